Source: an optimization exercise on an open RTL-to-GDS flow (aim: small area). Production flows keep margins and buffers that such runs may drop.
At most, simulation tests tie the RTL to the original design; equivalence was not proved.
Runs are listed by start time; runs that overlapped did not see each other's results, and the first one shown may already differ from the original design.
Some runs may be left out. An edit can pass the tests and still lose a function that they never use.
Only the layout flow was run in runs 8 to 11, 21 and 22; the RTL was not checked for function there.
Power is estimated from default activity; no workload was simulated. No driver is modelled on the clock port, so clocking that relies on it looks cheaper here than on a real chip.

`config.mk`:
```
export PLATFORM = sky130hd
export DESIGN_NAME = ANITA3_simple_trigger
export DESIGN_NICKNAME = ANITA3_simple_trigger
export VERILOG_FILES = /design/flow/design.v
export SDC_FILE = /design/flow/constraint.sdc
export NUM_CORES = 4
export LEC_CHECK = 0
export CAP_MARGIN = 20
export CORE_MARGIN = 2
export CORE_UTILIZATION = 40
export SLEW_MARGIN = 20
```
`constraint.sdc`:
```
create_clock -name core_clock -period 4.0 [get_ports {clk250_i}]
set_input_delay 0.8000 -clock core_clock [delete_from_list [all_inputs] [get_ports {clk250_i}]]
set_output_delay 0.8000 -clock core_clock [all_outputs]
set_load 0.01 [all_outputs]
```
`design.v`:
```
`timescale 1ns / 1ps
module srl_oneshot(
		input clk250_i,
		input rst_i,
		input trig_i,
		output scal_o
    );
	parameter ONESHOT_LENGTH = 16;
	reg flag;
	reg [15:0] delay_line;
	always @(posedge clk250_i) begin
		if (rst_i) begin
			flag <= 0;
			delay_line <= {16{1'b0}};
		end else begin
			if (trig_i) flag <= 1;
			else if (delay_line[ONESHOT_LENGTH-1]) flag <= 0;
			delay_line <= {delay_line[14:0],trig_i};
		end
	end
	assign scal_o = flag;
endmodule
`timescale 1ns / 1ps
module srl_oneshot_with_ref(
		input clk250_i,
		input rst_i,
		input pulse_i,
		input trig_i,
		output mon_scal_o,
		output scal_o
    );
	parameter ONESHOT_LENGTH = 16;
	reg [1:0] mon_flag_reg;
	reg mon_flag;
	reg flag;
	reg [15:0] delay_line;
	reg [15:0] mon_delay_line;
	always @(posedge clk250_i) begin
		if (rst_i) begin
			mon_flag_reg <= 2'b00;
			mon_flag <= 0;
			mon_delay_line <= {16{1'b0}};
			flag <= 0;
			delay_line <= {16{1'b0}};
		end else begin
			mon_flag_reg <= {mon_flag_reg[0],flag & pulse_i};
			if (mon_flag_reg[0] && !mon_flag_reg[1]) mon_flag <= 1;
			else if (mon_delay_line[ONESHOT_LENGTH-1]) mon_flag <= 0;
			mon_delay_line <= {mon_delay_line[14:0],mon_flag_reg[0] && !mon_flag_reg[1]};
			if (trig_i) flag <= 1;
			else if (delay_line[ONESHOT_LENGTH-1]) flag <= 0;
			delay_line <= {delay_line[14:0],trig_i};
		end
	end
	assign scal_o = flag;
	assign mon_scal_o = mon_flag;
endmodule
`timescale 1ns / 1ps
module ANITA3_trigger_holdoff(
		input clk250_i,
		input rst_i,
		input trig_i,
		output holdoff_o
    );
	reg holdoff_div_2;
	reg [3:0] holdoff_counter;
	wire [4:0] holdoff_counter_plus_one = holdoff_counter + 1;
	reg trigger_holdoff;
	reg clear_holdoff;
	always @(posedge clk250_i) begin
		if (rst_i) begin
			trigger_holdoff <= 0;
			holdoff_div_2 <= 0;
			holdoff_counter <= {4{1'b0}};
			clear_holdoff <= 0;
		end else begin
			if (clear_holdoff) trigger_holdoff <= 0;
			else if (trig_i) trigger_holdoff <= 1;
			if (!trigger_holdoff) holdoff_div_2 <= 0;
			else holdoff_div_2 <= ~holdoff_div_2;
			if (!trigger_holdoff) holdoff_counter <= {4{1'b0}};
			else if (holdoff_div_2) holdoff_counter <= holdoff_counter_plus_one;
			clear_holdoff <= holdoff_counter_plus_one[4];
		end
	end
	assign holdoff_o = trigger_holdoff;
endmodule
`timescale 1ns / 1ps
module ANITA3_simple_trigger_map(
		clk250_i,
		rst_i,
		L1_i,
		mask_i,
		V_pol_phi_o,
		H_pol_phi_o
    );
	parameter NUM_SURFS = 12;
	parameter NUM_TRIG = 4;
	parameter NUM_PHI = 16;
	input clk250_i;
	input rst_i;
	input [NUM_SURFS*NUM_TRIG-1:0] L1_i;
	input [2*NUM_PHI-1:0] mask_i;
	output [NUM_PHI-1:0] V_pol_phi_o;
	output [NUM_PHI-1:0] H_pol_phi_o;
	wire [NUM_PHI-1:0] V_pol_phi_in;
	wire [NUM_PHI-1:0] H_pol_phi_in;
	wire [NUM_TRIG-1:0] SURF_L1[NUM_SURFS-1:0];
	generate
		genvar s;
		for (s=0;s<NUM_SURFS;s=s+1) begin : SL
			assign SURF_L1[s] = L1_i[4*s +: 4];
		end
	endgenerate
	wire [NUM_PHI-1:0] V_pol_mask = mask_i[0 +: NUM_PHI];
	wire [NUM_PHI-1:0] H_pol_mask = mask_i[NUM_PHI +: NUM_PHI];
	reg [NUM_PHI-1:0] V_pol_phi_reg;
	reg [NUM_PHI-1:0] H_pol_phi_reg;
	reg [NUM_PHI-1:0] V_pol_phi_pipe;
	reg [NUM_PHI-1:0] H_pol_phi_pipe;
	assign V_pol_phi_in[0] = SURF_L1[2][0];
	assign V_pol_phi_in[4] = SURF_L1[2][1];
	assign H_pol_phi_in[0] = SURF_L1[2][2];
	assign H_pol_phi_in[4] = SURF_L1[2][3];
	assign V_pol_phi_in[2] = SURF_L1[3][0];
	assign V_pol_phi_in[6] = SURF_L1[3][1];
	assign H_pol_phi_in[2] = SURF_L1[3][2];
	assign H_pol_phi_in[6] = SURF_L1[3][3];
	assign V_pol_phi_in[1] = SURF_L1[4][0];
	assign V_pol_phi_in[5] = SURF_L1[4][1];
	assign H_pol_phi_in[1] = SURF_L1[4][2];
	assign H_pol_phi_in[5] = SURF_L1[4][3];
	assign V_pol_phi_in[3] = SURF_L1[5][0];
	assign V_pol_phi_in[7] = SURF_L1[5][1];
	assign H_pol_phi_in[3] = SURF_L1[5][2];
	assign H_pol_phi_in[7] = SURF_L1[5][3];
	assign V_pol_phi_in[15] = SURF_L1[6][0];
	assign V_pol_phi_in[11] = SURF_L1[6][1];
	assign H_pol_phi_in[15] = SURF_L1[6][2];
	assign H_pol_phi_in[11] = SURF_L1[6][3];
	assign V_pol_phi_in[13] = SURF_L1[7][0];
	assign V_pol_phi_in[9] = SURF_L1[7][1];
	assign H_pol_phi_in[13] = SURF_L1[7][2];
	assign H_pol_phi_in[9] = SURF_L1[7][3];
	assign V_pol_phi_in[14] = SURF_L1[8][0];
	assign V_pol_phi_in[10] = SURF_L1[8][1];
	assign H_pol_phi_in[14] = SURF_L1[8][2];
	assign H_pol_phi_in[10] = SURF_L1[8][3];
	assign V_pol_phi_in[12] = SURF_L1[9][0];
	assign V_pol_phi_in[8] = SURF_L1[9][1];
	assign H_pol_phi_in[12] = SURF_L1[9][2];
	assign H_pol_phi_in[8] = SURF_L1[9][3];
	generate
		genvar j;
		for (j=0;j<NUM_PHI;j=j+1) begin : PHI
			always @(posedge clk250_i) begin : IFF
				if (rst_i) V_pol_phi_reg[j] <= 0;
				else if (V_pol_mask[j]) V_pol_phi_reg[j] <= 0;
				else V_pol_phi_reg[j] <= V_pol_phi_in[j];
				if (rst_i) H_pol_phi_reg[j] <= 0;
				else if (H_pol_mask[j]) H_pol_phi_reg[j] <= 0;
				else H_pol_phi_reg[j] <= H_pol_phi_in[j];
			end
		end
	endgenerate
	always @(posedge clk250_i) begin
		if (rst_i) begin
			V_pol_phi_pipe <= {NUM_PHI{1'b0}};
			H_pol_phi_pipe <= {NUM_PHI{1'b0}};
		end else begin
			V_pol_phi_pipe <= V_pol_phi_reg;
			H_pol_phi_pipe <= H_pol_phi_reg;
		end
	end
	assign V_pol_phi_o = V_pol_phi_pipe;
	assign H_pol_phi_o = H_pol_phi_pipe;
endmodule
`timescale 1ns / 1ps
module ANITA3_simple_trigger( clk250_i,
										rst_i,
										L1_i,
										trig_o,
										scal_o,
										scal_L1_o,
										disable_i,
										refpulse_i,
										mon_scal_o,
										ant_mask_i,
										phi_mask_i,
										phi_o,
										count_o
										);
   parameter NUM_SURFS = 12;
   parameter NUM_TRIG = 4;
   parameter NUM_HOLD = 4;   
	parameter NUM_PHI = 16;
   input clk250_i;
	input rst_i;
   input [NUM_SURFS*NUM_TRIG-1:0] L1_i;
	input [2*NUM_PHI-1:0] ant_mask_i;
	input [2*NUM_PHI-1:0] phi_mask_i;
   output 			  trig_o;
	output [2*NUM_PHI-1:0] phi_o;
	output [2*NUM_PHI-1:0] scal_o;
	output [2*NUM_PHI-1:0] scal_L1_o;
	input refpulse_i;
	output [2*NUM_PHI-1:0] mon_scal_o;
	output [7:0] count_o;
	input disable_i;
	wire [NUM_PHI-1:0] V_pol_phi;
	wire [NUM_PHI-1:0] H_pol_phi;
	ANITA3_simple_trigger_map u_map(.clk250_i(clk250_i),
											  .rst_i(rst_i),
											  .mask_i(ant_mask_i),
											  .L1_i(L1_i),
											  .V_pol_phi_o(V_pol_phi),
											  .H_pol_phi_o(H_pol_phi));
	reg [NUM_PHI-1:0] V_pol_trig;
	reg [NUM_PHI-1:0] H_pol_trig;
	reg [NUM_PHI-1:0] V_pol_phi_del;
	reg [NUM_PHI-1:0] H_pol_phi_del;
	reg [NUM_PHI-1:0] V_pol_hold;
	reg [NUM_PHI-1:0] H_pol_hold;
	reg [NUM_PHI-1:0] V_pol_pat;
	reg [NUM_PHI-1:0] H_pol_pat;	
	reg H_rf_trigger;
	reg V_rf_trigger;
	reg rf_trigger;
	reg [1:0] raw_rf_trigger;
	wire trigger_holdoff;
	reg [7:0] raw_rf_count;
	reg rf_count_flag;
	reg [7:0] rf_count;	
	reg trig_disable;
	generate
		genvar i;
		for (i=0;i<NUM_PHI;i=i+1) begin : RF_TRIG
			srl_oneshot l1v_scaler(.clk250_i(clk250_i),.rst_i(rst_i),.trig_i(V_pol_phi[i]), 
													.scal_o(scal_L1_o[i]));
			srl_oneshot l1h_scaler(.clk250_i(clk250_i),.rst_i(rst_i),.trig_i(H_pol_phi[i]), 
													.scal_o(scal_L1_o[NUM_PHI+i]));
			srl_oneshot_with_ref v_scaler(.clk250_i(clk250_i),.rst_i(rst_i),.trig_i(V_pol_trig[i]),.pulse_i(refpulse_i), 
													.scal_o(scal_o[i]), .mon_scal_o(mon_scal_o[i]));
			srl_oneshot_with_ref h_scaler(.clk250_i(clk250_i),.rst_i(rst_i),.trig_i(H_pol_trig[i]),.pulse_i(refpulse_i), 
													.scal_o(scal_o[NUM_PHI+i]), .mon_scal_o(mon_scal_o[NUM_PHI+i]));
			always @(posedge clk250_i) begin
				if (rst_i) begin
					V_pol_trig[i] <= 1'b0;
					H_pol_trig[i] <= 1'b0;
				end else begin
				V_pol_trig[i] <= ((V_pol_phi[i]) && (V_pol_phi[(i+1)%NUM_PHI])) && !phi_mask_i[i];  
				H_pol_trig[i] <= ((H_pol_phi[i]) && (H_pol_phi[(i+1)%NUM_PHI])) && !phi_mask_i[NUM_PHI+i];	
				end
				end
		end
	endgenerate
	always @(posedge clk250_i) begin
		if (rst_i) begin
			trig_disable <= 0;
			V_pol_phi_del <= {NUM_PHI{1'b0}};
			H_pol_phi_del <= {NUM_PHI{1'b0}};
			H_pol_hold <= {NUM_PHI{1'b0}};
			V_pol_hold <= {NUM_PHI{1'b0}};
			H_pol_pat <= {NUM_PHI{1'b0}};
			V_pol_pat <= {NUM_PHI{1'b0}};
			H_rf_trigger <= 0;
			V_rf_trigger <= 0;
			rf_trigger <= 0;
			raw_rf_trigger <= {2{1'b0}};
			rf_count_flag <= 0;
			raw_rf_count <= {8{1'b0}};
			rf_count <= {8{1'b0}};
		end else begin
		trig_disable <= disable_i;
		V_pol_phi_del <= V_pol_phi;
		H_pol_phi_del <= H_pol_phi;
		H_pol_hold <= H_pol_phi_del;
		V_pol_hold <= V_pol_phi_del;
		if ((H_rf_trigger || V_rf_trigger) && !trigger_holdoff) H_pol_pat <= H_pol_hold;
		if ((H_rf_trigger || V_rf_trigger) && !trigger_holdoff) V_pol_pat <= V_pol_hold;		
		H_rf_trigger <= |H_pol_trig;
		V_rf_trigger <= |V_pol_trig;
		rf_trigger <= (H_rf_trigger | V_rf_trigger) && !trigger_holdoff && !trig_disable;
		raw_rf_trigger <= {raw_rf_trigger[0],(H_rf_trigger | V_rf_trigger)};
		rf_count_flag <= (raw_rf_trigger[0] && !raw_rf_trigger[1]);
		if (rf_count_flag) raw_rf_count <= raw_rf_count + 1;
		if (rf_count_flag && trigger_holdoff) rf_count <= raw_rf_count;
			end
	end
	ANITA3_trigger_holdoff u_rf_holdoff(.clk250_i(clk250_i),
													.rst_i(rst_i),
													.trig_i(V_rf_trigger | H_rf_trigger),
													.holdoff_o(trigger_holdoff));
	assign trig_o = rf_trigger;
	assign phi_o = {H_pol_pat,V_pol_pat};
	assign count_o = rf_count;
endmodule
```
`run.sh`:
```
#!/bin/bash
# synth_recipe.tcl (not shown) runs the flow's synth.tcl, then flattens the netlist and writes it again
# the make line also repeats each setting of config.mk as NAME=value (left out here)
make -C /OpenROAD-flow-scripts/flow DESIGN_CONFIG=/design/flow/config.mk WORK_HOME=/design/flow/orfs CLKGATE_MAP_FILE= SYNTH_SCRIPT=/design/flow/synth_recipe.tcl finish
```
==> results by group, run 1 <==
Timing
  • Fin crit share: 0.672
  • RSZ-0062 raised after global routing: no
  • Setup TNS: 0 ps
  • Fmax: 372 MHz
  • Fin. Hold Viols: 0
  • Max Slew Vio Count: 0
  • Minimum clock period: 2690 ps
  • Final setup margin: 1310 ps
  • Slew margin rel.: 0.421
  • Worst Skew: 19.5 ps
  • Worst slew pin tran: 861 ps
  • Final setup fails: 0

Drt
  • Post-route antenna net violation count: 0
  • Via Count: 26000
  • Via density: 4.08
  • Routed Wire Length: 83300 µm
  • DR iter-0 viols: 1232
  • Remaining DRCs: 0
  • Wire per inst: 13.1 µm
  • Router iterations before antenna repair: 4

CTS
  • Clk slew on worst S/H paths: 60 ps
  • H-tree levels: 4
  • CTS Root Cell: clkbuf_16
  • Clk sinks: 1854
  • Hold_buf cts: 0
  • Setup Buffers After CTS: 0
  • CTS Buffer Depth: 3
  • Worst-skew pair later-pin latency: 770 ps
  • CTS tree: yes
  • Post-CTS Resized: 0
  • CTS Buf Count: 179

Worst setup path
  • CP max stage delay: 800 ps
  • Worst r2r src: u_rf_holdoff.trigger_holdoff
  • Worst path required time: 3200 ps
  • Setup CP Type: flip-flop to output port
  • Reg2Reg Setup Slack: 2070 ps
  • Buf/Inv on CP: 1
  • Setup crit end kind: output port
  • RR Endpoint: H_pol_pat[3]
  • Crit path max fanout: 2
  • CP Launch Point: V_pol_pat[5]
  • Critical path arrival: 1890 ps
  • Cell count along the critical path: 1
  • Crit path max-delay cell type: clkdlybuf4s50_1
  • R2R depth: 4
  • Startpoint Class: flip-flop
  • CP top delay family: buffers and inverters
  • Worst Setup EP: phi_o[5]
  • Cells along the critical path: clkdlybuf4s50_1

Floorplanning
  • Initial core utilization: 0.404
  • Die Width: 366 µm
  • Row cnt: 132
  • I/O pin cnt: 253
  • Die Height: 366 µm
  • Die area: 0.134 mm²
  • Core ar.: 0.130 mm²

Yosys
  • Sequential area share after synthesis: 0.708
  • Synthesis Warnings: 5
  • Mapped Cells: 4322
  • Synthesized area: 0.0524 mm²
  • Netlist cell types: 31
  • Syn_nets: 4440
  • #FFs+latches synth: 1854
  • Avg Cell Area, Syn: 12.1 µm²

Global route
  • First-pass GRT wire length: 134000 µm
  • Largest net degree at the start of global routing: 147
  • Initial antenna violation count: 10
  • Number of global-route vias before repair: 24800
  • Grt ovf: 0
  • Gr usage total: 0.125

Worst hold path
  • Min-delay src: u_rf_holdoff.clear_holdoff
  • Worst Hold Class: flip-flop to flip-flop

Finish
  • Fin nets: 4599
  • Area grow syn2layout: 17.7%
  • Commonest non-fill, non-tap cell in the layout: dfxtp_1
  • Layout cells sized above 1: 0.0704
  • Leading cell types in the layout, fill and taps excluded: 1854 x dfxtp_1, 1100 x nor2b_1, 503 x and2b_1
  • Layout Utilization: 0.475

Placement
  • Gpl congestion: 0.713
  • Final HPWL DP: 49500 µm
  • PortBufs: 236
  • Place WS: 1430 ps

Power and ir drop
  • Sw power: 7160 µW
  • Net Sw Frac: 0.201
  • P_leak: 0.0257 µW
  • Peak VDD IR: 0.000325 V
  • Share of power burned in combinational logic: 0.015
  • Share of power burned in registers: 0.521
  • P per Cell Area: 577 mW/mm²
  • Internal: 28400 µW
  • Clock power share: 0.464

Flow run
  • Max-cap violation count: 0

Outcome
  • Status: timing/DRC/antenna clean
area by class of cell:
class,count,area [µm²]
Fill cell,11700,68100
Sequential cell,1854,37100
Multi-Input combinational cell,2102,13400
Clock buffer,274,5310
Timing Repair Buffer,279,2870
Tap cell,1742,2180
Clock inverter,54,579
Inverter,65,244
Antenna cell,3,7.51
logic make-up after synthesis:
family | after synthesis | synth area share
AO/OA/AOI/OAI | 147 | 0.0143
buffers and inverters | 366 | 0.0367
adder cells (fa/ha/maj) | 2 | 0.000477
AND/OR/NAND/NOR | 1944 | 0.239
multiplexers | 2 | 0.000382
XOR/XNOR | 7 | 0.00117
flip-flops | 1854 | 0.708
cells in the mapped netlist:
master / instances / area [µm²]
dfxtp_1: 1854 / 37100
nor2b_1: 1100 / 6880
and2b_1: 504 / 3780
clkbuf_1: 144 / 541
a21oi_1: 140 / 701
buf_4: 109 / 818
nand2_1: 76 / 285
nor2_1: 75 / 282
inv_1: 65 / 244
nand2b_1: 65 / 407
buf_2: 34 / 170
and2_1: 32 / 200
and3b_1: 32 / 280
nor3b_1: 32 / 240
buf_6: 13 / 146
nand3_1: 10 / 50.1
nor4_1: 8 / 50.1
xor2_1: 5 / 43.8
nand4_1: 4 / 25.0
o21ai_0: 3 / 15.0
or3_1: 3 / 18.8
a41oi_1: 2 / 17.5
ha_1: 2 / 25.0
mux2i_1: 2 / 20.0
xnor2_1: 2 / 17.5
and4b_1: 1 / 10.0
clkbuf_2: 1 / 5.00
nor3_1: 1 / 5.00
o21ba_2: 1 / 10.0
o21bai_1: 1 / 7.51
or2_2: 1 / 6.26
metrics by stage:
step | hold WS, ps | cell area (µm²) | total power (µW) | instances
6_report | 390 | 61700 | 35600 | 6373
3_5_place_dp | 388 | 55800 | 19500 | 6042
5_1_grt | 404 | 61700 | 37000 | 6370
4_1_cts | 397 | 61700 | 36200 | 6370
3_3_place_gp | 367 | 55800 | 19500 | 6042
2_1_floorplan | 365 | 52400 | 19300 | 4322
layer usage:
metal  GRT usage  part of all wire  up-vias
met3      0.0397             0.069      167
met2       0.177              0.40      426
li1            -                 -    13400
met4      0.0476             0.025        4
met5           0           0.00031        -
met1       0.178              0.50    12000
power by group through the flow:
stage	sequential, µW	clock (µW)	combinational (µW)
floorplan	18900	0	362
global placement	19000	0	560
detailed placement	19000	0	563
CTS	18500	17000	565
global route	18500	17800	608
finish	18500	16500	547
worst min path at each step:
stage | endpoint | cells after the start
after global placement | u_rf_holdoff.trigger_holdoff | 1
after detailed placement | u_rf_holdoff.trigger_holdoff | 1
final | u_rf_holdoff.trigger_holdoff | 1
after CTS | u_rf_holdoff.trigger_holdoff | 1
after global routing | u_rf_holdoff.trigger_holdoff | 1
after floorplan | u_rf_holdoff.trigger_holdoff | 1
==> run 2: changes to the inputs <==
==> design.v (replaced) <==
`timescale 1ns / 1ps
module srl_oneshot(
		input clk250_i,
		input rst_i,
		input valid_i,
		input trig_i,
		output hold_o,
		output scal_o
    );
	reg flag;
	reg [15:0] delay_line;
	always @(posedge clk250_i) begin
		if (rst_i) flag <= 1'b0;
		else if (trig_i) flag <= 1'b1;
		else if (delay_line[15] && valid_i) flag <= 1'b0;
		delay_line <= {delay_line[14:0],trig_i};
	end
	assign scal_o = flag;
	assign hold_o = delay_line[1];
endmodule
`timescale 1ns / 1ps
module srl_oneshot_with_ref(
		input clk250_i,
		input rst_i,
		input valid_i,
		input pulse_i,
		input trig_i,
		output mon_scal_o,
		output scal_o
    );
	reg [1:0] mon_flag_reg;
	reg mon_flag;
	reg flag;
	reg [15:0] delay_line;
	reg [15:0] mon_hist;
	wire mon_edge = mon_flag_reg[0] && !mon_flag_reg[1];
	wire mon_old = mon_hist[14] && !mon_hist[15];
	always @(posedge clk250_i) begin
		if (rst_i) begin
			mon_flag_reg <= 2'b00;
			mon_flag <= 1'b0;
			flag <= 1'b0;
		end else begin
			mon_flag_reg <= {mon_flag_reg[0],flag & pulse_i};
			if (mon_edge) mon_flag <= 1'b1;
			else if (mon_old && valid_i) mon_flag <= 1'b0;
			if (trig_i) flag <= 1'b1;
			else if (delay_line[15] && valid_i) flag <= 1'b0;
		end
		mon_hist <= {mon_hist[14:0],mon_flag_reg[1]};
		delay_line <= {delay_line[14:0],trig_i};
	end
	assign scal_o = flag;
	assign mon_scal_o = mon_flag;
endmodule
`timescale 1ns / 1ps
module ANITA3_trigger_holdoff(
		input clk250_i,
		input rst_i,
		input trig_i,
		output holdoff_o
    );
	reg holdoff_div_2;
	reg [3:0] holdoff_counter;
	wire [4:0] holdoff_counter_plus_one = holdoff_counter + 1;
	reg trigger_holdoff;
	reg clear_holdoff;
	always @(posedge clk250_i) begin
		if (rst_i) begin
			trigger_holdoff <= 0;
			holdoff_div_2 <= 0;
			holdoff_counter <= {4{1'b0}};
			clear_holdoff <= 0;
		end else begin
			if (clear_holdoff) trigger_holdoff <= 0;
			else if (trig_i) trigger_holdoff <= 1;
			if (!trigger_holdoff) holdoff_div_2 <= 0;
			else holdoff_div_2 <= ~holdoff_div_2;
			if (!trigger_holdoff) holdoff_counter <= {4{1'b0}};
			else if (holdoff_div_2) holdoff_counter <= holdoff_counter_plus_one;
			clear_holdoff <= holdoff_counter_plus_one[4];
		end
	end
	assign holdoff_o = trigger_holdoff;
endmodule
`timescale 1ns / 1ps
module ANITA3_simple_trigger_map(
		input clk250_i,
		input rst_i,
		input [47:0] L1_i,
		input [31:0] mask_i,
		output [15:0] V_pol_phi_o,
		output [15:0] H_pol_phi_o
    );
	wire [15:0] V_in;
	wire [15:0] H_in;
	assign V_in[0]  = L1_i[4*2+0];  assign V_in[4]  = L1_i[4*2+1];
	assign H_in[0]  = L1_i[4*2+2];  assign H_in[4]  = L1_i[4*2+3];
	assign V_in[2]  = L1_i[4*3+0];  assign V_in[6]  = L1_i[4*3+1];
	assign H_in[2]  = L1_i[4*3+2];  assign H_in[6]  = L1_i[4*3+3];
	assign V_in[1]  = L1_i[4*4+0];  assign V_in[5]  = L1_i[4*4+1];
	assign H_in[1]  = L1_i[4*4+2];  assign H_in[5]  = L1_i[4*4+3];
	assign V_in[3]  = L1_i[4*5+0];  assign V_in[7]  = L1_i[4*5+1];
	assign H_in[3]  = L1_i[4*5+2];  assign H_in[7]  = L1_i[4*5+3];
	assign V_in[15] = L1_i[4*6+0];  assign V_in[11] = L1_i[4*6+1];
	assign H_in[15] = L1_i[4*6+2];  assign H_in[11] = L1_i[4*6+3];
	assign V_in[13] = L1_i[4*7+0];  assign V_in[9]  = L1_i[4*7+1];
	assign H_in[13] = L1_i[4*7+2];  assign H_in[9]  = L1_i[4*7+3];
	assign V_in[14] = L1_i[4*8+0];  assign V_in[10] = L1_i[4*8+1];
	assign H_in[14] = L1_i[4*8+2];  assign H_in[10] = L1_i[4*8+3];
	assign V_in[12] = L1_i[4*9+0];  assign V_in[8]  = L1_i[4*9+1];
	assign H_in[12] = L1_i[4*9+2];  assign H_in[8]  = L1_i[4*9+3];
	reg [15:0] V_pol_phi_reg;
	reg [15:0] H_pol_phi_reg;
	reg [15:0] V_pol_phi_pipe;
	reg [15:0] H_pol_phi_pipe;
	always @(posedge clk250_i) begin
		if (rst_i) begin
			V_pol_phi_reg <= 16'd0;
			H_pol_phi_reg <= 16'd0;
			V_pol_phi_pipe <= 16'd0;
			H_pol_phi_pipe <= 16'd0;
		end else begin
			V_pol_phi_reg <= V_in & ~mask_i[15:0];
			H_pol_phi_reg <= H_in & ~mask_i[31:16];
			V_pol_phi_pipe <= V_pol_phi_reg;
			H_pol_phi_pipe <= H_pol_phi_reg;
		end
	end
	assign V_pol_phi_o = V_pol_phi_pipe;
	assign H_pol_phi_o = H_pol_phi_pipe;
endmodule
`timescale 1ns / 1ps
module ANITA3_simple_trigger( clk250_i,
										rst_i,
										L1_i,
										trig_o,
										scal_o,
										scal_L1_o,
										disable_i,
										refpulse_i,
										mon_scal_o,
										ant_mask_i,
										phi_mask_i,
										phi_o,
										count_o
										);
	input clk250_i;
	input rst_i;
	input [47:0] L1_i;
	input [31:0] ant_mask_i;
	input [31:0] phi_mask_i;
	output trig_o;
	output [31:0] phi_o;
	output [31:0] scal_o;
	output [31:0] scal_L1_o;
	input refpulse_i;
	output [31:0] mon_scal_o;
	output [7:0] count_o;
	input disable_i;
	wire [15:0] V_pol_phi;
	wire [15:0] H_pol_phi;
	wire [15:0] V_pol_hold;
	wire [15:0] H_pol_hold;
	ANITA3_simple_trigger_map u_map(.clk250_i(clk250_i),
											  .rst_i(rst_i),
											  .mask_i(ant_mask_i),
											  .L1_i(L1_i),
											  .V_pol_phi_o(V_pol_phi),
											  .H_pol_phi_o(H_pol_phi));
	reg [4:0] rst_age;
	wire valid = rst_age[4];
	always @(posedge clk250_i) begin
		if (rst_i) rst_age <= 5'd0;
		else if (!rst_age[4]) rst_age <= rst_age + 5'd1;
	end
	reg [15:0] V_pol_trig;
	reg [15:0] H_pol_trig;
	reg [15:0] V_pol_pat;
	reg [15:0] H_pol_pat;
	reg rf_trigger;
	reg any_rf_trigger;
	reg [1:0] raw_rf_trigger;
	wire trigger_holdoff;
	reg [7:0] raw_rf_count;
	reg rf_count_flag;
	reg [7:0] rf_count;
	reg trig_disable;
	generate
		genvar i;
		for (i=0;i<16;i=i+1) begin : RF_TRIG
			srl_oneshot l1v_scaler(.clk250_i(clk250_i),.rst_i(rst_i),.valid_i(valid),.trig_i(V_pol_phi[i]),
													.hold_o(V_pol_hold[i]),.scal_o(scal_L1_o[i]));
			srl_oneshot l1h_scaler(.clk250_i(clk250_i),.rst_i(rst_i),.valid_i(valid),.trig_i(H_pol_phi[i]),
													.hold_o(H_pol_hold[i]),.scal_o(scal_L1_o[16+i]));
			srl_oneshot_with_ref v_scaler(.clk250_i(clk250_i),.rst_i(rst_i),.valid_i(valid),.trig_i(V_pol_trig[i]),.pulse_i(refpulse_i),
													.scal_o(scal_o[i]), .mon_scal_o(mon_scal_o[i]));
			srl_oneshot_with_ref h_scaler(.clk250_i(clk250_i),.rst_i(rst_i),.valid_i(valid),.trig_i(H_pol_trig[i]),.pulse_i(refpulse_i),
													.scal_o(scal_o[16+i]), .mon_scal_o(mon_scal_o[16+i]));
			always @(posedge clk250_i) begin
				if (rst_i) begin
					V_pol_trig[i] <= 1'b0;
					H_pol_trig[i] <= 1'b0;
				end else begin
					V_pol_trig[i] <= V_pol_phi[i] && V_pol_phi[(i+1)%16] && !phi_mask_i[i];
					H_pol_trig[i] <= H_pol_phi[i] && H_pol_phi[(i+1)%16] && !phi_mask_i[16+i];
				end
			end
		end
	endgenerate
	wire latch_pat = any_rf_trigger && !trigger_holdoff;
	always @(posedge clk250_i) begin
		if (rst_i) begin
			trig_disable <= 1'b0;
			H_pol_pat <= 16'd0;
			V_pol_pat <= 16'd0;
			any_rf_trigger <= 1'b0;
			rf_trigger <= 1'b0;
			raw_rf_trigger <= 2'b00;
			rf_count_flag <= 1'b0;
			raw_rf_count <= 8'd0;
			rf_count <= 8'd0;
		end else begin
			trig_disable <= disable_i;
			if (latch_pat) H_pol_pat <= H_pol_hold;
			if (latch_pat) V_pol_pat <= V_pol_hold;
			any_rf_trigger <= (|H_pol_trig) | (|V_pol_trig);
			rf_trigger <= latch_pat && !trig_disable;
			raw_rf_trigger <= {raw_rf_trigger[0],any_rf_trigger};
			rf_count_flag <= raw_rf_trigger[0] && !raw_rf_trigger[1];
			if (rf_count_flag) raw_rf_count <= raw_rf_count + 8'd1;
			if (rf_count_flag && trigger_holdoff) rf_count <= raw_rf_count;
		end
	end
	ANITA3_trigger_holdoff u_rf_holdoff(.clk250_i(clk250_i),
													.rst_i(rst_i),
													.trig_i(any_rf_trigger),
													.holdoff_o(trigger_holdoff));
	assign trig_o = rf_trigger;
	assign phi_o = {H_pol_pat,V_pol_pat};
	assign count_o = rf_count;
endmodule
==> results by group, run 2 <==
Power and ir drop
  • P per Cell Area: 689 mW/mm²
  • Peak VDD IR: 0.000411 V
  • Share of power burned in combinational logic: 0.007
  • Clock power share: 0.457
  • Internal: 28300 µW
  • Sw power: 6690 µW
  • Net Sw Frac: 0.191
  • Share of power burned in registers: 0.536
  • P_leak: 0.0197 µW

Yosys
  • Async SR Flop Fraction: 0
  • Sequential area share after synthesis: 0.889
  • Post-synth EDFFs: 0
  • Cell with the most instances after synthesis: dfxtp_1
  • Syn_nets: 2807
  • Synth area leader: dfxtp_1
  • Post-synth top cells: 1858 x dfxtp_1, 144 x nand2_1, 141 x a21oi_1, 111 x nor2_1, 102 x nor2b_1
  • Synthesized area: 0.0418 mm²
  • Netlist cell types: 33
  • Mapped Cells: 2688
  • Synthesis Warnings: 5
  • #FFs+latches synth: 1858
  • Avg Cell Area, Syn: 15.6 µm²
  • Largest cells by area after synthesis: dfxtp_1 89%, buf_4 1.7%, a21oi_1 1.7%, nor2b_1 1.5%, nand2_1 1.3%
  • Synth Flop Type: dfxtp_1
  • Synth top area share: 0.889

Timing
  • Fin. Hold Viols: 0
  • Worst slew pin tran: 1010 ps
  • Final setup margin: 1410 ps
  • Final setup fails: 0
  • Worst Skew: 25.1 ps
  • RSZ-0062 raised after global routing: no
  • Slew margin rel.: 0.325
  • Max Slew Vio Count: 0
  • Fin crit share: 0.647
  • Min Hold Slack: 304 ps
  • Setup TNS: 0 ps
  • Minimum clock period: 2590 ps
  • Fmax: 387 MHz

CTS
  • CTS tree: yes
  • Clk slew on worst S/H paths: 60 ps
  • Clk sinks: 1858
  • Post-CTS Resized: 0
  • Hold_buf cts: 0
  • CTS Root Cell: clkbuf_16
  • H-tree levels: 4
  • Setup Buffers After CTS: 0
  • CTS Buffer Depth: 3
  • Worst-skew pair later-pin latency: 740 ps
  • CTS Buf Count: 170

Finish
  • Fin nets: 3071
  • Layout cells sized above 1: 0.0893
  • Leading cell types in the layout, fill and taps excluded: 1857 x dfxtp_1, 235 x clkdlybuf4s50_1, 174 x clkbuf_16
  • Commonest non-fill, non-tap cell in the layout: dfxtp_1
  • Area grow syn2layout: 21.3%
  • Final instance area: 0.0508 mm²
  • Post-route insts no fill: 4464

Drt
  • Routed Wire Length: 61700 µm
  • DR iter-0 viols: 661
  • Wire per inst: 13.8 µm
  • Via density: 3.97
  • Via Count: 17700
  • Remaining DRCs: 0
  • Post-route antenna net violation count: 0
  • Router iterations before antenna repair: 4

Floorplanning
  • Die area: 0.107 mm²
  • Row cnt: 118
  • I/O pin cnt: 253
  • Core ar.: 0.104 mm²
  • Initial core utilization: 0.404
  • Die Width: 327 µm
  • Die Height: 327 µm

Worst setup path
  • CP top delay family: buffers and inverters
  • Worst path required time: 3200 ps
  • Buf/Inv on CP: 1
  • Worst r2r src: u_rf_holdoff.trigger_holdoff
  • Crit path max-delay cell type: clkdlybuf4s50_1
  • Setup CP Type: flip-flop to output port
  • Crit path max fanout: 3
  • Setup crit end kind: output port
  • Critical path arrival: 1790 ps
  • CP Launch Point: RF_TRIG[7].h_scaler.flag
  • Startpoint Class: flip-flop
  • CP max stage delay: 620 ps
  • Cells along the critical path: clkdlybuf4s50_1

Placement
  • PortBufs: 236
  • Final HPWL DP: 38400 µm
  • Inst Count DP: 4160
  • Gpl congestion: 0.709
  • Place WS: 1530 ps
  • Placement Cell Area: 0.0451 mm²

Global route
  • Number of global-route vias before repair: 17000
  • Initial antenna violation count: 12
  • Gr usage total: 0.116
  • Largest net degree at the start of global routing: 101
  • Grt ovf: 0
  • First-pass GRT wire length: 94400 µm

Worst hold path
  • Min-delay src: RF_TRIG[4].h_scaler.delay_line[1]
  • Worst Hold Class: flip-flop to flip-flop

Outcome
  • Status: timing/DRC/antenna clean

Flow run
  • Max-cap violation count: 0
-- run 2: cell count changes in the layout (fill, tap and decap cells not counted), sizes merged, moves of 36 or more --
cell / delta
nand2b: -62
nor2: +36
buf: -37
nand2: +68
nor2b: -998
and2b: -504
inv: -63
-- run 2: path summary, 6_finish.rpt --
path / endpoint / depth (start not counted) / slack [ps]
worst max-delay path: scal_o[23] / 1 / 1410
worst min-delay path: RF_TRIG[4].h_scaler.delay_line[2] / 0 / 300
worst max register to register: V_pol_pat[7] / 3 / 2110
worst min register to register: RF_TRIG[4].h_scaler.delay_line[2] / 0 / 300
-- run 2: kinds of logic after synthesis --
family	Yosys count	share of synthesized area
multiplexers	3	0.000718
buffers and inverters	152	0.0232
AO/OA/AOI/OAI	145	0.0174
XOR/XNOR	10	0.00209
AND/OR/NAND/NOR	517	0.0666
adder cells (fa/ha/maj)	3	0.000897
flip-flops	1858	0.889
-- run 2: layout make-up --
type | instances | area (µm²)
diodes | 5 | 12.5
clock buffers | 244 | 4950
clock inverters | 55 | 747
fillers | 8919 | 52900
inverters | 2 | 7.51
multi-input cells | 678 | 3690
flip-flops and latches | 1858 | 37200
well taps | 1380 | 1730
repair buffers | 242 | 2440
-- run 2: power groups by stage --
stage                     Combinational (µW)  Clock, µW  Sequential, µW
after floorplan                          111          0           19100
after global placement                   250          0           19200
after detailed placement                 252          0           19200
after CTS                                253      16500           18800
after global routing                     269      17300           18800
final                                    247      16000           18700
-- run 2: per-stage QoR --
| step | power [µW] | utilization |
|---|---|---|
| after floorplan | 19200 | - |
| after global placement | 19400 | 0.435 |
| final | 35000 | 0.490 |
| after detailed placement | 19400 | 0.435 |
| after global routing | 36300 | 0.490 |
| after CTS | 35500 | 0.490 |
-- run 2: layer usage --
metal | track usage | wire (µm) | vias up | share of wire
met4 | 0.0584 | 1850 | 0 | 0.030
li1 | - | - | 8985 | -
met3 | 0.0429 | 4030 | 126 | 0.065
met2 | 0.167 | 25900 | 348 | 0.42
met1 | 0.154 | 29900 | 8261 | 0.48
met5 | 0 | 0 | - | 0
==> run 3: changes to the inputs <==
--- a/config.mk
+++ b/config.mk
@@ -8,4 +8,5 @@
 export CAP_MARGIN = 20
 export CORE_MARGIN = 2
 export CORE_UTILIZATION = 40
+export CTS_BUF_LIST = sky130_fd_sc_hd__clkbuf_4 sky130_fd_sc_hd__clkbuf_8
 export SLEW_MARGIN = 20
==> results by group, run 3 <==
Outcome
  • Status: timing/DRC/antenna clean

Worst setup path
  • Crit path max-delay cell type: clkdlybuf4s50_1
  • Setup CP Type: flip-flop to output port
  • CP top delay family: buffers and inverters
  • R2R depth: 3
  • Worst path required time: 3200 ps
  • Critical path arrival: 1930 ps
  • Cell count along the critical path: 1
  • Worst Setup EP: scal_o[23]
  • Cells along the critical path: clkdlybuf4s50_1
  • Setup crit end kind: output port
  • Worst r2r src: u_rf_holdoff.trigger_holdoff
  • Reg2Reg Setup Slack: 2110 ps
  • Startpoint Class: flip-flop
  • CP max stage delay: 610 ps
  • Crit path max fanout: 3
  • Buf/Inv on CP: 1
  • CP Launch Point: RF_TRIG[7].h_scaler.flag
  • RR Endpoint: V_pol_pat[7]

Finish
  • Post-route insts no fill: 4658
  • Area grow syn2layout: 22.1%
  • Fin nets: 3194
  • Leading cell types in the layout, fill and taps excluded: 1857 x dfxtp_1, 360 x clkbuf_8, 235 x clkdlybuf4s50_1
  • Filler cells: 8963
  • Final instance area: 0.0511 mm²
  • Layout cells sized above 1: 0.155
  • Commonest non-fill, non-tap cell in the layout: dfxtp_1

Drt
  • DR iter-0 viols: 601
  • Via density: 3.95
  • Remaining DRCs: 0
  • Post-route antenna net violation count: 0
  • Router iterations before antenna repair: 4
  • Via Count: 18400
  • Wire per inst: 13.5 µm
  • Routed Wire Length: 63000 µm

Global route
  • Gr usage total: 0.119
  • Grt ovf: 0
  • First-pass GRT wire length: 97000 µm
  • Initial antenna violation count: 10
  • Number of global-route vias before repair: 18200
  • Largest net degree at the start of global routing: 101

Yosys
  • Netlist cell types: 33
  • Synthesis Warnings: 5
  • Post-synth top cells: 1858 x dfxtp_1, 144 x nand2_1, 141 x a21oi_1, 111 x nor2_1, 102 x nor2b_1
  • Synth area leader: dfxtp_1
  • Async SR Flop Fraction: 0
  • Cell with the most instances after synthesis: dfxtp_1
  • Avg Cell Area, Syn: 15.6 µm²
  • Largest cells by area after synthesis: dfxtp_1 89%, buf_4 1.7%, a21oi_1 1.7%, nor2b_1 1.5%, nand2_1 1.3%
  • Sequential area share after synthesis: 0.889
  • Syn_nets: 2807
  • #FFs+latches synth: 1858
  • Synth Flop Type: dfxtp_1
  • Mapped Cells: 2688
  • Synthesized area: 0.0418 mm²
  • Synth top area share: 0.889
  • Post-synth EDFFs: 0

Floorplanning
  • Die Height: 327 µm
  • Die Width: 327 µm
  • Row cnt: 118
  • I/O pin cnt: 253
  • Initial core utilization: 0.404
  • Die area: 0.107 mm²
  • Core ar.: 0.104 mm²

CTS
  • CTS tree: yes
  • Setup Buffers After CTS: 0
  • Worst-skew pair later-pin latency: 900 ps
  • CTS Buf Count: 293
  • Hold_buf cts: 0
  • Clk slew on worst S/H paths: 60 ps
  • CTS Root Cell: clkbuf_8
  • Clk sinks: 1858
  • Post-CTS Resized: 0
  • H-tree levels: 5
  • CTS Buffer Depth: 4

Power and ir drop
  • P per Cell Area: 681 mW/mm²
  • Peak VDD IR: 0.000317 V
  • P_leak: 0.0201 µW

Placement
  • Inst Count DP: 4160
  • Place WS: 1530 ps
  • Final HPWL DP: 38400 µm
  • Gpl congestion: 0.709
  • PortBufs: 236
  • Placement Cell Area: 0.0451 mm²

Timing
  • Worst slew pin tran: 989 ps
  • Min Hold Slack: 285 ps
  • RSZ-0062 raised after global routing: no
  • Fin crit share: 0.682
  • Fmax: 367 MHz
  • Final setup fails: 0
  • Slew margin rel.: 0.340
  • Final setup margin: 1270 ps
  • Worst Skew: 62.1 ps
  • Fin. Hold Viols: 0
  • Minimum clock period: 2730 ps
  • Setup TNS: 0 ps
  • Max Slew Vio Count: 0

Worst hold path
  • Worst Hold Class: flip-flop to flip-flop

Flow run
  • Max-cap violation count: 0
==> run 3: cell types whose count changed in the layout (fill, tap and decap cells not counted), moves of 4 or more <==
| cell | previous run | this run |
|---|---|---|
| clkbuf_1 | 37 | 0 |
| clkinv_2 | 25 | 21 |
| clkbuf_4 | 0 | 94 |
| clkbuf_8 | 33 | 360 |
| bufinv_16 | 13 | 4 |
| clkbuf_16 | 174 | 0 |
==> run 3: final cells by class <==
class | count | area, µm² | area share
clock inverters | 39 | 348 | 0.00681
multi-input cells | 678 | 3690 | 0.0722
diodes | 5 | 12.5 | 0.000245
clock buffers | 454 | 5660 | 0.111
well taps | 1380 | 1730 | 0.0338
repair buffers | 242 | 2440 | 0.0477
flip-flops and latches | 1858 | 37200 | 0.728
inverters | 2 | 7.51 | 0.000147
==> run 3: metrics by stage <==
step,util,total power (µW)
2_1_floorplan,-,19200
3_3_place_gp,0.435,19400
3_5_place_dp,0.435,19400
4_1_cts,0.493,35400
5_1_grt,0.493,36300
6_report,0.493,34800
==> run 3: worst min-delay path by stage <==
stage / endpoint / slack, ps / startpoint / depth (start not counted)
finish: RF_TRIG[13].v_scaler.delay_line[9] / 290 / RF_TRIG[13].v_scaler.delay_line[8] / 0
global route: RF_TRIG[12].h_scaler.delay_line[6] / 280 / RF_TRIG[12].h_scaler.delay_line[5] / 0
CTS: u_map.V_pol_phi_pipe[14] / 270 / rst_i / 2
detailed placement: RF_TRIG[0].v_scaler.delay_line[13] / 310 / RF_TRIG[0].v_scaler.delay_line[12] / 0
global placement: RF_TRIG[15].h_scaler.delay_line[8] / 310 / RF_TRIG[15].h_scaler.delay_line[7] / 0
floorplan: RF_TRIG[0].h_scaler.delay_line[10] / 310 / RF_TRIG[0].h_scaler.delay_line[9] / 0
==> run 3: cells by family (layout without fill, tap and decap cells) <==
kind of cell | count (synthesis) | in the layout | share of synthesized area
mux | 3 | 3 | 0.000718
fa+ha+maj | 3 | 3 | 0.000897
xor+xnor | 10 | 10 | 0.00209
simple gates | 517 | 517 | 0.0666
flops | 1858 | 1858 | 0.889
buf+inv | 152 | 737 | 0.0232
other cells | 0 | 5 | 0
compound gates | 145 | 145 | 0.0174
==> run 3: metal layers <==
layer / GRT usage / part of all wire
met4: 0.0595 / 0.026
met2: 0.170 / 0.43
met5: 0 / 0
met3: 0.0507 / 0.071
met1: 0.153 / 0.48
==> run 3: power by group <==
part           internal (µW)  total (µW)  leakage (µW)  switching, µW
registers              18700       18800        0.0150           63.8
clock network           9230       15800       0.00320           6560
logic                    139         247       0.00189            108
==> run 4: changes to the inputs <==
--- a/config.mk
+++ b/config.mk
@@ -8,5 +8,7 @@
 export CAP_MARGIN = 20
 export CORE_MARGIN = 2
 export CORE_UTILIZATION = 40
-export CTS_BUF_LIST = sky130_fd_sc_hd__clkbuf_4 sky130_fd_sc_hd__clkbuf_8
+export CTS_BUF_LIST = sky130_fd_sc_hd__clkbuf_8
+export CTS_CLUSTER_DIAMETER = 60
+export CTS_CLUSTER_SIZE = 20
 export SLEW_MARGIN = 20
==> results by group, run 4 <==
Outcome
  • Status: timing/DRC/antenna clean

Yosys
  • Cell with the most instances after synthesis: dfxtp_1
  • Synthesis Warnings: 5
  • Synthesized area: 0.0418 mm²
  • Sequential area share after synthesis: 0.889
  • Async SR Flop Fraction: 0
  • Synth top area share: 0.889
  • Post-synth top cells: 1858 x dfxtp_1, 144 x nand2_1, 141 x a21oi_1, 111 x nor2_1, 102 x nor2b_1
  • Syn_nets: 2807
  • Largest cells by area after synthesis: dfxtp_1 89%, buf_4 1.7%, a21oi_1 1.7%, nor2b_1 1.5%, nand2_1 1.3%
  • Synth Flop Type: dfxtp_1
  • Post-synth EDFFs: 0
  • Netlist cell types: 33
  • #FFs+latches synth: 1858
  • Mapped Cells: 2688
  • Avg Cell Area, Syn: 15.6 µm²
  • Synth area leader: dfxtp_1

Timing
  • Fin. Hold Viols: 0
  • Fmax: 377 MHz
  • Slew margin rel.: 0.358
  • Final setup fails: 0
  • Setup TNS: 0 ps
  • Fin crit share: 0.663
  • Worst Skew: 33.6 ps
  • Minimum clock period: 2650 ps
  • Worst slew pin tran: 961 ps
  • Min Hold Slack: 307 ps
  • Final setup margin: 1350 ps
  • RSZ-0062 raised after global routing: no
  • Max Slew Vio Count: 0

Floorplanning
  • Die Height: 327 µm
  • Core ar.: 0.104 mm²
  • Initial core utilization: 0.404
  • Row cnt: 118
  • Die area: 0.107 mm²
  • Die Width: 327 µm
  • I/O pin cnt: 253

Placement
  • PortBufs: 236
  • Final HPWL DP: 38400 µm
  • Inst Count DP: 4160
  • Gpl congestion: 0.709
  • Place WS: 1530 ps

Finish
  • Layout cells sized above 1: 0.0578
  • Layout Utilization: 0.456
  • Leading cell types in the layout, fill and taps excluded: 1857 x dfxtp_1, 235 x clkdlybuf4s50_1, 144 x nand2_1
  • Area grow syn2layout: 13.0%
  • Commonest non-fill, non-tap cell in the layout: dfxtp_1
  • Filler cells: 9258
  • Fin nets: 3016
  • Post-route insts no fill: 4325

Worst setup path
  • Crit path max-delay cell type: clkdlybuf4s50_1
  • Crit path max fanout: 3
  • Buf/Inv on CP: 1
  • CP max stage delay: 590 ps
  • Cells along the critical path: clkdlybuf4s50_1
  • CP top delay family: buffers and inverters
  • Critical path arrival: 1850 ps
  • Setup crit end kind: output port
  • Startpoint Class: flip-flop
  • Worst path required time: 3200 ps
  • Setup CP Type: flip-flop to output port

Power and ir drop
  • P_leak: 0.0180 µW
  • Share of power burned in combinational logic: 0.009
  • Net Sw Frac: 0.203
  • Peak VDD IR: 0.000259 V
  • Sw power: 5640 µW
  • Clock power share: 0.317
  • P per Cell Area: 588 mW/mm²
  • Internal: 22200 µW
  • Share of power burned in registers: 0.674

CTS
  • CTS Buffer Depth: 3
  • Clk slew on worst S/H paths: 110 ps
  • H-tree levels: 3
  • Setup Buffers After CTS: 0
  • CTS tree: yes
  • CTS Buf Count: 115
  • Post-CTS Resized: 0
  • Hold_buf cts: 0
  • Clk sinks: 1858
  • CTS Root Cell: clkbuf_8
  • Worst-skew pair later-pin latency: 780 ps

Flow run
  • Max-cap violation count: 0

Global route
  • Number of global-route vias before repair: 16200
  • Gr usage total: 0.111
  • First-pass GRT wire length: 91100 µm
  • Initial antenna violation count: 12
  • Grt ovf: 0
  • Largest net degree at the start of global routing: 101

Worst hold path
  • Worst Hold Class: flip-flop to flip-flop

Drt
  • Remaining DRCs: 0
  • Wire per inst: 13.8 µm
  • Via Count: 17200
  • Via density: 3.99
  • DR iter-0 viols: 575
  • Routed Wire Length: 59900 µm
  • Post-route antenna net violation count: 0
  • Router iterations before antenna repair: 4
## run 4: final timing paths
| path | from | endpoint | slack (ps) | cells past startpoint |
|---|---|---|---|---|
| max | RF_TRIG[6].h_scaler.flag | scal_o[22] | 1350 | 1 |
| min | RF_TRIG[12].h_scaler.mon_hist[0] | RF_TRIG[12].h_scaler.mon_hist[1] | 310 | 0 |
| max reg2reg | u_rf_holdoff.trigger_holdoff | V_pol_pat[7] | 2080 | 3 |
| min reg2reg | RF_TRIG[12].h_scaler.mon_hist[0] | RF_TRIG[12].h_scaler.mon_hist[1] | 310 | 0 |
## run 4: layout make-up
class / instances / area (µm²) / share of cell area
flip-flops and latches: 1858 / 37200 / 0.787
multi-input cells: 678 / 3690 / 0.0780
repair buffers: 242 / 2440 / 0.0516
well taps: 1380 / 1730 / 0.0365
clock buffers: 124 / 1710 / 0.0361
clock inverters: 37 / 504 / 0.0107
diodes: 4 / 10.0 / 0.000212
inverters: 2 / 7.51 / 0.000159
## run 4: cell families (layout without fill, tap and decap cells)
family                   Yosys count  count (layout)  share of synthesized area
flip-flops                      1858            1858                      0.889
AND/OR/NAND/NOR                  517             517                     0.0666
buffers and inverters            152             405                     0.0232
AO/OA/AOI/OAI                    145             145                     0.0174
XOR/XNOR                          10              10                    0.00209
adder cells (fa/ha/maj)            3               3                   0.000897
multiplexers                       3               3                   0.000718
other                              0               4                          0
## run 4: power by group through the flow
| stage | logic [µW] | clock network [µW] | registers, µW |
|---|---|---|---|
| floorplan | 111 | 0 | 19100 |
| global placement | 250 | 0 | 19200 |
| detailed placement | 252 | 0 | 19200 |
| CTS | 253 | 9250 | 18700 |
| global route | 269 | 9930 | 18800 |
| finish | 246 | 8810 | 18700 |
## run 4: routing by layer
metal  part of all wire  track usage  vias up  routed length (µm)
met4              0.028       0.0459        0                1690
li1                   -            -     8763                   -
met1               0.49        0.153     8067               29500
met2               0.42        0.162      293               24900
met5                  0            0        -                   0
met3              0.064       0.0356      116                3810
## run 4: per-stage QoR
step                cell area [µm²]  power [µW]
global placement              45100       19400
detailed placement            45100       19400
floorplan                     41800       19200
CTS                           47300       28200
finish                        47300       27800
global route                  47300       29000
==> run 5: changes to the inputs <==
--- a/config.mk
+++ b/config.mk
@@ -7,8 +7,8 @@
 export LEC_CHECK = 0
 export CAP_MARGIN = 20
 export CORE_MARGIN = 2
-export CORE_UTILIZATION = 40
-export CTS_BUF_LIST = sky130_fd_sc_hd__clkbuf_8
+export CORE_UTILIZATION = 60
+export CTS_BUF_LIST = sky130_fd_sc_hd__clkbuf_16
 export CTS_CLUSTER_DIAMETER = 60
-export CTS_CLUSTER_SIZE = 20
+export CTS_CLUSTER_SIZE = 36
 export SLEW_MARGIN = 20
==> results by group, run 5 <==
Yosys
  • Netlist cell types: 33
  • #FFs+latches synth: 1858
  • Post-synth EDFFs: 0
  • Synth area leader: dfxtp_1
  • Synthesized area: 0.0418 mm²
  • Largest cells by area after synthesis: dfxtp_1 89%, buf_4 1.7%, a21oi_1 1.7%, nor2b_1 1.5%, nand2_1 1.3%
  • Synth Flop Type: dfxtp_1
  • Async SR Flop Fraction: 0
  • Post-synth top cells: 1858 x dfxtp_1, 144 x nand2_1, 141 x a21oi_1, 111 x nor2_1, 102 x nor2b_1
  • Mapped Cells: 2688
  • Synthesis Warnings: 5
  • Avg Cell Area, Syn: 15.6 µm²
  • Cell with the most instances after synthesis: dfxtp_1
  • Sequential area share after synthesis: 0.889
  • Syn_nets: 2807
  • Synth top area share: 0.889

Worst setup path
  • Setup crit end kind: output port
  • CP max stage delay: 780 ps
  • Worst path required time: 3200 ps
  • Crit path max-delay cell type: clkdlybuf4s50_1
  • CP top delay family: buffers and inverters
  • Buf/Inv on CP: 1
  • Startpoint Class: flip-flop
  • Critical path arrival: 1780 ps
  • Cells along the critical path: clkdlybuf4s50_1
  • Crit path max fanout: 2
  • Setup CP Type: flip-flop to output port

Timing
  • Setup TNS: 0 ps
  • Final setup fails: 0
  • RSZ-0062 raised after global routing: no
  • Fin crit share: 0.645
  • Fin. Hold Viols: 0
  • Slew margin rel.: 0.382
  • Worst Skew: 37.8 ps
  • Fmax: 387 MHz
  • Max Slew Vio Count: 0
  • Minimum clock period: 2580 ps
  • Worst slew pin tran: 926 ps

Floorplanning
  • I/O pin cnt: 253
  • Core ar.: 0.0688 mm²
  • Die Width: 268 µm
  • Die area: 0.0719 mm²
  • Die Height: 268 µm
  • Initial core utilization: 0.608
  • Row cnt: 96

CTS
  • Setup Buffers After CTS: 0
  • Clk slew on worst S/H paths: 120 ps
  • CTS Buffer Depth: 3
  • CTS Root Cell: clkbuf_16
  • CTS tree: yes
  • Post-CTS Resized: 0
  • Hold_buf cts: 0
  • CTS Buf Count: 72
  • Worst-skew pair later-pin latency: 650 ps
  • Clk sinks: 1858
  • H-tree levels: 3

Placement
  • Final HPWL DP: 36200 µm
  • Gpl congestion: 0.761
  • PortBufs: 236
  • Placement Cell Area: 0.0445 mm²

Global route
  • First-pass GRT wire length: 87200 µm
  • Gr usage total: 0.158
  • Largest net degree at the start of global routing: 165
  • Initial antenna violation count: 8
  • Number of global-route vias before repair: 16300
  • Grt ovf: 0

Finish
  • Layout cells sized above 1: 0.0448
  • Commonest non-fill, non-tap cell in the layout: dfxtp_1
  • Filler cells: 4832
  • Final instance area: 0.0470 mm²
  • Fin nets: 2974
  • Leading cell types in the layout, fill and taps excluded: 1857 x dfxtp_1, 235 x clkdlybuf4s50_1, 144 x nand2_1
  • Area grow syn2layout: 12.4%

Drt
  • DR iter-0 viols: 786
  • Remaining DRCs: 0
  • Wire per inst: 14.8 µm
  • Routed Wire Length: 56700 µm
  • Router iterations before antenna repair: 4
  • Via density: 4.46
  • Via Count: 17100
  • Post-route antenna net violation count: 0

Power and ir drop
  • Net Sw Frac: 0.201
  • Share of power burned in combinational logic: 0.009
  • Peak VDD IR: 0.000422 V
  • Sw power: 5730 µW
  • Clock power share: 0.334
  • Internal: 22800 µW
  • P_leak: 0.0181 µW
  • Share of power burned in registers: 0.657
  • P per Cell Area: 606 mW/mm²

Outcome
  • Status: timing/DRC/antenna clean

Flow run
  • Max-cap violation count: 0

Worst hold path
  • Worst Hold Class: flip-flop to flip-flop
[run 5: cell counts after synthesis]
No cell type changed its count.
[run 5: power by group through the flow]
| stage | logic [µW] | clock network, µW | registers, µW |
|---|---|---|---|
| after floorplan | 111 | 0 | 19100 |
| after global placement | 241 | 0 | 19200 |
| after detailed placement | 245 | 0 | 19200 |
| after CTS | 247 | 9840 | 18700 |
| after global routing | 265 | 10500 | 18800 |
| final | 246 | 9530 | 18700 |
[run 5: final timing paths]
path / cells past startpoint / to / startpoint / slack (ps)
worst min register to register: 0 / RF_TRIG[4].h_scaler.mon_hist[4] / RF_TRIG[4].h_scaler.mon_hist[3] / 290
worst max-delay path: 1 / count_o[6] / rf_count[6] / 1420
worst max register to register: 4 / RF_TRIG[1].h_scaler.mon_flag / rst_age[4] / 2010
worst min-delay path: 0 / RF_TRIG[4].h_scaler.mon_hist[4] / RF_TRIG[4].h_scaler.mon_hist[3] / 290
[run 5: kinds of logic (layout without fill, tap and decap cells)]
family,after synthesis,count (layout),share of synthesized area
compound gates,145,145,0.0174
buf+inv,152,369,0.0232
xor+xnor,10,10,0.00209
simple gates,517,517,0.0666
mux,3,3,0.000718
fa+ha+maj,3,3,0.000897
other cells,0,5,0
flops,1858,1858,0.889
[run 5: routing by layer]
layer,vias up,part of all wire,GRT usage
li1,8708,-,-
met1,8070,0.49,0.220
met2,249,0.43,0.242
met3,99,0.057,0.0463
met4,8,0.024,0.0479
met5,-,0.00090,0
[run 5: through the flow]
| stage | std cells | util | power, µW | worst slack [ps] | hold WS, ps |
|---|---|---|---|---|---|
| global route | 3838 | 0.683 | 29500 | 1260 | 300 |
| CTS | 3835 | 0.683 | 28800 | 1370 | 297 |
| detailed placement | 3711 | 0.646 | 19400 | 1350 | 312 |
| floorplan | 2688 | - | 19200 | 2460 | 310 |
| global placement | 3711 | 0.646 | 19400 | 1390 | 310 |
| finish | 3841 | 0.683 | 28500 | 1420 | 291 |
[run 5: layout make-up]
type	count	area [µm²]	area share
clock inverter	49	634	0.0135
antenna	5	12.5	0.000266
clock buffer	75	1880	0.0399
timing repair buffer	243	2440	0.0519
tap	931	1160	0.0248
sequential	1858	37200	0.791
inverter	2	7.51	0.000160
multi-input combinational	678	3680	0.0783
==> run 6: changes to the inputs <==
--- a/design.v
+++ b/design.v
@@ -32,22 +32,22 @@
 	reg mon_flag;
 	reg flag;
 	reg [15:0] delay_line;
-	reg [15:0] mon_hist;
+	reg [15:0] mon_delay_line;
 	wire mon_edge = mon_flag_reg[0] && !mon_flag_reg[1];
-	wire mon_old = mon_hist[14] && !mon_hist[15];
-	always @(posedge clk250_i) begin
-		if (rst_i) begin
-			mon_flag_reg <= 2'b00;
+	always @(posedge clk250_i) begin
+		if (rst_i) begin
+			mon_flag_reg[1] <= 1'b1;
 			mon_flag <= 1'b0;
 			flag <= 1'b0;
 		end else begin
-			mon_flag_reg <= {mon_flag_reg[0],flag & pulse_i};
+			mon_flag_reg[1] <= mon_flag_reg[0];
 			if (mon_edge) mon_flag <= 1'b1;
-			else if (mon_old && valid_i) mon_flag <= 1'b0;
+			else if (mon_delay_line[15] && valid_i) mon_flag <= 1'b0;
 			if (trig_i) flag <= 1'b1;
 			else if (delay_line[15] && valid_i) flag <= 1'b0;
 		end
-		mon_hist <= {mon_hist[14:0],mon_flag_reg[1]};
+		mon_flag_reg[0] <= flag & pulse_i;
+		mon_delay_line <= {mon_delay_line[14:0],mon_edge};
 		delay_line <= {delay_line[14:0],trig_i};
 	end
 	assign scal_o = flag;
@@ -209,11 +209,15 @@
 		end
 	endgenerate
 	wire latch_pat = any_rf_trigger && !trigger_holdoff;
+	wire pat_load = latch_pat & ~rst_i;
+	wire pat_keep = ~latch_pat & ~rst_i;
+	always @(posedge clk250_i) begin
+		V_pol_pat <= (V_pol_hold & {16{pat_load}}) | (V_pol_pat & {16{pat_keep}});
+		H_pol_pat <= (H_pol_hold & {16{pat_load}}) | (H_pol_pat & {16{pat_keep}});
+	end
 	always @(posedge clk250_i) begin
 		if (rst_i) begin
 			trig_disable <= 1'b0;
-			H_pol_pat <= 16'd0;
-			V_pol_pat <= 16'd0;
 			any_rf_trigger <= 1'b0;
 			rf_trigger <= 1'b0;
 			raw_rf_trigger <= 2'b00;
@@ -222,8 +226,6 @@
 			rf_count <= 8'd0;
 		end else begin
 			trig_disable <= disable_i;
-			if (latch_pat) H_pol_pat <= H_pol_hold;
-			if (latch_pat) V_pol_pat <= V_pol_hold;
 			any_rf_trigger <= (|H_pol_trig) | (|V_pol_trig);
 			rf_trigger <= latch_pat && !trig_disable;
 			raw_rf_trigger <= {raw_rf_trigger[0],any_rf_trigger};
==> config.mk (replaced) <==
export PLATFORM = sky130hd
export DESIGN_NAME = ANITA3_simple_trigger
export DESIGN_NICKNAME = ANITA3_simple_trigger
export VERILOG_FILES = /design/flow/design.v
export SDC_FILE = /design/flow/constraint.sdc
export NUM_CORES = 4
export LEC_CHECK = 0
export ABC_AREA = 1
export CAP_MARGIN = 20
export CORE_MARGIN = 2
export CORE_UTILIZATION = 40
export CTS_BUF_LIST = sky130_fd_sc_hd__clkbuf_8
export CTS_CLUSTER_DIAMETER = 60
export CTS_CLUSTER_SIZE = 20
export SLEW_MARGIN = 20
==> results by group, run 6 <==
Finish
  • Layout Utilization: 0.455
  • Fin nets: 3185
  • Layout cells sized above 1: 0.0522
  • Commonest non-fill, non-tap cell in the layout: dfxtp_1
  • Leading cell types in the layout, fill and taps excluded: 1857 x dfxtp_1, 235 x clkdlybuf4s50_1, 230 x nand2_1
  • Area grow syn2layout: 12.6%
  • Filler cells: 9171

Drt
  • Remaining DRCs: 0
  • Routed Wire Length: 60200 µm
  • Via Count: 17700
  • Post-route antenna net violation count: 0
  • Via density: 3.94
  • DR iter-0 viols: 706
  • Wire per inst: 13.4 µm
  • Router iterations before antenna repair: 4

Worst setup path
  • Crit path max fanout: 2
  • Reg2Reg Setup Slack: 2370 ps
  • Worst r2r src: rst_age[4]
  • RR Endpoint: RF_TRIG[4].l1h_scaler.flag
  • CP max stage delay: 830 ps
  • Startpoint Class: flip-flop
  • Setup crit end kind: output port
  • Critical path arrival: 1970 ps
  • Crit path max-delay cell type: clkdlybuf4s50_1
  • R2R depth: 4
  • Cells along the critical path: clkdlybuf4s50_1
  • Cell count along the critical path: 1
  • Worst path required time: 3200 ps
  • Worst Setup EP: scal_L1_o[28]
  • CP Launch Point: RF_TRIG[12].l1h_scaler.flag
  • Buf/Inv on CP: 1
  • CP top delay family: buffers and inverters
  • Setup CP Type: flip-flop to output port

Timing
  • Minimum clock period: 2770 ps
  • Fin crit share: 0.693
  • Slew margin rel.: 0.312
  • Fmax: 361 MHz
  • Final setup fails: 0
  • RSZ-0062 raised after global routing: no
  • Setup TNS: 0 ps
  • Worst slew pin tran: 1030 ps
  • Max Slew Vio Count: 0
  • Worst Skew: 38.0 ps
  • Fin. Hold Viols: 0

Global route
  • Largest net degree at the start of global routing: 115
  • Number of global-route vias before repair: 16700
  • Grt ovf: 0
  • First-pass GRT wire length: 92400 µm
  • Gr usage total: 0.113
  • Initial antenna violation count: 10

CTS
  • CTS Buffer Depth: 3
  • Setup Buffers After CTS: 0
  • Hold_buf cts: 0
  • Clk slew on worst S/H paths: 110 ps
  • Post-CTS Resized: 0
  • CTS Root Cell: clkbuf_8
  • Worst-skew pair later-pin latency: 790 ps
  • H-tree levels: 3
  • CTS Buf Count: 112
  • CTS tree: yes
  • Clk sinks: 1858

Worst hold path
  • Worst Hold Class: flip-flop to flip-flop
  • Hold Crit Depth: 0

Power and ir drop
  • Net Sw Frac: 0.202
  • Peak VDD IR: 0.000249 V
  • Internal: 22000 µW
  • Sw power: 5560 µW
  • Tot Pwr: 27600 µW
  • Clock power share: 0.310
  • P_leak: 0.0186 µW
  • Share of power burned in combinational logic: 0.010
  • P per Cell Area: 584 mW/mm²
  • Share of power burned in registers: 0.680

Yosys
  • #FFs+latches synth: 1858
  • Async SR Flop Fraction: 0
  • Synth Flop Type: dfxtp_1
  • Largest cells by area after synthesis: dfxtp_1 89%, nand2_1 2.1%, buf_4 1.8%, nor2_1 1.6%, inv_1 1.5%
  • Syn_nets: 2972
  • Synthesis Warnings: 5
  • Sequential area share after synthesis: 0.887
  • Mapped Cells: 2853
  • Post-synth top cells: 1858 x dfxtp_1, 230 x nand2_1, 180 x nor2_1, 165 x inv_1, 99 x buf_4
  • Avg Cell Area, Syn: 14.7 µm²
  • Synth area leader: dfxtp_1
  • Synthesized area: 0.0419 mm²
  • Post-synth EDFFs: 0
  • Cell with the most instances after synthesis: dfxtp_1
  • Netlist cell types: 25
  • Synth top area share: 0.887

Floorplanning
  • Die area: 0.107 mm²
  • I/O pin cnt: 253
  • Die Height: 328 µm
  • Die Width: 328 µm
  • Initial core utilization: 0.404
  • Core ar.: 0.104 mm²
  • Row cnt: 118

Placement
  • PortBufs: 236
  • Final HPWL DP: 39100 µm
  • Gpl congestion: 0.757

Flow run
  • Max-cap violation count: 0

Outcome
  • Status: timing/DRC/antenna clean
[run 6: kinds of logic after synthesis]
logic type	Yosys count	share of synthesized area
fa+ha+maj	3	0.000896
compound gates	178	0.0252
simple gates	501	0.0480
buf+inv	312	0.0384
xor+xnor	1	0.000209
flops	1858	0.887
[run 6: layout make-up]
cell class              instances  area (µm²)  area share
multi-input cells             683        3120      0.0661
well taps                    1380        1730      0.0366
flip-flops and latches       1858       37200       0.788
clock inverters                34         458     0.00970
clock buffers                 118        1620      0.0344
repair buffers                244        2430      0.0515
diodes                          5        12.5    0.000265
inverters                     167         632      0.0134
[run 6: worst min path at each step]
stage               slack, ps                                   start                                endpoint
finish                    300  RF_TRIG[5].h_scaler.mon_delay_line[13]  RF_TRIG[5].h_scaler.mon_delay_line[14]
global route              300                                   rst_i                 u_map.H_pol_phi_pipe[4]
CTS                       260                                   rst_i                 u_map.H_pol_phi_pipe[4]
detailed placement        310  RF_TRIG[15].v_scaler.mon_delay_line[0]  RF_TRIG[15].v_scaler.mon_delay_line[1]
global placement          310       RF_TRIG[4].h_scaler.delay_line[1]       RF_TRIG[4].h_scaler.delay_line[2]
floorplan                 310       RF_TRIG[0].h_scaler.delay_line[9]      RF_TRIG[0].h_scaler.delay_line[10]
[run 6: power by group through the flow]
| stage | logic [µW] | clock network (µW) | registers [µW] |
|---|---|---|---|
| final | 274 | 8550 | 18700 |
| after global placement | 278 | 0 | 19200 |
| after detailed placement | 281 | 0 | 19200 |
| after global routing | 302 | 9650 | 18800 |
| after floorplan | 120 | 0 | 19100 |
| after CTS | 281 | 8970 | 18700 |
[run 6: worst reg2reg max path: cells and delay by family, from the launching register on]
kind                   cells  cell delay, ps
buffers and inverters      1             390
AND/OR/NAND/NOR            3             320
flip-flops                 1             800
[run 6: per-stage QoR]
step,cell area (µm²),std cells,hold slack (ps),setup slack (ps)
2_1_floorplan,41900,2853,310,2610
3_3_place_gp,45100,4331,309,1390
3_5_place_dp,45100,4331,312,1340
4_1_cts,47200,4483,257,1160
5_1_grt,47200,4485,305,1170
6_report,47200,4489,301,1230
[run 6: layer usage]
layer	wire (µm)	share of wire	global-route usage
met4	1610	0.027	0.0401
met1	29200	0.48	0.151
met5	88	0.0015	0
met3	4430	0.074	0.0399
met2	24900	0.41	0.168
==> run 7: changes to the inputs <==
==> flow/run.sh (new file) <==
#!/bin/bash
# Standard ORFS layout with three changes: port buffers are buf_1, CTS uses
# clkbuf_8 sink clusters of up to 20 flops, and CTS adds no dummy loads.
set -euo pipefail
export BUFFER_PORTS_ARGS="-buffer_cell sky130_fd_sc_hd__buf_1"
export CTS_ARGS="-sink_clustering_enable -repair_clock_nets -buf_list sky130_fd_sc_hd__clkbuf_8 -sink_clustering_size 20 -sink_clustering_max_diameter 60 -dont_use_dummy_load"
bash standard.sh finish > standard_make.log 2>&1
==> standard.sh (new file) <==
#!/bin/bash
# synth_recipe.tcl (not shown) runs the flow's synth.tcl, then flattens the netlist and writes it again
# the make line also repeats each setting of config.mk as NAME=value (left out here)
make -C /OpenROAD-flow-scripts/flow DESIGN_CONFIG=/design/flow/config.mk WORK_HOME=/design/flow/orfs CLKGATE_MAP_FILE= SYNTH_SCRIPT=/design/flow/synth_recipe.tcl "${@:-finish}"
==> config.mk (replaced) <==
export PLATFORM = sky130hd
export DESIGN_NAME = ANITA3_simple_trigger
export DESIGN_NICKNAME = ANITA3_simple_trigger
export VERILOG_FILES = /design/flow/design.v
export SDC_FILE = /design/flow/constraint.sdc
export NUM_CORES = 4
export LEC_CHECK = 0
export CAP_MARGIN = 20
export CORE_MARGIN = 2
export CORE_UTILIZATION = 40
export SLEW_MARGIN = 20
removed: run.sh
==> results by group, run 7 <==
Worst setup path
  • Crit path max fanout: 2
  • Buf/Inv on CP: 1
  • R2R depth: 4
  • RR Endpoint: V_pol_pat[11]
  • Worst r2r src: u_rf_holdoff.trigger_holdoff
  • Reg2Reg Setup Slack: 1970 ps
  • Critical path arrival: 1530 ps
  • CP top delay family: buffers and inverters
  • Cells along the critical path: buf_1
  • CP max stage delay: 420 ps
  • Setup crit end kind: output port
  • Setup CP Type: flip-flop to output port
  • Crit path max-delay cell type: buf_1
  • Worst path required time: 3200 ps
  • Startpoint Class: flip-flop

Yosys
  • Netlist cell types: 32
  • Main combinational cell family by area after synthesis: simple AND/OR/NAND/NOR gates
  • Synth area leader: dfxtp_1
  • #FFs+latches synth: 1858
  • Avg Cell Area, Syn: 15.9 µm²
  • Cell with the most instances after synthesis: dfxtp_1
  • Post-Synth Simple-Gate Area: 0.0582
  • Mapped Cells: 2620
  • Post-synthesis mux area share: 0.000722
  • Synthesis Warnings: 5
  • Post-synth top cells: 1858 x dfxtp_1, 112 x nand2_1, 111 x nor2_1, 110 x a21oi_1, 104 x buf_4
  • Synth Flop Type: dfxtp_1
  • Async SR Flop Fraction: 0
  • Syn_nets: 2739
  • Post-synth EDFFs: 0
  • Synth top area share: 0.894
  • Synthesized area: 0.0416 mm²
  • Adder-cell area share of the yosys netlist: 0.000902
  • Synth Area in Compound Gates: 0.0205
  • Sequential area share after synthesis: 0.894
  • Post-Synth XOR/XNOR Area: 0.00211
  • Largest cells by area after synthesis: dfxtp_1 89%, buf_4 1.9%, a21oi_1 1.3%, nor2b_1 1.0%, nand2_1 1.0%

Finish
  • Fin nets: 2955
  • Layout Utilization: 0.435
  • Layout cells sized above 1: 0.0469
  • Filler cells: 9274
  • Commonest non-fill, non-tap cell in the layout: dfxtp_1
  • Area grow syn2layout: 8.07%
  • Leading cell types in the layout, fill and taps excluded: 1857 x dfxtp_1, 234 x buf_1, 116 x clkbuf_8

Drt
  • DR iter-0 viols: 707
  • Routed Wire Length: 61300 µm
  • Router iterations before antenna repair: 5
  • Wire per inst: 14.5 µm
  • Via density: 3.98
  • Remaining DRCs: 0
  • Post-route antenna net violation count: 0
  • Via Count: 16800

Timing
  • Fmax: 430 MHz
  • Worst Skew: 106 ps
  • Final setup fails: 0
  • Max Slew Vio Count: 0
  • Setup TNS: 0 ps
  • RSZ-0062 raised after global routing: no
  • Minimum clock period: 2330 ps
  • Worst slew pin tran: 830 ps
  • Fin. Hold Viols: 0
  • Slew margin rel.: 0.447
  • Fin crit share: 0.582

Global route
  • First-pass GRT wire length: 91900 µm
  • Gr usage total: 0.114
  • Initial antenna violation count: 15
  • Largest net degree at the start of global routing: 111
  • Grt ovf: 0
  • Number of global-route vias before repair: 15900

CTS
  • CTS tree: yes
  • CTS Buf Count: 116
  • Post-CTS Resized: 0
  • Hold_buf cts: 0
  • CTS Buffer Depth: 3
  • Clk slew on worst S/H paths: 120 ps
  • Setup Buffers After CTS: 0
  • Worst-skew pair later-pin latency: 780 ps
  • CTS Root Cell: clkbuf_8
  • H-tree levels: 3
  • Clk sinks: 1858

Placement
  • Gpl congestion: 0.695
  • Final HPWL DP: 38800 µm
  • PortBufs: 236

Worst hold path
  • Worst Hold Class: input pin to flip-flop
  • Min-delay src: ant_mask_i[28]
  • Hold Crit Depth: 2
  • Hold endpoint: u_map.H_pol_phi_reg[12]

Floorplanning
  • I/O pin cnt: 253
  • Die area: 0.107 mm²
  • Die Width: 327 µm
  • Initial core utilization: 0.403
  • Row cnt: 118
  • Core ar.: 0.103 mm²
  • Die Height: 327 µm

Power and ir drop
  • Clock power share: 0.287
  • Peak VDD IR: 0.000268 V
  • Net Sw Frac: 0.196
  • P_leak: 0.0172 µW
  • P per Cell Area: 591 mW/mm²
  • Internal: 21400 µW
  • Share of power burned in combinational logic: 0.007
  • Sw power: 5220 µW
  • Share of power burned in registers: 0.706

Outcome
  • Status: timing/DRC/antenna clean

Flow run
  • Max-cap violation count: 0
[run 7: how the worst max path moves through the flow]
stage                                           from                      endpoint  slack [ps]  cells after the start
after global routing                     rf_count[2]                    count_o[2]        1510                      1
after CTS                                rf_count[2]                    count_o[2]        1510                      1
after global placement                         rst_i  u_rf_holdoff.trigger_holdoff        1700                      4
after detailed placement                       rst_i  u_rf_holdoff.trigger_holdoff        1700                      4
after floorplan                                rst_i      RF_TRIG[0].h_scaler.flag        2350                      5
final                     RF_TRIG[3].l1h_scaler.flag                 scal_L1_o[19]        1670                      1
[run 7: power groups by stage]
| stage | clock network, µW | registers, µW | logic, µW |
|---|---|---|---|
| after floorplan | 0 | 19200 | 119 |
| after global placement | 0 | 19200 | 192 |
| after detailed placement | 0 | 19200 | 194 |
| after CTS | 8080 | 18800 | 194 |
| after global routing | 8690 | 18800 | 210 |
| final | 7630 | 18800 | 187 |
[run 7: kinds of logic after synthesis]
kind of cell | Yosys count
simple gates | 452
compound gates | 146
flops | 1858
buf+inv | 148
xor+xnor | 10
mux | 3
fa+ha+maj | 3
[run 7: per-layer routing]
metal  wire (µm)  GRT usage  up-vias
met2       24700      0.164      301
met5          27          0        -
met4        1970     0.0420        4
met3        3650     0.0329      127
li1            -          -     8535
met1       30900      0.163     7860
[run 7: area by class of cell]
class	instances	area, µm²	area share
clock buffers	116	1600	0.0355
well taps	1380	1730	0.0384
diodes	10	25.0	0.000557
repair buffers	244	963	0.0214
flip-flops and latches	1858	37200	0.827
inverters	2	7.51	0.000167
multi-input cells	614	3440	0.0766
[run 7: per-stage QoR]
step	worst slack (ps)	std cells	total power, µW	instance area [µm²]	hold WS (ps)
2_1_floorplan	2350	2620	19300	41600	310
3_3_place_gp	1700	4098	19400	43300	309
3_5_place_dp	1700	4098	19400	43300	312
4_1_cts	1510	4214	27000	44900	34.9
5_1_grt	1510	4216	27700	44900	63.8
6_report	1670	4224	26600	45000	162
==> run 8: changes to the inputs <==
--- a/design.v
+++ b/design.v
@@ -86,7 +86,6 @@
 `timescale 1ns / 1ps
 module ANITA3_simple_trigger_map(
 		input clk250_i,
-		input rst_i,
 		input [47:0] L1_i,
 		input [31:0] mask_i,
 		output [15:0] V_pol_phi_o,
@@ -115,17 +114,10 @@
 	reg [15:0] V_pol_phi_pipe;
 	reg [15:0] H_pol_phi_pipe;
 	always @(posedge clk250_i) begin
-		if (rst_i) begin
-			V_pol_phi_reg <= 16'd0;
-			H_pol_phi_reg <= 16'd0;
-			V_pol_phi_pipe <= 16'd0;
-			H_pol_phi_pipe <= 16'd0;
-		end else begin
-			V_pol_phi_reg <= V_in & ~mask_i[15:0];
-			H_pol_phi_reg <= H_in & ~mask_i[31:16];
-			V_pol_phi_pipe <= V_pol_phi_reg;
-			H_pol_phi_pipe <= H_pol_phi_reg;
-		end
+		V_pol_phi_reg <= V_in & ~mask_i[15:0];
+		H_pol_phi_reg <= H_in & ~mask_i[31:16];
+		V_pol_phi_pipe <= V_pol_phi_reg;
+		H_pol_phi_pipe <= H_pol_phi_reg;
 	end
 	assign V_pol_phi_o = V_pol_phi_pipe;
 	assign H_pol_phi_o = H_pol_phi_pipe;
@@ -163,16 +155,18 @@
 	wire [15:0] V_pol_hold;
 	wire [15:0] H_pol_hold;
 	ANITA3_simple_trigger_map u_map(.clk250_i(clk250_i),
-											  .rst_i(rst_i),
 											  .mask_i(ant_mask_i),
 											  .L1_i(L1_i),
 											  .V_pol_phi_o(V_pol_phi),
 											  .H_pol_phi_o(H_pol_phi));
+	reg [1:0] rst_d;
+	always @(posedge clk250_i) rst_d <= {rst_d[0], rst_i};
+	wire rst_hold = rst_i | rst_d[0] | rst_d[1];
 	reg [4:0] rst_age;
-	wire valid = rst_age[4];
+	wire valid = rst_age[4] & rst_age[1];
 	always @(posedge clk250_i) begin
 		if (rst_i) rst_age <= 5'd0;
-		else if (!rst_age[4]) rst_age <= rst_age + 5'd1;
+		else if (!valid) rst_age <= rst_age + 5'd1;
 	end
 	reg [15:0] V_pol_trig;
 	reg [15:0] H_pol_trig;
@@ -189,16 +183,16 @@
 	generate
 		genvar i;
 		for (i=0;i<16;i=i+1) begin : RF_TRIG
-			srl_oneshot l1v_scaler(.clk250_i(clk250_i),.rst_i(rst_i),.valid_i(valid),.trig_i(V_pol_phi[i]),
+			srl_oneshot l1v_scaler(.clk250_i(clk250_i),.rst_i(rst_hold),.valid_i(valid),.trig_i(V_pol_phi[i]),
 													.hold_o(V_pol_hold[i]),.scal_o(scal_L1_o[i]));
-			srl_oneshot l1h_scaler(.clk250_i(clk250_i),.rst_i(rst_i),.valid_i(valid),.trig_i(H_pol_phi[i]),
+			srl_oneshot l1h_scaler(.clk250_i(clk250_i),.rst_i(rst_hold),.valid_i(valid),.trig_i(H_pol_phi[i]),
 													.hold_o(H_pol_hold[i]),.scal_o(scal_L1_o[16+i]));
 			srl_oneshot_with_ref v_scaler(.clk250_i(clk250_i),.rst_i(rst_i),.valid_i(valid),.trig_i(V_pol_trig[i]),.pulse_i(refpulse_i),
 													.scal_o(scal_o[i]), .mon_scal_o(mon_scal_o[i]));
 			srl_oneshot_with_ref h_scaler(.clk250_i(clk250_i),.rst_i(rst_i),.valid_i(valid),.trig_i(H_pol_trig[i]),.pulse_i(refpulse_i),
 													.scal_o(scal_o[16+i]), .mon_scal_o(mon_scal_o[16+i]));
 			always @(posedge clk250_i) begin
-				if (rst_i) begin
+				if (rst_hold) begin
 					V_pol_trig[i] <= 1'b0;
 					H_pol_trig[i] <= 1'b0;
 				end else begin
==> results by group, run 8 <==
Drt
  • Router iterations before antenna repair: 4
  • Remaining DRCs: 0
  • Via density: 4.03
  • DR iter-0 viols: 707
  • Via Count: 17000
  • Routed Wire Length: 60000 µm
  • Post-route antenna net violation count: 0
  • Wire per inst: 14.3 µm

CTS
  • CTS Root Cell: clkbuf_8
  • Worst-skew pair later-pin latency: 760 ps
  • Setup Buffers After CTS: 0
  • CTS Buf Count: 115
  • Clk sinks: 1860
  • Hold_buf cts: 0
  • CTS tree: yes
  • CTS Buffer Depth: 3
  • H-tree levels: 3
  • Post-CTS Resized: 0
  • Clk slew on worst S/H paths: 110 ps

Floorplanning
  • Initial core utilization: 0.403
  • Row cnt: 118
  • Die area: 0.106 mm²
  • I/O pin cnt: 253
  • Die Height: 326 µm
  • Core ar.: 0.103 mm²
  • Die Width: 326 µm

Power and ir drop
  • Share of power burned in combinational logic: 0.008
  • Share of power burned in registers: 0.711
  • Internal: 21500 µW
  • Tot Pwr: 26800 µW
  • Net Sw Frac: 0.196
  • Sw power: 5250 µW
  • P per Cell Area: 597 mW/mm²
  • Peak VDD IR: 0.000338 V
  • Clock power share: 0.282
  • P_leak: 0.0173 µW

Yosys
  • Post-synth top cells: 1860 x dfxtp_1, 111 x a21oi_1, 111 x nor2_1, 107 x nand3_1, 97 x buf_4
  • Post-synth EDFFs: 0
  • Synth area leader: dfxtp_1
  • Mapped Cells: 2611
  • Avg Cell Area, Syn: 15.9 µm²
  • Synth Flop Type: dfxtp_1
  • Syn_nets: 2730
  • Netlist cell types: 38
  • #FFs+latches synth: 1860
  • Synthesized area: 0.0415 mm²
  • Synth top area share: 0.896
  • Cell with the most instances after synthesis: dfxtp_1
  • Sequential area share after synthesis: 0.896
  • Async SR Flop Fraction: 0
  • Synthesis Warnings: 5
  • Largest cells by area after synthesis: dfxtp_1 90%, buf_4 1.8%, a21oi_1 1.3%, nand3_1 1.3%, nor2b_1 1.0%

Worst setup path
  • CP top delay family: buffers and inverters
  • Setup crit end kind: output port
  • Crit path max fanout: 2
  • Reg2Reg Setup Slack: 1840 ps
  • Cells along the critical path: buf_1
  • Setup CP Type: flip-flop to output port
  • Worst r2r src: u_rf_holdoff.trigger_holdoff
  • Crit path max-delay cell type: buf_1
  • RR Endpoint: V_pol_pat[8]
  • Startpoint Class: flip-flop
  • Worst path required time: 3200 ps
  • CP max stage delay: 420 ps
  • R2R depth: 3
  • Critical path arrival: 1470 ps
  • Buf/Inv on CP: 1

Timing
  • RSZ-0062 raised after global routing: no
  • Fin. Hold Viols: 0
  • Max Slew Vio Count: 0
  • Final setup margin: 1730 ps
  • Worst slew pin tran: 1010 ps
  • Fmax: 440 MHz
  • Setup TNS: 0 ps
  • Minimum clock period: 2270 ps
  • Final setup fails: 0
  • Slew margin rel.: 0.328
  • Fin crit share: 0.568
  • Worst Skew: 88.7 ps

Placement
  • PortBufs: 236
  • Final HPWL DP: 38600 µm
  • Place WS: 1460 ps
  • Gpl congestion: 0.720
  • Inst Count DP: 4085

Global route
  • First-pass GRT wire length: 91400 µm
  • Grt ovf: 0
  • Number of global-route vias before repair: 16300
  • Largest net degree at the start of global routing: 124
  • Initial antenna violation count: 9
  • Gr usage total: 0.113

Finish
  • Fin nets: 2941
  • Post-route insts no fill: 4207
  • Commonest non-fill, non-tap cell in the layout: dfxtp_1
  • Layout Utilization: 0.435
  • Leading cell types in the layout, fill and taps excluded: 1858 x dfxtp_1, 234 x buf_1, 115 x clkbuf_8
  • Layout cells sized above 1: 0.0574
  • Area grow syn2layout: 7.99%

Worst hold path
  • Min-delay src: ant_mask_i[28]
  • Worst Hold Class: input pin to flip-flop
  • Hold Crit Depth: 2
  • Hold endpoint: u_map.H_pol_phi_reg[12]

Outcome
  • Status: timing/DRC/antenna clean

Flow run
  • Max-cap violation count: 0
## run 8: changes by cell type after synthesis, moves of 3 or more
cell	delta
buf_2	-10
nand2_1	-81
clkbuf_1	+13
or2_1	-32
nor3b_1	-4
or2_2	+32
inv_1	+3
buf_4	-7
buf_6	+5
nor4bb_1	-28
nand3_1	+97
## run 8: final cells by class
type,count,area (µm²)
fill,9289,58300
inverter,3,11.3
timing repair buffer,242,948
multi-input combinational,600,3340
clock buffer,115,1580
sequential,1860,37200
antenna,7,17.5
tap,1380,1730
## run 8: power by group through the flow
stage | clock network (µW) | registers [µW] | logic (µW)
after floorplan | 0 | 19400 | 143
after global placement | 0 | 19500 | 211
after detailed placement | 0 | 19500 | 214
after CTS | 7980 | 19000 | 215
after global routing | 8650 | 19100 | 230
final | 7540 | 19000 | 207
## run 8: stage by stage
stage	hold slack, ps	cell area (µm²)
after floorplan	310	41500
after detailed placement	312	43300
after global routing	96.5	44900
after CTS	59.3	44800
final	170	44900
after global placement	309	43300
## run 8: cell families (layout without fill, tap and decap cells)
kind of cell,after synthesis,count (layout),share of synthesized area
flip-flops,1860,1860,0.896
AND/OR/NAND/NOR,436,436,0.0554
buffers and inverters,151,360,0.0239
AO/OA/AOI/OAI,149,149,0.0211
XOR/XNOR,10,10,0.00211
adder cells (fa/ha/maj),3,3,0.000904
multiplexers,2,2,0.000482
other,0,7,0
## run 8: worst max-delay path by stage
stage,depth (start not counted),endpoint,start,slack (ps)
floorplan,5,RF_TRIG[10].l1h_scaler.flag,rst_i,2310
global placement,4,V_pol_trig[9],rst_i,1450
detailed placement,4,H_pol_trig[15],rst_i,1460
CTS,1,count_o[4],rf_count[4],1560
global route,1,count_o[5],rf_count[5],1550
finish,1,count_o[5],rf_count[5],1730
## run 8: per-layer routing
metal	GRT usage	part of all wire	routed length, µm
met5	0	0	0
met4	0.0477	0.029	1740
met3	0.0285	0.057	3450
met2	0.172	0.43	25900
met1	0.154	0.48	29000
==> run 9: changes to the inputs <==
==> flow/run.sh (replaced) <==
#!/bin/bash
set -euo pipefail
export BUFFER_PORTS_ARGS="-buffer_cell sky130_fd_sc_hd__buf_1"
export CTS_ARGS="-sink_clustering_enable -repair_clock_nets -dont_use_dummy_load -buf_list sky130_fd_sc_hd__clkbuf_16 -sink_clustering_size 40 -sink_clustering_max_diameter 60"

bash standard.sh finish > standard_make.log 2>&1
==> results by group, run 9 <==
Yosys
  • Synthesized area: 0.0415 mm²
  • Syn_nets: 2730
  • Avg Cell Area, Syn: 15.9 µm²
  • Synth top area share: 0.896
  • Mapped Cells: 2611
  • Synthesis Warnings: 5
  • Post-synth top cells: 1860 x dfxtp_1, 111 x a21oi_1, 111 x nor2_1, 107 x nand3_1, 97 x buf_4
  • Synth area leader: dfxtp_1
  • #FFs+latches synth: 1860
  • Cell with the most instances after synthesis: dfxtp_1
  • Sequential area share after synthesis: 0.896
  • Synth Flop Type: dfxtp_1
  • Netlist cell types: 38
  • Largest cells by area after synthesis: dfxtp_1 90%, buf_4 1.8%, a21oi_1 1.3%, nand3_1 1.3%, nor2b_1 1.0%
  • Async SR Flop Fraction: 0
  • Post-synth EDFFs: 0

Finish
  • Fin nets: 2929
  • Layout cells sized above 1: 0.0534
  • Leading cell types in the layout, fill and taps excluded: 1858 x dfxtp_1, 234 x buf_1, 111 x nor2_1
  • Multi-input gate area: 0.00334 mm²
  • Commonest non-fill, non-tap cell in the layout: dfxtp_1
  • Register area: 0.0372 mm²
  • Filler cells: 9159
  • Area grow syn2layout: 10.4%
  • Final instance area: 0.0459 mm²

Timing
  • Worst slew pin tran: 1020 ps
  • Fmax: 446 MHz
  • Setup TNS: 0 ps
  • Slew margin rel.: 0.319
  • Max Slew Vio Count: 0
  • Minimum clock period: 2240 ps
  • Worst Skew: 71.0 ps
  • RSZ-0062 raised after global routing: no
  • Final setup fails: 0
  • Fin. Hold Viols: 0
  • Fin crit share: 0.561

Worst setup path
  • Worst path required time: 3200 ps
  • Cell count along the critical path: 1
  • R2R depth: 3
  • Startpoint Class: flip-flop
  • Setup crit end kind: output port
  • Cells along the critical path: buf_1
  • Crit path max fanout: 2
  • Crit path max-delay cell type: buf_1
  • CP top delay family: buffers and inverters
  • CP max stage delay: 420 ps
  • Critical path arrival: 1440 ps
  • Setup CP Type: flip-flop to output port
  • Buf/Inv on CP: 1

Global route
  • First-pass GRT wire length: 91700 µm
  • Number of global-route vias before repair: 16100
  • Grt ovf: 0
  • Largest net degree at the start of global routing: 124
  • Gr usage total: 0.114
  • Initial antenna violation count: 9

Floorplanning
  • Die area: 0.106 mm²
  • Die Width: 326 µm
  • Die Height: 326 µm
  • I/O pin cnt: 253
  • Core ar.: 0.103 mm²
  • Row cnt: 118
  • Initial core utilization: 0.403

Drt
  • Post-route antenna net violation count: 0
  • DR iter-0 viols: 697
  • Routed Wire Length: 60500 µm
  • Router iterations before antenna repair: 4
  • Via Count: 17000
  • Via density: 4.04
  • Remaining DRCs: 0
  • Wire per inst: 14.4 µm

Flow run
  • Max-cap violation count: 0

CTS
  • CTS tree: yes
  • CTS Buf Count: 103
  • Post-CTS Resized: 0
  • Worst-skew pair later-pin latency: 710 ps
  • Hold_buf cts: 0
  • CTS Buffer Depth: 3
  • Clk slew on worst S/H paths: 110 ps
  • Setup Buffers After CTS: 0
  • Clk sinks: 1860
  • CTS Root Cell: clkbuf_16
  • H-tree levels: 3

Power and ir drop
  • Peak VDD IR: 0.000428 V
  • P per Cell Area: 633 mW/mm²
  • P_leak: 0.0177 µW

Placement
  • PortBufs: 236
  • Placement Cell Area: 0.0433 mm²
  • Final HPWL DP: 38600 µm
  • Gpl congestion: 0.720

Worst hold path
  • Worst Hold Class: input pin to flip-flop
  • Hold Crit Depth: 2

Outcome
  • Status: timing/DRC/antenna clean
## run 9: cell types whose count changed in the layout (fill, tap and decap cells not counted)
cell       delta
clkbuf_16   +103
clkbuf_8    -115
diode_2       -1
## run 9: layout make-up
class,instances,share of cell area
inverter,3,0.000246
clock buffer,103,0.0562
timing repair buffer,242,0.0207
multi-input combinational,600,0.0728
sequential,1860,0.812
tap,1380,0.0377
antenna,6,0.000327
## run 9: metal layers
layer,wire length [µm],share of wire,vias to the layer above,track usage
li1,-,-,8517,-
met3,3360,0.056,110,0.0296
met5,13,0.00022,-,0
met1,29300,0.48,8007,0.154
met2,26000,0.43,317,0.174
met4,1830,0.030,2,0.0483
## run 9: final timing paths
kind              slack [ps]                          startpoint                            endpoint
hold reg to reg          250  RF_TRIG[15].h_scaler.delay_line[5]  RF_TRIG[15].h_scaler.delay_line[6]
setup / recovery        1760                         rf_count[5]                          count_o[5]
setup reg to reg        1830        u_rf_holdoff.trigger_holdoff                        V_pol_pat[3]
hold / removal           230                      ant_mask_i[28]             u_map.H_pol_phi_reg[12]
## run 9: cell families after synthesis
group	Yosys count	synth area share
xor+xnor	10	0.00211
flops	1860	0.896
fa+ha+maj	3	0.000904
buf+inv	151	0.0239
compound gates	149	0.0211
simple gates	436	0.0554
mux	2	0.000482
## run 9: worst register-to-register path, stage by stage, from the launching register on
cell	delay (ps)
dfxtp_1	790
inv_1	170
a21oi_4	820
a22o_1	300
## run 9: through the flow
stage	std cells	setup slack, ps	hold WS, ps	total power (µW)	utilization
global placement	4085	1450	309	19700	0.419
global route	4189	1630	204	30200	0.444
floorplan	2611	2310	310	19500	-
finish	4194	1760	230	29000	0.444
CTS	4188	1660	160	29500	0.444
detailed placement	4085	1460	312	19700	0.419
## run 9: where the power goes
part | internal (µW) | switching [µW] | total (µW)
Clock | 4550 | 5250 | 9810
Sequential | 18900 | 152 | 19000
Combinational | 78.5 | 129 | 207
==> run 10: changes to the inputs <==
--- a/design.v
+++ b/design.v
@@ -28,25 +28,26 @@
 		output mon_scal_o,
 		output scal_o
     );
-	reg [1:0] mon_flag_reg;
+	reg mon_x;
+	reg mon_edge;
 	reg mon_flag;
 	reg flag;
 	reg [15:0] delay_line;
 	reg [15:0] mon_delay_line;
-	wire mon_edge = mon_flag_reg[0] && !mon_flag_reg[1];
+	wire x = flag & pulse_i;
 	always @(posedge clk250_i) begin
 		if (rst_i) begin
-			mon_flag_reg[1] <= 1'b1;
+			mon_edge <= 1'b0;
 			mon_flag <= 1'b0;
 			flag <= 1'b0;
 		end else begin
-			mon_flag_reg[1] <= mon_flag_reg[0];
+			mon_edge <= x && !mon_x;
 			if (mon_edge) mon_flag <= 1'b1;
 			else if (mon_delay_line[15] && valid_i) mon_flag <= 1'b0;
 			if (trig_i) flag <= 1'b1;
 			else if (delay_line[15] && valid_i) flag <= 1'b0;
 		end
-		mon_flag_reg[0] <= flag & pulse_i;
+		mon_x <= x;
 		mon_delay_line <= {mon_delay_line[14:0],mon_edge};
 		delay_line <= {delay_line[14:0],trig_i};
 	end
==> flow/run.sh (replaced) <==
#!/bin/bash
# Standard ORFS layout with three changes: port buffers are buf_1, CTS uses
# clkbuf_8 sink clusters of up to 20 flops, and CTS adds no dummy loads.
set -euo pipefail
export BUFFER_PORTS_ARGS="-buffer_cell sky130_fd_sc_hd__buf_1"
export CTS_ARGS="-sink_clustering_enable -repair_clock_nets -buf_list sky130_fd_sc_hd__clkbuf_8 -sink_clustering_size 20 -sink_clustering_max_diameter 60 -dont_use_dummy_load"
bash standard.sh finish > standard_make.log 2>&1
==> results by group, run 10 <==
Floorplanning
  • Initial core utilization: 0.405
  • Die Height: 326 µm
  • Die Width: 326 µm
  • I/O pin cnt: 253
  • Die area: 0.106 mm²
  • Row cnt: 117
  • Core ar.: 0.102 mm²

CTS
  • CTS Buffer Depth: 3
  • Clk sinks: 1860
  • CTS tree: yes
  • Setup Buffers After CTS: 0
  • Clk slew on worst S/H paths: 120 ps
  • CTS Root Cell: clkbuf_8
  • H-tree levels: 3
  • CTS Buf Count: 114
  • Post-CTS Resized: 0
  • Worst-skew pair later-pin latency: 770 ps
  • Hold_buf cts: 0

Global route
  • Grt ovf: 0
  • Initial antenna violation count: 10
  • GRT Max-Usage Layer: met2
  • GR Layer Usage met1: 0.165
  • Gr usage total: 0.119
  • Number of global-route vias before repair: 16300
  • Met3 Use GR: 0.0368
  • Grt met2 use: 0.175
  • Largest net degree at the start of global routing: 83
  • First-pass GRT wire length: 95600 µm

Worst hold path
  • Hold Crit Depth: 2
  • Hold endpoint: u_map.V_pol_phi_reg[14]
  • Min-delay src: ant_mask_i[14]
  • Worst Hold Class: input pin to flip-flop

Yosys
  • Synth Flop Type: dfxtp_1
  • Sequential area share after synthesis: 0.900
  • #FFs+latches synth: 1860
  • Avg Cell Area, Syn: 16.0 µm²
  • Syn_nets: 2698
  • Synthesis Warnings: 5
  • Synthesized area: 0.0414 mm²
  • Async SR Flop Fraction: 0
  • Cell with the most instances after synthesis: dfxtp_1
  • Largest cells by area after synthesis: dfxtp_1 90%, buf_4 1.8%, a21oi_1 1.3%, nand3_1 1.3%, nor3b_1 1.1%
  • Synth area leader: dfxtp_1
  • Synth top area share: 0.900
  • Post-synth top cells: 1860 x dfxtp_1, 112 x nor2_1, 111 x a21oi_1, 107 x nand3_1, 97 x buf_4
  • Post-synth EDFFs: 0
  • Mapped Cells: 2579
  • Netlist cell types: 32

Worst setup path
  • Setup crit end kind: output port
  • CP top delay family: flip-flops
  • Crit path max-delay cell type: dfxtp_1
  • Buf/Inv on CP: 1
  • Worst r2r src: rst_age[4]
  • Startpoint Class: flip-flop
  • Critical path arrival: 1480 ps
  • Reg2Reg Setup Slack: 2040 ps
  • R2R depth: 4
  • Setup CP Type: flip-flop to output port
  • Crit path max fanout: 4
  • CP max stage delay: 420 ps
  • Cells along the critical path: buf_1
  • RR Endpoint: RF_TRIG[2].v_scaler.flag
  • Worst path required time: 3200 ps

Placement
  • Inst Count DP: 4047
  • Gpl congestion: 0.730
  • PortBufs: 236
  • Final HPWL DP: 39500 µm

Finish
  • Filler cells: 9327
  • Commonest non-fill, non-tap cell in the layout: dfxtp_1
  • Layout cells sized above 1: 0.0480
  • Multi-input gate area: 0.00318 mm²
  • Layout Utilization: 0.437
  • Post-route insts no fill: 4164
  • Fin nets: 2914
  • Register area: 0.0372 mm²
  • Area grow syn2layout: 8.04%
  • Leading cell types in the layout, fill and taps excluded: 1858 x dfxtp_1, 234 x buf_1, 114 x clkbuf_8

Power and ir drop
  • Tot Pwr: 26800 µW
  • P_leak: 0.0171 µW
  • P per Cell Area: 600 mW/mm²
  • Peak VDD IR: 0.000273 V

Drt
  • Via density: 4.08
  • Post-route antenna net violation count: 0
  • Via Count: 17000
  • Wire per inst: 15.1 µm
  • Router iterations before antenna repair: 4
  • Routed Wire Length: 63100 µm
  • DR iter-0 viols: 738
  • Remaining DRCs: 0

Timing
  • Minimum clock period: 2280 ps
  • RSZ-0062 raised after global routing: no
  • Fin crit share: 0.570
  • Worst Skew: 89.4 ps
  • Worst slew pin tran: 1080 ps
  • Fmax: 438 MHz
  • Setup TNS: 0 ps
  • Max Slew Vio Count: 0
  • Fin. Hold Viols: 0
  • Slew margin rel.: 0.282
  • Min Hold Slack: 157 ps
  • Final setup fails: 0

Outcome
  • Status: timing/DRC/antenna clean

Flow run
  • Max-cap violation count: 0
run 10: cell count changes after synthesis, sizes merged, moves of 7 or more:
cell | before | now
nor3b | 28 | 60
nor2b | 67 | 35
buf | 121 | 128
clkbuf | 27 | 19
or2 | 32 | 0
run 10: cells by family after synthesis:
| kind of cell | Yosys count | share of synthesized area |
|---|---|---|
| flip-flops | 1860 | 0.900 |
| AND/OR/NAND/NOR | 406 | 0.0515 |
| AO/OA/AOI/OAI | 149 | 0.0211 |
| buffers and inverters | 149 | 0.0237 |
| XOR/XNOR | 10 | 0.00212 |
| adder cells (fa/ha/maj) | 3 | 0.000908 |
| multiplexers | 2 | 0.000484 |
run 10: through the flow:
stage	instance area, µm²	worst slack [ps]
after floorplan	41400	2400
after global placement	43100	1320
after detailed placement	43100	1250
after CTS	44700	1600
after global routing	44700	1560
final	44700	1720
run 10: report_power, final:
part	internal, µW	total, µW	switching, µW
registers	18900	19000	151
logic	70.9	210	139
clock network	2550	7600	5040
run 10: worst max-delay path by stage:
stage	from	endpoint	slack (ps)	cells after the start
finish	RF_TRIG[0].h_scaler.flag	scal_o[16]	1720	1
global route	RF_TRIG[0].v_scaler.flag	scal_o[0]	1560	1
CTS	RF_TRIG[0].v_scaler.flag	scal_o[0]	1600	1
detailed placement	rst_i	V_pol_trig[15]	1250	4
global placement	rst_i	V_pol_trig[15]	1320	4
floorplan	rst_i	RF_TRIG[0].l1h_scaler.flag	2400	4
run 10: area by class of cell:
class | count | share of cell area
Sequential cell | 1860 | 0.833
Multi-Input combinational cell | 570 | 0.0711
Tap cell | 1368 | 0.0383
Clock buffer | 114 | 0.0351
Timing Repair Buffer | 247 | 0.0218
Inverter | 2 | 0.000168
Antenna cell | 3 | 0.000168
run 10: layer usage:
layer,vias up,wire length [µm]
met3,125,4080
met2,297,25900
met4,4,1750
met1,8113,31300
li1,8468,-
met5,-,24
==> run 11: changes to the inputs <==
==> flow/run.sh (replaced) <==
#!/bin/bash
set -euo pipefail
export BUFFER_PORTS_ARGS="-buffer_cell sky130_fd_sc_hd__buf_1"
export CTS_ARGS="-sink_clustering_enable -repair_clock_nets -dont_use_dummy_load -buf_list sky130_fd_sc_hd__clkbuf_4 -sink_clustering_size 10 -sink_clustering_max_diameter 50"

bash standard.sh finish > standard_make.log 2>&1
==> results by group, run 11 <==
Floorplanning
  • Die Width: 326 µm
  • I/O pin cnt: 253
  • Initial core utilization: 0.405
  • Core ar.: 0.102 mm²
  • Die Height: 326 µm
  • Die area: 0.106 mm²
  • Row cnt: 117

CTS
  • H-tree levels: 4
  • CTS tree: yes
  • Clk slew on worst S/H paths: 100 ps
  • Post-CTS Resized: 0
  • Clk sinks: 1860
  • CTS Root Cell: clkbuf_4
  • Worst-skew pair later-pin latency: 1060 ps
  • Hold_buf cts: 98
  • Setup Buffers After CTS: 0
  • CTS Buf Count: 209
  • CTS Buffer Depth: 3

Worst setup path
  • Buf/Inv on CP: 1
  • Setup crit end kind: output port
  • CP top delay family: flip-flops
  • Crit path max-delay cell type: dfxtp_1
  • Cells along the critical path: buf_1
  • CP max stage delay: 410 ps
  • Critical path arrival: 1740 ps
  • Worst path required time: 3200 ps
  • Crit path max fanout: 4
  • Setup CP Type: flip-flop to output port
  • Startpoint Class: flip-flop

Placement
  • Inst Count DP: 4047
  • PortBufs: 236
  • Final HPWL DP: 39500 µm
  • Gpl congestion: 0.730

Finish
  • Filler cells: 9272
  • Leading cell types in the layout, fill and taps excluded: 1858 x dfxtp_1, 234 x buf_1, 210 x clkbuf_4
  • Post-route insts no fill: 4359
  • Commonest non-fill, non-tap cell in the layout: dfxtp_1
  • Layout Utilization: 0.447
  • Register area: 0.0372 mm²
  • Fin nets: 3107
  • Area grow syn2layout: 10.4%
  • Multi-input gate area: 0.00318 mm²
  • Layout cells sized above 1: 0.0767

Power and ir drop
  • P_leak: 0.0177 µW
  • Sw power: 5470 µW
  • P per Cell Area: 588 mW/mm²
  • Internal: 21400 µW
  • Clock power share: 0.281
  • Net Sw Frac: 0.204
  • Share of power burned in combinational logic: 0.011
  • Share of power burned in registers: 0.708
  • Tot Pwr: 26900 µW
  • Peak VDD IR: 0.000271 V

Timing
  • Setup TNS: 0 ps
  • Slew margin rel.: 0.286
  • Fin. Hold Viols: 0
  • Min Hold Slack: 205 ps
  • Final setup fails: 0
  • RSZ-0062 raised after global routing: no
  • Fmax: 394 MHz
  • Worst Skew: 123 ps
  • Fin crit share: 0.634
  • Worst slew pin tran: 1070 ps
  • Minimum clock period: 2540 ps
  • Max Slew Vio Count: 0

Yosys
  • Post-synth EDFFs: 0
  • #FFs+latches synth: 1860
  • Synthesized area: 0.0414 mm²
  • Synth area leader: dfxtp_1
  • Synth Flop Type: dfxtp_1
  • Mapped Cells: 2579
  • Netlist cell types: 32
  • Synthesis Warnings: 5
  • Syn_nets: 2698
  • Cell with the most instances after synthesis: dfxtp_1
  • Sequential area share after synthesis: 0.900
  • Post-synth top cells: 1860 x dfxtp_1, 112 x nor2_1, 111 x a21oi_1, 107 x nand3_1, 97 x buf_4
  • Synth top area share: 0.900
  • Async SR Flop Fraction: 0
  • Avg Cell Area, Syn: 16.0 µm²
  • Largest cells by area after synthesis: dfxtp_1 90%, buf_4 1.8%, a21oi_1 1.3%, nand3_1 1.3%, nor3b_1 1.1%

Drt
  • Remaining DRCs: 0
  • Router iterations before antenna repair: 6
  • DR iter-0 viols: 676
  • Via density: 4.12
  • Routed Wire Length: 65000 µm
  • Via Count: 17900
  • Post-route antenna net violation count: 0
  • Wire per inst: 14.9 µm

Worst hold path
  • Worst Hold Class: flip-flop to flip-flop

Global route
  • First-pass GRT wire length: 99800 µm
  • Largest net degree at the start of global routing: 83
  • Number of global-route vias before repair: 17700
  • Gr usage total: 0.125
  • Grt ovf: 0
  • Initial antenna violation count: 10

Outcome
  • Status: timing/DRC/antenna clean

Flow run
  • Max-cap violation count: 0
==> run 11: cell counts after synthesis <==
Identical to the previous run, type by type.
==> run 11: final timing paths <==
kind,slack (ps),from,depth (start not counted),endpoint
min reg2reg,200,RF_TRIG[10].l1h_scaler.delay_line[10],0,RF_TRIG[10].l1h_scaler.delay_line[11]
min,200,RF_TRIG[10].l1h_scaler.delay_line[10],0,RF_TRIG[10].l1h_scaler.delay_line[11]
max reg2reg,2010,rst_age[4],4,RF_TRIG[1].l1v_scaler.flag
max,1460,RF_TRIG[11].v_scaler.flag,1,scal_o[11]
==> run 11: logic make-up after synthesis <==
family / Yosys count / share of synthesized area
muxes: 2 / 0.000484
adders and majority gates: 3 / 0.000908
AOI/OAI and AO/OA: 149 / 0.0211
DFF: 1860 / 0.900
and+or+nand+nor: 406 / 0.0515
buffers and inverters: 149 / 0.0237
xor gates and xnor gates: 10 / 0.00212
==> run 11: per-stage QoR <==
step                      area [µm²]  setup WS, ps
after floorplan                41400          2400
after global placement         43100          1320
after detailed placement       43100          1250
after CTS                      45700          1220
after global routing           45700          1220
final                          45700          1460
==> run 11: per-layer routing <==
metal / track usage / share of wire
met1: 0.165 / 0.48
met2: 0.183 / 0.42
met3: 0.0427 / 0.065
met4: 0.0588 / 0.030
met5: 0 / 0.00037
==> run 11: cell type report <==
class / instances / share of cell area
Tap cell: 1368 / 0.0375
Clock buffer: 209 / 0.0344
Multi-Input combinational cell: 570 / 0.0696
Sequential cell: 1860 / 0.815
Inverter: 2 / 0.000164
Antenna cell: 5 / 0.000274
Timing Repair Buffer: 345 / 0.0428
==> run 11: power by group through the flow <==
| stage | clock network [µW] | logic, µW | registers [µW] |
|---|---|---|---|
| 2_1_floorplan | 0 | 131 | 19400 |
| 3_3_place_gp | 0 | 214 | 19400 |
| 3_5_place_dp | 0 | 216 | 19500 |
| 4_1_cts | 8000 | 291 | 19000 |
| 5_1_grt | 8740 | 316 | 19100 |
| 6_report | 7560 | 289 | 19000 |
==> run 12: changes to the inputs <==
--- a/design.v
+++ b/design.v
@@ -164,10 +164,15 @@
 	always @(posedge clk250_i) rst_d <= {rst_d[0], rst_i};
 	wire rst_hold = rst_i | rst_d[0] | rst_d[1];
 	reg [4:0] rst_age;
-	wire valid = rst_age[4] & rst_age[1];
-	always @(posedge clk250_i) begin
-		if (rst_i) rst_age <= 5'd0;
-		else if (!valid) rst_age <= rst_age + 5'd1;
+	reg valid;
+	always @(posedge clk250_i) begin
+		if (rst_i) begin
+			rst_age <= 5'd0;
+			valid <= 1'b0;
+		end else begin
+			if (!valid) rst_age <= rst_age + 5'd1;
+			if (rst_age == 5'd17) valid <= 1'b1;
+		end
 	end
 	reg [15:0] V_pol_trig;
 	reg [15:0] H_pol_trig;
==> flow/run.sh (replaced) <==
#!/bin/bash
set -euo pipefail
export BUFFER_PORTS_ARGS="-buffer_cell sky130_fd_sc_hd__buf_1"
export CTS_ARGS="-sink_clustering_enable -repair_clock_nets -dont_use_dummy_load -buf_list sky130_fd_sc_hd__clkbuf_8 -sink_clustering_size 22 -sink_clustering_max_diameter 60"

bash standard.sh finish > standard_make.log 2>&1
==> results by group, run 12 <==
Outcome
  • Status: timing/DRC/antenna clean

Yosys
  • Post-Synth Simple-Gate Area: 0.0493
  • Sequential area share after synthesis: 0.903
  • Synthesized area: 0.0413 mm²
  • Cell with the most instances after synthesis: dfxtp_1
  • Adder-cell area share of the yosys netlist: 0.00121
  • Post-synthesis mux area share: 0.000485
  • Mapped Cells: 2573
  • #FFs+latches synth: 1861
  • Post-synth EDFFs: 0
  • Synthesis Warnings: 5
  • Post-Synth XOR/XNOR Area: 0.00234
  • Async SR Flop Fraction: 0
  • Largest cells by area after synthesis: dfxtp_1 90%, buf_4 1.8%, a21oi_1 1.3%, nand2_1 1.1%, nor3b_1 1.1%
  • Post-synth top cells: 1861 x dfxtp_1, 126 x nand2_1, 115 x nor2_1, 111 x a21oi_1, 97 x buf_4
  • Main combinational cell family by area after synthesis: simple AND/OR/NAND/NOR gates
  • Avg Cell Area, Syn: 16.0 µm²
  • Synth Area in Compound Gates: 0.0208
  • Synth Flop Type: dfxtp_1
  • Synth top area share: 0.903
  • Netlist cell types: 34
  • Syn_nets: 2693
  • Synth area leader: dfxtp_1

CTS
  • Worst-skew pair later-pin latency: 780 ps
  • Hold_buf cts: 0
  • Setup Buffers After CTS: 0
  • CTS Buffer Depth: 3
  • CTS tree: yes
  • Clk sinks: 1861
  • Post-CTS Resized: 0
  • Clk slew on worst S/H paths: 120 ps
  • H-tree levels: 3
  • CTS Buf Count: 112
  • CTS Root Cell: clkbuf_8

Floorplanning
  • Initial core utilization: 0.404
  • Row cnt: 117
  • I/O pin cnt: 253
  • Die Width: 325 µm
  • Core ar.: 0.102 mm²
  • Die Height: 325 µm
  • Die area: 0.106 mm²

Timing
  • Minimum clock period: 2260 ps
  • Worst slew pin tran: 895 ps
  • Setup TNS: 0 ps
  • Fin. Hold Viols: 0
  • Worst Skew: 118 ps
  • Min Hold Slack: 149 ps
  • Fmax: 442 MHz
  • Final setup margin: 1740 ps
  • Slew margin rel.: 0.403
  • Max Slew Vio Count: 0
  • Final setup fails: 0
  • Fin crit share: 0.566
  • RSZ-0062 raised after global routing: no

Drt
  • Router iterations before antenna repair: 4
  • Via Count: 16500
  • Via density: 3.96
  • Wire per inst: 14.0 µm
  • Remaining DRCs: 0
  • DR iter-0 viols: 682
  • Routed Wire Length: 58500 µm
  • Post-route antenna net violation count: 0

Worst setup path
  • Cells along the critical path: buf_1
  • Crit path max fanout: 4
  • Buf/Inv on CP: 1
  • Startpoint Class: flip-flop
  • Worst path required time: 3200 ps
  • Crit path max-delay cell type: dfxtp_1
  • Critical path arrival: 1460 ps
  • CP top delay family: flip-flops
  • CP max stage delay: 400 ps
  • Setup CP Type: flip-flop to output port
  • Setup crit end kind: output port

Global route
  • Initial antenna violation count: 4
  • Number of global-route vias before repair: 15700
  • Gr usage total: 0.111
  • First-pass GRT wire length: 89100 µm
  • Largest net degree at the start of global routing: 59
  • Grt ovf: 0

Placement
  • Inst Count DP: 4048
  • Place WS: 1320 ps
  • Gpl congestion: 0.710
  • Final HPWL DP: 37300 µm
  • PortBufs: 236

Worst hold path
  • Worst Hold Class: input pin to flip-flop

Finish
  • Fin nets: 2914
  • Commonest non-fill, non-tap cell in the layout: dfxtp_1
  • Area grow syn2layout: 8.07%
  • Filler cells: 9205
  • Layout cells sized above 1: 0.0462
  • Post-route insts no fill: 4164
  • Leading cell types in the layout, fill and taps excluded: 1860 x dfxtp_1, 234 x buf_1, 126 x nand2_1

Flow run
  • Max-cap violation count: 0

Power and ir drop
  • P_leak: 0.0171 µW
  • Peak VDD IR: 0.000303 V
  • P per Cell Area: 598 mW/mm²
-- run 12: power by group --
| group | internal, µW | switching [µW] | total, µW |
|---|---|---|---|
| clock network | 2510 | 4960 | 7470 |
| logic | 66.3 | 116 | 182 |
| registers | 18900 | 121 | 19000 |
-- run 12: per-stage QoR --
| stage | area [µm²] | util | total power [µW] |
|---|---|---|---|
| 3_3_place_gp | 43000 | 0.422 | 19600 |
| 5_1_grt | 44600 | 0.437 | 27800 |
| 4_1_cts | 44600 | 0.437 | 27100 |
| 2_1_floorplan | 41300 | - | 19500 |
| 3_5_place_dp | 43000 | 0.422 | 19600 |
| 6_report | 44600 | 0.437 | 26700 |
-- run 12: worst reg2reg max path, stage by stage (launching register included) --
cell     delay [ps]
dfxtp_1         730
inv_1           160
a21oi_4         620
buf_4           390
a22o_1          190
-- run 12: cell type report --
class	count	area, µm²	share of cell area
inverters	4	15.0	0.000337
multi-input cells	572	3090	0.0693
flip-flops and latches	1861	37300	0.836
well taps	1368	1710	0.0384
clock buffers	112	1540	0.0346
diodes	4	10.0	0.000225
repair buffers	243	956	0.0214
-- run 12: logic make-up (layout without fill, tap and decap cells) --
group,count (synthesis),count (layout)
buffers and inverters,140,359
XOR/XNOR,11,11
multiplexers,2,2
other,0,4
AO/OA/AOI/OAI,147,147
flip-flops,1861,1861
adder cells (fa/ha/maj),4,4
AND/OR/NAND/NOR,408,408
-- run 12: path summary, 6_finish.rpt --
kind | from | endpoint | slack, ps | depth (start not counted)
min reg2reg | RF_TRIG[2].h_scaler.delay_line[0] | RF_TRIG[2].h_scaler.delay_line[1] | 230 | 0
max reg2reg | u_rf_holdoff.trigger_holdoff | V_pol_pat[1] | 1780 | 4
max | RF_TRIG[0].h_scaler.flag | scal_o[16] | 1740 | 1
min | ant_mask_i[1] | u_map.V_pol_phi_reg[1] | 150 | 2
-- run 12: per-layer routing --
layer,global-route usage,share of wire,up-vias
met5,0,0.00017,-
met1,0.149,0.49,7725
met4,0.0426,0.025,2
li1,-,-,8366
met3,0.0338,0.063,103
met2,0.168,0.42,276
==> run 13: changes to the inputs <==
==> flow/run.sh (replaced) <==
#!/bin/bash
set -euo pipefail
export BUFFER_PORTS_ARGS="-buffer_cell sky130_fd_sc_hd__buf_1"
export CTS_ARGS="-sink_clustering_enable -repair_clock_nets -dont_use_dummy_load -buf_list sky130_fd_sc_hd__clkbuf_8 -sink_clustering_size 20 -sink_clustering_max_diameter 60"

bash standard.sh finish > standard_make.log 2>&1
--- a/config.mk
+++ b/config.mk
@@ -7,5 +7,6 @@
 export LEC_CHECK = 0
 export CAP_MARGIN = 20
 export CORE_MARGIN = 2
-export CORE_UTILIZATION = 40
+export CORE_UTILIZATION = 60
+export PLACE_DENSITY = 0.7
 export SLEW_MARGIN = 20
==> results by group, run 13 <==
Yosys
  • Adder-cell area share of the yosys netlist: 0.00121
  • Netlist cell types: 34
  • Post-synth top cells: 1861 x dfxtp_1, 126 x nand2_1, 115 x nor2_1, 111 x a21oi_1, 97 x buf_4
  • Avg Cell Area, Syn: 16.0 µm²
  • Sequential area share after synthesis: 0.903
  • Mapped Cells: 2573
  • Synth Flop Type: dfxtp_1
  • Synthesis Warnings: 5
  • Largest cells by area after synthesis: dfxtp_1 90%, buf_4 1.8%, a21oi_1 1.3%, nand2_1 1.1%, nor3b_1 1.1%
  • Post-Synth XOR/XNOR Area: 0.00234
  • Cell with the most instances after synthesis: dfxtp_1
  • Post-Synth Simple-Gate Area: 0.0493
  • Post-synth EDFFs: 0
  • Synthesized area: 0.0413 mm²
  • Synth area leader: dfxtp_1
  • Syn_nets: 2693
  • Async SR Flop Fraction: 0
  • Post-synthesis mux area share: 0.000485
  • Synth top area share: 0.903
  • #FFs+latches synth: 1861
  • Main combinational cell family by area after synthesis: simple AND/OR/NAND/NOR gates
  • Synth Area in Compound Gates: 0.0208

CTS
  • Post-CTS Resized: 0
  • CTS Root Cell: clkbuf_8
  • Clk sinks: 1861
  • CTS tree: yes
  • Worst-skew pair later-pin latency: 730 ps
  • CTS Buf Count: 104
  • Clk slew on worst S/H paths: 110 ps
  • H-tree levels: 3
  • Hold_buf cts: 0
  • CTS Buffer Depth: 3
  • Setup Buffers After CTS: 0

Drt
  • Post-route antenna net violation count: 0
  • Remaining DRCs: 0
  • Router iterations before antenna repair: 4
  • Via density: 4.56
  • Via Count: 16700
  • DR iter-0 viols: 634
  • Wire per inst: 15.0 µm
  • Routed Wire Length: 55200 µm

Worst setup path
  • RR Endpoint: RF_TRIG[3].v_scaler.flag
  • Crit path max-delay cell type: dfxtp_1
  • Buf/Inv on CP: 1
  • CP Launch Point: RF_TRIG[1].v_scaler.flag
  • Cells along the critical path: buf_1
  • Setup crit end kind: output port
  • Critical path arrival: 1340 ps
  • Setup CP Type: flip-flop to output port
  • CP top delay family: flip-flops
  • R2R depth: 4
  • Reg2Reg Setup Slack: 2170 ps
  • Crit path max fanout: 4
  • Worst r2r src: valid
  • CP max stage delay: 390 ps
  • Startpoint Class: flip-flop
  • Worst path required time: 3200 ps

Timing
  • Fin. Hold Viols: 0
  • Worst slew pin tran: 1070 ps
  • Fin crit share: 0.534
  • Final setup fails: 0
  • Setup TNS: 0 ps
  • RSZ-0062 raised after global routing: no
  • Worst Skew: 81.8 ps
  • Minimum clock period: 2140 ps
  • Fmax: 468 MHz
  • Slew margin rel.: 0.284
  • Max Slew Vio Count: 0

Finish
  • Filler cells: 4816
  • Leading cell types in the layout, fill and taps excluded: 1860 x dfxtp_1, 235 x buf_1, 126 x nand2_1
  • Fin nets: 2907
  • Layout Utilization: 0.642
  • Commonest non-fill, non-tap cell in the layout: dfxtp_1
  • Area grow syn2layout: 6.41%
  • Layout cells sized above 1: 0.0431

Worst hold path
  • Hold endpoint: u_map.V_pol_phi_reg[3]
  • Hold Crit Depth: 2
  • Worst Hold Class: input pin to flip-flop
  • Min-delay src: ant_mask_i[3]

Placement
  • Final HPWL DP: 36000 µm
  • PortBufs: 236
  • Gpl congestion: 0.809

Flow run
  • Max-cap violation count: 0

Floorplanning
  • I/O pin cnt: 253
  • Row cnt: 96
  • Die area: 0.0709 mm²
  • Die Width: 266 µm
  • Die Height: 266 µm
  • Initial core utilization: 0.604
  • Core ar.: 0.0683 mm²

Global route
  • Grt ovf: 0
  • First-pass GRT wire length: 85800 µm
  • Gr usage total: 0.157
  • Number of global-route vias before repair: 16700
  • Largest net degree at the start of global routing: 92
  • Initial antenna violation count: 10

Power and ir drop
  • Peak VDD IR: 0.000335 V
  • P per Cell Area: 600 mW/mm²
  • P_leak: 0.0171 µW

Outcome
  • Status: timing/DRC/antenna clean
-- run 13: layout make-up --
class / instances / area, µm² / area share
antenna: 6 / 15.0 / 0.000342
multi-input combinational: 572 / 3080 / 0.0702
tap: 882 / 1100 / 0.0251
inverter: 4 / 15.0 / 0.000342
timing repair buffer: 244 / 990 / 0.0225
sequential: 1861 / 37300 / 0.849
clock buffer: 104 / 1430 / 0.0326
-- run 13: logic make-up after synthesis --
| family | after synthesis |
|---|---|
| adders and majority gates | 4 |
| muxes | 2 |
| DFF | 1861 |
| and+or+nand+nor | 408 |
| buffers and inverters | 140 |
| xor gates and xnor gates | 11 |
| AOI/OAI and AO/OA | 147 |
-- run 13: power breakdown --
part,switching [µW],internal [µW],leakage [µW]
registers,121,18900,0.0152
clock network,4820,2350,0.000748
logic,109,72.5,0.00115
-- run 13: worst max path at each step --
stage                                 end  slack (ps)  cells after the start
6_report                        scal_o[1]        1860                      1
5_1_grt                     scal_L1_o[13]        1770                      1
4_1_cts                         scal_o[5]        1780                      1
3_5_place_dp                H_pol_pat[14]        1470                      4
3_3_place_gp                 V_pol_pat[4]        1530                      4
2_1_floorplan  RF_TRIG[0].l1h_scaler.flag        2400                      4
-- run 13: routing by layer --
layer  GRT usage  vias to the layer above  routed length [µm]
li1            -                     8344                   -
met1       0.210                     7948               25900
met2       0.251                      323               25000
met3      0.0349                      113                2700
met4      0.0624                        8                1600
met5           0                        -                  57
-- run 13: metrics by stage --
step | cells | setup WS (ps) | power, µW | instance area, µm² | hold WS [ps]
after floorplan | 2573 | 2400 | 19500 | 41300 | 310
after global routing | 3669 | 1770 | 27300 | 43900 | 164
after detailed placement | 3563 | 1470 | 19600 | 42500 | 312
after CTS | 3667 | 1780 | 26600 | 43900 | 127
final | 3673 | 1860 | 26300 | 43900 | 205
after global placement | 3561 | 1530 | 19600 | 42400 | 310
==> run 14: changes to the inputs <==
==> flow/run.sh (replaced) <==
#!/bin/bash
# Standard ORFS layout with three changes: port buffers are buf_1, CTS uses
# clkbuf_8 sink clusters of up to 20 flops, and CTS adds no dummy loads.
set -euo pipefail
export BUFFER_PORTS_ARGS="-buffer_cell sky130_fd_sc_hd__buf_1"
export CTS_ARGS="-sink_clustering_enable -repair_clock_nets -buf_list sky130_fd_sc_hd__clkbuf_8 -sink_clustering_size 20 -sink_clustering_max_diameter 60 -dont_use_dummy_load"
bash standard.sh finish > standard_make.log 2>&1
--- a/config.mk
+++ b/config.mk
@@ -7,6 +7,5 @@
 export LEC_CHECK = 0
 export CAP_MARGIN = 20
 export CORE_MARGIN = 2
-export CORE_UTILIZATION = 60
-export PLACE_DENSITY = 0.7
+export CORE_UTILIZATION = 40
 export SLEW_MARGIN = 20
==> results by group, run 14 <==
Outcome
  • Status: timing/DRC/antenna clean

Yosys
  • Synthesis Warnings: 5
  • Mapped Cells: 2573
  • Syn_nets: 2693
  • Post-synth EDFFs: 0
  • #FFs+latches synth: 1861
  • Synth Flop Type: dfxtp_1
  • Avg Cell Area, Syn: 16.0 µm²
  • Synth area leader: dfxtp_1
  • Synth top area share: 0.903
  • Async SR Flop Fraction: 0
  • Cell with the most instances after synthesis: dfxtp_1
  • Netlist cell types: 34
  • Synthesized area: 0.0413 mm²
  • Largest cells by area after synthesis: dfxtp_1 90%, buf_4 1.8%, a21oi_1 1.3%, nand2_1 1.1%, nor3b_1 1.1%
  • Post-synth top cells: 1861 x dfxtp_1, 126 x nand2_1, 115 x nor2_1, 111 x a21oi_1, 97 x buf_4
  • Sequential area share after synthesis: 0.903

CTS
  • H-tree levels: 3
  • CTS tree: yes
  • CTS Buf Count: 115
  • CTS Root Cell: clkbuf_8
  • Worst-skew pair later-pin latency: 780 ps
  • Clk sinks: 1861
  • CTS Buffer Depth: 3
  • Setup Buffers After CTS: 0
  • Hold_buf cts: 0
  • Clk slew on worst S/H paths: 110 ps
  • Post-CTS Resized: 0

Power and ir drop
  • Peak VDD IR: 0.000382 V
  • Internal: 21500 µW
  • Sw power: 5230 µW
  • Share of power burned in registers: 0.710
  • Net Sw Frac: 0.196
  • Share of power burned in combinational logic: 0.007
  • P_leak: 0.0171 µW
  • P per Cell Area: 599 mW/mm²
  • Clock power share: 0.283

Floorplanning
  • Row cnt: 117
  • Die area: 0.106 mm²
  • Core ar.: 0.102 mm²
  • Die Height: 325 µm
  • Die Width: 325 µm
  • I/O pin cnt: 253
  • Initial core utilization: 0.404

Flow run
  • Max-cap violation count: 0

Worst setup path
  • Crit path max fanout: 4
  • Crit path max-delay cell type: dfxtp_1
  • CP max stage delay: 400 ps
  • Startpoint Class: flip-flop
  • Setup crit end kind: output port
  • Cells along the critical path: buf_1
  • Buf/Inv on CP: 1
  • Critical path arrival: 1470 ps
  • Worst path required time: 3200 ps
  • Setup CP Type: flip-flop to output port
  • CP top delay family: flip-flops

Timing
  • Fmax: 441 MHz
  • Worst slew pin tran: 901 ps
  • Fin crit share: 0.567
  • Minimum clock period: 2270 ps
  • Max Slew Vio Count: 0
  • Worst Skew: 106 ps
  • Slew margin rel.: 0.399
  • Setup TNS: 0 ps
  • Fin. Hold Viols: 0
  • Final setup fails: 0
  • RSZ-0062 raised after global routing: no

Worst hold path
  • Worst Hold Class: input pin to flip-flop

Drt
  • Remaining DRCs: 0
  • Via Count: 16500
  • Wire per inst: 14.1 µm
  • Via density: 3.95
  • Router iterations before antenna repair: 4
  • Post-route antenna net violation count: 0
  • Routed Wire Length: 58700 µm
  • DR iter-0 viols: 685

Finish
  • Commonest non-fill, non-tap cell in the layout: dfxtp_1
  • Leading cell types in the layout, fill and taps excluded: 1860 x dfxtp_1, 234 x buf_1, 126 x nand2_1
  • Layout Utilization: 0.437
  • Fin nets: 2917
  • Layout cells sized above 1: 0.0472
  • Filler cells: 9181
  • Area grow syn2layout: 8.17%

Global route
  • Number of global-route vias before repair: 15800
  • Largest net degree at the start of global routing: 59
  • Initial antenna violation count: 4
  • Gr usage total: 0.112
  • First-pass GRT wire length: 89600 µm
  • Grt ovf: 0

Placement
  • Gpl congestion: 0.710
  • PortBufs: 236
  • Final HPWL DP: 37300 µm
[run 14: worst paths after layout]
kind                            cells after the start                                 start  slack, ps                              endpoint
worst max-delay path                                1              RF_TRIG[0].h_scaler.flag       1730                            scal_o[16]
worst min register to register                      0  RF_TRIG[12].l1v_scaler.delay_line[6]        270  RF_TRIG[12].l1v_scaler.delay_line[7]
worst max register to register                      4          u_rf_holdoff.trigger_holdoff       1880                          V_pol_pat[1]
worst min-delay path                                2                        ant_mask_i[17]        160                u_map.H_pol_phi_reg[1]
[run 14: power by group through the flow]
stage | clock (µW) | sequential [µW] | combinational (µW)
after floorplan | 0 | 19400 | 101
after global placement | 0 | 19400 | 187
after detailed placement | 0 | 19400 | 189
after CTS | 7990 | 19000 | 189
after global routing | 8700 | 19000 | 204
final | 7570 | 19000 | 181
[run 14: logic make-up (layout without fill, tap and decap cells)]
| group | count (synthesis) | count (layout) | synth area share |
|---|---|---|---|
| simple gates | 408 | 408 | 0.0493 |
| flops | 1861 | 1861 | 0.903 |
| compound gates | 147 | 147 | 0.0208 |
| fa+ha+maj | 4 | 4 | 0.00121 |
| xor+xnor | 11 | 11 | 0.00234 |
| buf+inv | 140 | 362 | 0.0227 |
| other cells | 0 | 4 | 0 |
| mux | 2 | 2 | 0.000485 |
[run 14: per-stage QoR]
stage | cells | worst slack [ps] | total power, µW | area (µm²) | hold WS [ps]
after floorplan | 2573 | 2400 | 19500 | 41300 | 310
after global placement | 4048 | 1350 | 19600 | 43000 | 309
after detailed placement | 4048 | 1320 | 19600 | 43000 | 312
after CTS | 4163 | 1620 | 27200 | 44600 | 39.2
after global routing | 4164 | 1590 | 27900 | 44600 | 66.7
final | 4167 | 1730 | 26700 | 44600 | 160
[run 14: area by class of cell]
type	instances	area, µm²	area share
diodes	4	10.0	0.000224
inverters	4	15.0	0.000336
clock buffers	115	1580	0.0355
multi-input cells	572	3090	0.0693
repair buffers	243	956	0.0214
flip-flops and latches	1861	37300	0.835
well taps	1368	1710	0.0384
[run 14: metal layers]
| layer | wire length, µm | up-vias | global-route usage |
|---|---|---|---|
| met5 | 13 | - | 0 |
| met2 | 24800 | 279 | 0.169 |
| met4 | 1640 | 2 | 0.0443 |
| met1 | 28400 | 7697 | 0.148 |
| li1 | - | 8374 | - |
| met3 | 3880 | 119 | 0.0348 |
==> run 15: changes to the inputs <==
==> flow/run.sh (replaced) <==
#!/bin/bash
set -euo pipefail
export BUFFER_PORTS_ARGS="-buffer_cell sky130_fd_sc_hd__buf_1"
export CTS_ARGS="-sink_clustering_enable -repair_clock_nets -dont_use_dummy_load -buf_list sky130_fd_sc_hd__clkbuf_8 -sink_clustering_size 20 -sink_clustering_max_diameter 60"

bash standard.sh finish > standard_make.log 2>&1
--- a/config.mk
+++ b/config.mk
@@ -7,5 +7,6 @@
 export LEC_CHECK = 0
 export CAP_MARGIN = 20
 export CORE_MARGIN = 2
-export CORE_UTILIZATION = 40
+export CORE_UTILIZATION = 75
+export PLACE_DENSITY = 0.85
 export SLEW_MARGIN = 20
==> results by group, run 15 <==
Worst setup path
  • Buf/Inv on CP: 1
  • Critical path arrival: 1390 ps
  • Crit path max fanout: 2
  • Cells along the critical path: buf_1
  • Startpoint Class: flip-flop
  • Worst path required time: 3200 ps
  • CP top delay family: flip-flops
  • Setup crit end kind: output port
  • CP max stage delay: 370 ps
  • Setup CP Type: flip-flop to output port
  • Crit path max-delay cell type: dfxtp_1

CTS
  • Setup Buffers After CTS: 0
  • Hold_buf cts: 0
  • Post-CTS Resized: 0
  • CTS Buf Count: 103
  • CTS Buffer Depth: 3
  • Clk slew on worst S/H paths: 110 ps
  • Clk sinks: 1861
  • CTS tree: yes
  • CTS Root Cell: clkbuf_8
  • H-tree levels: 3
  • Worst-skew pair later-pin latency: 720 ps

Yosys
  • Synth area leader: dfxtp_1
  • Synthesized area: 0.0413 mm²
  • Avg Cell Area, Syn: 16.0 µm²
  • Cell with the most instances after synthesis: dfxtp_1
  • Post-synth top cells: 1861 x dfxtp_1, 126 x nand2_1, 115 x nor2_1, 111 x a21oi_1, 97 x buf_4
  • Largest cells by area after synthesis: dfxtp_1 90%, buf_4 1.8%, a21oi_1 1.3%, nand2_1 1.1%, nor3b_1 1.1%
  • #FFs+latches synth: 1861
  • Netlist cell types: 34
  • Async SR Flop Fraction: 0
  • Synth top area share: 0.903
  • Post-synth EDFFs: 0
  • Synthesis Warnings: 5
  • Sequential area share after synthesis: 0.903
  • Syn_nets: 2693
  • Synth Flop Type: dfxtp_1
  • Mapped Cells: 2573

Drt
  • Wire per inst: 17.3 µm
  • Via Count: 17000
  • Via density: 4.89
  • Post-route antenna net violation count: 0
  • Routed Wire Length: 60200 µm
  • DR iter-0 viols: 683
  • Remaining DRCs: 0
  • Router iterations before antenna repair: 5

Timing
  • Setup TNS: 0 ps
  • Final setup fails: 0
  • RSZ-0062 raised after global routing: no
  • Fin. Hold Viols: 0
  • Worst slew pin tran: 1040 ps
  • Max Slew Vio Count: 0
  • Final setup margin: 1810 ps
  • Fin crit share: 0.547
  • Fmax: 457 MHz
  • Worst Skew: 71.1 ps
  • Slew margin rel.: 0.308
  • Minimum clock period: 2190 ps

Global route
  • Initial antenna violation count: 8
  • First-pass GRT wire length: 93700 µm
  • Grt ovf: 0
  • Largest net degree at the start of global routing: 93
  • Gr usage total: 0.217
  • Number of global-route vias before repair: 17900

Power and ir drop
  • Internal: 21300 µW
  • Sw power: 5110 µW
  • Share of power burned in registers: 0.721
  • Share of power burned in combinational logic: 0.007
  • Peak VDD IR: 0.000537 V
  • Tot Pwr: 26400 µW
  • P per Cell Area: 605 mW/mm²
  • Clock power share: 0.273
  • Net Sw Frac: 0.194
  • P_leak: 0.0170 µW

Placement
  • Place WS: 1280 ps
  • Placement Cell Area: 0.0422 mm²
  • Gpl congestion: 0.793
  • Final HPWL DP: 39000 µm
  • PortBufs: 236

Finish
  • Leading cell types in the layout, fill and taps excluded: 1860 x dfxtp_1, 235 x buf_1, 126 x nand2_1
  • Layout cells sized above 1: 0.0417
  • Area grow syn2layout: 5.67%
  • Final instance area: 0.0436 mm²
  • Fin nets: 2903
  • Commonest non-fill, non-tap cell in the layout: dfxtp_1

Floorplanning
  • Row cnt: 85
  • I/O pin cnt: 253
  • Core ar.: 0.0541 mm²
  • Die area: 0.0569 mm²
  • Die Width: 239 µm
  • Die Height: 239 µm
  • Initial core utilization: 0.762

Outcome
  • Status: timing/DRC/antenna clean

Worst hold path
  • Worst Hold Class: input pin to flip-flop

Flow run
  • Max-cap violation count: 0
[run 15: cell counts after synthesis]
Identical to the previous run, type by type.
[run 15: per-layer routing]
metal | wire, µm | global-route usage
met1 | 26900 | 0.280
met2 | 28500 | 0.361
met3 | 2610 | 0.0430
met4 | 2140 | 0.0955
met5 | 41 | 0
[run 15: layout make-up]
| type | instances | area [µm²] |
|---|---|---|
| diodes | 4 | 10.0 |
| clock buffers | 103 | 1420 |
| fillers | 2747 | 10500 |
| inverters | 4 | 15.0 |
| multi-input cells | 572 | 3090 |
| flip-flops and latches | 1861 | 37300 |
| well taps | 696 | 871 |
| repair buffers | 241 | 935 |
[run 15: per-stage QoR]
step / hold WS, ps / instances / util
3_3_place_gp: 310 / 3373 / 0.779
2_1_floorplan: 310 / 2573 / -
5_1_grt: 180 / 3480 / 0.805
3_5_place_dp: 312 / 3373 / 0.779
4_1_cts: 146 / 3476 / 0.805
6_report: 215 / 3481 / 0.805
[run 15: cells by family after synthesis]
kind of cell,Yosys count,synth area share
mux,2,0.000485
buf+inv,140,0.0227
flops,1861,0.903
simple gates,408,0.0493
xor+xnor,11,0.00234
compound gates,147,0.0208
fa+ha+maj,4,0.00121
[run 15: path summary, 6_finish.rpt]
kind                                                           from                                  end  slack (ps)  cells after the start
worst max-delay path                     RF_TRIG[0].l1h_scaler.flag                        scal_L1_o[16]        1810                      1
worst max register to register         u_rf_holdoff.trigger_holdoff                         H_pol_pat[3]        1920                      4
worst min register to register  RF_TRIG[8].l1v_scaler.delay_line[3]  RF_TRIG[8].l1v_scaler.delay_line[4]         240                      0
worst min-delay path                                  ant_mask_i[3]               u_map.V_pol_phi_reg[3]         220                      2
[run 15: power by group through the flow]
| stage | Sequential [µW] | Combinational, µW | Clock, µW |
|---|---|---|---|
| final | 19000 | 178 | 7190 |
| after global routing | 19100 | 193 | 8040 |
| after CTS | 19000 | 176 | 7370 |
| after detailed placement | 19400 | 174 | 0 |
| after global placement | 19400 | 164 | 0 |
| after floorplan | 19400 | 101 | 0 |
==> run 16: changes to the inputs <==
==> flow/run.sh (replaced) <==
#!/bin/bash
set -euo pipefail
export BUFFER_PORTS_ARGS="-buffer_cell sky130_fd_sc_hd__buf_1"
export CTS_ARGS="-sink_clustering_enable -repair_clock_nets -dont_use_dummy_load -buf_list sky130_fd_sc_hd__clkbuf_8 -sink_clustering_size 24 -sink_clustering_max_diameter 40"

bash standard.sh finish > standard_make.log 2>&1
--- a/config.mk
+++ b/config.mk
@@ -7,6 +7,6 @@
 export LEC_CHECK = 0
 export CAP_MARGIN = 20
 export CORE_MARGIN = 2
-export CORE_UTILIZATION = 75
-export PLACE_DENSITY = 0.85
+export CORE_UTILIZATION = 60
+export PLACE_DENSITY = 0.7
 export SLEW_MARGIN = 20
==> results by group, run 16 <==
Floorplanning
  • I/O pin cnt: 253
  • Core ar.: 0.0683 mm²
  • Initial core utilization: 0.604
  • Row cnt: 96
  • Die area: 0.0709 mm²
  • Die Height: 266 µm
  • Die Width: 266 µm

Worst hold path
  • Hold Crit Depth: 2
  • Worst Hold Class: input pin to flip-flop

CTS
  • Post-CTS Resized: 0
  • CTS Buffer Depth: 3
  • Clk sinks: 1861
  • CTS Buf Count: 141
  • Hold_buf cts: 0
  • Clk slew on worst S/H paths: 110 ps
  • Worst-skew pair later-pin latency: 790 ps
  • CTS tree: yes
  • Setup Buffers After CTS: 0
  • H-tree levels: 4
  • CTS Root Cell: clkbuf_8

Yosys
  • Synthesis Warnings: 5
  • Synth top area share: 0.903
  • Synthesized area: 0.0413 mm²
  • Avg Cell Area, Syn: 16.0 µm²
  • Cell with the most instances after synthesis: dfxtp_1
  • Mapped Cells: 2573
  • Synth area leader: dfxtp_1
  • Largest cells by area after synthesis: dfxtp_1 90%, buf_4 1.8%, a21oi_1 1.3%, nand2_1 1.1%, nor3b_1 1.1%
  • #FFs+latches synth: 1861
  • Post-synth EDFFs: 0
  • Synth Flop Type: dfxtp_1
  • Sequential area share after synthesis: 0.903
  • Netlist cell types: 34
  • Syn_nets: 2693
  • Post-synth top cells: 1861 x dfxtp_1, 126 x nand2_1, 115 x nor2_1, 111 x a21oi_1, 97 x buf_4
  • Async SR Flop Fraction: 0

Power and ir drop
  • Tot Pwr: 27300 µW
  • P per Cell Area: 616 mW/mm²
  • Peak VDD IR: 0.000350 V
  • P_leak: 0.0173 µW

Worst setup path
  • Reg2Reg Setup Slack: 2090 ps
  • Cell count along the critical path: 1
  • CP top delay family: flip-flops
  • Worst path required time: 3200 ps
  • Setup CP Type: flip-flop to output port
  • Startpoint Class: flip-flop
  • R2R depth: 4
  • Crit path max-delay cell type: dfxtp_1
  • CP max stage delay: 370 ps
  • Setup crit end kind: output port
  • Buf/Inv on CP: 1
  • Cells along the critical path: buf_1
  • Critical path arrival: 1380 ps
  • Crit path max fanout: 4

Timing
  • Max Slew Vio Count: 0
  • Final setup fails: 0
  • Final setup margin: 1820 ps
  • Minimum clock period: 2180 ps
  • Slew margin rel.: 0.276
  • RSZ-0062 raised after global routing: no
  • Fin. Hold Viols: 0
  • Fmax: 458 MHz
  • Setup TNS: 0 ps
  • Worst Skew: 105 ps
  • Worst slew pin tran: 1080 ps
  • Fin crit share: 0.545

Drt
  • Router iterations before antenna repair: 4
  • Wire per inst: 15.1 µm
  • Via Count: 16900
  • Routed Wire Length: 55900 µm
  • DR iter-0 viols: 576
  • Via density: 4.55
  • Remaining DRCs: 0
  • Post-route antenna net violation count: 0

Global route
  • Initial antenna violation count: 9
  • Gr usage total: 0.160
  • Number of global-route vias before repair: 16800
  • Largest net degree at the start of global routing: 92
  • Grt ovf: 0
  • First-pass GRT wire length: 86300 µm

Finish
  • Layout cells sized above 1: 0.0556
  • Layout Utilization: 0.650
  • Commonest non-fill, non-tap cell in the layout: dfxtp_1
  • Fin nets: 2944
  • Area grow syn2layout: 7.62%
  • Leading cell types in the layout, fill and taps excluded: 1860 x dfxtp_1, 235 x buf_1, 141 x clkbuf_8

Flow run
  • Max-cap violation count: 0

Outcome
  • Status: timing/DRC/antenna clean

Placement
  • PortBufs: 236
  • Final HPWL DP: 36000 µm
  • Gpl congestion: 0.809
  • Place WS: 1470 ps
run 16: cell count changes in the layout (fill, tap and decap cells not counted), sizes merged:
| cell | previous run | this run |
|---|---|---|
| clkbuf | 104 | 142 |
| buf | 240 | 243 |
| diode | 4 | 3 |
run 16: worst register-to-register path, stage by stage (launching register included):
cell	delay, ps
dfxtp_4	980
buf_4	440
nand2_1	90
a21oi_1	180
nor2_1	60
run 16: metrics by stage:
step	hold WS (ps)	area, µm²	cells
3_5_place_dp	312	42500	3563
4_1_cts	50.7	44400	3704
3_3_place_gp	310	42400	3561
2_1_floorplan	310	41300	2573
5_1_grt	62.1	44400	3705
6_report	141	44400	3707
run 16: area by class of cell:
type	count	area, µm²
diodes	3	7.51
repair buffers	244	990
inverters	4	15.0
well taps	882	1100
multi-input cells	572	3080
fillers	4792	23900
flip-flops and latches	1861	37300
clock buffers	141	1940
run 16: cells by family (layout without fill, tap and decap cells):
group	count (synthesis)	after routing	share of synthesized area
xor gates and xnor gates	11	11	0.00234
DFF	1861	1861	0.903
other	0	3	0
buffers and inverters	140	389	0.0227
adders and majority gates	4	4	0.00121
AOI/OAI and AO/OA	147	147	0.0208
muxes	2	2	0.000485
and+or+nand+nor	408	408	0.0493
run 16: path summary, 6_finish.rpt:
kind / start / endpoint
worst max-delay path: RF_TRIG[4].h_scaler.flag / scal_o[20]
worst min-delay path: ant_mask_i[9] / u_map.V_pol_phi_reg[9]
worst max register to register: valid / RF_TRIG[15].v_scaler.flag
worst min register to register: RF_TRIG[12].v_scaler.delay_line[0] / RF_TRIG[12].v_scaler.delay_line[1]
run 16: layer usage:
metal  vias to the layer above  GRT usage  routed length (µm)
met4                         8     0.0717                1730
li1                       8422          -                   -
met5                         -          0                  61
met2                       346      0.251               25100
met3                       130     0.0464                3090
met1                      7974      0.208               25800
run 16: where the power goes:
part / switching (µW) / total, µW / internal [µW] / leakage [µW]
clock network: 5010 / 8170 / 3160 / 0.00101
logic: 110 / 182 / 72.5 / 0.00115
registers: 121 / 19000 / 18900 / 0.0152
==> run 17: changes to the inputs <==
==> flow/run.sh (replaced) <==
#!/bin/bash
set -euo pipefail
export BUFFER_PORTS_ARGS="-buffer_cell sky130_fd_sc_hd__buf_1"
export CTS_ARGS="-sink_clustering_enable -repair_clock_nets -dont_use_dummy_load -buf_list sky130_fd_sc_hd__clkbuf_16 -sink_clustering_size 36 -sink_clustering_max_diameter 40"

bash standard.sh finish > standard_make.log 2>&1
--- a/config.mk
+++ b/config.mk
@@ -7,6 +7,6 @@
 export LEC_CHECK = 0
 export CAP_MARGIN = 20
 export CORE_MARGIN = 2
-export CORE_UTILIZATION = 60
-export PLACE_DENSITY = 0.7
+export CORE_UTILIZATION = 75
+export PLACE_DENSITY = 0.85
 export SLEW_MARGIN = 20
==> results by group, run 17 <==
Outcome
  • Status: timing/DRC/antenna clean

Timing
  • Max Slew Vio Count: 0
  • RSZ-0062 raised after global routing: no
  • Worst slew pin tran: 1090 ps
  • Final setup margin: 1600 ps
  • Setup TNS: 0 ps
  • Fmax: 416 MHz
  • Worst Skew: 61.7 ps
  • Slew margin rel.: 0.271
  • Final setup fails: 0
  • Minimum clock period: 2400 ps
  • Fin crit share: 0.601
  • Fin. Hold Viols: 0

Worst setup path
  • Setup CP Type: flip-flop to output port
  • Crit path max-delay cell type: dfxtp_1
  • CP top delay family: flip-flops
  • Crit path max fanout: 2
  • Buf/Inv on CP: 1
  • CP max stage delay: 620 ps
  • RR Endpoint: H_pol_pat[1]
  • Worst path required time: 3200 ps
  • Critical path arrival: 1600 ps
  • Cells along the critical path: buf_1
  • Reg2Reg Setup Slack: 1690 ps
  • R2R depth: 4
  • Setup crit end kind: output port
  • Startpoint Class: flip-flop
  • Worst r2r src: u_rf_holdoff.trigger_holdoff

Flow run
  • Max-cap violation count: 0

Power and ir drop
  • Internal: 25100 µW
  • Share of power burned in registers: 0.608
  • P per Cell Area: 686 mW/mm²
  • Sw power: 6220 µW
  • Peak VDD IR: 0.000558 V
  • Clock power share: 0.386
  • P_leak: 0.0180 µW
  • Share of power burned in combinational logic: 0.006
  • Net Sw Frac: 0.198

Placement
  • PortBufs: 236
  • Final HPWL DP: 39000 µm
  • Gpl congestion: 0.793
  • Place WS: 1280 ps

CTS
  • Setup Buffers After CTS: 0
  • Clk sinks: 1861
  • Worst-skew pair later-pin latency: 750 ps
  • Hold_buf cts: 0
  • CTS tree: yes
  • H-tree levels: 4
  • Post-CTS Resized: 0
  • CTS Buffer Depth: 3
  • CTS Root Cell: clkbuf_16
  • CTS Buf Count: 140
  • Clk slew on worst S/H paths: 100 ps

Global route
  • Number of global-route vias before repair: 19800
  • Initial antenna violation count: 3
  • Largest net degree at the start of global routing: 93
  • Gr usage total: 0.267
  • Grt ovf: 0
  • First-pass GRT wire length: 112000 µm

Drt
  • Max layer used: met5
  • Via Count: 18200
  • Met2 routed wirelength: 40500 µm
  • Remaining DRCs: 0
  • Via density: 5.18
  • Routed Wire Length: 77700 µm
  • Wire per inst: 22.1 µm
  • Post-route antenna net violation count: 0
  • Router iterations before antenna repair: 8
  • Met1 wire length: 30600 µm
  • DR iter-0 viols: 998
  • Met3 wire length: 3720 µm

Yosys
  • Synthesized area: 0.0413 mm²
  • Netlist cell types: 34
  • Cell with the most instances after synthesis: dfxtp_1
  • Mapped Cells: 2573
  • Largest cells by area after synthesis: dfxtp_1 90%, buf_4 1.8%, a21oi_1 1.3%, nand2_1 1.1%, nor3b_1 1.1%
  • Synth top area share: 0.903
  • Synthesis Warnings: 5
  • Synth area leader: dfxtp_1
  • Syn_nets: 2693
  • Post-synth EDFFs: 0
  • Avg Cell Area, Syn: 16.0 µm²
  • Async SR Flop Fraction: 0
  • #FFs+latches synth: 1861
  • Synth Flop Type: dfxtp_1
  • Sequential area share after synthesis: 0.903
  • Post-synth top cells: 1861 x dfxtp_1, 126 x nand2_1, 115 x nor2_1, 111 x a21oi_1, 97 x buf_4

Worst hold path
  • Hold endpoint: u_map.H_pol_phi_reg[13]
  • Min-delay src: ant_mask_i[29]
  • Worst Hold Class: input pin to flip-flop
  • Hold Crit Depth: 2

Finish
  • Layout cells sized above 1: 0.0543
  • Commonest non-fill, non-tap cell in the layout: dfxtp_1
  • Fin nets: 2940
  • Area grow syn2layout: 10.8%
  • Leading cell types in the layout, fill and taps excluded: 1860 x dfxtp_1, 235 x buf_1, 140 x clkbuf_16
  • Filler cells: 2268

Floorplanning
  • Initial core utilization: 0.762
  • Die area: 0.0569 mm²
  • Die Width: 239 µm
  • Die Height: 239 µm
  • Row cnt: 85
  • Core ar.: 0.0541 mm²
  • I/O pin cnt: 253
run 17: cell type report:
cell class | instances | area (µm²) | share of cell area
timing repair buffer | 241 | 947 | 0.0207
inverter | 4 | 15.0 | 0.000329
tap | 696 | 871 | 0.0191
antenna | 3 | 7.51 | 0.000164
multi-input combinational | 572 | 3090 | 0.0676
clock buffer | 140 | 3500 | 0.0767
sequential | 1861 | 37300 | 0.815
run 17: logic make-up (layout without fill, tap and decap cells):
logic type / after synthesis / in the layout / share of synthesized area
xor gates and xnor gates: 11 / 11 / 0.00234
and+or+nand+nor: 408 / 408 / 0.0493
other: 0 / 3 / 0
muxes: 2 / 2 / 0.000485
DFF: 1861 / 1861 / 0.903
adders and majority gates: 4 / 4 / 0.00121
buffers and inverters: 140 / 385 / 0.0227
AOI/OAI and AO/OA: 147 / 147 / 0.0208
run 17: through the flow:
step | power, µW | utilization | instance area (µm²) | instances | hold slack [ps]
after detailed placement | 19600 | 0.779 | 42200 | 3373 | 312
after global routing | 32100 | 0.844 | 45700 | 3514 | 186
after global placement | 19600 | 0.779 | 42200 | 3373 | 310
final | 31300 | 0.844 | 45700 | 3517 | 219
after floorplan | 19500 | - | 41300 | 2573 | 310
after CTS | 31300 | 0.843 | 45700 | 3513 | 178
run 17: how the worst max path moves through the flow:
stage	startpoint	endpoint	slack (ps)	depth (start not counted)
3_5_place_dp	rst_i	RF_TRIG[4].v_scaler.mon_edge	1280	5
3_3_place_gp	rst_i	RF_TRIG[15].h_scaler.mon_edge	1370	5
6_report	H_pol_pat[1]	phi_o[17]	1600	1
5_1_grt	u_rf_holdoff.trigger_holdoff	H_pol_pat[1]	1580	4
4_1_cts	u_rf_holdoff.trigger_holdoff	H_pol_pat[1]	1460	3
2_1_floorplan	rst_i	RF_TRIG[0].l1h_scaler.flag	2400	4
run 17: routing by layer:
metal,vias up,GRT usage
met5,-,0
met4,2,0.114
met3,192,0.0600
met2,578,0.470
met1,8961,0.316
li1,8470,-
run 17: power by group through the flow:
stage | Clock [µW] | Combinational (µW) | Sequential, µW
after floorplan | 0 | 101 | 19400
after global placement | 0 | 164 | 19400
after detailed placement | 0 | 174 | 19400
after CTS | 12100 | 187 | 19000
after global routing | 12900 | 206 | 19100
final | 12100 | 195 | 19100
==> run 18: changes to the inputs <==
--- a/design.v
+++ b/design.v
@@ -3,20 +3,20 @@
 		input clk250_i,
 		input rst_i,
 		input valid_i,
-		input trig_i,
-		output hold_o,
+		input trig_n_i,
+		output hold_n_o,
 		output scal_o
     );
 	reg flag;
-	reg [15:0] delay_line;
+	reg [15:0] delay_line_n;
 	always @(posedge clk250_i) begin
 		if (rst_i) flag <= 1'b0;
-		else if (trig_i) flag <= 1'b1;
-		else if (delay_line[15] && valid_i) flag <= 1'b0;
-		delay_line <= {delay_line[14:0],trig_i};
+		else if (!trig_n_i) flag <= 1'b1;
+		else if (!delay_line_n[15] && valid_i) flag <= 1'b0;
+		delay_line_n <= {delay_line_n[14:0],trig_n_i};
 	end
 	assign scal_o = flag;
-	assign hold_o = delay_line[1];
+	assign hold_n_o = delay_line_n[1];
 endmodule
 `timescale 1ns / 1ps
 module srl_oneshot_with_ref(
@@ -24,32 +24,32 @@
 		input rst_i,
 		input valid_i,
 		input pulse_i,
-		input trig_i,
+		input trig_n_i,
 		output mon_scal_o,
 		output scal_o
     );
-	reg mon_x;
-	reg mon_edge;
+	reg mon_x_n;
+	reg mon_edge_n;
 	reg mon_flag;
 	reg flag;
-	reg [15:0] delay_line;
-	reg [15:0] mon_delay_line;
-	wire x = flag & pulse_i;
-	always @(posedge clk250_i) begin
-		if (rst_i) begin
-			mon_edge <= 1'b0;
+	reg [15:0] delay_line_n;
+	reg [15:0] mon_delay_line_n;
+	wire x_n = !(flag & pulse_i);
+	always @(posedge clk250_i) begin
+		if (rst_i) begin
+			mon_edge_n <= 1'b1;
 			mon_flag <= 1'b0;
 			flag <= 1'b0;
 		end else begin
-			mon_edge <= x && !mon_x;
-			if (mon_edge) mon_flag <= 1'b1;
-			else if (mon_delay_line[15] && valid_i) mon_flag <= 1'b0;
-			if (trig_i) flag <= 1'b1;
-			else if (delay_line[15] && valid_i) flag <= 1'b0;
-		end
-		mon_x <= x;
-		mon_delay_line <= {mon_delay_line[14:0],mon_edge};
-		delay_line <= {delay_line[14:0],trig_i};
+			mon_edge_n <= x_n || !mon_x_n;
+			if (!mon_edge_n) mon_flag <= 1'b1;
+			else if (!mon_delay_line_n[15] && valid_i) mon_flag <= 1'b0;
+			if (!trig_n_i) flag <= 1'b1;
+			else if (!delay_line_n[15] && valid_i) flag <= 1'b0;
+		end
+		mon_x_n <= x_n;
+		mon_delay_line_n <= {mon_delay_line_n[14:0],mon_edge_n};
+		delay_line_n <= {delay_line_n[14:0],trig_n_i};
 	end
 	assign scal_o = flag;
 	assign mon_scal_o = mon_flag;
@@ -89,8 +89,8 @@
 		input clk250_i,
 		input [47:0] L1_i,
 		input [31:0] mask_i,
-		output [15:0] V_pol_phi_o,
-		output [15:0] H_pol_phi_o
+		output [15:0] V_pol_phi_n_o,
+		output [15:0] H_pol_phi_n_o
     );
 	wire [15:0] V_in;
 	wire [15:0] H_in;
@@ -115,13 +115,13 @@
 	reg [15:0] V_pol_phi_pipe;
 	reg [15:0] H_pol_phi_pipe;
 	always @(posedge clk250_i) begin
-		V_pol_phi_reg <= V_in & ~mask_i[15:0];
-		H_pol_phi_reg <= H_in & ~mask_i[31:16];
+		V_pol_phi_reg <= ~(V_in & ~mask_i[15:0]);
+		H_pol_phi_reg <= ~(H_in & ~mask_i[31:16]);
 		V_pol_phi_pipe <= V_pol_phi_reg;
 		H_pol_phi_pipe <= H_pol_phi_reg;
 	end
-	assign V_pol_phi_o = V_pol_phi_pipe;
-	assign H_pol_phi_o = H_pol_phi_pipe;
+	assign V_pol_phi_n_o = V_pol_phi_pipe;
+	assign H_pol_phi_n_o = H_pol_phi_pipe;
 endmodule
 `timescale 1ns / 1ps
 module ANITA3_simple_trigger( clk250_i,
@@ -151,15 +151,15 @@
 	output [31:0] mon_scal_o;
 	output [7:0] count_o;
 	input disable_i;
-	wire [15:0] V_pol_phi;
-	wire [15:0] H_pol_phi;
-	wire [15:0] V_pol_hold;
-	wire [15:0] H_pol_hold;
+	wire [15:0] V_pol_phi_n;
+	wire [15:0] H_pol_phi_n;
+	wire [15:0] V_pol_hold_n;
+	wire [15:0] H_pol_hold_n;
 	ANITA3_simple_trigger_map u_map(.clk250_i(clk250_i),
 											  .mask_i(ant_mask_i),
 											  .L1_i(L1_i),
-											  .V_pol_phi_o(V_pol_phi),
-											  .H_pol_phi_o(H_pol_phi));
+											  .V_pol_phi_n_o(V_pol_phi_n),
+											  .H_pol_phi_n_o(H_pol_phi_n));
 	reg [1:0] rst_d;
 	always @(posedge clk250_i) rst_d <= {rst_d[0], rst_i};
 	wire rst_hold = rst_i | rst_d[0] | rst_d[1];
@@ -174,8 +174,8 @@
 			if (rst_age == 5'd17) valid <= 1'b1;
 		end
 	end
-	reg [15:0] V_pol_trig;
-	reg [15:0] H_pol_trig;
+	reg [15:0] V_pol_trig_n;
+	reg [15:0] H_pol_trig_n;
 	reg [15:0] V_pol_pat;
 	reg [15:0] H_pol_pat;
 	reg rf_trigger;
@@ -189,21 +189,21 @@
 	generate
 		genvar i;
 		for (i=0;i<16;i=i+1) begin : RF_TRIG
-			srl_oneshot l1v_scaler(.clk250_i(clk250_i),.rst_i(rst_hold),.valid_i(valid),.trig_i(V_pol_phi[i]),
-													.hold_o(V_pol_hold[i]),.scal_o(scal_L1_o[i]));
-			srl_oneshot l1h_scaler(.clk250_i(clk250_i),.rst_i(rst_hold),.valid_i(valid),.trig_i(H_pol_phi[i]),
-													.hold_o(H_pol_hold[i]),.scal_o(scal_L1_o[16+i]));
-			srl_oneshot_with_ref v_scaler(.clk250_i(clk250_i),.rst_i(rst_i),.valid_i(valid),.trig_i(V_pol_trig[i]),.pulse_i(refpulse_i),
+			srl_oneshot l1v_scaler(.clk250_i(clk250_i),.rst_i(rst_hold),.valid_i(valid),.trig_n_i(V_pol_phi_n[i]),
+													.hold_n_o(V_pol_hold_n[i]),.scal_o(scal_L1_o[i]));
+			srl_oneshot l1h_scaler(.clk250_i(clk250_i),.rst_i(rst_hold),.valid_i(valid),.trig_n_i(H_pol_phi_n[i]),
+													.hold_n_o(H_pol_hold_n[i]),.scal_o(scal_L1_o[16+i]));
+			srl_oneshot_with_ref v_scaler(.clk250_i(clk250_i),.rst_i(rst_i),.valid_i(valid),.trig_n_i(V_pol_trig_n[i]),.pulse_i(refpulse_i),
 													.scal_o(scal_o[i]), .mon_scal_o(mon_scal_o[i]));
-			srl_oneshot_with_ref h_scaler(.clk250_i(clk250_i),.rst_i(rst_i),.valid_i(valid),.trig_i(H_pol_trig[i]),.pulse_i(refpulse_i),
+			srl_oneshot_with_ref h_scaler(.clk250_i(clk250_i),.rst_i(rst_i),.valid_i(valid),.trig_n_i(H_pol_trig_n[i]),.pulse_i(refpulse_i),
 													.scal_o(scal_o[16+i]), .mon_scal_o(mon_scal_o[16+i]));
 			always @(posedge clk250_i) begin
 				if (rst_hold) begin
-					V_pol_trig[i] <= 1'b0;
-					H_pol_trig[i] <= 1'b0;
+					V_pol_trig_n[i] <= 1'b1;
+					H_pol_trig_n[i] <= 1'b1;
 				end else begin
-					V_pol_trig[i] <= V_pol_phi[i] && V_pol_phi[(i+1)%16] && !phi_mask_i[i];
-					H_pol_trig[i] <= H_pol_phi[i] && H_pol_phi[(i+1)%16] && !phi_mask_i[16+i];
+					V_pol_trig_n[i] <= V_pol_phi_n[i] || V_pol_phi_n[(i+1)%16] || phi_mask_i[i];
+					H_pol_trig_n[i] <= H_pol_phi_n[i] || H_pol_phi_n[(i+1)%16] || phi_mask_i[16+i];
 				end
 			end
 		end
@@ -212,8 +212,8 @@
 	wire pat_load = latch_pat & ~rst_i;
 	wire pat_keep = ~latch_pat & ~rst_i;
 	always @(posedge clk250_i) begin
-		V_pol_pat <= (V_pol_hold & {16{pat_load}}) | (V_pol_pat & {16{pat_keep}});
-		H_pol_pat <= (H_pol_hold & {16{pat_load}}) | (H_pol_pat & {16{pat_keep}});
+		V_pol_pat <= (~V_pol_hold_n & {16{pat_load}}) | (V_pol_pat & {16{pat_keep}});
+		H_pol_pat <= (~H_pol_hold_n & {16{pat_load}}) | (H_pol_pat & {16{pat_keep}});
 	end
 	always @(posedge clk250_i) begin
 		if (rst_i) begin
@@ -226,7 +226,7 @@
 			rf_count <= 8'd0;
 		end else begin
 			trig_disable <= disable_i;
-			any_rf_trigger <= (|H_pol_trig) | (|V_pol_trig);
+			any_rf_trigger <= !((&H_pol_trig_n) & (&V_pol_trig_n));
 			rf_trigger <= latch_pat && !trig_disable;
 			raw_rf_trigger <= {raw_rf_trigger[0],any_rf_trigger};
 			rf_count_flag <= raw_rf_trigger[0] && !raw_rf_trigger[1];
==> flow/run.sh (replaced) <==
#!/bin/bash
# Standard ORFS layout with three changes: port buffers are buf_1, CTS uses
# clkbuf_8 sink clusters of up to 20 flops, and CTS adds no dummy loads.
set -euo pipefail
export BUFFER_PORTS_ARGS="-buffer_cell sky130_fd_sc_hd__buf_1"
export CTS_ARGS="-sink_clustering_enable -repair_clock_nets -buf_list sky130_fd_sc_hd__clkbuf_8 -sink_clustering_size 20 -sink_clustering_max_diameter 60 -dont_use_dummy_load"
bash standard.sh finish > standard_make.log 2>&1
--- a/config.mk
+++ b/config.mk
@@ -7,6 +7,5 @@
 export LEC_CHECK = 0
 export CAP_MARGIN = 20
 export CORE_MARGIN = 2
-export CORE_UTILIZATION = 75
-export PLACE_DENSITY = 0.85
+export CORE_UTILIZATION = 40
 export SLEW_MARGIN = 20
==> results by group, run 18 <==
Yosys
  • Mapped Cells: 2462
  • Avg Cell Area, Syn: 16.6 µm²
  • Largest cells by area after synthesis: dfxtp_1 91%, buf_4 1.8%, a21oi_1 1.4%, o21ai_0 1.2%, o2bb2ai_1 0.69%
  • Cell with the most instances after synthesis: dfxtp_1
  • Synth Flop Type: dfxtp_1
  • Syn_nets: 2582
  • Post-synth EDFFs: 0
  • Synth top area share: 0.914
  • Async SR Flop Fraction: 0
  • Synthesized area: 0.0408 mm²
  • Sequential area share after synthesis: 0.914
  • Netlist cell types: 26
  • Post-synth top cells: 1861 x dfxtp_1, 111 x a21oi_1, 99 x o21ai_0, 96 x buf_4, 45 x nand2_1
  • #FFs+latches synth: 1861
  • Synth area leader: dfxtp_1
  • Synthesis Warnings: 5

Finish
  • Commonest non-fill, non-tap cell in the layout: dfxtp_1
  • Area grow syn2layout: 8.43%
  • Fin nets: 2804
  • Final instance area: 0.0442 mm²
  • Post-route insts no fill: 4056
  • Layout cells sized above 1: 0.0485
  • Leading cell types in the layout, fill and taps excluded: 1861 x dfxtp_1, 234 x buf_1, 116 x clkbuf_8
  • Filler cells: 8939

Floorplanning
  • Die Height: 323 µm
  • Row cnt: 117
  • Initial core utilization: 0.402
  • Core ar.: 0.101 mm²
  • I/O pin cnt: 253
  • Die Width: 323 µm
  • Die area: 0.104 mm²

CTS
  • Post-CTS Resized: 0
  • Clk sinks: 1861
  • Setup Buffers After CTS: 0
  • Clk slew on worst S/H paths: 110 ps
  • Worst-skew pair later-pin latency: 770 ps
  • CTS Root Cell: clkbuf_8
  • H-tree levels: 3
  • CTS Buffer Depth: 3
  • Hold_buf cts: 0
  • CTS Buf Count: 116
  • CTS tree: yes

Global route
  • First-pass GRT wire length: 88100 µm
  • Grt ovf: 0
  • Largest net degree at the start of global routing: 87
  • Initial antenna violation count: 11
  • Number of global-route vias before repair: 16000
  • Gr usage total: 0.111

Worst setup path
  • Worst path required time: 3200 ps
  • Setup CP Type: flip-flop to output port
  • CP top delay family: flip-flops
  • Crit path max-delay cell type: dfxtp_1
  • Buf/Inv on CP: 1
  • CP max stage delay: 610 ps
  • Setup crit end kind: output port
  • Critical path arrival: 1550 ps
  • Cells along the critical path: buf_1
  • Crit path max fanout: 4
  • Startpoint Class: flip-flop

Drt
  • Via density: 4.05
  • Post-route antenna net violation count: 0
  • DR iter-0 viols: 664
  • Router iterations before antenna repair: 6
  • Via Count: 16400
  • Routed Wire Length: 57900 µm
  • Remaining DRCs: 0
  • Wire per inst: 14.3 µm

Placement
  • Inst Count DP: 3931
  • Final HPWL DP: 36800 µm
  • PortBufs: 236
  • Place WS: 1250 ps
  • Gpl congestion: 0.767
  • Placement Cell Area: 0.0425 mm²

Timing
  • Max Slew Vio Count: 0
  • Fmax: 426 MHz
  • Worst Skew: 101 ps
  • Fin. Hold Viols: 0
  • Worst slew pin tran: 829 ps
  • Final setup fails: 0
  • Min Hold Slack: 186 ps
  • Slew margin rel.: 0.445
  • RSZ-0062 raised after global routing: no
  • Minimum clock period: 2350 ps
  • Fin crit share: 0.587
  • Final setup margin: 1650 ps
  • Setup TNS: 0 ps

Outcome
  • Status: timing/DRC/antenna clean

Power and ir drop
  • Clock power share: 0.284
  • Internal: 21500 µW
  • Share of power burned in combinational logic: 0.006
  • Sw power: 5230 µW
  • P_leak: 0.0169 µW
  • P per Cell Area: 605 mW/mm²
  • Net Sw Frac: 0.195
  • Peak VDD IR: 0.000246 V
  • Share of power burned in registers: 0.710

Worst hold path
  • Worst Hold Class: input pin to flip-flop

Flow run
  • Max-cap violation count: 0
run 18: logic make-up after synthesis:
| group | count (synthesis) | share of synthesized area |
|---|---|---|
| buffers and inverters | 142 | 0.0227 |
| DFF | 1861 | 0.914 |
| AOI/OAI and AO/OA | 242 | 0.0327 |
| xor gates and xnor gates | 11 | 0.00236 |
| adders and majority gates | 4 | 0.00123 |
| muxes | 2 | 0.000491 |
| and+or+nand+nor | 200 | 0.0266 |
run 18: power groups by stage:
stage / clock (µW) / combinational (µW) / sequential (µW)
2_1_floorplan: 0 / 89.1 / 19400
3_5_place_dp: 0 / 163 / 19400
4_1_cts: 7980 / 164 / 19000
5_1_grt: 8650 / 187 / 19000
6_report: 7600 / 169 / 19000
3_3_place_gp: 0 / 159 / 19400
run 18: per-layer routing:
metal	track usage	part of all wire	vias up
li1	-	-	8158
met1	0.149	0.48	7760
met2	0.168	0.43	364
met3	0.0265	0.056	127
met4	0.0526	0.035	0
met5	0	0	-
run 18: worst register-to-register path, cell delays in order (launching register included):
cell	delay (ps)
dfxtp_1	390
inv_4	640
buf_4	490
o21ai_0	180
a21oi_1	180
run 18: path summary, 6_finish.rpt:
kind                                                 from                                  endpoint  cells after the start  slack [ps]
setup / recovery                RF_TRIG[14].h_scaler.flag                                scal_o[30]                      1        1650
hold reg to reg   RF_TRIG[0].h_scaler.mon_delay_line_n[9]  RF_TRIG[0].h_scaler.mon_delay_line_n[10]                      0         220
hold / removal                                   L1_i[19]                    u_map.H_pol_phi_reg[5]                      2         190
setup reg to reg                                    valid               RF_TRIG[14].l1v_scaler.flag                      4        2050
run 18: layout make-up:
cell class | count | area (µm²) | share of cell area
clock buffer | 116 | 1600 | 0.0361
multi-input combinational | 459 | 2610 | 0.0590
tap | 1368 | 1710 | 0.0387
sequential | 1861 | 37300 | 0.843
timing repair buffer | 243 | 1000 | 0.0227
inverter | 3 | 13.8 | 0.000311
antenna | 6 | 15.0 | 0.000340
run 18: per-stage QoR:
stage / util / total power, µW
5_1_grt: 0.436 / 27900
4_1_cts: 0.435 / 27200
3_5_place_dp: 0.419 / 19600
3_3_place_gp: 0.419 / 19600
6_report: 0.436 / 26800
2_1_floorplan: - / 19500
==> run 19: changes to the inputs <==
==> flow/run.sh (replaced) <==
#!/bin/bash
set -euo pipefail
export BUFFER_PORTS_ARGS="-buffer_cell sky130_fd_sc_hd__buf_1"
export CTS_ARGS="-sink_clustering_enable -repair_clock_nets -dont_use_dummy_load -buf_list sky130_fd_sc_hd__clkbuf_8 -sink_clustering_size 20 -sink_clustering_max_diameter 60"

bash standard.sh finish > standard_make.log 2>&1
--- a/config.mk
+++ b/config.mk
@@ -7,5 +7,6 @@
 export LEC_CHECK = 0
 export CAP_MARGIN = 20
 export CORE_MARGIN = 2
-export CORE_UTILIZATION = 40
+export CORE_UTILIZATION = 60
+export PLACE_DENSITY = 0.7
 export SLEW_MARGIN = 20
==> results by group, run 19 <==
Finish
  • Post-route insts no fill: 3543
  • Commonest non-fill, non-tap cell in the layout: dfxtp_1
  • Layout Utilization: 0.645
  • Filler cells: 4739
  • Area grow syn2layout: 6.28%
  • Layout cells sized above 1: 0.0427
  • Fin nets: 2789
  • Register area: 0.0373 mm²
  • Multi-input gate area: 0.00260 mm²
  • Leading cell types in the layout, fill and taps excluded: 1861 x dfxtp_1, 234 x buf_1, 110 x a21oi_1

Yosys
  • Synthesized area: 0.0408 mm²
  • Sequential area share after synthesis: 0.914
  • Async SR Flop Fraction: 0
  • #FFs+latches synth: 1861
  • Synth top area share: 0.914
  • Post-synth EDFFs: 0
  • Synth Flop Type: dfxtp_1
  • Largest cells by area after synthesis: dfxtp_1 91%, buf_4 1.8%, a21oi_1 1.4%, o21ai_0 1.2%, o2bb2ai_1 0.69%
  • Cell with the most instances after synthesis: dfxtp_1
  • Avg Cell Area, Syn: 16.6 µm²
  • Netlist cell types: 26
  • Mapped Cells: 2462
  • Synthesis Warnings: 5
  • Post-synth top cells: 1861 x dfxtp_1, 111 x a21oi_1, 99 x o21ai_0, 96 x buf_4, 45 x nand2_1
  • Syn_nets: 2582
  • Synth area leader: dfxtp_1

Timing
  • Minimum clock period: 2210 ps
  • Fmax: 453 MHz
  • Worst Skew: 47.9 ps
  • RSZ-0062 raised after global routing: no
  • Setup TNS: 0 ps
  • Fin. Hold Viols: 0
  • Final setup margin: 1790 ps
  • Max Slew Vio Count: 0
  • Final setup fails: 0
  • Slew margin rel.: 0.293
  • Worst slew pin tran: 1060 ps
  • Fin crit share: 0.552

Worst hold path
  • Worst Hold Class: input pin to flip-flop
  • Hold Crit Depth: 2

Power and ir drop
  • Peak VDD IR: 0.000350 V
  • P per Cell Area: 608 mW/mm²
  • P_leak: 0.0168 µW
  • Tot Pwr: 26300 µW

Global route
  • Grt ovf: 0
  • First-pass GRT wire length: 83000 µm
  • Gr usage total: 0.153
  • Largest net degree at the start of global routing: 80
  • Initial antenna violation count: 6
  • Number of global-route vias before repair: 15900

Worst setup path
  • Crit path max-delay cell type: dfxtp_1
  • Buf/Inv on CP: 1
  • Setup CP Type: flip-flop to output port
  • Cell count along the critical path: 1
  • Worst path required time: 3200 ps
  • Startpoint Class: flip-flop
  • Cells along the critical path: buf_1
  • CP max stage delay: 510 ps
  • Setup crit end kind: output port
  • R2R depth: 4
  • Crit path max fanout: 4
  • Critical path arrival: 1410 ps
  • CP top delay family: flip-flops

Floorplanning
  • Row cnt: 95
  • Die area: 0.0700 mm²
  • Die Height: 265 µm
  • I/O pin cnt: 253
  • Core ar.: 0.0672 mm²
  • Initial core utilization: 0.607
  • Die Width: 265 µm

CTS
  • CTS Buffer Depth: 3
  • Clk slew on worst S/H paths: 110 ps
  • Setup Buffers After CTS: 0
  • CTS Buf Count: 104
  • Clk sinks: 1861
  • H-tree levels: 3
  • Hold_buf cts: 0
  • Post-CTS Resized: 0
  • Worst-skew pair later-pin latency: 710 ps
  • CTS tree: yes
  • CTS Root Cell: clkbuf_8

Placement
  • Gpl congestion: 0.809
  • Final HPWL DP: 34700 µm
  • Place WS: 1230 ps
  • Inst Count DP: 3436
  • PortBufs: 236

Drt
  • Via density: 4.59
  • Router iterations before antenna repair: 4
  • Wire per inst: 15.1 µm
  • Met3 wire length: 2790 µm
  • Remaining DRCs: 0
  • Met2 routed wirelength: 23300 µm
  • Met1 wire length: 25900 µm
  • DR iter-0 viols: 685
  • Via Count: 16300
  • Routed Wire Length: 53500 µm
  • Max layer used: met4
  • Post-route antenna net violation count: 0

Outcome
  • Status: timing/DRC/antenna clean

Flow run
  • Max-cap violation count: 0
## run 19: cell counts after synthesis
Identical to the previous run, type by type.
## run 19: layer usage
layer	global-route usage	up-vias
li1	-	8116
met1	0.212	7692
met2	0.235	342
met3	0.0342	104
met4	0.0618	0
met5	0	-
## run 19: worst paths after layout
path	startpoint	slack [ps]	end
worst max-delay path	RF_TRIG[1].h_scaler.flag	1790	scal_o[17]
worst max register to register	valid	2030	RF_TRIG[13].v_scaler.mon_flag
worst min-delay path	L1_i[25]	250	u_map.V_pol_phi_reg[11]
worst min register to register	RF_TRIG[15].v_scaler.delay_line_n[13]	300	RF_TRIG[15].v_scaler.delay_line_n[14]
## run 19: final cells by class
class / instances / area share
flip-flops and latches: 1861 / 0.860
multi-input cells: 459 / 0.0601
clock buffers: 104 / 0.0330
well taps: 873 / 0.0252
repair buffers: 240 / 0.0213
inverters: 3 / 0.000289
diodes: 3 / 0.000173
## run 19: power breakdown
group	internal, µW	leakage [µW]	switching (µW)	total (µW)
clock network	2350	0.000748	4830	7180
logic	55.2	0.000839	97.3	153
registers	18900	0.0152	123	19000
total	21300	0.0168	5050	26300
## run 19: cells by family (layout without fill, tap and decap cells)
kind of cell    Yosys count  count (layout)  share of synthesized area
flops                  1861            1861                      0.914
compound gates          242             242                     0.0327
simple gates            200             200                     0.0266
buf+inv                 142             347                     0.0227
xor+xnor                 11              11                    0.00236
fa+ha+maj                 4               4                    0.00123
mux                       2               2                   0.000491
other cells               0               3                          0
## run 19: stage by stage
step           hold slack, ps  cell area [µm²]
3_5_place_dp              312            41900
4_1_cts                   146            43300
2_1_floorplan             310            40800
3_3_place_gp              310            41900
5_1_grt                   178            43300
6_report                  246            43300
## run 19: worst reg2reg max path: stages, from the launching register on
cell,delay (ps)
dfxtp_1,400
clkinv_2,290
buf_4,730
o21ai_0,310
a21oi_1,190
==> run 20: changes to the inputs <==
--- a/config.mk
+++ b/config.mk
@@ -7,6 +7,6 @@
 export LEC_CHECK = 0
 export CAP_MARGIN = 20
 export CORE_MARGIN = 2
-export CORE_UTILIZATION = 60
-export PLACE_DENSITY = 0.7
+export CORE_UTILIZATION = 75
+export PLACE_DENSITY = 0.85
 export SLEW_MARGIN = 20
==> results by group, run 20 <==
Outcome
  • Status: timing/DRC/antenna clean

Finish
  • ANT cells: 0
  • Layout cells sized above 1: 0.0431
  • Layout Utilization: 0.801
  • Commonest non-fill, non-tap cell in the layout: dfxtp_1
  • Area grow syn2layout: 5.72%
  • Fin nets: 2790
  • Post-route insts no fill: 3364
  • Leading cell types in the layout, fill and taps excluded: 1861 x dfxtp_1, 234 x buf_1, 110 x a21oi_1

Drt
  • Met1 wire length: 26500 µm
  • Via density: 4.93
  • Max layer used: met4
  • Met2 routed wirelength: 27400 µm
  • Routed Wire Length: 57800 µm
  • Router iterations before antenna repair: 5
  • Post-route antenna net violation count: 0
  • Met3 wire length: 2420 µm
  • Wire per inst: 17.2 µm
  • Via Count: 16600
  • Remaining DRCs: 0
  • DR iter-0 viols: 764

Placement
  • Gpl congestion: 0.793
  • Final HPWL DP: 37900 µm
  • PortBufs: 236
  • Inst Count DP: 3261

Flow run
  • Max-cap violation count: 0

Worst setup path
  • Cells along the critical path: clkinv_2 -> buf_4 -> o21ai_0 -> a21oi_1
  • Critical path arrival: 2810 ps
  • Setup CP Type: flip-flop to flip-flop
  • Worst r2r src: valid
  • Startpoint Class: flip-flop
  • R2R depth: 4
  • Cell count along the critical path: 4
  • Worst path required time: 4580 ps
  • Crit path max-delay cell type: clkinv_2
  • RR Endpoint: RF_TRIG[14].l1v_scaler.flag
  • Crit path max fanout: 51
  • CP Launch Point: valid
  • CP max stage delay: 570 ps
  • Buf/Inv on CP: 2
  • Worst Setup EP: RF_TRIG[14].l1v_scaler.flag
  • Reg2Reg Setup Slack: 1770 ps
  • CP top delay family: buffers and inverters
  • Setup crit end kind: flip-flop

Timing
  • Final setup fails: 0
  • Worst Skew: 66.9 ps
  • Fin crit share: 0.558
  • Setup TNS: 0 ps
  • Slew margin rel.: 0.326
  • Fmax: 448 MHz
  • Worst slew pin tran: 1010 ps
  • Fin. Hold Viols: 0
  • Minimum clock period: 2230 ps
  • RSZ-0062 raised after global routing: no
  • Min Hold Slack: 224 ps
  • Max Slew Vio Count: 0

CTS
  • CTS Root Cell: clkbuf_8
  • Hold_buf cts: 0
  • Clk sinks: 1861
  • Clk slew on worst S/H paths: 110 ps
  • Post-CTS Resized: 0
  • CTS tree: yes
  • CTS Buffer Depth: 3
  • Worst-skew pair later-pin latency: 720 ps
  • Setup Buffers After CTS: 0
  • H-tree levels: 3
  • CTS Buf Count: 103

Global route
  • Initial antenna violation count: 2
  • Largest net degree at the start of global routing: 65
  • Grt ovf: 0
  • Gr usage total: 0.210
  • Number of global-route vias before repair: 17100
  • First-pass GRT wire length: 89800 µm

Worst hold path
  • Worst Hold Class: input pin to flip-flop

Yosys
  • Synthesized area: 0.0408 mm²
  • Synthesis Warnings: 5
  • Netlist cell types: 26
  • Avg Cell Area, Syn: 16.6 µm²
  • Synth Flop Type: dfxtp_1
  • Syn_nets: 2582
  • Post-synth top cells: 1861 x dfxtp_1, 111 x a21oi_1, 99 x o21ai_0, 96 x buf_4, 45 x nand2_1
  • Async SR Flop Fraction: 0
  • Synth top area share: 0.914
  • #FFs+latches synth: 1861
  • Synth area leader: dfxtp_1
  • Sequential area share after synthesis: 0.914
  • Largest cells by area after synthesis: dfxtp_1 91%, buf_4 1.8%, a21oi_1 1.4%, o21ai_0 1.2%, o2bb2ai_1 0.69%
  • Cell with the most instances after synthesis: dfxtp_1
  • Post-synth EDFFs: 0
  • Mapped Cells: 2462

Floorplanning
  • Die Height: 237 µm
  • Die Width: 237 µm
  • Core ar.: 0.0538 mm²
  • I/O pin cnt: 253
  • Row cnt: 85
  • Die area: 0.0562 mm²
  • Initial core utilization: 0.757

Power and ir drop
  • P per Cell Area: 611 mW/mm²
  • Peak VDD IR: 0.000489 V
  • P_leak: 0.0168 µW
==> run 20: cell counts after synthesis <==
Identical to the previous run, type by type.
==> run 20: logic make-up after synthesis <==
| group | Yosys count | share of synthesized area |
|---|---|---|
| adders and majority gates | 4 | 0.00123 |
| AOI/OAI and AO/OA | 242 | 0.0327 |
| and+or+nand+nor | 200 | 0.0266 |
| xor gates and xnor gates | 11 | 0.00236 |
| DFF | 1861 | 0.914 |
| muxes | 2 | 0.000491 |
| buffers and inverters | 142 | 0.0227 |
==> run 20: worst min path at each step <==
stage / from / to / depth (start not counted)
floorplan: RF_TRIG[0].h_scaler.delay_line_n[9] / RF_TRIG[0].h_scaler.delay_line_n[10] / 0
detailed placement: RF_TRIG[9].v_scaler.mon_delay_line_n[14] / RF_TRIG[9].v_scaler.mon_delay_line_n[15] / 0
CTS: L1_i[29] / u_map.V_pol_phi_reg[9] / 2
finish: L1_i[29] / u_map.V_pol_phi_reg[9] / 2
global placement: RF_TRIG[1].v_scaler.delay_line_n[13] / RF_TRIG[1].v_scaler.delay_line_n[14] / 0
global route: L1_i[36] / u_map.V_pol_phi_reg[12] / 2
==> run 20: routing by layer <==
layer  vias up  GRT usage
li1       8123          -
met1      7983      0.281
met2       368      0.349
met3       109     0.0379
met4         0     0.0749
met5         -          0
==> run 20: stage by stage <==
step,setup WS [ps],cell area (µm²),power [µW]
final,1770,43100,26300
after detailed placement,1280,41700,19600
after global routing,1570,43100,27200
after floorplan,2060,40800,19500
after global placement,1380,41700,19600
after CTS,1710,43100,26500
==> run 20: area by class of cell <==
class                      instances  area, µm²
inverter                           3       12.5
clock buffer                     103       1420
fill                            2778      10700
tap                              696        871
sequential                      1861      37300
timing repair buffer             242        936
multi-input combinational        459       2600
==> run 20: report_power, final <==
part	total (µW)	switching, µW	internal, µW
Combinational	157	101	56.2
Clock	7150	4820	2330
Sequential	19000	135	18900
==> run 21: changes to the inputs <==
--- a/design.v
+++ b/design.v
@@ -25,6 +25,7 @@
 		input valid_i,
 		input pulse_i,
 		input trig_n_i,
+		output trig_d_n_o,
 		output mon_scal_o,
 		output scal_o
     );
@@ -52,6 +53,7 @@
 		delay_line_n <= {delay_line_n[14:0],trig_n_i};
 	end
 	assign scal_o = flag;
+	assign trig_d_n_o = delay_line_n[0];
 	assign mon_scal_o = mon_flag;
 endmodule
 `timescale 1ns / 1ps
@@ -176,10 +178,12 @@
 	end
 	reg [15:0] V_pol_trig_n;
 	reg [15:0] H_pol_trig_n;
+	wire [15:0] V_pol_trig_d_n;
+	wire [15:0] H_pol_trig_d_n;
 	reg [15:0] V_pol_pat;
 	reg [15:0] H_pol_pat;
 	reg rf_trigger;
-	reg any_rf_trigger;
+	wire any_rf_trigger = !rst_d[0] && !((&H_pol_trig_d_n) && (&V_pol_trig_d_n));
 	reg [1:0] raw_rf_trigger;
 	wire trigger_holdoff;
 	reg [7:0] raw_rf_count;
@@ -193,9 +197,9 @@
 													.hold_n_o(V_pol_hold_n[i]),.scal_o(scal_L1_o[i]));
 			srl_oneshot l1h_scaler(.clk250_i(clk250_i),.rst_i(rst_hold),.valid_i(valid),.trig_n_i(H_pol_phi_n[i]),
 													.hold_n_o(H_pol_hold_n[i]),.scal_o(scal_L1_o[16+i]));
-			srl_oneshot_with_ref v_scaler(.clk250_i(clk250_i),.rst_i(rst_i),.valid_i(valid),.trig_n_i(V_pol_trig_n[i]),.pulse_i(refpulse_i),
+			srl_oneshot_with_ref v_scaler(.clk250_i(clk250_i),.rst_i(rst_i),.valid_i(valid),.trig_n_i(V_pol_trig_n[i]),.pulse_i(refpulse_i),.trig_d_n_o(V_pol_trig_d_n[i]),
 													.scal_o(scal_o[i]), .mon_scal_o(mon_scal_o[i]));
-			srl_oneshot_with_ref h_scaler(.clk250_i(clk250_i),.rst_i(rst_i),.valid_i(valid),.trig_n_i(H_pol_trig_n[i]),.pulse_i(refpulse_i),
+			srl_oneshot_with_ref h_scaler(.clk250_i(clk250_i),.rst_i(rst_i),.valid_i(valid),.trig_n_i(H_pol_trig_n[i]),.pulse_i(refpulse_i),.trig_d_n_o(H_pol_trig_d_n[i]),
 													.scal_o(scal_o[16+i]), .mon_scal_o(mon_scal_o[16+i]));
 			always @(posedge clk250_i) begin
 				if (rst_hold) begin
@@ -218,7 +222,6 @@
 	always @(posedge clk250_i) begin
 		if (rst_i) begin
 			trig_disable <= 1'b0;
-			any_rf_trigger <= 1'b0;
 			rf_trigger <= 1'b0;
 			raw_rf_trigger <= 2'b00;
 			rf_count_flag <= 1'b0;
@@ -226,7 +229,6 @@
 			rf_count <= 8'd0;
 		end else begin
 			trig_disable <= disable_i;
-			any_rf_trigger <= !((&H_pol_trig_n) & (&V_pol_trig_n));
 			rf_trigger <= latch_pat && !trig_disable;
 			raw_rf_trigger <= {raw_rf_trigger[0],any_rf_trigger};
 			rf_count_flag <= raw_rf_trigger[0] && !raw_rf_trigger[1];
==> results by group, run 21 <==
Outcome
  • Status: timing/DRC/antenna clean

Floorplanning
  • Die area: 0.0568 mm²
  • I/O pin cnt: 253
  • Die Height: 238 µm
  • Die Width: 238 µm
  • Row cnt: 85
  • Initial core utilization: 0.762
  • Core ar.: 0.0540 mm²

Timing
  • Setup TNS: 0 ps
  • Worst Skew: 30.9 ps
  • RSZ-0062 raised after global routing: no
  • Worst slew pin tran: 956 ps
  • Slew margin rel.: 0.363
  • Final setup fails: 0
  • Minimum clock period: 2360 ps
  • Max Slew Vio Count: 0
  • Fin. Hold Viols: 0
  • Fmax: 425 MHz
  • Fin crit share: 0.589

Placement
  • Placement Cell Area: 0.0420 mm²
  • PortBufs: 236
  • Gpl congestion: 0.831
  • Final HPWL DP: 38800 µm

Global route
  • Number of global-route vias before repair: 17100
  • Largest net degree at the start of global routing: 84
  • Gr usage total: 0.209
  • First-pass GRT wire length: 89700 µm
  • Grt ovf: 0
  • GR Layer Usage met1: 0.271
  • Met3 Use GR: 0.0436
  • Initial antenna violation count: 2
  • GRT Max-Usage Layer: met2
  • Grt met2 use: 0.350

Yosys
  • Post-synth EDFFs: 0
  • Synth area leader: dfxtp_1
  • Synth top area share: 0.905
  • Synthesized area: 0.0412 mm²
  • Cell with the most instances after synthesis: dfxtp_1
  • Async SR Flop Fraction: 0
  • #FFs+latches synth: 1860
  • Sequential area share after synthesis: 0.905
  • Synth Flop Type: dfxtp_1
  • Avg Cell Area, Syn: 16.5 µm²
  • Largest cells by area after synthesis: dfxtp_1 90%, buf_4 1.8%, a21oi_1 1.3%, o21ai_0 1.2%, o32ai_2 1.1%
  • Syn_nets: 2617
  • Mapped Cells: 2497
  • Netlist cell types: 31
  • Synthesis Warnings: 5
  • Post-synth top cells: 1860 x dfxtp_1, 109 x a21oi_1, 99 x buf_4, 99 x o21ai_0, 45 x nand2_1

Drt
  • Wire per inst: 17.2 µm
  • Remaining DRCs: 0
  • Router iterations before antenna repair: 5
  • Via density: 4.95
  • DR iter-0 viols: 761
  • Via Count: 16800
  • Routed Wire Length: 58600 µm
  • Post-route antenna net violation count: 0

Worst setup path
  • CP top delay family: simple AND/OR/NAND/NOR gates
  • Crit path max-delay cell type: or4_4
  • Worst path required time: 4560 ps
  • Setup crit end kind: flip-flop
  • Cells along the critical path: nand4_1 -> or4_4 -> o21ai_4 -> buf_4 -> o32ai_1
  • Crit path max fanout: 33
  • CP max stage delay: 530 ps
  • Setup CP Type: flip-flop to flip-flop
  • Critical path arrival: 2920 ps
  • Startpoint Class: flip-flop
  • Buf/Inv on CP: 1

Power and ir drop
  • Peak VDD IR: 0.000518 V
  • P_leak: 0.0169 µW
  • P per Cell Area: 605 mW/mm²

CTS
  • CTS tree: yes
  • Setup Buffers After CTS: 0
  • Clk sinks: 1860
  • Clk slew on worst S/H paths: 110 ps
  • H-tree levels: 3
  • CTS Buffer Depth: 3
  • CTS Buf Count: 102
  • Worst-skew pair later-pin latency: 710 ps
  • Hold_buf cts: 0
  • CTS Root Cell: clkbuf_8
  • Post-CTS Resized: 0

Finish
  • Final instance area: 0.0435 mm²
  • Layout cells sized above 1: 0.0545
  • Fin nets: 2820
  • Leading cell types in the layout, fill and taps excluded: 1860 x dfxtp_1, 234 x buf_1, 109 x a21oi_1
  • Area grow syn2layout: 5.58%
  • Commonest non-fill, non-tap cell in the layout: dfxtp_1

Worst hold path
  • Worst Hold Class: input pin to flip-flop

Flow run
  • Max-cap violation count: 0
==> run 21: worst reg2reg max path, stage by stage (launching register included) <==
cell	delay, ps
dfxtp_1	480
nand4_1	280
or4_4	530
o21ai_4	160
buf_4	530
o32ai_1	220
==> run 21: cell type report <==
type                            count  area [µm²]
Antenna cell                        4        10.0
Clock buffer                      102        1400
Fill cell                        2760       10600
Inverter                           35         133
Multi-Input combinational cell    459        2860
Sequential cell                  1860       37200
Tap cell                          696         871
Timing Repair Buffer              242         936
==> run 21: worst paths after layout <==
| kind | from | to | slack (ps) | depth (start not counted) |
|---|---|---|---|---|
| min reg2reg | RF_TRIG[14].h_scaler.mon_delay_line_n[6] | RF_TRIG[14].h_scaler.mon_delay_line_n[7] | 320 | 0 |
| max | RF_TRIG[8].h_scaler.delay_line_n[0] | H_pol_pat[14] | 1640 | 5 |
| min | L1_i[20] | u_map.V_pol_phi_reg[3] | 230 | 2 |
| max reg2reg | RF_TRIG[8].h_scaler.delay_line_n[0] | H_pol_pat[14] | 1640 | 5 |
==> run 21: cells by family (layout without fill, tap and decap cells) <==
logic type               count (synthesis)  in the layout  share of synthesized area
adder cells (fa/ha/maj)                  4              4                    0.00122
XOR/XNOR                                12             12                    0.00255
other                                    0              4                          0
AO/OA/AOI/OAI                          242            242                     0.0389
buffers and inverters                  178            379                     0.0259
AND/OR/NAND/NOR                        199            199                     0.0262
flip-flops                            1860           1860                      0.905
multiplexers                             2              2                   0.000486
==> run 21: per-stage QoR <==
step                      hold WS [ps]  setup slack [ps]  instances  utilization  power (µW)
after floorplan                    310              1880       2497            -       19500
after global placement             310              1390       3292        0.778       19600
after detailed placement           312              1270       3292        0.778       19600
after CTS                          163              1620       3394        0.804       26500
after global routing               198              1610       3395        0.804       27200
final                              230              1640       3398        0.804       26300
==> run 21: routing by layer <==
layer / vias to the layer above / part of all wire
li1: 8226 / -
met1: 8104 / 0.45
met2: 372 / 0.48
met3: 121 / 0.047
met4: 2 / 0.030
met5: - / 0.00022
==> run 21: power breakdown <==
group          internal [µW]  switching, µW  leakage [µW]
logic                   66.2            113      0.000941
registers              18900            135        0.0152
clock network           2310           4800      0.000733
total                  21200           5050        0.0169
==> run 22: changes to the inputs <==
--- a/design.v
+++ b/design.v
@@ -1,22 +1,65 @@
 `timescale 1ns / 1ps
 module srl_oneshot(
 		input clk250_i,
-		input rst_i,
+		input rst_i,           
+		input rst_hold_i,      
 		input valid_i,
-		input trig_n_i,
-		output hold_n_o,
-		output scal_o
-    );
-	reg flag;
-	reg [15:0] delay_line_n;
-	always @(posedge clk250_i) begin
-		if (rst_i) flag <= 1'b0;
-		else if (!trig_n_i) flag <= 1'b1;
-		else if (!delay_line_n[15] && valid_i) flag <= 1'b0;
-		delay_line_n <= {delay_line_n[14:0],trig_n_i};
-	end
+		input [1:0] phi_n_i,   
+		input phi_n_next_i,    
+		input [1:0] pmask_i,   
+		output [1:0] hold_n_o,    
+		output [1:0] trig_d_n_o,  
+		output [1:0] scal_L1_o,
+		output [1:0] scal_o
+    );
+	reg [1:0] trig_n;
+	reg [1:0] dl0_n;
+	reg [1:0] dl1_n;
+	reg [1:0] tdl0_n;
+	reg [41:0] code;         
+	reg [1:0] tdl15_n;
+	reg [1:0] l1_flag;
+	reg [1:0] flag;
+	wire pa = !dl1_n[0];
+	wire pb = !dl1_n[1];
+	wire ta = !tdl0_n[0];
+	wire tb = !tdl0_n[1];
+	wire [2:0] enc = {pa & pb, pb & (!pa | ta), tb | (pa & !pb)};
+	wire [2:0] y = code[41:39];
+	wire pb15 = y[2] | y[1];
+	wire pa15 = y[2] | (!y[1] & y[0]);
+	wire ta15 = y[2] & y[1];
+	wire tb15 = pb15 & y[0];
+	wire [1:0] p15 = {pb15, pa15};
+	always @(posedge clk250_i) begin
+		if (rst_hold_i) trig_n <= 2'b11;
+		else begin
+			trig_n[0] <= phi_n_i[0] | phi_n_i[1] | pmask_i[0];
+			trig_n[1] <= phi_n_i[1] | phi_n_next_i | pmask_i[1];
+		end
+		dl0_n <= phi_n_i;
+		dl1_n <= dl0_n;
+		tdl0_n <= trig_n;
+		code <= {code[38:0], enc};
+		tdl15_n <= {!tb15, !ta15};
+	end
+	genvar s;
+	generate
+		for (s = 0; s < 2; s = s + 1) begin : SEC
+			always @(posedge clk250_i) begin
+				if (rst_hold_i) l1_flag[s] <= 1'b0;
+				else if (!phi_n_i[s]) l1_flag[s] <= 1'b1;
+				else if (p15[s] && valid_i) l1_flag[s] <= 1'b0;
+				if (rst_i) flag[s] <= 1'b0;
+				else if (!trig_n[s]) flag[s] <= 1'b1;
+				else if (!tdl15_n[s] && valid_i) flag[s] <= 1'b0;
+			end
+		end
+	endgenerate
+	assign hold_n_o = dl1_n;
+	assign trig_d_n_o = tdl0_n;
+	assign scal_L1_o = l1_flag;
 	assign scal_o = flag;
-	assign hold_n_o = delay_line_n[1];
 endmodule
 `timescale 1ns / 1ps
 module srl_oneshot_with_ref(
@@ -24,36 +67,26 @@
 		input rst_i,
 		input valid_i,
 		input pulse_i,
-		input trig_n_i,
-		output trig_d_n_o,
-		output mon_scal_o,
-		output scal_o
+		input flag_i,
+		output mon_scal_o
     );
 	reg mon_x_n;
 	reg mon_edge_n;
 	reg mon_flag;
-	reg flag;
-	reg [15:0] delay_line_n;
 	reg [15:0] mon_delay_line_n;
-	wire x_n = !(flag & pulse_i);
+	wire x_n = !(flag_i & pulse_i);
 	always @(posedge clk250_i) begin
 		if (rst_i) begin
 			mon_edge_n <= 1'b1;
 			mon_flag <= 1'b0;
-			flag <= 1'b0;
 		end else begin
 			mon_edge_n <= x_n || !mon_x_n;
 			if (!mon_edge_n) mon_flag <= 1'b1;
 			else if (!mon_delay_line_n[15] && valid_i) mon_flag <= 1'b0;
-			if (!trig_n_i) flag <= 1'b1;
-			else if (!delay_line_n[15] && valid_i) flag <= 1'b0;
 		end
 		mon_x_n <= x_n;
 		mon_delay_line_n <= {mon_delay_line_n[14:0],mon_edge_n};
-		delay_line_n <= {delay_line_n[14:0],trig_n_i};
-	end
-	assign scal_o = flag;
-	assign trig_d_n_o = delay_line_n[0];
+	end
 	assign mon_scal_o = mon_flag;
 endmodule
 `timescale 1ns / 1ps
@@ -153,15 +186,14 @@
 	output [31:0] mon_scal_o;
 	output [7:0] count_o;
 	input disable_i;
-	wire [15:0] V_pol_phi_n;
-	wire [15:0] H_pol_phi_n;
-	wire [15:0] V_pol_hold_n;
-	wire [15:0] H_pol_hold_n;
+	wire [31:0] phi_n;
+	wire [31:0] hold_n;
+	wire [31:0] trig_d_n;
 	ANITA3_simple_trigger_map u_map(.clk250_i(clk250_i),
 											  .mask_i(ant_mask_i),
 											  .L1_i(L1_i),
-											  .V_pol_phi_n_o(V_pol_phi_n),
-											  .H_pol_phi_n_o(H_pol_phi_n));
+											  .V_pol_phi_n_o(phi_n[15:0]),
+											  .H_pol_phi_n_o(phi_n[31:16]));
 	reg [1:0] rst_d;
 	always @(posedge clk250_i) rst_d <= {rst_d[0], rst_i};
 	wire rst_hold = rst_i | rst_d[0] | rst_d[1];
@@ -176,14 +208,10 @@
 			if (rst_age == 5'd17) valid <= 1'b1;
 		end
 	end
-	reg [15:0] V_pol_trig_n;
-	reg [15:0] H_pol_trig_n;
-	wire [15:0] V_pol_trig_d_n;
-	wire [15:0] H_pol_trig_d_n;
 	reg [15:0] V_pol_pat;
 	reg [15:0] H_pol_pat;
 	reg rf_trigger;
-	wire any_rf_trigger = !rst_d[0] && !((&H_pol_trig_d_n) && (&V_pol_trig_d_n));
+	wire any_rf_trigger = !rst_d[0] && !(&trig_d_n);
 	reg [1:0] raw_rf_trigger;
 	wire trigger_holdoff;
 	reg [7:0] raw_rf_count;
@@ -191,33 +219,35 @@
 	reg [7:0] rf_count;
 	reg trig_disable;
 	generate
+		genvar p, j;
+		for (p = 0; p < 2; p = p + 1) begin : POL
+			for (j = 0; j < 8; j = j + 1) begin : PAIR
+				srl_oneshot u_pair(.clk250_i(clk250_i),
+										 .rst_i(rst_i),
+										 .rst_hold_i(rst_hold),
+										 .valid_i(valid),
+										 .phi_n_i(phi_n[16*p+2*j +: 2]),
+										 .phi_n_next_i(phi_n[16*p+(2*j+2)%16]),
+										 .pmask_i(phi_mask_i[16*p+2*j +: 2]),
+										 .hold_n_o(hold_n[16*p+2*j +: 2]),
+										 .trig_d_n_o(trig_d_n[16*p+2*j +: 2]),
+										 .scal_L1_o(scal_L1_o[16*p+2*j +: 2]),
+										 .scal_o(scal_o[16*p+2*j +: 2]));
+			end
+		end
 		genvar i;
-		for (i=0;i<16;i=i+1) begin : RF_TRIG
-			srl_oneshot l1v_scaler(.clk250_i(clk250_i),.rst_i(rst_hold),.valid_i(valid),.trig_n_i(V_pol_phi_n[i]),
-													.hold_n_o(V_pol_hold_n[i]),.scal_o(scal_L1_o[i]));
-			srl_oneshot l1h_scaler(.clk250_i(clk250_i),.rst_i(rst_hold),.valid_i(valid),.trig_n_i(H_pol_phi_n[i]),
-													.hold_n_o(H_pol_hold_n[i]),.scal_o(scal_L1_o[16+i]));
-			srl_oneshot_with_ref v_scaler(.clk250_i(clk250_i),.rst_i(rst_i),.valid_i(valid),.trig_n_i(V_pol_trig_n[i]),.pulse_i(refpulse_i),.trig_d_n_o(V_pol_trig_d_n[i]),
-													.scal_o(scal_o[i]), .mon_scal_o(mon_scal_o[i]));
-			srl_oneshot_with_ref h_scaler(.clk250_i(clk250_i),.rst_i(rst_i),.valid_i(valid),.trig_n_i(H_pol_trig_n[i]),.pulse_i(refpulse_i),.trig_d_n_o(H_pol_trig_d_n[i]),
-													.scal_o(scal_o[16+i]), .mon_scal_o(mon_scal_o[16+i]));
-			always @(posedge clk250_i) begin
-				if (rst_hold) begin
-					V_pol_trig_n[i] <= 1'b1;
-					H_pol_trig_n[i] <= 1'b1;
-				end else begin
-					V_pol_trig_n[i] <= V_pol_phi_n[i] || V_pol_phi_n[(i+1)%16] || phi_mask_i[i];
-					H_pol_trig_n[i] <= H_pol_phi_n[i] || H_pol_phi_n[(i+1)%16] || phi_mask_i[16+i];
-				end
-			end
+		for (i = 0; i < 32; i = i + 1) begin : MON
+			srl_oneshot_with_ref u_mon(.clk250_i(clk250_i),.rst_i(rst_i),.valid_i(valid),
+												.pulse_i(refpulse_i),.flag_i(scal_o[i]),
+												.mon_scal_o(mon_scal_o[i]));
 		end
 	endgenerate
 	wire latch_pat = any_rf_trigger && !trigger_holdoff;
 	wire pat_load = latch_pat & ~rst_i;
 	wire pat_keep = ~latch_pat & ~rst_i;
 	always @(posedge clk250_i) begin
-		V_pol_pat <= (~V_pol_hold_n & {16{pat_load}}) | (V_pol_pat & {16{pat_keep}});
-		H_pol_pat <= (~H_pol_hold_n & {16{pat_load}}) | (H_pol_pat & {16{pat_keep}});
+		V_pol_pat <= (~hold_n[15:0] & {16{pat_load}}) | (V_pol_pat & {16{pat_keep}});
+		H_pol_pat <= (~hold_n[31:16] & {16{pat_load}}) | (H_pol_pat & {16{pat_keep}});
 	end
 	always @(posedge clk250_i) begin
 		if (rst_i) begin
==> results by group, run 22 <==
Outcome
  • Status: timing/DRC/antenna clean

Timing
  • Fin crit share: 0.596
  • Final setup fails: 0
  • Slew margin rel.: 0.360
  • Max Slew Vio Count: 0
  • RSZ-0062 raised after global routing: no
  • Fin. Hold Viols: 0
  • Worst Skew: 27.5 ps
  • Minimum clock period: 2390 ps
  • Fmax: 419 MHz
  • Worst slew pin tran: 958 ps
  • Setup TNS: 0 ps

Finish
  • Fin nets: 2745
  • Register area: 0.0328 mm²
  • Multi-input gate area: 0.00335 mm²
  • Commonest non-fill, non-tap cell in the layout: dfxtp_1
  • Biggest regs: POL.PAIR.u_pair.code x672, MON.u_mon.mon_delay_line_n x512
  • Leading cell types in the layout, fill and taps excluded: 1636 x dfxtp_1, 234 x buf_1, 141 x a21oi_1
  • Layout Utilization: 0.807
  • Max FFs per register: 672
  • Final instance area: 0.0394 mm²
  • Post-route insts no fill: 3289
  • Layout cells sized above 1: 0.0518
  • Filler cells: 2499
  • Area grow syn2layout: 6.31%
  • Register bank with the most flops: POL.PAIR.u_pair.code

CTS
  • CTS Buf Count: 91
  • CTS Root Cell: clkbuf_8
  • Clk slew on worst S/H paths: 110 ps
  • CTS Buffer Depth: 3
  • Clk sinks: 1636
  • Hold_buf cts: 0
  • Setup Buffers After CTS: 0
  • Worst-skew pair later-pin latency: 710 ps
  • H-tree levels: 3
  • CTS tree: yes
  • Post-CTS Resized: 0

Drt
  • DR iter-0 viols: 1060
  • Post-route antenna net violation count: 0
  • Router iterations before antenna repair: 5
  • Wire per inst: 18.9 µm
  • Remaining DRCs: 0
  • Routed Wire Length: 62200 µm
  • Via Count: 16700
  • Via density: 5.07

Yosys
  • Synthesized area: 0.0371 mm²
  • Main combinational cell family by area after synthesis: compound AO/OA/AOI/OAI gates
  • Async SR Flop Fraction: 0
  • Synth top area share: 0.883
  • Adder-cell area share of the yosys netlist: 0.00135
  • Synthesis Warnings: 5
  • Largest cells by area after synthesis: dfxtp_1 88%, a21oi_1 1.9%, o21ai_0 1.8%, buf_4 1.4%, o32ai_2 1.3%
  • Post-synth top cells: 1636 x dfxtp_1, 141 x a21oi_1, 131 x o21ai_0, 82 x inv_1, 77 x nand2_1
  • Synth Area in Compound Gates: 0.0512
  • Mapped Cells: 2401
  • Cell with the most instances after synthesis: dfxtp_1
  • Syn_nets: 2521
  • Sequential area share after synthesis: 0.883
  • Post-synthesis mux area share: 0.000540
  • #FFs+latches synth: 1636
  • Post-Synth XOR/XNOR Area: 0.00283
  • Post-Synth Simple-Gate Area: 0.0340
  • Post-synth EDFFs: 0
  • Avg Cell Area, Syn: 15.4 µm²
  • Synth area leader: dfxtp_1
  • Netlist cell types: 30
  • Synth Flop Type: dfxtp_1

Power and ir drop
  • P per Cell Area: 596 mW/mm²
  • P_leak: 0.0153 µW
  • Tot Pwr: 23500 µW
  • Peak VDD IR: 0.000423 V

Placement
  • Placement Cell Area: 0.0382 mm²
  • PortBufs: 236
  • Final HPWL DP: 39600 µm
  • Gpl congestion: 0.831
  • Inst Count DP: 3196

Floorplanning
  • Die area: 0.0512 mm²
  • Row cnt: 81
  • I/O pin cnt: 253
  • Die Width: 226 µm
  • Core ar.: 0.0488 mm²
  • Die Height: 226 µm
  • Initial core utilization: 0.759

Global route
  • Grt ovf: 0
  • Gr usage total: 0.245
  • First-pass GRT wire length: 93300 µm
  • Number of global-route vias before repair: 17200
  • Largest net degree at the start of global routing: 65
  • Initial antenna violation count: 2

Worst setup path
  • Worst path required time: 4560 ps
  • Setup CP Type: input pin to flip-flop
  • Setup crit end kind: flip-flop
  • Crit path max fanout: 47
  • Critical path arrival: 2950 ps
  • Startpoint Class: input pin

Flow run
  • Max-cap violation count: 0

Worst hold path
  • Worst Hold Class: input pin to flip-flop
[run 22: cell types whose count changed in the layout (fill, tap and decap cells not counted)]
| cell | delta |
|---|---|
| a21oi_1 | +32 |
| clkbuf_8 | -11 |
| clkinv_2 | -1 |
| dfxtp_1 | -224 |
| diode_2 | -2 |
| inv_1 | +48 |
| inv_2 | +1 |
| nand2_1 | +32 |
| nor2_1 | +16 |
| nor2b_2 | -1 |
| nor2b_4 | +1 |
| o21ai_0 | +32 |
| o32ai_2 | +2 |
| o32ai_4 | -2 |
[run 22: final cells by class]
class / instances / share of cell area
Multi-Input combinational cell: 571 / 0.0848
Tap cell: 664 / 0.0211
Antenna cell: 2 / 0.000127
Clock buffer: 91 / 0.0318
Sequential cell: 1636 / 0.831
Timing Repair Buffer: 242 / 0.0237
Inverter: 83 / 0.00790
[run 22: cells by family after synthesis]
group                    after synthesis
buffers and inverters                194
AO/OA/AOI/OAI                        306
AND/OR/NAND/NOR                      247
adder cells (fa/ha/maj)                4
XOR/XNOR                              12
multiplexers                           2
flip-flops                          1636
[run 22: stage by stage]
step,setup slack [ps],hold WS (ps)
after floorplan,1870,310
final,1610,242
after global placement,976,310
after CTS,1690,180
after global routing,1580,214
after detailed placement,899,312
[run 22: power breakdown]
part	total [µW]	leakage (µW)	switching (µW)	internal, µW
Sequential	16900	0.0134	174	16700
Combinational	221	0.00131	143	78.1
Clock	6410	0.000654	4340	2070
Total	23500	0.0153	4660	18800
[run 22: worst paths after layout]
check | startpoint | end | slack, ps | depth (start not counted)
setup / recovery | rst_i | V_pol_pat[15] | 1610 | 6
hold / removal | L1_i[21] | u_map.V_pol_phi_reg[7] | 240 | 2
setup reg to reg | POL[0].PAIR[5].u_pair.tdl0_n[0] | V_pol_pat[15] | 1700 | 5
hold reg to reg | MON[23].u_mon.mon_delay_line_n[10] | MON[23].u_mon.mon_delay_line_n[11] | 320 | 0
[run 22: routing by layer]
metal,vias up,global-route usage,wire length (µm)
li1,8023,-,-
met1,8072,0.308,26400
met2,427,0.408,30100
met3,151,0.0430,2750
met4,0,0.130,2910
met5,-,0,0
[run 22: worst max-delay path, cell delays in order]
cell and delay, ps:
clkbuf_4 450, buf_4 590, nor3_1 180, o21ai_4 90
buf_4 570, o32ai_1 200
==> run 23: changes to the inputs <==
--- a/design.v
+++ b/design.v
@@ -8,7 +8,7 @@
 		input phi_n_next_i,    
 		input [1:0] pmask_i,   
 		output [1:0] hold_n_o,    
-		output [1:0] trig_d_n_o,  
+		output [1:0] trig_n_o,    
 		output [1:0] scal_L1_o,
 		output [1:0] scal_o
     );
@@ -57,7 +57,7 @@
 		end
 	endgenerate
 	assign hold_n_o = dl1_n;
-	assign trig_d_n_o = tdl0_n;
+	assign trig_n_o = trig_n;
 	assign scal_L1_o = l1_flag;
 	assign scal_o = flag;
 endmodule
@@ -188,7 +188,7 @@
 	input disable_i;
 	wire [31:0] phi_n;
 	wire [31:0] hold_n;
-	wire [31:0] trig_d_n;
+	wire [31:0] trig_n;
 	ANITA3_simple_trigger_map u_map(.clk250_i(clk250_i),
 											  .mask_i(ant_mask_i),
 											  .L1_i(L1_i),
@@ -211,7 +211,7 @@
 	reg [15:0] V_pol_pat;
 	reg [15:0] H_pol_pat;
 	reg rf_trigger;
-	wire any_rf_trigger = !rst_d[0] && !(&trig_d_n);
+	reg any_rf_trigger;
 	reg [1:0] raw_rf_trigger;
 	wire trigger_holdoff;
 	reg [7:0] raw_rf_count;
@@ -230,7 +230,7 @@
 										 .phi_n_next_i(phi_n[16*p+(2*j+2)%16]),
 										 .pmask_i(phi_mask_i[16*p+2*j +: 2]),
 										 .hold_n_o(hold_n[16*p+2*j +: 2]),
-										 .trig_d_n_o(trig_d_n[16*p+2*j +: 2]),
+										 .trig_n_o(trig_n[16*p+2*j +: 2]),
 										 .scal_L1_o(scal_L1_o[16*p+2*j +: 2]),
 										 .scal_o(scal_o[16*p+2*j +: 2]));
 			end
@@ -252,6 +252,7 @@
 	always @(posedge clk250_i) begin
 		if (rst_i) begin
 			trig_disable <= 1'b0;
+			any_rf_trigger <= 1'b0;
 			rf_trigger <= 1'b0;
 			raw_rf_trigger <= 2'b00;
 			rf_count_flag <= 1'b0;
@@ -259,6 +260,7 @@
 			rf_count <= 8'd0;
 		end else begin
 			trig_disable <= disable_i;
+			any_rf_trigger <= !(&trig_n);
 			rf_trigger <= latch_pat && !trig_disable;
 			raw_rf_trigger <= {raw_rf_trigger[0],any_rf_trigger};
 			rf_count_flag <= raw_rf_trigger[0] && !raw_rf_trigger[1];
==> results by group, run 23 <==
Outcome
  • Status: timing/DRC/antenna clean

Timing
  • Min Hold Slack: 225 ps
  • Max Slew Vio Count: 0
  • Fin. Hold Viols: 0
  • Worst Skew: 55.4 ps
  • Setup TNS: 0 ps
  • Fmax: 439 MHz
  • Slew margin rel.: 0.325
  • Worst slew pin tran: 1010 ps
  • Final setup fails: 0
  • Minimum clock period: 2280 ps
  • Fin crit share: 0.569
  • RSZ-0062 raised after global routing: no

Worst setup path
  • CP top delay family: flip-flops
  • CP max stage delay: 500 ps
  • Buf/Inv on CP: 1
  • Startpoint Class: flip-flop
  • Worst path required time: 3200 ps
  • Critical path arrival: 1480 ps
  • Setup crit end kind: output port
  • Reg2Reg Setup Slack: 1770 ps
  • Cells along the critical path: buf_1
  • Setup CP Type: flip-flop to output port
  • Crit path max-delay cell type: dfxtp_1
  • Crit path max fanout: 4

Yosys
  • Synth top area share: 0.893
  • Largest cells by area after synthesis: dfxtp_1 89%, o21ai_0 2.2%, a21oi_1 1.9%, buf_4 1.3%, nand2_1 1.1%
  • Async SR Flop Fraction: 0
  • Sequential area share after synthesis: 0.893
  • Synthesis Warnings: 5
  • Synthesized area: 0.0367 mm²
  • Netlist cell types: 24
  • Mapped Cells: 2397
  • Syn_nets: 2517
  • Synth Flop Type: dfxtp_1
  • Synth area leader: dfxtp_1
  • Post-synth EDFFs: 0
  • Avg Cell Area, Syn: 15.3 µm²
  • Post-synth top cells: 1637 x dfxtp_1, 162 x o21ai_0, 142 x a21oi_1, 110 x nand2_1, 64 x buf_4
  • #FFs+latches synth: 1637
  • Cell with the most instances after synthesis: dfxtp_1

Global route
  • Grt ovf: 0
  • First-pass GRT wire length: 91300 µm
  • Largest net degree at the start of global routing: 80
  • Gr usage total: 0.241
  • Number of global-route vias before repair: 16900
  • Initial antenna violation count: 1

Floorplanning
  • Die area: 0.0507 mm²
  • Initial core utilization: 0.755
  • Core ar.: 0.0486 mm²
  • Die Height: 225 µm
  • I/O pin cnt: 253
  • Row cnt: 81
  • Die Width: 225 µm

CTS
  • Post-CTS Resized: 0
  • Setup Buffers After CTS: 0
  • Clk slew on worst S/H paths: 120 ps
  • CTS tree: yes
  • CTS Buf Count: 91
  • CTS Root Cell: clkbuf_8
  • Worst-skew pair later-pin latency: 700 ps
  • Clk sinks: 1637
  • CTS Buffer Depth: 3
  • Hold_buf cts: 0
  • H-tree levels: 3

Finish
  • Layout Utilization: 0.803
  • Area grow syn2layout: 6.38%
  • Register bank with the most flops: POL.PAIR.u_pair.code
  • Leading cell types in the layout, fill and taps excluded: 1637 x dfxtp_1, 234 x buf_1, 162 x o21ai_0
  • Final instance area: 0.0391 mm²
  • Max FFs per register: 672
  • Biggest regs: POL.PAIR.u_pair.code x672, MON.u_mon.mon_delay_line_n x512
  • Commonest non-fill, non-tap cell in the layout: dfxtp_1
  • Fin nets: 2747
  • Filler cells: 2465
  • Layout cells sized above 1: 0.0400

Worst hold path
  • Worst Hold Class: input pin to flip-flop

Placement
  • Placement Cell Area: 0.0378 mm²
  • Gpl congestion: 0.838
  • Final HPWL DP: 38700 µm
  • PortBufs: 236

Power and ir drop
  • P_leak: 0.0153 µW
  • P per Cell Area: 601 mW/mm²
  • Tot Pwr: 23500 µW
  • Peak VDD IR: 0.000366 V

Drt
  • Via Count: 16600
  • Router iterations before antenna repair: 7
  • Remaining DRCs: 0
  • Routed Wire Length: 60600 µm
  • Via density: 5.11
  • DR iter-0 viols: 1039
  • Wire per inst: 18.6 µm
  • Post-route antenna net violation count: 0

Flow run
  • Max-cap violation count: 0
==> run 23: cell types whose count changed in the layout (fill, tap and decap cells not counted), moves of 30 or more <==
cell and change:
inv_1 -32, o21ai_0 +31, nand2_1 +33, o32ai_2 -30
==> run 23: through the flow <==
stage	worst slack [ps]	std cells
after global placement	1350	3156
after global routing	1650	3247
after CTS	1670	3247
final	1720	3250
after floorplan	2060	2397
after detailed placement	1280	3156
==> run 23: logic make-up after synthesis <==
family          after synthesis  synth area share
compound gates              304            0.0414
xor+xnor                     12           0.00286
fa+ha+maj                     4           0.00136
buf+inv                     158            0.0236
flops                      1637             0.893
mux                           2          0.000545
simple gates                280            0.0375
==> run 23: power by group <==
group | switching [µW] | internal, µW | leakage (µW)
Clock | 4330 | 2060 | 0.000654
Combinational | 128 | 69.1 | 0.00129
Sequential | 166 | 16700 | 0.0134
Total | 4630 | 18800 | 0.0153
==> run 23: worst reg2reg max path, stage by stage (launching register included) <==
cell and delay [ps]:
dfxtp_1 640, inv_1 170, a21oi_4 730, buf_4 370, nand2_1 100, o21ai_0 110
==> run 23: routing by layer <==
metal,global-route usage,share of wire,vias to the layer above
met3,0.0494,0.050,171
li1,-,-,7988
met2,0.392,0.47,482
met5,0,0,-
met4,0.114,0.046,0
met1,0.312,0.43,7971
==> run 23: worst paths after layout <==
check	to	cells past startpoint	startpoint
max	scal_o[11]	1	POL[0].PAIR[5].u_pair.flag[1]
min	u_map.H_pol_phi_reg[10]	2	L1_i[35]
max reg2reg	H_pol_pat[15]	5	u_rf_holdoff.trigger_holdoff
min reg2reg	POL[1].PAIR[2].u_pair.dl1_n[1]	0	POL[1].PAIR[2].u_pair.dl0_n[1]
==> run 23: cell type report <==
class                      count  area, µm²  share of cell area
sequential                  1637      32800               0.839
multi-input combinational    602       3090              0.0791
tap                          622        778              0.0199
timing repair buffer         244        963              0.0247
antenna                        3       7.51            0.000192
inverter                      51        191             0.00490
clock buffer                  91       1250              0.0321
==> run 24: changes to the inputs <==
--- a/design.v
+++ b/design.v
@@ -8,39 +8,34 @@
 		input phi_n_next_i,    
 		input [1:0] pmask_i,   
 		output [1:0] hold_n_o,    
-		output [1:0] trig_n_o,    
+		output any_trig_next_o,   
 		output [1:0] scal_L1_o,
 		output [1:0] scal_o
     );
-	reg [1:0] trig_n;
-	reg [1:0] dl0_n;
-	reg [1:0] dl1_n;
-	reg [1:0] tdl0_n;
-	reg [41:0] code;         
+	reg [47:0] code;         
 	reg [1:0] tdl15_n;
 	reg [1:0] l1_flag;
 	reg [1:0] flag;
-	wire pa = !dl1_n[0];
-	wire pb = !dl1_n[1];
-	wire ta = !tdl0_n[0];
-	wire tb = !tdl0_n[1];
-	wire [2:0] enc = {pa & pb, pb & (!pa | ta), tb | (pa & !pb)};
-	wire [2:0] y = code[41:39];
+	wire pa_now = !phi_n_i[0];
+	wire pb_now = !phi_n_i[1];
+	wire ta_next = !rst_hold_i & pa_now & pb_now & !pmask_i[0];
+	wire tb_next = !rst_hold_i & pb_now & !phi_n_next_i & !pmask_i[1];
+	wire [2:0] enc = {pa_now & pb_now, pb_now & (!pa_now | ta_next), tb_next | (pa_now & !pb_now)};
+	wire [2:0] y0 = code[2:0];
+	wire ta0 = y0[2] & y0[1];
+	wire tb0 = (y0[2] | y0[1]) & y0[0];
+	wire [2:0] y1 = code[5:3];
+	wire pb1 = y1[2] | y1[1];
+	wire pa1 = y1[2] | (!y1[1] & y1[0]);
+	wire [2:0] y = code[47:45];
 	wire pb15 = y[2] | y[1];
 	wire pa15 = y[2] | (!y[1] & y[0]);
 	wire ta15 = y[2] & y[1];
 	wire tb15 = pb15 & y[0];
 	wire [1:0] p15 = {pb15, pa15};
-	always @(posedge clk250_i) begin
-		if (rst_hold_i) trig_n <= 2'b11;
-		else begin
-			trig_n[0] <= phi_n_i[0] | phi_n_i[1] | pmask_i[0];
-			trig_n[1] <= phi_n_i[1] | phi_n_next_i | pmask_i[1];
-		end
-		dl0_n <= phi_n_i;
-		dl1_n <= dl0_n;
-		tdl0_n <= trig_n;
-		code <= {code[38:0], enc};
+	wire [1:0] t0 = {tb0, ta0};
+	always @(posedge clk250_i) begin
+		code <= {code[44:0], enc};
 		tdl15_n <= {!tb15, !ta15};
 	end
 	genvar s;
@@ -51,13 +46,13 @@
 				else if (!phi_n_i[s]) l1_flag[s] <= 1'b1;
 				else if (p15[s] && valid_i) l1_flag[s] <= 1'b0;
 				if (rst_i) flag[s] <= 1'b0;
-				else if (!trig_n[s]) flag[s] <= 1'b1;
+				else if (t0[s]) flag[s] <= 1'b1;
 				else if (!tdl15_n[s] && valid_i) flag[s] <= 1'b0;
 			end
 		end
 	endgenerate
-	assign hold_n_o = dl1_n;
-	assign trig_n_o = trig_n;
+	assign hold_n_o = {!pb1, !pa1};
+	assign any_trig_next_o = ta_next | tb_next;
 	assign scal_L1_o = l1_flag;
 	assign scal_o = flag;
 endmodule
@@ -188,7 +183,7 @@
 	input disable_i;
 	wire [31:0] phi_n;
 	wire [31:0] hold_n;
-	wire [31:0] trig_n;
+	wire [15:0] any_trig_next;
 	ANITA3_simple_trigger_map u_map(.clk250_i(clk250_i),
 											  .mask_i(ant_mask_i),
 											  .L1_i(L1_i),
@@ -212,6 +207,7 @@
 	reg [15:0] H_pol_pat;
 	reg rf_trigger;
 	reg any_rf_trigger;
+	reg any_rf_next;
 	reg [1:0] raw_rf_trigger;
 	wire trigger_holdoff;
 	reg [7:0] raw_rf_count;
@@ -230,7 +226,7 @@
 										 .phi_n_next_i(phi_n[16*p+(2*j+2)%16]),
 										 .pmask_i(phi_mask_i[16*p+2*j +: 2]),
 										 .hold_n_o(hold_n[16*p+2*j +: 2]),
-										 .trig_n_o(trig_n[16*p+2*j +: 2]),
+										 .any_trig_next_o(any_trig_next[8*p+j]),
 										 .scal_L1_o(scal_L1_o[16*p+2*j +: 2]),
 										 .scal_o(scal_o[16*p+2*j +: 2]));
 			end
@@ -253,6 +249,7 @@
 		if (rst_i) begin
 			trig_disable <= 1'b0;
 			any_rf_trigger <= 1'b0;
+			any_rf_next <= 1'b0;
 			rf_trigger <= 1'b0;
 			raw_rf_trigger <= 2'b00;
 			rf_count_flag <= 1'b0;
@@ -260,7 +257,8 @@
 			rf_count <= 8'd0;
 		end else begin
 			trig_disable <= disable_i;
-			any_rf_trigger <= !(&trig_n);
+			any_rf_trigger <= any_rf_next;
+			any_rf_next <= |any_trig_next;
 			rf_trigger <= latch_pat && !trig_disable;
 			raw_rf_trigger <= {raw_rf_trigger[0],any_rf_trigger};
 			rf_count_flag <= raw_rf_trigger[0] && !raw_rf_trigger[1];
==> results by group, run 24 <==
Outcome
  • Status: timing/DRC/antenna clean

Worst setup path
  • Critical path arrival: 1500 ps
  • Worst path required time: 3200 ps
  • Reg2Reg Setup Slack: 1990 ps
  • Crit path max fanout: 4
  • Setup CP Type: flip-flop to output port
  • Worst r2r src: valid
  • CP max stage delay: 540 ps
  • RR Endpoint: MON[2].u_mon.mon_flag
  • Crit path max-delay cell type: dfxtp_1
  • CP top delay family: flip-flops
  • Cell count along the critical path: 1
  • Worst Setup EP: scal_o[31]
  • Setup crit end kind: output port
  • Cells along the critical path: buf_1
  • R2R depth: 5
  • Startpoint Class: flip-flop
  • Buf/Inv on CP: 1
  • CP Launch Point: POL[1].PAIR[7].u_pair.flag[1]

Floorplanning
  • Initial core utilization: 0.762
  • Die Height: 225 µm
  • I/O pin cnt: 253
  • Die Width: 225 µm
  • Die area: 0.0505 mm²
  • Core ar.: 0.0479 mm²
  • Row cnt: 80

Timing
  • Fin. Hold Viols: 0
  • Fin crit share: 0.574
  • Max Slew Vio Count: 0
  • Slew margin rel.: 0.489
  • Final setup fails: 0
  • Setup TNS: 0 ps
  • Worst Skew: 63.4 ps
  • Minimum clock period: 2300 ps
  • Worst slew pin tran: 765 ps
  • Fmax: 436 MHz
  • RSZ-0062 raised after global routing: no

Yosys
  • Main combinational cell family by area after synthesis: compound AO/OA/AOI/OAI gates
  • Post-synthesis mux area share: 0.000548
  • #FFs+latches synth: 1606
  • Post-synth top cells: 1606 x dfxtp_1, 162 x o21ai_0, 141 x a21oi_1, 125 x nand2_1, 103 x nor2_1
  • Async SR Flop Fraction: 0
  • Netlist cell types: 30
  • Sequential area share after synthesis: 0.880
  • Largest cells by area after synthesis: dfxtp_1 88%, o21ai_0 2.2%, a21oi_1 1.9%, buf_4 1.3%, nand2_1 1.3%
  • Post-synth EDFFs: 0
  • Synth area leader: dfxtp_1
  • Synth top area share: 0.880
  • Post-Synth Simple-Gate Area: 0.0411
  • Avg Cell Area, Syn: 14.9 µm²
  • Synthesized area: 0.0365 mm²
  • Synth Flop Type: dfxtp_1
  • Adder-cell area share of the yosys netlist: 0.00137
  • Mapped Cells: 2449
  • Syn_nets: 2569
  • Cell with the most instances after synthesis: dfxtp_1
  • Synth Area in Compound Gates: 0.0517
  • Post-Synth XOR/XNOR Area: 0.00288
  • Synthesis Warnings: 5

Power and ir drop
  • P_leak: 0.0150 µW
  • Sw power: 4700 µW
  • Clock power share: 0.273
  • Internal: 18600 µW
  • Share of power burned in registers: 0.715
  • Share of power burned in combinational logic: 0.012
  • P per Cell Area: 599 mW/mm²
  • Peak VDD IR: 0.000433 V
  • Net Sw Frac: 0.202

Drt
  • Wire per inst: 19.6 µm
  • Via density: 5.23
  • Remaining DRCs: 0
  • Router iterations before antenna repair: 5
  • DR iter-0 viols: 1173
  • Post-route antenna net violation count: 0
  • Via Count: 17200
  • Routed Wire Length: 64700 µm

Global route
  • First-pass GRT wire length: 95200 µm
  • Number of global-route vias before repair: 17700
  • Gr usage total: 0.252
  • Largest net degree at the start of global routing: 59
  • Initial antenna violation count: 5
  • Grt ovf: 0

Finish
  • Fin nets: 2800
  • Register area: 0.0322 mm²
  • Biggest regs: POL.PAIR.u_pair.code x768, MON.u_mon.mon_delay_line_n x512
  • Leading cell types in the layout, fill and taps excluded: 1606 x dfxtp_1, 234 x buf_1, 162 x o21ai_0
  • Max FFs per register: 768
  • Commonest non-fill, non-tap cell in the layout: dfxtp_1
  • Multi-input gate area: 0.00358 mm²
  • Layout cells sized above 1: 0.0418
  • Area grow syn2layout: 6.50%
  • Register bank with the most flops: POL.PAIR.u_pair.code
  • Filler cells: 2389
  • Layout Utilization: 0.811

Placement
  • Gpl congestion: 0.858
  • Final HPWL DP: 41200 µm
  • PortBufs: 236

CTS
  • Hold_buf cts: 0
  • CTS Buffer Depth: 3
  • Worst-skew pair later-pin latency: 710 ps
  • CTS tree: yes
  • Post-CTS Resized: 0
  • Setup Buffers After CTS: 0
  • H-tree levels: 3
  • CTS Root Cell: clkbuf_8
  • CTS Buf Count: 90
  • Clk sinks: 1606
  • Clk slew on worst S/H paths: 110 ps

Worst hold path
  • Worst Hold Class: input pin to flip-flop

Flow run
  • Max-cap violation count: 0
run 24: routing by layer:
layer | up-vias | share of wire | GRT usage
met5 | - | 0 | 0
li1 | 8172 | - | -
met3 | 163 | 0.046 | 0.0479
met4 | 0 | 0.044 | 0.118
met1 | 8398 | 0.41 | 0.310
met2 | 514 | 0.50 | 0.433
run 24: stage by stage:
stage	hold WS, ps	worst slack [ps]	cells	area, µm²	power, µW
5_1_grt	206	1670	3297	38900	24000
2_1_floorplan	310	2260	2449	36500	17100
3_3_place_gp	310	1350	3201	37600	17200
6_report	246	1700	3297	38900	23300
4_1_cts	192	1660	3291	38800	23300
3_5_place_dp	312	1180	3201	37600	17300
run 24: how the worst min path moves through the flow:
stage / start / to / slack [ps] / cells past startpoint
2_1_floorplan: MON[0].u_mon.mon_delay_line_n[9] / MON[0].u_mon.mon_delay_line_n[10] / 310 / 0
3_3_place_gp: MON[7].u_mon.mon_delay_line_n[6] / MON[7].u_mon.mon_delay_line_n[7] / 310 / 0
3_5_place_dp: MON[17].u_mon.mon_delay_line_n[4] / MON[17].u_mon.mon_delay_line_n[5] / 310 / 0
4_1_cts: L1_i[31] / u_map.H_pol_phi_reg[9] / 190 / 2
5_1_grt: L1_i[8] / u_map.V_pol_phi_reg[0] / 210 / 2
6_report: L1_i[31] / u_map.H_pol_phi_reg[9] / 250 / 2
run 24: cells by family (layout without fill, tap and decap cells):
group / after synthesis / in the layout
xor+xnor: 12 / 12
flops: 1606 / 1606
buf+inv: 143 / 372
other cells: 0 / 4
compound gates: 343 / 343
fa+ha+maj: 4 / 4
mux: 2 / 2
simple gates: 339 / 339
run 24: area by class of cell:
type,instances,share of cell area
Antenna cell,4,0.000257
Multi-Input combinational cell,700,0.0921
Clock buffer,90,0.0318
Timing Repair Buffer,246,0.0259
Tap cell,615,0.0198
Inverter,36,0.00347
Sequential cell,1606,0.827
run 24: worst register-to-register path, cell delays in order (launching register included):
cell,delay [ps]
dfxtp_1,310
buf_4,260
inv_2,470
buf_4,470
o21ai_0,230
a21oi_1,170
run 24: power by group through the flow:
stage	sequential [µW]	combinational [µW]	clock (µW)
2_1_floorplan	16900	156	0
3_3_place_gp	17000	253	0
3_5_place_dp	17000	272	0
4_1_cts	16700	277	6390
5_1_grt	16700	307	6970
6_report	16700	288	6350
==> run 25: changes to the inputs <==
==> flow/run.sh (replaced) <==
#!/bin/bash
set -euo pipefail
export BUFFER_PORTS_ARGS="-buffer_cell sky130_fd_sc_hd__buf_1"
export CTS_ARGS="-sink_clustering_enable -repair_clock_nets -dont_use_dummy_load -buf_list sky130_fd_sc_hd__clkbuf_8 -sink_clustering_size 20 -sink_clustering_max_diameter 50"

bash standard.sh finish > standard_make.log 2>&1
--- a/config.mk
+++ b/config.mk
@@ -7,6 +7,6 @@
 export LEC_CHECK = 0
 export CAP_MARGIN = 20
 export CORE_MARGIN = 2
-export CORE_UTILIZATION = 75
-export PLACE_DENSITY = 0.85
+export CORE_UTILIZATION = 60
+export PLACE_DENSITY = 0.7
 export SLEW_MARGIN = 20
==> results by group, run 25 <==
Timing
  • Setup TNS: 0 ps
  • Fin. Hold Viols: 0
  • Slew margin rel.: 0.437
  • Worst Skew: 76.7 ps
  • RSZ-0062 raised after global routing: no
  • Fmax: 434 MHz
  • Fin crit share: 0.577
  • Worst slew pin tran: 843 ps
  • Max Slew Vio Count: 0
  • Minimum clock period: 2310 ps
  • Final setup fails: 0

Worst setup path
  • Worst Setup EP: scal_o[3]
  • RR Endpoint: V_pol_pat[14]
  • Crit path max fanout: 4
  • Crit path max-delay cell type: dfxtp_1
  • Cells along the critical path: buf_1
  • Startpoint Class: flip-flop
  • Setup crit end kind: output port
  • CP Launch Point: POL[0].PAIR[1].u_pair.flag[1]
  • R2R depth: 5
  • Cell count along the critical path: 1
  • Setup CP Type: flip-flop to output port
  • Critical path arrival: 1510 ps
  • Worst r2r src: u_rf_holdoff.trigger_holdoff
  • Reg2Reg Setup Slack: 1870 ps
  • CP max stage delay: 490 ps
  • Buf/Inv on CP: 1
  • Worst path required time: 3200 ps
  • CP top delay family: flip-flops

Yosys
  • Synthesis Warnings: 5
  • Largest cells by area after synthesis: dfxtp_1 88%, o21ai_0 2.2%, a21oi_1 1.9%, buf_4 1.3%, nand2_1 1.3%
  • Synthesized area: 0.0365 mm²
  • Synth Flop Type: dfxtp_1
  • Sequential area share after synthesis: 0.880
  • Synth area leader: dfxtp_1
  • Async SR Flop Fraction: 0
  • Avg Cell Area, Syn: 14.9 µm²
  • Post-synth EDFFs: 0
  • #FFs+latches synth: 1606
  • Synth top area share: 0.880
  • Post-synth top cells: 1606 x dfxtp_1, 162 x o21ai_0, 141 x a21oi_1, 125 x nand2_1, 103 x nor2_1
  • Netlist cell types: 30
  • Cell with the most instances after synthesis: dfxtp_1
  • Mapped Cells: 2449
  • Syn_nets: 2569

Global route
  • Initial antenna violation count: 5
  • Gr usage total: 0.182
  • First-pass GRT wire length: 87300 µm
  • Number of global-route vias before repair: 16400
  • Largest net degree at the start of global routing: 58
  • Grt ovf: 0

Finish
  • Register bank with the most flops: POL.PAIR.u_pair.code
  • Leading cell types in the layout, fill and taps excluded: 1606 x dfxtp_1, 234 x buf_1, 162 x o21ai_0
  • Fin nets: 2814
  • Post-route insts no fill: 3479
  • Layout cells sized above 1: 0.0472
  • Commonest non-fill, non-tap cell in the layout: dfxtp_1
  • Max FFs per register: 768
  • Biggest regs: POL.PAIR.u_pair.code x768, MON.u_mon.mon_delay_line_n x512
  • Area grow syn2layout: 7.50%

Power and ir drop
  • Share of power burned in combinational logic: 0.012
  • Clock power share: 0.282
  • P per Cell Area: 600 mW/mm²
  • Share of power burned in registers: 0.706
  • P_leak: 0.0151 µW
  • Sw power: 4660 µW
  • Internal: 18900 µW
  • Peak VDD IR: 0.000301 V
  • Net Sw Frac: 0.198

Floorplanning
  • Row cnt: 90
  • Die Width: 251 µm
  • Die Height: 251 µm
  • I/O pin cnt: 253
  • Core ar.: 0.0602 mm²
  • Initial core utilization: 0.606
  • Die area: 0.0629 mm²

Drt
  • Post-route antenna net violation count: 0
  • Remaining DRCs: 0
  • DR iter-0 viols: 828
  • Routed Wire Length: 57100 µm
  • Wire per inst: 16.4 µm
  • Via Count: 16500
  • Router iterations before antenna repair: 5
  • Via density: 4.73

CTS
  • Setup Buffers After CTS: 0
  • CTS tree: yes
  • Clk slew on worst S/H paths: 110 ps
  • CTS Buf Count: 104
  • CTS Root Cell: clkbuf_8
  • CTS Buffer Depth: 3
  • Hold_buf cts: 0
  • Clk sinks: 1606
  • Worst-skew pair later-pin latency: 720 ps
  • Post-CTS Resized: 0
  • H-tree levels: 3

Outcome
  • Status: timing/DRC/antenna clean

Placement
  • Gpl congestion: 0.832
  • Final HPWL DP: 38400 µm
  • Inst Count DP: 3370
  • PortBufs: 236

Flow run
  • Max-cap violation count: 0

Worst hold path
  • Worst Hold Class: input pin to flip-flop
## run 25: cell counts after synthesis
No cell type changed its count.
## run 25: kinds of logic (layout without fill, tap and decap cells)
| family | after synthesis | count (layout) | synth area share |
|---|---|---|---|
| DFF | 1606 | 1606 | 0.880 |
| AOI/OAI and AO/OA | 343 | 343 | 0.0517 |
| and+or+nand+nor | 339 | 339 | 0.0411 |
| buffers and inverters | 143 | 386 | 0.0221 |
| xor gates and xnor gates | 12 | 12 | 0.00288 |
| adders and majority gates | 4 | 4 | 0.00137 |
| muxes | 2 | 2 | 0.000548 |
| other | 0 | 5 | 0 |
## run 25: power by group through the flow
stage / sequential, µW / combinational [µW] / clock, µW
2_1_floorplan: 16900 / 156 / 0
3_3_place_gp: 17000 / 263 / 0
3_5_place_dp: 17000 / 273 / 0
4_1_cts: 16600 / 274 / 6860
5_1_grt: 16700 / 299 / 7430
6_report: 16600 / 271 / 6640
## run 25: stage by stage
step                worst slack, ps  area (µm²)  utilization  total power, µW  hold slack, ps
floorplan                      2260       36500            -            17100             310
global placement               1420       37800        0.628            17200             310
detailed placement             1280       37800        0.628            17300             312
CTS                            1620       39200        0.651            23800             148
global route                   1630       39300        0.652            24400             186
finish                         1690       39300        0.652            23500             221
## run 25: worst min path at each step
stage / start / endpoint / slack [ps] / depth (start not counted)
6_report: L1_i[9] / u_map.V_pol_phi_reg[4] / 220 / 2
3_3_place_gp: POL[1].PAIR[1].u_pair.code[7] / POL[1].PAIR[1].u_pair.code[10] / 310 / 0
3_5_place_dp: MON[12].u_mon.mon_delay_line_n[14] / MON[12].u_mon.mon_delay_line_n[15] / 310 / 0
5_1_grt: L1_i[9] / u_map.V_pol_phi_reg[4] / 190 / 2
2_1_floorplan: MON[0].u_mon.mon_delay_line_n[9] / MON[0].u_mon.mon_delay_line_n[10] / 310 / 0
4_1_cts: L1_i[9] / u_map.V_pol_phi_reg[4] / 150 / 2
## run 25: worst register-to-register path, cell delays in order, from the launching register on
cell and delay, ps:
dfxtp_1 640, inv_1 180, a21oi_4 710, buf_4 360, nand2_1 70, o21ai_0 100
## run 25: routing by layer
layer / global-route usage / up-vias / part of all wire
li1: - / 8208 / -
met1: 0.241 / 7799 / 0.46
met2: 0.295 / 324 / 0.46
met3: 0.0343 / 126 / 0.045
met4: 0.0765 / 0 / 0.034
met5: 0 / - / 0
## run 25: cell type report
class                   count  area (µm²)
fillers                  4300       21000
clock buffers             104        1430
diodes                      5        12.5
well taps                 782         978
repair buffers            246         966
flip-flops and latches   1606       32200
multi-input cells         700        3590
inverters                  36         136
==> run 26: changes to the inputs <==
==> flow/run.sh (replaced) <==
#!/bin/bash
set -euo pipefail
export BUFFER_PORTS_ARGS="-buffer_cell sky130_fd_sc_hd__buf_1"
export CTS_ARGS="-sink_clustering_enable -repair_clock_nets -dont_use_dummy_load -buf_list sky130_fd_sc_hd__clkbuf_8 -sink_clustering_size 18 -sink_clustering_max_diameter 60"

bash standard.sh finish > standard_make.log 2>&1
--- a/config.mk
+++ b/config.mk
@@ -7,6 +7,6 @@
 export LEC_CHECK = 0
 export CAP_MARGIN = 20
 export CORE_MARGIN = 2
-export CORE_UTILIZATION = 60
-export PLACE_DENSITY = 0.7
+export CORE_UTILIZATION = 75
+export PLACE_DENSITY = 0.85
 export SLEW_MARGIN = 20
==> results by group, run 26 <==
Worst setup path
  • Critical path arrival: 1490 ps
  • Cells along the critical path: buf_1
  • CP top delay family: flip-flops
  • Crit path max fanout: 4
  • Setup crit end kind: output port
  • CP max stage delay: 530 ps
  • Crit path max-delay cell type: dfxtp_1
  • Buf/Inv on CP: 1
  • Setup CP Type: flip-flop to output port
  • Startpoint Class: flip-flop
  • Worst path required time: 3200 ps

Drt
  • DR iter-0 viols: 1226
  • Routed Wire Length: 65900 µm
  • Via density: 5.22
  • Via Count: 17300
  • Post-route antenna net violation count: 0
  • Wire per inst: 19.9 µm
  • Remaining DRCs: 0
  • Router iterations before antenna repair: 7

Global route
  • Gr usage total: 0.260
  • Initial antenna violation count: 4
  • GRT Max-Usage Layer: met2
  • Number of global-route vias before repair: 17900
  • First-pass GRT wire length: 98300 µm
  • Grt ovf: 0
  • Largest net degree at the start of global routing: 59
  • Met3 Use GR: 0.0495
  • GR Layer Usage met1: 0.318
  • Grt met2 use: 0.451

Placement
  • PortBufs: 236
  • Gpl congestion: 0.858
  • Final HPWL DP: 41200 µm

Yosys
  • Post-synth EDFFs: 0
  • Largest cells by area after synthesis: dfxtp_1 88%, o21ai_0 2.2%, a21oi_1 1.9%, buf_4 1.3%, nand2_1 1.3%
  • Mapped Cells: 2449
  • Synth top area share: 0.880
  • Main combinational cell family by area after synthesis: compound AO/OA/AOI/OAI gates
  • Netlist cell types: 30
  • Post-synth top cells: 1606 x dfxtp_1, 162 x o21ai_0, 141 x a21oi_1, 125 x nand2_1, 103 x nor2_1
  • Synth area leader: dfxtp_1
  • Adder-cell area share of the yosys netlist: 0.00137
  • Synthesis Warnings: 5
  • #FFs+latches synth: 1606
  • Syn_nets: 2569
  • Synth Area in Compound Gates: 0.0517
  • Cell with the most instances after synthesis: dfxtp_1
  • Post-synthesis mux area share: 0.000548
  • Sequential area share after synthesis: 0.880
  • Avg Cell Area, Syn: 14.9 µm²
  • Post-Synth Simple-Gate Area: 0.0411
  • Synth Flop Type: dfxtp_1
  • Synthesized area: 0.0365 mm²
  • Post-Synth XOR/XNOR Area: 0.00288
  • Async SR Flop Fraction: 0

Flow run
  • Max-cap violation count: 0

Power and ir drop
  • Share of power burned in combinational logic: 0.012
  • Clock power share: 0.281
  • Peak VDD IR: 0.000404 V
  • P_leak: 0.0151 µW
  • Internal: 18800 µW
  • Share of power burned in registers: 0.707
  • Sw power: 4790 µW
  • Net Sw Frac: 0.203
  • P per Cell Area: 604 mW/mm²
  • Tot Pwr: 23600 µW

Finish
  • Commonest non-fill, non-tap cell in the layout: dfxtp_1
  • Fin nets: 2809
  • Layout cells sized above 1: 0.0450
  • Leading cell types in the layout, fill and taps excluded: 1606 x dfxtp_1, 234 x buf_1, 162 x o21ai_0
  • Area grow syn2layout: 6.83%
  • Register bank with the most flops: POL.PAIR.u_pair.code
  • Biggest regs: POL.PAIR.u_pair.code x768, MON.u_mon.mon_delay_line_n x512
  • Max FFs per register: 768

Timing
  • Worst Skew: 75.1 ps
  • Fmax: 437 MHz
  • Max Slew Vio Count: 0
  • Final setup fails: 0
  • Fin crit share: 0.572
  • Minimum clock period: 2290 ps
  • Setup TNS: 0 ps
  • Worst slew pin tran: 794 ps
  • RSZ-0062 raised after global routing: no
  • Slew margin rel.: 0.471
  • Fin. Hold Viols: 0

CTS
  • CTS Buffer Depth: 3
  • Clk slew on worst S/H paths: 100 ps
  • CTS tree: yes
  • Worst-skew pair later-pin latency: 730 ps
  • CTS Root Cell: clkbuf_8
  • H-tree levels: 3
  • Post-CTS Resized: 0
  • Hold_buf cts: 0
  • Clk sinks: 1606
  • CTS Buf Count: 99
  • Setup Buffers After CTS: 0

Floorplanning
  • Die Width: 225 µm
  • Core ar.: 0.0479 mm²
  • Die area: 0.0505 mm²
  • Die Height: 225 µm
  • I/O pin cnt: 253
  • Row cnt: 80
  • Initial core utilization: 0.762

Outcome
  • Status: timing/DRC/antenna clean

Worst hold path
  • Worst Hold Class: input pin to flip-flop
run 26: cell count changes in the layout (fill, tap and decap cells not counted), sizes merged:
cell / delta
clkbuf: -5
clkinv: -1
diode: -1
inv: +1
run 26: final timing paths:
path | from | end | slack (ps) | cells past startpoint
worst max-delay path | POL[1].PAIR[7].u_pair.flag[1] | scal_o[31] | 1710 | 1
worst min-delay path | L1_i[31] | u_map.H_pol_phi_reg[9] | 240 | 2
worst max register to register | valid | MON[0].u_mon.mon_flag | 1830 | 5
worst min register to register | POL[1].PAIR[5].u_pair.code[8] | POL[1].PAIR[5].u_pair.code[11] | 270 | 0
run 26: cell type report:
class | count | area, µm²
flip-flops and latches | 1606 | 32200
fillers | 2328 | 8930
multi-input cells | 700 | 3580
clock buffers | 99 | 1360
repair buffers | 246 | 1010
well taps | 615 | 769
inverters | 36 | 135
diodes | 4 | 10.0
run 26: kinds of logic (layout without fill, tap and decap cells):
group                    count (synthesis)  after routing
AO/OA/AOI/OAI                          343            343
XOR/XNOR                                12             12
adder cells (fa/ha/maj)                  4              4
buffers and inverters                  143            381
flip-flops                            1606           1606
multiplexers                             2              2
other                                    0              4
AND/OR/NAND/NOR                        339            339
run 26: metrics by stage:
stage	hold slack, ps	area (µm²)	setup WS [ps]	std cells	utilization
finish	244	39000	1710	3306	0.814
global route	213	39000	1670	3305	0.814
CTS	191	39000	1660	3300	0.812
detailed placement	312	37600	1180	3201	0.784
global placement	310	37600	1350	3201	0.784
floorplan	310	36500	2260	2449	-
run 26: per-layer routing:
metal | vias up | routed length (µm)
met5 | - | 16
met4 | 2 | 3080
met3 | 185 | 3180
met2 | 502 | 32600
met1 | 8377 | 27000
li1 | 8191 | -
run 26: power by group through the flow:
| stage | sequential [µW] | clock (µW) | combinational [µW] |
|---|---|---|---|
| detailed placement | 17000 | 0 | 272 |
| finish | 16700 | 6630 | 289 |
| floorplan | 16900 | 0 | 156 |
| global placement | 17000 | 0 | 253 |
| CTS | 16700 | 6680 | 279 |
| global route | 16700 | 7220 | 308 |
==> run 27: changes to the inputs <==
==> flow/run.sh (replaced) <==
#!/bin/bash
set -euo pipefail
export BUFFER_PORTS_ARGS="-buffer_cell sky130_fd_sc_hd__buf_1"
export CTS_ARGS="-sink_clustering_enable -repair_clock_nets -dont_use_dummy_load -buf_list sky130_fd_sc_hd__clkbuf_16 -sink_clustering_size 32 -sink_clustering_max_diameter 70"

bash standard.sh finish > standard_make.log 2>&1
==> results by group, run 27 <==
Outcome
  • Status: timing/DRC/antenna clean

Yosys
  • Syn_nets: 2569
  • Sequential area share after synthesis: 0.880
  • #FFs+latches synth: 1606
  • Mapped Cells: 2449
  • Largest cells by area after synthesis: dfxtp_1 88%, o21ai_0 2.2%, a21oi_1 1.9%, buf_4 1.3%, nand2_1 1.3%
  • Netlist cell types: 30
  • Post-synth EDFFs: 0
  • Synthesis Warnings: 5
  • Synth area leader: dfxtp_1
  • Synthesized area: 0.0365 mm²
  • Post-synth top cells: 1606 x dfxtp_1, 162 x o21ai_0, 141 x a21oi_1, 125 x nand2_1, 103 x nor2_1
  • Synth top area share: 0.880
  • Cell with the most instances after synthesis: dfxtp_1
  • Async SR Flop Fraction: 0
  • Avg Cell Area, Syn: 14.9 µm²
  • Synth Flop Type: dfxtp_1

Global route
  • Grt ovf: 0
  • First-pass GRT wire length: 101000 µm
  • Initial antenna violation count: 5
  • Gr usage total: 0.268
  • Number of global-route vias before repair: 17800
  • Largest net degree at the start of global routing: 59

Floorplanning
  • Row cnt: 80
  • Die Height: 225 µm
  • Die Width: 225 µm
  • I/O pin cnt: 253
  • Die area: 0.0505 mm²
  • Initial core utilization: 0.762
  • Core ar.: 0.0479 mm²

Finish
  • Area grow syn2layout: 6.95%
  • Filler cells: 2319
  • Register area: 0.0322 mm²
  • Leading cell types in the layout, fill and taps excluded: 1606 x dfxtp_1, 234 x buf_1, 162 x o21ai_0
  • Final instance area: 0.0391 mm²
  • Commonest non-fill, non-tap cell in the layout: dfxtp_1
  • Layout cells sized above 1: 0.0295
  • Multi-input gate area: 0.00358 mm²
  • Max FFs per register: 768
  • Biggest regs: POL.PAIR.u_pair.code x768, MON.u_mon.mon_delay_line_n x512
  • Register bank with the most flops: POL.PAIR.u_pair.code
  • Layout Utilization: 0.815
  • Fin nets: 2766

Flow run
  • Max-cap violation count: 0

Timing
  • Fin crit share: 0.582
  • Worst slew pin tran: 749 ps
  • Slew margin rel.: 0.501
  • Worst Skew: 27.4 ps
  • Fin. Hold Viols: 0
  • RSZ-0062 raised after global routing: no
  • Setup TNS: 0 ps
  • Max Slew Vio Count: 0
  • Fmax: 429 MHz
  • Minimum clock period: 2330 ps
  • Final setup fails: 0

Worst setup path
  • Critical path arrival: 2830 ps
  • Worst path required time: 4510 ps
  • Crit path max fanout: 39
  • Cells along the critical path: clkbuf_4 -> or3_2 -> buf_4 -> o41ai_1
  • Cell count along the critical path: 4
  • CP top delay family: simple AND/OR/NAND/NOR gates
  • R2R depth: 5
  • Setup crit end kind: flip-flop
  • CP max stage delay: 810 ps
  • Startpoint Class: input pin
  • Crit path max-delay cell type: or3_2
  • Setup CP Type: input pin to flip-flop
  • Buf/Inv on CP: 2

Power and ir drop
  • P_leak: 0.0151 µW
  • P per Cell Area: 610 mW/mm²
  • Peak VDD IR: 0.000445 V

CTS
  • Clk slew on worst S/H paths: 110 ps
  • CTS Buf Count: 56
  • Post-CTS Resized: 0
  • CTS Root Cell: clkbuf_16
  • Worst-skew pair later-pin latency: 650 ps
  • H-tree levels: 2
  • CTS Buffer Depth: 3
  • Setup Buffers After CTS: 0
  • Clk sinks: 1606
  • Hold_buf cts: 0
  • CTS tree: yes

Drt
  • DR iter-0 viols: 1189
  • Router iterations before antenna repair: 6
  • Remaining DRCs: 0
  • Via Count: 17200
  • Wire per inst: 20.6 µm
  • Routed Wire Length: 67100 µm
  • Post-route antenna net violation count: 0
  • Via density: 5.26

Placement
  • PortBufs: 236
  • Placement Cell Area: 0.0376 mm²
  • Gpl congestion: 0.858
  • Final HPWL DP: 41200 µm

Worst hold path
  • Worst Hold Class: input pin to flip-flop
  • Hold Crit Depth: 2
-- run 27: cell counts after synthesis --
Identical to the previous run, type by type.
-- run 27: per-stage QoR --
stage	hold slack, ps	power, µW	setup WS (ps)	instances
CTS	260	23900	1710	3257
global placement	310	17200	1350	3201
global route	266	24400	1700	3262
detailed placement	312	17300	1180	3201
finish	286	23800	1670	3264
floorplan	310	17100	2260	2449
-- run 27: cell type report --
| type | instances | area share |
|---|---|---|
| flip-flops and latches | 1606 | 0.823 |
| multi-input cells | 700 | 0.0917 |
| clock buffers | 56 | 0.0359 |
| repair buffers | 246 | 0.0258 |
| well taps | 615 | 0.0197 |
| inverters | 36 | 0.00346 |
| diodes | 5 | 0.000320 |
-- run 27: report_power, final --
group	switching, µW	internal [µW]	total (µW)
logic	186	106	292
registers	219	16400	16700
clock network	4350	2530	6880
total	4750	19100	23800
-- run 27: final timing paths --
| check | slack [ps] | start | to |
|---|---|---|---|
| setup reg to reg | 1900 | valid | POL[1].PAIR[3].u_pair.flag[0] |
| hold / removal | 290 | L1_i[8] | u_map.V_pol_phi_reg[0] |
| hold reg to reg | 300 | POL[1].PAIR[5].u_pair.code[32] | POL[1].PAIR[5].u_pair.code[35] |
| setup / recovery | 1670 | rst_i | POL[1].PAIR[6].u_pair.code[0] |
-- run 27: kinds of logic (layout without fill, tap and decap cells) --
logic type,after synthesis,after routing,synth area share
flip-flops,1606,1606,0.880
AO/OA/AOI/OAI,343,343,0.0517
buffers and inverters,143,338,0.0221
adder cells (fa/ha/maj),4,4,0.00137
other,0,5,0
XOR/XNOR,12,12,0.00288
AND/OR/NAND/NOR,339,339,0.0411
multiplexers,2,2,0.000548
-- run 27: metal layers --
layer | part of all wire | track usage | up-vias
li1 | - | - | 8120
met1 | 0.41 | 0.331 | 8387
met2 | 0.50 | 0.464 | 478
met3 | 0.047 | 0.0481 | 173
met4 | 0.041 | 0.116 | 4
met5 | 0.00043 | 0 | -
==> run 28: changes to the inputs <==
--- a/design.v
+++ b/design.v
@@ -189,11 +189,9 @@
 											  .L1_i(L1_i),
 											  .V_pol_phi_n_o(phi_n[15:0]),
 											  .H_pol_phi_n_o(phi_n[31:16]));
-	reg [1:0] rst_d;
-	always @(posedge clk250_i) rst_d <= {rst_d[0], rst_i};
-	wire rst_hold = rst_i | rst_d[0] | rst_d[1];
 	reg [4:0] rst_age;
 	reg valid;
+	wire rst_hold = rst_i | (rst_age[4:1] == 4'd0);
 	always @(posedge clk250_i) begin
 		if (rst_i) begin
 			rst_age <= 5'd0;
==> flow/run.sh (replaced) <==
#!/bin/bash
set -euo pipefail
export BUFFER_PORTS_ARGS="-buffer_cell sky130_fd_sc_hd__buf_1"
export CTS_ARGS="-sink_clustering_enable -repair_clock_nets -dont_use_dummy_load -buf_list sky130_fd_sc_hd__clkbuf_8 -sink_clustering_size 18 -sink_clustering_max_diameter 60"

bash standard.sh finish > standard_make.log 2>&1
==> results by group, run 28 <==
Drt
  • Routed Wire Length: 63700 µm
  • Router iterations before antenna repair: 5
  • Post-route antenna net violation count: 0
  • Wire per inst: 19.3 µm
  • Via Count: 17200
  • Via density: 5.20
  • DR iter-0 viols: 1208
  • Remaining DRCs: 0

Timing
  • Final setup margin: 1770 ps
  • Fin. Hold Viols: 0
  • Worst Skew: 48.7 ps
  • RSZ-0062 raised after global routing: no
  • Worst slew pin tran: 1150 ps
  • Slew margin rel.: 0.230
  • Fmax: 448 MHz
  • Final setup fails: 0
  • Fin crit share: 0.558
  • Max Slew Vio Count: 0
  • Minimum clock period: 2230 ps
  • Setup TNS: 0 ps

Floorplanning
  • I/O pin cnt: 253
  • Initial core utilization: 0.762
  • Die area: 0.0504 mm²
  • Row cnt: 80
  • Die Width: 225 µm
  • Die Height: 225 µm
  • Core ar.: 0.0478 mm²

Yosys
  • Largest cells by area after synthesis: dfxtp_1 88%, o21ai_0 2.2%, a21oi_1 2.0%, buf_4 1.3%, nand2_1 1.3%
  • Syn_nets: 2568
  • Synthesized area: 0.0365 mm²
  • Synth top area share: 0.880
  • Post-synth top cells: 1604 x dfxtp_1, 163 x o21ai_0, 146 x a21oi_1, 127 x nand2_1, 66 x nor2_1
  • Sequential area share after synthesis: 0.880
  • Synthesis Warnings: 5
  • Avg Cell Area, Syn: 14.9 µm²
  • Async SR Flop Fraction: 0
  • Synth area leader: dfxtp_1
  • #FFs+latches synth: 1604
  • Netlist cell types: 31
  • Mapped Cells: 2448
  • Synth Flop Type: dfxtp_1
  • Cell with the most instances after synthesis: dfxtp_1
  • Post-synth EDFFs: 0

Worst setup path
  • Setup CP Type: flip-flop to output port
  • RR Endpoint: V_pol_pat[4]
  • Buf/Inv on CP: 1
  • Worst r2r src: u_rf_holdoff.trigger_holdoff
  • Cells along the critical path: buf_1
  • R2R depth: 5
  • Worst path required time: 3200 ps
  • Critical path arrival: 1430 ps
  • Worst Setup EP: scal_o[28]
  • CP max stage delay: 420 ps
  • Setup crit end kind: output port
  • CP Launch Point: POL[1].PAIR[6].u_pair.flag[0]
  • Reg2Reg Setup Slack: 1770 ps
  • Startpoint Class: flip-flop
  • Crit path max-delay cell type: dfxtp_1
  • CP top delay family: flip-flops
  • Cell count along the critical path: 1
  • Crit path max fanout: 4

Placement
  • Final HPWL DP: 41100 µm
  • PortBufs: 236
  • Gpl congestion: 0.802
  • Place WS: 1110 ps
  • Placement Cell Area: 0.0376 mm²

CTS
  • Clk slew on worst S/H paths: 110 ps
  • Setup Buffers After CTS: 0
  • CTS tree: yes
  • CTS Root Cell: clkbuf_8
  • Post-CTS Resized: 0
  • CTS Buffer Depth: 3
  • Worst-skew pair later-pin latency: 710 ps
  • H-tree levels: 3
  • Clk sinks: 1604
  • CTS Buf Count: 99
  • Hold_buf cts: 0

Finish
  • Layout cells sized above 1: 0.0455
  • Leading cell types in the layout, fill and taps excluded: 1604 x dfxtp_1, 234 x buf_1, 163 x o21ai_0
  • Fin nets: 2806
  • Commonest non-fill, non-tap cell in the layout: dfxtp_1
  • Register bank with the most flops: POL.PAIR.u_pair.code
  • Area grow syn2layout: 6.71%
  • Biggest regs: POL.PAIR.u_pair.code x768, MON.u_mon.mon_delay_line_n x512
  • Max FFs per register: 768
  • Final instance area: 0.0389 mm²

Flow run
  • Max-cap violation count: 0

Power and ir drop
  • Peak VDD IR: 0.000504 V
  • Internal: 18800 µW
  • P_leak: 0.0152 µW
  • P per Cell Area: 604 mW/mm²
  • Clock power share: 0.278
  • Share of power burned in registers: 0.708
  • Share of power burned in combinational logic: 0.014
  • Sw power: 4730 µW
  • Net Sw Frac: 0.201

Global route
  • Grt ovf: 0
  • Gr usage total: 0.255
  • Initial antenna violation count: 6
  • Number of global-route vias before repair: 17800
  • First-pass GRT wire length: 96400 µm
  • Largest net degree at the start of global routing: 50

Worst hold path
  • Worst Hold Class: input pin to flip-flop
  • Min-delay src: L1_i[29]

Outcome
  • Status: timing/DRC/antenna clean
## run 28: cell count changes after synthesis, moves of 6 or more
cell,change
nor2_1,-37
o41ai_2,-6
o22a_1,-15
a22o_1,+16
o22ai_1,-8
nor3_1,+27
o41ai_1,-9
inv_1,+20
nand2b_1,-16
o21a_1,+13
## run 28: per-layer routing
| metal | GRT usage | vias up | part of all wire |
|---|---|---|---|
| met2 | 0.422 | 515 | 0.48 |
| met3 | 0.0576 | 164 | 0.061 |
| met1 | 0.328 | 8315 | 0.42 |
| met5 | 0 | - | 0.00020 |
| li1 | - | 8172 | - |
| met4 | 0.109 | 2 | 0.039 |
## run 28: layout make-up
| cell class | count | area (µm²) |
|---|---|---|
| sequential | 1604 | 32100 |
| timing repair buffer | 244 | 951 |
| antenna | 5 | 12.5 |
| clock buffer | 99 | 1360 |
| multi-input combinational | 681 | 3510 |
| tap | 615 | 769 |
| inverter | 56 | 210 |
| fill | 2451 | 8920 |
## run 28: worst min-delay path by stage
stage / to / slack, ps / cells past startpoint
after floorplan: MON[0].u_mon.mon_delay_line_n[10] / 310 / 0
after global placement: u_map.V_pol_phi_pipe[11] / 310 / 0
after detailed placement: MON[14].u_mon.mon_delay_line_n[8] / 310 / 0
after CTS: u_map.V_pol_phi_reg[9] / 180 / 2
after global routing: u_map.V_pol_phi_reg[1] / 200 / 2
final: u_map.V_pol_phi_reg[9] / 240 / 2
## run 28: power by group through the flow
stage | Clock (µW) | Combinational, µW | Sequential (µW)
6_report | 6540 | 322 | 16700
5_1_grt | 7180 | 346 | 16700
4_1_cts | 6640 | 321 | 16700
3_5_place_dp | 0 | 317 | 17000
3_3_place_gp | 0 | 298 | 17000
2_1_floorplan | 0 | 179 | 16900
## run 28: worst reg2reg max path, cell delays in order (launching register included)
cell,delay [ps]
dfxtp_1,660
inv_1,180
a21oi_4,730
buf_4,370
nand2_1,100
o21ai_0,100
## run 28: metrics by stage
step                 util  power, µW  instances  hold WS, ps
floorplan               -      17100       2448          310
global placement    0.785      17300       3200          310
detailed placement  0.785      17300       3200          312
CTS                 0.813      23600       3299          179
global route        0.814      24200       3303          201
finish              0.814      23500       3304          239
## run 28: logic make-up (layout without fill, tap and decap cells)
group | count (synthesis) | after routing | share of synthesized area
and+or+nand+nor | 320 | 320 | 0.0395
other | 0 | 5 | 0
muxes | 2 | 2 | 0.000549
DFF | 1604 | 1604 | 0.880
xor gates and xnor gates | 12 | 12 | 0.00288
AOI/OAI and AO/OA | 343 | 343 | 0.0511
buffers and inverters | 163 | 399 | 0.0244
adders and majority gates | 4 | 4 | 0.00137
==> run 29: changes to the inputs <==
==> flow/run.sh (replaced) <==
#!/bin/bash
set -euo pipefail
export BUFFER_PORTS_ARGS="-buffer_cell sky130_fd_sc_hd__buf_1"
export CTS_ARGS="-sink_clustering_enable -repair_clock_nets -dont_use_dummy_load -buf_list sky130_fd_sc_hd__clkbuf_8 -sink_clustering_size 19 -sink_clustering_max_diameter 60"

bash standard.sh finish > standard_make.log 2>&1
==> results by group, run 29 <==
Timing
  • RSZ-0062 raised after global routing: no
  • Fin crit share: 0.550
  • Final setup fails: 0
  • Fin. Hold Viols: 0
  • Final setup margin: 1800 ps
  • Max Slew Vio Count: 0
  • Worst slew pin tran: 1130 ps
  • Setup TNS: 0 ps
  • Worst Skew: 53.7 ps
  • Slew margin rel.: 0.249
  • Minimum clock period: 2200 ps
  • Fmax: 454 MHz

Yosys
  • Cell with the most instances after synthesis: dfxtp_1
  • Syn_nets: 2568
  • Synthesized area: 0.0365 mm²
  • Synth Flop Type: dfxtp_1
  • Netlist cell types: 31
  • Post-synth EDFFs: 0
  • Avg Cell Area, Syn: 14.9 µm²
  • #FFs+latches synth: 1604
  • Synth area leader: dfxtp_1
  • Sequential area share after synthesis: 0.880
  • Mapped Cells: 2448
  • Largest cells by area after synthesis: dfxtp_1 88%, o21ai_0 2.2%, a21oi_1 2.0%, buf_4 1.3%, nand2_1 1.3%
  • Synthesis Warnings: 5
  • Synth top area share: 0.880
  • Async SR Flop Fraction: 0
  • Post-synth top cells: 1604 x dfxtp_1, 163 x o21ai_0, 146 x a21oi_1, 127 x nand2_1, 66 x nor2_1

Finish
  • Area grow syn2layout: 6.52%
  • Leading cell types in the layout, fill and taps excluded: 1604 x dfxtp_1, 234 x buf_1, 163 x o21ai_0
  • Layout cells sized above 1: 0.0437
  • Post-route insts no fill: 3299
  • Register bank with the most flops: POL.PAIR.u_pair.code
  • Fin nets: 2801
  • Layout Utilization: 0.812
  • Biggest regs: POL.PAIR.u_pair.code x768, MON.u_mon.mon_delay_line_n x512
  • Commonest non-fill, non-tap cell in the layout: dfxtp_1
  • Max FFs per register: 768

Floorplanning
  • Die Width: 225 µm
  • Die Height: 225 µm
  • Die area: 0.0504 mm²
  • I/O pin cnt: 253
  • Row cnt: 80
  • Core ar.: 0.0478 mm²
  • Initial core utilization: 0.762

Power and ir drop
  • P_leak: 0.0151 µW
  • P per Cell Area: 603 mW/mm²
  • Peak VDD IR: 0.000433 V
  • Tot Pwr: 23400 µW

Drt
  • Remaining DRCs: 0
  • Routed Wire Length: 64900 µm
  • Via Count: 17300
  • Via density: 5.25
  • Post-route antenna net violation count: 0
  • Router iterations before antenna repair: 8
  • Wire per inst: 19.7 µm
  • DR iter-0 viols: 1228

Outcome
  • Status: timing/DRC/antenna clean

Global route
  • Initial antenna violation count: 5
  • Gr usage total: 0.259
  • Number of global-route vias before repair: 18000
  • Largest net degree at the start of global routing: 50
  • Grt ovf: 0
  • First-pass GRT wire length: 97600 µm

Worst setup path
  • Critical path arrival: 1400 ps
  • RR Endpoint: V_pol_pat[4]
  • Crit path max-delay cell type: dfxtp_1
  • Buf/Inv on CP: 1
  • Reg2Reg Setup Slack: 1800 ps
  • Cells along the critical path: buf_1
  • Worst path required time: 3200 ps
  • CP top delay family: flip-flops
  • Setup crit end kind: output port
  • Startpoint Class: flip-flop
  • Worst r2r src: u_rf_holdoff.trigger_holdoff
  • Setup CP Type: flip-flop to output port
  • CP max stage delay: 410 ps
  • Crit path max fanout: 4
  • R2R depth: 5

CTS
  • Hold_buf cts: 0
  • Setup Buffers After CTS: 0
  • Clk sinks: 1604
  • CTS Buffer Depth: 3
  • Worst-skew pair later-pin latency: 730 ps
  • H-tree levels: 3
  • CTS Root Cell: clkbuf_8
  • Clk slew on worst S/H paths: 110 ps
  • CTS Buf Count: 94
  • CTS tree: yes
  • Post-CTS Resized: 0

Worst hold path
  • Hold Crit Depth: 2
  • Min-delay src: L1_i[12]
  • Worst Hold Class: input pin to flip-flop
  • Hold endpoint: u_map.V_pol_phi_reg[2]

Placement
  • PortBufs: 236
  • Place WS: 1110 ps
  • Final HPWL DP: 41100 µm
  • Gpl congestion: 0.802
  • Inst Count DP: 3200

Flow run
  • Max-cap violation count: 0
run 29: changes by cell type in the layout (fill, tap and decap cells not counted):
| cell | delta |
|---|---|
| clkbuf_8 | -5 |
run 29: logic make-up (layout without fill, tap and decap cells):
kind of cell             Yosys count  after routing  synth area share
AND/OR/NAND/NOR                  320            320            0.0395
adder cells (fa/ha/maj)            4              4           0.00137
buffers and inverters            163            394            0.0244
other                              0              5                 0
flip-flops                      1604           1604             0.880
multiplexers                       2              2          0.000549
XOR/XNOR                          12             12           0.00288
AO/OA/AOI/OAI                    343            343            0.0511
run 29: worst max-delay path by stage:
stage / from / end / slack [ps] / cells past startpoint
after CTS: MON[31].u_mon.mon_flag / mon_scal_o[31] / 1730 / 1
after global routing: u_rf_holdoff.trigger_holdoff / H_pol_pat[12] / 1690 / 5
after detailed placement: rst_i / MON[31].u_mon.mon_edge_n / 1110 / 4
after global placement: rst_i / POL[0].PAIR[5].u_pair.code[1] / 1220 / 4
after floorplan: refpulse_i / MON[0].u_mon.mon_edge_n / 2360 / 5
final: POL[1].PAIR[7].u_pair.flag[1] / scal_o[31] / 1800 / 1
run 29: layout make-up:
cell class / count / area, µm²
Sequential cell: 1604 / 32100
Fill cell: 2466 / 8990
Multi-Input combinational cell: 681 / 3510
Clock buffer: 94 / 1290
Timing Repair Buffer: 244 / 951
Tap cell: 615 / 769
Inverter: 56 / 210
Antenna cell: 5 / 12.5
run 29: through the flow:
stage | cell area (µm²) | hold WS [ps]
3_5_place_dp | 37600 | 312
3_3_place_gp | 37600 | 310
4_1_cts | 38800 | 170
6_report | 38900 | 214
5_1_grt | 38900 | 203
2_1_floorplan | 36500 | 310
run 29: routing by layer:
metal  share of wire  global-route usage  vias to the layer above
li1                -                   -                     8172
met1            0.42               0.328                     8400
met2            0.47               0.429                      569
met3           0.062              0.0566                      190
met4           0.045               0.123                        0
met5               0                   0                        -
run 29: power by group:
part           switching [µW]  internal (µW)  leakage, µW
registers                 209          16400       0.0131
clock network            4310           2120     0.000676
logic                     220            107      0.00133
==> run 30: changes to the inputs <==
--- a/config.mk
+++ b/config.mk
@@ -5,8 +5,8 @@
 export SDC_FILE = /design/flow/constraint.sdc
 export NUM_CORES = 4
 export LEC_CHECK = 0
-export CAP_MARGIN = 20
+export CAP_MARGIN = 0
 export CORE_MARGIN = 2
 export CORE_UTILIZATION = 75
 export PLACE_DENSITY = 0.85
-export SLEW_MARGIN = 20
+export SLEW_MARGIN = 0
==> results by group, run 30 <==
Timing
  • Fmax: 454 MHz
  • RSZ-0062 raised after global routing: no
  • Final setup fails: 0
  • Worst slew pin tran: 1130 ps
  • Setup TNS: 0 ps
  • Fin crit share: 0.550
  • Slew margin rel.: 0.249
  • Minimum clock period: 2200 ps
  • Min Hold Slack: 214 ps
  • Worst Skew: 53.7 ps
  • Fin. Hold Viols: 0
  • Max Slew Vio Count: 0

Yosys
  • Post-synth top cells: 1604 x dfxtp_1, 163 x o21ai_0, 146 x a21oi_1, 127 x nand2_1, 66 x nor2_1
  • Netlist cell types: 31
  • Synth Flop Type: dfxtp_1
  • Synth area leader: dfxtp_1
  • Post-synth EDFFs: 0
  • Avg Cell Area, Syn: 14.9 µm²
  • Synthesized area: 0.0365 mm²
  • Syn_nets: 2568
  • Sequential area share after synthesis: 0.880
  • Cell with the most instances after synthesis: dfxtp_1
  • #FFs+latches synth: 1604
  • Synth top area share: 0.880
  • Largest cells by area after synthesis: dfxtp_1 88%, o21ai_0 2.2%, a21oi_1 2.0%, buf_4 1.3%, nand2_1 1.3%
  • Async SR Flop Fraction: 0
  • Mapped Cells: 2448
  • Synthesis Warnings: 5

Finish
  • Max FFs per register: 768
  • Fin nets: 2801
  • Post-route insts no fill: 3299
  • Biggest regs: POL.PAIR.u_pair.code x768, MON.u_mon.mon_delay_line_n x512
  • Area grow syn2layout: 6.52%
  • Leading cell types in the layout, fill and taps excluded: 1604 x dfxtp_1, 234 x buf_1, 163 x o21ai_0
  • Register bank with the most flops: POL.PAIR.u_pair.code
  • Filler cells: 2466
  • Commonest non-fill, non-tap cell in the layout: dfxtp_1
  • Layout cells sized above 1: 0.0437

Power and ir drop
  • Share of power burned in registers: 0.711
  • Peak VDD IR: 0.000433 V
  • Share of power burned in combinational logic: 0.014
  • Internal: 18700 µW
  • Net Sw Frac: 0.202
  • P per Cell Area: 603 mW/mm²
  • Clock power share: 0.275
  • Tot Pwr: 23400 µW
  • Sw power: 4740 µW
  • P_leak: 0.0151 µW

Floorplanning
  • Row cnt: 80
  • Initial core utilization: 0.762
  • Die Height: 225 µm
  • Die area: 0.0504 mm²
  • Core ar.: 0.0478 mm²
  • Die Width: 225 µm
  • I/O pin cnt: 253

Worst setup path
  • Worst path required time: 3200 ps
  • Setup crit end kind: output port
  • Critical path arrival: 1400 ps
  • Setup CP Type: flip-flop to output port
  • Cells along the critical path: buf_1
  • Cell count along the critical path: 1
  • CP max stage delay: 410 ps
  • CP top delay family: flip-flops
  • Buf/Inv on CP: 1
  • R2R depth: 5
  • Crit path max-delay cell type: dfxtp_1
  • Crit path max fanout: 4
  • Startpoint Class: flip-flop

Placement
  • Gpl congestion: 0.802
  • Final HPWL DP: 41100 µm
  • PortBufs: 236
  • Inst Count DP: 3200

Drt
  • Met2 routed wirelength: 30700 µm
  • Wire per inst: 19.7 µm
  • Max layer used: met4
  • Via density: 5.25
  • Router iterations before antenna repair: 8
  • DR iter-0 viols: 1228
  • Met1 wire length: 27300 µm
  • Routed Wire Length: 64900 µm
  • Post-route antenna net violation count: 0
  • Remaining DRCs: 0
  • Met3 wire length: 4000 µm
  • Via Count: 17300

CTS
  • Worst-skew pair later-pin latency: 730 ps
  • Post-CTS Resized: 0
  • Clk sinks: 1604
  • CTS Root Cell: clkbuf_8
  • Clk slew on worst S/H paths: 110 ps
  • CTS tree: yes
  • H-tree levels: 3
  • Setup Buffers After CTS: 0
  • CTS Buffer Depth: 3
  • CTS Buf Count: 94
  • Hold_buf cts: 0

Worst hold path
  • Worst Hold Class: input pin to flip-flop
  • Hold Crit Depth: 2

Global route
  • First-pass GRT wire length: 97600 µm
  • Initial antenna violation count: 5
  • Gr usage total: 0.259
  • Largest net degree at the start of global routing: 50
  • Grt ovf: 0
  • Number of global-route vias before repair: 18000

Outcome
  • Status: timing/DRC/antenna clean

Flow run
  • Max-cap violation count: 0
==> run 30: cell counts in the layout (fill, tap and decap cells not counted) <==
Identical to the previous run, type by type.
==> run 30: layout make-up <==
type | instances | area, µm² | share of cell area
Timing Repair Buffer | 244 | 951 | 0.0245
Multi-Input combinational cell | 681 | 3510 | 0.0904
Tap cell | 615 | 769 | 0.0198
Antenna cell | 5 | 12.5 | 0.000322
Sequential cell | 1604 | 32100 | 0.826
Clock buffer | 94 | 1290 | 0.0333
Inverter | 56 | 210 | 0.00541
==> run 30: metrics by stage <==
step                      utilization  area, µm²  worst slack, ps
after floorplan                     -      36500             2360
after global placement          0.785      37600             1220
after detailed placement        0.785      37600             1110
after CTS                       0.812      38800             1730
after global routing            0.812      38900             1690
final                           0.812      38900             1800
==> run 30: power groups by stage <==
stage	Sequential (µW)	Clock [µW]	Combinational (µW)
floorplan	16900	0	179
global placement	17000	0	298
detailed placement	17000	0	317
CTS	16700	6510	323
global route	16700	7050	350
finish	16700	6430	327
==> run 30: worst paths after layout <==
path	from	to	slack, ps
max	POL[1].PAIR[7].u_pair.flag[1]	scal_o[31]	1800
min	L1_i[12]	u_map.V_pol_phi_reg[2]	210
max reg2reg	u_rf_holdoff.trigger_holdoff	V_pol_pat[4]	1800
min reg2reg	MON[7].u_mon.mon_delay_line_n[6]	MON[7].u_mon.mon_delay_line_n[7]	300
==> run 30: kinds of logic (layout without fill, tap and decap cells) <==
| kind of cell | Yosys count | count (layout) | synth area share |
|---|---|---|---|
| AOI/OAI and AO/OA | 343 | 343 | 0.0511 |
| muxes | 2 | 2 | 0.000549 |
| buffers and inverters | 163 | 394 | 0.0244 |
| adders and majority gates | 4 | 4 | 0.00137 |
| DFF | 1604 | 1604 | 0.880 |
| and+or+nand+nor | 320 | 320 | 0.0395 |
| other | 0 | 5 | 0 |
| xor gates and xnor gates | 12 | 12 | 0.00288 |
==> run 30: routing by layer <==
layer | track usage | up-vias
met5 | 0 | -
met1 | 0.328 | 8400
li1 | - | 8172
met4 | 0.123 | 0
met3 | 0.0566 | 190
met2 | 0.429 | 569
==> run 30: worst reg2reg max path: stages, from the launching register on <==
cell and delay, ps:
dfxtp_1 650, inv_1 170, a21oi_4 740, buf_4 370
nand2_1 100, o21ai_0 100
==> run 31: changes to the inputs <==
--- a/config.mk
+++ b/config.mk
@@ -5,8 +5,10 @@
 export SDC_FILE = /design/flow/constraint.sdc
 export NUM_CORES = 4
 export LEC_CHECK = 0
-export CAP_MARGIN = 0
+export CAP_MARGIN = 20
 export CORE_MARGIN = 2
 export CORE_UTILIZATION = 75
+export GPL_ROUTABILITY_DRIVEN = 0
+export GPL_TIMING_DRIVEN = 0
 export PLACE_DENSITY = 0.85
-export SLEW_MARGIN = 0
+export SLEW_MARGIN = 20
==> results by group, run 31 <==
Power and ir drop
  • Sw power: 4760 µW
  • Clock power share: 0.274
  • P per Cell Area: 595 mW/mm²
  • Share of power burned in registers: 0.710
  • P_leak: 0.0155 µW
  • Net Sw Frac: 0.203
  • Internal: 18700 µW
  • Peak VDD IR: 0.000418 V
  • Share of power burned in combinational logic: 0.016

CTS
  • CTS tree: yes
  • Clk sinks: 1604
  • H-tree levels: 3
  • CTS Buffer Depth: 3
  • Clk slew on worst S/H paths: 110 ps
  • Post-CTS Resized: 0
  • CTS Buf Count: 94
  • CTS Root Cell: clkbuf_8
  • Hold_buf cts: 0
  • Worst-skew pair later-pin latency: 710 ps
  • Setup Buffers After CTS: 0

Finish
  • Filler cells: 2339
  • Biggest regs: POL.PAIR.u_pair.code x768, MON.u_mon.mon_delay_line_n x512
  • Layout cells sized above 1: 0.0666
  • Final instance area: 0.0394 mm²
  • Leading cell types in the layout, fill and taps excluded: 1604 x dfxtp_1, 235 x buf_1, 163 x o21ai_0
  • Post-route insts no fill: 3398
  • Commonest non-fill, non-tap cell in the layout: dfxtp_1
  • Max FFs per register: 768
  • Fin nets: 2899
  • Area grow syn2layout: 8.12%
  • Register bank with the most flops: POL.PAIR.u_pair.code

Timing
  • Fin. Hold Viols: 0
  • Fmax: 424 MHz
  • Worst Skew: 46.3 ps
  • Worst slew pin tran: 1090 ps
  • Slew margin rel.: 0.275
  • Minimum clock period: 2360 ps
  • Setup TNS: 0 ps
  • Min Hold Slack: 224 ps
  • RSZ-0062 raised after global routing: no
  • Final setup fails: 0
  • Fin crit share: 0.590
  • Max Slew Vio Count: 0

Global route
  • Largest net degree at the start of global routing: 20
  • First-pass GRT wire length: 101000 µm
  • Number of global-route vias before repair: 18500
  • Grt ovf: 0
  • Initial antenna violation count: 5
  • Gr usage total: 0.269

Placement
  • Final HPWL DP: 45200 µm
  • PortBufs: 235
  • Inst Count DP: 3298
  • Placement Cell Area: 0.0381 mm²

Outcome
  • Status: timing/DRC/antenna clean

Yosys
  • Syn_nets: 2568
  • Synthesized area: 0.0365 mm²
  • Synth Flop Type: dfxtp_1
  • Largest cells by area after synthesis: dfxtp_1 88%, o21ai_0 2.2%, a21oi_1 2.0%, buf_4 1.3%, nand2_1 1.3%
  • Cell with the most instances after synthesis: dfxtp_1
  • Synth area leader: dfxtp_1
  • Synth top area share: 0.880
  • Synthesis Warnings: 5
  • #FFs+latches synth: 1604
  • Sequential area share after synthesis: 0.880
  • Async SR Flop Fraction: 0
  • Mapped Cells: 2448
  • Post-synth EDFFs: 0
  • Netlist cell types: 31
  • Post-synth top cells: 1604 x dfxtp_1, 163 x o21ai_0, 146 x a21oi_1, 127 x nand2_1, 66 x nor2_1
  • Avg Cell Area, Syn: 14.9 µm²

Drt
  • Remaining DRCs: 0
  • Via density: 5.22
  • Wire per inst: 19.8 µm
  • Post-route antenna net violation count: 0
  • Router iterations before antenna repair: 5
  • DR iter-0 viols: 1194
  • Routed Wire Length: 67200 µm
  • Via Count: 17700

Flow run
  • Max-cap violation count: 0

Floorplanning
  • Die Height: 225 µm
  • I/O pin cnt: 253
  • Row cnt: 80
  • Die area: 0.0504 mm²
  • Initial core utilization: 0.762
  • Core ar.: 0.0478 mm²
  • Die Width: 225 µm

Worst setup path
  • Setup crit end kind: output port
  • Startpoint Class: flip-flop
  • Crit path max fanout: 4
  • Reg2Reg Setup Slack: 1820 ps
  • Setup CP Type: flip-flop to output port
  • Critical path arrival: 1560 ps
  • Worst path required time: 3200 ps

Worst hold path
  • Worst Hold Class: input pin to flip-flop
-- run 31: cell count changes in the layout (fill, tap and decap cells not counted), sizes merged --
cell | previous run | this run
buf | 242 | 318
clkbuf | 96 | 118
clkinv | 0 | 1
diode | 5 | 6
inv | 56 | 55
-- run 31: worst max-delay path, stage by stage (launching register included) --
cell and delay [ps]:
dfxtp_1 520, buf_4 170, buf_1 140
-- run 31: power by group through the flow --
| stage | clock (µW) | combinational (µW) | sequential [µW] |
|---|---|---|---|
| global route | 7030 | 391 | 16700 |
| detailed placement | 0 | 358 | 17000 |
| CTS | 6500 | 365 | 16700 |
| finish | 6430 | 368 | 16700 |
| floorplan | 0 | 179 | 16900 |
| global placement | 0 | 338 | 17000 |
-- run 31: per-stage QoR --
step           worst slack [ps]  power, µW  utilization
3_5_place_dp               1530      17400        0.797
4_1_cts                    1610      23500        0.824
3_3_place_gp               1550      17300        0.797
5_1_grt                    1600      24100        0.824
2_1_floorplan              2360      17100            -
6_report                   1640      23500        0.824
-- run 31: logic make-up after synthesis --
| group | Yosys count | synth area share |
|---|---|---|
| AOI/OAI and AO/OA | 343 | 0.0511 |
| and+or+nand+nor | 320 | 0.0395 |
| DFF | 1604 | 0.880 |
| adders and majority gates | 4 | 0.00137 |
| muxes | 2 | 0.000549 |
| buffers and inverters | 163 | 0.0244 |
| xor gates and xnor gates | 12 | 0.00288 |
-- run 31: routing by layer --
layer  global-route usage  up-vias  wire [µm]
li1                     -     8356          -
met1                0.337     8538      27700
met2                0.446      617      32000
met3               0.0555      212       3980
met4                0.140        0       3570
met5                    0        -          0
-- run 31: cell type report --
type / instances / area, µm² / area share
antenna: 6 / 15.0 / 0.000381
buffer: 107 / 678 / 0.0172
clock buffer: 94 / 1290 / 0.0328
inverter: 56 / 210 / 0.00533
multi-input combinational: 681 / 3480 / 0.0882
sequential: 1604 / 32100 / 0.814
tap: 615 / 769 / 0.0195
timing repair buffer: 235 / 882 / 0.0224
-- run 31: final timing paths --
path	from	endpoint	cells after the start
max reg2reg	valid	POL[1].PAIR[1].u_pair.l1_flag[1]	5
min	L1_i[16]	u_map.V_pol_phi_reg[1]	2
min reg2reg	MON[7].u_mon.mon_delay_line_n[3]	MON[7].u_mon.mon_delay_line_n[4]	0
max	POL[1].PAIR[5].u_pair.flag[0]	scal_o[26]	2
==> run 32: changes to the inputs <==
==> flow/run.sh (replaced) <==
#!/bin/bash
set -euo pipefail
export BUFFER_PORTS_ARGS="-buffer_cell sky130_fd_sc_hd__buf_1"
export CTS_ARGS="-sink_clustering_enable -repair_clock_nets -dont_use_dummy_load -buf_list sky130_fd_sc_hd__clkbuf_8 -sink_clustering_size 20 -sink_clustering_max_diameter 60"

bash standard.sh finish > standard_make.log 2>&1
--- a/config.mk
+++ b/config.mk
@@ -7,8 +7,6 @@
 export LEC_CHECK = 0
 export CAP_MARGIN = 20
 export CORE_MARGIN = 2
-export CORE_UTILIZATION = 75
-export GPL_ROUTABILITY_DRIVEN = 0
-export GPL_TIMING_DRIVEN = 0
-export PLACE_DENSITY = 0.85
+export CORE_UTILIZATION = 85
+export PLACE_DENSITY = 0.92
 export SLEW_MARGIN = 20
==> results by group, run 32 <==
Yosys
  • Mapped Cells: 2448
  • Cell with the most instances after synthesis: dfxtp_1
  • Synthesized area: 0.0365 mm²
  • Netlist cell types: 31
  • #FFs+latches synth: 1604
  • Synthesis Warnings: 5
  • Synth Flop Type: dfxtp_1
  • Largest cells by area after synthesis: dfxtp_1 88%, o21ai_0 2.2%, a21oi_1 2.0%, buf_4 1.3%, nand2_1 1.3%
  • Post-synth EDFFs: 0
  • Avg Cell Area, Syn: 14.9 µm²
  • Post-synth top cells: 1604 x dfxtp_1, 163 x o21ai_0, 146 x a21oi_1, 127 x nand2_1, 66 x nor2_1
  • Syn_nets: 2568
  • Synth area leader: dfxtp_1
  • Sequential area share after synthesis: 0.880
  • Synth top area share: 0.880
  • Async SR Flop Fraction: 0

Floorplanning
  • Die Height: 211 µm
  • Die Width: 211 µm
  • Initial core utilization: 0.866
  • Row cnt: 75
  • I/O pin cnt: 253

Outcome
  • Fail Step: detailed placement
  • Status: did not finish
  • Log Error: [ERROR DPL-0033] detailed placement checks failed during check placement.

Placement
  • Gpl congestion: 0.838
  • Final HPWL DP: 49300 µm
  • PortBufs: 236
## run 32: cell counts after synthesis
Identical to the previous run, type by type.
## run 32: cell families after synthesis
kind of cell	after synthesis	synth area share
and+or+nand+nor	320	0.0395
muxes	2	0.000549
AOI/OAI and AO/OA	343	0.0511
xor gates and xnor gates	12	0.00288
adders and majority gates	4	0.00137
buffers and inverters	163	0.0244
DFF	1604	0.880
## run 32: how the worst max path moves through the flow
stage	startpoint	endpoint	slack (ps)	depth (start not counted)
floorplan	refpulse_i	MON[0].u_mon.mon_edge_n	2360	5
global placement	rst_i	V_pol_pat[6]	1240	6
## run 32: power by group through the flow
stage / sequential, µW / combinational [µW] / clock (µW)
3_3_place_gp: 17000 / 295 / 0
2_1_floorplan: 16900 / 179 / 0
## run 32: metrics by stage
step           setup slack (ps)  power [µW]
3_3_place_gp               1240       17300
2_1_floorplan              2360       17100
==> run 33: changes to the inputs <==
==> flow/run.sh (replaced) <==
#!/bin/bash
set -euo pipefail
export BUFFER_PORTS_ARGS="-buffer_cell sky130_fd_sc_hd__buf_1"
export CTS_ARGS="-sink_clustering_enable -repair_clock_nets -dont_use_dummy_load -buf_list sky130_fd_sc_hd__clkbuf_8 -sink_clustering_size 22 -sink_clustering_max_diameter 40"

bash standard.sh finish > standard_make.log 2>&1
==> results by group, run 33 <==
Yosys
  • Post-synth top cells: 1604 x dfxtp_1, 163 x o21ai_0, 146 x a21oi_1, 127 x nand2_1, 66 x nor2_1
  • Adder-cell area share of the yosys netlist: 0.00137
  • #FFs+latches synth: 1604
  • Synthesis Warnings: 5
  • Post-synthesis mux area share: 0.000549
  • Synthesized area: 0.0365 mm²
  • Sequential area share after synthesis: 0.880
  • Synth top area share: 0.880
  • Netlist cell types: 31
  • Post-Synth Simple-Gate Area: 0.0395
  • Synth area leader: dfxtp_1
  • Synth Area in Compound Gates: 0.0511
  • Largest cells by area after synthesis: dfxtp_1 88%, o21ai_0 2.2%, a21oi_1 2.0%, buf_4 1.3%, nand2_1 1.3%
  • Synth Flop Type: dfxtp_1
  • Syn_nets: 2568
  • Post-Synth XOR/XNOR Area: 0.00288
  • Mapped Cells: 2448
  • Post-synth EDFFs: 0
  • Async SR Flop Fraction: 0
  • Main combinational cell family by area after synthesis: compound AO/OA/AOI/OAI gates
  • Avg Cell Area, Syn: 14.9 µm²
  • Cell with the most instances after synthesis: dfxtp_1

Floorplanning
  • Initial core utilization: 0.866
  • Die Width: 211 µm
  • I/O pin cnt: 253
  • Row cnt: 75
  • Die Height: 211 µm

Placement
  • PortBufs: 236
  • Final HPWL DP: 49300 µm
  • Gpl congestion: 0.838

Outcome
  • Fail Step: detailed placement
  • Status: did not finish
  • Log Error: [ERROR DPL-0033] detailed placement checks failed during check placement.
-- run 33: cell counts after synthesis --
No cell type changed its count.
-- run 33: cells by family after synthesis --
kind of cell	count (synthesis)
flip-flops	1604
AND/OR/NAND/NOR	320
multiplexers	2
XOR/XNOR	12
adder cells (fa/ha/maj)	4
AO/OA/AOI/OAI	343
buffers and inverters	163
-- run 33: worst min-delay path by stage --
stage                                            to  slack (ps)                        startpoint  cells past startpoint
global placement     POL[1].PAIR[2].u_pair.code[41]         310    POL[1].PAIR[2].u_pair.code[38]                      0
floorplan         MON[0].u_mon.mon_delay_line_n[10]         310  MON[0].u_mon.mon_delay_line_n[9]                      0
-- run 33: stage by stage --
step	std cells	hold WS, ps	power, µW
after global placement	3124	310	17300
after floorplan	2448	310	17100
-- run 33: power groups by stage --
stage | Combinational (µW) | Clock (µW) | Sequential [µW]
2_1_floorplan | 179 | 0 | 16900
3_3_place_gp | 295 | 0 | 17000

-- what the ideal ports hide --
The flow's constraints put no driver on any port. The routed layouts listed below were extracted and timed again, unchanged, in two steps.
Step 1: set_driving_cell puts a clkbuf_16 on clk250_i and a buf_2 on each other input, an assumption about the parent block.
Step 2 adds t to the input delays and takes it off the output delays; t is the mean of the earliest and latest rising clock arrival at the registers after step 1. Input paths then give back, and output paths get back, about the clock's delay inside the block.
a / b / c = no drivers / after step 1 / after step 2; a / b = the first two.
| run | t, ns | setup slack, ns | latest minus earliest clock arrival (ns) | worst register clock-pin slew, ns |
|---|---|---|---|---|
| run 1 | 0.835 | 1.311 / 1.235 / 1.445 | 0.031 / 0.031 | 0.06 / 0.06 |
| run 2 | 0.800 | 1.413 / 1.343 / 1.568 | 0.039 / 0.038 | 0.06 / 0.06 |
| run 3 | 0.930 | 1.272 / 1.207 / 1.583 | 0.068 / 0.067 | 0.06 / 0.06 |
| run 4 | 0.835 | 1.349 / 1.278 / 1.639 | 0.048 / 0.048 | 0.12 / 0.12 |
| run 5 | 0.696 | 1.418 / 1.353 / 1.542 | 0.040 / 0.040 | 0.12 / 0.12 |
| run 6 | 0.824 | 1.229 / 1.164 / 1.439 | 0.055 / 0.055 | 0.12 / 0.12 |
| run 7 | 0.777 | 1.672 / 1.612 / 1.795 | 0.125 / 0.125 | 0.12 / 0.12 |
| run 8 | 0.775 | 1.728 / 1.663 / 1.575 | 0.102 / 0.102 | 0.11 / 0.11 |
| run 9 | 0.731 | 1.757 / 1.689 / 1.542 | 0.091 / 0.091 | 0.12 / 0.12 |
| run 10 | 0.775 | 1.718 / 1.660 / 1.265 | 0.113 / 0.113 | 0.12 / 0.12 |
| run 11 | 1.033 | 1.465 / 1.406 / 0.661 | 0.190 / 0.189 | 0.11 / 0.11 |
| run 12 | 0.781 | 1.736 / 1.678 / 1.410 | 0.125 / 0.125 | 0.12 / 0.12 |
| run 13 | 0.749 | 1.863 / 1.803 / 1.476 | 0.082 / 0.082 | 0.11 / 0.11 |
| run 14 | 0.784 | 1.733 / 1.676 / 1.423 | 0.107 / 0.107 | 0.11 / 0.11 |
| run 15 | 0.748 | 1.813 / 1.754 / 1.285 | 0.073 / 0.074 | 0.12 / 0.12 |
| run 16 | 0.803 | 1.819 / 1.759 / 1.474 | 0.111 / 0.111 | 0.12 / 0.12 |
| run 17 | 0.768 | 1.598 / 1.535 / 1.083 | 0.081 / 0.081 | 0.10 / 0.10 |
| run 18 | 0.784 | 1.652 / 1.592 / 1.288 | 0.108 / 0.108 | 0.11 / 0.11 |
| run 19 | 0.736 | 1.791 / 1.732 / 1.205 | 0.073 / 0.073 | 0.12 / 0.12 |
| run 20 | 0.740 | 1.767 / 1.755 / 1.425 | 0.071 / 0.071 | 0.11 / 0.11 |
| run 21 | 0.750 | 1.644 / 1.644 / 1.505 | 0.039 / 0.039 | 0.11 / 0.11 |
| run 22 | 0.746 | 1.615 / 1.644 / 0.898 | 0.038 / 0.038 | 0.12 / 0.12 |
| run 23 | 0.743 | 1.724 / 1.664 / 1.248 | 0.070 / 0.070 | 0.12 / 0.12 |
| run 24 | 0.742 | 1.704 / 1.643 / 1.046 | 0.068 / 0.069 | 0.12 / 0.12 |
| run 25 | 0.737 | 1.694 / 1.638 / 1.260 | 0.085 / 0.086 | 0.11 / 0.11 |
| run 26 | 0.744 | 1.710 / 1.653 / 1.160 | 0.079 / 0.079 | 0.11 / 0.11 |
| run 27 | 0.701 | 1.672 / 1.649 / 0.995 | 0.049 / 0.048 | 0.12 / 0.12 |
| run 28 | 0.750 | 1.767 / 1.708 / 1.087 | 0.067 / 0.066 | 0.11 / 0.11 |
| run 29 | 0.764 | 1.798 / 1.740 / 1.106 | 0.055 / 0.055 | 0.11 / 0.11 |
| run 30 | 0.764 | 1.798 / 1.740 / 1.106 | 0.055 / 0.055 | 0.11 / 0.11 |
| run 31 | 0.768 | 1.642 / 1.566 / 1.439 | 0.066 / 0.065 | 0.11 / 0.11 |
After both steps setup and hold are still met in every run listed. For run 11, which loses most, drivers alone change the setup slack by -0.059 ns; drivers and shift together by -0.804 ns.
